This design comes from an exercise in tuning for small area and a short achievable clock period on the open sky130 flow, not from production work.
RTL that was checked went through simulation tests only; none was proved equivalent to the original.
Runs are listed by start time; runs that overlapped did not see each other's results, and the first one shown may already differ from the original design.
Not every run is shown, and edits may drop behaviour that the tests do not exercise.
The RTL of runs 2 to 7, 10, 16, 19 and 20 was laid out without a check of its function.
Power figures rest on the tool's default switching activity, not on a simulated workload.

### flow/design.v
module shifter #(
  parameter WIDTH = 16
)  
(
  input logic [WIDTH-1:0] shift_in,
  input logic direction,
  input logic [($clog2(WIDTH))-1:0] shift_amount,
  output logic [WIDTH-1:0] shift_out
);
  logic [WIDTH-1:0] temp ;
  always_comb begin
    if (direction == 1'b1)
      temp = (shift_in >> shift_amount) | (shift_in << (WIDTH - shift_amount));
    else
      temp = (shift_in << shift_amount) | (shift_in >> (WIDTH - shift_amount));
  end
  assign shift_out = temp;
endmodule
module round (
  input logic clk, reset,
  input logic [15:0] x_in, y_in, key_in,
  output logic [15:0] x_out, y_out
);
  logic [15:0] S1_sig, S2_sig, S8_sig;
  logic [15:0] x_temp, y_temp;
  shifter #(16) S1 (x_in, 1'b0, 4'd1, S1_sig);
  shifter #(16) S2 (x_in, 1'b0, 4'd8, S8_sig);
  shifter #(16) S3 (x_in, 1'b0, 4'd2, S2_sig);
  always_ff @(posedge clk) begin
	  if (reset) begin
		x_temp <= 16'h00;
		y_temp <= 16'h00;
	  end
	  else begin
		x_temp <= (S1_sig & S8_sig) ^ y_in ^ S2_sig ^ key_in;
		y_temp <= x_in;
	  end
  end
  assign x_out = x_temp;
  assign y_out = y_temp;
endmodule
module key_gen (
  input logic clk, reset,
  input logic [63:0] key_in,
  input logic [31:0] z_in,
  output logic [31:0] z_out,
  output logic [15:0] key_out,
  output logic [63:0] next_key 
);
  logic [15:0] k1;
  logic [15:0] k2;
  logic [15:0] k3;
  logic [15:0] k4;
  logic [15:0] encrypt_c, k4_shifted, temp_1_shifted, C_Z;  
  logic [15:0] temp_1, temp_2, temp_3, temp_4; 			    
  logic [31:0] z_shifted, z_temp;
  shifter #(16) S1 (k4, 1'b1, 4'd3, k4_shifted);
  shifter #(16) S2 (temp_1, 1'b1, 4'd1, temp_1_shifted); 
  shifter #(32) S3 (z_in, 1'b0, 5'd1, z_shifted); 
  always_comb begin
	k1 = key_in[15:0];
	k2 = key_in[31:16];
	k3 = key_in[47:32];
	k4 = key_in[63:48];
  end
  always_comb begin
	C_Z = {{15'd0},{z_in[31]}};
	temp_1 = k4_shifted ^ k2;
	temp_2 = (temp_1 ^ k1);
	temp_3 = temp_2 ^ temp_1_shifted;
	temp_4 = 16'hfffc ^ C_Z;
	encrypt_c = temp_3 ^ temp_4;
  end
  always_ff @(posedge clk) begin
	if (reset) begin
		next_key <= {64{1'b0}};
		z_temp <= {32{1'b0}};
	end
	else begin
		next_key <= {{encrypt_c},{k4},{k3},{k2}};
		z_temp <= z_shifted;
	end
  end
  assign z_out = z_temp;
  assign key_out = k1;
endmodule
module simon32_64 (
	input logic clk, reset,
	input logic in_valid,
	input logic [31:0] plaintext,
	input logic [63:0] key,
	output logic out_valid,
	output logic [31:0] ciphertext
);
	logic [15:0] round_xin, round_yin, round_xout, round_yout;
	logic [15:0] x_in, y_in;
	logic [31:0] plaintext_r, temp_out;
	logic [63:0] key_r;
	logic [511:0] xx_in, yy_in, key_out;
	logic [2047:0] next_key;
	logic [1023:0] z_values;
	logic [31:0] z_0;
	logic [33:0] valid_r;
	assign z_0 = 32'hFA2561CD;
	always_ff @(posedge clk) begin
		plaintext_r <= plaintext;
		key_r <= key;
	end
	assign x_in = plaintext_r[31:16];
	assign y_in = plaintext_r[15:0];
	round round_function_1 (clk, reset, x_in, y_in, key_out[15:0],
							xx_in[15:0], yy_in[15:0]);
	key_gen key_generator_1(clk, reset, key_r, z_0, z_values[31:0],
							key_out[15:0], next_key[63:0]);
	generate
		genvar i;
		for(i=1; i<32; i=i+1) begin : encryption
			round round_function (clk, reset, xx_in[(i-1)*16 +: 16], yy_in[(i-1)*16 +: 16], 
									key_out[i*16 +: 16], xx_in[i*16 +: 16], yy_in[i*16 +: 16]);
			key_gen key_generator(clk, reset, next_key[(i-1)*64 +: 64], z_values[(i-1)*32 +: 32], z_values[i*32 +: 32],
									key_out[i*16 +: 16], next_key[i*64 +: 64]);
		end
	endgenerate
	always_ff @(posedge clk) begin
		if (reset)
			temp_out <= {32{1'b0}};
		else
			temp_out <= {{xx_in[511:496]},{yy_in[511:496]}};			
	end
	assign ciphertext = temp_out;
	always_ff @(posedge clk) begin
		if (reset)
			valid_r <= {34{1'b0}};
		else
			valid_r <= {valid_r[32:0], in_valid};
	end
	assign out_valid = valid_r[33];
endmodule
### flow/run.sh
#!/bin/bash
# synth_recipe.tcl (not shown) runs the flow's synth.tcl, then flattens the netlist and writes it again
# the make line also repeats each setting of config.mk as NAME=value (left out here)
make -C /OpenROAD-flow-scripts/flow DESIGN_CONFIG=/design/flow/config.mk WORK_HOME=/design/flow/orfs CLKGATE_MAP_FILE= SYNTH_SCRIPT=/design/flow/synth_recipe.tcl finish
### flow/config.mk
export PLATFORM = sky130hd
export DESIGN_NAME = simon32_64
export DESIGN_NICKNAME = simon32_64
export VERILOG_FILES = /design/flow/design.v
export SDC_FILE = /design/flow/constraint.sdc
export NUM_CORES = 4
export LEC_CHECK = 0
export CAP_MARGIN = 20
export CORE_MARGIN = 2
export CORE_UTILIZATION = 40
export SLEW_MARGIN = 20
### flow/constraint.sdc
create_clock -name core_clock -period 2.5 [get_ports {clk}]
set_input_delay 0.5000 -clock core_clock [delete_from_list [all_inputs] [get_ports {clk}]]
set_output_delay 0.5000 -clock core_clock [all_outputs]
set_load 0.01 [all_outputs]
==> summary.md, run 1 <==
| Metric | Value |
|---|---|
| Power density over the cells | `1160 mW/mm^2` |
| Max Freq | `423 MHz` |
| Maxcap violations | `0` |
| Fin. Hold Viols | `0` |
| Multi-input gate area | `0.0506 mm^2` |
| Sink of the worst hold path | `key_r[32]` |
| Endpoints failing setup | `0` |
| GRT Overall Usage | `0.190` |
| Critical Path Start Type | `register` |
| Synthesized Nets | `9,037` |
| Final ANT Viol Nets | `0` |
| Routability congestion estimate from global placement | `0.856` |
| Clock Sinks | `3,099` |
| Vias in the first global route | `61.9k` |
| Ratio of cells with drive above 1 in the final layout | `0.0766` |
| Nets | `9,304` |
| DP Wirelength | `214,000 um` |
| Synth top area cells | `dfxtp_1 54%, xnor3_1 13%, nor2b_1 11%, xor3_1 5.5%, xor2_1 4.3%` |
| Antenna violations before repair | `12` |
| Hold-fix buffers at CTS | `62` |
| Fin Setup TNS | `0 ps` |
| Port bufs | `131` |
| Critical Path Fanout Max | `1` |
| Worst reg2reg path depth | `3` |
| Critical R2R Launch | `encryption[8].round_function.x_temp[6]` |
| Unrepaired setup endpoints after global routing | `no` |
| DRC errors left | `0` |
| CTS max path bufs | `4` |
| CTS root buf | `clkbuf_16` |
| Vias | `58.3k` |
| Synthesized flop and latch total | `3,099` |
| Top delay family on crit path | `buffers and inverters` |
| R2R setup slack | `940 ps` |
| Starting Density | `0.401` |
| Detailed-route vias per instance | `4.41` |
| Synthesized cell area | `0.114 mm^2` |
| Data arrival, critical path | `1870 ps` |
| Seq/Total Area, Yosys | `0.543` |
| Reg2reg end | `encryption[9].round_function.x_temp[8]` |
| Synth unique cells | `18` |
| Total routed wirelength | `281,000 um` |
| Final period util | `0.947` |
| Worst-Margin Slew | `760 ps` |
| Iter 0 DRT Violations | `3,268` |
| Die Ht | `538 um` |
| Largest net degree at the start of global routing | `150` |
| CTS tree | `yes` |
| Core Area | `0.285 mm^2` |
| X dimension of the die | `538 um` |
| Cell taking the most area after synthesis | `dfxtp_1` |
| Critical path capture point type | `output port` |
| Insertion delay to the later sink of the worst-skew pair | `910 ps` |
| First-pass detailed-route iteration total | `5` |
| Clock Skew | `60.6 ps` |
| Num ports | `132` |
| Hold Path Stages | `1` |
| Register clock-pin slew on the reported worst setup and hold paths | `60 ps` |
| FILL cells | `25.3k` |
| Total clock buffers created by CTS | `325` |
| HP Class | `primary input to register` |
| Setup Buffers After CTS | `0` |
| Crit-path max cell delay | `570 ps` |
| Slew Limit Fails | `0` |
| Wire per inst | `21.2 um` |
| Warnings, synthesis | `5` |
| Synth Area per Inst | `12.8 um^2` |
| Crit-path cells | `clkdlybuf4s50_1` |
| FF/Latch Area | `0.0620 mm^2` |
| Final Power | `152 mW` |
| Die footprint | `0.290 mm^2` |
| H-tree depth | `5` |
| Total congestion overflow | `0` |
| First-pass GRT wire length | `410,000 um` |
| Critical path type | `register to output port` |
| Cells after Synth | `8,938` |
| Buf/Inv on CP | `1` |
| Status | `finished clean` |
| CP required | `2000 ps` |
| Final core utilization | `0.461` |
| Leak | `63.1 nW` |
| Top-area cell type share of the netlist area | `0.543` |
| Relative slew slack | `0.493` |
| Final worst path period need | `2370 ps` |
| Max IR drop VDD | `607 uV` |
| CP max-delay cell | `clkdlybuf4s50_1` |
| # rows | `196` |
| Hold_sp | `key[32]` |
| Cts repair resizes | `0` |
| Area Growth Syn to Fin | `14.9%` |
## per-stage QoR
step | hold slack [ps] | setup slack [ps] | cells | instance area [um^2]
after global routing | 9.47 | 38.3 | 13200 | 131000
final | 66.1 | 134 | 13200 | 131000
after detailed placement | 420 | 461 | 12600 | 120000
after global placement | 418 | 489 | 12600 | 120000
after floorplan | 414 | 1150 | 8938 | 114000
after CTS | 0.545 | 2.71 | 13200 | 131000
## per-layer routing
layer | global-route usage | wire length (um) | up-vias
li1 | - | - | 28400
met1 | 0.248 | 124000 | 28400
met2 | 0.331 | 138000 | 1119
met3 | 0.0228 | 10200 | 438
met4 | 0.0573 | 8480 | 0
met5 | 0 | 0 | -
## area by class of cell
cell class                      count  share of cell area
Sequential cell                  3099               0.473
Clock inverter                    115              0.0120
Timing Repair Buffer              273              0.0219
Antenna cell                        4           0.0000763
Inverter                            1           0.0000858
Clock buffer                      467              0.0719
Multi-Input combinational cell   5505               0.386
Tap cell                         3762              0.0359
## synth_stat cells
cell      count
dfxtp_1    3099
nor2b_1    2042
xnor3_1     638
and2_1      583
xor2_1      556
nand2_1     512
xnor2_1     405
nor2_1      377
xor3_1      264
buf_2       251
clkbuf_1     77
mux2_2       58
xnor2_2      47
xor2_2       23
buf_4         3
buf_6         1
clkbuf_2      1
inv_2         1
## worst max-delay path by stage
stage / endpoint / depth (start not counted) / slack (ps) / start
detailed placement: encryption[13].round_function.x_temp[1] / 5 / 460 / reset
global placement: encryption[14].round_function.x_temp[4] / 5 / 490 / reset
floorplan: encryption[12].round_function.x_temp[0] / 6 / 1150 / reset
CTS: ciphertext[20] / 1 / 3 / temp_out[20]
global route: ciphertext[20] / 1 / 40 / temp_out[20]
finish: ciphertext[20] / 1 / 130 / temp_out[20]
## cell families (layout without fill, tap and decap cells)
group,count (synthesis),in the layout,synth area share
xor+xnor,1933,1933,0.264
buf+inv,334,856,0.0139
flops,3099,3099,0.543
mux,58,58,0.00572
other cells,0,4,0
simple gates,3514,3514,0.173
## report_power, final
part	leakage (nW)	switching, mW	internal (mW)
clock	5.43	20.1	29.0
sequential	25.4	9.21	58.5
combinational	32.3	13.4	21.4
## registers in the layout (all words and copies together) (netlist names)
name / flops
key_r: 64
round_function_1.x_temp: 16
round_function_1.y_temp: 16
temp_out: 32
encryption.round_function.y_temp: 496
encryption.key_generator.z_temp: 24
plaintext_r: 32
key_generator_1.next_key: 64
encryption.key_generator.next_key: 1824
encryption.round_function.x_temp: 496
valid_r: 34
key_generator_1.z_temp: 1
## placed cells by master, fill, tap and decap left out, types with 47 or more instances in the layout
cell             synthesis  final
xnor2_1                405    405
xor2_1                 556    556
clkbuf_8                 0     73
buf_4                    3     54
clkinv_2                 0     56
xnor2_2                 47     47
nor2_1                 377    377
dfxtp_1               3099   3099
dlygate4sd3_1            0     62
mux2_2                  58     58
clkbuf_1                77     67
clkbuf_16                0    327
and2_1                 583    583
nand2_1                512    512
xor3_1                 264    264
clkdlybuf4s50_1          0    130
nor2b_1               2042   2042
xnor3_1                638    638
==> run 2, diff against run 1 <==
==> flow/design.v (replaced) <==
module shifter #(
  parameter int AMOUNT = 1
) (
  input  logic [15:0] shift_in,
  output logic [15:0] shift_out
);
  assign shift_out = (shift_in << AMOUNT) | (shift_in >> (16 - AMOUNT));
endmodule
module round (
  input  logic [15:0] x_in, y_in, key_in,
  output logic [15:0] x_out, y_out
);
  logic [15:0] s1, s2, s8;
  shifter #(1) S1 (x_in, s1);
  shifter #(8) S8 (x_in, s8);
  shifter #(2) S2 (x_in, s2);
  assign x_out = (s1 & s8) ^ y_in ^ s2 ^ key_in;
  assign y_out = x_in;
endmodule
module key_gen (
  input  logic [63:0] key_in,
  input  logic        zbit,
  output logic [63:0] key_out
);
  logic [15:0] k3r3, t, tr1;
  shifter #(13) S3 (key_in[63:48], k3r3);    
  assign t = k3r3 ^ key_in[31:16];
  shifter #(15) S1 (t, tr1);                 
  assign key_out = {key_in[15:0] ^ t ^ tr1 ^ 16'hfffc ^ {15'd0, zbit}, key_in[63:16]};
endmodule
module simon32_64 (
  input  logic        clk, reset,
  input  logic        in_valid,
  input  logic [31:0] plaintext,
  input  logic [63:0] key,
  output logic        out_valid,
  output logic [31:0] ciphertext
);
  localparam logic [32:0] REG_AFTER = 33'h155555555;
  localparam int NREG = 17;
  localparam logic [31:0] Z0 = 32'hFA2561CD;
  logic [15:0] xc [0:32], yc [0:32], xs [0:32], ys [0:32];
  logic [63:0] kc [0:32], ks [0:32];
  assign xc[0] = plaintext[31:16];
  assign yc[0] = plaintext[15:0];
  assign kc[0] = key;
  genvar r;
  generate
    for (r = 0; r <= 32; r++) begin : st
      if (REG_AFTER[r]) begin : q
        logic [15:0] xq, yq;
        logic [63:0] kq;
        always_ff @(posedge clk) begin
          xq <= xc[r];
          yq <= yc[r];
          kq <= kc[r];
        end
        assign xs[r] = xq;
        assign ys[r] = yq;
        assign ks[r] = kq;
      end else begin : w
        assign xs[r] = xc[r];
        assign ys[r] = yc[r];
        assign ks[r] = kc[r];
      end
      if (r < 32) begin : rd
        round   R (xs[r], ys[r], ks[r][15:0], xc[r+1], yc[r+1]);
        key_gen K (ks[r], Z0[31-r], kc[r+1]);
      end
    end
  endgenerate
  assign ciphertext = {xs[32], ys[32]};
  logic [NREG-1:0] valid_r;
  always_ff @(posedge clk) begin
    if (reset)
      valid_r <= '0;
    else
      valid_r <= {valid_r, in_valid};
  end
  assign out_valid = valid_r[NREG-1];
endmodule
==> run 2 against run 1 <==
Effect of this change:
- hold slack improved by 75 ps
- synthesized area decreased by 44%
- cell area decreased by 44%
- fmax increased by 9.8%
- register-to-register slack got worse by 560 ps
- via count decreased by 43%
- non-clock buffer count decreased by 113
- critical path depth unchanged
- sequential cell count decreased by 1546
- global-route usage increased by 4.1 points
- critical endpoint is now ciphertext[31]
==> summary.md, run 2 <==
| Metric | Value |
|---|---|
| Cell taking the most area after synthesis | `dfxtp_1 (unchanged)` |
| Synth async-reset ratio | `0 (unchanged)` |
| Synthesized cell area | `0.0635 mm^2 (was 0.114 mm^2)` |
| Dominant synthesized flop cell | `dfxtp_1 (unchanged)` |
| CTS max path bufs | `3 (was 4)` |
| H-tree depth | `4 (was 5)` |
| Register clock-pin slew on the reported worst setup and hold paths | `60 ps (about the same)` |
| Slew Limit Fails | `0 (unchanged)` |
| Cts repair resizes | `0 (unchanged)` |
| Seq/Total Area, Yosys | `0.489 (was 0.543)` |
| Most frequent cells in the layout | `1,700 x xnor2_1, 1,553 x dfxtp_1, 608 x xor2_1 (was 3,099 x dfxtp_1, 2,042 x nor2b_1, 638 x xnor3_1)` |
| Most used routing layer | `met2 (unchanged)` |
| Final worst path period need | `2150 ps (was 2370 ps)` |
| Total routed wirelength | `187,000 um (was 281,000 um)` |
| Critical path type | `register to output port (unchanged)` |
| Critical path capture point type | `output port (unchanged)` |
| Synthesized flop and latch total | `1,553 (was 3,099)` |
| Synth top area cells | `dfxtp_1 49%, xnor2_1 23%, xnor3_1 14%, xor2_1 8.4%, nand2_1 3.0% (was dfxtp_1 54%, xnor3_1 13%, nor2b_1 11%, xor3_1 5.5%, xor2_1 4.3%)` |
| X dimension of the die | `403 um (was 538 um)` |
| Met1 usage | `0.293 (was 0.248)` |
| Largest net degree at the start of global routing | `18 (was 150)` |
| Detailed-route vias per instance | `4.53 (was 4.41)` |
| Crit-path cells | `clkdlybuf4s50_1 (unchanged)` |
| Total clock buffers created by CTS | `165 (was 325)` |
| Port bufs | `131 (unchanged)` |
| Final period util | `0.862 (was 0.947)` |
| CTS tree | `yes (unchanged)` |
| # rows | `146 (was 196)` |
| Crit-path max cell delay | `540 ps (was 570 ps)` |
| Synth unique cells | `15 (was 18)` |
| Nets | `5,276 (was 9,304)` |
| Core Area | `0.158 mm^2 (was 0.285 mm^2)` |
| Total congestion overflow | `0 (unchanged)` |
| Iter 0 DRT Violations | `2,371 (was 3,268)` |
| Insertion delay to the later sink of the worst-skew pair | `800 ps (was 910 ps)` |
| Maxcap violations | `0 (unchanged)` |
| DRC errors left | `0 (unchanged)` |
| Die footprint | `0.162 mm^2 (was 0.290 mm^2)` |
| Unrepaired setup endpoints after global routing | `no (unchanged)` |
| First-pass detailed-route iteration total | `5 (unchanged)` |
| Starting Density | `0.402 (was 0.401)` |
| Relative slew slack | `0.500 (was 0.493)` |
| Worst-Margin Slew | `745 ps (was 760 ps)` |
| Critical Path Fanout Max | `1 (unchanged)` |
| Buf/Inv on CP | `1 (unchanged)` |
| Cells after Synth | `4,878 (was 8,938)` |
| Ratio of cells with drive above 1 in the final layout | `0.0638 (was 0.0766)` |
| Fin Setup TNS | `0 ps (unchanged)` |
| Num ports | `132 (unchanged)` |
| FILL cells | `14.3k (was 25.3k)` |
| Max Freq | `464 MHz (was 423 MHz)` |
| CP max-delay cell | `clkdlybuf4s50_1 (unchanged)` |
| Clock Sinks | `1,553 (was 3,099)` |
| Antenna violations before repair | `2 (was 12)` |
| Most common cell after layout, fill and taps aside | `xnor2_1 (was dfxtp_1)` |
| First-pass GRT wire length | `265,000 um (was 410,000 um)` |
| Synthesized Nets | `4,977 (was 9,037)` |
| Data arrival, critical path | `1650 ps (was 1870 ps)` |
| Routability congestion estimate from global placement | `0.921 (was 0.856)` |
| EDFF count, synth | `0 (unchanged)` |
| Critical Path Start Type | `register (unchanged)` |
| Top delay family on crit path | `buffers and inverters (unchanged)` |
| Status | `finished clean (unchanged)` |
| Reg with most FFs | `st.q.kq (was encryption.key_generator.next_key)` |
| Top flop regs | `st.q.kq: 960 flops, st.q.xq: 272 flops, st.q.yq: 272 flops (was encryption.key_generator.next_key: 1824 flops, encryption.round_function.x_temp: 496 flops, encryption.round_function.y_temp: 496 flops)` |
| Hold-fix buffers at CTS | `0 (was 62)` |
| Top-area cell type share of the netlist area | `0.489 (was 0.543)` |
| Endpoints failing setup | `0 (unchanged)` |
| CP required | `2000 ps (about the same)` |
| Max FFs per register | `960 (was 1,824)` |
| Met3 Resource Use GR | `0.0293 (was 0.0228)` |
| DP Wirelength | `153,000 um (was 214,000 um)` |
| CTS root buf | `clkbuf_16 (unchanged)` |
| Commonest cells post-synth | `1,700 x xnor2_1, 1,553 x dfxtp_1, 608 x xor2_1 (was 3,099 x dfxtp_1, 2,042 x nor2b_1, 638 x xnor3_1)` |
| Die Ht | `403 um (was 538 um)` |
| Area Growth Syn to Fin | `15.5% (was 14.9%)` |
| Synth Area per Inst | `13.0 um^2 (was 12.8 um^2)` |
| Warnings, synthesis | `13 (was 5)` |
| Clock Skew | `40.3 ps (was 60.6 ps)` |
| Final ANT Viol Nets | `0 (unchanged)` |
| Wire per inst | `25.3 um (was 21.2 um)` |
| GR Util met2 | `0.409 (was 0.331)` |
| Vias in the first global route | `36.0k (was 61.9k)` |
| Vias | `33.4k (was 58.3k)` |
| HP Class | `primary input to register (unchanged)` |
| Setup Buffers After CTS | `0 (unchanged)` |
| Fin. Hold Viols | `0 (unchanged)` |
| Most frequent cell after synthesis | `xnor2_1 (was dfxtp_1)` |
| GRT Overall Usage | `0.231 (was 0.190)` |
run 2: layer usage:
layer	part of all wire	wire (um)
met5	0	0
met4	0.029	5400
met3	0.041	7730
met2	0.50	93800
met1	0.43	80200
run 2: final timing paths:
kind | slack, ps | depth (start not counted) | startpoint | to
worst max-delay path | 350 | 1 | st[32].q.xq[15] | ciphertext[31]
worst max register to register | 380 | 4 | st[4].q.kq[17] | st[6].q.kq[60]
worst min-delay path | 140 | 1 | key[0] | st[0].q.kq[0]
worst min register to register | 320 | 0 | st[28].q.kq[58] | ks[30][26]
run 2: per-stage QoR:
stage	utilization	hold WS, ps	worst slack (ps)	cell area (um^2)	cells
floorplan	-	310	782	63500	4878
global placement	0.427	312	427	67500	7082
detailed placement	0.427	314	428	67500	7082
CTS	0.465	84.9	267	73400	7385
global route	0.465	101	273	73400	7385
finish	0.465	141	346	73400	7386
run 2: cell type report:
type,count,area (um^2),area share
Multi-Input combinational cell,3291,32300,0.440
Antenna cell,1,2.50,0.0000341
Clock inverter,68,1050,0.0144
Inverter,6,22.5,0.000307
Sequential cell,1553,31100,0.424
Clock buffer,235,4800,0.0655
Timing Repair Buffer,160,1530,0.0208
Tap cell,2072,2590,0.0353
run 2: kinds of logic (layout without fill, tap and decap cells):
group | count (synthesis) | after routing | share of synthesized area
XOR/XNOR | 2762 | 2762 | 0.477
buffers and inverters | 34 | 469 | 0.00223
flip-flops | 1553 | 1553 | 0.489
other | 0 | 1 | 0
AND/OR/NAND/NOR | 529 | 529 | 0.0319
Power of run 2 is left out: the tool's default activity adds up to more than one toggle a clock period on the data nets, which glitch-free logic cannot reach.
==> run 3, diff against run 2 <==
--- a/flow/design.v
+++ b/flow/design.v
@@ -36,8 +36,8 @@
   output logic        out_valid,
   output logic [31:0] ciphertext
 );
-  localparam logic [32:0] REG_AFTER = 33'h155555555;
-  localparam int NREG = 17;
+  localparam logic [32:0] REG_AFTER = 33'h111111110;
+  localparam int NREG = 8;
   localparam logic [31:0] Z0 = 32'hFA2561CD;
   logic [15:0] xc [0:32], yc [0:32], xs [0:32], ys [0:32];
   logic [63:0] kc [0:32], ks [0:32];
==> run 3 against run 2 <==
Effect of this change:
- now fails the layout checks on setup timing
- global-route usage up 6.5 points
- hold slack better by 240 ps
- register-to-register slack worse by 710 ps
- fmax down 24%
- routed wire length up 9.1%
- sequential cell count down 841
- critical path depth up 9
- setup slack worse by 680 ps
- non-clock buffer count up 2084
- critical endpoint is now st[12].q.xq[14]
- largest cell class unchanged
==> summary.md, run 3 <==
| Metric | Value |
|---|---|
| Status | `finished with violations (was finished clean)` |
| Layout Check Fails | `setup timing` |
| Synth unique cells | `24 (was 15)` |
| EDFF count, synth | `0 (unchanged)` |
| Critical Path Fanout Max | `4 (was 1)` |
| Top-area cell type share of the netlist area | `0.270 (was 0.489)` |
| Final ANT Viol Nets | `0 (unchanged)` |
| Slew Limit Fails | `0 (unchanged)` |
| DP Wirelength | `161,000 um (was 153,000 um)` |
| Critical path capture point type | `register (was output port)` |
| Most common cell after layout, fill and taps aside | `buf_4 (was xnor2_1)` |
| Relative slew slack | `0.612 (was 0.500)` |
| CP max-delay cell | `xnor3_2 (was clkdlybuf4s50_1)` |
| Max FFs per register | `448 (was 960)` |
| Dpl cell area | `0.0696 mm^2 (was 0.0675 mm^2)` |
| Setup ws final | `-330 ps (was 346 ps)` |
| CTS max path bufs | `3 (unchanged)` |
| Commonest cells post-synth | `1,217 x xnor2_1, 712 x dfxtp_1, 587 x xor2_1 (was 1,700 x xnor2_1, 1,553 x dfxtp_1, 608 x xor2_1)` |
| Warnings, synthesis | `13 (unchanged)` |
| Nets | `6,624 (was 5,276)` |
| Top flop regs | `st.q.kq: 448 flops, st.q.xq: 128 flops, st.q.yq: 128 flops (was st.q.kq: 960 flops, st.q.xq: 272 flops, st.q.yq: 272 flops)` |
| Synth top area cells | `dfxtp_1 27%, xnor3_1 24%, xnor2_1 20%, xor2_1 9.7%, xnor2_2 7.0% (was dfxtp_1 49%, xnor2_1 23%, xnor3_1 14%, xor2_1 8.4%, nand2_1 3.0%)` |
| Worst-Margin Slew | `581 ps (was 745 ps)` |
| Data arrival, critical path | `3380 ps (was 1650 ps)` |
| Finished Layout Cells | `8,350 (was 7,386)` |
| Hold-fix buffers at CTS | `0 (unchanged)` |
| CTS root buf | `clkbuf_16 (unchanged)` |
| HP Class | `primary input to register (unchanged)` |
| Die footprint | `0.135 mm^2 (was 0.162 mm^2)` |
| Critical Path Start Type | `register (unchanged)` |
| Vias in the first global route | `43.3k (was 36.0k)` |
| Fin Setup TNS | `-23,070 ps (was 0 ps)` |
| Max Freq | `353 MHz (was 464 MHz)` |
| Cell taking the most area after synthesis | `dfxtp_1 (unchanged)` |
| Total routed wirelength | `204,000 um (was 187,000 um)` |
| Clock Skew | `55.4 ps (was 40.3 ps)` |
| Area Growth Syn to Fin | `59.4% (was 15.5%)` |
| Maxcap violations | `0 (unchanged)` |
| GRT Overall Usage | `0.296 (was 0.231)` |
| Crit-path max cell delay | `460 ps (was 540 ps)` |
| Cells after Synth | `4,325 (was 4,878)` |
| Vias | `40.0k (was 33.4k)` |
| Crit-path cells | `xor2_2, xnor3_2, buf_6, nand2_2, xnor3_2, and3_4, buf_4, nor4_4, buf_4, xnor3_1 (was clkdlybuf4s50_1)` |
| Routability congestion estimate from global placement | `0.929 (was 0.921)` |
| # rows | `133 (was 146)` |
| CP required | `3050 ps (was 2000 ps)` |
| Reg with most FFs | `st.q.kq (unchanged)` |
| Register clock-pin slew on the reported worst setup and hold paths | `70 ps (was 60 ps)` |
| Largest net degree at the start of global routing | `15 (was 18)` |
| Fin. Hold Viols | `0 (unchanged)` |
| Total congestion overflow | `0 (unchanged)` |
| Die Ht | `368 um (was 403 um)` |
| Antenna violations before repair | `3 (was 2)` |
| Port bufs | `131 (unchanged)` |
| Placed cells | `7,889 (was 7,082)` |
| Ratio of cells with drive above 1 in the final layout | `0.586 (was 0.0638)` |
| Synth async-reset ratio | `0 (unchanged)` |
| Synthesized flop and latch total | `712 (was 1,553)` |
| Synthesized Nets | `4,424 (was 4,977)` |
| Multi-input gate area | `0.0461 mm^2 (was 0.0323 mm^2)` |
| DRC errors left | `0 (unchanged)` |
| Insertion delay to the later sink of the worst-skew pair | `710 ps (was 800 ps)` |
| Final worst path period need | `2830 ps (was 2150 ps)` |
| CTS tree | `yes (unchanged)` |
| Unrepaired setup endpoints after global routing | `yes (was no)` |
| Wire per inst | `24.5 um (was 25.3 um)` |
| Dominant synthesized flop cell | `dfxtp_1 (unchanged)` |
| Starting Density | `0.403 (was 0.402)` |
| Core Area | `0.131 mm^2 (was 0.158 mm^2)` |
| Num ports | `132 (unchanged)` |
| Most frequent cells in the layout | `1,917 x buf_4, 1,047 x xnor2_1, 503 x dfxtp_1 (was 1,700 x xnor2_1, 1,553 x dfxtp_1, 608 x xor2_1)` |
| Total clock buffers created by CTS | `82 (was 165)` |
| Critical path type | `register to register (was register to output port)` |
| Detailed-route vias per instance | `4.79 (was 4.53)` |
| First-pass GRT wire length | `291,000 um (was 265,000 um)` |
| First-pass detailed-route iteration total | `5 (unchanged)` |
| FILL cells | `9,668 (was 14.3k)` |
| Endpoints failing setup | `180 (was 0)` |
| Final period util | `1.13 (was 0.862)` |
| Clock Sinks | `712 (was 1,553)` |
| H-tree depth | `3 (was 4)` |
| FF/Latch Area | `0.0147 mm^2 (was 0.0311 mm^2)` |
| Final instance area | `0.0843 mm^2 (was 0.0734 mm^2)` |
| Iter 0 DRT Violations | `2,342 (was 2,371)` |
| Synthesized cell area | `0.0529 mm^2 (was 0.0635 mm^2)` |
| Seq/Total Area, Yosys | `0.270 (was 0.489)` |
| X dimension of the die | `368 um (was 403 um)` |
| Synth Area per Inst | `12.2 um^2 (was 13.0 um^2)` |
| Most frequent cell after synthesis | `xnor2_1 (unchanged)` |
[run 3: worst max-delay path, delay by kind of cell, from the launching register on]
kind / cells / cell delay [ps]
buffers and inverters: 3 / 480
AND/OR/NAND/NOR: 3 / 460
XOR/XNOR: 4 / 1390
flip-flops: 1 / 370
[run 3: timing repair]
action,in CTS,in global routing
setup endpoints to repair,253,277
buffers inserted,265,73
gates resized for setup,1650,373
pin swaps,555,165
[run 3: final cells by class]
class	count	share of cell area
Clock inverter	43	0.00781
Inverter	27	0.00120
Tap cell	1755	0.0261
Sequential cell	712	0.175
Clock buffer	109	0.0272
Antenna cell	2	0.0000594
Timing Repair Buffer	2244	0.215
Multi-Input combinational cell	3458	0.547
[run 3: worst paths after layout]
path / startpoint / endpoint / slack, ps / depth (start not counted)
hold / removal: in_valid / valid_r[0] / 380 / 2
hold reg to reg: valid_r[1] / valid_r[2] / 440 / 1
setup reg to reg: st[8].q.xq[10] / st[12].q.xq[14] / -330 / 10
setup / recovery: st[8].q.xq[10] / st[12].q.xq[14] / -330 / 10
[run 3: cells by family (layout without fill, tap and decap cells)]
logic type | after synthesis | in the layout | synth area share
DFF | 712 | 712 | 0.270
xor gates and xnor gates | 2682 | 2682 | 0.645
and+or+nand+nor | 648 | 648 | 0.0600
buffers and inverters | 155 | 2423 | 0.0134
other | 0 | 2 | 0
AOI/OAI and AO/OA | 128 | 128 | 0.0121
[run 3: layer usage]
| layer | track usage | share of wire | vias to the layer above |
|---|---|---|---|
| li1 | - | - | 18400 |
| met1 | 0.362 | 0.40 | 20100 |
| met2 | 0.535 | 0.51 | 1075 |
| met3 | 0.0292 | 0.036 | 434 |
| met4 | 0.114 | 0.046 | 2 |
| met5 | 0 | 0.000064 | - |
[run 3: stage by stage]
stage | setup slack [ps] | util | hold slack (ps)
2_1_floorplan | -44.5 | - | 414
3_3_place_gp | -1160 | 0.530 | 422
3_5_place_dp | -1140 | 0.530 | 428
4_1_cts | -289 | 0.623 | 331
5_1_grt | -384 | 0.642 | 351
6_report | -330 | 0.642 | 379
Power of run 3 is left out for the same reason.
==> run 4, diff against run 3 <==
--- a/flow/design.v
+++ b/flow/design.v
@@ -36,8 +36,8 @@
   output logic        out_valid,
   output logic [31:0] ciphertext
 );
-  localparam logic [32:0] REG_AFTER = 33'h111111110;
-  localparam int NREG = 8;
+  localparam logic [32:0] REG_AFTER = 33'h122108420;
+  localparam int NREG = 7;
   localparam logic [31:0] Z0 = 32'hFA2561CD;
   logic [15:0] xc [0:32], yc [0:32], xs [0:32], ys [0:32];
   logic [63:0] kc [0:32], ks [0:32];
==> run 4 against run 3 <==
Effect of this change:
- the layout still fails its checks (setup timing)
- critical endpoint is now st[20].q.kq[51]
- critical path depth grew 1
- cell area up 1.0%
- hold slack worse by 47 ps
- global-route usage increased by 2.0 points
- first-iteration DRC count increased by 31%
- setup slack got worse by 390 ps
==> summary.md, run 4 <==
| Metric | Value |
|---|---|
| Critical Path Start Type | `register (unchanged)` |
| Synthesized flop and latch total | `599 (was 712)` |
| Synthesized cell area | `0.0469 mm^2 (was 0.0529 mm^2)` |
| Status | `finished with violations (unchanged)` |
| X dimension of the die | `346 um (was 368 um)` |
| Antenna violations before repair | `2 (was 3)` |
| Reg with most FFs | `st.q.kq (unchanged)` |
| Unrepaired setup endpoints after global routing | `yes (unchanged)` |
| Max FFs per register | `320 (was 448)` |
| Routability congestion estimate from global placement | `0.999 (was 0.929)` |
| Final period util | `1.29 (was 1.13)` |
| Vias | `40.4k (was 40.0k)` |
| Hold-fix buffers at CTS | `0 (unchanged)` |
| Top delay family on crit path | `XOR/XNOR gates (unchanged)` |
| Cells after Synth | `4,331 (was 4,325)` |
| Synth async-reset ratio | `0 (unchanged)` |
| Dominant synthesized flop cell | `dfxtp_1 (unchanged)` |
| Starting Density | `0.404 (was 0.403)` |
| H-tree depth | `3 (unchanged)` |
| Worst reg2reg path depth | `11 (was 10)` |
| Total routed wirelength | `207,000 um (was 204,000 um)` |
| Critical path type | `register to register (unchanged)` |
| Insertion delay to the later sink of the worst-skew pair | `670 ps (was 710 ps)` |
| Die Ht | `346 um (was 368 um)` |
| Num ports | `132 (unchanged)` |
| Seq/Total Area, Yosys | `0.256 (was 0.270)` |
| CTS root buf | `clkbuf_16 (unchanged)` |
| Detailed-route vias per instance | `4.86 (was 4.79)` |
| Die footprint | `0.120 mm^2 (was 0.135 mm^2)` |
| CTS max path bufs | `3 (unchanged)` |
| Layout Check Fails | `setup timing (unchanged)` |
| FILL cells | `7,201 (was 9,668)` |
| Max Freq | `310 MHz (was 353 MHz)` |
| Cell taking the most area after synthesis | `xnor2_1 (was dfxtp_1)` |
| Total congestion overflow | `0 (unchanged)` |
| Crit-path max cell delay | `500 ps (was 460 ps)` |
| Hold Slack | `332 ps (was 379 ps)` |
| Crit-path cells | `xnor3_1, xor2_2, xor2_2, buf_6, buf_6, xor3_2, xor2_4, xnor2_4, xnor2_2, xnor2_1, xnor2_1 (was xor2_2, xnor3_2, buf_6, nand2_2, xnor3_2, and3_4, buf_4, nor4_4, buf_4, xnor3_1)` |
| Synth top area cells | `xnor2_1 33%, dfxtp_1 26%, xnor3_1 15%, xor2_1 11%, nand2_1 2.4% (was dfxtp_1 27%, xnor3_1 24%, xnor2_1 20%, xor2_1 9.7%, xnor2_2 7.0%)` |
| DP Wirelength | `152,000 um (was 161,000 um)` |
| Iter 0 DRT Violations | `3,068 (was 2,342)` |
| Crit path depth | `11 (was 10)` |
| Clock Sinks | `599 (was 712)` |
| CP required | `3070 ps (was 3050 ps)` |
| Final worst path period need | `3220 ps (was 2830 ps)` |
| EDFF count, synth | `0 (unchanged)` |
| Worst-Margin Slew | `909 ps (was 581 ps)` |
| Slew Limit Fails | `0 (unchanged)` |
| Top flop regs | `st.q.kq: 320 flops, st.q.xq: 112 flops, st.q.yq: 112 flops (was st.q.kq: 448 flops, st.q.xq: 128 flops, st.q.yq: 128 flops)` |
| Relative slew slack | `0.390 (was 0.612)` |
| Synth unique cells | `39 (was 24)` |
| Multi-input gate area | `0.0472 mm^2 (was 0.0461 mm^2)` |
| Most common cell after layout, fill and taps aside | `buf_4 (unchanged)` |
| CTS tree | `yes (unchanged)` |
| Critical R2R Launch | `st[15].q.kq[55] (was st[8].q.xq[10])` |
| CP max-delay cell | `xor3_2 (was xnor3_2)` |
| # rows | `125 (was 133)` |
| Clock Skew | `40.3 ps (was 55.4 ps)` |
| Register clock-pin slew on the reported worst setup and hold paths | `60 ps (was 70 ps)` |
| Reg2reg end | `st[20].q.kq[51] (was st[12].q.xq[14])` |
| Nets | `6,829 (was 6,624)` |
| Critical path capture point type | `register (unchanged)` |
| Most frequent cells in the layout | `1,822 x buf_4, 1,089 x xnor2_1, 488 x xnor2_2 (was 1,917 x buf_4, 1,047 x xnor2_1, 503 x dfxtp_1)` |
| R2R setup slack | `-720 ps (was -330 ps)` |
| GRT Overall Usage | `0.316 (was 0.296)` |
| HP Class | `primary input to register (unchanged)` |
| DRC errors left | `0 (unchanged)` |
| Endpoints failing setup | `292 (was 180)` |
| Most frequent cell after synthesis | `xnor2_1 (unchanged)` |
| Synthesized Nets | `4,430 (was 4,424)` |
| Total clock buffers created by CTS | `69 (was 82)` |
| Data arrival, critical path | `3790 ps (was 3380 ps)` |
| First-pass detailed-route iteration total | `5 (unchanged)` |
| Warnings, synthesis | `13 (unchanged)` |
| Top-area cell type share of the netlist area | `0.330 (was 0.270)` |
| Port bufs | `131 (unchanged)` |
| Setup ws final | `-721 ps (was -330 ps)` |
| Vias in the first global route | `41.1k (was 43.3k)` |
| Synth Area per Inst | `10.8 um^2 (was 12.2 um^2)` |
| Buf/Inv on CP | `2 (was 3)` |
| Fin. Hold Viols | `0 (unchanged)` |
| Ratio of cells with drive above 1 in the final layout | `0.647 (was 0.586)` |
| Commonest cells post-synth | `1,767 x xnor2_1, 610 x xor2_1, 599 x dfxtp_1 (was 1,217 x xnor2_1, 712 x dfxtp_1, 587 x xor2_1)` |
| First-pass GRT wire length | `276,000 um (was 291,000 um)` |
| Wire per inst | `24.9 um (was 24.5 um)` |
| CP endpoint | `st[20].q.kq[51] (was st[12].q.xq[14])` |
| Worst Setup SP | `st[15].q.kq[55] (was st[8].q.xq[10])` |
| Critical Path Fanout Max | `4 (unchanged)` |
| Final ANT Viol Nets | `0 (unchanged)` |
| Area Growth Syn to Fin | `81.6% (was 59.4%)` |
| Largest net degree at the start of global routing | `15 (unchanged)` |
| FF/Latch Area | `0.0125 mm^2 (was 0.0147 mm^2)` |
| Core Area | `0.116 mm^2 (was 0.131 mm^2)` |
| Maxcap violations | `0 (unchanged)` |
==> run 4: cell types whose count changed in the layout (fill, tap and decap cells not counted), moves of 75 or more <==
| cell | change |
|---|---|
| and3_4 | -75 |
| buf_4 | -95 |
| buf_6 | +268 |
| dfxtp_1 | -105 |
| xnor2_2 | +217 |
| xnor2_4 | +128 |
| xnor3_1 | -256 |
==> run 4: cell type report <==
class / instances / share of cell area
clock inverter: 28 / 0.00482
timing repair buffer: 2435 / 0.245
antenna: 3 / 0.0000882
sequential: 599 / 0.147
tap: 1524 / 0.0224
multi-input combinational: 3535 / 0.554
clock buffer: 94 / 0.0232
inverter: 90 / 0.00409
==> run 4: worst min path at each step <==
stage | startpoint | endpoint | cells past startpoint
floorplan | valid_r[0] | valid_r[1] | 1
global placement | valid_r[5] | valid_r[6] | 1
detailed placement | valid_r[1] | valid_r[2] | 1
CTS | key[19] | st[5].q.kq[3] | 3
global route | key[19] | st[5].q.kq[3] | 3
finish | key[19] | st[5].q.kq[3] | 3
==> run 4: kinds of logic (layout without fill, tap and decap cells) <==
kind of cell / after synthesis / in the layout / synth area share
DFF: 599 / 599 / 0.256
buffers and inverters: 197 / 2647 / 0.0181
and+or+nand+nor: 615 / 615 / 0.0622
xor gates and xnor gates: 2830 / 2830 / 0.652
AOI/OAI and AO/OA: 90 / 90 / 0.0120
other: 0 / 3 / 0
==> run 4: routing by layer <==
layer / vias up / part of all wire / track usage
met5: - / 0 / 0
met4: 0 / 0.048 / 0.107
met3: 498 / 0.067 / 0.0627
met2: 1534 / 0.49 / 0.534
met1: 20100 / 0.40 / 0.403
li1: 18300 / - / -
==> run 4: repair_timing <==
action / CTS / global route
gates resized for setup: 1658 / 843
setup buffers: 420 / 293
setup endpoints to repair: 370 / 363
pin swaps: 677 / 606
==> run 4: metrics by stage <==
stage,instance area [um^2],util,std cells,setup slack (ps),setup TNS [ps]
final,85100,0.733,8308,-721,-92950
after global routing,85100,0.733,8305,-812,-110500
after CTS,79000,0.680,8095,-545,-66990
after detailed placement,66100,0.569,7612,-1250,-188000
after global placement,66100,0.569,7612,-1190,-185030
after floorplan,50100,-,4331,-417,-22310
==> run 4: worst min-delay path, delay by kind of cell <==
family	cells	cell delay, ps
xor gates and xnor gates	1	70
buffers and inverters	2	350
Power of run 4 is left out for the same reason.
==> run 5, diff against run 4 <==
--- a/flow/design.v
+++ b/flow/design.v
@@ -36,8 +36,8 @@
   output logic        out_valid,
   output logic [31:0] ciphertext
 );
-  localparam logic [32:0] REG_AFTER = 33'h122108420;
-  localparam int NREG = 7;
+  localparam logic [32:0] REG_AFTER = 33'h149249248;
+  localparam int NREG = 11;
   localparam logic [31:0] Z0 = 32'hFA2561CD;
   logic [15:0] xc [0:32], yc [0:32], xs [0:32], ys [0:32];
   logic [63:0] kc [0:32], ks [0:32];
==> run 5 against run 4 <==
Effect of this change:
- the run now finishes clean
- sequential cell count rose by 372
- die area is 9.4% higher
- routed wire length down 17%
- critical path type unchanged
- largest cell class unchanged
- highest routed layer unchanged
==> summary.md, run 5 <==
| Metric | Value |
|---|---|
| Status | `finished clean (was finished with violations)` |
| Slew Limit Fails | `0 (unchanged)` |
| Clock Skew | `42.1 ps (was 40.3 ps)` |
| X dimension of the die | `362 um (was 346 um)` |
| Total congestion overflow | `0 (unchanged)` |
| Crit-path max cell delay | `540 ps (was 500 ps)` |
| Die Ht | `362 um (was 346 um)` |
| Final ANT Viol Nets | `0 (unchanged)` |
| Sink of the worst hold path | `valid_r[0] (was st[5].q.kq[3])` |
| Hold-fix buffers at CTS | `0 (unchanged)` |
| Register clock-pin slew on the reported worst setup and hold paths | `60 ps (about the same)` |
| Area Growth Syn to Fin | `21.2% (was 81.6%)` |
| Synthesized flop and latch total | `971 (was 599)` |
| Cells after Synth | `4,401 (was 4,331)` |
| Relative slew slack | `0.502 (was 0.390)` |
| CP max-delay cell | `xor3_1 (was xor3_2)` |
| Final worst path period need | `2430 ps (was 3220 ps)` |
| Synth top area cells | `dfxtp_1 38%, xnor2_1 34%, xnor3_1 13%, xor2_1 9.0%, nand2_1 3.7% (was xnor2_1 33%, dfxtp_1 26%, xnor3_1 15%, xor2_1 11%, nand2_1 2.4%)` |
| Clock Sinks | `971 (was 599)` |
| Multi-input gate area | `0.0319 mm^2 (was 0.0472 mm^2)` |
| Routability congestion estimate from global placement | `0.961 (was 0.999)` |
| Critical Path Start Type | `register (unchanged)` |
| Synth unique cells | `15 (was 39)` |
| Largest net degree at the start of global routing | `17 (was 15)` |
| Wire per inst | `24.8 um (was 24.9 um)` |
| Synthesized cell area | `0.0513 mm^2 (was 0.0469 mm^2)` |
| Maxcap violations | `0 (unchanged)` |
| Detailed-route vias per instance | `4.64 (was 4.86)` |
| Data arrival, critical path | `3040 ps (was 3790 ps)` |
| H-tree depth | `3 (unchanged)` |
| Commonest cells post-synth | `2,021 x xnor2_1, 971 x dfxtp_1, 525 x xor2_1 (was 1,767 x xnor2_1, 610 x xor2_1, 599 x dfxtp_1)` |
| Max FFs per register | `576 (was 320)` |
| Max Freq | `412 MHz (was 310 MHz)` |
| Crit path top cell by count | `xnor2_1` |
| CP required | `3120 ps (was 3070 ps)` |
| Worst reg2reg path depth | `6 (was 11)` |
| Vias | `31.9k (was 40.4k)` |
| Most frequent cell after synthesis | `xnor2_1 (unchanged)` |
| Die footprint | `0.131 mm^2 (was 0.120 mm^2)` |
| Buf/Inv on CP | `0 (was 2)` |
| R2R setup slack | `70 ps (was -720 ps)` |
| Most common cell after layout, fill and taps aside | `xnor2_1 (was buf_4)` |
| Cell taking the most area after synthesis | `dfxtp_1 (was xnor2_1)` |
| Total routed wirelength | `171,000 um (was 207,000 um)` |
| Top flop regs | `st.q.kq: 576 flops, st.q.xq: 176 flops, st.q.yq: 176 flops (was st.q.kq: 320 flops, st.q.xq: 112 flops, st.q.yq: 112 flops)` |
| Synth async-reset ratio | `0 (unchanged)` |
| Synthesized Nets | `4,500 (was 4,430)` |
| DRC errors left | `0 (unchanged)` |
| Warnings, synthesis | `13 (unchanged)` |
| Core Area | `0.128 mm^2 (was 0.116 mm^2)` |
| FF/Latch Area | `0.0194 mm^2 (was 0.0125 mm^2)` |
| GRT Overall Usage | `0.260 (was 0.316)` |
| Hold Slack | `333 ps (was 332 ps)` |
| Top-area cell type share of the netlist area | `0.379 (was 0.330)` |
| Endpoints failing setup | `0 (was 292)` |
| Port bufs | `131 (unchanged)` |
| CTS tree | `yes (unchanged)` |
| Top delay family on crit path | `XOR/XNOR gates (unchanged)` |
| Critical Path Fanout Max | `3 (was 4)` |
| Num ports | `132 (unchanged)` |
| Insertion delay to the later sink of the worst-skew pair | `750 ps (was 670 ps)` |
| Hold_sp | `in_valid (was key[19])` |
| Dominant synthesized flop cell | `dfxtp_1 (unchanged)` |
| Starting Density | `0.403 (was 0.404)` |
| Critical path capture point type | `register (unchanged)` |
| Critical path type | `register to register (unchanged)` |
| Final period util | `0.971 (was 1.29)` |
| FILL cells | `11.7k (was 7,201)` |
| Nets | `5,241 (was 6,829)` |
| HP Class | `primary input to register (unchanged)` |
| Hold Path Stages | `2 (was 3)` |
| Seq/Total Area, Yosys | `0.379 (was 0.256)` |
| DP Wirelength | `144,000 um (was 152,000 um)` |
| Total clock buffers created by CTS | `105 (was 69)` |
| CTS root buf | `clkbuf_16 (unchanged)` |
| Crit-path cells | `xnor3_1, xor2_1, xnor2_1, xor3_1, xnor2_2, xnor2_1 (was xnor3_1, xor2_2, xor2_2, buf_6, buf_6, xor3_2, xor2_4, xnor2_4, xnor2_2, xnor2_1, xnor2_1)` |
| EDFF count, synth | `0 (unchanged)` |
| Reg with most FFs | `st.q.kq (unchanged)` |
| Most frequent cells in the layout | `2,011 x xnor2_1, 969 x dfxtp_1, 525 x buf_4 (was 1,822 x buf_4, 1,089 x xnor2_1, 488 x xnor2_2)` |
| Vias in the first global route | `33.6k (was 41.1k)` |
| Ratio of cells with drive above 1 in the final layout | `0.139 (was 0.647)` |
| Synth Area per Inst | `11.7 um^2 (was 10.8 um^2)` |
| Reg2reg end | `st[27].q.kq[55] (was st[20].q.kq[51])` |
| Iter 0 DRT Violations | `2,361 (was 3,068)` |
| Antenna violations before repair | `3 (was 2)` |
| First-pass GRT wire length | `243,000 um (was 276,000 um)` |
| # rows | `131 (was 125)` |
| Worst-Margin Slew | `741 ps (was 909 ps)` |
| Fin. Hold Viols | `0 (unchanged)` |
| Critical R2R Launch | `st[24].q.kq[30] (was st[15].q.kq[55])` |
| CTS max path bufs | `3 (unchanged)` |
| First-pass detailed-route iteration total | `5 (unchanged)` |
[run 5: cell types whose count changed after synthesis, sizes merged, moves of 43 or more]
cell	change
dfxtp	+372
nand2	+217
xnor2	+196
xor2	-106
nor2	-92
inv	-87
buf	-62
nand3	-45
a21oi	-44
a21o	-43
[run 5: cell type report]
type                            count  area share
Multi-Input combinational cell   3404       0.513
Sequential cell                   971       0.312
Timing Repair Buffer              657      0.0847
Clock buffer                      146      0.0477
Tap cell                         1662      0.0334
Clock inverter                     40     0.00862
Inverter                            3    0.000181
Antenna cell                        2   0.0000804
[run 5: metal layers]
| metal | vias up | part of all wire | global-route usage |
|---|---|---|---|
| met5 | - | 0 | 0 |
| met4 | 0 | 0.034 | 0.0872 |
| li1 | 15200 | - | - |
| met3 | 261 | 0.045 | 0.0297 |
| met1 | 15700 | 0.44 | 0.342 |
| met2 | 832 | 0.48 | 0.442 |
[run 5: timing repair]
item | in CTS | in global routing
hold endpoints to repair | 0 | 0
buffers inserted | 0 | 0
pin swaps | 0 | 1
resized for setup | 3 | 18
setup endpoints to repair | 3 | 16
[run 5: per-stage QoR]
stage | setup WS [ps] | cells | area, um^2 | util | setup TNS (ps)
3_3_place_gp | -333 | 6697 | 58600 | 0.460 | -4250
2_1_floorplan | 209 | 4401 | 51300 | - | 0
6_report | 72.0 | 6885 | 62200 | 0.488 | 0
3_5_place_dp | -322 | 6697 | 58600 | 0.460 | -4820
4_1_cts | 5.38 | 6883 | 62100 | 0.487 | 0
5_1_grt | -2.03 | 6885 | 62200 | 0.488 | -2.03
[run 5: cells by family (layout without fill, tap and decap cells)]
| kind of cell | count (synthesis) | count (layout) | share of synthesized area |
|---|---|---|---|
| DFF | 971 | 971 | 0.379 |
| and+or+nand+nor | 523 | 523 | 0.0388 |
| buffers and inverters | 26 | 846 | 0.00200 |
| xor gates and xnor gates | 2881 | 2881 | 0.581 |
| other | 0 | 2 | 0 |
[run 5: worst max-delay path by stage]
stage                          startpoint               to  slack [ps]  cells past startpoint
final                     st[24].q.kq[30]  st[27].q.kq[55]          70                      6
after detailed placement          key[20]   st[3].q.kq[60]        -320                      8
after floorplan           st[18].q.kq[18]  st[21].q.kq[59]         210                      5
after CTS                 st[24].q.kq[22]  st[27].q.kq[61]           5                      6
after global routing      st[24].q.kq[30]  st[27].q.kq[55]          -2                      7
after global placement            key[20]   st[3].q.kq[60]        -330                      8
Power of run 5 is left out for the same reason.
==> run 6, diff against run 5 <==
--- a/flow/config.mk
+++ b/flow/config.mk
@@ -5,6 +5,7 @@
 export SDC_FILE = /design/flow/constraint.sdc
 export NUM_CORES = 4
 export LEC_CHECK = 0
+export ABC_CLOCK_PERIOD_IN_PS = 1700
 export CAP_MARGIN = 20
 export CORE_MARGIN = 2
 export CORE_UTILIZATION = 40
==> run 6 against run 5 <==
Effect of this change:
- first-iteration DRC count unchanged
- critical path depth did not move
- register-to-register slack about the same
- non-clock buffer count did not move
- critical path type unchanged
==> summary.md, run 6 <==
| Metric | Value |
|---|---|
| Seq/Total Area, Yosys | `0.379 (unchanged)` |
| Synthesized cell area | `0.0513 mm^2 (unchanged)` |
| Data arrival, critical path | `3040 ps (about the same)` |
| Antenna violations before repair | `3 (unchanged)` |
| Register clock-pin slew on the reported worst setup and hold paths | `60 ps (about the same)` |
| Critical Path Start Type | `register (unchanged)` |
| Synth async-reset ratio | `0 (unchanged)` |
| First-pass detailed-route iteration total | `5 (unchanged)` |
| CTS root buf | `clkbuf_16 (unchanged)` |
| Worst Setup SP | `st[24].q.kq[30] (unchanged)` |
| Hold_sp | `in_valid (unchanged)` |
| Clock Skew | `42.1 ps (unchanged)` |
| First-pass GRT wire length | `243,000 um (unchanged)` |
| Met3 WL post-DR | `7770 um (unchanged)` |
| Synth Area per Inst | `11.7 um^2 (unchanged)` |
| Insertion delay to the later sink of the worst-skew pair | `750 ps (about the same)` |
| Maxcap violations | `0 (unchanged)` |
| Nets | `5,241 (unchanged)` |
| Endpoints failing setup | `0 (unchanged)` |
| EDFF count, synth | `0 (unchanged)` |
| HP Class | `primary input to register (unchanged)` |
| Largest net degree at the start of global routing | `17 (unchanged)` |
| Top delay family on crit path | `XOR/XNOR gates (unchanged)` |
| Critical R2R Launch | `st[24].q.kq[30] (unchanged)` |
| Synth top area cells | `dfxtp_1 38%, xnor2_1 34%, xnor3_1 13%, xor2_1 9.0%, nand2_1 3.7% (unchanged)` |
| Wire per inst | `24.8 um (unchanged)` |
| Port bufs | `131 (unchanged)` |
| Fin. Hold Viols | `0 (unchanged)` |
| Total clock buffers created by CTS | `105 (unchanged)` |
| X dimension of the die | `362 um (unchanged)` |
| Total congestion overflow | `0 (unchanged)` |
| DP Wirelength | `144,000 um (unchanged)` |
| Reg with most FFs | `st.q.kq (unchanged)` |
| DRC errors left | `0 (unchanged)` |
| H-tree depth | `3 (unchanged)` |
| WL met2 | `81,800 um (unchanged)` |
| Iter 0 DRT Violations | `2,361 (unchanged)` |
| Critical Path Fanout Max | `3 (unchanged)` |
| Max Freq | `412 MHz (unchanged)` |
| CP required | `3120 ps (about the same)` |
| Detailed-route vias per instance | `4.64 (unchanged)` |
| Warnings, synthesis | `13 (unchanged)` |
| Dominant synthesized flop cell | `dfxtp_1 (unchanged)` |
| Cells after Synth | `4,401 (unchanged)` |
| Place WS | `-322 ps (unchanged)` |
| Area Growth Syn to Fin | `21.2% (unchanged)` |
| GRT Overall Usage | `0.260 (unchanged)` |
| Routability congestion estimate from global placement | `0.961 (unchanged)` |
| Core Area | `0.128 mm^2 (unchanged)` |
| Relative slew slack | `0.502 (unchanged)` |
| Most frequent cells in the layout | `2,011 x xnor2_1, 969 x dfxtp_1, 525 x buf_4 (unchanged)` |
| Top sig layer | `met4 (unchanged)` |
| Synthesized Nets | `4,500 (unchanged)` |
| Crit-path max cell delay | `540 ps (about the same)` |
| Slew Limit Fails | `0 (unchanged)` |
| Crit path top cell by count | `xnor2_1 (unchanged)` |
| Num ports | `132 (unchanged)` |
| Die Ht | `362 um (unchanged)` |
| Total routed wirelength | `171,000 um (unchanged)` |
| Max FFs per register | `576 (unchanged)` |
| Final ANT Viol Nets | `0 (unchanged)` |
| Clock Sinks | `971 (unchanged)` |
| Final period util | `0.971 (unchanged)` |
| Critical path type | `register to register (unchanged)` |
| Status | `finished clean (unchanged)` |
| Vias in the first global route | `33.6k (unchanged)` |
| Ratio of cells with drive above 1 in the final layout | `0.139 (unchanged)` |
| Final worst path period need | `2430 ps (unchanged)` |
| Setup Buffers After CTS | `0 (unchanged)` |
| Starting Density | `0.403 (unchanged)` |
| Vias | `31.9k (unchanged)` |
| Top-area cell type share of the netlist area | `0.379 (unchanged)` |
| Synthesized flop and latch total | `971 (unchanged)` |
| Crit-path cells | `xnor3_1, xor2_1, xnor2_1, xor3_1, xnor2_2, xnor2_1 (unchanged)` |
| Most frequent cell after synthesis | `xnor2_1 (unchanged)` |
| CTS max path bufs | `3 (unchanged)` |
| Top flop regs | `st.q.kq: 576 flops, st.q.xq: 176 flops, st.q.yq: 176 flops (unchanged)` |
| Worst-Margin Slew | `741 ps (unchanged)` |
| Cell taking the most area after synthesis | `dfxtp_1 (unchanged)` |
| Buf/Inv on CP | `0 (unchanged)` |
| Critical path capture point type | `register (unchanged)` |
| # rows | `131 (unchanged)` |
| Setup ws final | `72.0 ps (unchanged)` |
| Synth unique cells | `15 (unchanged)` |
| Commonest cells post-synth | `2,021 x xnor2_1, 971 x dfxtp_1, 525 x xor2_1 (unchanged)` |
| CTS tree | `yes (unchanged)` |
| M1 wire length | `75,600 um (unchanged)` |
| Die footprint | `0.131 mm^2 (unchanged)` |
| Most common cell after layout, fill and taps aside | `xnor2_1 (unchanged)` |
| CP max-delay cell | `xor3_1 (unchanged)` |
[run 6: cell counts after synthesis]
No cell type changed its count.
[run 6: worst paths after layout]
kind	end	slack [ps]	depth (start not counted)
max	st[27].q.kq[55]	70	6
min	valid_r[0]	330	2
max reg2reg	st[27].q.kq[55]	70	6
min reg2reg	ks[30][11]	370	0
[run 6: through the flow]
step	hold slack (ps)	cells	utilization	TNS [ps]	instance area, um^2
floorplan	329	4401	-	0	51300
global placement	356	6697	0.460	-4250	58600
detailed placement	361	6697	0.460	-4820	58600
CTS	279	6883	0.487	0	62100
global route	354	6885	0.488	-2.03	62200
finish	333	6885	0.488	0	62200
[run 6: layer usage]
layer,up-vias,track usage
met1,15700,0.342
li1,15200,-
met5,-,0
met4,0,0.0872
met3,261,0.0297
met2,832,0.442
[run 6: cell families (layout without fill, tap and decap cells)]
| logic type | count (synthesis) | count (layout) | share of synthesized area |
|---|---|---|---|
| other cells | 0 | 2 | 0 |
| xor+xnor | 2881 | 2881 | 0.581 |
| buf+inv | 26 | 846 | 0.00200 |
| flops | 971 | 971 | 0.379 |
| simple gates | 523 | 523 | 0.0388 |
[run 6: repair_timing]
action / CTS / global route
cloned: 0 / 0
hold buffers: 0 / 0
pin swaps: 0 / 1
gates resized for setup: 3 / 18
setup endpoints to repair: 3 / 16
[run 6: worst reg2reg max path, delay by kind of cell, from the launching register on]
kind	cells	cell delay [ps]
XOR/XNOR	6	1830
flip-flops	1	470
[run 6: final cells by class]
class / count / area, um^2
well taps: 1662 / 2080
repair buffers: 657 / 5270
diodes: 2 / 5.00
clock inverters: 40 / 537
multi-input cells: 3404 / 31900
inverters: 3 / 11.3
clock buffers: 146 / 2970
flip-flops and latches: 971 / 19400
fillers: 11700 / 65300
Power of run 6 is left out for the same reason.
==> run 7, diff against run 6 <==
==> flow/flow/run.sh (new file) <==
#!/bin/bash
# The standard layout, except that the output ports get a fast buffer (buf_4) instead of the
# default port buffer; the input ports keep the default. Everything else is standard.sh as is.
set -euo pipefail
here=$(pwd)
bash standard.sh DONT_BUFFER_PORTS=1 PRE_GLOBAL_PLACE_TCL="$here/flow/ports.tcl" finish > "$here/flow_standard.log" 2>&1
==> flow/flow/ports.tcl (new file) <==
# Port buffers, placed where global_place.tcl would put them: inputs with the default cell,
# outputs with a fast buffer.
buffer_ports -inputs
buffer_ports -outputs -buffer_cell sky130_fd_sc_hd__buf_4
==> flow/standard.sh (new file) <==
#!/bin/bash
# synth_recipe.tcl (not shown) runs the flow's synth.tcl, then flattens the netlist and writes it again
# the make line also repeats each setting of config.mk as NAME=value (left out here)
make -C /OpenROAD-flow-scripts/flow DESIGN_CONFIG=/design/flow/config.mk WORK_HOME=/design/flow/orfs CLKGATE_MAP_FILE= SYNTH_SCRIPT=/design/flow/synth_recipe.tcl "${@:-finish}"
--- a/flow/config.mk
+++ b/flow/config.mk
@@ -5,7 +5,6 @@
 export SDC_FILE = /design/flow/constraint.sdc
 export NUM_CORES = 4
 export LEC_CHECK = 0
-export ABC_CLOCK_PERIOD_IN_PS = 1700
 export CAP_MARGIN = 20
 export CORE_MARGIN = 2
 export CORE_UTILIZATION = 40
removed: flow/run.sh
==> run 7 against run 6 <==
Effect of this change:
- count of clock-buffer cells in the layout decreased by 9
- die area unchanged
- sequential cell count unchanged
- synthesized area unchanged
- non-clock buffer count decreased by 249
- utilization decreased by 1.4 points
- critical endpoint is now st[15].q.xq[9]
- via count decreased by 2.2%
- sequential share of layout area increased by 0.95 points
- cell area decreased by 3.0%
- clock skew about the same
==> summary.md, run 7 <==
| Metric | Value |
|---|---|
| Synth unique cells | `15 (unchanged)` |
| Critical path type | `register to register (unchanged)` |
| Max Freq | `409 MHz (was 412 MHz)` |
| Data arrival, critical path | `3040 ps (about the same)` |
| Die Ht | `362 um (unchanged)` |
| Warnings, synthesis | `13 (unchanged)` |
| Most common cell after layout, fill and taps aside | `xnor2_1 (unchanged)` |
| Cells after Synth | `4,401 (unchanged)` |
| Core Area | `0.128 mm^2 (unchanged)` |
| Iter 0 DRT Violations | `2,532 (was 2,361)` |
| Final worst path period need | `2440 ps (was 2430 ps)` |
| Dominant synthesized flop cell | `dfxtp_1 (unchanged)` |
| Insertion delay to the later sink of the worst-skew pair | `740 ps (was 750 ps)` |
| Most frequent cell after synthesis | `xnor2_1 (unchanged)` |
| Area Growth Syn to Fin | `17.6% (was 21.2%)` |
| Synth Area per Inst | `11.7 um^2 (unchanged)` |
| Wire per inst | `25.6 um (was 24.8 um)` |
| Synthesized cell area | `0.0513 mm^2 (unchanged)` |
| CTS max path bufs | `3 (unchanged)` |
| HP Class | `primary input to register (unchanged)` |
| Reg with most FFs | `st.q.kq (unchanged)` |
| Crit-path cells | `nand2_1, xnor3_1, nand2_1, xnor2_1, xnor2_1, xnor2_1 (was xnor3_1, xor2_1, xnor2_1, xor3_1, xnor2_2, xnor2_1)` |
| Synthesized flop and latch total | `971 (unchanged)` |
| Synthesized Nets | `4,500 (unchanged)` |
| Critical Path Fanout Max | `4 (was 3)` |
| Most frequent cells in the layout | `2,010 x xnor2_1, 970 x dfxtp_1, 522 x xor2_1 (was 2,011 x xnor2_1, 969 x dfxtp_1, 525 x buf_4)` |
| DP Wirelength | `142,000 um (was 144,000 um)` |
| Multi-input gate area | `0.0319 mm^2 (about the same)` |
| CTS tree | `yes (unchanged)` |
| H-tree depth | `3 (unchanged)` |
| Vias | `31.2k (was 31.9k)` |
| Die footprint | `0.131 mm^2 (unchanged)` |
| Worst-Margin Slew | `748 ps (was 741 ps)` |
| Dpl cell area | `0.0561 mm^2 (was 0.0586 mm^2)` |
| Slew Limit Fails | `0 (unchanged)` |
| Vias in the first global route | `32.8k (was 33.6k)` |
| Final ANT Viol Nets | `0 (unchanged)` |
| Clock Sinks | `971 (unchanged)` |
| Top sig layer | `met5 (was met4)` |
| Synth async-reset ratio | `0 (unchanged)` |
| Crit path top cell by count | `xnor2_1 (unchanged)` |
| Commonest cells post-synth | `2,021 x xnor2_1, 971 x dfxtp_1, 525 x xor2_1 (unchanged)` |
| M1 wire length | `74,000 um (was 75,600 um)` |
| # rows | `131 (unchanged)` |
| Top flop regs | `st.q.kq: 576 flops, st.q.xq: 176 flops, st.q.yq: 176 flops (unchanged)` |
| CP max-delay cell | `dfxtp_1 (was xor3_1)` |
| GRT Overall Usage | `0.259 (was 0.260)` |
| Critical path capture point type | `register (unchanged)` |
| X dimension of the die | `362 um (unchanged)` |
| Final instance area | `0.0604 mm^2 (was 0.0622 mm^2)` |
| Crit-path max cell delay | `620 ps (was 540 ps)` |
| Fin. Hold Viols | `0 (unchanged)` |
| Top-area cell type share of the netlist area | `0.379 (unchanged)` |
| EDFF count, synth | `0 (unchanged)` |
| Total routed wirelength | `170,000 um (was 171,000 um)` |
| Maxcap violations | `0 (unchanged)` |
| Num ports | `132 (unchanged)` |
| Synth top area cells | `dfxtp_1 38%, xnor2_1 34%, xnor3_1 13%, xor2_1 9.0%, nand2_1 3.7% (unchanged)` |
| Final period util | `0.977 (was 0.971)` |
| Register clock-pin slew on the reported worst setup and hold paths | `70 ps (was 60 ps)` |
| FILL cells | `11.9k (was 11.7k)` |
| Max FFs per register | `576 (unchanged)` |
| Relative slew slack | `0.498 (was 0.502)` |
| Largest net degree at the start of global routing | `15 (was 17)` |
| First-pass GRT wire length | `242,000 um (was 243,000 um)` |
| Endpoints failing setup | `0 (unchanged)` |
| Cell taking the most area after synthesis | `dfxtp_1 (unchanged)` |
| Routability congestion estimate from global placement | `0.958 (was 0.961)` |
| Seq/Total Area, Yosys | `0.379 (unchanged)` |
| Met3 WL post-DR | `9290 um (was 7770 um)` |
| Nets | `4,993 (was 5,241)` |
| WL met2 | `80,500 um (was 81,800 um)` |
| Clock Skew | `42.2 ps (was 42.1 ps)` |
| Total clock buffers created by CTS | `106 (was 105)` |
| DRC errors left | `0 (unchanged)` |
| Starting Density | `0.403 (unchanged)` |
| Critical Path Start Type | `register (unchanged)` |
| Total congestion overflow | `0 (unchanged)` |
| Ratio of cells with drive above 1 in the final layout | `0.117 (was 0.139)` |
| Detailed-route vias per instance | `4.70 (was 4.64)` |
| Port bufs | `130 (was 131)` |
| Antenna violations before repair | `2 (was 3)` |
| ANT cells | `0 (was 2)` |
| FF/Latch Area | `0.0194 mm^2 (about the same)` |
| First-pass detailed-route iteration total | `5 (unchanged)` |
| CP required | `3100 ps (was 3120 ps)` |
| Status | `finished clean (unchanged)` |
| CTS root buf | `clkbuf_16 (unchanged)` |
[run 7: cell counts after synthesis]
No cell type changed its count.
[run 7: kinds of logic (layout without fill, tap and decap cells)]
kind of cell           Yosys count  after routing  synth area share
flip-flops                     971            971             0.379
AND/OR/NAND/NOR                523            523            0.0388
buffers and inverters           26            608           0.00200
XOR/XNOR                      2881           2881             0.581
[run 7: cell type report]
cell class	instances	area share
multi-input combinational	3404	0.528
sequential	971	0.322
inverter	3	0.000186
timing repair buffer	408	0.0522
tap	1662	0.0344
clock inverter	60	0.0144
clock buffer	137	0.0487
[run 7: path summary, 6_finish.rpt]
kind                            cells after the start            start        endpoint  slack (ps)
worst max-delay path                                6  st[12].q.xq[14]  st[15].q.xq[9]          60
worst min-delay path                                2          key[53]  st[3].q.kq[52]          60
worst max register to register                      6  st[12].q.xq[14]  st[15].q.xq[9]          60
worst min register to register                      0  st[27].q.kq[51]       ks[30][3]         360
[run 7: metrics by stage]
stage	worst slack, ps	cells	hold slack (ps)	util	TNS (ps)
floorplan	209	4401	329	-	0
global placement	-109	6412	357	0.440	-117
detailed placement	-36.2	6412	360	0.440	-36.2
CTS	44.5	6645	1.74	0.473	0
global route	-28.6	6645	30.6	0.474	-28.6
finish	56.6	6645	61.2	0.474	0
[run 7: repair_timing]
action,CTS,global route
hold buffers,36,0
gates resized for setup,4,12
endpoints found under the setup margin,3,14
gates cloned,0,0
pin swaps,0,1
hold endpoints to repair,46,0
setup buffers,0,0
[run 7: critical path: cells and delay by family, from the launching register on]
kind | cells | cell delay [ps]
xor+xnor | 4 | 1410
flops | 1 | 620
simple gates | 2 | 270
[run 7: metal layers]
| metal | GRT usage | vias to the layer above |
|---|---|---|
| li1 | - | 14700 |
| met1 | 0.341 | 15300 |
| met2 | 0.435 | 956 |
| met3 | 0.0346 | 278 |
| met4 | 0.0958 | 2 |
| met5 | 0 | - |
Power of run 7 is left out for the same reason.
==> run 8, diff against run 7 <==
==> flow/design.v (replaced) <==
module g_xor2 (input logic a, b, output logic y);
  assign y = a ^ b;
endmodule
module g_xnor2 (input logic a, b, output logic y);
  assign y = ~(a ^ b);
endmodule
module g_nand2 (input logic a, b, output logic y);
  assign y = ~(a & b);
endmodule
module round #(
  parameter bit NEXT = 1
) (
  input  logic [15:0] x, w, kn,
  output logic [15:0] xn, wn
);
  genvar j;
  generate
    for (j = 0; j < 16; j++) begin : b
      logic q, p;
      g_nand2 Q (.a(x[(j+15)%16]), .b(x[(j+8)%16]), .y(q));
      g_xor2  P (.a(x[(j+14)%16]), .b(w[j]), .y(p));
      g_xnor2 X (.a(q), .b(p), .y(xn[j]));
      if (NEXT) begin : n
        g_xor2 W (.a(x[j]), .b(kn[j]), .y(wn[j]));
      end else begin : z
        assign wn[j] = 1'b0;
      end
    end
  endgenerate
endmodule
module key_d (
  input  logic [15:0] k,
  output logic [15:0] d
);
  genvar j;
  generate
    for (j = 0; j < 16; j++) begin : b
      g_xor2 D (.a(k[j]), .b(k[(j+1)%16]), .y(d[j]));
    end
  endgenerate
endmodule
module key_s #(
  parameter bit ZBIT = 0
) (
  input  logic [15:0] k0, d1,
  output logic [15:0] s
);
  localparam logic [15:0] C = 16'hfffc ^ {15'd0, ZBIT};
  genvar j;
  generate
    for (j = 0; j < 16; j++) begin : b
      if (C[j]) begin : one
        g_xnor2 S (.a(k0[j]), .b(d1[j]), .y(s[j]));
      end else begin : zero
        g_xor2  S (.a(k0[j]), .b(d1[j]), .y(s[j]));
      end
    end
  endgenerate
endmodule
module key_f (
  input  logic [15:0] s, d3,
  output logic [15:0] kn
);
  genvar j;
  generate
    for (j = 0; j < 16; j++) begin : b
      g_xor2 K (.a(s[j]), .b(d3[(j+3)%16]), .y(kn[j]));
    end
  endgenerate
endmodule
module simon32_64 (
  input  logic        clk, reset,
  input  logic        in_valid,
  input  logic [31:0] plaintext,
  input  logic [63:0] key,
  output logic        out_valid,
  output logic [31:0] ciphertext
);
  logic [15:0] w_0;
  logic [15:0] d1_r0;
  logic [15:0] s0_r0;
  logic [15:0] d3_r0;
  logic [15:0] k4;
  logic [15:0] x_1;
  logic [15:0] w_1;
  logic [15:0] d2_r1;
  logic [15:0] s1_r1;
  logic [15:0] d4_r1;
  logic [15:0] k5;
  logic [15:0] x_2;
  logic [15:0] w_2;
  logic [15:0] s2_r1;
  logic [15:0] xq2, wq2;
  logic [15:0] kq2_3;
  logic [15:0] kq2_4;
  logic [15:0] kq2_5;
  logic [15:0] sq2;
  logic [15:0] d5_r2;
  logic [15:0] k6;
  logic [15:0] x_3;
  logic [15:0] w_3;
  logic [15:0] d4_r3;
  logic [15:0] s3_r3;
  logic [15:0] d6_r3;
  logic [15:0] k7;
  logic [15:0] x_4;
  logic [15:0] w_4;
  logic [15:0] s4_r3;
  logic [15:0] xq4, wq4;
  logic [15:0] kq4_5;
  logic [15:0] kq4_6;
  logic [15:0] kq4_7;
  logic [15:0] sq4;
  logic [15:0] d7_r4;
  logic [15:0] k8;
  logic [15:0] x_5;
  logic [15:0] w_5;
  logic [15:0] d6_r5;
  logic [15:0] s5_r5;
  logic [15:0] d8_r5;
  logic [15:0] k9;
  logic [15:0] x_6;
  logic [15:0] w_6;
  logic [15:0] s6_r5;
  logic [15:0] xq6, wq6;
  logic [15:0] kq6_7;
  logic [15:0] kq6_8;
  logic [15:0] kq6_9;
  logic [15:0] sq6;
  logic [15:0] d9_r6;
  logic [15:0] k10;
  logic [15:0] x_7;
  logic [15:0] w_7;
  logic [15:0] d8_r7;
  logic [15:0] s7_r7;
  logic [15:0] d10_r7;
  logic [15:0] k11;
  logic [15:0] x_8;
  logic [15:0] w_8;
  logic [15:0] s8_r7;
  logic [15:0] xq8, wq8;
  logic [15:0] kq8_9;
  logic [15:0] kq8_10;
  logic [15:0] kq8_11;
  logic [15:0] sq8;
  logic [15:0] d11_r8;
  logic [15:0] k12;
  logic [15:0] x_9;
  logic [15:0] w_9;
  logic [15:0] d10_r9;
  logic [15:0] s9_r9;
  logic [15:0] d12_r9;
  logic [15:0] k13;
  logic [15:0] x_10;
  logic [15:0] w_10;
  logic [15:0] s10_r9;
  logic [15:0] xq10, wq10;
  logic [15:0] kq10_11;
  logic [15:0] kq10_12;
  logic [15:0] kq10_13;
  logic [15:0] sq10;
  logic [15:0] d13_r10;
  logic [15:0] k14;
  logic [15:0] x_11;
  logic [15:0] w_11;
  logic [15:0] d12_r11;
  logic [15:0] s11_r11;
  logic [15:0] d14_r11;
  logic [15:0] k15;
  logic [15:0] x_12;
  logic [15:0] w_12;
  logic [15:0] s12_r11;
  logic [15:0] xq12, wq12;
  logic [15:0] kq12_13;
  logic [15:0] kq12_14;
  logic [15:0] kq12_15;
  logic [15:0] sq12;
  logic [15:0] d15_r12;
  logic [15:0] k16;
  logic [15:0] x_13;
  logic [15:0] w_13;
  logic [15:0] d14_r13;
  logic [15:0] s13_r13;
  logic [15:0] d16_r13;
  logic [15:0] k17;
  logic [15:0] x_14;
  logic [15:0] w_14;
  logic [15:0] s14_r13;
  logic [15:0] xq14, wq14;
  logic [15:0] kq14_15;
  logic [15:0] kq14_16;
  logic [15:0] kq14_17;
  logic [15:0] sq14;
  logic [15:0] d17_r14;
  logic [15:0] k18;
  logic [15:0] x_15;
  logic [15:0] w_15;
  logic [15:0] d16_r15;
  logic [15:0] s15_r15;
  logic [15:0] d18_r15;
  logic [15:0] k19;
  logic [15:0] x_16;
  logic [15:0] w_16;
  logic [15:0] s16_r15;
  logic [15:0] xq16, wq16;
  logic [15:0] kq16_17;
  logic [15:0] kq16_18;
  logic [15:0] kq16_19;
  logic [15:0] sq16;
  logic [15:0] d19_r16;
  logic [15:0] k20;
  logic [15:0] x_17;
  logic [15:0] w_17;
  logic [15:0] d18_r17;
  logic [15:0] s17_r17;
  logic [15:0] d20_r17;
  logic [15:0] k21;
  logic [15:0] x_18;
  logic [15:0] w_18;
  logic [15:0] s18_r17;
  logic [15:0] xq18, wq18;
  logic [15:0] kq18_19;
  logic [15:0] kq18_20;
  logic [15:0] kq18_21;
  logic [15:0] sq18;
  logic [15:0] d21_r18;
  logic [15:0] k22;
  logic [15:0] x_19;
  logic [15:0] w_19;
  logic [15:0] d20_r19;
  logic [15:0] s19_r19;
  logic [15:0] d22_r19;
  logic [15:0] k23;
  logic [15:0] x_20;
  logic [15:0] w_20;
  logic [15:0] s20_r19;
  logic [15:0] xq20, wq20;
  logic [15:0] kq20_21;
  logic [15:0] kq20_22;
  logic [15:0] kq20_23;
  logic [15:0] sq20;
  logic [15:0] d23_r20;
  logic [15:0] k24;
  logic [15:0] x_21;
  logic [15:0] w_21;
  logic [15:0] d22_r21;
  logic [15:0] s21_r21;
  logic [15:0] d24_r21;
  logic [15:0] k25;
  logic [15:0] x_22;
  logic [15:0] w_22;
  logic [15:0] s22_r21;
  logic [15:0] xq22, wq22;
  logic [15:0] kq22_23;
  logic [15:0] kq22_24;
  logic [15:0] kq22_25;
  logic [15:0] sq22;
  logic [15:0] d25_r22;
  logic [15:0] k26;
  logic [15:0] x_23;
  logic [15:0] w_23;
  logic [15:0] d24_r23;
  logic [15:0] s23_r23;
  logic [15:0] d26_r23;
  logic [15:0] k27;
  logic [15:0] x_24;
  logic [15:0] w_24;
  logic [15:0] s24_r23;
  logic [15:0] xq24, wq24;
  logic [15:0] kq24_25;
  logic [15:0] kq24_26;
  logic [15:0] kq24_27;
  logic [15:0] sq24;
  logic [15:0] d27_r24;
  logic [15:0] k28;
  logic [15:0] x_25;
  logic [15:0] w_25;
  logic [15:0] d26_r25;
  logic [15:0] s25_r25;
  logic [15:0] d28_r25;
  logic [15:0] k29;
  logic [15:0] x_26;
  logic [15:0] w_26;
  logic [15:0] s26_r25;
  logic [15:0] xq26, wq26;
  logic [15:0] kq26_27;
  logic [15:0] kq26_28;
  logic [15:0] kq26_29;
  logic [15:0] sq26;
  logic [15:0] d29_r26;
  logic [15:0] k30;
  logic [15:0] x_27;
  logic [15:0] w_27;
  logic [15:0] d28_r27;
  logic [15:0] s27_r27;
  logic [15:0] d30_r27;
  logic [15:0] k31;
  logic [15:0] x_28;
  logic [15:0] w_28;
  logic [15:0] xq28, wq28;
  logic [15:0] kq28_29;
  logic [15:0] kq28_30;
  logic [15:0] kq28_31;
  logic [15:0] x_29;
  logic [15:0] w_29;
  logic [15:0] x_30;
  logic [15:0] w_30;
  logic [15:0] xq30, wq30;
  logic [15:0] kq30_31;
  logic [15:0] x_31;
  logic [15:0] w_31;
  logic [15:0] x_32;
  logic [31:0] ct_q;
  for (genvar j = 0; j < 16; j++) begin : w0
    g_xor2 W (.a(plaintext[j]), .b(key[j]), .y(w_0[j]));
  end
  key_d D1_r0 (.k(key[31:16]), .d(d1_r0));
  key_s #(.ZBIT(1'b1)) S0_r0 (.k0(key[15:0]), .d1(d1_r0), .s(s0_r0));
  key_d D3_r0 (.k(key[63:48]), .d(d3_r0));
  key_f K4 (.s(s0_r0), .d3(d3_r0), .kn(k4));
  round #(.NEXT(1'b1)) R0 (.x(plaintext[31:16]), .w(w_0), .kn(key[31:16]), .xn(x_1), .wn(w_1));
  key_d D2_r1 (.k(key[47:32]), .d(d2_r1));
  key_s #(.ZBIT(1'b1)) S1_r1 (.k0(key[31:16]), .d1(d2_r1), .s(s1_r1));
  key_d D4_r1 (.k(k4), .d(d4_r1));
  key_f K5 (.s(s1_r1), .d3(d4_r1), .kn(k5));
  round #(.NEXT(1'b1)) R1 (.x(x_1), .w(w_1), .kn(key[47:32]), .xn(x_2), .wn(w_2));
  key_s #(.ZBIT(1'b1)) S2_r1 (.k0(key[47:32]), .d1(d3_r0), .s(s2_r1));
  always_ff @(posedge clk) begin
    xq2 <= x_2;
    wq2 <= w_2;
    kq2_3 <= key[63:48];
    kq2_4 <= k4;
    kq2_5 <= k5;
    sq2 <= s2_r1;
  end
  key_d D5_r2 (.k(kq2_5), .d(d5_r2));
  key_f K6 (.s(sq2), .d3(d5_r2), .kn(k6));
  round #(.NEXT(1'b1)) R2 (.x(xq2), .w(wq2), .kn(kq2_3), .xn(x_3), .wn(w_3));
  key_d D4_r3 (.k(kq2_4), .d(d4_r3));
  key_s #(.ZBIT(1'b1)) S3_r3 (.k0(kq2_3), .d1(d4_r3), .s(s3_r3));
  key_d D6_r3 (.k(k6), .d(d6_r3));
  key_f K7 (.s(s3_r3), .d3(d6_r3), .kn(k7));
  round #(.NEXT(1'b1)) R3 (.x(x_3), .w(w_3), .kn(kq2_4), .xn(x_4), .wn(w_4));
  key_s #(.ZBIT(1'b1)) S4_r3 (.k0(kq2_4), .d1(d5_r2), .s(s4_r3));
  always_ff @(posedge clk) begin
    xq4 <= x_4;
    wq4 <= w_4;
    kq4_5 <= kq2_5;
    kq4_6 <= k6;
    kq4_7 <= k7;
    sq4 <= s4_r3;
  end
  key_d D7_r4 (.k(kq4_7), .d(d7_r4));
  key_f K8 (.s(sq4), .d3(d7_r4), .kn(k8));
  round #(.NEXT(1'b1)) R4 (.x(xq4), .w(wq4), .kn(kq4_5), .xn(x_5), .wn(w_5));
  key_d D6_r5 (.k(kq4_6), .d(d6_r5));
  key_s #(.ZBIT(1'b0)) S5_r5 (.k0(kq4_5), .d1(d6_r5), .s(s5_r5));
  key_d D8_r5 (.k(k8), .d(d8_r5));
  key_f K9 (.s(s5_r5), .d3(d8_r5), .kn(k9));
  round #(.NEXT(1'b1)) R5 (.x(x_5), .w(w_5), .kn(kq4_6), .xn(x_6), .wn(w_6));
  key_s #(.ZBIT(1'b1)) S6_r5 (.k0(kq4_6), .d1(d7_r4), .s(s6_r5));
  always_ff @(posedge clk) begin
    xq6 <= x_6;
    wq6 <= w_6;
    kq6_7 <= kq4_7;
    kq6_8 <= k8;
    kq6_9 <= k9;
    sq6 <= s6_r5;
  end
  key_d D9_r6 (.k(kq6_9), .d(d9_r6));
  key_f K10 (.s(sq6), .d3(d9_r6), .kn(k10));
  round #(.NEXT(1'b1)) R6 (.x(xq6), .w(wq6), .kn(kq6_7), .xn(x_7), .wn(w_7));
  key_d D8_r7 (.k(kq6_8), .d(d8_r7));
  key_s #(.ZBIT(1'b0)) S7_r7 (.k0(kq6_7), .d1(d8_r7), .s(s7_r7));
  key_d D10_r7 (.k(k10), .d(d10_r7));
  key_f K11 (.s(s7_r7), .d3(d10_r7), .kn(k11));
  round #(.NEXT(1'b1)) R7 (.x(x_7), .w(w_7), .kn(kq6_8), .xn(x_8), .wn(w_8));
  key_s #(.ZBIT(1'b0)) S8_r7 (.k0(kq6_8), .d1(d9_r6), .s(s8_r7));
  always_ff @(posedge clk) begin
    xq8 <= x_8;
    wq8 <= w_8;
    kq8_9 <= kq6_9;
    kq8_10 <= k10;
    kq8_11 <= k11;
    sq8 <= s8_r7;
  end
  key_d D11_r8 (.k(kq8_11), .d(d11_r8));
  key_f K12 (.s(sq8), .d3(d11_r8), .kn(k12));
  round #(.NEXT(1'b1)) R8 (.x(xq8), .w(wq8), .kn(kq8_9), .xn(x_9), .wn(w_9));
  key_d D10_r9 (.k(kq8_10), .d(d10_r9));
  key_s #(.ZBIT(1'b0)) S9_r9 (.k0(kq8_9), .d1(d10_r9), .s(s9_r9));
  key_d D12_r9 (.k(k12), .d(d12_r9));
  key_f K13 (.s(s9_r9), .d3(d12_r9), .kn(k13));
  round #(.NEXT(1'b1)) R9 (.x(x_9), .w(w_9), .kn(kq8_10), .xn(x_10), .wn(w_10));
  key_s #(.ZBIT(1'b1)) S10_r9 (.k0(kq8_10), .d1(d11_r8), .s(s10_r9));
  always_ff @(posedge clk) begin
    xq10 <= x_10;
    wq10 <= w_10;
    kq10_11 <= kq8_11;
    kq10_12 <= k12;
    kq10_13 <= k13;
    sq10 <= s10_r9;
  end
  key_d D13_r10 (.k(kq10_13), .d(d13_r10));
  key_f K14 (.s(sq10), .d3(d13_r10), .kn(k14));
  round #(.NEXT(1'b1)) R10 (.x(xq10), .w(wq10), .kn(kq10_11), .xn(x_11), .wn(w_11));
  key_d D12_r11 (.k(kq10_12), .d(d12_r11));
  key_s #(.ZBIT(1'b0)) S11_r11 (.k0(kq10_11), .d1(d12_r11), .s(s11_r11));
  key_d D14_r11 (.k(k14), .d(d14_r11));
  key_f K15 (.s(s11_r11), .d3(d14_r11), .kn(k15));
  round #(.NEXT(1'b1)) R11 (.x(x_11), .w(w_11), .kn(kq10_12), .xn(x_12), .wn(w_12));
  key_s #(.ZBIT(1'b0)) S12_r11 (.k0(kq10_12), .d1(d13_r10), .s(s12_r11));
  always_ff @(posedge clk) begin
    xq12 <= x_12;
    wq12 <= w_12;
    kq12_13 <= kq10_13;
    kq12_14 <= k14;
    kq12_15 <= k15;
    sq12 <= s12_r11;
  end
  key_d D15_r12 (.k(kq12_15), .d(d15_r12));
  key_f K16 (.s(sq12), .d3(d15_r12), .kn(k16));
  round #(.NEXT(1'b1)) R12 (.x(xq12), .w(wq12), .kn(kq12_13), .xn(x_13), .wn(w_13));
  key_d D14_r13 (.k(kq12_14), .d(d14_r13));
  key_s #(.ZBIT(1'b1)) S13_r13 (.k0(kq12_13), .d1(d14_r13), .s(s13_r13));
  key_d D16_r13 (.k(k16), .d(d16_r13));
  key_f K17 (.s(s13_r13), .d3(d16_r13), .kn(k17));
  round #(.NEXT(1'b1)) R13 (.x(x_13), .w(w_13), .kn(kq12_14), .xn(x_14), .wn(w_14));
  key_s #(.ZBIT(1'b0)) S14_r13 (.k0(kq12_14), .d1(d15_r12), .s(s14_r13));
  always_ff @(posedge clk) begin
    xq14 <= x_14;
    wq14 <= w_14;
    kq14_15 <= kq12_15;
    kq14_16 <= k16;
    kq14_17 <= k17;
    sq14 <= s14_r13;
  end
  key_d D17_r14 (.k(kq14_17), .d(d17_r14));
  key_f K18 (.s(sq14), .d3(d17_r14), .kn(k18));
  round #(.NEXT(1'b1)) R14 (.x(xq14), .w(wq14), .kn(kq14_15), .xn(x_15), .wn(w_15));
  key_d D16_r15 (.k(kq14_16), .d(d16_r15));
  key_s #(.ZBIT(1'b1)) S15_r15 (.k0(kq14_15), .d1(d16_r15), .s(s15_r15));
  key_d D18_r15 (.k(k18), .d(d18_r15));
  key_f K19 (.s(s15_r15), .d3(d18_r15), .kn(k19));
  round #(.NEXT(1'b1)) R15 (.x(x_15), .w(w_15), .kn(kq14_16), .xn(x_16), .wn(w_16));
  key_s #(.ZBIT(1'b0)) S16_r15 (.k0(kq14_16), .d1(d17_r14), .s(s16_r15));
  always_ff @(posedge clk) begin
    xq16 <= x_16;
    wq16 <= w_16;
    kq16_17 <= kq14_17;
    kq16_18 <= k18;
    kq16_19 <= k19;
    sq16 <= s16_r15;
  end
  key_d D19_r16 (.k(kq16_19), .d(d19_r16));
  key_f K20 (.s(sq16), .d3(d19_r16), .kn(k20));
  round #(.NEXT(1'b1)) R16 (.x(xq16), .w(wq16), .kn(kq16_17), .xn(x_17), .wn(w_17));
  key_d D18_r17 (.k(kq16_18), .d(d18_r17));
  key_s #(.ZBIT(1'b1)) S17_r17 (.k0(kq16_17), .d1(d18_r17), .s(s17_r17));
  key_d D20_r17 (.k(k20), .d(d20_r17));
  key_f K21 (.s(s17_r17), .d3(d20_r17), .kn(k21));
  round #(.NEXT(1'b1)) R17 (.x(x_17), .w(w_17), .kn(kq16_18), .xn(x_18), .wn(w_18));
  key_s #(.ZBIT(1'b1)) S18_r17 (.k0(kq16_18), .d1(d19_r16), .s(s18_r17));
  always_ff @(posedge clk) begin
    xq18 <= x_18;
    wq18 <= w_18;
    kq18_19 <= kq16_19;
    kq18_20 <= k20;
    kq18_21 <= k21;
    sq18 <= s18_r17;
  end
  key_d D21_r18 (.k(kq18_21), .d(d21_r18));
  key_f K22 (.s(sq18), .d3(d21_r18), .kn(k22));
  round #(.NEXT(1'b1)) R18 (.x(xq18), .w(wq18), .kn(kq18_19), .xn(x_19), .wn(w_19));
  key_d D20_r19 (.k(kq18_20), .d(d20_r19));
  key_s #(.ZBIT(1'b0)) S19_r19 (.k0(kq18_19), .d1(d20_r19), .s(s19_r19));
  key_d D22_r19 (.k(k22), .d(d22_r19));
  key_f K23 (.s(s19_r19), .d3(d22_r19), .kn(k23));
  round #(.NEXT(1'b1)) R19 (.x(x_19), .w(w_19), .kn(kq18_20), .xn(x_20), .wn(w_20));
  key_s #(.ZBIT(1'b0)) S20_r19 (.k0(kq18_20), .d1(d21_r18), .s(s20_r19));
  always_ff @(posedge clk) begin
    xq20 <= x_20;
    wq20 <= w_20;
    kq20_21 <= kq18_21;
    kq20_22 <= k22;
    kq20_23 <= k23;
    sq20 <= s20_r19;
  end
  key_d D23_r20 (.k(kq20_23), .d(d23_r20));
  key_f K24 (.s(sq20), .d3(d23_r20), .kn(k24));
  round #(.NEXT(1'b1)) R20 (.x(xq20), .w(wq20), .kn(kq20_21), .xn(x_21), .wn(w_21));
  key_d D22_r21 (.k(kq20_22), .d(d22_r21));
  key_s #(.ZBIT(1'b0)) S21_r21 (.k0(kq20_21), .d1(d22_r21), .s(s21_r21));
  key_d D24_r21 (.k(k24), .d(d24_r21));
  key_f K25 (.s(s21_r21), .d3(d24_r21), .kn(k25));
  round #(.NEXT(1'b1)) R21 (.x(x_21), .w(w_21), .kn(kq20_22), .xn(x_22), .wn(w_22));
  key_s #(.ZBIT(1'b0)) S22_r21 (.k0(kq20_22), .d1(d23_r20), .s(s22_r21));
  always_ff @(posedge clk) begin
    xq22 <= x_22;
    wq22 <= w_22;
    kq22_23 <= kq20_23;
    kq22_24 <= k24;
    kq22_25 <= k25;
    sq22 <= s22_r21;
  end
  key_d D25_r22 (.k(kq22_25), .d(d25_r22));
  key_f K26 (.s(sq22), .d3(d25_r22), .kn(k26));
  round #(.NEXT(1'b1)) R22 (.x(xq22), .w(wq22), .kn(kq22_23), .xn(x_23), .wn(w_23));
  key_d D24_r23 (.k(kq22_24), .d(d24_r23));
  key_s #(.ZBIT(1'b1)) S23_r23 (.k0(kq22_23), .d1(d24_r23), .s(s23_r23));
  key_d D26_r23 (.k(k26), .d(d26_r23));
  key_f K27 (.s(s23_r23), .d3(d26_r23), .kn(k27));
  round #(.NEXT(1'b1)) R23 (.x(x_23), .w(w_23), .kn(kq22_24), .xn(x_24), .wn(w_24));
  key_s #(.ZBIT(1'b1)) S24_r23 (.k0(kq22_24), .d1(d25_r22), .s(s24_r23));
  always_ff @(posedge clk) begin
    xq24 <= x_24;
    wq24 <= w_24;
    kq24_25 <= kq22_25;
    kq24_26 <= k26;
    kq24_27 <= k27;
    sq24 <= s24_r23;
  end
  key_d D27_r24 (.k(kq24_27), .d(d27_r24));
  key_f K28 (.s(sq24), .d3(d27_r24), .kn(k28));
  round #(.NEXT(1'b1)) R24 (.x(xq24), .w(wq24), .kn(kq24_25), .xn(x_25), .wn(w_25));
  key_d D26_r25 (.k(kq24_26), .d(d26_r25));
  key_s #(.ZBIT(1'b1)) S25_r25 (.k0(kq24_25), .d1(d26_r25), .s(s25_r25));
  key_d D28_r25 (.k(k28), .d(d28_r25));
  key_f K29 (.s(s25_r25), .d3(d28_r25), .kn(k29));
  round #(.NEXT(1'b1)) R25 (.x(x_25), .w(w_25), .kn(kq24_26), .xn(x_26), .wn(w_26));
  key_s #(.ZBIT(1'b0)) S26_r25 (.k0(kq24_26), .d1(d27_r24), .s(s26_r25));
  always_ff @(posedge clk) begin
    xq26 <= x_26;
    wq26 <= w_26;
    kq26_27 <= kq24_27;
    kq26_28 <= k28;
    kq26_29 <= k29;
    sq26 <= s26_r25;
  end
  key_d D29_r26 (.k(kq26_29), .d(d29_r26));
  key_f K30 (.s(sq26), .d3(d29_r26), .kn(k30));
  round #(.NEXT(1'b1)) R26 (.x(xq26), .w(wq26), .kn(kq26_27), .xn(x_27), .wn(w_27));
  key_d D28_r27 (.k(kq26_28), .d(d28_r27));
  key_s #(.ZBIT(1'b0)) S27_r27 (.k0(kq26_27), .d1(d28_r27), .s(s27_r27));
  key_d D30_r27 (.k(k30), .d(d30_r27));
  key_f K31 (.s(s27_r27), .d3(d30_r27), .kn(k31));
  round #(.NEXT(1'b1)) R27 (.x(x_27), .w(w_27), .kn(kq26_28), .xn(x_28), .wn(w_28));
  always_ff @(posedge clk) begin
    xq28 <= x_28;
    wq28 <= w_28;
    kq28_29 <= kq26_29;
    kq28_30 <= k30;
    kq28_31 <= k31;
  end
  round #(.NEXT(1'b1)) R28 (.x(xq28), .w(wq28), .kn(kq28_29), .xn(x_29), .wn(w_29));
  round #(.NEXT(1'b1)) R29 (.x(x_29), .w(w_29), .kn(kq28_30), .xn(x_30), .wn(w_30));
  always_ff @(posedge clk) begin
    xq30 <= x_30;
    wq30 <= w_30;
    kq30_31 <= kq28_31;
  end
  round #(.NEXT(1'b1)) R30 (.x(xq30), .w(wq30), .kn(kq30_31), .xn(x_31), .wn(w_31));
  round #(.NEXT(1'b0)) R31 (.x(x_31), .w(w_31), .kn(16'd0), .xn(x_32), .wn());
  always_ff @(posedge clk) ct_q <= {x_32, x_31};
  assign ciphertext = ct_q;
  logic [15:0] valid_r;
  always_ff @(posedge clk) begin
    if (reset)
      valid_r <= '0;
    else
      valid_r <= {valid_r[14:0], in_valid};
  end
  assign out_valid = valid_r[15];
endmodule
--- a/flow/config.mk
+++ b/flow/config.mk
@@ -9,3 +9,5 @@
 export CORE_MARGIN = 2
 export CORE_UTILIZATION = 40
 export SLEW_MARGIN = 20
+export SYNTH_HIERARCHICAL = 1
+export SYNTH_MINIMUM_KEEP_SIZE = 0
==> run 8 against run 7 <==
Effect of this change:
- non-clock buffer count decreased by 305
- sequential cell count up 453
- critical path depth is 2 lower
- routed wire length increased by 2.5%
- largest cell class unchanged
==> summary.md, run 8 <==
| Metric | Value |
|---|---|
| Status | `finished clean (unchanged)` |
| Most common cell after layout, fill and taps aside | `xor2_1 (was xnor2_1)` |
| Relative slew slack | `0.424 (was 0.498)` |
| Synthesized Nets | `5,172 (was 4,500)` |
| Dpl cell area | `0.0606 mm^2 (was 0.0561 mm^2)` |
| GRT Overall Usage | `0.235 (was 0.259)` |
| Critical path capture point type | `register (unchanged)` |
| Total congestion overflow | `0 (unchanged)` |
| Final period util | `0.819 (was 0.977)` |
| Final instance area | `0.0665 mm^2 (was 0.0604 mm^2)` |
| CTS max path bufs | `3 (unchanged)` |
| FILL cells | `13.4k (was 11.9k)` |
| CTS tree | `yes (unchanged)` |
| Final ANT Viol Nets | `0 (unchanged)` |
| Total clock buffers created by CTS | `148 (was 106)` |
| Cts repair resizes | `0 (was 4)` |
| Cells after Synth | `5,073 (was 4,401)` |
| Port bufs | `131 (was 130)` |
| Fin Setup TNS | `0 ps (unchanged)` |
| Vias in the first global route | `34.4k (was 32.8k)` |
| Max Freq | `488 MHz (was 409 MHz)` |
| Final worst path period need | `2050 ps (was 2440 ps)` |
| Synth Area per Inst | `11.4 um^2 (was 11.7 um^2)` |
| Clock Skew | `65.5 ps (was 42.2 ps)` |
| HP Class | `primary input to register (unchanged)` |
| Unrepaired setup endpoints after global routing | `no` |
| Fin. Hold Viols | `0 (unchanged)` |
| Ratio of cells with drive above 1 in the final layout | `0.0562 (was 0.117)` |
| Detailed-route vias per instance | `4.41 (was 4.70)` |
| X dimension of the die | `384 um (was 362 um)` |
| Maxcap violations | `0 (unchanged)` |
| Critical Path Start Type | `register (unchanged)` |
| CP required | `3100 ps (about the same)` |
| Die footprint | `0.148 mm^2 (was 0.131 mm^2)` |
| First-pass GRT wire length | `248,000 um (was 242,000 um)` |
| Most frequent cells in the layout | `2,202 x xor2_1, 1,424 x dfxtp_1, 918 x xnor2_1 (was 2,010 x xnor2_1, 970 x dfxtp_1, 522 x xor2_1)` |
| H-tree depth | `4 (was 3)` |
| Clock Sinks | `1,424 (was 971)` |
| Worst-Margin Slew | `858 ps (was 748 ps)` |
| Nets | `5,424 (was 4,993)` |
| Core Area | `0.144 mm^2 (was 0.128 mm^2)` |
| Iter 0 DRT Violations | `2,001 (was 2,532)` |
| Endpoints failing setup | `0 (unchanged)` |
| Antenna violations before repair | `5 (was 2)` |
| Hold Slack | `46.3 ps (was 61.2 ps)` |
| Largest net degree at the start of global routing | `17 (was 15)` |
| Max FFs per register | `32 (was 576)` |
| Die Ht | `384 um (was 362 um)` |
| DP Wirelength | `144,000 um (was 142,000 um)` |
| Insertion delay to the later sink of the worst-skew pair | `790 ps (was 740 ps)` |
| Critical path type | `register to register (unchanged)` |
| Vias | `32.4k (was 31.2k)` |
| Register clock-pin slew on the reported worst setup and hold paths | `60 ps (was 70 ps)` |
| Warnings, synthesis | `7 (was 13)` |
| Num ports | `132 (unchanged)` |
| Routability congestion estimate from global placement | `0.927 (was 0.958)` |
| Area Growth Syn to Fin | `14.9% (was 17.6%)` |
| First-pass detailed-route iteration total | `4 (was 5)` |
| # rows | `139 (was 131)` |
| Data arrival, critical path | `2650 ps (was 3040 ps)` |
| Slew Limit Fails | `0 (unchanged)` |
| Wire per inst | `23.7 um (was 25.6 um)` |
| CTS root buf | `clkbuf_16 (unchanged)` |
| Reg with most FFs | `ct_q (was st.q.kq)` |
| Total routed wirelength | `175,000 um (was 170,000 um)` |
| Synthesized cell area | `0.0579 mm^2 (was 0.0513 mm^2)` |
| Critical Path Fanout Max | `4 (unchanged)` |
| DRC errors left | `0 (unchanged)` |
| Starting Density | `0.403 (about the same)` |
run 8: layer usage:
layer / share of wire / GRT usage / wire (um)
met1: 0.45 / 0.305 / 78500
met2: 0.48 / 0.402 / 84200
met3: 0.039 / 0.0348 / 6740
met4: 0.029 / 0.0720 / 5130
met5: 0.00015 / 0 / 27
run 8: area by class of cell:
class	count	area, um^2	area share
diodes	2	5.00	0.0000752
clock buffers	205	4250	0.0639
clock inverters	66	1070	0.0161
multi-input cells	3648	29400	0.442
flip-flops and latches	1424	28500	0.429
well taps	1903	2380	0.0358
repair buffers	103	913	0.0137
run 8: metrics by stage:
stage	worst slack (ps)	utilization	instances
floorplan	975	-	5073
global route	480	0.463	7350
finish	452	0.463	7351
CTS	514	0.463	7349
global placement	554	0.422	7022
detailed placement	563	0.422	7022
run 8: path summary, 6_finish.rpt:
check	endpoint	cells past startpoint	startpoint	slack, ps
worst min-delay path	kq2_4[14]	2	key[14]	50
worst max-delay path	xq10[5]	4	xq8[11]	450
worst min register to register	kq30_31[9]	0	kq28_31[9]	320
worst max register to register	xq10[5]	4	xq8[11]	450
run 8: critical path, stage by stage (launching register included):
cell and delay [ps]:
dfxtp_1 520, xor2_1 140, xnor2_1 630, nand2_1 140, xnor2_1 450
run 8: timing repair:
item                                   4_1_cts  5_1_grt
hold buffers                                56        0
endpoints found under the hold margin       86        0
buffers inserted                             0        0
Power of run 8 is left out for the same reason.
==> run 9, diff against run 8 <==
--- a/flow/config.mk
+++ b/flow/config.mk
@@ -7,7 +7,9 @@
 export LEC_CHECK = 0
 export CAP_MARGIN = 20
 export CORE_MARGIN = 2
-export CORE_UTILIZATION = 40
+export CORE_UTILIZATION = 55
+export GPL_TIMING_DRIVEN = 0
+export SETUP_SLACK_MARGIN = 0.8
 export SLEW_MARGIN = 20
 export SYNTH_HIERARCHICAL = 1
 export SYNTH_MINIMUM_KEEP_SIZE = 0
==> run 9 against run 8 <==
Effect of this change:
- global-route usage up 7.0 points
- non-clock buffer count up 60
- utilization up 19 points
- still clean on timing, DRC and antenna
- fmax up 16%
- setup slack better by 290 ps
- die area down 27%
- register-to-register slack better by 290 ps
- synthesized area unchanged
- sequential cell count unchanged
- largest cell class unchanged
- first-iteration DRC count up 8.6%
- synthesized cell count unchanged
- hold slack better by 220 ps
==> summary.md, run 9 <==
| Metric | Value |
|---|---|
| Status | `finished clean (unchanged)` |
| CTS root buf | `clkbuf_16 (unchanged)` |
| Reg with most FFs | `ct_q (unchanged)` |
| X dimension of the die | `328 um (was 384 um)` |
| Crit-path max cell delay | `610 ps (was 630 ps)` |
| Buf/Inv on CP | `0 (unchanged)` |
| First-pass detailed-route iteration total | `7 (was 4)` |
| ANT cells | `0 (was 2)` |
| Iter 0 DRT Violations | `2,174 (was 2,001)` |
| Port bufs | `131 (unchanged)` |
| Top delay family on crit path | `XOR/XNOR gates (unchanged)` |
| Critical path type | `register to register (unchanged)` |
| CTS tree | `yes (unchanged)` |
| Vias in the first global route | `33.4k (was 34.4k)` |
| First-pass GRT wire length | `234,000 um (was 248,000 um)` |
| Hold Slack | `269 ps (was 46.3 ps)` |
| Vias | `33.0k (was 32.4k)` |
| Data arrival, critical path | `2420 ps (was 2650 ps)` |
| Clock Sinks | `1,424 (unchanged)` |
| Final ANT Viol Nets | `0 (unchanged)` |
| Die Ht | `328 um (was 384 um)` |
| Fin. Hold Viols | `0 (unchanged)` |
| Ratio of cells with drive above 1 in the final layout | `0.111 (was 0.0562)` |
| Insertion delay to the later sink of the worst-skew pair | `750 ps (was 790 ps)` |
| Worst-Margin Slew | `751 ps (was 858 ps)` |
| GRT Overall Usage | `0.305 (was 0.235)` |
| Most common cell after layout, fill and taps aside | `xor2_1 (unchanged)` |
| Relative slew slack | `0.496 (was 0.424)` |
| Synth Area per Inst | `11.4 um^2 (unchanged)` |
| CP max-delay cell | `dfxtp_1 (was xnor2_1)` |
| Synthesized Nets | `5,172 (unchanged)` |
| Starting Density | `0.552 (was 0.403)` |
| Detailed-route vias per instance | `4.79 (was 4.41)` |
| Final core utilization | `0.650 (was 0.463)` |
| DP Wirelength | `136,000 um (was 144,000 um)` |
| CP required | `3170 ps (was 3100 ps)` |
| Hold-fix buffers at CTS | `0 (was 56)` |
| Warnings, synthesis | `7 (unchanged)` |
| Critical Path Fanout Max | `4 (unchanged)` |
| Crit-path cells | `nand2_1, xnor2_2, xor2_1, xnor2_1 (was xor2_1, xnor2_1, nand2_1, xnor2_1)` |
| Total routed wirelength | `166,000 um (was 175,000 um)` |
| Max Freq | `569 MHz (was 488 MHz)` |
| H-tree depth | `4 (unchanged)` |
| HP Class | `primary input to register (unchanged)` |
| Core Area | `0.105 mm^2 (was 0.144 mm^2)` |
| Routability congestion estimate from global placement | `0.912 (was 0.927)` |
| # rows | `119 (was 139)` |
| CTS max path bufs | `3 (unchanged)` |
| Largest net degree at the start of global routing | `17 (unchanged)` |
| Unrepaired setup endpoints after global routing | `yes (was no)` |
| Critical Path Start Type | `register (unchanged)` |
| Slew Limit Fails | `0 (unchanged)` |
| Maxcap violations | `0 (unchanged)` |
| Cells after Synth | `5,073 (unchanged)` |
| Register clock-pin slew on the reported worst setup and hold paths | `60 ps (about the same)` |
| Most frequent cells in the layout | `2,028 x xor2_1, 1,377 x dfxtp_1, 824 x xnor2_1 (was 2,202 x xor2_1, 1,424 x dfxtp_1, 918 x xnor2_1)` |
| Endpoints failing setup | `0 (unchanged)` |
| Max FFs per register | `32 (unchanged)` |
| Final period util | `0.703 (was 0.819)` |
| Critical path capture point type | `register (unchanged)` |
| Synthesized cell area | `0.0579 mm^2 (unchanged)` |
| Num ports | `132 (unchanged)` |
| Clock Skew | `21.5 ps (was 65.5 ps)` |
| Final worst path period need | `1760 ps (was 2050 ps)` |
| Total clock buffers created by CTS | `147 (was 148)` |
| Die footprint | `0.108 mm^2 (was 0.148 mm^2)` |
| Antenna violations before repair | `3 (was 5)` |
| Nets | `5,483 (was 5,424)` |
| Wire per inst | `24.1 um (was 23.7 um)` |
| DRC errors left | `0 (unchanged)` |
| Total congestion overflow | `0 (unchanged)` |
| Area Growth Syn to Fin | `17.7% (was 14.9%)` |
-- run 9: layout make-up --
class	count	area [um^2]
fillers	8450	36700
multi-input cells	3648	31500
clock inverters	40	434
plain buffers	1	11.3
flip-flops and latches	1424	28600
repair buffers	162	1590
clock buffers	218	4300
well taps	1391	1740
-- run 9: worst paths after layout --
path | start | endpoint | slack (ps) | cells after the start
worst max-delay path | xq8[14] | xq10[8] | 740 | 4
worst min-delay path | key[25] | kq2_5[9] | 270 | 3
worst max register to register | xq8[14] | xq10[8] | 740 | 4
worst min register to register | kq28_31[6] | kq30_31[6] | 320 | 0
-- run 9: worst min-delay path, cell delays in order --
cell and delay [ps]:
dlymetal6s2s_1 210, xnor2_1 200, xor2_1 60
-- run 9: timing repair --
item	in CTS	in global routing
cloned	0	0
endpoints found under the setup margin	132	222
pin swaps	15	38
buffers inserted	13	18
gates resized for setup	155	209
-- run 9: layer usage --
metal / part of all wire / vias up / track usage
met5: 0 / - / 0
met4: 0.020 / 0 / 0.0695
met3: 0.044 / 192 / 0.0356
met2: 0.46 / 806 / 0.486
met1: 0.48 / 16100 / 0.442
li1: - / 15900 / -
-- run 9: per-stage QoR --
stage,worst slack [ps],area [um^2],TNS [ps],std cells
final,742,68200,0,6884
after global routing,717,68200,0,6884
after CTS,660,66600,0,6866
after detailed placement,-153,60900,-537,6595
after global placement,-143,60900,-567,6595
after floorplan,975,57900,0,5073
Power of run 9 is left out for the same reason.
==> run 10, diff against run 9 <==
==> flow/design.v (replaced) <==
module g_xor2 (input logic a, b, output logic y);
  assign y = a ^ b;
endmodule
module g_xnor2 (input logic a, b, output logic y);
  assign y = ~(a ^ b);
endmodule
module g_nand2 (input logic a, b, output logic y);
  assign y = ~(a & b);
endmodule
module round #(
  parameter bit NEXT = 1
) (
  input  logic [15:0] x, w, kn,
  output logic [15:0] xn, wn
);
  genvar j;
  generate
    for (j = 0; j < 16; j++) begin : b
      logic q, p;
      g_nand2 Q (.a(x[(j+15)%16]), .b(x[(j+8)%16]), .y(q));
      g_xor2  P (.a(x[(j+14)%16]), .b(w[j]), .y(p));
      g_xnor2 X (.a(q), .b(p), .y(xn[j]));
      if (NEXT) begin : n
        g_xor2 W (.a(x[j]), .b(kn[j]), .y(wn[j]));
      end else begin : z
        assign wn[j] = 1'b0;
      end
    end
  endgenerate
endmodule
module key_d (
  input  logic [15:0] k,
  output logic [15:0] d
);
  genvar j;
  generate
    for (j = 0; j < 16; j++) begin : b
      g_xor2 D (.a(k[j]), .b(k[(j+1)%16]), .y(d[j]));
    end
  endgenerate
endmodule
module key_s #(
  parameter bit ZBIT = 0
) (
  input  logic [15:0] k0, d1,
  output logic [15:0] s
);
  localparam logic [15:0] C = 16'hfffc ^ {15'd0, ZBIT};
  genvar j;
  generate
    for (j = 0; j < 16; j++) begin : b
      if (C[j]) begin : one
        g_xnor2 S (.a(k0[j]), .b(d1[j]), .y(s[j]));
      end else begin : zero
        g_xor2  S (.a(k0[j]), .b(d1[j]), .y(s[j]));
      end
    end
  endgenerate
endmodule
module key_f (
  input  logic [15:0] s, d3,
  output logic [15:0] kn
);
  genvar j;
  generate
    for (j = 0; j < 16; j++) begin : b
      g_xor2 K (.a(s[j]), .b(d3[(j+3)%16]), .y(kn[j]));
    end
  endgenerate
endmodule
module simon32_64 (
  input  logic        clk, reset,
  input  logic        in_valid,
  input  logic [31:0] plaintext,
  input  logic [63:0] key,
  output logic        out_valid,
  output logic [31:0] ciphertext
);
  logic [15:0] w_0;
  logic [15:0] d1_r0;
  logic [15:0] s0_r0;
  logic [15:0] d3_r0;
  logic [15:0] k4;
  logic [15:0] x_1;
  logic [15:0] w_1;
  logic [15:0] d2_r1;
  logic [15:0] s1_r1;
  logic [15:0] d4_r1;
  logic [15:0] k5;
  logic [15:0] x_2;
  logic [15:0] w_2;
  logic [15:0] s2_r2;
  logic [15:0] d5_r2;
  logic [15:0] k6;
  logic [15:0] x_3;
  logic [15:0] w_3;
  logic [15:0] s3_r2;
  logic [15:0] xq3, wq3;
  logic [15:0] kq3_4;
  logic [15:0] kq3_5;
  logic [15:0] kq3_6;
  logic [15:0] sq3;
  logic [15:0] d6_r3;
  logic [15:0] k7;
  logic [15:0] x_4;
  logic [15:0] w_4;
  logic [15:0] d5_r4;
  logic [15:0] s4_r4;
  logic [15:0] d7_r4;
  logic [15:0] k8;
  logic [15:0] x_5;
  logic [15:0] w_5;
  logic [15:0] s5_r5;
  logic [15:0] d8_r5;
  logic [15:0] k9;
  logic [15:0] x_6;
  logic [15:0] w_6;
  logic [15:0] s6_r5;
  logic [15:0] xq6, wq6;
  logic [15:0] kq6_7;
  logic [15:0] kq6_8;
  logic [15:0] kq6_9;
  logic [15:0] sq6;
  logic [15:0] d9_r6;
  logic [15:0] k10;
  logic [15:0] x_7;
  logic [15:0] w_7;
  logic [15:0] d8_r7;
  logic [15:0] s7_r7;
  logic [15:0] d10_r7;
  logic [15:0] k11;
  logic [15:0] x_8;
  logic [15:0] w_8;
  logic [15:0] s8_r8;
  logic [15:0] d11_r8;
  logic [15:0] k12;
  logic [15:0] x_9;
  logic [15:0] w_9;
  logic [15:0] s9_r8;
  logic [15:0] xq9, wq9;
  logic [15:0] kq9_10;
  logic [15:0] kq9_11;
  logic [15:0] kq9_12;
  logic [15:0] sq9;
  logic [15:0] d12_r9;
  logic [15:0] k13;
  logic [15:0] x_10;
  logic [15:0] w_10;
  logic [15:0] d11_r10;
  logic [15:0] s10_r10;
  logic [15:0] d13_r10;
  logic [15:0] k14;
  logic [15:0] x_11;
  logic [15:0] w_11;
  logic [15:0] s11_r11;
  logic [15:0] d14_r11;
  logic [15:0] k15;
  logic [15:0] x_12;
  logic [15:0] w_12;
  logic [15:0] s12_r11;
  logic [15:0] xq12, wq12;
  logic [15:0] kq12_13;
  logic [15:0] kq12_14;
  logic [15:0] kq12_15;
  logic [15:0] sq12;
  logic [15:0] d15_r12;
  logic [15:0] k16;
  logic [15:0] x_13;
  logic [15:0] w_13;
  logic [15:0] d14_r13;
  logic [15:0] s13_r13;
  logic [15:0] d16_r13;
  logic [15:0] k17;
  logic [15:0] x_14;
  logic [15:0] w_14;
  logic [15:0] s14_r14;
  logic [15:0] d17_r14;
  logic [15:0] k18;
  logic [15:0] x_15;
  logic [15:0] w_15;
  logic [15:0] s15_r14;
  logic [15:0] xq15, wq15;
  logic [15:0] kq15_16;
  logic [15:0] kq15_17;
  logic [15:0] kq15_18;
  logic [15:0] sq15;
  logic [15:0] d18_r15;
  logic [15:0] k19;
  logic [15:0] x_16;
  logic [15:0] w_16;
  logic [15:0] d17_r16;
  logic [15:0] s16_r16;
  logic [15:0] d19_r16;
  logic [15:0] k20;
  logic [15:0] x_17;
  logic [15:0] w_17;
  logic [15:0] s17_r17;
  logic [15:0] d20_r17;
  logic [15:0] k21;
  logic [15:0] x_18;
  logic [15:0] w_18;
  logic [15:0] s18_r17;
  logic [15:0] xq18, wq18;
  logic [15:0] kq18_19;
  logic [15:0] kq18_20;
  logic [15:0] kq18_21;
  logic [15:0] sq18;
  logic [15:0] d21_r18;
  logic [15:0] k22;
  logic [15:0] x_19;
  logic [15:0] w_19;
  logic [15:0] d20_r19;
  logic [15:0] s19_r19;
  logic [15:0] d22_r19;
  logic [15:0] k23;
  logic [15:0] x_20;
  logic [15:0] w_20;
  logic [15:0] s20_r20;
  logic [15:0] d23_r20;
  logic [15:0] k24;
  logic [15:0] x_21;
  logic [15:0] w_21;
  logic [15:0] s21_r20;
  logic [15:0] xq21, wq21;
  logic [15:0] kq21_22;
  logic [15:0] kq21_23;
  logic [15:0] kq21_24;
  logic [15:0] sq21;
  logic [15:0] d24_r21;
  logic [15:0] k25;
  logic [15:0] x_22;
  logic [15:0] w_22;
  logic [15:0] d23_r22;
  logic [15:0] s22_r22;
  logic [15:0] d25_r22;
  logic [15:0] k26;
  logic [15:0] x_23;
  logic [15:0] w_23;
  logic [15:0] s23_r23;
  logic [15:0] d26_r23;
  logic [15:0] k27;
  logic [15:0] x_24;
  logic [15:0] w_24;
  logic [15:0] s24_r23;
  logic [15:0] xq24, wq24;
  logic [15:0] kq24_25;
  logic [15:0] kq24_26;
  logic [15:0] kq24_27;
  logic [15:0] sq24;
  logic [15:0] d27_r24;
  logic [15:0] k28;
  logic [15:0] x_25;
  logic [15:0] w_25;
  logic [15:0] d26_r25;
  logic [15:0] s25_r25;
  logic [15:0] d28_r25;
  logic [15:0] k29;
  logic [15:0] x_26;
  logic [15:0] w_26;
  logic [15:0] s26_r26;
  logic [15:0] d29_r26;
  logic [15:0] k30;
  logic [15:0] x_27;
  logic [15:0] w_27;
  logic [15:0] s27_r26;
  logic [15:0] xq27, wq27;
  logic [15:0] kq27_28;
  logic [15:0] kq27_29;
  logic [15:0] kq27_30;
  logic [15:0] sq27;
  logic [15:0] d30_r27;
  logic [15:0] k31;
  logic [15:0] x_28;
  logic [15:0] w_28;
  logic [15:0] x_29;
  logic [15:0] w_29;
  logic [15:0] x_30;
  logic [15:0] w_30;
  logic [15:0] xq30, wq30;
  logic [15:0] kq30_31;
  logic [15:0] x_31;
  logic [15:0] w_31;
  logic [15:0] x_32;
  logic [31:0] ct_q;
  for (genvar j = 0; j < 16; j++) begin : w0
    g_xor2 W (.a(plaintext[j]), .b(key[j]), .y(w_0[j]));
  end
  key_d D1_r0 (.k(key[31:16]), .d(d1_r0));
  key_s #(.ZBIT(1'b1)) S0_r0 (.k0(key[15:0]), .d1(d1_r0), .s(s0_r0));
  key_d D3_r0 (.k(key[63:48]), .d(d3_r0));
  key_f K4 (.s(s0_r0), .d3(d3_r0), .kn(k4));
  round #(.NEXT(1'b1)) R0 (.x(plaintext[31:16]), .w(w_0), .kn(key[31:16]), .xn(x_1), .wn(w_1));
  key_d D2_r1 (.k(key[47:32]), .d(d2_r1));
  key_s #(.ZBIT(1'b1)) S1_r1 (.k0(key[31:16]), .d1(d2_r1), .s(s1_r1));
  key_d D4_r1 (.k(k4), .d(d4_r1));
  key_f K5 (.s(s1_r1), .d3(d4_r1), .kn(k5));
  round #(.NEXT(1'b1)) R1 (.x(x_1), .w(w_1), .kn(key[47:32]), .xn(x_2), .wn(w_2));
  key_s #(.ZBIT(1'b1)) S2_r2 (.k0(key[47:32]), .d1(d3_r0), .s(s2_r2));
  key_d D5_r2 (.k(k5), .d(d5_r2));
  key_f K6 (.s(s2_r2), .d3(d5_r2), .kn(k6));
  round #(.NEXT(1'b1)) R2 (.x(x_2), .w(w_2), .kn(key[63:48]), .xn(x_3), .wn(w_3));
  key_s #(.ZBIT(1'b1)) S3_r2 (.k0(key[63:48]), .d1(d4_r1), .s(s3_r2));
  always_ff @(posedge clk) begin
    xq3 <= x_3;
    wq3 <= w_3;
    kq3_4 <= k4;
    kq3_5 <= k5;
    kq3_6 <= k6;
    sq3 <= s3_r2;
  end
  key_d D6_r3 (.k(kq3_6), .d(d6_r3));
  key_f K7 (.s(sq3), .d3(d6_r3), .kn(k7));
  round #(.NEXT(1'b1)) R3 (.x(xq3), .w(wq3), .kn(kq3_4), .xn(x_4), .wn(w_4));
  key_d D5_r4 (.k(kq3_5), .d(d5_r4));
  key_s #(.ZBIT(1'b1)) S4_r4 (.k0(kq3_4), .d1(d5_r4), .s(s4_r4));
  key_d D7_r4 (.k(k7), .d(d7_r4));
  key_f K8 (.s(s4_r4), .d3(d7_r4), .kn(k8));
  round #(.NEXT(1'b1)) R4 (.x(x_4), .w(w_4), .kn(kq3_5), .xn(x_5), .wn(w_5));
  key_s #(.ZBIT(1'b0)) S5_r5 (.k0(kq3_5), .d1(d6_r3), .s(s5_r5));
  key_d D8_r5 (.k(k8), .d(d8_r5));
  key_f K9 (.s(s5_r5), .d3(d8_r5), .kn(k9));
  round #(.NEXT(1'b1)) R5 (.x(x_5), .w(w_5), .kn(kq3_6), .xn(x_6), .wn(w_6));
  key_s #(.ZBIT(1'b1)) S6_r5 (.k0(kq3_6), .d1(d7_r4), .s(s6_r5));
  always_ff @(posedge clk) begin
    xq6 <= x_6;
    wq6 <= w_6;
    kq6_7 <= k7;
    kq6_8 <= k8;
    kq6_9 <= k9;
    sq6 <= s6_r5;
  end
  key_d D9_r6 (.k(kq6_9), .d(d9_r6));
  key_f K10 (.s(sq6), .d3(d9_r6), .kn(k10));
  round #(.NEXT(1'b1)) R6 (.x(xq6), .w(wq6), .kn(kq6_7), .xn(x_7), .wn(w_7));
  key_d D8_r7 (.k(kq6_8), .d(d8_r7));
  key_s #(.ZBIT(1'b0)) S7_r7 (.k0(kq6_7), .d1(d8_r7), .s(s7_r7));
  key_d D10_r7 (.k(k10), .d(d10_r7));
  key_f K11 (.s(s7_r7), .d3(d10_r7), .kn(k11));
  round #(.NEXT(1'b1)) R7 (.x(x_7), .w(w_7), .kn(kq6_8), .xn(x_8), .wn(w_8));
  key_s #(.ZBIT(1'b0)) S8_r8 (.k0(kq6_8), .d1(d9_r6), .s(s8_r8));
  key_d D11_r8 (.k(k11), .d(d11_r8));
  key_f K12 (.s(s8_r8), .d3(d11_r8), .kn(k12));
  round #(.NEXT(1'b1)) R8 (.x(x_8), .w(w_8), .kn(kq6_9), .xn(x_9), .wn(w_9));
  key_s #(.ZBIT(1'b0)) S9_r8 (.k0(kq6_9), .d1(d10_r7), .s(s9_r8));
  always_ff @(posedge clk) begin
    xq9 <= x_9;
    wq9 <= w_9;
    kq9_10 <= k10;
    kq9_11 <= k11;
    kq9_12 <= k12;
    sq9 <= s9_r8;
  end
  key_d D12_r9 (.k(kq9_12), .d(d12_r9));
  key_f K13 (.s(sq9), .d3(d12_r9), .kn(k13));
  round #(.NEXT(1'b1)) R9 (.x(xq9), .w(wq9), .kn(kq9_10), .xn(x_10), .wn(w_10));
  key_d D11_r10 (.k(kq9_11), .d(d11_r10));
  key_s #(.ZBIT(1'b1)) S10_r10 (.k0(kq9_10), .d1(d11_r10), .s(s10_r10));
  key_d D13_r10 (.k(k13), .d(d13_r10));
  key_f K14 (.s(s10_r10), .d3(d13_r10), .kn(k14));
  round #(.NEXT(1'b1)) R10 (.x(x_10), .w(w_10), .kn(kq9_11), .xn(x_11), .wn(w_11));
  key_s #(.ZBIT(1'b0)) S11_r11 (.k0(kq9_11), .d1(d12_r9), .s(s11_r11));
  key_d D14_r11 (.k(k14), .d(d14_r11));
  key_f K15 (.s(s11_r11), .d3(d14_r11), .kn(k15));
  round #(.NEXT(1'b1)) R11 (.x(x_11), .w(w_11), .kn(kq9_12), .xn(x_12), .wn(w_12));
  key_s #(.ZBIT(1'b0)) S12_r11 (.k0(kq9_12), .d1(d13_r10), .s(s12_r11));
  always_ff @(posedge clk) begin
    xq12 <= x_12;
    wq12 <= w_12;
    kq12_13 <= k13;
    kq12_14 <= k14;
    kq12_15 <= k15;
    sq12 <= s12_r11;
  end
  key_d D15_r12 (.k(kq12_15), .d(d15_r12));
  key_f K16 (.s(sq12), .d3(d15_r12), .kn(k16));
  round #(.NEXT(1'b1)) R12 (.x(xq12), .w(wq12), .kn(kq12_13), .xn(x_13), .wn(w_13));
  key_d D14_r13 (.k(kq12_14), .d(d14_r13));
  key_s #(.ZBIT(1'b1)) S13_r13 (.k0(kq12_13), .d1(d14_r13), .s(s13_r13));
  key_d D16_r13 (.k(k16), .d(d16_r13));
  key_f K17 (.s(s13_r13), .d3(d16_r13), .kn(k17));
  round #(.NEXT(1'b1)) R13 (.x(x_13), .w(w_13), .kn(kq12_14), .xn(x_14), .wn(w_14));
  key_s #(.ZBIT(1'b0)) S14_r14 (.k0(kq12_14), .d1(d15_r12), .s(s14_r14));
  key_d D17_r14 (.k(k17), .d(d17_r14));
  key_f K18 (.s(s14_r14), .d3(d17_r14), .kn(k18));
  round #(.NEXT(1'b1)) R14 (.x(x_14), .w(w_14), .kn(kq12_15), .xn(x_15), .wn(w_15));
  key_s #(.ZBIT(1'b1)) S15_r14 (.k0(kq12_15), .d1(d16_r13), .s(s15_r14));
  always_ff @(posedge clk) begin
    xq15 <= x_15;
    wq15 <= w_15;
    kq15_16 <= k16;
    kq15_17 <= k17;
    kq15_18 <= k18;
    sq15 <= s15_r14;
  end
  key_d D18_r15 (.k(kq15_18), .d(d18_r15));
  key_f K19 (.s(sq15), .d3(d18_r15), .kn(k19));
  round #(.NEXT(1'b1)) R15 (.x(xq15), .w(wq15), .kn(kq15_16), .xn(x_16), .wn(w_16));
  key_d D17_r16 (.k(kq15_17), .d(d17_r16));
  key_s #(.ZBIT(1'b0)) S16_r16 (.k0(kq15_16), .d1(d17_r16), .s(s16_r16));
  key_d D19_r16 (.k(k19), .d(d19_r16));
  key_f K20 (.s(s16_r16), .d3(d19_r16), .kn(k20));
  round #(.NEXT(1'b1)) R16 (.x(x_16), .w(w_16), .kn(kq15_17), .xn(x_17), .wn(w_17));
  key_s #(.ZBIT(1'b1)) S17_r17 (.k0(kq15_17), .d1(d18_r15), .s(s17_r17));
  key_d D20_r17 (.k(k20), .d(d20_r17));
  key_f K21 (.s(s17_r17), .d3(d20_r17), .kn(k21));
  round #(.NEXT(1'b1)) R17 (.x(x_17), .w(w_17), .kn(kq15_18), .xn(x_18), .wn(w_18));
  key_s #(.ZBIT(1'b1)) S18_r17 (.k0(kq15_18), .d1(d19_r16), .s(s18_r17));
  always_ff @(posedge clk) begin
    xq18 <= x_18;
    wq18 <= w_18;
    kq18_19 <= k19;
    kq18_20 <= k20;
    kq18_21 <= k21;
    sq18 <= s18_r17;
  end
  key_d D21_r18 (.k(kq18_21), .d(d21_r18));
  key_f K22 (.s(sq18), .d3(d21_r18), .kn(k22));
  round #(.NEXT(1'b1)) R18 (.x(xq18), .w(wq18), .kn(kq18_19), .xn(x_19), .wn(w_19));
  key_d D20_r19 (.k(kq18_20), .d(d20_r19));
  key_s #(.ZBIT(1'b0)) S19_r19 (.k0(kq18_19), .d1(d20_r19), .s(s19_r19));
  key_d D22_r19 (.k(k22), .d(d22_r19));
  key_f K23 (.s(s19_r19), .d3(d22_r19), .kn(k23));
  round #(.NEXT(1'b1)) R19 (.x(x_19), .w(w_19), .kn(kq18_20), .xn(x_20), .wn(w_20));
  key_s #(.ZBIT(1'b0)) S20_r20 (.k0(kq18_20), .d1(d21_r18), .s(s20_r20));
  key_d D23_r20 (.k(k23), .d(d23_r20));
  key_f K24 (.s(s20_r20), .d3(d23_r20), .kn(k24));
  round #(.NEXT(1'b1)) R20 (.x(x_20), .w(w_20), .kn(kq18_21), .xn(x_21), .wn(w_21));
  key_s #(.ZBIT(1'b0)) S21_r20 (.k0(kq18_21), .d1(d22_r19), .s(s21_r20));
  always_ff @(posedge clk) begin
    xq21 <= x_21;
    wq21 <= w_21;
    kq21_22 <= k22;
    kq21_23 <= k23;
    kq21_24 <= k24;
    sq21 <= s21_r20;
  end
  key_d D24_r21 (.k(kq21_24), .d(d24_r21));
  key_f K25 (.s(sq21), .d3(d24_r21), .kn(k25));
  round #(.NEXT(1'b1)) R21 (.x(xq21), .w(wq21), .kn(kq21_22), .xn(x_22), .wn(w_22));
  key_d D23_r22 (.k(kq21_23), .d(d23_r22));
  key_s #(.ZBIT(1'b0)) S22_r22 (.k0(kq21_22), .d1(d23_r22), .s(s22_r22));
  key_d D25_r22 (.k(k25), .d(d25_r22));
  key_f K26 (.s(s22_r22), .d3(d25_r22), .kn(k26));
  round #(.NEXT(1'b1)) R22 (.x(x_22), .w(w_22), .kn(kq21_23), .xn(x_23), .wn(w_23));
  key_s #(.ZBIT(1'b1)) S23_r23 (.k0(kq21_23), .d1(d24_r21), .s(s23_r23));
  key_d D26_r23 (.k(k26), .d(d26_r23));
  key_f K27 (.s(s23_r23), .d3(d26_r23), .kn(k27));
  round #(.NEXT(1'b1)) R23 (.x(x_23), .w(w_23), .kn(kq21_24), .xn(x_24), .wn(w_24));
  key_s #(.ZBIT(1'b1)) S24_r23 (.k0(kq21_24), .d1(d25_r22), .s(s24_r23));
  always_ff @(posedge clk) begin
    xq24 <= x_24;
    wq24 <= w_24;
    kq24_25 <= k25;
    kq24_26 <= k26;
    kq24_27 <= k27;
    sq24 <= s24_r23;
  end
  key_d D27_r24 (.k(kq24_27), .d(d27_r24));
  key_f K28 (.s(sq24), .d3(d27_r24), .kn(k28));
  round #(.NEXT(1'b1)) R24 (.x(xq24), .w(wq24), .kn(kq24_25), .xn(x_25), .wn(w_25));
  key_d D26_r25 (.k(kq24_26), .d(d26_r25));
  key_s #(.ZBIT(1'b1)) S25_r25 (.k0(kq24_25), .d1(d26_r25), .s(s25_r25));
  key_d D28_r25 (.k(k28), .d(d28_r25));
  key_f K29 (.s(s25_r25), .d3(d28_r25), .kn(k29));
  round #(.NEXT(1'b1)) R25 (.x(x_25), .w(w_25), .kn(kq24_26), .xn(x_26), .wn(w_26));
  key_s #(.ZBIT(1'b0)) S26_r26 (.k0(kq24_26), .d1(d27_r24), .s(s26_r26));
  key_d D29_r26 (.k(k29), .d(d29_r26));
  key_f K30 (.s(s26_r26), .d3(d29_r26), .kn(k30));
  round #(.NEXT(1'b1)) R26 (.x(x_26), .w(w_26), .kn(kq24_27), .xn(x_27), .wn(w_27));
  key_s #(.ZBIT(1'b0)) S27_r26 (.k0(kq24_27), .d1(d28_r25), .s(s27_r26));
  always_ff @(posedge clk) begin
    xq27 <= x_27;
    wq27 <= w_27;
    kq27_28 <= k28;
    kq27_29 <= k29;
    kq27_30 <= k30;
    sq27 <= s27_r26;
  end
  key_d D30_r27 (.k(kq27_30), .d(d30_r27));
  key_f K31 (.s(sq27), .d3(d30_r27), .kn(k31));
  round #(.NEXT(1'b1)) R27 (.x(xq27), .w(wq27), .kn(kq27_28), .xn(x_28), .wn(w_28));
  round #(.NEXT(1'b1)) R28 (.x(x_28), .w(w_28), .kn(kq27_29), .xn(x_29), .wn(w_29));
  round #(.NEXT(1'b1)) R29 (.x(x_29), .w(w_29), .kn(kq27_30), .xn(x_30), .wn(w_30));
  always_ff @(posedge clk) begin
    xq30 <= x_30;
    wq30 <= w_30;
    kq30_31 <= k31;
  end
  round #(.NEXT(1'b1)) R30 (.x(xq30), .w(wq30), .kn(kq30_31), .xn(x_31), .wn(w_31));
  round #(.NEXT(1'b0)) R31 (.x(x_31), .w(w_31), .kn(16'd0), .xn(x_32), .wn());
  always_ff @(posedge clk) ct_q <= {x_32, x_31};
  assign ciphertext = ct_q;
  logic [10:0] valid_r;
  always_ff @(posedge clk) begin
    if (reset)
      valid_r <= '0;
    else
      valid_r <= {valid_r[9:0], in_valid};
  end
  assign out_valid = valid_r[10];
endmodule
--- a/flow/config.mk
+++ b/flow/config.mk
@@ -9,7 +9,7 @@
 export CORE_MARGIN = 2
 export CORE_UTILIZATION = 55
 export GPL_TIMING_DRIVEN = 0
-export SETUP_SLACK_MARGIN = 0.8
+export SETUP_SLACK_MARGIN = 0.4
 export SLEW_MARGIN = 20
 export SYNTH_HIERARCHICAL = 1
 export SYNTH_MINIMUM_KEEP_SIZE = 0
==> run 10 against run 9 <==
Effect of this change:
- global-route usage is 3.0 points higher
- register-to-register slack worse by 420 ps
- cell area decreased by 3.0%
- critical endpoint is now kq12_15[2]
- clock skew up 7.2 ps
- fmax down 19%
- non-clock buffer count is 282 higher
- utilization rose by 11 points
- setup slack got worse by 420 ps
- routed wire length fell by 4.5%
- hold slack improved by 9.2 ps
- die area fell by 17%
- synthesized cell count is 11% lower
==> summary.md, run 10 <==
| Metric | Value |
|---|---|
| Status | `finished clean (unchanged)` |
| Core Area | `0.0865 mm^2 (was 0.105 mm^2)` |
| Relative slew slack | `0.547 (was 0.496)` |
| DRC errors left | `0 (unchanged)` |
| Unrepaired setup endpoints after global routing | `yes (unchanged)` |
| Final core utilization | `0.764 (was 0.650)` |
| X dimension of the die | `299 um (was 328 um)` |
| Vias | `31.8k (was 33.0k)` |
| Critical R2R Launch | `kq9_12[13] (was xq8[14])` |
| Most frequent cells in the layout | `1,499 x xor2_1, 814 x dfxtp_1, 616 x xnor2_1 (was 2,028 x xor2_1, 1,377 x dfxtp_1, 824 x xnor2_1)` |
| Multi-input gate area | `0.0381 mm^2 (was 0.0315 mm^2)` |
| CP max-delay cell | `dfxtp_4 (was dfxtp_1)` |
| Total clock buffers created by CTS | `98 (was 147)` |
| Buf/Inv on CP | `1 (was 0)` |
| Cells after Synth | `4,519 (was 5,073)` |
| H-tree depth | `3 (was 4)` |
| FF/Latch Area | `0.0195 mm^2 (was 0.0286 mm^2)` |
| Starting Density | `0.553 (was 0.552)` |
| Largest net degree at the start of global routing | `15 (was 17)` |
| Worst reg2reg path depth | `7 (was 4)` |
| Insertion delay to the later sink of the worst-skew pair | `700 ps (was 750 ps)` |
| Die footprint | `0.0893 mm^2 (was 0.108 mm^2)` |
| Endpoints failing setup | `0 (unchanged)` |
| First-pass detailed-route iteration total | `5 (was 7)` |
| Final period util | `0.873 (was 0.703)` |
| Hold_sp | `key[62] (was key[25])` |
| Maxcap violations | `0 (unchanged)` |
| DP Wirelength | `120,000 um (was 136,000 um)` |
| Top delay family on crit path | `XOR/XNOR gates (unchanged)` |
| CTS root buf | `clkbuf_16 (unchanged)` |
| Hold Slack | `279 ps (was 269 ps)` |
| GRT Overall Usage | `0.335 (was 0.305)` |
| Place WS | `-811 ps (was -153 ps)` |
| Slew Limit Fails | `0 (unchanged)` |
| Crit-path max cell delay | `460 ps (was 610 ps)` |
| Reg with most FFs | `ct_q (unchanged)` |
| Hold-fix buffers at CTS | `0 (unchanged)` |
| R2R setup slack | `320 ps (was 740 ps)` |
| CTS tree | `yes (unchanged)` |
| Synthesized cell area | `0.0478 mm^2 (was 0.0579 mm^2)` |
| Antenna violations before repair | `2 (was 3)` |
| Ratio of cells with drive above 1 in the final layout | `0.309 (was 0.111)` |
| HP Class | `primary input to register (unchanged)` |
| Vias in the first global route | `31.9k (was 33.4k)` |
| Nets | `5,162 (was 5,483)` |
| Register clock-pin slew on the reported worst setup and hold paths | `60 ps (about the same)` |
| Warnings, synthesis | `7 (unchanged)` |
| Sink of the worst hold path | `sq3[14] (was kq2_5[9])` |
| Crit-path cells | `xor2_2, xor2_2, buf_4, xor2_2, xor2_2, xor2_1, xor2_1 (was nand2_1, xnor2_2, xor2_1, xnor2_1)` |
| Port bufs | `131 (unchanged)` |
| Clock Sinks | `955 (was 1,424)` |
| Critical path capture point type | `register (unchanged)` |
| Critical Path Fanout Max | `4 (unchanged)` |
| Max FFs per register | `32 (unchanged)` |
| Area Growth Syn to Fin | `38.3% (was 17.7%)` |
| CP required | `3090 ps (was 3170 ps)` |
| FILL cells | `5,548 (was 8,450)` |
| Crit path top cell by count | `xor2_2` |
| # rows | `108 (was 119)` |
| Wire per inst | `25.2 um (was 24.1 um)` |
| Data arrival, critical path | `2780 ps (was 2420 ps)` |
| Routability congestion estimate from global placement | `0.944 (was 0.912)` |
| Reg2reg end | `kq12_15[2] (was xq10[8])` |
| Setup ws final | `318 ps (was 742 ps)` |
| Total routed wirelength | `159,000 um (was 166,000 um)` |
| Synthesized Nets | `4,618 (was 5,172)` |
| Final worst path period need | `2180 ps (was 1760 ps)` |
| First-pass GRT wire length | `216,000 um (was 234,000 um)` |
| Synth Area per Inst | `10.6 um^2 (was 11.4 um^2)` |
| Detailed-route vias per instance | `5.05 (was 4.79)` |
| Max Freq | `458 MHz (was 569 MHz)` |
| ANT cells | `0 (unchanged)` |
| Hold Path Stages | `2 (was 3)` |
| CTS max path bufs | `3 (unchanged)` |
| Clock Skew | `28.7 ps (was 21.5 ps)` |
| Critical Path Start Type | `register (unchanged)` |
| Critical path type | `register to register (unchanged)` |
| Die Ht | `299 um (was 328 um)` |
| Iter 0 DRT Violations | `2,668 (was 2,174)` |
| Fin. Hold Viols | `0 (unchanged)` |
| Final ANT Viol Nets | `0 (unchanged)` |
| Num ports | `132 (unchanged)` |
| Worst-Margin Slew | `675 ps (was 751 ps)` |
| Most common cell after layout, fill and taps aside | `xor2_1 (unchanged)` |
| Total congestion overflow | `0 (unchanged)` |
[run 10: worst max path at each step]
stage	startpoint	to	slack, ps	cells after the start
2_1_floorplan	key[18]	kq3_6[9]	480	7
6_report	kq9_12[13]	kq12_15[2]	320	7
5_1_grt	kq3_6[10]	kq6_9[15]	250	6
4_1_cts	kq3_6[10]	kq6_9[15]	240	6
3_3_place_gp	key[16]	kq3_6[8]	-750	8
3_5_place_dp	key[16]	kq3_6[8]	-810	8
[run 10: area by class of cell]
class,instances,area share
plain buffers,1,0.000170
flip-flops and latches,955,0.296
clock inverters,37,0.00642
repair buffers,444,0.0550
well taps,1155,0.0219
clock buffers,142,0.0439
multi-input cells,3563,0.577
[run 10: per-layer routing]
metal	part of all wire	track usage	routed length, um	up-vias
met5	0	0	0	-
met4	0.028	0.0888	4390	0
met3	0.068	0.0489	10800	254
met2	0.48	0.537	75400	1128
met1	0.43	0.476	68100	16100
li1	-	-	-	14300
[run 10: repair_timing]
action / CTS / global route
buffers inserted: 152 / 161
cloned: 0 / 0
setup endpoints to repair: 436 / 377
pin swaps: 212 / 195
resized for setup: 734 / 696
[run 10: metrics by stage]
step / area, um^2 / instances / setup TNS (ps)
2_1_floorplan: 47800 / 4519 / 0
3_3_place_gp: 50500 / 5805 / -38000
3_5_place_dp: 50500 / 5805 / -38680
4_1_cts: 59700 / 6136 / 0
5_1_grt: 66100 / 6297 / 0
6_report: 66100 / 6297 / 0
Power of run 10 is left out for the same reason.
==> run 11, diff against run 10 <==
==> flow/design.v: back to that of run 8 <==
--- a/flow/config.mk
+++ b/flow/config.mk
@@ -9,7 +9,7 @@
 export CORE_MARGIN = 2
 export CORE_UTILIZATION = 55
 export GPL_TIMING_DRIVEN = 0
-export SETUP_SLACK_MARGIN = 0.4
+export SETUP_SLACK_MARGIN = 1.0
 export SLEW_MARGIN = 20
 export SYNTH_HIERARCHICAL = 1
 export SYNTH_MINIMUM_KEEP_SIZE = 0
==> run 11 against run 10 <==
Effect of this change:
- cell count up 13%
- global-route usage down 0.51 points
- first-iteration DRC count down 9.6%
- via count up 8.7%
- critical path type is now register to output port
- fmax up 28%
- count of clock-buffer cells in the layout up 73
- still clean
- critical path depth down 6
- critical endpoint is now ciphertext[24]
- die area up 21%
- clock skew down 0.70 ps
==> summary.md, run 11 <==
| Metric | Value |
|---|---|
| Status | `finished clean (unchanged)` |
| Most frequent cells in the layout | `1,654 x xor2_1, 1,142 x dfxtp_1, 641 x xnor2_1 (was 1,499 x xor2_1, 814 x dfxtp_1, 616 x xnor2_1)` |
| CP required | `2000 ps (was 3090 ps)` |
| R2R setup slack | `880 ps (was 320 ps)` |
| Antenna violations before repair | `5 (was 2)` |
| Area Growth Syn to Fin | `32.9% (was 38.3%)` |
| Total routed wirelength | `181,000 um (was 159,000 um)` |
| Nets | `5,676 (was 5,162)` |
| Register clock-pin slew on the reported worst setup and hold paths | `60 ps (about the same)` |
| Num ports | `132 (unchanged)` |
| Max Freq | `589 MHz (was 458 MHz)` |
| X dimension of the die | `328 um (was 299 um)` |
| CTS root buf | `clkbuf_16 (unchanged)` |
| Crit-path cells | `buf_6 (was xor2_2, xor2_2, buf_4, xor2_2, xor2_2, xor2_1, xor2_1)` |
| Synthesized cell area | `0.0579 mm^2 (was 0.0478 mm^2)` |
| Critical Path Start Type | `register (unchanged)` |
| Final ANT Viol Nets | `0 (unchanged)` |
| Placed cells | `6,595 (was 5,805)` |
| Wire per inst | `25.5 um (was 25.2 um)` |
| CTS tree | `yes (unchanged)` |
| Crit-path max cell delay | `330 ps (was 460 ps)` |
| Fin. Hold Viols | `0 (unchanged)` |
| Clock Sinks | `1,424 (was 955)` |
| GRT Overall Usage | `0.330 (was 0.335)` |
| Finished Layout Cells | `7,088 (was 6,297)` |
| Top delay family on crit path | `flip-flops (was XOR/XNOR gates)` |
| DRC errors left | `0 (unchanged)` |
| Critical path capture point type | `output port (was register)` |
| Critical Path Fanout Max | `1 (was 4)` |
| Routability congestion estimate from global placement | `0.928 (was 0.944)` |
| Max FFs per register | `32 (unchanged)` |
| Iter 0 DRT Violations | `2,413 (was 2,668)` |
| Largest net degree at the start of global routing | `17 (was 15)` |
| Hold-fix buffers at CTS | `0 (unchanged)` |
| Final core utilization | `0.734 (was 0.764)` |
| Unrepaired setup endpoints after global routing | `yes (unchanged)` |
| Starting Density | `0.552 (was 0.553)` |
| Dpl cell area | `0.0610 mm^2 (was 0.0505 mm^2)` |
| Core Area | `0.105 mm^2 (was 0.0865 mm^2)` |
| Die Ht | `328 um (was 299 um)` |
| H-tree depth | `4 (was 3)` |
| FILL cells | `7,146 (was 5,548)` |
| Final instance area | `0.0769 mm^2 (was 0.0661 mm^2)` |
| # rows | `119 (was 108)` |
| First-pass detailed-route iteration total | `5 (unchanged)` |
| Most common cell after layout, fill and taps aside | `xor2_1 (unchanged)` |
| Total clock buffers created by CTS | `147 (was 98)` |
| First-pass GRT wire length | `252,000 um (was 216,000 um)` |
| HP Class | `primary input to register (unchanged)` |
| Vias in the first global route | `35.8k (was 31.9k)` |
| Worst-Margin Slew | `620 ps (was 675 ps)` |
| Detailed-route vias per instance | `4.87 (was 5.05)` |
| Die footprint | `0.108 mm^2 (was 0.0893 mm^2)` |
| Insertion delay to the later sink of the worst-skew pair | `770 ps (was 700 ps)` |
| Final worst path period need | `1700 ps (was 2180 ps)` |
| CP max-delay cell | `dfxtp_2 (was dfxtp_4)` |
| Final period util | `0.680 (was 0.873)` |
| Reg with most FFs | `ct_q (unchanged)` |
| Vias | `34.5k (was 31.8k)` |
| Warnings, synthesis | `7 (unchanged)` |
| Buf/Inv on CP | `1 (unchanged)` |
| Maxcap violations | `0 (unchanged)` |
| Ratio of cells with drive above 1 in the final layout | `0.286 (was 0.309)` |
| Slew Limit Fails | `0 (unchanged)` |
| Relative slew slack | `0.584 (was 0.547)` |
| DP Wirelength | `143,000 um (was 120,000 um)` |
| Total congestion overflow | `0 (unchanged)` |
| Cells after Synth | `5,073 (was 4,519)` |
| CTS max path bufs | `3 (unchanged)` |
| Port bufs | `131 (unchanged)` |
| Clock Skew | `28.0 ps (was 28.7 ps)` |
| Synth Area per Inst | `11.4 um^2 (was 10.6 um^2)` |
| Synthesized Nets | `5,172 (was 4,618)` |
| Critical path type | `register to output port (was register to register)` |
| Data arrival, critical path | `1200 ps (was 2780 ps)` |
| Endpoints failing setup | `0 (unchanged)` |
run 11: through the flow:
| stage | worst slack, ps | hold slack, ps | setup TNS, ps |
|---|---|---|---|
| CTS | 773 | 92.3 | 0 |
| global route | 762 | 6.78 | 0 |
| global placement | -539 | 311 | -5330 |
| floorplan | 1010 | 310 | 0 |
| finish | 801 | 22.9 | 0 |
| detailed placement | -537 | 312 | -5270 |
run 11: repair_timing:
action | in CTS | in global routing
gates resized for setup | 882 | 589
endpoints found under the setup margin | 517 | 423
setup buffers | 123 | 101
pin swaps | 258 | 225
run 11: final cells by class:
type / count / area [um^2] / area share
Antenna cell: 1 / 2.50 / 0.0000325
Buffer: 1 / 11.3 / 0.000146
Clock buffer: 215 / 4340 / 0.0564
Clock inverter: 53 / 686 / 0.00891
Multi-Input combinational cell: 3648 / 37900 / 0.493
Sequential cell: 1424 / 29100 / 0.378
Tap cell: 1391 / 1740 / 0.0226
Timing Repair Buffer: 355 / 3120 / 0.0406
run 11: worst paths after layout:
check / startpoint / end / cells past startpoint
min reg2reg: kq28_31[4] / kq30_31[4] / 0
min: key[61] / kq2_3[13] / 1
max: ct_q[24] / ciphertext[24] / 1
max reg2reg: kq8_11[4] / kq10_13[14] / 4
run 11: per-layer routing:
metal,wire (um),up-vias,track usage
li1,-,16000,-
met1,74200,17300,0.417
met2,90300,970,0.569
met3,7770,316,0.0400
met4,8360,2,0.142
met5,7,-,0
Power of run 11 is left out for the same reason.
==> run 12, diff against run 11 <==
--- a/flow/config.mk
+++ b/flow/config.mk
@@ -8,6 +8,8 @@
 export CAP_MARGIN = 20
 export CORE_MARGIN = 2
 export CORE_UTILIZATION = 55
+export CTS_CLUSTER_DIAMETER = 80
+export CTS_CLUSTER_SIZE = 30
 export GPL_TIMING_DRIVEN = 0
 export SETUP_SLACK_MARGIN = 1.0
 export SLEW_MARGIN = 20
==> run 12 against run 11 <==
Effect of this change:
- synthesized area is the same
- fmax grew 1.2%
- synthesized cell count is the same
- cell area shrank 4.2%
- critical path depth is the same
- hold slack gained 18 ps
- non-clock buffer count shrank 9
- first-iteration DRC count shrank 4.8%
- critical endpoint is now ciphertext[19]
- sequential cell count is the same
- highest routed layer unchanged
- count of clock-buffer cells in the layout shrank 147
==> summary.md, run 12 <==
| Metric | Value |
|---|---|
| Status | `finished clean (unchanged)` |
| Area Growth Syn to Fin | `27.2% (was 32.9%)` |
| Iter 0 DRT Violations | `2,297 (was 2,413)` |
| Data arrival, critical path | `1180 ps (was 1200 ps)` |
| Crit-path max cell delay | `340 ps (was 330 ps)` |
| Largest net degree at the start of global routing | `31 (was 17)` |
| Max FFs per register | `32 (unchanged)` |
| Worst Setup SP | `ct_q[19] (was ct_q[24])` |
| Fin Setup TNS | `0 ps (unchanged)` |
| Clock Sinks | `1,424 (unchanged)` |
| Ratio of cells with drive above 1 in the final layout | `0.272 (was 0.286)` |
| Place WS | `-537 ps (unchanged)` |
| GRT Overall Usage | `0.323 (was 0.330)` |
| Critical Path Fanout Max | `1 (unchanged)` |
| Detailed-route vias per instance | `4.86 (was 4.87)` |
| X dimension of the die | `328 um (unchanged)` |
| Cells after Synth | `5,073 (unchanged)` |
| Vias | `33.5k (was 34.5k)` |
| DP Wirelength | `143,000 um (unchanged)` |
| CP required | `2000 ps (about the same)` |
| Reg with most FFs | `ct_q (unchanged)` |
| Final ANT Viol Nets | `0 (unchanged)` |
| Vias in the first global route | `34.6k (was 35.8k)` |
| Hold-fix buffers at CTS | `0 (unchanged)` |
| Top delay family on crit path | `flip-flops (unchanged)` |
| CP max-delay cell | `dfxtp_2 (unchanged)` |
| Routability congestion estimate from global placement | `0.928 (unchanged)` |
| Maxcap violations | `0 (unchanged)` |
| Slew Limit Fails | `0 (unchanged)` |
| Worst-Margin Slew | `649 ps (was 620 ps)` |
| Final period util | `0.672 (was 0.680)` |
| Total congestion overflow | `0 (unchanged)` |
| Total routed wirelength | `177,000 um (was 181,000 um)` |
| Port bufs | `131 (unchanged)` |
| Unrepaired setup endpoints after global routing | `yes (unchanged)` |
| Core Area | `0.105 mm^2 (unchanged)` |
| Die Ht | `328 um (unchanged)` |
| ANT cells | `0 (was 1)` |
| Final core utilization | `0.703 (was 0.734)` |
| First-pass GRT wire length | `247,000 um (was 252,000 um)` |
| Endpoints failing setup | `0 (unchanged)` |
| Fin. Hold Viols | `0 (unchanged)` |
| Critical Path Start Type | `register (unchanged)` |
| Final worst path period need | `1680 ps (was 1700 ps)` |
| Crit-path cells | `buf_6 (unchanged)` |
| Synth Area per Inst | `11.4 um^2 (unchanged)` |
| Buf/Inv on CP | `1 (unchanged)` |
| DRC errors left | `0 (unchanged)` |
| Critical R2R Launch | `kq24_27[14] (was kq8_11[4])` |
| Starting Density | `0.552 (unchanged)` |
| CTS root buf | `clkbuf_16 (unchanged)` |
| Die footprint | `0.108 mm^2 (unchanged)` |
| Total clock buffers created by CTS | `58 (was 147)` |
| Max Freq | `595 MHz (was 589 MHz)` |
| Most frequent cells in the layout | `1,656 x xor2_1, 1,110 x dfxtp_1, 636 x xnor2_1 (was 1,654 x xor2_1, 1,142 x dfxtp_1, 641 x xnor2_1)` |
| Critical path capture point type | `output port (unchanged)` |
| CTS max path bufs | `3 (unchanged)` |
| Wire per inst | `25.6 um (was 25.5 um)` |
| Critical path type | `register to output port (unchanged)` |
| Num ports | `132 (unchanged)` |
| Nets | `5,578 (was 5,676)` |
| Clock Skew | `26.9 ps (was 28.0 ps)` |
| Synthesized Nets | `5,172 (unchanged)` |
| Relative slew slack | `0.565 (was 0.584)` |
| First-pass detailed-route iteration total | `5 (unchanged)` |
| Register clock-pin slew on the reported worst setup and hold paths | `110 ps (was 60 ps)` |
| CTS tree | `yes (unchanged)` |
| Synthesized cell area | `0.0579 mm^2 (unchanged)` |
| Most common cell after layout, fill and taps aside | `xor2_1 (unchanged)` |
| Warnings, synthesis | `7 (unchanged)` |
| Hold_sp | `key[48] (was key[61])` |
| H-tree depth | `2 (was 4)` |
| Setup ws final | `820 ps (was 801 ps)` |
| Antenna violations before repair | `2 (was 5)` |
| Hold Slack | `40.5 ps (was 22.9 ps)` |
| HP Class | `primary input to register (unchanged)` |
| # rows | `119 (unchanged)` |
| Insertion delay to the later sink of the worst-skew pair | `740 ps (was 770 ps)` |
[run 12: cell count changes in the layout (fill, tap and decap cells not counted), moves of 5 or more]
cell / change
clkbuf_16: -90
xnor2_1: -5
buf_4: -13
dfxtp_1: -32
xor2_2: +8
xor2_4: -10
clkinv_2: -17
clkbuf_8: -27
clkbuf_1: -30
dfxtp_4: +21
bufinv_16: -12
inv_6: -7
xnor2_2: +8
dfxtp_2: +11
[run 12: path summary, 6_finish.rpt]
| path | cells past startpoint | end | slack (ps) |
|---|---|---|---|
| setup reg to reg | 4 | kq26_29[7] | 900 |
| hold / removal | 1 | kq2_3[0] | 40 |
| hold reg to reg | 0 | kq30_31[4] | 340 |
| setup / recovery | 1 | ciphertext[19] | 820 |
[run 12: repair_timing]
item                                    in CTS  in global routing
pin swaps                                  256                199
endpoints found under the setup margin     527                441
buffers inserted                           120                 95
resized for setup                          924                593
[run 12: stage by stage]
stage          instances  cell area [um^2]
2_1_floorplan       5073             58000
3_3_place_gp        6595             61000
3_5_place_dp        6595             61000
4_1_cts             6801             69400
5_1_grt             6896             73700
6_report            6896             73700
[run 12: cell type report]
class / count / area (um^2)
Timing Repair Buffer: 346 / 3100
Clock inverter: 18 / 218
Fill cell: 7608 / 31200
Multi-Input combinational cell: 3648 / 37800
Tap cell: 1391 / 1740
Clock buffer: 68 / 1600
Buffer: 1 / 11.3
Sequential cell: 1424 / 29200
[run 12: layer usage]
metal  part of all wire  GRT usage  routed length [um]  up-vias
met5           0.000074          0                  13        -
met4              0.043      0.120                7620        2
met3              0.039     0.0333                6870      262
met2               0.50      0.563               88300      801
met1               0.42      0.416               73700    16800
li1                   -          -                   -    15700
[run 12: worst register-to-register path: stages (launching register included)]
cell and delay, ps:
dfxtp_4 430, xor2_4 190, xor2_2 260, xor2_1 220, xor2_1 370
Power of run 12 is left out for the same reason.
==> run 13, diff against run 12 <==
--- a/flow/config.mk
+++ b/flow/config.mk
@@ -7,11 +7,11 @@
 export LEC_CHECK = 0
 export CAP_MARGIN = 20
 export CORE_MARGIN = 2
-export CORE_UTILIZATION = 55
+export CORE_UTILIZATION = 65
 export CTS_CLUSTER_DIAMETER = 80
 export CTS_CLUSTER_SIZE = 30
 export GPL_TIMING_DRIVEN = 0
-export SETUP_SLACK_MARGIN = 1.0
+export SETUP_SLACK_MARGIN = 0.85
 export SLEW_MARGIN = 20
 export SYNTH_HIERARCHICAL = 1
 export SYNTH_MINIMUM_KEEP_SIZE = 0
==> run 13 against run 12 <==
Effect of this change:
- register-to-register slack got worse by 110 ps
- count of clock-buffer cells in the layout down 6
- highest routed layer unchanged
- first-iteration DRC count increased by 15%
- global-route usage increased by 3.2 points
- non-clock buffer count fell by 174
- cell area decreased by 9.4%
- via count down 0.37%
- setup slack got worse by 26 ps
- fmax down 1.5%
- cell count is 5.9% lower
- clock skew down 2.3 ps
- synthesized area did not move
==> summary.md, run 13 <==
| Metric | Value |
|---|---|
| Fin. Hold Viols | `0 (unchanged)` |
| Core Area | `0.0884 mm^2 (was 0.105 mm^2)` |
| Num ports | `132 (unchanged)` |
| Setup ws final | `794 ps (was 820 ps)` |
| Maxcap violations | `0 (unchanged)` |
| CTS tree | `yes (unchanged)` |
| X dimension of the die | `302 um (was 328 um)` |
| Reg with most FFs | `ct_q (unchanged)` |
| ANT cells | `0 (unchanged)` |
| Fin Setup TNS | `0 ps (unchanged)` |
| Critical Path Start Type | `register (unchanged)` |
| Final ANT Viol Nets | `0 (unchanged)` |
| Critical R2R Launch | `kq24_27[10] (was kq24_27[14])` |
| CTS max path bufs | `3 (unchanged)` |
| Clock Skew | `24.6 ps (was 26.9 ps)` |
| GRT Overall Usage | `0.356 (was 0.323)` |
| DP Wirelength | `135,000 um (was 143,000 um)` |
| Final period util | `0.682 (was 0.672)` |
| Slew Limit Fails | `0 (unchanged)` |
| Area Growth Syn to Fin | `15.3% (was 27.2%)` |
| Synthesized Nets | `5,172 (unchanged)` |
| Iter 0 DRT Violations | `2,636 (was 2,297)` |
| Hold-fix buffers at CTS | `0 (unchanged)` |
| Register clock-pin slew on the reported worst setup and hold paths | `110 ps (about the same)` |
| Crit-path cells | `xor2_4, xor2_2, xor2_1, xor2_1 (was buf_6)` |
| Die footprint | `0.0915 mm^2 (was 0.108 mm^2)` |
| Synth Area per Inst | `11.4 um^2 (unchanged)` |
| Nets | `5,403 (was 5,578)` |
| First-pass GRT wire length | `232,000 um (was 247,000 um)` |
| Vias | `33.4k (was 33.5k)` |
| Antenna violations before repair | `2 (unchanged)` |
| DRC errors left | `0 (unchanged)` |
| Max FFs per register | `32 (unchanged)` |
| CP max-delay cell | `dfxtp_1 (was dfxtp_2)` |
| Most common cell after layout, fill and taps aside | `xor2_1 (unchanged)` |
| Dpl cell area | `0.0606 mm^2 (was 0.0610 mm^2)` |
| Cells after Synth | `5,073 (unchanged)` |
| HP Class | `register to register (was primary input to register)` |
| CTS root buf | `clkbuf_16 (unchanged)` |
| Data arrival, critical path | `2320 ps (was 1180 ps)` |
| Status | `finished clean (unchanged)` |
| Critical Path Fanout Max | `3 (was 1)` |
| Wire per inst | `25.4 um (was 25.6 um)` |
| Clock Sinks | `1,424 (unchanged)` |
| Critical path capture point type | `register (was output port)` |
| H-tree depth | `2 (unchanged)` |
| Hold_sp | `kq28_31[13] (was key[48])` |
| Most frequent cells in the layout | `1,901 x xor2_1, 1,309 x dfxtp_1, 752 x xnor2_1 (was 1,656 x xor2_1, 1,110 x dfxtp_1, 636 x xnor2_1)` |
| Critical path type | `register to register (was register to output port)` |
| Warnings, synthesis | `7 (unchanged)` |
| R2R setup slack | `790 ps (was 900 ps)` |
| Sink of the worst hold path | `kq30_31[13] (was kq2_3[0])` |
| Relative slew slack | `0.534 (was 0.565)` |
| Worst-Margin Slew | `694 ps (was 649 ps)` |
| Routability congestion estimate from global placement | `0.958 (was 0.928)` |
| Final instance area | `0.0668 mm^2 (was 0.0737 mm^2)` |
| Total congestion overflow | `0 (unchanged)` |
| First-pass detailed-route iteration total | `5 (unchanged)` |
| Endpoints failing setup | `0 (unchanged)` |
| Starting Density | `0.655 (was 0.552)` |
| Total clock buffers created by CTS | `57 (was 58)` |
| Ratio of cells with drive above 1 in the final layout | `0.141 (was 0.272)` |
| CP required | `3110 ps (was 2000 ps)` |
| Unrepaired setup endpoints after global routing | `yes (unchanged)` |
| Reg2reg end | `kq26_29[2] (was kq26_29[7])` |
| Hold Path Stages | `0 (was 1)` |
| Final core utilization | `0.755 (was 0.703)` |
| # rows | `109 (was 119)` |
| Vias in the first global route | `34.2k (was 34.6k)` |
| Place WS | `-469 ps (was -537 ps)` |
| Detailed-route vias per instance | `5.14 (was 4.86)` |
| Insertion delay to the later sink of the worst-skew pair | `690 ps (was 740 ps)` |
| Port bufs | `131 (unchanged)` |
| Crit-path max cell delay | `550 ps (was 340 ps)` |
| Total routed wirelength | `165,000 um (was 177,000 um)` |
| Largest net degree at the start of global routing | `31 (unchanged)` |
| Die Ht | `302 um (was 328 um)` |
| Synthesized cell area | `0.0579 mm^2 (unchanged)` |
| Crit path top cell by count | `xor2_1` |
| Max Freq | `586 MHz (was 595 MHz)` |
| Final worst path period need | `1710 ps (was 1680 ps)` |
| Worst reg2reg path depth | `4 (unchanged)` |
[run 13: cell count changes in the layout (fill, tap and decap cells not counted), sizes merged]
| cell | previous run | this run |
|---|---|---|
| buf | 249 | 75 |
| clkdlybuf4s50 | 71 | 82 |
| clkbuf | 70 | 62 |
| clkdlybuf4s15 | 7 | 0 |
| clkinvlp | 2 | 5 |
| dlymetal6s2s | 5 | 2 |
| clkinv | 6 | 5 |
| dlygate4sd2 | 13 | 14 |
| inv | 9 | 8 |
[run 13: worst max path at each step]
stage	startpoint	endpoint	slack [ps]	cells after the start
finish	kq24_27[10]	kq26_29[2]	790	4
CTS	xq2[11]	xq4[15]	710	4
global route	kq24_27[10]	kq26_29[2]	750	4
detailed placement	key[30]	kq2_5[9]	-470	6
floorplan	key[14]	xq2[0]	980	5
global placement	key[30]	kq2_5[9]	-480	6
[run 13: stage by stage]
stage	hold slack (ps)	instances
2_1_floorplan	310	5073
3_3_place_gp	312	6369
3_5_place_dp	312	6369
4_1_cts	315	6473
5_1_grt	344	6491
6_report	332	6491
[run 13: area by class of cell]
class                   instances  area [um^2]
multi-input cells            3648        33300
flip-flops and latches       1424        28700
fillers                      6067        21600
repair buffers                172         1660
clock buffers                  62         1490
well taps                    1165         1460
clock inverters                19          210
plain buffers                   1         11.3
[run 13: timing repair]
item | CTS | global route
endpoints found under the setup margin | 263 | 291
pin swaps | 59 | 73
resized for setup | 368 | 302
setup buffers | 23 | 18
cloned | 0 | 0
[run 13: metal layers]
layer  part of all wire  wire length (um)  up-vias  GRT usage
met5           0.000079                13        -          0
met4              0.049              8110        2      0.157
met3              0.052              8530      332     0.0356
met2               0.49             81100     1071      0.615
met1               0.41             66900    16400      0.454
li1                   -                 -    15500          -
[run 13: worst max-delay path: cells and delay by family (launching register included)]
kind                      cells  cell delay (ps)
xor gates and xnor gates      4             1070
DFF                           1              550
Power of run 13 is left out for the same reason.
==> run 14, diff against run 13 <==
--- a/flow/config.mk
+++ b/flow/config.mk
@@ -8,8 +8,6 @@
 export CAP_MARGIN = 20
 export CORE_MARGIN = 2
 export CORE_UTILIZATION = 65
-export CTS_CLUSTER_DIAMETER = 80
-export CTS_CLUSTER_SIZE = 30
 export GPL_TIMING_DRIVEN = 0
 export SETUP_SLACK_MARGIN = 0.85
 export SLEW_MARGIN = 20
==> run 14 against run 13 <==
Effect of this change:
- via count grew 3.4%
- sequential share of layout area shrank 1.9 points
- fmax grew 0.11%
- cell area grew 4.7%
- critical path depth is the same
- still clean
==> summary.md, run 14 <==
| Metric | Value |
|---|---|
| Status | `finished clean (unchanged)` |
| Starting Density | `0.655 (unchanged)` |
| CTS root buf | `clkbuf_16 (unchanged)` |
| Clock Skew | `22.4 ps (was 24.6 ps)` |
| Num ports | `132 (unchanged)` |
| CP required | `3140 ps (was 3110 ps)` |
| Fin. Hold Viols | `0 (unchanged)` |
| Port bufs | `131 (unchanged)` |
| GRT Overall Usage | `0.369 (was 0.356)` |
| Largest net degree at the start of global routing | `17 (was 31)` |
| Final instance area | `0.0699 mm^2 (was 0.0668 mm^2)` |
| Final period util | `0.682 (about the same)` |
| Finished Layout Cells | `6,673 (was 6,491)` |
| Iter 0 DRT Violations | `3,103 (was 2,636)` |
| Most common cell after layout, fill and taps aside | `xor2_1 (unchanged)` |
| DP Wirelength | `135,000 um (unchanged)` |
| Antenna violations before repair | `5 (was 2)` |
| Most frequent cells in the layout | `1,899 x xor2_1, 1,319 x dfxtp_1, 765 x xnor2_1 (was 1,901 x xor2_1, 1,309 x dfxtp_1, 752 x xnor2_1)` |
| Final ANT Viol Nets | `0 (unchanged)` |
| Crit-path max cell delay | `430 ps (was 550 ps)` |
| Clock Sinks | `1,424 (unchanged)` |
| First-pass GRT wire length | `241,000 um (was 232,000 um)` |
| DRC errors left | `0 (unchanged)` |
| Die Ht | `302 um (unchanged)` |
| Total routed wirelength | `170,000 um (was 165,000 um)` |
| Detailed-route vias per instance | `5.17 (was 5.14)` |
| Critical Path Start Type | `register (unchanged)` |
| Final core utilization | `0.791 (was 0.755)` |
| Vias | `34.5k (was 33.4k)` |
| Max FFs per register | `32 (unchanged)` |
| Relative slew slack | `0.525 (was 0.534)` |
| HP Class | `primary input to register (was register to register)` |
| Nets | `5,500 (was 5,403)` |
| Data arrival, critical path | `2340 ps (was 2320 ps)` |
| Top delay family on crit path | `XOR/XNOR gates (unchanged)` |
| Crit-path cells | `xor2_1, xor2_2, xor2_1, xor2_1 (was xor2_4, xor2_2, xor2_1, xor2_1)` |
| Critical path type | `register to register (unchanged)` |
| Synth Area per Inst | `11.4 um^2 (unchanged)` |
| Max Freq | `587 MHz (was 586 MHz)` |
| Cells after Synth | `5,073 (unchanged)` |
| Crit path top cell by count | `xor2_1 (unchanged)` |
| Multi-input gate area | `0.0332 mm^2 (was 0.0333 mm^2)` |
| Wire per inst | `25.5 um (was 25.4 um)` |
| Buf/Inv on CP | `0 (unchanged)` |
| X dimension of the die | `302 um (unchanged)` |
| Unrepaired setup endpoints after global routing | `yes (unchanged)` |
| # rows | `109 (unchanged)` |
| Critical path capture point type | `register (unchanged)` |
| Placed cells | `6,369 (unchanged)` |
| Vias in the first global route | `35.7k (was 34.2k)` |
| FILL cells | `5,516 (was 6,067)` |
| First-pass detailed-route iteration total | `6 (was 5)` |
| Routability congestion estimate from global placement | `0.958 (unchanged)` |
| Core Area | `0.0884 mm^2 (unchanged)` |
| Register clock-pin slew on the reported worst setup and hold paths | `60 ps (was 110 ps)` |
| CTS max path bufs | `3 (unchanged)` |
| Slew Limit Fails | `0 (unchanged)` |
| Dpl cell area | `0.0606 mm^2 (unchanged)` |
| CTS tree | `yes (unchanged)` |
| H-tree depth | `4 (was 2)` |
| Endpoints failing setup | `0 (unchanged)` |
| Ratio of cells with drive above 1 in the final layout | `0.162 (was 0.141)` |
| Die footprint | `0.0915 mm^2 (unchanged)` |
| Synthesized cell area | `0.0579 mm^2 (unchanged)` |
| FF/Latch Area | `0.0286 mm^2 (was 0.0287 mm^2)` |
| Insertion delay to the later sink of the worst-skew pair | `750 ps (was 690 ps)` |
| Total congestion overflow | `0 (unchanged)` |
| Worst-Margin Slew | `707 ps (was 694 ps)` |
| Critical Path Fanout Max | `3 (unchanged)` |
| Hold-fix buffers at CTS | `0 (unchanged)` |
| Area Growth Syn to Fin | `20.7% (was 15.3%)` |
| Final worst path period need | `1700 ps (was 1710 ps)` |
| CP max-delay cell | `dfxtp_1 (unchanged)` |
| Total clock buffers created by CTS | `142 (was 57)` |
| Reg with most FFs | `ct_q (unchanged)` |
| Synthesized Nets | `5,172 (unchanged)` |
| Maxcap violations | `0 (unchanged)` |
| Warnings, synthesis | `7 (unchanged)` |
[run 14: metrics by stage]
| stage | setup WS, ps | TNS (ps) | hold slack, ps |
|---|---|---|---|
| after floorplan | 975 | 0 | 310 |
| after global placement | -483 | -4170 | 312 |
| after detailed placement | -469 | -4440 | 312 |
| after CTS | 676 | 0 | 281 |
| after global routing | 722 | 0 | 309 |
| final | 796 | 0 | 303 |
[run 14: worst paths after layout]
check,to,slack (ps),cells after the start,from
worst max-delay path,kq18_21[7],800,4,kq16_19[13]
worst min-delay path,kq2_3[7],300,1,key[55]
worst max register to register,kq18_21[7],800,4,kq16_19[13]
worst min register to register,kq30_31[6],320,0,kq28_31[6]
[run 14: timing repair]
item,CTS,global route
buffers inserted,21,32
gates resized for setup,352,290
setup endpoints to repair,244,286
pin swaps,61,76
[run 14: worst register-to-register path, delay by kind of cell (launching register included)]
kind | cells | cell delay [ps]
xor gates and xnor gates | 4 | 1170
DFF | 1 | 430
[run 14: area by class of cell]
type                       instances  share of cell area
buffer                             1            0.000161
clock inverter                    60              0.0112
timing repair buffer             184              0.0255
tap                             1165              0.0209
sequential                      1424               0.410
multi-input combinational       3648               0.475
clock buffer                     190              0.0578
antenna                            1           0.0000358
[run 14: routing by layer]
metal / GRT usage / vias to the layer above / routed length, um
li1: - / 15800 / -
met1: 0.461 / 16900 / 67400
met2: 0.634 / 1325 / 83000
met3: 0.0488 / 440 / 10000
met4: 0.180 / 4 / 9400
met5: 0 / - / 20
Power of run 14 is left out for the same reason.
==> run 15, diff against run 14 <==
--- a/flow/config.mk
+++ b/flow/config.mk
@@ -8,8 +8,10 @@
 export CAP_MARGIN = 20
 export CORE_MARGIN = 2
 export CORE_UTILIZATION = 65
+export CTS_CLUSTER_DIAMETER = 80
+export CTS_CLUSTER_SIZE = 30
 export GPL_TIMING_DRIVEN = 0
-export SETUP_SLACK_MARGIN = 0.85
+export SETUP_SLACK_MARGIN = 1.0
 export SLEW_MARGIN = 20
 export SYNTH_HIERARCHICAL = 1
 export SYNTH_MINIMUM_KEEP_SIZE = 0
==> run 15 against run 14 <==
Effect of this change:
- clock skew increased by 9.8 ps
- non-clock buffer count increased by 164
- hold slack lost 220 ps
- via count is 2.2% higher
- largest cell class unchanged
==> summary.md, run 15 <==
| Metric | Value |
|---|---|
| Final core utilization | `0.831 (was 0.791)` |
| GRT Overall Usage | `0.374 (was 0.369)` |
| Clock Skew | `32.2 ps (was 22.4 ps)` |
| CTS tree | `yes (unchanged)` |
| Cells after Synth | `5,073 (unchanged)` |
| DRC errors left | `0 (unchanged)` |
| Nets | `5,580 (was 5,500)` |
| Final worst path period need | `1680 ps (was 1700 ps)` |
| HP Class | `primary input to register (unchanged)` |
| Critical Path Fanout Max | `1 (was 3)` |
| Clock Sinks | `1,424 (unchanged)` |
| R2R setup slack | `830 ps (was 800 ps)` |
| Most common cell after layout, fill and taps aside | `xor2_1 (unchanged)` |
| Warnings, synthesis | `7 (unchanged)` |
| Relative slew slack | `0.573 (was 0.525)` |
| FILL cells | `4,828 (was 5,516)` |
| Iter 0 DRT Violations | `3,182 (was 3,103)` |
| CP required | `2000 ps (was 3140 ps)` |
| X dimension of the die | `302 um (unchanged)` |
| Max FFs per register | `32 (unchanged)` |
| Final ANT Viol Nets | `0 (unchanged)` |
| Unrepaired setup endpoints after global routing | `yes (unchanged)` |
| Detailed-route vias per instance | `5.29 (was 5.17)` |
| Buf/Inv on CP | `1 (was 0)` |
| Maxcap violations | `0 (unchanged)` |
| Insertion delay to the later sink of the worst-skew pair | `710 ps (was 750 ps)` |
| Area Growth Syn to Fin | `26.9% (was 20.7%)` |
| Reg with most FFs | `ct_q (unchanged)` |
| Synth Area per Inst | `11.4 um^2 (unchanged)` |
| Worst-Margin Slew | `636 ps (was 707 ps)` |
| First-pass detailed-route iteration total | `7 (was 6)` |
| Die footprint | `0.0915 mm^2 (unchanged)` |
| Total routed wirelength | `181,000 um (was 170,000 um)` |
| Synthesized cell area | `0.0579 mm^2 (unchanged)` |
| First-pass GRT wire length | `243,000 um (was 241,000 um)` |
| Hold_sp | `key[62] (was key[55])` |
| # rows | `109 (unchanged)` |
| Reg2reg end | `kq16_19[8] (was kq18_21[7])` |
| H-tree depth | `2 (was 4)` |
| CP max-delay cell | `dfxtp_2 (was dfxtp_1)` |
| Starting Density | `0.655 (unchanged)` |
| Total congestion overflow | `0 (unchanged)` |
| Critical path type | `register to output port (was register to register)` |
| Worst reg2reg path depth | `5 (was 4)` |
| Crit-path max cell delay | `370 ps (was 430 ps)` |
| Most frequent cells in the layout | `1,653 x xor2_1, 1,110 x dfxtp_1, 654 x xnor2_1 (was 1,899 x xor2_1, 1,319 x dfxtp_1, 765 x xnor2_1)` |
| Placed cells | `6,369 (unchanged)` |
| Die Ht | `302 um (unchanged)` |
| Sink of the worst hold path | `kq2_3[14] (was kq2_3[7])` |
| Critical path capture point type | `output port (was register)` |
| Wire per inst | `27.1 um (was 25.5 um)` |
| Synthesized Nets | `5,172 (unchanged)` |
| Port bufs | `131 (unchanged)` |
| DP Wirelength | `134,000 um (was 135,000 um)` |
| Antenna violations before repair | `6 (was 5)` |
| Largest net degree at the start of global routing | `31 (was 17)` |
| Critical R2R Launch | `kq14_17[0] (was kq16_19[13])` |
| Data arrival, critical path | `1180 ps (was 2340 ps)` |
| Crit-path cells | `buf_6 (was xor2_1, xor2_2, xor2_1, xor2_1)` |
| CTS root buf | `clkbuf_16 (unchanged)` |
| Total clock buffers created by CTS | `58 (was 142)` |
| Routability congestion estimate from global placement | `0.970 (was 0.958)` |
| Core Area | `0.0884 mm^2 (unchanged)` |
| Top delay family on crit path | `flip-flops (was XOR/XNOR gates)` |
| Max Freq | `595 MHz (was 587 MHz)` |
| Status | `finished clean (unchanged)` |
| Finished Layout Cells | `6,668 (was 6,673)` |
| Endpoints failing setup | `0 (unchanged)` |
| Register clock-pin slew on the reported worst setup and hold paths | `110 ps (was 60 ps)` |
| Slew Limit Fails | `0 (unchanged)` |
| Num ports | `132 (unchanged)` |
| Fin. Hold Viols | `0 (unchanged)` |
| Ratio of cells with drive above 1 in the final layout | `0.267 (was 0.162)` |
| Critical Path Start Type | `register (unchanged)` |
| Vias in the first global route | `35.3k (was 35.7k)` |
| Hold Path Stages | `1 (unchanged)` |
| Hold-fix buffers at CTS | `0 (unchanged)` |
| CTS max path bufs | `3 (unchanged)` |
| Vias | `35.3k (was 34.5k)` |
| Final period util | `0.672 (was 0.682)` |
[run 15: metal layers]
layer,global-route usage,wire length (um)
met1,0.488,71200
met2,0.622,87500
met3,0.0516,11400
met4,0.167,10400
met5,0,13
[run 15: worst max path at each step]
| stage | to | start | cells after the start |
|---|---|---|---|
| 4_1_cts | ciphertext[21] | ct_q[21] | 1 |
| 2_1_floorplan | kq2_5[13] | key[18] | 5 |
| 5_1_grt | ciphertext[22] | ct_q[22] | 1 |
| 6_report | ciphertext[21] | ct_q[21] | 1 |
| 3_5_place_dp | kq2_5[7] | key[26] | 6 |
| 3_3_place_gp | kq2_5[7] | key[27] | 6 |
[run 15: final cells by class]
type,instances,area [um^2],area share
sequential,1424,29200,0.397
multi-input combinational,3648,38100,0.518
tap,1165,1460,0.0198
clock inverter,16,208,0.00283
clock buffer,63,1540,0.0210
timing repair buffer,348,3010,0.0410
buffer,1,11.3,0.000153
antenna,3,7.51,0.000102
[run 15: repair_timing]
| item | in CTS | in global routing |
|---|---|---|
| buffers inserted | 107 | 110 |
| pin swaps | 198 | 252 |
| resized for setup | 827 | 692 |
| endpoints found under the setup margin | 492 | 453 |
[run 15: through the flow]
stage	instance area (um^2)	worst slack [ps]	TNS [ps]	hold WS, ps
floorplan	58000	1010	0	310
global placement	60700	-222	-584	312
detailed placement	60700	-223	-596	314
CTS	68300	820	0	225
global route	73500	806	0	73.6
finish	73500	820	0	78.2
Power of run 15 is left out for the same reason.
==> run 16, diff against run 15 <==
==> flow/design.v (replaced) <==
module g_xor2 (input logic a, b, output logic y);
  assign y = a ^ b;
endmodule
module g_xnor2 (input logic a, b, output logic y);
  assign y = ~(a ^ b);
endmodule
module g_nand2 (input logic a, b, output logic y);
  assign y = ~(a & b);
endmodule
module round #(
  parameter bit NEXT = 1
) (
  input  logic [15:0] x, w, kn,
  output logic [15:0] xn, wn
);
  genvar j;
  generate
    for (j = 0; j < 16; j++) begin : b
      logic q, p;
      g_nand2 Q (.a(x[(j+15)%16]), .b(x[(j+8)%16]), .y(q));
      g_xor2  P (.a(x[(j+14)%16]), .b(w[j]), .y(p));
      g_xnor2 X (.a(q), .b(p), .y(xn[j]));
      if (NEXT) begin : n
        g_xor2 W (.a(x[j]), .b(kn[j]), .y(wn[j]));
      end else begin : z
        assign wn[j] = 1'b0;
      end
    end
  endgenerate
endmodule
module key_d (
  input  logic [15:0] k,
  output logic [15:0] d
);
  genvar j;
  generate
    for (j = 0; j < 16; j++) begin : b
      g_xor2 D (.a(k[j]), .b(k[(j+1)%16]), .y(d[j]));
    end
  endgenerate
endmodule
module key_s #(
  parameter bit ZBIT = 0
) (
  input  logic [15:0] k0, d1,
  output logic [15:0] s
);
  localparam logic [15:0] C = 16'hfffc ^ {15'd0, ZBIT};
  genvar j;
  generate
    for (j = 0; j < 16; j++) begin : b
      if (C[j]) begin : one
        g_xnor2 S (.a(k0[j]), .b(d1[j]), .y(s[j]));
      end else begin : zero
        g_xor2  S (.a(k0[j]), .b(d1[j]), .y(s[j]));
      end
    end
  endgenerate
endmodule
module key_f (
  input  logic [15:0] s, d3,
  output logic [15:0] kn
);
  genvar j;
  generate
    for (j = 0; j < 16; j++) begin : b
      g_xor2 K (.a(s[j]), .b(d3[(j+3)%16]), .y(kn[j]));
    end
  endgenerate
endmodule
module simon32_64 (
  input  logic        clk, reset,
  input  logic        in_valid,
  input  logic [31:0] plaintext,
  input  logic [63:0] key,
  output logic        out_valid,
  output logic [31:0] ciphertext
);
  logic [15:0] w_0;
  logic [15:0] d1_r0;
  logic [15:0] s0_r0;
  logic [15:0] d3_r0;
  logic [15:0] k4;
  logic [15:0] x_1;
  logic [15:0] w_1;
  logic [15:0] d2_r1;
  logic [15:0] s1_r1;
  logic [15:0] d4_r1;
  logic [15:0] k5;
  logic [15:0] x_2;
  logic [15:0] w_2;
  logic [15:0] s2_r2;
  logic [15:0] d5_r2;
  logic [15:0] k6;
  logic [15:0] x_3;
  logic [15:0] w_3;
  logic [15:0] s3_r2;
  logic [15:0] xq3, wq3;
  logic [15:0] kq3_4;
  logic [15:0] kq3_5;
  logic [15:0] kq3_6;
  logic [15:0] sq3;
  logic [15:0] d6_r3;
  logic [15:0] k7;
  logic [15:0] x_4;
  logic [15:0] w_4;
  logic [15:0] d5_r4;
  logic [15:0] s4_r4;
  logic [15:0] d7_r4;
  logic [15:0] k8;
  logic [15:0] x_5;
  logic [15:0] w_5;
  logic [15:0] s5_r4;
  logic [15:0] xq5, wq5;
  logic [15:0] kq5_6;
  logic [15:0] kq5_7;
  logic [15:0] kq5_8;
  logic [15:0] sq5;
  logic [15:0] d8_r5;
  logic [15:0] k9;
  logic [15:0] x_6;
  logic [15:0] w_6;
  logic [15:0] d7_r6;
  logic [15:0] s6_r6;
  logic [15:0] d9_r6;
  logic [15:0] k10;
  logic [15:0] x_7;
  logic [15:0] w_7;
  logic [15:0] s7_r6;
  logic [15:0] xq7, wq7;
  logic [15:0] kq7_8;
  logic [15:0] kq7_9;
  logic [15:0] kq7_10;
  logic [15:0] sq7;
  logic [15:0] d10_r7;
  logic [15:0] k11;
  logic [15:0] x_8;
  logic [15:0] w_8;
  logic [15:0] d9_r8;
  logic [15:0] s8_r8;
  logic [15:0] d11_r8;
  logic [15:0] k12;
  logic [15:0] x_9;
  logic [15:0] w_9;
  logic [15:0] s9_r8;
  logic [15:0] xq9, wq9;
  logic [15:0] kq9_10;
  logic [15:0] kq9_11;
  logic [15:0] kq9_12;
  logic [15:0] sq9;
  logic [15:0] d12_r9;
  logic [15:0] k13;
  logic [15:0] x_10;
  logic [15:0] w_10;
  logic [15:0] d11_r10;
  logic [15:0] s10_r10;
  logic [15:0] d13_r10;
  logic [15:0] k14;
  logic [15:0] x_11;
  logic [15:0] w_11;
  logic [15:0] s11_r10;
  logic [15:0] xq11, wq11;
  logic [15:0] kq11_12;
  logic [15:0] kq11_13;
  logic [15:0] kq11_14;
  logic [15:0] sq11;
  logic [15:0] d14_r11;
  logic [15:0] k15;
  logic [15:0] x_12;
  logic [15:0] w_12;
  logic [15:0] d13_r12;
  logic [15:0] s12_r12;
  logic [15:0] d15_r12;
  logic [15:0] k16;
  logic [15:0] x_13;
  logic [15:0] w_13;
  logic [15:0] s13_r12;
  logic [15:0] xq13, wq13;
  logic [15:0] kq13_14;
  logic [15:0] kq13_15;
  logic [15:0] kq13_16;
  logic [15:0] sq13;
  logic [15:0] d16_r13;
  logic [15:0] k17;
  logic [15:0] x_14;
  logic [15:0] w_14;
  logic [15:0] d15_r14;
  logic [15:0] s14_r14;
  logic [15:0] d17_r14;
  logic [15:0] k18;
  logic [15:0] x_15;
  logic [15:0] w_15;
  logic [15:0] s15_r14;
  logic [15:0] xq15, wq15;
  logic [15:0] kq15_16;
  logic [15:0] kq15_17;
  logic [15:0] kq15_18;
  logic [15:0] sq15;
  logic [15:0] d18_r15;
  logic [15:0] k19;
  logic [15:0] x_16;
  logic [15:0] w_16;
  logic [15:0] d17_r16;
  logic [15:0] s16_r16;
  logic [15:0] d19_r16;
  logic [15:0] k20;
  logic [15:0] x_17;
  logic [15:0] w_17;
  logic [15:0] s17_r16;
  logic [15:0] xq17, wq17;
  logic [15:0] kq17_18;
  logic [15:0] kq17_19;
  logic [15:0] kq17_20;
  logic [15:0] sq17;
  logic [15:0] d20_r17;
  logic [15:0] k21;
  logic [15:0] x_18;
  logic [15:0] w_18;
  logic [15:0] d19_r18;
  logic [15:0] s18_r18;
  logic [15:0] d21_r18;
  logic [15:0] k22;
  logic [15:0] x_19;
  logic [15:0] w_19;
  logic [15:0] s19_r18;
  logic [15:0] xq19, wq19;
  logic [15:0] kq19_20;
  logic [15:0] kq19_21;
  logic [15:0] kq19_22;
  logic [15:0] sq19;
  logic [15:0] d22_r19;
  logic [15:0] k23;
  logic [15:0] x_20;
  logic [15:0] w_20;
  logic [15:0] d21_r20;
  logic [15:0] s20_r20;
  logic [15:0] d23_r20;
  logic [15:0] k24;
  logic [15:0] x_21;
  logic [15:0] w_21;
  logic [15:0] s21_r20;
  logic [15:0] xq21, wq21;
  logic [15:0] kq21_22;
  logic [15:0] kq21_23;
  logic [15:0] kq21_24;
  logic [15:0] sq21;
  logic [15:0] d24_r21;
  logic [15:0] k25;
  logic [15:0] x_22;
  logic [15:0] w_22;
  logic [15:0] d23_r22;
  logic [15:0] s22_r22;
  logic [15:0] d25_r22;
  logic [15:0] k26;
  logic [15:0] x_23;
  logic [15:0] w_23;
  logic [15:0] s23_r22;
  logic [15:0] xq23, wq23;
  logic [15:0] kq23_24;
  logic [15:0] kq23_25;
  logic [15:0] kq23_26;
  logic [15:0] sq23;
  logic [15:0] d26_r23;
  logic [15:0] k27;
  logic [15:0] x_24;
  logic [15:0] w_24;
  logic [15:0] d25_r24;
  logic [15:0] s24_r24;
  logic [15:0] d27_r24;
  logic [15:0] k28;
  logic [15:0] x_25;
  logic [15:0] w_25;
  logic [15:0] s25_r24;
  logic [15:0] xq25, wq25;
  logic [15:0] kq25_26;
  logic [15:0] kq25_27;
  logic [15:0] kq25_28;
  logic [15:0] sq25;
  logic [15:0] d28_r25;
  logic [15:0] k29;
  logic [15:0] x_26;
  logic [15:0] w_26;
  logic [15:0] d27_r26;
  logic [15:0] s26_r26;
  logic [15:0] d29_r26;
  logic [15:0] k30;
  logic [15:0] x_27;
  logic [15:0] w_27;
  logic [15:0] s27_r26;
  logic [15:0] xq27, wq27;
  logic [15:0] kq27_28;
  logic [15:0] kq27_29;
  logic [15:0] kq27_30;
  logic [15:0] sq27;
  logic [15:0] d30_r27;
  logic [15:0] k31;
  logic [15:0] x_28;
  logic [15:0] w_28;
  logic [15:0] x_29;
  logic [15:0] w_29;
  logic [15:0] xq29, wq29;
  logic [15:0] kq29_30;
  logic [15:0] kq29_31;
  logic [15:0] x_30;
  logic [15:0] w_30;
  logic [15:0] x_31;
  logic [15:0] w_31;
  logic [15:0] xq31, wq31;
  logic [15:0] x_32;
  logic [31:0] ct_q;
  for (genvar j = 0; j < 16; j++) begin : w0
    g_xor2 W (.a(plaintext[j]), .b(key[j]), .y(w_0[j]));
  end
  key_d D1_r0 (.k(key[31:16]), .d(d1_r0));
  key_s #(.ZBIT(1'b1)) S0_r0 (.k0(key[15:0]), .d1(d1_r0), .s(s0_r0));
  key_d D3_r0 (.k(key[63:48]), .d(d3_r0));
  key_f K4 (.s(s0_r0), .d3(d3_r0), .kn(k4));
  round #(.NEXT(1'b1)) R0 (.x(plaintext[31:16]), .w(w_0), .kn(key[31:16]), .xn(x_1), .wn(w_1));
  key_d D2_r1 (.k(key[47:32]), .d(d2_r1));
  key_s #(.ZBIT(1'b1)) S1_r1 (.k0(key[31:16]), .d1(d2_r1), .s(s1_r1));
  key_d D4_r1 (.k(k4), .d(d4_r1));
  key_f K5 (.s(s1_r1), .d3(d4_r1), .kn(k5));
  round #(.NEXT(1'b1)) R1 (.x(x_1), .w(w_1), .kn(key[47:32]), .xn(x_2), .wn(w_2));
  key_s #(.ZBIT(1'b1)) S2_r2 (.k0(key[47:32]), .d1(d3_r0), .s(s2_r2));
  key_d D5_r2 (.k(k5), .d(d5_r2));
  key_f K6 (.s(s2_r2), .d3(d5_r2), .kn(k6));
  round #(.NEXT(1'b1)) R2 (.x(x_2), .w(w_2), .kn(key[63:48]), .xn(x_3), .wn(w_3));
  key_s #(.ZBIT(1'b1)) S3_r2 (.k0(key[63:48]), .d1(d4_r1), .s(s3_r2));
  always_ff @(posedge clk) begin
    xq3 <= x_3;
    wq3 <= w_3;
    kq3_4 <= k4;
    kq3_5 <= k5;
    kq3_6 <= k6;
    sq3 <= s3_r2;
  end
  key_d D6_r3 (.k(kq3_6), .d(d6_r3));
  key_f K7 (.s(sq3), .d3(d6_r3), .kn(k7));
  round #(.NEXT(1'b1)) R3 (.x(xq3), .w(wq3), .kn(kq3_4), .xn(x_4), .wn(w_4));
  key_d D5_r4 (.k(kq3_5), .d(d5_r4));
  key_s #(.ZBIT(1'b1)) S4_r4 (.k0(kq3_4), .d1(d5_r4), .s(s4_r4));
  key_d D7_r4 (.k(k7), .d(d7_r4));
  key_f K8 (.s(s4_r4), .d3(d7_r4), .kn(k8));
  round #(.NEXT(1'b1)) R4 (.x(x_4), .w(w_4), .kn(kq3_5), .xn(x_5), .wn(w_5));
  key_s #(.ZBIT(1'b0)) S5_r4 (.k0(kq3_5), .d1(d6_r3), .s(s5_r4));
  always_ff @(posedge clk) begin
    xq5 <= x_5;
    wq5 <= w_5;
    kq5_6 <= kq3_6;
    kq5_7 <= k7;
    kq5_8 <= k8;
    sq5 <= s5_r4;
  end
  key_d D8_r5 (.k(kq5_8), .d(d8_r5));
  key_f K9 (.s(sq5), .d3(d8_r5), .kn(k9));
  round #(.NEXT(1'b1)) R5 (.x(xq5), .w(wq5), .kn(kq5_6), .xn(x_6), .wn(w_6));
  key_d D7_r6 (.k(kq5_7), .d(d7_r6));
  key_s #(.ZBIT(1'b1)) S6_r6 (.k0(kq5_6), .d1(d7_r6), .s(s6_r6));
  key_d D9_r6 (.k(k9), .d(d9_r6));
  key_f K10 (.s(s6_r6), .d3(d9_r6), .kn(k10));
  round #(.NEXT(1'b1)) R6 (.x(x_6), .w(w_6), .kn(kq5_7), .xn(x_7), .wn(w_7));
  key_s #(.ZBIT(1'b0)) S7_r6 (.k0(kq5_7), .d1(d8_r5), .s(s7_r6));
  always_ff @(posedge clk) begin
    xq7 <= x_7;
    wq7 <= w_7;
    kq7_8 <= kq5_8;
    kq7_9 <= k9;
    kq7_10 <= k10;
    sq7 <= s7_r6;
  end
  key_d D10_r7 (.k(kq7_10), .d(d10_r7));
  key_f K11 (.s(sq7), .d3(d10_r7), .kn(k11));
  round #(.NEXT(1'b1)) R7 (.x(xq7), .w(wq7), .kn(kq7_8), .xn(x_8), .wn(w_8));
  key_d D9_r8 (.k(kq7_9), .d(d9_r8));
  key_s #(.ZBIT(1'b0)) S8_r8 (.k0(kq7_8), .d1(d9_r8), .s(s8_r8));
  key_d D11_r8 (.k(k11), .d(d11_r8));
  key_f K12 (.s(s8_r8), .d3(d11_r8), .kn(k12));
  round #(.NEXT(1'b1)) R8 (.x(x_8), .w(w_8), .kn(kq7_9), .xn(x_9), .wn(w_9));
  key_s #(.ZBIT(1'b0)) S9_r8 (.k0(kq7_9), .d1(d10_r7), .s(s9_r8));
  always_ff @(posedge clk) begin
    xq9 <= x_9;
    wq9 <= w_9;
    kq9_10 <= kq7_10;
    kq9_11 <= k11;
    kq9_12 <= k12;
    sq9 <= s9_r8;
  end
  key_d D12_r9 (.k(kq9_12), .d(d12_r9));
  key_f K13 (.s(sq9), .d3(d12_r9), .kn(k13));
  round #(.NEXT(1'b1)) R9 (.x(xq9), .w(wq9), .kn(kq9_10), .xn(x_10), .wn(w_10));
  key_d D11_r10 (.k(kq9_11), .d(d11_r10));
  key_s #(.ZBIT(1'b1)) S10_r10 (.k0(kq9_10), .d1(d11_r10), .s(s10_r10));
  key_d D13_r10 (.k(k13), .d(d13_r10));
  key_f K14 (.s(s10_r10), .d3(d13_r10), .kn(k14));
  round #(.NEXT(1'b1)) R10 (.x(x_10), .w(w_10), .kn(kq9_11), .xn(x_11), .wn(w_11));
  key_s #(.ZBIT(1'b0)) S11_r10 (.k0(kq9_11), .d1(d12_r9), .s(s11_r10));
  always_ff @(posedge clk) begin
    xq11 <= x_11;
    wq11 <= w_11;
    kq11_12 <= kq9_12;
    kq11_13 <= k13;
    kq11_14 <= k14;
    sq11 <= s11_r10;
  end
  key_d D14_r11 (.k(kq11_14), .d(d14_r11));
  key_f K15 (.s(sq11), .d3(d14_r11), .kn(k15));
  round #(.NEXT(1'b1)) R11 (.x(xq11), .w(wq11), .kn(kq11_12), .xn(x_12), .wn(w_12));
  key_d D13_r12 (.k(kq11_13), .d(d13_r12));
  key_s #(.ZBIT(1'b0)) S12_r12 (.k0(kq11_12), .d1(d13_r12), .s(s12_r12));
  key_d D15_r12 (.k(k15), .d(d15_r12));
  key_f K16 (.s(s12_r12), .d3(d15_r12), .kn(k16));
  round #(.NEXT(1'b1)) R12 (.x(x_12), .w(w_12), .kn(kq11_13), .xn(x_13), .wn(w_13));
  key_s #(.ZBIT(1'b1)) S13_r12 (.k0(kq11_13), .d1(d14_r11), .s(s13_r12));
  always_ff @(posedge clk) begin
    xq13 <= x_13;
    wq13 <= w_13;
    kq13_14 <= kq11_14;
    kq13_15 <= k15;
    kq13_16 <= k16;
    sq13 <= s13_r12;
  end
  key_d D16_r13 (.k(kq13_16), .d(d16_r13));
  key_f K17 (.s(sq13), .d3(d16_r13), .kn(k17));
  round #(.NEXT(1'b1)) R13 (.x(xq13), .w(wq13), .kn(kq13_14), .xn(x_14), .wn(w_14));
  key_d D15_r14 (.k(kq13_15), .d(d15_r14));
  key_s #(.ZBIT(1'b0)) S14_r14 (.k0(kq13_14), .d1(d15_r14), .s(s14_r14));
  key_d D17_r14 (.k(k17), .d(d17_r14));
  key_f K18 (.s(s14_r14), .d3(d17_r14), .kn(k18));
  round #(.NEXT(1'b1)) R14 (.x(x_14), .w(w_14), .kn(kq13_15), .xn(x_15), .wn(w_15));
  key_s #(.ZBIT(1'b1)) S15_r14 (.k0(kq13_15), .d1(d16_r13), .s(s15_r14));
  always_ff @(posedge clk) begin
    xq15 <= x_15;
    wq15 <= w_15;
    kq15_16 <= kq13_16;
    kq15_17 <= k17;
    kq15_18 <= k18;
    sq15 <= s15_r14;
  end
  key_d D18_r15 (.k(kq15_18), .d(d18_r15));
  key_f K19 (.s(sq15), .d3(d18_r15), .kn(k19));
  round #(.NEXT(1'b1)) R15 (.x(xq15), .w(wq15), .kn(kq15_16), .xn(x_16), .wn(w_16));
  key_d D17_r16 (.k(kq15_17), .d(d17_r16));
  key_s #(.ZBIT(1'b0)) S16_r16 (.k0(kq15_16), .d1(d17_r16), .s(s16_r16));
  key_d D19_r16 (.k(k19), .d(d19_r16));
  key_f K20 (.s(s16_r16), .d3(d19_r16), .kn(k20));
  round #(.NEXT(1'b1)) R16 (.x(x_16), .w(w_16), .kn(kq15_17), .xn(x_17), .wn(w_17));
  key_s #(.ZBIT(1'b1)) S17_r16 (.k0(kq15_17), .d1(d18_r15), .s(s17_r16));
  always_ff @(posedge clk) begin
    xq17 <= x_17;
    wq17 <= w_17;
    kq17_18 <= kq15_18;
    kq17_19 <= k19;
    kq17_20 <= k20;
    sq17 <= s17_r16;
  end
  key_d D20_r17 (.k(kq17_20), .d(d20_r17));
  key_f K21 (.s(sq17), .d3(d20_r17), .kn(k21));
  round #(.NEXT(1'b1)) R17 (.x(xq17), .w(wq17), .kn(kq17_18), .xn(x_18), .wn(w_18));
  key_d D19_r18 (.k(kq17_19), .d(d19_r18));
  key_s #(.ZBIT(1'b1)) S18_r18 (.k0(kq17_18), .d1(d19_r18), .s(s18_r18));
  key_d D21_r18 (.k(k21), .d(d21_r18));
  key_f K22 (.s(s18_r18), .d3(d21_r18), .kn(k22));
  round #(.NEXT(1'b1)) R18 (.x(x_18), .w(w_18), .kn(kq17_19), .xn(x_19), .wn(w_19));
  key_s #(.ZBIT(1'b0)) S19_r18 (.k0(kq17_19), .d1(d20_r17), .s(s19_r18));
  always_ff @(posedge clk) begin
    xq19 <= x_19;
    wq19 <= w_19;
    kq19_20 <= kq17_20;
    kq19_21 <= k21;
    kq19_22 <= k22;
    sq19 <= s19_r18;
  end
  key_d D22_r19 (.k(kq19_22), .d(d22_r19));
  key_f K23 (.s(sq19), .d3(d22_r19), .kn(k23));
  round #(.NEXT(1'b1)) R19 (.x(xq19), .w(wq19), .kn(kq19_20), .xn(x_20), .wn(w_20));
  key_d D21_r20 (.k(kq19_21), .d(d21_r20));
  key_s #(.ZBIT(1'b0)) S20_r20 (.k0(kq19_20), .d1(d21_r20), .s(s20_r20));
  key_d D23_r20 (.k(k23), .d(d23_r20));
  key_f K24 (.s(s20_r20), .d3(d23_r20), .kn(k24));
  round #(.NEXT(1'b1)) R20 (.x(x_20), .w(w_20), .kn(kq19_21), .xn(x_21), .wn(w_21));
  key_s #(.ZBIT(1'b0)) S21_r20 (.k0(kq19_21), .d1(d22_r19), .s(s21_r20));
  always_ff @(posedge clk) begin
    xq21 <= x_21;
    wq21 <= w_21;
    kq21_22 <= kq19_22;
    kq21_23 <= k23;
    kq21_24 <= k24;
    sq21 <= s21_r20;
  end
  key_d D24_r21 (.k(kq21_24), .d(d24_r21));
  key_f K25 (.s(sq21), .d3(d24_r21), .kn(k25));
  round #(.NEXT(1'b1)) R21 (.x(xq21), .w(wq21), .kn(kq21_22), .xn(x_22), .wn(w_22));
  key_d D23_r22 (.k(kq21_23), .d(d23_r22));
  key_s #(.ZBIT(1'b0)) S22_r22 (.k0(kq21_22), .d1(d23_r22), .s(s22_r22));
  key_d D25_r22 (.k(k25), .d(d25_r22));
  key_f K26 (.s(s22_r22), .d3(d25_r22), .kn(k26));
  round #(.NEXT(1'b1)) R22 (.x(x_22), .w(w_22), .kn(kq21_23), .xn(x_23), .wn(w_23));
  key_s #(.ZBIT(1'b1)) S23_r22 (.k0(kq21_23), .d1(d24_r21), .s(s23_r22));
  always_ff @(posedge clk) begin
    xq23 <= x_23;
    wq23 <= w_23;
    kq23_24 <= kq21_24;
    kq23_25 <= k25;
    kq23_26 <= k26;
    sq23 <= s23_r22;
  end
  key_d D26_r23 (.k(kq23_26), .d(d26_r23));
  key_f K27 (.s(sq23), .d3(d26_r23), .kn(k27));
  round #(.NEXT(1'b1)) R23 (.x(xq23), .w(wq23), .kn(kq23_24), .xn(x_24), .wn(w_24));
  key_d D25_r24 (.k(kq23_25), .d(d25_r24));
  key_s #(.ZBIT(1'b1)) S24_r24 (.k0(kq23_24), .d1(d25_r24), .s(s24_r24));
  key_d D27_r24 (.k(k27), .d(d27_r24));
  key_f K28 (.s(s24_r24), .d3(d27_r24), .kn(k28));
  round #(.NEXT(1'b1)) R24 (.x(x_24), .w(w_24), .kn(kq23_25), .xn(x_25), .wn(w_25));
  key_s #(.ZBIT(1'b1)) S25_r24 (.k0(kq23_25), .d1(d26_r23), .s(s25_r24));
  always_ff @(posedge clk) begin
    xq25 <= x_25;
    wq25 <= w_25;
    kq25_26 <= kq23_26;
    kq25_27 <= k27;
    kq25_28 <= k28;
    sq25 <= s25_r24;
  end
  key_d D28_r25 (.k(kq25_28), .d(d28_r25));
  key_f K29 (.s(sq25), .d3(d28_r25), .kn(k29));
  round #(.NEXT(1'b1)) R25 (.x(xq25), .w(wq25), .kn(kq25_26), .xn(x_26), .wn(w_26));
  key_d D27_r26 (.k(kq25_27), .d(d27_r26));
  key_s #(.ZBIT(1'b0)) S26_r26 (.k0(kq25_26), .d1(d27_r26), .s(s26_r26));
  key_d D29_r26 (.k(k29), .d(d29_r26));
  key_f K30 (.s(s26_r26), .d3(d29_r26), .kn(k30));
  round #(.NEXT(1'b1)) R26 (.x(x_26), .w(w_26), .kn(kq25_27), .xn(x_27), .wn(w_27));
  key_s #(.ZBIT(1'b0)) S27_r26 (.k0(kq25_27), .d1(d28_r25), .s(s27_r26));
  always_ff @(posedge clk) begin
    xq27 <= x_27;
    wq27 <= w_27;
    kq27_28 <= kq25_28;
    kq27_29 <= k29;
    kq27_30 <= k30;
    sq27 <= s27_r26;
  end
  key_d D30_r27 (.k(kq27_30), .d(d30_r27));
  key_f K31 (.s(sq27), .d3(d30_r27), .kn(k31));
  round #(.NEXT(1'b1)) R27 (.x(xq27), .w(wq27), .kn(kq27_28), .xn(x_28), .wn(w_28));
  round #(.NEXT(1'b1)) R28 (.x(x_28), .w(w_28), .kn(kq27_29), .xn(x_29), .wn(w_29));
  always_ff @(posedge clk) begin
    xq29 <= x_29;
    wq29 <= w_29;
    kq29_30 <= kq27_30;
    kq29_31 <= k31;
  end
  round #(.NEXT(1'b1)) R29 (.x(xq29), .w(wq29), .kn(kq29_30), .xn(x_30), .wn(w_30));
  round #(.NEXT(1'b1)) R30 (.x(x_30), .w(w_30), .kn(kq29_31), .xn(x_31), .wn(w_31));
  always_ff @(posedge clk) begin
    xq31 <= x_31;
    wq31 <= w_31;
  end
  round #(.NEXT(1'b0)) R31 (.x(xq31), .w(wq31), .kn(16'd0), .xn(x_32), .wn());
  always_ff @(posedge clk) ct_q <= {x_32, xq31};
  assign ciphertext = ct_q;
  logic [15:0] valid_r;
  always_ff @(posedge clk) begin
    if (reset)
      valid_r <= '0;
    else
      valid_r <= {valid_r[14:0], in_valid};
  end
  assign out_valid = valid_r[15];
endmodule
--- a/flow/config.mk
+++ b/flow/config.mk
@@ -11,7 +11,8 @@
 export CTS_CLUSTER_DIAMETER = 80
 export CTS_CLUSTER_SIZE = 30
 export GPL_TIMING_DRIVEN = 0
-export SETUP_SLACK_MARGIN = 1.0
+export PLACE_DENSITY = 0.8
+export SETUP_SLACK_MARGIN = 0.85
 export SLEW_MARGIN = 20
 export SYNTH_HIERARCHICAL = 1
 export SYNTH_MINIMUM_KEEP_SIZE = 0
==> run 16 against run 15 <==
Effect of this change:
- utilization shrank 4.4 points
- critical path type is now primary input to register
- sequential cell count shrank 32
- non-clock buffer count shrank 62
- routed wire length shrank 3.4%
- critical endpoint is now kq3_6[0]
- still clean
- critical path depth grew 10
- first-iteration DRC count grew 14%
- via count shrank 2.2%
- global-route usage shrank 0.38 points
- setup slack lost 200 ps
- synthesized cell count shrank 0.95%
==> summary.md, run 16 <==
| Metric | Value |
|---|---|
| Status | `finished clean (unchanged)` |
| Core Area | `0.0869 mm^2 (was 0.0884 mm^2)` |
| Insertion delay to the later sink of the worst-skew pair | `690 ps (was 710 ps)` |
| Fin Setup TNS | `0 ps (unchanged)` |
| DP Wirelength | `133,000 um (was 134,000 um)` |
| Wire per inst | `26.6 um (was 27.1 um)` |
| Num ports | `132 (unchanged)` |
| Slew Limit Fails | `0 (unchanged)` |
| Reg with most FFs | `ct_q (unchanged)` |
| FILL cells | `5,367 (was 4,828)` |
| Dpl cell area | `0.0600 mm^2 (was 0.0607 mm^2)` |
| First-pass GRT wire length | `240,000 um (was 243,000 um)` |
| Synthesized Nets | `5,124 (was 5,172)` |
| Total clock buffers created by CTS | `55 (was 58)` |
| Port bufs | `131 (unchanged)` |
| First-pass detailed-route iteration total | `5 (was 7)` |
| Reg2reg end | `xq15[14] (was kq16_19[8])` |
| Endpoints failing setup | `0 (unchanged)` |
| Fin. Hold Viols | `0 (unchanged)` |
| Total congestion overflow | `0 (unchanged)` |
| H-tree depth | `2 (unchanged)` |
| CP endpoint | `kq3_6[0] (was ciphertext[21])` |
| Nets | `5,467 (was 5,580)` |
| Hold-fix buffers at CTS | `0 (unchanged)` |
| Critical path capture point type | `register (was output port)` |
| Ratio of cells with drive above 1 in the final layout | `0.193 (was 0.267)` |
| Worst-Margin Slew | `688 ps (was 636 ps)` |
| Max Freq | `531 MHz (was 595 MHz)` |
| Most frequent cells in the layout | `1,798 x xor2_1, 1,288 x dfxtp_1, 729 x xnor2_1 (was 1,653 x xor2_1, 1,110 x dfxtp_1, 654 x xnor2_1)` |
| Crit path depth | `11 (was 1)` |
| Final period util | `0.753 (was 0.672)` |
| R2R setup slack | `770 ps (was 830 ps)` |
| Critical R2R Launch | `xq13[10] (was kq14_17[0])` |
| Cells after Synth | `5,025 (was 5,073)` |
| CTS tree | `yes (unchanged)` |
| Warnings, synthesis | `7 (unchanged)` |
| Clock Sinks | `1,392 (was 1,424)` |
| Crit-path cells | `buf_12, buf_12, xor2_4, xnor2_2, xor2_2, buf_6, xor2_4, xor2_2, buf_6, xor2_4, xor2_2 (was buf_6)` |
| Vias in the first global route | `34.3k (was 35.3k)` |
| Critical Path Fanout Max | `3 (was 1)` |
| Critical path type | `primary input to register (was register to output port)` |
| Top delay family on crit path | `XOR/XNOR gates (was flip-flops)` |
| Crit-path max cell delay | `250 ps (was 370 ps)` |
| Routability congestion estimate from global placement | `0.962 (was 0.970)` |
| Detailed-route vias per instance | `5.27 (was 5.29)` |
| CP required | `3110 ps (was 2000 ps)` |
| Register clock-pin slew on the reported worst setup and hold paths | `120 ps (was 110 ps)` |
| CP max-delay cell | `xor2_2 (was dfxtp_2)` |
| Critical Path Start Type | `primary input (was register)` |
| Final worst path period need | `1880 ps (was 1680 ps)` |
| # rows | `108 (was 109)` |
| CTS root buf | `clkbuf_16 (unchanged)` |
| CTS max path bufs | `3 (unchanged)` |
| Vias | `34.5k (was 35.3k)` |
| Buf/Inv on CP | `4 (was 1)` |
| Multi-input gate area | `0.0349 mm^2 (was 0.0381 mm^2)` |
| X dimension of the die | `300 um (was 302 um)` |
| Die Ht | `300 um (was 302 um)` |
| DRC errors left | `0 (unchanged)` |
| Final core utilization | `0.788 (was 0.831)` |
| Starting Density | `0.657 (was 0.655)` |
| Relative slew slack | `0.538 (was 0.573)` |
| Most common cell after layout, fill and taps aside | `xor2_1 (unchanged)` |
| Setup ws final | `618 ps (was 820 ps)` |
| Synth Area per Inst | `11.4 um^2 (about the same)` |
| Worst reg2reg path depth | `4 (was 5)` |
| Area Growth Syn to Fin | `19.8% (was 26.9%)` |
| Max FFs per register | `32 (unchanged)` |
| Antenna violations before repair | `8 (was 6)` |
| Total routed wirelength | `174,000 um (was 181,000 um)` |
| Clock Skew | `27.4 ps (was 32.2 ps)` |
| Largest net degree at the start of global routing | `31 (unchanged)` |
| Synthesized cell area | `0.0571 mm^2 (was 0.0579 mm^2)` |
| Worst Setup SP | `key[24] (was ct_q[21])` |
| FF/Latch Area | `0.0280 mm^2 (was 0.0292 mm^2)` |
| HP Class | `primary input to register (unchanged)` |
| Final ANT Viol Nets | `0 (unchanged)` |
| Maxcap violations | `0 (unchanged)` |
| Final instance area | `0.0684 mm^2 (was 0.0735 mm^2)` |
| Place WS | `-992 ps (was -223 ps)` |
| Data arrival, critical path | `2490 ps (was 1180 ps)` |
| GRT Overall Usage | `0.370 (was 0.374)` |
| Unrepaired setup endpoints after global routing | `yes (unchanged)` |
| Die footprint | `0.0903 mm^2 (was 0.0915 mm^2)` |
| Iter 0 DRT Violations | `3,642 (was 3,182)` |
run 16: metal layers:
metal | up-vias | GRT usage | part of all wire
li1 | 15500 | - | -
met2 | 1576 | 0.566 | 0.45
met1 | 17000 | 0.543 | 0.43
met5 | - | 0 | 0.00020
met4 | 6 | 0.101 | 0.037
met3 | 347 | 0.0610 | 0.085
run 16: metrics by stage:
| stage | hold WS, ps | instances |
|---|---|---|
| after floorplan | 373 | 5025 |
| after global placement | 379 | 6311 |
| after detailed placement | 382 | 6311 |
| after CTS | 157 | 6493 |
| after global routing | 173 | 6544 |
| final | 176 | 6547 |
run 16: layout make-up:
cell class / instances / share of cell area
multi-input cells: 3632 / 0.509
flip-flops and latches: 1392 / 0.409
repair buffers: 286 / 0.0362
clock buffers: 60 / 0.0213
well taps: 1155 / 0.0211
clock inverters: 15 / 0.00219
diodes: 6 / 0.000219
plain buffers: 1 / 0.000165
run 16: timing repair:
item / CTS / global route
pin swaps: 158 / 188
buffers inserted: 107 / 48
gates cloned: 0 / 0
gates resized for setup: 685 / 526
setup endpoints to repair: 256 / 323
run 16: worst min-delay path by stage:
stage               start          to  cells past startpoint  slack [ps]
2_1_floorplan   kq9_12[0]  kq11_12[0]                      0         370
3_3_place_gp   kq13_16[4]  kq15_16[4]                      0         380
3_5_place_dp    kq9_12[4]  kq11_12[4]                      0         380
4_1_cts           key[58]     sq3[10]                      2         160
5_1_grt           key[62]     sq3[14]                      2         170
6_report          key[62]     sq3[14]                      2         180
Power of run 16 is left out for the same reason.
==> run 17, diff against run 16 <==
==> flow/design.v: back to that of run 8 <==
--- a/flow/config.mk
+++ b/flow/config.mk
@@ -7,11 +7,11 @@
 export LEC_CHECK = 0
 export CAP_MARGIN = 20
 export CORE_MARGIN = 2
-export CORE_UTILIZATION = 65
+export CORE_UTILIZATION = 70
 export CTS_CLUSTER_DIAMETER = 80
 export CTS_CLUSTER_SIZE = 30
 export GPL_TIMING_DRIVEN = 0
-export PLACE_DENSITY = 0.8
+export PLACE_DENSITY = 0.9
 export SETUP_SLACK_MARGIN = 0.85
 export SLEW_MARGIN = 20
 export SYNTH_HIERARCHICAL = 1
==> run 17 against run 16 <==
Effect of this change:
- hold slack gained 4.7 ps
- first-iteration DRC count shrank 4.1%
- clock skew grew 8.9 ps
- global-route usage shrank 1.3 points
- count of clock-buffer cells in the layout is the same
- utilization grew 1.0 points
- synthesized area grew 1.4%
- non-clock buffer count shrank 123
- die area shrank 5.8%
- highest routed layer is now met4
- cell area shrank 4.5%
- register-to-register slack lost 80 ps
- setup slack gained 70 ps
- critical endpoint is now kq8_11[13]
==> summary.md, run 17 <==
| Metric | Value |
|---|---|
| Status | `finished clean (unchanged)` |
| Place WS | `-178 ps (was -992 ps)` |
| Critical path type | `register to register (was primary input to register)` |
| DP Wirelength | `123,000 um (was 133,000 um)` |
| Vias in the first global route | `34.6k (was 34.3k)` |
| Core Area | `0.0820 mm^2 (was 0.0869 mm^2)` |
| Unrepaired setup endpoints after global routing | `yes (unchanged)` |
| Routability congestion estimate from global placement | `0.977 (was 0.962)` |
| First-pass detailed-route iteration total | `7 (was 5)` |
| FILL cells | `4,730 (was 5,367)` |
| Total congestion overflow | `0 (unchanged)` |
| Total clock buffers created by CTS | `54 (was 55)` |
| Starting Density | `0.706 (was 0.657)` |
| Fin. Hold Viols | `0 (unchanged)` |
| CTS max path bufs | `3 (unchanged)` |
| DRC errors left | `0 (unchanged)` |
| Synth Area per Inst | `11.4 um^2 (about the same)` |
| Die footprint | `0.0850 mm^2 (was 0.0903 mm^2)` |
| Total routed wirelength | `163,000 um (was 174,000 um)` |
| Hold Slack | `181 ps (was 176 ps)` |
| Iter 0 DRT Violations | `3,494 (was 3,642)` |
| Maxcap violations | `0 (unchanged)` |
| Register clock-pin slew on the reported worst setup and hold paths | `120 ps (about the same)` |
| Hold-fix buffers at CTS | `0 (unchanged)` |
| Reg with most FFs | `ct_q (unchanged)` |
| Port bufs | `131 (unchanged)` |
| Cells after Synth | `5,073 (was 5,025)` |
| Nets | `5,391 (was 5,467)` |
| R2R setup slack | `690 ps (was 770 ps)` |
| Die Ht | `292 um (was 300 um)` |
| Num ports | `132 (unchanged)` |
| Most frequent cells in the layout | `1,909 x xor2_1, 1,353 x dfxtp_1, 836 x xnor2_1 (was 1,798 x xor2_1, 1,288 x dfxtp_1, 729 x xnor2_1)` |
| Antenna violations before repair | `0 (was 8)` |
| Critical Path Start Type | `register (was primary input)` |
| # rows | `105 (was 108)` |
| Critical Path Fanout Max | `3 (unchanged)` |
| Final ANT Viol Nets | `0 (unchanged)` |
| Synthesized Nets | `5,172 (was 5,124)` |
| ANT cells | `0 (was 6)` |
| Max FFs per register | `32 (unchanged)` |
| Slew Limit Fails | `0 (unchanged)` |
| Wire per inst | `25.6 um (was 26.6 um)` |
| Vias | `34.7k (was 34.5k)` |
| Area Growth Syn to Fin | `12.9% (was 19.8%)` |
| First-pass GRT wire length | `224,000 um (was 240,000 um)` |
| Ratio of cells with drive above 1 in the final layout | `0.111 (was 0.193)` |
| Synthesized cell area | `0.0579 mm^2 (was 0.0571 mm^2)` |
| Clock Sinks | `1,424 (was 1,392)` |
| Relative slew slack | `0.529 (was 0.538)` |
| FF/Latch Area | `0.0286 mm^2 (was 0.0280 mm^2)` |
| Data arrival, critical path | `2390 ps (was 2490 ps)` |
| Detailed-route vias per instance | `5.44 (was 5.27)` |
| CTS root buf | `clkbuf_16 (unchanged)` |
| Final core utilization | `0.797 (was 0.788)` |
| Endpoints failing setup | `0 (unchanged)` |
| Setup ws final | `688 ps (was 618 ps)` |
| Critical path capture point type | `register (unchanged)` |
| Worst-Margin Slew | `701 ps (was 688 ps)` |
| H-tree depth | `2 (unchanged)` |
| Warnings, synthesis | `7 (unchanged)` |
| Multi-input gate area | `0.0324 mm^2 (was 0.0349 mm^2)` |
| Clock Skew | `36.3 ps (was 27.4 ps)` |
| GRT Overall Usage | `0.357 (was 0.370)` |
| HP Class | `primary input to register (unchanged)` |
| X dimension of the die | `292 um (was 300 um)` |
| Max Freq | `552 MHz (was 531 MHz)` |
| CP required | `3080 ps (was 3110 ps)` |
| Fin Setup TNS | `0 ps (unchanged)` |
| Final period util | `0.725 (was 0.753)` |
| Final worst path period need | `1810 ps (was 1880 ps)` |
| CTS tree | `yes (unchanged)` |
| Most common cell after layout, fill and taps aside | `xor2_1 (unchanged)` |
| Insertion delay to the later sink of the worst-skew pair | `690 ps (about the same)` |
| Largest net degree at the start of global routing | `31 (unchanged)` |
[run 17: per-layer routing]
layer  GRT usage  wire [um]
met1       0.476      64000
met4       0.114       6890
met3      0.0657      14000
met2       0.589      78400
met5           0          0
[run 17: layout make-up]
class,count,area share
Multi-Input combinational cell,3648,0.495
Timing Repair Buffer,163,0.0244
Clock buffer,60,0.0215
Sequential cell,1424,0.437
Buffer,1,0.000172
Clock inverter,6,0.00119
Tap cell,1070,0.0205
[run 17: worst paths after layout]
kind,start,to,depth (start not counted)
min reg2reg,kq28_31[5],kq30_31[5],0
max reg2reg,kq6_9[4],kq8_11[13],4
min,key[49],kq2_3[1],1
max,kq6_9[4],kq8_11[13],4
[run 17: stage by stage]
| stage | area (um^2) | std cells |
|---|---|---|
| 4_1_cts | 63300 | 6357 |
| 5_1_grt | 65400 | 6372 |
| 6_report | 65400 | 6372 |
| 3_3_place_gp | 60500 | 6274 |
| 2_1_floorplan | 57900 | 5073 |
| 3_5_place_dp | 60500 | 6274 |
[run 17: worst max-delay path: stages (launching register included)]
cell     delay, ps
dfxtp_1        480
xor2_2         290
xor2_2         370
xor2_1         270
xor2_1         300
[run 17: repair_timing]
item / CTS / global route
setup endpoints to repair: 176 / 260
buffers inserted: 17 / 15
gates resized for setup: 210 / 296
pin swaps: 31 / 60
Power of run 17 is left out for the same reason.
==> run 18, diff against run 17 <==
--- a/flow/config.mk
+++ b/flow/config.mk
@@ -7,11 +7,11 @@
 export LEC_CHECK = 0
 export CAP_MARGIN = 20
 export CORE_MARGIN = 2
-export CORE_UTILIZATION = 70
+export CORE_UTILIZATION = 65
 export CTS_CLUSTER_DIAMETER = 80
 export CTS_CLUSTER_SIZE = 30
 export GPL_TIMING_DRIVEN = 0
-export PLACE_DENSITY = 0.9
+export PLACE_DENSITY = 0.8
 export SETUP_SLACK_MARGIN = 0.85
 export SLEW_MARGIN = 20
 export SYNTH_HIERARCHICAL = 1
==> run 18 against run 17 <==
Effect of this change:
- still clean on timing, DRC and antenna
- register-to-register slack improved by 110 ps
- cell count increased by 2.0%
- utilization decreased by 4.6 points
- non-clock buffer count increased by 24
- critical path type unchanged
- largest cell class unchanged
- highest routed layer is now met5
==> summary.md, run 18 <==
| Metric | Value |
|---|---|
| Max Freq | `588 MHz (was 552 MHz)` |
| Largest net degree at the start of global routing | `31 (unchanged)` |
| Nets | `5,417 (was 5,391)` |
| FF/Latch Area | `0.0286 mm^2 (about the same)` |
| Cells after Synth | `5,073 (unchanged)` |
| Die footprint | `0.0915 mm^2 (was 0.0850 mm^2)` |
| CP max-delay cell | `dfxtp_1 (unchanged)` |
| Area Growth Syn to Fin | `14.7% (was 12.9%)` |
| CTS max path bufs | `3 (unchanged)` |
| Total congestion overflow | `0 (unchanged)` |
| Final ANT Viol Nets | `0 (unchanged)` |
| Critical path type | `register to register (unchanged)` |
| CTS root buf | `clkbuf_16 (unchanged)` |
| Critical Path Start Type | `register (unchanged)` |
| Most frequent cells in the layout | `1,917 x xor2_1, 1,337 x dfxtp_1, 771 x xnor2_1 (was 1,909 x xor2_1, 1,353 x dfxtp_1, 836 x xnor2_1)` |
| Routability congestion estimate from global placement | `0.951 (was 0.977)` |
| Die Ht | `302 um (was 292 um)` |
| Multi-input gate area | `0.0329 mm^2 (was 0.0324 mm^2)` |
| X dimension of the die | `302 um (was 292 um)` |
| Setup ws final | `799 ps (was 688 ps)` |
| Max FFs per register | `32 (unchanged)` |
| Reg with most FFs | `ct_q (unchanged)` |
| Relative slew slack | `0.518 (was 0.529)` |
| Total routed wirelength | `164,000 um (was 163,000 um)` |
| Critical R2R Launch | `xq10[9] (was kq6_9[4])` |
| Endpoints failing setup | `0 (unchanged)` |
| Ratio of cells with drive above 1 in the final layout | `0.130 (was 0.111)` |
| First-pass detailed-route iteration total | `7 (unchanged)` |
| Place WS | `-194 ps (was -178 ps)` |
| HP Class | `primary input to register (unchanged)` |
| Synthesized cell area | `0.0579 mm^2 (unchanged)` |
| Top delay family on crit path | `XOR/XNOR gates (unchanged)` |
| Critical Path Fanout Max | `4 (was 3)` |
| Worst Setup SP | `xq10[9] (was kq6_9[4])` |
| Warnings, synthesis | `7 (unchanged)` |
| Wire per inst | `25.3 um (was 25.6 um)` |
| Clock Skew | `47.5 ps (was 36.3 ps)` |
| Insertion delay to the later sink of the worst-skew pair | `700 ps (was 690 ps)` |
| Final worst path period need | `1700 ps (was 1810 ps)` |
| R2R setup slack | `800 ps (was 690 ps)` |
| FILL cells | `6,023 (was 4,730)` |
| Hold-fix buffers at CTS | `0 (unchanged)` |
| Final period util | `0.680 (was 0.725)` |
| Fin. Hold Viols | `0 (unchanged)` |
| ANT cells | `0 (unchanged)` |
| Hold Slack | `127 ps (was 181 ps)` |
| Worst reg2reg path depth | `4 (unchanged)` |
| Synth Area per Inst | `11.4 um^2 (unchanged)` |
| Hold Path Stages | `1 (unchanged)` |
| Iter 0 DRT Violations | `2,731 (was 3,494)` |
| Final core utilization | `0.752 (was 0.797)` |
| Clock Sinks | `1,424 (unchanged)` |
| Vias | `33.2k (was 34.7k)` |
| Vias in the first global route | `34.2k (was 34.6k)` |
| Unrepaired setup endpoints after global routing | `yes (unchanged)` |
| H-tree depth | `2 (unchanged)` |
| CTS tree | `yes (unchanged)` |
| Total clock buffers created by CTS | `56 (was 54)` |
| CP endpoint | `xq12[3] (was kq8_11[13])` |
| Crit path depth | `4 (unchanged)` |
| Slew Limit Fails | `0 (unchanged)` |
| # rows | `109 (was 105)` |
| Most common cell after layout, fill and taps aside | `xor2_1 (unchanged)` |
| Maxcap violations | `0 (unchanged)` |
| First-pass GRT wire length | `233,000 um (was 224,000 um)` |
| Data arrival, critical path | `2290 ps (was 2390 ps)` |
| GRT Overall Usage | `0.354 (was 0.357)` |
| Num ports | `132 (unchanged)` |
| Critical path capture point type | `register (unchanged)` |
| Starting Density | `0.655 (was 0.706)` |
| Worst-Margin Slew | `718 ps (was 701 ps)` |
| Core Area | `0.0884 mm^2 (was 0.0820 mm^2)` |
| Synthesized Nets | `5,172 (unchanged)` |
| Detailed-route vias per instance | `5.11 (was 5.44)` |
| Buf/Inv on CP | `0 (unchanged)` |
| Antenna violations before repair | `1 (was 0)` |
| DRC errors left | `0 (unchanged)` |
| Crit-path max cell delay | `570 ps (was 480 ps)` |
| DP Wirelength | `131,000 um (was 123,000 um)` |
| Final instance area | `0.0664 mm^2 (was 0.0654 mm^2)` |
| Status | `finished clean (unchanged)` |
| Crit-path cells | `nand2_1, xnor2_2, xor2_1, xnor2_1 (was xor2_2, xor2_2, xor2_1, xor2_1)` |
| Dpl cell area | `0.0606 mm^2 (was 0.0605 mm^2)` |
| Reg2reg end | `xq12[3] (was kq8_11[13])` |
| Register clock-pin slew on the reported worst setup and hold paths | `110 ps (was 120 ps)` |
| CP required | `3090 ps (was 3080 ps)` |
| Port bufs | `131 (unchanged)` |
run 18: cell count changes in the layout (fill, tap and decap cells not counted), moves of 4 or more:
cell	change
xnor2_1	-65
xnor2_2	+56
buf_4	+19
dfxtp_1	-16
dfxtp_4	+10
xnor2_4	+9
xor2_1	+8
xor2_2	-8
dfxtp_2	+6
inv_6	+4
run 18: cell type report:
type | count | area share
flip-flops and latches | 1424 | 0.431
well taps | 1165 | 0.0219
multi-input cells | 3648 | 0.495
clock buffers | 62 | 0.0218
repair buffers | 187 | 0.0275
clock inverters | 13 | 0.00250
plain buffers | 1 | 0.000170
run 18: metrics by stage:
stage	instances	TNS [ps]
after global routing	6500	0
final	6500	0
after global placement	6369	-555
after floorplan	5073	0
after detailed placement	6370	-640
after CTS	6471	0
run 18: what timing repair did:
action | CTS | global route
hold endpoints to repair | 0 | 0
pin swaps | 50 | 71
buffers inserted | 26 | 29
endpoints found under the setup margin | 249 | 282
resized for setup | 309 | 294
run 18: how the worst min path moves through the flow:
stage                      startpoint           to  slack, ps
after floorplan            kq28_31[0]   kq30_31[0]        310
after global placement     kq28_31[4]   kq30_31[4]        310
after detailed placement   kq28_31[7]   kq30_31[7]        310
after CTS                 kq28_31[12]  kq30_31[12]        340
after global routing          key[61]    kq2_3[13]        110
final                         key[61]    kq2_3[13]        130
run 18: per-layer routing:
| layer | track usage | wire, um |
|---|---|---|
| met3 | 0.0447 | 9320 |
| met2 | 0.596 | 78800 |
| met1 | 0.465 | 68800 |
| met4 | 0.141 | 7490 |
| met5 | 0 | 13 |
Power of run 18 is left out for the same reason.
==> run 19, diff against run 18 <==
==> flow/design.v: back to that of run 16 <==
==> flow/flow/run.sh (replaced) <==
#!/bin/bash
# The standard layout, except that the output ports get a fast buffer (buf_4) instead of the
# default port buffer; the input ports get buf_4 too. Everything else is standard.sh as is.
set -euo pipefail
here=$(pwd)
bash standard.sh DONT_BUFFER_PORTS=1 PRE_GLOBAL_PLACE_TCL="$here/flow/ports.tcl" finish > "$here/flow_standard.log" 2>&1
==> flow/flow/ports.tcl (replaced) <==
# Port buffers, placed where global_place.tcl would put them: a fast buffer (buf_4) on every
# input and output port instead of the default delay buffer.
buffer_ports -inputs -buffer_cell sky130_fd_sc_hd__buf_4
buffer_ports -outputs -buffer_cell sky130_fd_sc_hd__buf_4
==> run 19 against run 18 <==
Effect of this change:
- register-to-register slack worse by 80 ps
- cell area is 1.5% higher
- critical path type is now primary input to register
- cell count is 0.42% higher
==> summary.md, run 19 <==
| Metric | Value |
|---|---|
| Crit path top cell by count | `xor2_1` |
| DP Wirelength | `133,000 um (was 131,000 um)` |
| Cells after Synth | `5,025 (was 5,073)` |
| Max FFs per register | `32 (unchanged)` |
| Most common cell after layout, fill and taps aside | `xor2_1 (unchanged)` |
| CTS tree | `yes (unchanged)` |
| Num ports | `132 (unchanged)` |
| Clock Sinks | `1,392 (was 1,424)` |
| Slew Limit Fails | `0 (unchanged)` |
| Vias | `33.8k (was 33.2k)` |
| R2R setup slack | `720 ps (was 800 ps)` |
| Total routed wirelength | `168,000 um (was 164,000 um)` |
| Worst-Margin Slew | `828 ps (was 718 ps)` |
| Most frequent cells in the layout | `1,829 x xor2_1, 1,293 x dfxtp_1, 741 x xnor2_1 (was 1,917 x xor2_1, 1,337 x dfxtp_1, 771 x xnor2_1)` |
| Synth Area per Inst | `11.4 um^2 (about the same)` |
| Starting Density | `0.657 (was 0.655)` |
| Data arrival, critical path | `2390 ps (was 2290 ps)` |
| Core Area | `0.0869 mm^2 (was 0.0884 mm^2)` |
| Hold Path Stages | `2 (was 1)` |
| Worst reg2reg path depth | `4 (unchanged)` |
| CTS max path bufs | `3 (unchanged)` |
| Relative slew slack | `0.444 (was 0.518)` |
| X dimension of the die | `300 um (was 302 um)` |
| Crit-path cells | `buf_12, xor2_2, xnor2_2, xor2_1, buf_4, xor2_4, xor2_2, xor2_1, xor2_1 (was nand2_1, xnor2_2, xor2_1, xnor2_1)` |
| Nets | `5,450 (was 5,417)` |
| Status | `finished clean (unchanged)` |
| FF/Latch Area | `0.0280 mm^2 (was 0.0286 mm^2)` |
| Critical Path Start Type | `primary input (was register)` |
| Buf/Inv on CP | `2 (was 0)` |
| Routability congestion estimate from global placement | `0.965 (was 0.951)` |
| Insertion delay to the later sink of the worst-skew pair | `710 ps (was 700 ps)` |
| Final period util | `0.722 (was 0.680)` |
| Total congestion overflow | `0 (unchanged)` |
| Sink of the worst hold path | `sq3[2] (was kq2_3[13])` |
| Clock Skew | `22.5 ps (was 47.5 ps)` |
| Detailed-route vias per instance | `5.18 (was 5.11)` |
| Vias in the first global route | `33.7k (was 34.2k)` |
| H-tree depth | `2 (unchanged)` |
| Endpoints failing setup | `0 (unchanged)` |
| Reg2reg end | `xq15[5] (was xq12[3])` |
| Die Ht | `300 um (was 302 um)` |
| Maxcap violations | `0 (unchanged)` |
| First-pass GRT wire length | `236,000 um (was 233,000 um)` |
| Die footprint | `0.0903 mm^2 (was 0.0915 mm^2)` |
| GRT Overall Usage | `0.365 (was 0.354)` |
| Worst Setup SP | `key[26] (was xq10[9])` |
| Final ANT Viol Nets | `0 (unchanged)` |
| Ratio of cells with drive above 1 in the final layout | `0.185 (was 0.130)` |
| Iter 0 DRT Violations | `3,592 (was 2,731)` |
| FILL cells | `5,661 (was 6,023)` |
| Hold_sp | `key[50] (was key[61])` |
| Finished Layout Cells | `6,527 (was 6,500)` |
| Port bufs | `131 (unchanged)` |
| Area Growth Syn to Fin | `18.0% (was 14.7%)` |
| Antenna violations before repair | `7 (was 1)` |
| Synthesized Nets | `5,124 (was 5,172)` |
| # rows | `108 (was 109)` |
| DRC errors left | `0 (unchanged)` |
| CP required | `3080 ps (was 3090 ps)` |
| Register clock-pin slew on the reported worst setup and hold paths | `120 ps (was 110 ps)` |
| First-pass detailed-route iteration total | `5 (was 7)` |
| Warnings, synthesis | `7 (unchanged)` |
| Critical path capture point type | `register (unchanged)` |
| Critical Path Fanout Max | `4 (unchanged)` |
| Critical path type | `primary input to register (was register to register)` |
| Synthesized cell area | `0.0571 mm^2 (was 0.0579 mm^2)` |
| CTS root buf | `clkbuf_16 (unchanged)` |
| Crit-path max cell delay | `310 ps (was 570 ps)` |
| Final worst path period need | `1800 ps (was 1700 ps)` |
| Wire per inst | `25.8 um (was 25.3 um)` |
| Largest net degree at the start of global routing | `31 (unchanged)` |
| Unrepaired setup endpoints after global routing | `yes (unchanged)` |
| Placed cells | `6,311 (was 6,370)` |
| Fin Setup TNS | `0 ps (unchanged)` |
| Top delay family on crit path | `XOR/XNOR gates (unchanged)` |
| Critical R2R Launch | `xq13[2] (was xq10[9])` |
| Final core utilization | `0.776 (was 0.752)` |
| CP max-delay cell | `xor2_1 (was dfxtp_1)` |
| Reg with most FFs | `ct_q (unchanged)` |
| Fin. Hold Viols | `0 (unchanged)` |
| Total clock buffers created by CTS | `56 (unchanged)` |
| Max Freq | `554 MHz (was 588 MHz)` |
| HP Class | `primary input to register (unchanged)` |
| Multi-input gate area | `0.0339 mm^2 (was 0.0329 mm^2)` |
[run 19: worst max-delay path by stage]
stage                 to  slack [ps]  cells after the start
2_1_floorplan   kq3_6[9]         490                      7
3_3_place_gp   kq3_6[14]        -460                      8
3_5_place_dp   kq3_6[14]        -490                      8
4_1_cts        kq3_6[15]         710                     10
5_1_grt         kq3_6[3]         640                      9
6_report        kq3_6[3]         700                      9
[run 19: cell type report]
type | count | area share
Multi-Input combinational cell | 3632 | 0.503
Sequential cell | 1392 | 0.415
Timing Repair Buffer | 268 | 0.0346
Clock buffer | 63 | 0.0223
Tap cell | 1155 | 0.0214
Clock inverter | 15 | 0.00349
Buffer | 1 | 0.000167
Antenna cell | 1 | 0.0000371
[run 19: what timing repair did]
item                       CTS  global route
hold endpoints to repair     1             0
setup endpoints to repair  214           302
resized for setup          343           396
buffers inserted            67            69
pin swaps                   56           141
hold buffers                 1             0
[run 19: per-layer routing]
layer  GRT usage  vias up  part of all wire
met5           0        -           0.00019
met4      0.0802        4             0.026
met3      0.0536      238             0.080
met2       0.560     1373              0.45
met1       0.546    16700              0.45
li1            -    15500                 -
[run 19: through the flow]
step,worst slack [ps],cell area (um^2),hold slack (ps)
3_3_place_gp,-463,59800,380
5_1_grt,640,67400,51.2
2_1_floorplan,485,57400,373
4_1_cts,714,64300,32.7
6_report,696,67400,71.6
3_5_place_dp,-485,59800,381
Power of run 19 is left out for the same reason.
==> run 20, diff against run 19 <==
--- a/flow/config.mk
+++ b/flow/config.mk
@@ -12,7 +12,7 @@
 export CTS_CLUSTER_SIZE = 30
 export GPL_TIMING_DRIVEN = 0
 export PLACE_DENSITY = 0.8
-export SETUP_SLACK_MARGIN = 0.85
+export SETUP_SLACK_MARGIN = 0.8
 export SLEW_MARGIN = 20
 export SYNTH_HIERARCHICAL = 1
 export SYNTH_MINIMUM_KEEP_SIZE = 0
==> run 20 against run 19 <==
Effect of this change:
- register-to-register slack got worse by 40 ps
- die area unchanged
- still clean
- cell area decreased by 3.3%
- global-route usage decreased by 0.83 points
- hold slack got worse by 34 ps
- via count decreased by 1.8%
- clock skew increased by 9.4 ps
- fmax decreased by 2.4%
- sequential share of layout area increased by 1.3 points
==> summary.md, run 20 <==
| Metric | Value |
|---|---|
| # rows | `108 (unchanged)` |
| CTS tree | `yes (unchanged)` |
| Area Growth Syn to Fin | `14.1% (was 18.0%)` |
| Most frequent cells in the layout | `1,954 x xor2_1, 1,356 x dfxtp_1, 798 x xnor2_1 (was 1,829 x xor2_1, 1,293 x dfxtp_1, 741 x xnor2_1)` |
| CTS max path bufs | `3 (unchanged)` |
| Die footprint | `0.0903 mm^2 (unchanged)` |
| FILL cells | `6,082 (was 5,661)` |
| Clock Skew | `31.9 ps (was 22.5 ps)` |
| Starting Density | `0.657 (unchanged)` |
| Multi-input gate area | `0.0324 mm^2 (was 0.0339 mm^2)` |
| Insertion delay to the later sink of the worst-skew pair | `680 ps (was 710 ps)` |
| Worst-Margin Slew | `871 ps (was 828 ps)` |
| Wire per inst | `25.2 um (was 25.8 um)` |
| Vias | `33.2k (was 33.8k)` |
| Reg with most FFs | `ct_q (unchanged)` |
| H-tree depth | `2 (unchanged)` |
| Nets | `5,398 (was 5,450)` |
| Synth Area per Inst | `11.4 um^2 (unchanged)` |
| Max FFs per register | `32 (unchanged)` |
| Port bufs | `131 (unchanged)` |
| Max Freq | `541 MHz (was 554 MHz)` |
| HP Class | `primary input to register (unchanged)` |
| Final period util | `0.740 (was 0.722)` |
| Total congestion overflow | `0 (unchanged)` |
| Status | `finished clean (unchanged)` |
| Antenna violations before repair | `6 (was 7)` |
| First-pass detailed-route iteration total | `5 (unchanged)` |
| Warnings, synthesis | `7 (unchanged)` |
| Critical Path Start Type | `primary input (unchanged)` |
| Fin. Hold Viols | `0 (unchanged)` |
| Ratio of cells with drive above 1 in the final layout | `0.131 (was 0.185)` |
| Total clock buffers created by CTS | `56 (unchanged)` |
| Critical path capture point type | `register (unchanged)` |
| Maxcap violations | `0 (unchanged)` |
| Critical Path Fanout Max | `4 (unchanged)` |
| Routability congestion estimate from global placement | `0.959 (was 0.965)` |
| Detailed-route vias per instance | `5.12 (was 5.18)` |
| Die Ht | `300 um (unchanged)` |
| First-pass GRT wire length | `231,000 um (was 236,000 um)` |
| Endpoints failing setup | `0 (unchanged)` |
| Cells after Synth | `5,025 (unchanged)` |
| Num ports | `132 (unchanged)` |
| Clock Sinks | `1,392 (unchanged)` |
| DP Wirelength | `132,000 um (was 133,000 um)` |
| Final worst path period need | `1850 ps (was 1800 ps)` |
| FF/Latch Area | `0.0279 mm^2 (was 0.0280 mm^2)` |
| Vias in the first global route | `33.5k (was 33.7k)` |
| Most common cell after layout, fill and taps aside | `xor2_1 (unchanged)` |
| Critical path type | `primary input to register (unchanged)` |
| Relative slew slack | `0.415 (was 0.444)` |
| CTS root buf | `clkbuf_16 (unchanged)` |
| Synthesized Nets | `5,124 (unchanged)` |
| Total routed wirelength | `163,000 um (was 168,000 um)` |
| DRC errors left | `0 (unchanged)` |
| Slew Limit Fails | `0 (unchanged)` |
| Data arrival, critical path | `2410 ps (was 2390 ps)` |
| CP required | `3060 ps (was 3080 ps)` |
| Register clock-pin slew on the reported worst setup and hold paths | `110 ps (was 120 ps)` |
| Final core utilization | `0.750 (was 0.776)` |
| Iter 0 DRT Violations | `3,338 (was 3,592)` |
| GRT Overall Usage | `0.357 (was 0.365)` |
| X dimension of the die | `300 um (unchanged)` |
| Unrepaired setup endpoints after global routing | `yes (unchanged)` |
| Synthesized cell area | `0.0571 mm^2 (unchanged)` |
| Hold-fix buffers at CTS | `0 (was 1)` |
| Largest net degree at the start of global routing | `31 (unchanged)` |
| Final ANT Viol Nets | `0 (unchanged)` |
| Core Area | `0.0869 mm^2 (unchanged)` |
-- run 20: final timing paths --
check	startpoint	endpoint	slack, ps	cells after the start
worst min register to register	kq23_26[0]	kq25_26[0]	390	0
worst min-delay path	in_valid	valid_r[0]	40	2
worst max-delay path	key[25]	kq3_6[2]	650	9
worst max register to register	xq9[14]	xq11[8]	680	4
-- run 20: final cells by class --
type / instances / area share
well taps: 1155 / 0.0222
clock inverters: 19 / 0.00401
diodes: 1 / 0.0000384
multi-input cells: 3632 / 0.496
flip-flops and latches: 1392 / 0.428
repair buffers: 216 / 0.0263
clock buffers: 62 / 0.0228
plain buffers: 1 / 0.000173
-- run 20: critical path, stage by stage --
cell and delay (ps):
buf_12 120, xor2_4 180, xnor2_2 180, xor2_1 180, buf_4 200, xor2_4 210
xor2_4 230, xor2_1 250, xor2_1 360
-- run 20: timing repair --
item / in CTS / in global routing
setup buffers: 52 / 33
pin swaps: 35 / 73
gates resized for setup: 178 / 245
endpoints found under the setup margin: 121 / 182
hold endpoints to repair: 0 / 0
-- run 20: routing by layer --
metal / track usage / wire length [um] / vias up
li1: - / - / 15500
met1: 0.517 / 73600 / 16300
met2: 0.540 / 71400 / 1186
met3: 0.0817 / 13900 / 213
met4: 0.0879 / 4290 / 2
met5: 0 / 12 / -
-- run 20: through the flow --
stage               std cells  TNS, ps  hold WS [ps]  instance area [um^2]  setup slack, ps
floorplan                5025        0           373                 57400              485
global placement         6311    -3330           378                 59800             -370
detailed placement       6311    -3900           381                 59800             -417
CTS                      6444        0          3.04                 63200              719
global route             6477        0          18.2                 65200              633
finish                   6478        0          37.2                 65200              651
Power of run 20 is left out for the same reason.
==> run 21, diff against run 20 <==
==> flow/design.v: back to that of run 8 <==
==> flow/flow/run.sh (replaced) <==
#!/bin/bash
# The standard layout, except that the output ports get a fast buffer (buf_4) instead of the
# default port buffer; the input ports keep the default. Everything else is standard.sh as is.
set -euo pipefail
here=$(pwd)
bash standard.sh DONT_BUFFER_PORTS=1 PRE_GLOBAL_PLACE_TCL="$here/flow/ports.tcl" finish > "$here/flow_standard.log" 2>&1
==> flow/flow/ports.tcl (replaced) <==
# Port buffers, placed where global_place.tcl would put them: inputs with the default cell,
# outputs with a fast buffer.
buffer_ports -inputs
buffer_ports -outputs -buffer_cell sky130_fd_sc_hd__buf_4
==> run 21 against run 20 <==
Effect of this change:
- still clean
- die area up 1.3%
- critical path depth shrank 4
- count of clock-buffer cells in the layout stayed put
- global-route usage fell by 0.52 points
==> summary.md, run 21 <==
| Metric | Value |
|---|---|
| Antenna violations before repair | `0 (was 6)` |
| Data arrival, critical path | `2310 ps (was 2410 ps)` |
| Area Growth Syn to Fin | `12.2% (was 14.1%)` |
| Max Freq | `569 MHz (was 541 MHz)` |
| ANT cells | `0 (was 1)` |
| Final worst path period need | `1760 ps (was 1850 ps)` |
| Fin. Hold Viols | `0 (unchanged)` |
| DRC errors left | `0 (unchanged)` |
| # rows | `109 (was 108)` |
| Total clock buffers created by CTS | `56 (unchanged)` |
| Vias in the first global route | `34.0k (was 33.5k)` |
| Max FFs per register | `32 (unchanged)` |
| Vias | `33.1k (was 33.2k)` |
| Critical path capture point type | `register (unchanged)` |
| Synth Area per Inst | `11.4 um^2 (about the same)` |
| Most frequent cells in the layout | `1,995 x xor2_1, 1,398 x dfxtp_1, 809 x xnor2_1 (was 1,954 x xor2_1, 1,356 x dfxtp_1, 798 x xnor2_1)` |
| Fin Setup TNS | `0 ps (unchanged)` |
| Hold-fix buffers at CTS | `0 (unchanged)` |
| CTS max path bufs | `3 (unchanged)` |
| Reg with most FFs | `ct_q (unchanged)` |
| Synthesized cell area | `0.0579 mm^2 (was 0.0571 mm^2)` |
| Most common cell after layout, fill and taps aside | `xor2_1 (unchanged)` |
| HP Class | `register to register (was primary input to register)` |
| CP required | `3050 ps (was 3060 ps)` |
| Clock Sinks | `1,424 (was 1,392)` |
| CTS tree | `yes (unchanged)` |
| Slew Limit Fails | `0 (unchanged)` |
| CP max-delay cell | `clkdlybuf4s50_1 (was xor2_1)` |
| First-pass detailed-route iteration total | `5 (unchanged)` |
| Relative slew slack | `0.491 (was 0.415)` |
| Warnings, synthesis | `7 (unchanged)` |
| Status | `finished clean (unchanged)` |
| Iter 0 DRT Violations | `2,838 (was 3,338)` |
| Crit-path cells | `clkdlybuf4s50_1, xor2_1, xor2_1, xor2_1, xor2_1 (was buf_12, xor2_4, xnor2_2, xor2_1, buf_4, xor2_4, xor2_4, xor2_1, xor2_1)` |
| Total congestion overflow | `0 (unchanged)` |
| Nets | `5,389 (was 5,398)` |
| Critical Path Start Type | `primary input (unchanged)` |
| Unrepaired setup endpoints after global routing | `yes (unchanged)` |
| Register clock-pin slew on the reported worst setup and hold paths | `110 ps (about the same)` |
| Final ANT Viol Nets | `0 (unchanged)` |
| Core Area | `0.0884 mm^2 (was 0.0869 mm^2)` |
| DP Wirelength | `131,000 um (was 132,000 um)` |
| Endpoints failing setup | `0 (unchanged)` |
| Routability congestion estimate from global placement | `0.951 (was 0.959)` |
| First-pass GRT wire length | `231,000 um (about the same)` |
| GRT Overall Usage | `0.352 (was 0.357)` |
| Port bufs | `131 (unchanged)` |
| Insertion delay to the later sink of the worst-skew pair | `690 ps (was 680 ps)` |
| Wire per inst | `25.2 um (about the same)` |
| H-tree depth | `2 (unchanged)` |
| Cells after Synth | `5,073 (was 5,025)` |
| Ratio of cells with drive above 1 in the final layout | `0.0918 (was 0.131)` |
| Maxcap violations | `0 (unchanged)` |
| Die footprint | `0.0915 mm^2 (was 0.0903 mm^2)` |
| Final period util | `0.702 (was 0.740)` |
| Critical Path Fanout Max | `3 (was 4)` |
| X dimension of the die | `302 um (was 300 um)` |
| Synthesized Nets | `5,172 (was 5,124)` |
| Largest net degree at the start of global routing | `31 (unchanged)` |
| CTS root buf | `clkbuf_16 (unchanged)` |
| Critical path type | `primary input to register (unchanged)` |
| Starting Density | `0.655 (was 0.657)` |
| Detailed-route vias per instance | `5.11 (was 5.12)` |
| Total routed wirelength | `163,000 um (about the same)` |
| Crit-path max cell delay | `610 ps (was 360 ps)` |
| Num ports | `132 (unchanged)` |
| Clock Skew | `47.2 ps (was 31.9 ps)` |
| Die Ht | `302 um (was 300 um)` |
| Crit path top cell by count | `xor2_1` |
| Worst-Margin Slew | `758 ps (was 871 ps)` |
==> run 21: worst paths after layout <==
kind / startpoint / endpoint / slack, ps / cells past startpoint
hold / removal: kq28_31[8] / kq30_31[8] / 330 / 0
setup reg to reg: xq18[13] / xq20[7] / 770 / 4
hold reg to reg: kq28_31[8] / kq30_31[8] / 330 / 0
setup / recovery: key[62] / kq2_5[7] / 740 / 5
==> run 21: stage by stage <==
| stage | hold slack (ps) | std cells | cell area [um^2] | setup WS (ps) | utilization |
|---|---|---|---|---|---|
| after floorplan | 310 | 5073 | 57900 | 975 | - |
| final | 329 | 6472 | 65000 | 744 | 0.735 |
| after global placement | 312 | 6369 | 60600 | -185 | 0.686 |
| after global routing | 339 | 6472 | 65000 | 722 | 0.735 |
| after CTS | 337 | 6462 | 63400 | 774 | 0.717 |
| after detailed placement | 313 | 6370 | 60600 | -194 | 0.686 |
==> run 21: what timing repair did <==
action / in CTS / in global routing
hold endpoints to repair: 0 / 0
gates resized for setup: 149 / 222
endpoints found under the setup margin: 138 / 200
pin swaps: 24 / 35
setup buffers: 17 / 10
==> run 21: final cells by class <==
type                            count  area (um^2)
Fill cell                        6290        23400
Clock inverter                     13          166
Multi-Input combinational cell   3648        31900
Tap cell                         1165         1460
Clock buffer                       62         1450
Timing Repair Buffer              159         1470
Sequential cell                  1424        28500
Buffer                              1         11.3
==> run 21: routing by layer <==
| metal | global-route usage | part of all wire | routed length [um] | vias to the layer above |
|---|---|---|---|---|
| li1 | - | - | - | 15600 |
| met1 | 0.464 | 0.42 | 69100 | 16200 |
| met2 | 0.591 | 0.47 | 77300 | 1023 |
| met3 | 0.0414 | 0.053 | 8710 | 320 |
| met4 | 0.142 | 0.047 | 7700 | 0 |
| met5 | 0 | 0 | 0 | - |
==> run 21: critical path, delay by kind of cell <==
family | cells | cell delay [ps]
xor gates and xnor gates | 4 | 1190
buffers and inverters | 1 | 610
Power of run 21 is left out for the same reason.
==> run 22, diff against run 21 <==
--- a/flow/config.mk
+++ b/flow/config.mk
@@ -10,9 +10,9 @@
 export CORE_UTILIZATION = 65
 export CTS_CLUSTER_DIAMETER = 80
 export CTS_CLUSTER_SIZE = 30
-export GPL_TIMING_DRIVEN = 0
+export GPL_TIMING_DRIVEN = 1
 export PLACE_DENSITY = 0.8
-export SETUP_SLACK_MARGIN = 0.8
+export SETUP_SLACK_MARGIN = 0.85
 export SLEW_MARGIN = 20
 export SYNTH_HIERARCHICAL = 1
 export SYNTH_MINIMUM_KEEP_SIZE = 0
==> run 22 against run 21 <==
Effect of this change:
- routed wire length is 5.0% higher
- register-to-register slack better by 20 ps
- cell count is 0.79% lower
- setup slack better by 48 ps
- synthesized area stayed put
- cell area is 0.21% higher
- non-clock buffer count is 55 lower
- critical path depth stayed put
- fmax is 2.8% higher
- sequential cell count stayed put
- via count is 1.5% higher
==> summary.md, run 22 <==
| Metric | Value |
|---|---|
| Crit path top cell by count | `xnor2_1 (was xor2_1)` |
| Routability congestion estimate from global placement | `1.02 (was 0.951)` |
| Area Growth Syn to Fin | `12.5% (was 12.2%)` |
| CP required | `3050 ps (about the same)` |
| DP Wirelength | `137,000 um (was 131,000 um)` |
| Critical path type | `register to register (was primary input to register)` |
| Endpoints failing setup | `0 (unchanged)` |
| First-pass GRT wire length | `241,000 um (was 231,000 um)` |
| CTS root buf | `clkbuf_16 (unchanged)` |
| Vias | `33.6k (was 33.1k)` |
| GR Util met2 | `0.611 (was 0.591)` |
| Register clock-pin slew on the reported worst setup and hold paths | `110 ps (about the same)` |
| GRT Overall Usage | `0.368 (was 0.352)` |
| # rows | `109 (unchanged)` |
| Vias in the first global route | `34.4k (was 34.0k)` |
| Clock Skew | `44.6 ps (was 47.2 ps)` |
| Largest net degree at the start of global routing | `31 (unchanged)` |
| Place WS | `306 ps (was -194 ps)` |
| Worst-Margin Slew | `738 ps (was 758 ps)` |
| X dimension of the die | `302 um (unchanged)` |
| Cells after Synth | `5,073 (unchanged)` |
| Warnings, synthesis | `7 (unchanged)` |
| Met3 Resource Use GR | `0.0532 (was 0.0414)` |
| Setup ws final | `792 ps (was 744 ps)` |
| Fin Setup TNS | `0 ps (unchanged)` |
| Critical path capture point type | `register (unchanged)` |
| Nets | `5,335 (was 5,389)` |
| Starting Density | `0.655 (unchanged)` |
| Max Freq | `585 MHz (was 569 MHz)` |
| Clock Sinks | `1,424 (unchanged)` |
| Fin. Hold Viols | `0 (unchanged)` |
| Crit-path max cell delay | `430 ps (was 610 ps)` |
| Insertion delay to the later sink of the worst-skew pair | `720 ps (was 690 ps)` |
| Antenna violations before repair | `6 (was 0)` |
| Most common cell after layout, fill and taps aside | `xor2_1 (unchanged)` |
| Core Area | `0.0884 mm^2 (unchanged)` |
| Relative slew slack | `0.505 (was 0.491)` |
| HP Class | `primary input to register (was register to register)` |
| Status | `finished clean (unchanged)` |
| Critical Path Fanout Max | `4 (was 3)` |
| Detailed-route vias per instance | `5.23 (was 5.11)` |
| Synthesized cell area | `0.0579 mm^2 (unchanged)` |
| Die Ht | `302 um (unchanged)` |
| Reg with most FFs | `ct_q (unchanged)` |
| Synth Area per Inst | `11.4 um^2 (unchanged)` |
| Iter 0 DRT Violations | `3,152 (was 2,838)` |
| Num ports | `132 (unchanged)` |
| CTS tree | `yes (unchanged)` |
| Total clock buffers created by CTS | `57 (was 56)` |
| Max FFs per register | `32 (unchanged)` |
| Port bufs | `131 (unchanged)` |
| Most used routing layer | `met2 (unchanged)` |
| Most frequent cells in the layout | `1,937 x xor2_1, 1,350 x dfxtp_1, 795 x xnor2_1 (was 1,995 x xor2_1, 1,398 x dfxtp_1, 809 x xnor2_1)` |
| Total routed wirelength | `171,000 um (was 163,000 um)` |
| CTS max path bufs | `3 (unchanged)` |
| Critical Path Start Type | `register (was primary input)` |
| CP max-delay cell | `dfxtp_1 (was clkdlybuf4s50_1)` |
| Synthesized Nets | `5,172 (unchanged)` |
| Crit-path cells | `nand2_1, xnor2_1, buf_4, xor2_1, xnor2_1 (was clkdlybuf4s50_1, xor2_1, xor2_1, xor2_1, xor2_1)` |
| H-tree depth | `2 (unchanged)` |
| Final period util | `0.683 (was 0.702)` |
| Slew Limit Fails | `0 (unchanged)` |
| Met1 usage | `0.501 (was 0.464)` |
| Final ANT Viol Nets | `0 (unchanged)` |
| Data arrival, critical path | `2260 ps (was 2310 ps)` |
| Die footprint | `0.0915 mm^2 (unchanged)` |
| Final worst path period need | `1710 ps (was 1760 ps)` |
| Wire per inst | `26.6 um (was 25.2 um)` |
| Total congestion overflow | `0 (unchanged)` |
| First-pass detailed-route iteration total | `5 (unchanged)` |
| DRC errors left | `0 (unchanged)` |
| Maxcap violations | `0 (unchanged)` |
| Unrepaired setup endpoints after global routing | `yes (unchanged)` |
| Ratio of cells with drive above 1 in the final layout | `0.118 (was 0.0918)` |
## run 22: cell count changes in the layout (fill, tap and decap cells not counted), moves of 14 or more
cell / change
xor2_2: +56
dfxtp_1: -48
clkdlybuf4s50_1: -83
dfxtp_2: +39
dlygate4sd3_1: +35
xnor2_1: -14
xor2_1: -58
## run 22: worst paths after layout
path	from	endpoint	slack, ps	cells after the start
max	xq24[8]	xq26[11]	790	5
min	reset	valid_r[1]	30	1
max reg2reg	xq24[8]	xq26[11]	790	5
min reg2reg	kq28_31[15]	kq30_31[15]	340	0
## run 22: repair_timing
item / in CTS / in global routing
hold buffers: 34 / 1
resized for setup: 194 / 295
setup buffers: 10 / 28
endpoints found under the hold margin: 60 / 3
pin swaps: 34 / 70
gates cloned: 0 / 0
endpoints found under the setup margin: 180 / 254
## run 22: layout make-up
class                           instances  area (um^2)
Multi-Input combinational cell       3648        32500
Clock buffer                           59         1450
Clock inverter                         15          219
Tap cell                             1165         1460
Fill cell                            6253        23300
Antenna cell                            5         12.5
Sequential cell                      1424        28600
Timing Repair Buffer                  105          876
## run 22: metal layers
metal,up-vias,part of all wire
li1,15400,-
met5,-,0.000059
met4,2,0.034
met2,1255,0.47
met1,16600,0.43
met3,290,0.066
## run 22: metrics by stage
step                 util  cells  hold slack, ps  area (um^2)
detailed placement  0.674   6269             312        59600
CTS                 0.713   6387           0.848        63000
global placement    0.674   6269             311        59600
floorplan               -   5073             310        57900
global route        0.737   6416            4.00        65100
finish              0.737   6421            26.1        65100
## run 22: worst max-delay path: cells and delay by family (launching register included)
family | cells | cell delay (ps)
AND/OR/NAND/NOR | 1 | 100
flip-flops | 1 | 430
buffers and inverters | 1 | 210
XOR/XNOR | 3 | 800
Power of run 22 is left out for the same reason.
==> run 23, diff against run 22 <==
==> flow/flow/run.sh (replaced) <==
#!/bin/bash
# The standard layout, with two changes made just before global placement (flow/ports.tcl):
# the output ports get a fast buffer (buf_4) instead of the default port buffer, and every
# flip-flop starts at drive strength 2. Everything else is standard.sh as is.
set -euo pipefail
here=$(pwd)
bash standard.sh DONT_BUFFER_PORTS=1 PRE_GLOBAL_PLACE_TCL="$here/flow/ports.tcl" finish > "$here/flow_standard.log" 2>&1
--- a/flow/flow/ports.tcl
+++ b/flow/flow/ports.tcl
@@ -2,3 +2,12 @@
 # outputs with a fast buffer.
 buffer_ports -inputs
 buffer_ports -outputs -buffer_cell sky130_fd_sc_hd__buf_4
+# Flip-flops at drive strength 2 (same cell type, stronger output).
+set n_ff2 0
+foreach inst [[ord::get_db_block] getInsts] {
+  if {[[$inst getMaster] getName] eq "sky130_fd_sc_hd__dfxtp_1"} {
+    replace_cell [get_cells [$inst getName]] sky130_fd_sc_hd__dfxtp_2
+    incr n_ff2
+  }
+}
+puts "ports.tcl: $n_ff2 flip-flops set to dfxtp_2"
--- a/flow/config.mk
+++ b/flow/config.mk
@@ -10,7 +10,8 @@
 export CORE_UTILIZATION = 65
 export CTS_CLUSTER_DIAMETER = 80
 export CTS_CLUSTER_SIZE = 30
-export GPL_TIMING_DRIVEN = 1
+export GPL_ROUTABILITY_DRIVEN = 0
+export GPL_TIMING_DRIVEN = 0
 export PLACE_DENSITY = 0.8
 export SETUP_SLACK_MARGIN = 0.85
 export SLEW_MARGIN = 20
==> run 23 against run 22 <==
Effect of this change:
- non-clock buffer count rose by 63
- cell count rose by 0.87%
- sequential cell count did not move
- global-route usage fell by 1.1 points
- critical endpoint is now kq20_23[4]
- highest routed layer unchanged
==> summary.md, run 23 <==
| Metric | Value |
|---|---|
| First-pass GRT wire length | `233,000 um (was 241,000 um)` |
| Worst reg2reg path depth | `5 (unchanged)` |
| Critical Path Start Type | `register (unchanged)` |
| Crit-path cells | `xor2_2, xor2_2, buf_4, xor2_2, xor2_1 (was nand2_1, xnor2_1, buf_4, xor2_1, xnor2_1)` |
| Cells after Synth | `5,073 (unchanged)` |
| Buf/Inv on CP | `1 (unchanged)` |
| # rows | `109 (unchanged)` |
| Die footprint | `0.0915 mm^2 (unchanged)` |
| Most used routing layer | `met2 (unchanged)` |
| Fin. Hold Viols | `0 (unchanged)` |
| Die Ht | `302 um (unchanged)` |
| Largest net degree at the start of global routing | `31 (unchanged)` |
| Insertion delay to the later sink of the worst-skew pair | `700 ps (was 720 ps)` |
| Ratio of cells with drive above 1 in the final layout | `0.349 (was 0.118)` |
| Crit-path max cell delay | `430 ps (about the same)` |
| Final period util | `0.693 (was 0.683)` |
| CTS tree | `yes (unchanged)` |
| HP Class | `primary input to register (unchanged)` |
| Hold_sp | `key[60] (was reset)` |
| Worst-Margin Slew | `845 ps (was 738 ps)` |
| Synthesized cell area | `0.0579 mm^2 (unchanged)` |
| Register clock-pin slew on the reported worst setup and hold paths | `120 ps (was 110 ps)` |
| GRT Overall Usage | `0.356 (was 0.368)` |
| Sink of the worst hold path | `kq2_3[12] (was valid_r[1])` |
| Vias | `33.3k (was 33.6k)` |
| Place WS | `-479 ps (was 306 ps)` |
| Top delay family on crit path | `XOR/XNOR gates (unchanged)` |
| Synthesized Nets | `5,172 (unchanged)` |
| Final worst path period need | `1730 ps (was 1710 ps)` |
| CTS max path bufs | `3 (unchanged)` |
| Status | `finished clean (unchanged)` |
| Reg2reg end | `kq20_23[4] (was xq26[11])` |
| Num ports | `132 (unchanged)` |
| Core Area | `0.0884 mm^2 (unchanged)` |
| Reg with most FFs | `ct_q (unchanged)` |
| FILL cells | `6,179 (was 6,253)` |
| Critical path capture point type | `register (unchanged)` |
| R2R setup slack | `770 ps (was 790 ps)` |
| Starting Density | `0.655 (unchanged)` |
| DRC errors left | `0 (unchanged)` |
| Slew Limit Fails | `0 (unchanged)` |
| Unrepaired setup endpoints after global routing | `yes (unchanged)` |
| First-pass detailed-route iteration total | `5 (unchanged)` |
| Critical Path Fanout Max | `3 (was 4)` |
| Most frequent cells in the layout | `2,010 x xor2_1, 1,417 x dfxtp_2, 837 x xnor2_1 (was 1,937 x xor2_1, 1,350 x dfxtp_1, 795 x xnor2_1)` |
| Port bufs | `131 (unchanged)` |
| CP required | `3090 ps (was 3050 ps)` |
| Final ANT Viol Nets | `0 (unchanged)` |
| Critical path type | `register to register (unchanged)` |
| Detailed-route vias per instance | `5.15 (was 5.23)` |
| Setup ws final | `767 ps (was 792 ps)` |
| Relative slew slack | `0.433 (was 0.505)` |
| Met3 Resource Use GR | `0.0460 (was 0.0532)` |
| Synth Area per Inst | `11.4 um^2 (unchanged)` |
| Met1 usage | `0.468 (was 0.501)` |
| Hold-fix buffers at CTS | `0 (was 34)` |
| DP Wirelength | `133,000 um (was 137,000 um)` |
| Max Freq | `577 MHz (was 585 MHz)` |
| Most common cell after layout, fill and taps aside | `xor2_1 (unchanged)` |
| H-tree depth | `2 (unchanged)` |
| Crit path top cell by count | `xor2_2 (was xnor2_1)` |
| Iter 0 DRT Violations | `2,901 (was 3,152)` |
| Total congestion overflow | `0 (unchanged)` |
| Clock Sinks | `1,424 (unchanged)` |
| Final core utilization | `0.754 (was 0.737)` |
| Wire per inst | `25.5 um (was 26.6 um)` |
| X dimension of the die | `302 um (unchanged)` |
| CTS root buf | `clkbuf_16 (unchanged)` |
| Data arrival, critical path | `2330 ps (was 2260 ps)` |
| Total routed wirelength | `165,000 um (was 171,000 um)` |
| Clock Skew | `27.9 ps (was 44.6 ps)` |
| Total clock buffers created by CTS | `55 (was 57)` |
| Antenna violations before repair | `4 (was 6)` |
| Max FFs per register | `32 (unchanged)` |
| Area Growth Syn to Fin | `15.1% (was 12.5%)` |
| Critical R2R Launch | `kq18_21[11] (was xq24[8])` |
| GR Util met2 | `0.605 (was 0.611)` |
| Vias in the first global route | `34.5k (was 34.4k)` |
| Warnings, synthesis | `7 (unchanged)` |
| Nets | `5,396 (was 5,335)` |
| Endpoints failing setup | `0 (unchanged)` |
| Maxcap violations | `0 (unchanged)` |
| Hold Path Stages | `1 (unchanged)` |
| CP max-delay cell | `dfxtp_4 (was dfxtp_1)` |
## run 23: final cells by class
class / instances / area [um^2] / area share
multi-input combinational: 3648 / 31600 / 0.474
sequential: 1424 / 30300 / 0.455
timing repair buffer: 167 / 1670 / 0.0251
tap: 1165 / 1460 / 0.0219
clock buffer: 57 / 1390 / 0.0209
clock inverter: 14 / 191 / 0.00287
buffer: 1 / 11.3 / 0.000169
antenna: 1 / 2.50 / 0.0000375
## run 23: stage by stage
step / hold slack (ps) / instance area, um^2 / instances / setup TNS [ps]
2_1_floorplan: 310 / 57900 / 5073 / 0
3_3_place_gp: 317 / 62400 / 6369 / -1230
3_5_place_dp: 318 / 62400 / 6369 / -1260
4_1_cts: 317 / 65300 / 6464 / 0
5_1_grt: 102 / 66700 / 6476 / 0
6_report: 104 / 66700 / 6477 / 0
## run 23: how the worst max path moves through the flow
stage / startpoint / end / cells after the start
floorplan: key[14] / xq2[0] / 5
global placement: key[24] / kq2_5[5] / 6
detailed placement: key[24] / kq2_5[5] / 6
CTS: ct_q[17] / ciphertext[17] / 1
global route: kq26_29[4] / kq28_31[13] / 4
finish: kq18_21[11] / kq20_23[4] / 5
## run 23: repair_timing
action,CTS,global route
gates resized for setup,172,179
buffers inserted,24,12
pin swaps,40,41
endpoints found under the setup margin,147,194
## run 23: worst register-to-register path, cell delays in order, from the launching register on
cell     delay, ps
dfxtp_4        430
xor2_2         240
xor2_2         280
buf_4          190
xor2_2         170
xor2_1         310
## run 23: layer usage
metal | wire [um] | vias to the layer above
met2 | 79200 | 1080
met3 | 9650 | 289
met5 | 23 | -
li1 | - | 15600
met1 | 69200 | 16400
met4 | 6900 | 4
Power of run 23 is left out for the same reason.
==> run 24, diff against run 23 <==
==> flow/flow/run.sh (replaced) <==
#!/bin/bash
# The standard layout, except that the output ports get a fast buffer (buf_4) instead of the
# default port buffer; the input ports keep the default. Everything else is standard.sh as is.
set -euo pipefail
here=$(pwd)
bash standard.sh DONT_BUFFER_PORTS=1 PRE_GLOBAL_PLACE_TCL="$here/flow/ports.tcl" finish > "$here/flow_standard.log" 2>&1
==> flow/flow/ports.tcl (replaced) <==
# Port buffers, placed where global_place.tcl would put them: inputs with the default cell,
# outputs with a fast buffer.
buffer_ports -inputs
buffer_ports -outputs -buffer_cell sky130_fd_sc_hd__buf_4
--- a/flow/config.mk
+++ b/flow/config.mk
@@ -8,8 +8,8 @@
 export CAP_MARGIN = 20
 export CORE_MARGIN = 2
 export CORE_UTILIZATION = 65
-export CTS_CLUSTER_DIAMETER = 80
-export CTS_CLUSTER_SIZE = 30
+export CTS_CLUSTER_DIAMETER = 70
+export CTS_CLUSTER_SIZE = 25
 export GPL_ROUTABILITY_DRIVEN = 0
 export GPL_TIMING_DRIVEN = 0
 export PLACE_DENSITY = 0.8
==> run 24 against run 23 <==
Effect of this change:
- count of clock-buffer cells in the layout grew 24
- synthesized cell count is the same
- first-iteration DRC count is essentially flat
- register-to-register slack improved by 20 ps
- global-route usage shrank 0.13 points
- via count rose by 1.7%
- hold slack improved by 8.3 ps
- sequential cell count is the same
- routed wire length grew 0.11%
- sequential share of layout area decreased by 2.9 points
- clock skew rose by 11 ps
- critical path depth is 2 higher
==> summary.md, run 24 <==
| Metric | Value |
|---|---|
| Wire per inst | `25.3 um (was 25.5 um)` |
| H-tree depth | `3 (was 2)` |
| CP required | `3030 ps (was 3090 ps)` |
| CP max-delay cell | `clkdlybuf4s50_1 (was dfxtp_4)` |
| Critical Path Fanout Max | `3 (unchanged)` |
| Vias | `33.9k (was 33.3k)` |
| Register clock-pin slew on the reported worst setup and hold paths | `90 ps (was 120 ps)` |
| Iter 0 DRT Violations | `2,903 (was 2,901)` |
| Cells after Synth | `5,073 (unchanged)` |
| Relative slew slack | `0.524 (was 0.433)` |
| HP Class | `primary input to register (unchanged)` |
| CTS tree | `yes (unchanged)` |
| Status | `finished clean (unchanged)` |
| Total routed wirelength | `165,000 um (about the same)` |
| Data arrival, critical path | `2260 ps (was 2330 ps)` |
| Largest net degree at the start of global routing | `26 (was 31)` |
| Final worst path period need | `1730 ps (about the same)` |
| Place WS | `-332 ps (was -479 ps)` |
| Maxcap violations | `0 (unchanged)` |
| Setup ws final | `770 ps (was 767 ps)` |
| Vias in the first global route | `34.8k (was 34.5k)` |
| Ratio of cells with drive above 1 in the final layout | `0.134 (was 0.349)` |
| Die footprint | `0.0915 mm^2 (unchanged)` |
| Fin. Hold Viols | `0 (unchanged)` |
| Total clock buffers created by CTS | `71 (was 55)` |
| Crit-path max cell delay | `500 ps (was 430 ps)` |
| Die Ht | `302 um (unchanged)` |
| Core Area | `0.0884 mm^2 (unchanged)` |
| Area Growth Syn to Fin | `16.1% (was 15.1%)` |
| Max Freq | `578 MHz (was 577 MHz)` |
| Critical path type | `primary input to register (was register to register)` |
| CTS max path bufs | `3 (unchanged)` |
| Critical path capture point type | `register (unchanged)` |
| Hold-fix buffers at CTS | `0 (unchanged)` |
| Unrepaired setup endpoints after global routing | `yes (unchanged)` |
| Max FFs per register | `32 (unchanged)` |
| R2R setup slack | `790 ps (was 770 ps)` |
| Crit-path cells | `clkdlybuf4s50_1, xor2_2, xor2_2, buf_4, buf_4, xor2_1, xor2_1 (was xor2_2, xor2_2, buf_4, xor2_2, xor2_1)` |
| Critical Path Start Type | `primary input (was register)` |
| Detailed-route vias per instance | `5.19 (was 5.15)` |
| Starting Density | `0.655 (unchanged)` |
| Worst-Margin Slew | `708 ps (was 845 ps)` |
| Final period util | `0.692 (was 0.693)` |
| DRC errors left | `0 (unchanged)` |
| First-pass detailed-route iteration total | `7 (was 5)` |
| X dimension of the die | `302 um (unchanged)` |
| CTS root buf | `clkbuf_16 (unchanged)` |
| Num ports | `132 (unchanged)` |
| DP Wirelength | `130,000 um (was 133,000 um)` |
| Antenna violations before repair | `3 (was 4)` |
| # rows | `109 (unchanged)` |
| Synth Area per Inst | `11.4 um^2 (unchanged)` |
| Synthesized Nets | `5,172 (unchanged)` |
| Endpoints failing setup | `0 (unchanged)` |
| Port bufs | `131 (unchanged)` |
| Synthesized cell area | `0.0579 mm^2 (unchanged)` |
| Nets | `5,433 (was 5,396)` |
| Clock Skew | `38.8 ps (was 27.9 ps)` |
| Final ANT Viol Nets | `0 (unchanged)` |
| Final instance area | `0.0672 mm^2 (was 0.0667 mm^2)` |
| GRT Overall Usage | `0.355 (was 0.356)` |
| Warnings, synthesis | `7 (unchanged)` |
| Slew Limit Fails | `0 (unchanged)` |
| First-pass GRT wire length | `233,000 um (about the same)` |
| Reg with most FFs | `ct_q (unchanged)` |
| Dpl cell area | `0.0606 mm^2 (was 0.0624 mm^2)` |
| Insertion delay to the later sink of the worst-skew pair | `670 ps (was 700 ps)` |
| Total congestion overflow | `0 (unchanged)` |
| Most frequent cells in the layout | `1,898 x xor2_1, 1,357 x dfxtp_1, 771 x xnor2_1 (was 2,010 x xor2_1, 1,417 x dfxtp_2, 837 x xnor2_1)` |
| Most common cell after layout, fill and taps aside | `xor2_1 (unchanged)` |
| Clock Sinks | `1,424 (unchanged)` |
==> run 24: repair_timing <==
item,4_1_cts,5_1_grt
pin swaps,60,97
resized for setup,262,333
setup buffers,29,28
setup endpoints to repair,182,291
==> run 24: layer usage <==
metal	global-route usage	share of wire
met1	0.462	0.41
met3	0.0520	0.062
met2	0.590	0.47
met5	0	0.000079
met4	0.159	0.055
==> run 24: worst max-delay path, delay by kind of cell <==
family / cells / cell delay [ps]
XOR/XNOR: 4 / 940
buffers and inverters: 3 / 810
==> run 24: final cells by class <==
class                      count  area, um^2
antenna                        2        5.00
sequential                  1424       28600
clock buffer                  81        1910
fill                        5784       21200
clock inverter                19         279
buffer                         1        11.3
multi-input combinational   3648       33200
tap                         1165        1460
timing repair buffer         188        1720
==> run 24: path summary, 6_finish.rpt <==
| kind | from | endpoint | depth (start not counted) |
|---|---|---|---|
| max reg2reg | kq18_21[13] | kq20_23[6] | 5 |
| min | key[61] | kq2_3[13] | 1 |
| max | key[60] | kq2_5[5] | 7 |
| min reg2reg | kq28_31[1] | kq30_31[1] | 0 |
==> run 24: metrics by stage <==
stage          hold slack [ps]  TNS, ps  std cells  utilization
2_1_floorplan              310        0       5073            -
3_3_place_gp               311    -1030       6369        0.686
3_5_place_dp               312    -1000       6369        0.686
4_1_cts                    222        0       6498        0.733
5_1_grt                    108        0       6526        0.760
6_report                   113        0       6528        0.760
Power of run 24 is left out for the same reason.
==> run 25, diff against run 24 <==
--- a/flow/config.mk
+++ b/flow/config.mk
@@ -8,12 +8,11 @@
 export CAP_MARGIN = 20
 export CORE_MARGIN = 2
 export CORE_UTILIZATION = 65
-export CTS_CLUSTER_DIAMETER = 70
-export CTS_CLUSTER_SIZE = 25
-export GPL_ROUTABILITY_DRIVEN = 0
+export CTS_CLUSTER_DIAMETER = 80
+export CTS_CLUSTER_SIZE = 30
 export GPL_TIMING_DRIVEN = 0
 export PLACE_DENSITY = 0.8
-export SETUP_SLACK_MARGIN = 0.85
+export SETUP_SLACK_MARGIN = 0.9
 export SLEW_MARGIN = 20
 export SYNTH_HIERARCHICAL = 1
 export SYNTH_MINIMUM_KEEP_SIZE = 0
==> run 25 against run 24 <==
Effect of this change:
- still clean
- routed wire length increased by 1.1%
- sequential share of layout area decreased by 0.46 points
- non-clock buffer count increased by 37
- setup slack improved by 64 ps
- critical path depth decreased by 3
- via count decreased by 0.88%
- count of clock-buffer cells in the layout decreased by 19
- clock skew about the same
- cell area increased by 1.5%
- first-iteration DRC count decreased by 0.93%
==> summary.md, run 25 <==
| Metric | Value |
|---|---|
| DP Wirelength | `131,000 um (was 130,000 um)` |
| Fin. Hold Viols | `0 (unchanged)` |
| # rows | `109 (unchanged)` |
| X dimension of the die | `302 um (unchanged)` |
| Reg2reg end | `kq28_31[7] (was kq20_23[6])` |
| Clock Sinks | `1,424 (unchanged)` |
| Final period util | `0.667 (was 0.692)` |
| Largest net degree at the start of global routing | `31 (was 26)` |
| Crit-path cells | `xor2_1, xor2_1, xor2_1, xor2_1 (was clkdlybuf4s50_1, xor2_2, xor2_2, buf_4, buf_4, xor2_1, xor2_1)` |
| CTS tree | `yes (unchanged)` |
| Clock Skew | `39.1 ps (was 38.8 ps)` |
| Final ANT Viol Nets | `0 (unchanged)` |
| Total clock buffers created by CTS | `56 (was 71)` |
| Die Ht | `302 um (unchanged)` |
| WL met2 | `80,400 um (was 78,000 um)` |
| First-pass GRT wire length | `234,000 um (was 233,000 um)` |
| Port bufs | `131 (unchanged)` |
| Final worst path period need | `1670 ps (was 1730 ps)` |
| Wire per inst | `25.5 um (was 25.3 um)` |
| Buf/Inv on CP | `0 (was 3)` |
| Worst reg2reg path depth | `4 (was 5)` |
| Critical Path Start Type | `register (was primary input)` |
| Synthesized Nets | `5,172 (unchanged)` |
| Most frequent cells in the layout | `1,799 x xor2_1, 1,275 x dfxtp_1, 727 x xnor2_1 (was 1,898 x xor2_1, 1,357 x dfxtp_1, 771 x xnor2_1)` |
| Ratio of cells with drive above 1 in the final layout | `0.178 (was 0.134)` |
| Max FFs per register | `32 (unchanged)` |
| Met3 WL post-DR | `9540 um (was 10,300 um)` |
| Unrepaired setup endpoints after global routing | `yes (unchanged)` |
| Antenna violations before repair | `0 (was 3)` |
| Core Area | `0.0884 mm^2 (unchanged)` |
| Detailed-route vias per instance | `5.14 (was 5.19)` |
| Num ports | `132 (unchanged)` |
| Hold Path Stages | `1 (unchanged)` |
| Synth Area per Inst | `11.4 um^2 (unchanged)` |
| Die footprint | `0.0915 mm^2 (unchanged)` |
| Warnings, synthesis | `7 (unchanged)` |
| Register clock-pin slew on the reported worst setup and hold paths | `120 ps (was 90 ps)` |
| Top delay family on crit path | `XOR/XNOR gates (unchanged)` |
| Starting Density | `0.655 (unchanged)` |
| DRC errors left | `0 (unchanged)` |
| Reg with most FFs | `ct_q (unchanged)` |
| HP Class | `primary input to register (unchanged)` |
| Status | `finished clean (unchanged)` |
| Vias | `33.6k (was 33.9k)` |
| Synthesized cell area | `0.0579 mm^2 (unchanged)` |
| CTS max path bufs | `3 (unchanged)` |
| H-tree depth | `2 (was 3)` |
| Crit-path max cell delay | `450 ps (was 500 ps)` |
| Critical Path Fanout Max | `3 (unchanged)` |
| Vias in the first global route | `34.5k (was 34.8k)` |
| Final instance area | `0.0682 mm^2 (was 0.0672 mm^2)` |
| Insertion delay to the later sink of the worst-skew pair | `690 ps (was 670 ps)` |
| Top sig layer | `met4 (was met5)` |
| Nets | `5,455 (was 5,433)` |
| Total routed wirelength | `167,000 um (was 165,000 um)` |
| Critical path type | `register to register (was primary input to register)` |
| Worst-Margin Slew | `652 ps (was 708 ps)` |
| Iter 0 DRT Violations | `2,876 (was 2,903)` |
| Relative slew slack | `0.562 (was 0.524)` |
| Maxcap violations | `0 (unchanged)` |
| Most common cell after layout, fill and taps aside | `xor2_1 (unchanged)` |
| CTS root buf | `clkbuf_16 (unchanged)` |
| Crit path top cell by count | `xor2_1` |
| Endpoints failing setup | `0 (unchanged)` |
| GRT Overall Usage | `0.356 (was 0.355)` |
| Cells after Synth | `5,073 (unchanged)` |
| Max Freq | `600 MHz (was 578 MHz)` |
| Hold-fix buffers at CTS | `0 (unchanged)` |
| Dpl cell area | `0.0606 mm^2 (about the same)` |
| M1 wire length | `69,000 um (was 67,600 um)` |
| Routability congestion estimate from global placement | `0.951` |
| Critical path capture point type | `register (unchanged)` |
| Sink of the worst hold path | `kq2_3[12] (was kq2_3[13])` |
| R2R setup slack | `830 ps (was 790 ps)` |
| Data arrival, critical path | `2280 ps (was 2260 ps)` |
| Area Growth Syn to Fin | `17.9% (was 16.1%)` |
| CP max-delay cell | `dfxtp_1 (was clkdlybuf4s50_1)` |
| First-pass detailed-route iteration total | `7 (unchanged)` |
| Hold_sp | `key[60] (was key[61])` |
| Total congestion overflow | `0 (unchanged)` |
| Slew Limit Fails | `0 (unchanged)` |
| Critical R2R Launch | `kq26_29[14] (was kq18_21[13])` |
| CP required | `3110 ps (was 3030 ps)` |
==> run 25: cell type report <==
cell class                 count  area [um^2]
clock buffer                  62         1450
clock inverter                13          166
timing repair buffer         225         2090
multi-input combinational   3648        34300
tap                         1165         1460
sequential                  1424        28700
buffer                         1         11.3
fill                        5670        20100
antenna                        1         2.50
==> run 25: metrics by stage <==
step	setup slack [ps]	setup TNS (ps)	cells	util	hold WS [ps]
CTS	822	0	6488	0.739	208
detailed placement	-194	-640	6370	0.686	313
global route	811	0	6538	0.772	96.3
global placement	-185	-555	6369	0.686	312
floorplan	975	0	5073	-	310
finish	834	0	6539	0.772	101
==> run 25: worst max path at each step <==
stage | from | endpoint | slack, ps | cells after the start
6_report | kq26_29[14] | kq28_31[7] | 830 | 4
5_1_grt | kq22_25[3] | kq24_27[11] | 810 | 4
4_1_cts | ct_q[19] | ciphertext[19] | 820 | 1
3_5_place_dp | key[24] | kq2_5[5] | -190 | 6
3_3_place_gp | key[24] | kq2_5[5] | -180 | 6
2_1_floorplan | key[14] | xq2[0] | 980 | 5
==> run 25: repair_timing <==
action | 4_1_cts | 5_1_grt
resized for setup | 455 | 407
endpoints found under the setup margin | 333 | 348
setup buffers | 43 | 50
pin swaps | 92 | 123
endpoints found under the hold margin | 0 | 0
==> run 25: routing by layer <==
layer	vias up	global-route usage
li1	15500	-
met1	16600	0.467
met2	1142	0.601
met3	337	0.0451
met4	0	0.144
met5	-	0
==> run 25: worst reg2reg max path, stage by stage, from the launching register on <==
cell	delay, ps
dfxtp_1	450
xor2_1	270
xor2_1	420
xor2_1	230
xor2_1	220
Power of run 25 is left out for the same reason.
==> run 26, diff against run 25 <==
--- a/flow/config.mk
+++ b/flow/config.mk
@@ -7,12 +7,12 @@
 export LEC_CHECK = 0
 export CAP_MARGIN = 20
 export CORE_MARGIN = 2
-export CORE_UTILIZATION = 65
+export CORE_UTILIZATION = 55
 export CTS_CLUSTER_DIAMETER = 80
 export CTS_CLUSTER_SIZE = 30
 export GPL_TIMING_DRIVEN = 0
 export PLACE_DENSITY = 0.8
-export SETUP_SLACK_MARGIN = 0.9
+export SETUP_SLACK_MARGIN = 0.85
 export SLEW_MARGIN = 20
 export SYNTH_HIERARCHICAL = 1
 export SYNTH_MINIMUM_KEEP_SIZE = 0
==> run 26 against run 25 <==
Effect of this change:
- still clean on timing, DRC and antenna
- non-clock buffer count shrank 52
- die area grew 18%
- clock skew grew 4.4 ps
- sequential share of layout area grew 1.1 points
- synthesized area is the same
- hold slack gained 230 ps
- via count shrank 2.3%
- sequential cell count is the same
- utilization shrank 14 points
- critical path depth shrank 3
- routed wire length shrank 3.9%
- critical path type is now register to output port
- highest routed layer unchanged
==> summary.md, run 26 <==
| Metric | Value |
|---|---|
| Hold Path Stages | `0 (was 1)` |
| X dimension of the die | `328 um (was 302 um)` |
| Reg with most FFs | `ct_q (unchanged)` |
| H-tree depth | `2 (unchanged)` |
| Antenna violations before repair | `1 (was 0)` |
| Reg2reg end | `kq8_11[1] (was kq28_31[7])` |
| Endpoints failing setup | `0 (unchanged)` |
| Setup ws final | `794 ps (was 834 ps)` |
| CP required | `2000 ps (was 3110 ps)` |
| ANT cells | `0 (was 1)` |
| Wire per inst | `23.9 um (was 25.5 um)` |
| Cells after Synth | `5,073 (unchanged)` |
| HP Class | `register to register (was primary input to register)` |
| Insertion delay to the later sink of the worst-skew pair | `740 ps (was 690 ps)` |
| Warnings, synthesis | `7 (unchanged)` |
| Maxcap violations | `0 (unchanged)` |
| R2R setup slack | `810 ps (was 830 ps)` |
| CTS tree | `yes (unchanged)` |
| Slew Limit Fails | `0 (unchanged)` |
| CP max-delay cell | `dfxtp_2 (was dfxtp_1)` |
| Ratio of cells with drive above 1 in the final layout | `0.119 (was 0.178)` |
| Critical path type | `register to output port (was register to register)` |
| Die Ht | `328 um (was 302 um)` |
| Starting Density | `0.552 (was 0.655)` |
| Clock Skew | `43.5 ps (was 39.1 ps)` |
| FF/Latch Area | `0.0286 mm^2 (was 0.0287 mm^2)` |
| Total clock buffers created by CTS | `57 (was 56)` |
| Status | `finished clean (unchanged)` |
| Max FFs per register | `32 (unchanged)` |
| CTS root buf | `clkbuf_16 (unchanged)` |
| Final worst path period need | `1710 ps (was 1670 ps)` |
| FILL cells | `8,153 (was 5,670)` |
| Detailed-route vias per instance | `4.89 (was 5.14)` |
| Hold_sp | `kq28_31[7] (was key[60])` |
| First-pass GRT wire length | `229,000 um (was 234,000 um)` |
| Clock Sinks | `1,424 (unchanged)` |
| Worst-Margin Slew | `739 ps (was 652 ps)` |
| Iter 0 DRT Violations | `2,149 (was 2,876)` |
| Die footprint | `0.108 mm^2 (was 0.0915 mm^2)` |
| Final instance area | `0.0662 mm^2 (was 0.0682 mm^2)` |
| # rows | `119 (was 109)` |
| DRC errors left | `0 (unchanged)` |
| Most frequent cells in the layout | `1,947 x xor2_1, 1,335 x dfxtp_1, 793 x xnor2_1 (was 1,799 x xor2_1, 1,275 x dfxtp_1, 727 x xnor2_1)` |
| Critical path capture point type | `output port (was register)` |
| Critical Path Fanout Max | `1 (was 3)` |
| Data arrival, critical path | `1210 ps (was 2280 ps)` |
| Final ANT Viol Nets | `0 (unchanged)` |
| First-pass detailed-route iteration total | `5 (was 7)` |
| Area Growth Syn to Fin | `14.4% (was 17.9%)` |
| Multi-input gate area | `0.0325 mm^2 (was 0.0343 mm^2)` |
| Worst reg2reg path depth | `4 (unchanged)` |
| Top delay family on crit path | `flip-flops (was XOR/XNOR gates)` |
| Core Area | `0.105 mm^2 (was 0.0884 mm^2)` |
| Synth Area per Inst | `11.4 um^2 (unchanged)` |
| Max Freq | `586 MHz (was 600 MHz)` |
| Place WS | `-187 ps (was -194 ps)` |
| Register clock-pin slew on the reported worst setup and hold paths | `110 ps (was 120 ps)` |
| Vias | `32.8k (was 33.6k)` |
| Relative slew slack | `0.504 (was 0.562)` |
| Sink of the worst hold path | `kq30_31[7] (was kq2_3[12])` |
| Port bufs | `131 (unchanged)` |
| Total routed wirelength | `160,000 um (was 167,000 um)` |
| CTS max path bufs | `3 (unchanged)` |
| Hold-fix buffers at CTS | `0 (unchanged)` |
| Synthesized Nets | `5,172 (unchanged)` |
| Total congestion overflow | `0 (unchanged)` |
| Buf/Inv on CP | `1 (was 0)` |
| Most common cell after layout, fill and taps aside | `xor2_1 (unchanged)` |
| GRT Overall Usage | `0.292 (was 0.356)` |
| Routability congestion estimate from global placement | `0.947 (was 0.951)` |
| Num ports | `132 (unchanged)` |
| Vias in the first global route | `34.4k (was 34.5k)` |
| Critical R2R Launch | `kq6_9[7] (was kq26_29[14])` |
| Fin Setup TNS | `0 ps (unchanged)` |
| Dpl cell area | `0.0609 mm^2 (was 0.0606 mm^2)` |
| DP Wirelength | `132,000 um (was 131,000 um)` |
| Synthesized cell area | `0.0579 mm^2 (unchanged)` |
| Crit-path cells | `buf_6 (was xor2_1, xor2_1, xor2_1, xor2_1)` |
| Final period util | `0.682 (was 0.667)` |
| Unrepaired setup endpoints after global routing | `yes (unchanged)` |
| Final core utilization | `0.632 (was 0.772)` |
| Critical Path Start Type | `register (unchanged)` |
| Crit-path max cell delay | `350 ps (was 450 ps)` |
| Largest net degree at the start of global routing | `31 (unchanged)` |
| Nets | `5,404 (was 5,455)` |
| Fin. Hold Viols | `0 (unchanged)` |
run 26: area by class of cell:
| cell class | instances | area share |
|---|---|---|
| Sequential cell | 1424 | 0.432 |
| Buffer | 1 | 0.000170 |
| Clock inverter | 15 | 0.00298 |
| Multi-Input combinational cell | 3648 | 0.491 |
| Clock buffer | 61 | 0.0221 |
| Tap cell | 1391 | 0.0263 |
| Timing Repair Buffer | 173 | 0.0256 |
run 26: how the worst max path moves through the flow:
stage,cells past startpoint,startpoint,to
final,1,ct_q[23],ciphertext[23]
after CTS,1,ct_q[23],ciphertext[23]
after global placement,6,key[24],kq2_5[5]
after global routing,4,kq6_9[8],kq8_11[1]
after floorplan,5,key[14],xq2[0]
after detailed placement,6,key[24],kq2_5[5]
run 26: what timing repair did:
action	4_1_cts	5_1_grt
pin swaps	42	59
hold endpoints to repair	0	0
gates resized for setup	275	263
buffers inserted	29	13
endpoints found under the setup margin	192	259
cloned	0	0
run 26: stage by stage:
step | hold WS, ps | instances
final | 329 | 6713
after global routing | 303 | 6713
after CTS | 302 | 6700
after detailed placement | 312 | 6595
after global placement | 312 | 6595
after floorplan | 310 | 5073
run 26: per-layer routing:
| layer | GRT usage | share of wire | vias up |
|---|---|---|---|
| li1 | - | - | 15600 |
| met1 | 0.345 | 0.39 | 16000 |
| met2 | 0.538 | 0.52 | 902 |
| met3 | 0.0303 | 0.042 | 333 |
| met4 | 0.122 | 0.048 | 0 |
| met5 | 0 | 0 | - |
Power of run 26 is left out for the same reason.
==> run 27, diff against run 26 <==
--- a/flow/config.mk
+++ b/flow/config.mk
@@ -8,8 +8,6 @@
 export CAP_MARGIN = 20
 export CORE_MARGIN = 2
 export CORE_UTILIZATION = 55
-export CTS_CLUSTER_DIAMETER = 80
-export CTS_CLUSTER_SIZE = 30
 export GPL_TIMING_DRIVEN = 0
 export PLACE_DENSITY = 0.8
 export SETUP_SLACK_MARGIN = 0.85
==> run 27 against run 26 <==
Effect of this change:
- still clean
- first-iteration DRC count up 12%
- sequential cell count unchanged
- count of clock-buffer cells in the layout up 143
- critical path depth is 3 higher
- sequential share of layout area fell by 2.1 points
- cell area rose by 5.1%
- routed wire length grew 3.5%
- hold slack got worse by 24 ps
- synthesized cell count is the same
- via count increased by 4.2%
- non-clock buffer count grew 10
- cell count increased by 3.0%
- critical endpoint is now xq28[1]
- largest cell class unchanged
==> summary.md, run 27 <==
| Metric | Value |
|---|---|
| M1 wire length | `63,300 um (was 63,100 um)` |
| Critical Path Fanout Max | `4 (was 1)` |
| Most common cell after layout, fill and taps aside | `xor2_1 (unchanged)` |
| CTS max path bufs | `3 (unchanged)` |
| Multi-input gate area | `0.0325 mm^2 (about the same)` |
| Final ANT Viol Nets | `0 (unchanged)` |
| Clock Skew | `25.4 ps (was 43.5 ps)` |
| CP required | `3120 ps (was 2000 ps)` |
| Slew Limit Fails | `0 (unchanged)` |
| Maxcap violations | `0 (unchanged)` |
| CTS tree | `yes (unchanged)` |
| Total congestion overflow | `0 (unchanged)` |
| Max Freq | `585 MHz (was 586 MHz)` |
| Worst-Margin Slew | `922 ps (was 739 ps)` |
| Insertion delay to the later sink of the worst-skew pair | `760 ps (was 740 ps)` |
| # rows | `119 (unchanged)` |
| Hold-fix buffers at CTS | `0 (unchanged)` |
| Total routed wirelength | `166,000 um (was 160,000 um)` |
| Top sig layer | `met4 (unchanged)` |
| Wire per inst | `24.0 um (was 23.9 um)` |
| Fin Setup TNS | `0 ps (unchanged)` |
| Met3 WL post-DR | `8020 um (was 6700 um)` |
| Synth Area per Inst | `11.4 um^2 (unchanged)` |
| Fin. Hold Viols | `0 (unchanged)` |
| Iter 0 DRT Violations | `2,404 (was 2,149)` |
| Final period util | `0.683 (was 0.682)` |
| HP Class | `primary input to register (was register to register)` |
| Hold Path Stages | `1 (was 0)` |
| Reg with most FFs | `ct_q (unchanged)` |
| GRT Overall Usage | `0.301 (was 0.292)` |
| Clock Sinks | `1,424 (unchanged)` |
| H-tree depth | `4 (was 2)` |
| Synthesized cell area | `0.0579 mm^2 (unchanged)` |
| Most frequent cells in the layout | `1,943 x xor2_1, 1,349 x dfxtp_1, 800 x xnor2_1 (was 1,947 x xor2_1, 1,335 x dfxtp_1, 793 x xnor2_1)` |
| Synthesized Nets | `5,172 (unchanged)` |
| Final worst path period need | `1710 ps (about the same)` |
| ANT cells | `0 (unchanged)` |
| Data arrival, critical path | `2330 ps (was 1210 ps)` |
| DP Wirelength | `132,000 um (unchanged)` |
| DRC errors left | `0 (unchanged)` |
| Critical path capture point type | `register (was output port)` |
| Starting Density | `0.552 (unchanged)` |
| X dimension of the die | `328 um (unchanged)` |
| Num ports | `132 (unchanged)` |
| Detailed-route vias per instance | `4.95 (was 4.89)` |
| FF/Latch Area | `0.0286 mm^2 (about the same)` |
| Endpoints failing setup | `0 (unchanged)` |
| Vias in the first global route | `35.7k (was 34.4k)` |
| Die Ht | `328 um (unchanged)` |
| Total clock buffers created by CTS | `145 (was 57)` |
| Port bufs | `131 (unchanged)` |
| Largest net degree at the start of global routing | `17 (was 31)` |
| First-pass GRT wire length | `235,000 um (was 229,000 um)` |
| WL met2 | `85,700 um (was 82,900 um)` |
| Register clock-pin slew on the reported worst setup and hold paths | `60 ps (was 110 ps)` |
| Critical Path Start Type | `register (unchanged)` |
| Critical path type | `register to register (was register to output port)` |
| Cells after Synth | `5,073 (unchanged)` |
| Unrepaired setup endpoints after global routing | `yes (unchanged)` |
| Relative slew slack | `0.381 (was 0.504)` |
| FILL cells | `7,609 (was 8,153)` |
| Core Area | `0.105 mm^2 (unchanged)` |
| Area Growth Syn to Fin | `20.2% (was 14.4%)` |
| Vias | `34.2k (was 32.8k)` |
| Antenna violations before repair | `0 (was 1)` |
| Routability congestion estimate from global placement | `0.947 (unchanged)` |
| Warnings, synthesis | `7 (unchanged)` |
| First-pass detailed-route iteration total | `5 (unchanged)` |
| Worst reg2reg path depth | `4 (unchanged)` |
| Nets | `5,502 (was 5,404)` |
| Die footprint | `0.108 mm^2 (unchanged)` |
| Ratio of cells with drive above 1 in the final layout | `0.144 (was 0.119)` |
| Max FFs per register | `32 (unchanged)` |
| CTS root buf | `clkbuf_16 (unchanged)` |
| Status | `finished clean (unchanged)` |
| Final core utilization | `0.664 (was 0.632)` |
==> run 27: repair_timing <==
item / 4_1_cts / 5_1_grt
buffers inserted: 29 / 23
pin swaps: 40 / 67
gates resized for setup: 246 / 274
endpoints found under the setup margin: 188 / 250
==> run 27: path summary, 6_finish.rpt <==
| check | startpoint | endpoint | slack [ps] |
|---|---|---|---|
| setup / recovery | xq26[7] | xq28[1] | 790 |
| hold / removal | key[51] | kq2_3[3] | 300 |
| setup reg to reg | xq26[7] | xq28[1] | 790 |
| hold reg to reg | kq28_31[5] | kq30_31[5] | 310 |
==> run 27: final cells by class <==
cell class | count | share of cell area
multi-input combinational | 3648 | 0.467
sequential | 1424 | 0.411
clock buffer | 204 | 0.0610
timing repair buffer | 183 | 0.0251
tap | 1391 | 0.0250
clock inverter | 64 | 0.0109
buffer | 1 | 0.000162
==> run 27: stage by stage <==
step	std cells	hold WS (ps)	area [um^2]	setup WS [ps]
finish	6915	305	69600	792
global placement	6595	312	60900	-246
CTS	6892	275	67700	690
global route	6915	285	69600	756
floorplan	5073	310	57900	975
detailed placement	6595	312	60900	-187
==> run 27: metal layers <==
layer,global-route usage,vias up
met1,0.345,16700
li1,-,15900
met2,0.548,1176
met3,0.0390,395
met4,0.149,0
met5,0,-
==> run 27: worst max-delay path, stage by stage, from the launching register on <==
cell and delay [ps]:
dfxtp_1 530, nand2_1 200, xnor2_4 340, xor2_1 160, xnor2_2 340
Power of run 27 is left out for the same reason.
==> run 28, diff against run 27 <==
--- a/flow/config.mk
+++ b/flow/config.mk
@@ -8,9 +8,12 @@
 export CAP_MARGIN = 20
 export CORE_MARGIN = 2
 export CORE_UTILIZATION = 55
+export CTS_CLUSTER_DIAMETER = 80
+export CTS_CLUSTER_SIZE = 30
 export GPL_TIMING_DRIVEN = 0
 export PLACE_DENSITY = 0.8
 export SETUP_SLACK_MARGIN = 0.85
 export SLEW_MARGIN = 20
 export SYNTH_HIERARCHICAL = 1
 export SYNTH_MINIMUM_KEEP_SIZE = 0
+export TNS_END_PERCENT = 0
==> run 28 against run 27 <==
Effect of this change:
- clock skew grew 17 ps
- die area did not move
- critical path depth did not move
- first-iteration DRC count shrank 16%
- routed wire length decreased by 4.8%
- via count decreased by 4.5%
- register-to-register slack worse by 210 ps
- critical path type unchanged
- sequential cell count stayed put
- global-route usage decreased by 1.1 points
- sequential share of layout area grew 4.1 points
==> summary.md, run 28 <==
| Metric | Value |
|---|---|
| Critical Path Start Type | `register (unchanged)` |
| Maxcap violations | `0 (unchanged)` |
| Critical path type | `register to register (unchanged)` |
| Total routed wirelength | `158,000 um (was 166,000 um)` |
| Hold-fix buffers at CTS | `0 (unchanged)` |
| Max FFs per register | `32 (unchanged)` |
| Total congestion overflow | `0 (unchanged)` |
| Wire per inst | `23.7 um (was 24.0 um)` |
| Register clock-pin slew on the reported worst setup and hold paths | `110 ps (was 60 ps)` |
| Final worst path period need | `1920 ps (was 1710 ps)` |
| Port bufs | `131 (unchanged)` |
| Clock Skew | `42.0 ps (was 25.4 ps)` |
| Insertion delay to the later sink of the worst-skew pair | `720 ps (was 760 ps)` |
| Max Freq | `521 MHz (was 585 MHz)` |
| Cells after Synth | `5,073 (unchanged)` |
| Starting Density | `0.552 (unchanged)` |
| # rows | `119 (unchanged)` |
| CTS max path bufs | `3 (unchanged)` |
| Slew Limit Fails | `0 (unchanged)` |
| Worst-Margin Slew | `844 ps (was 922 ps)` |
| Finished Layout Cells | `6,675 (was 6,915)` |
| CP max-delay cell | `dfxtp_1 (unchanged)` |
| WL met2 | `81,500 um (was 85,700 um)` |
| Final ANT Viol Nets | `0 (unchanged)` |
| Routability congestion estimate from global placement | `0.947 (unchanged)` |
| Vias in the first global route | `34.0k (was 35.7k)` |
| Buf/Inv on CP | `0 (unchanged)` |
| Unrepaired setup endpoints after global routing | `yes (unchanged)` |
| Largest net degree at the start of global routing | `31 (was 17)` |
| Top delay family on crit path | `XOR/XNOR gates (unchanged)` |
| Warnings, synthesis | `7 (unchanged)` |
| Critical Path Fanout Max | `4 (unchanged)` |
| Met3 WL post-DR | `6140 um (was 8020 um)` |
| Synthesized cell area | `0.0579 mm^2 (unchanged)` |
| Data arrival, critical path | `2490 ps (was 2330 ps)` |
| Critical path capture point type | `register (unchanged)` |
| Die Ht | `328 um (unchanged)` |
| Crit-path max cell delay | `560 ps (was 530 ps)` |
| Iter 0 DRT Violations | `2,031 (was 2,404)` |
| Placed cells | `6,595 (unchanged)` |
| Clock Sinks | `1,424 (unchanged)` |
| Detailed-route vias per instance | `4.89 (was 4.95)` |
| Most common cell after layout, fill and taps aside | `xor2_1 (unchanged)` |
| CP required | `3080 ps (was 3120 ps)` |
| H-tree depth | `2 (was 4)` |
| Synthesized Nets | `5,172 (unchanged)` |
| DRC errors left | `0 (unchanged)` |
| Reg with most FFs | `ct_q (unchanged)` |
| CTS tree | `yes (unchanged)` |
| HP Class | `register to register (was primary input to register)` |
| Die footprint | `0.108 mm^2 (unchanged)` |
| Relative slew slack | `0.433 (was 0.381)` |
| Nets | `5,365 (was 5,502)` |
| M1 wire length | `63,000 um (was 63,300 um)` |
| Num ports | `132 (unchanged)` |
| Hold Slack | `336 ps (was 305 ps)` |
| DP Wirelength | `132,000 um (unchanged)` |
| First-pass detailed-route iteration total | `7 (was 5)` |
| FILL cells | `8,661 (was 7,609)` |
| Endpoints failing setup | `0 (unchanged)` |
| Antenna violations before repair | `0 (unchanged)` |
| Final period util | `0.767 (was 0.683)` |
| X dimension of the die | `328 um (unchanged)` |
| CTS root buf | `clkbuf_16 (unchanged)` |
| Most frequent cells in the layout | `2,182 x xor2_1, 1,424 x dfxtp_1, 879 x xnor2_1 (was 1,943 x xor2_1, 1,349 x dfxtp_1, 800 x xnor2_1)` |
| First-pass GRT wire length | `227,000 um (was 235,000 um)` |
| Crit-path cells | `nand2_1, xnor2_2, xor2_1, xnor2_1 (was nand2_1, xnor2_4, xor2_1, xnor2_2)` |
| Fin. Hold Viols | `0 (unchanged)` |
| Area Growth Syn to Fin | `8.84% (was 20.2%)` |
| Top sig layer | `met4 (unchanged)` |
| Core Area | `0.105 mm^2 (unchanged)` |
| Status | `finished clean (unchanged)` |
| Synth Area per Inst | `11.4 um^2 (unchanged)` |
| Total clock buffers created by CTS | `57 (was 145)` |
| GRT Overall Usage | `0.290 (was 0.301)` |
| Ratio of cells with drive above 1 in the final layout | `0.0346 (was 0.144)` |
| Vias | `32.7k (was 34.2k)` |
==> run 28: repair_timing <==
| action | CTS | global route |
|---|---|---|
| pin swaps | 5 | 0 |
| hold endpoints to repair | 0 | 0 |
| setup endpoints to repair | 192 | 314 |
| buffers inserted | 3 | 0 |
| gates resized for setup | 53 | 8 |
==> run 28: metrics by stage <==
| step | utilization | setup WS (ps) | cell area, um^2 | TNS (ps) |
|---|---|---|---|---|
| finish | 0.601 | 582 | 63000 | 0 |
| global route | 0.601 | 622 | 63000 | 0 |
| CTS | 0.601 | 699 | 63000 | 0 |
| detailed placement | 0.581 | -187 | 60900 | -508 |
| global placement | 0.581 | -246 | 60900 | -536 |
| floorplan | - | 975 | 57900 | 0 |
==> run 28: routing by layer <==
| layer | track usage | up-vias |
|---|---|---|
| li1 | - | 15700 |
| met1 | 0.341 | 15900 |
| met2 | 0.534 | 792 |
| met3 | 0.0297 | 293 |
| met4 | 0.119 | 0 |
| met5 | 0 | - |
==> run 28: worst paths after layout <==
check | slack, ps | to | cells past startpoint | startpoint
min reg2reg | 340 | kq30_31[4] | 0 | kq28_31[4]
min | 340 | kq30_31[4] | 0 | kq28_31[4]
max reg2reg | 580 | xq28[1] | 4 | xq26[7]
max | 580 | xq28[1] | 4 | xq26[7]
==> run 28: area by class of cell <==
class,instances,area (um^2),area share
multi-input combinational,3648,29800,0.474
sequential,1424,28500,0.452
tap,1391,1740,0.0276
clock buffer,61,1460,0.0232
timing repair buffer,134,1250,0.0199
clock inverter,15,198,0.00314
buffer,1,11.3,0.000179
antenna,1,2.50,0.0000397
Power of run 28 is left out for the same reason.
==> run 29, diff against run 28 <==
--- a/flow/config.mk
+++ b/flow/config.mk
@@ -12,8 +12,8 @@
 export CTS_CLUSTER_SIZE = 30
 export GPL_TIMING_DRIVEN = 0
 export PLACE_DENSITY = 0.8
-export SETUP_SLACK_MARGIN = 0.85
+export SETUP_SLACK_MARGIN = 0.95
 export SLEW_MARGIN = 20
 export SYNTH_HIERARCHICAL = 1
 export SYNTH_MINIMUM_KEEP_SIZE = 0
-export TNS_END_PERCENT = 0
+export TNS_END_PERCENT = 10
==> run 29 against run 28 <==
Effect of this change:
- synthesized cell count stayed put
- cell area is 4.6% higher
- sequential share of layout area is 1.7 points lower
- sequential cell count stayed put
- global-route usage is 0.18 points higher
- non-clock buffer count is 58 higher
- still clean
- fmax is 11% higher
- hold slack worse by 79 ps
- clock skew is 2.2 ps lower
- via count is 0.92% higher
- utilization is 2.8 points higher
- first-iteration DRC count is 13% higher
==> summary.md, run 29 <==
| Metric | Value |
|---|---|
| Status | `finished clean (unchanged)` |
| Critical path capture point type | `register (unchanged)` |
| Critical path type | `register to register (unchanged)` |
| Max Freq | `578 MHz (was 521 MHz)` |
| Final ANT Viol Nets | `0 (unchanged)` |
| Maxcap violations | `0 (unchanged)` |
| CTS root buf | `clkbuf_16 (unchanged)` |
| GRT Overall Usage | `0.291 (was 0.290)` |
| Clock Sinks | `1,424 (unchanged)` |
| First-pass GRT wire length | `228,000 um (was 227,000 um)` |
| Most frequent cells in the layout | `2,014 x xor2_1, 1,317 x dfxtp_1, 838 x xnor2_1 (was 2,182 x xor2_1, 1,424 x dfxtp_1, 879 x xnor2_1)` |
| H-tree depth | `2 (unchanged)` |
| Endpoints failing setup | `0 (unchanged)` |
| Detailed-route vias per instance | `4.90 (was 4.89)` |
| FILL cells | `8,171 (was 8,661)` |
| Most common cell after layout, fill and taps aside | `xor2_1 (unchanged)` |
| Crit-path cells | `xor2_1, xor2_1, xor2_1, xor2_1 (was nand2_1, xnor2_2, xor2_1, xnor2_1)` |
| Unrepaired setup endpoints after global routing | `yes (unchanged)` |
| CP required | `3120 ps (was 3080 ps)` |
| Worst-Margin Slew | `810 ps (was 844 ps)` |
| Clock Skew | `39.7 ps (was 42.0 ps)` |
| Crit-path max cell delay | `440 ps (was 560 ps)` |
| DRC errors left | `0 (unchanged)` |
| HP Class | `primary input to register (was register to register)` |
| Final worst path period need | `1730 ps (was 1920 ps)` |
| Nets | `5,423 (was 5,365)` |
| Fin. Hold Viols | `0 (unchanged)` |
| X dimension of the die | `328 um (unchanged)` |
| Critical Path Start Type | `register (unchanged)` |
| Die Ht | `328 um (unchanged)` |
| Ratio of cells with drive above 1 in the final layout | `0.104 (was 0.0346)` |
| Core Area | `0.105 mm^2 (unchanged)` |
| Total congestion overflow | `0 (unchanged)` |
| Register clock-pin slew on the reported worst setup and hold paths | `110 ps (about the same)` |
| Slew Limit Fails | `0 (unchanged)` |
| Crit path top cell by count | `xor2_1` |
| First-pass detailed-route iteration total | `7 (unchanged)` |
| Antenna violations before repair | `0 (unchanged)` |
| # rows | `119 (unchanged)` |
| CTS max path bufs | `3 (unchanged)` |
| Starting Density | `0.552 (unchanged)` |
| Num ports | `132 (unchanged)` |
| Vias | `33.0k (was 32.7k)` |
| Largest net degree at the start of global routing | `31 (unchanged)` |
| CTS tree | `yes (unchanged)` |
| Max FFs per register | `32 (unchanged)` |
| Insertion delay to the later sink of the worst-skew pair | `730 ps (was 720 ps)` |
| Port bufs | `131 (unchanged)` |
| Buf/Inv on CP | `0 (unchanged)` |
| Relative slew slack | `0.456 (was 0.433)` |
| Warnings, synthesis | `7 (unchanged)` |
| CP max-delay cell | `dfxtp_1 (unchanged)` |
| Reg with most FFs | `ct_q (unchanged)` |
| Routability congestion estimate from global placement | `0.947 (unchanged)` |
| Final period util | `0.692 (was 0.767)` |
| Cells after Synth | `5,073 (unchanged)` |
| Data arrival, critical path | `2350 ps (was 2490 ps)` |
| Die footprint | `0.108 mm^2 (unchanged)` |
| Wire per inst | `23.8 um (was 23.7 um)` |
| Hold-fix buffers at CTS | `0 (unchanged)` |
| Synthesized cell area | `0.0579 mm^2 (unchanged)` |
| Synthesized Nets | `5,172 (unchanged)` |
| Synth Area per Inst | `11.4 um^2 (unchanged)` |
| Total clock buffers created by CTS | `57 (unchanged)` |
| Vias in the first global route | `34.2k (was 34.0k)` |
| Total routed wirelength | `160,000 um (was 158,000 um)` |
| Critical Path Fanout Max | `3 (was 4)` |
| Iter 0 DRT Violations | `2,297 (was 2,031)` |
| Area Growth Syn to Fin | `13.8% (was 8.84%)` |
| Hold Slack | `257 ps (was 336 ps)` |
| Top delay family on crit path | `XOR/XNOR gates (unchanged)` |
| DP Wirelength | `132,000 um (unchanged)` |
## run 29: cell count changes in the layout (fill, tap and decap cells not counted), sizes merged
cell and change:
buf +58, dlygate4sd2 +5, clkdlybuf4s50 -12, dlymetal6s2s +7
## run 29: final cells by class
type	count	area, um^2	share of cell area
timing repair buffer	192	1770	0.0268
clock buffer	61	1460	0.0222
tap	1391	1740	0.0264
clock inverter	15	198	0.00300
buffer	1	11.3	0.000171
sequential	1424	28700	0.435
antenna	1	2.50	0.0000380
multi-input combinational	3648	32000	0.486
## run 29: path summary, 6_finish.rpt
| path | startpoint | depth (start not counted) | slack [ps] | endpoint |
|---|---|---|---|---|
| min reg2reg | kq28_31[7] | 0 | 340 | kq30_31[7] |
| max | kq24_27[13] | 4 | 770 | kq26_29[6] |
| min | key[59] | 1 | 260 | kq2_3[11] |
| max reg2reg | kq24_27[13] | 4 | 770 | kq26_29[6] |
## run 29: what timing repair did
action                                  4_1_cts  5_1_grt
resized for setup                           196      277
endpoints found under the hold margin         0        0
pin swaps                                    34       76
buffers inserted                             30       31
endpoints found under the setup margin      366      481
## run 29: routing by layer
layer | up-vias | GRT usage | share of wire
li1 | 15700 | - | -
met1 | 16100 | 0.343 | 0.39
met2 | 904 | 0.538 | 0.52
met3 | 319 | 0.0307 | 0.041
met4 | 0 | 0.119 | 0.048
met5 | - | 0 | 0
## run 29: worst register-to-register path, stage by stage, from the launching register on
cell and delay [ps]:
dfxtp_1 440, xor2_1 300, xor2_1 400, xor2_1 220, xor2_1 280
## run 29: stage by stage
| stage | std cells | TNS, ps | utilization | setup slack [ps] | cell area, um^2 |
|---|---|---|---|---|---|
| detailed placement | 6595 | -508 | 0.581 | -187 | 60900 |
| CTS | 6701 | 0 | 0.611 | 761 | 64000 |
| global route | 6732 | 0 | 0.629 | 714 | 65900 |
| global placement | 6595 | -536 | 0.581 | -246 | 60900 |
| floorplan | 5073 | 0 | - | 975 | 57900 |
| finish | 6733 | 0 | 0.629 | 769 | 65900 |
Power of run 29 is left out for the same reason.
==> run 30, diff against run 29 <==
--- a/flow/config.mk
+++ b/flow/config.mk
@@ -12,8 +12,8 @@
 export CTS_CLUSTER_SIZE = 30
 export GPL_TIMING_DRIVEN = 0
 export PLACE_DENSITY = 0.8
-export SETUP_SLACK_MARGIN = 0.95
+export SETUP_SLACK_MARGIN = 1.0
 export SLEW_MARGIN = 20
 export SYNTH_HIERARCHICAL = 1
 export SYNTH_MINIMUM_KEEP_SIZE = 0
-export TNS_END_PERCENT = 10
+export TNS_END_PERCENT = 20
==> run 30 against run 29 <==
Effect of this change:
- still clean on timing, DRC and antenna
- count of clock-buffer cells in the layout is 2 higher
- cell count is 0.39% higher
- non-clock buffer count is 26 higher
- cell area is 3.0% higher
- sequential share of layout area is 1.0 points lower
- critical path type unchanged
- largest cell class unchanged
- highest routed layer unchanged
==> summary.md, run 30 <==
| Metric | Value |
|---|---|
| Status | `finished clean (unchanged)` |
| Most common cell after layout, fill and taps aside | `xor2_1 (unchanged)` |
| Vias | `33.4k (was 33.0k)` |
| Cells after Synth | `5,073 (unchanged)` |
| Insertion delay to the later sink of the worst-skew pair | `730 ps (about the same)` |
| Final period util | `0.694 (was 0.692)` |
| X dimension of the die | `328 um (unchanged)` |
| Detailed-route vias per instance | `4.94 (was 4.90)` |
| ANT cells | `0 (was 1)` |
| Fin. Hold Viols | `0 (unchanged)` |
| Largest net degree at the start of global routing | `31 (unchanged)` |
| Relative slew slack | `0.488 (was 0.456)` |
| Nets | `5,449 (was 5,423)` |
| FILL cells | `7,777 (was 8,171)` |
| Synthesized Nets | `5,172 (unchanged)` |
| Reg with most FFs | `ct_q (unchanged)` |
| CTS root buf | `clkbuf_16 (unchanged)` |
| Max Freq | `576 MHz (was 578 MHz)` |
| GRT Overall Usage | `0.292 (was 0.291)` |
| Total congestion overflow | `0 (unchanged)` |
| Endpoints failing setup | `0 (unchanged)` |
| Critical path type | `register to register (unchanged)` |
| CTS max path bufs | `3 (unchanged)` |
| Num ports | `132 (unchanged)` |
| CP required | `3150 ps (was 3120 ps)` |
| Total clock buffers created by CTS | `57 (unchanged)` |
| Fin Setup TNS | `0 ps (unchanged)` |
| Warnings, synthesis | `7 (unchanged)` |
| Place WS | `-67.7 ps (was -187 ps)` |
| Setup ws final | `764 ps (was 769 ps)` |
| Max FFs per register | `32 (unchanged)` |
| Port bufs | `131 (unchanged)` |
| First-pass GRT wire length | `229,000 um (was 228,000 um)` |
| Area Growth Syn to Fin | `17.3% (was 13.8%)` |
| Wire per inst | `24.0 um (was 23.8 um)` |
| Routability congestion estimate from global placement | `0.973 (was 0.947)` |
| Core Area | `0.105 mm^2 (unchanged)` |
| Ratio of cells with drive above 1 in the final layout | `0.149 (was 0.104)` |
| CP max-delay cell | `xnor2_1 (was dfxtp_1)` |
| Slew Limit Fails | `0 (unchanged)` |
| Critical Path Fanout Max | `4 (was 3)` |
| First-pass detailed-route iteration total | `5 (was 7)` |
| Iter 0 DRT Violations | `2,362 (was 2,297)` |
| Starting Density | `0.552 (unchanged)` |
| CTS tree | `yes (unchanged)` |
| Final worst path period need | `1740 ps (was 1730 ps)` |
| H-tree depth | `2 (unchanged)` |
| Clock Sinks | `1,424 (unchanged)` |
| Final ANT Viol Nets | `0 (unchanged)` |
| Synth Area per Inst | `11.4 um^2 (unchanged)` |
| Register clock-pin slew on the reported worst setup and hold paths | `110 ps (about the same)` |
| Total routed wirelength | `162,000 um (was 160,000 um)` |
| Unrepaired setup endpoints after global routing | `yes (unchanged)` |
| DRC errors left | `0 (unchanged)` |
| Maxcap violations | `0 (unchanged)` |
| Buf/Inv on CP | `0 (unchanged)` |
| Die footprint | `0.108 mm^2 (unchanged)` |
| Critical path capture point type | `register (unchanged)` |
| Vias in the first global route | `34.8k (was 34.2k)` |
| Final instance area | `0.0679 mm^2 (was 0.0659 mm^2)` |
| HP Class | `primary input to register (unchanged)` |
| Crit-path cells | `nand2_1, xnor2_1, nand2_1, xnor2_1 (was xor2_1, xor2_1, xor2_1, xor2_1)` |
| Data arrival, critical path | `2380 ps (was 2350 ps)` |
| Worst-Margin Slew | `763 ps (was 810 ps)` |
| DP Wirelength | `130,000 um (was 132,000 um)` |
| Clock Skew | `52.3 ps (was 39.7 ps)` |
| Dpl cell area | `0.0609 mm^2 (about the same)` |
| Die Ht | `328 um (unchanged)` |
| Most frequent cells in the layout | `1,914 x xor2_1, 1,239 x dfxtp_1, 800 x xnor2_1 (was 2,014 x xor2_1, 1,317 x dfxtp_1, 838 x xnor2_1)` |
| # rows | `119 (unchanged)` |
| Critical Path Start Type | `register (unchanged)` |
| Antenna violations before repair | `0 (unchanged)` |
| R2R setup slack | `760 ps (was 770 ps)` |
| Top delay family on crit path | `XOR/XNOR gates (unchanged)` |
| Synthesized cell area | `0.0579 mm^2 (unchanged)` |
| Crit-path max cell delay | `620 ps (was 440 ps)` |
## run 30: repair_timing
action | in CTS | in global routing
hold buffers | 0 | 0
pin swaps | 93 | 122
endpoints found under the hold margin | 0 | 0
endpoints found under the setup margin | 457 | 523
resized for setup | 363 | 422
buffers inserted | 55 | 32
## run 30: layer usage
metal | wire length (um) | global-route usage | vias to the layer above
li1 | - | - | 15600
met1 | 61400 | 0.332 | 16300
met2 | 83900 | 0.542 | 1060
met3 | 6780 | 0.0315 | 417
met4 | 10100 | 0.144 | 0
met5 | 0 | 0 | -
## run 30: worst reg2reg max path: stages (launching register included)
cell,delay [ps]
dfxtp_1,520
nand2_1,120
xnor2_1,620
nand2_1,170
xnor2_1,240
## run 30: final cells by class
| class | instances | area [um^2] | area share |
|---|---|---|---|
| Sequential cell | 1424 | 28900 | 0.425 |
| Tap cell | 1391 | 1740 | 0.0256 |
| Clock buffer | 63 | 1480 | 0.0218 |
| Clock inverter | 14 | 218 | 0.00321 |
| Multi-Input combinational cell | 3648 | 33600 | 0.494 |
| Timing Repair Buffer | 218 | 2020 | 0.0298 |
| Buffer | 1 | 11.3 | 0.000166 |
## run 30: final timing paths
check | startpoint | endpoint | depth (start not counted)
setup / recovery | xq26[4] | xq28[4] | 4
hold / removal | key[63] | kq2_3[15] | 1
hold reg to reg | kq28_31[9] | kq30_31[9] | 0
setup reg to reg | xq26[4] | xq28[4] | 4
## run 30: stage by stage
step	std cells	util	hold slack [ps]
after CTS	6727	0.622	172
after global placement	6595	0.581	313
final	6759	0.648	141
after detailed placement	6595	0.581	314
after global routing	6759	0.648	119
after floorplan	5073	-	310
Power of run 30 is left out for the same reason.
==> run 31, diff against run 30 <==
--- a/flow/config.mk
+++ b/flow/config.mk
@@ -12,8 +12,8 @@
 export CTS_CLUSTER_SIZE = 30
 export GPL_TIMING_DRIVEN = 0
 export PLACE_DENSITY = 0.8
-export SETUP_SLACK_MARGIN = 1.0
+export SETUP_SLACK_MARGIN = 0.9
 export SLEW_MARGIN = 20
 export SYNTH_HIERARCHICAL = 1
 export SYNTH_MINIMUM_KEEP_SIZE = 0
-export TNS_END_PERCENT = 20
+export TNS_END_PERCENT = 50
==> run 31 against run 30 <==
Effect of this change:
- critical path type is now register to output port
- cell count decreased by 0.46%
- largest cell class unchanged
- cell area decreased by 1.6%
- global-route usage decreased by 0.059 points
- fmax increased by 1.8%
- sequential cell count unchanged
- highest routed layer unchanged
- hold slack got worse by 5.7 ps
==> summary.md, run 31 <==
| Metric | Value |
|---|---|
| Status | `finished clean (unchanged)` |
| Top delay family on crit path | `flip-flops (was XOR/XNOR gates)` |
| Worst-Margin Slew | `739 ps (was 763 ps)` |
| Critical Path Fanout Max | `1 (was 4)` |
| Warnings, synthesis | `7 (unchanged)` |
| Hold-fix buffers at CTS | `0 (unchanged)` |
| Detailed-route vias per instance | `4.91 (was 4.94)` |
| Clock Sinks | `1,424 (unchanged)` |
| Fin. Hold Viols | `0 (unchanged)` |
| First-pass detailed-route iteration total | `5 (unchanged)` |
| Num ports | `132 (unchanged)` |
| Starting Density | `0.552 (unchanged)` |
| Port bufs | `131 (unchanged)` |
| Maxcap violations | `0 (unchanged)` |
| Reg2reg end | `kq16_19[12] (was xq28[4])` |
| Total clock buffers created by CTS | `57 (unchanged)` |
| Crit-path max cell delay | `350 ps (was 620 ps)` |
| Slew Limit Fails | `0 (unchanged)` |
| Final period util | `0.682 (was 0.694)` |
| Register clock-pin slew on the reported worst setup and hold paths | `110 ps (about the same)` |
| Most frequent cells in the layout | `1,905 x xor2_1, 1,295 x dfxtp_1, 790 x xnor2_1 (was 1,914 x xor2_1, 1,239 x dfxtp_1, 800 x xnor2_1)` |
| Most common cell after layout, fill and taps aside | `xor2_1 (unchanged)` |
| CP max-delay cell | `dfxtp_2 (was xnor2_1)` |
| R2R setup slack | `820 ps (was 760 ps)` |
| Total routed wirelength | `161,000 um (was 162,000 um)` |
| H-tree depth | `2 (unchanged)` |
| GRT Overall Usage | `0.292 (about the same)` |
| Die footprint | `0.108 mm^2 (unchanged)` |
| Buf/Inv on CP | `1 (was 0)` |
| Nets | `5,419 (was 5,449)` |
| Max FFs per register | `32 (unchanged)` |
| Iter 0 DRT Violations | `2,342 (was 2,362)` |
| Data arrival, critical path | `1200 ps (was 2380 ps)` |
| CTS root buf | `clkbuf_16 (unchanged)` |
| DRC errors left | `0 (unchanged)` |
| Final worst path period need | `1700 ps (was 1740 ps)` |
| Area Growth Syn to Fin | `15.4% (was 17.3%)` |
| ANT cells | `0 (unchanged)` |
| Insertion delay to the later sink of the worst-skew pair | `730 ps (about the same)` |
| Critical Path Start Type | `register (unchanged)` |
| Critical R2R Launch | `kq14_17[3] (was xq26[4])` |
| First-pass GRT wire length | `228,000 um (was 229,000 um)` |
| HP Class | `primary input to register (unchanged)` |
| Cells after Synth | `5,073 (unchanged)` |
| Max Freq | `587 MHz (was 576 MHz)` |
| CP endpoint | `ciphertext[23] (was xq28[4])` |
| Critical path type | `register to output port (was register to register)` |
| Place WS | `-187 ps (was -67.7 ps)` |
| CTS max path bufs | `3 (unchanged)` |
| Die Ht | `328 um (unchanged)` |
| CTS tree | `yes (unchanged)` |
| Wire per inst | `23.9 um (was 24.0 um)` |
| Vias | `33.1k (was 33.4k)` |
| Synthesized Nets | `5,172 (unchanged)` |
| Vias in the first global route | `34.4k (was 34.8k)` |
| Synthesized cell area | `0.0579 mm^2 (unchanged)` |
| Largest net degree at the start of global routing | `31 (unchanged)` |
| Relative slew slack | `0.504 (was 0.488)` |
| Unrepaired setup endpoints after global routing | `yes (unchanged)` |
| Setup ws final | `795 ps (was 764 ps)` |
| Routability congestion estimate from global placement | `0.947 (was 0.973)` |
| X dimension of the die | `328 um (unchanged)` |
| Core Area | `0.105 mm^2 (unchanged)` |
| Total congestion overflow | `0 (unchanged)` |
| DP Wirelength | `132,000 um (was 130,000 um)` |
| Critical path capture point type | `output port (was register)` |
| Worst Setup SP | `ct_q[23] (was xq26[4])` |
| Synth Area per Inst | `11.4 um^2 (unchanged)` |
| # rows | `119 (unchanged)` |
| CP required | `2000 ps (was 3150 ps)` |
| Endpoints failing setup | `0 (unchanged)` |
| Final ANT Viol Nets | `0 (unchanged)` |
| Clock Skew | `38.8 ps (was 52.3 ps)` |
| Worst reg2reg path depth | `4 (unchanged)` |
| Crit path depth | `1 (was 4)` |
| Ratio of cells with drive above 1 in the final layout | `0.137 (was 0.149)` |
| FILL cells | `8,028 (was 7,777)` |
| Crit-path cells | `buf_6 (was nand2_1, xnor2_1, nand2_1, xnor2_1)` |
| Reg with most FFs | `ct_q (unchanged)` |
| Antenna violations before repair | `0 (unchanged)` |
run 31: layer usage:
layer	part of all wire	vias up	GRT usage
met5	0	-	0
met4	0.046	0	0.120
met3	0.041	310	0.0298
met1	0.39	16300	0.343
met2	0.52	909	0.539
li1	-	15500	-
run 31: stage by stage:
| step | cell area (um^2) | setup TNS, ps | hold WS, ps | std cells | utilization |
|---|---|---|---|---|---|
| floorplan | 57900 | 0 | 310 | 5073 | - |
| global placement | 60900 | -536 | 312 | 6595 | 0.581 |
| detailed placement | 60900 | -508 | 312 | 6595 | 0.581 |
| CTS | 64500 | 0 | 302 | 6710 | 0.615 |
| global route | 66800 | 0 | 112 | 6728 | 0.637 |
| finish | 66800 | 0 | 135 | 6728 | 0.637 |
run 31: worst min-delay path by stage:
stage               depth (start not counted)  slack (ps)         from     endpoint
CTS                                         1         300      key[51]     kq2_3[3]
global route                                1         110      key[59]    kq2_3[11]
floorplan                                   0         310   kq28_31[0]   kq30_31[0]
detailed placement                          0         310   kq28_31[3]   kq30_31[3]
global placement                            0         310  kq28_31[10]  kq30_31[10]
finish                                      1         130      key[59]    kq2_3[11]
run 31: what timing repair did:
item / CTS / global route
pin swaps: 54 / 74
setup buffers: 39 / 18
endpoints found under the setup margin: 266 / 396
resized for setup: 289 / 347
run 31: layout make-up:
class | count | area, um^2 | share of cell area
multi-input combinational | 3648 | 32900 | 0.493
sequential | 1424 | 28700 | 0.429
timing repair buffer | 188 | 1800 | 0.0270
tap | 1391 | 1740 | 0.0261
clock buffer | 61 | 1460 | 0.0219
clock inverter | 15 | 198 | 0.00296
buffer | 1 | 11.3 | 0.000169
Power of run 31 is left out for the same reason.

[port drivers added, routing unchanged]
No port has a modelled driver above. Below, the same layouts with a new extraction and two added sets of constraints. Step 1: set_driving_cell puts a clkbuf_16 on clk and a buf_2 on each other input, an assumption about the parent block. Step 2 also shifts input and output timing later by t, the mid clock arrival at the registers, as if the neighbouring blocks saw the same clock. Three values: ideal ports, drivers, drivers and shift; two values: the first two.
run | t (ns) | setup slack, ns | worst hold slack (ns)
run 1 | 0.972 | 0.134 / 0.036 / -0.297 | 0.066 / -0.004 / 0.413
run 2 | 0.855 | 0.346 / 0.267 / 0.379 | 0.141 / 0.087 / 0.319
run 3 | 0.765 | -0.330 / -0.330 / -0.848 | 0.379 / 0.320 / 0.443
run 4 | 0.724 | -0.721 / -0.721 / -0.862 | 0.332 / 0.280 / 0.427
run 5 | 0.806 | 0.072 / 0.072 / -0.337 | 0.333 / 0.275 / 0.369
run 6 | 0.806 | 0.072 / 0.072 / -0.337 | 0.333 / 0.275 / 0.369
run 7 | 0.790 | 0.057 / 0.057 / 0.057 | 0.061 / 0.097 / 0.360
run 8 | 0.849 | 0.452 / 0.452 / 0.048 | 0.046 / 0.057 / 0.316
run 9 | 0.814 | 0.742 / 0.699 / 0.072 | 0.269 / 0.222 / 0.325
run 10 | 0.759 | 0.318 / 0.318 / -0.291 | 0.279 / 0.246 / 0.416
run 11 | 0.835 | 0.801 / 0.725 / 0.179 | 0.023 / -0.035 / 0.322
run 12 | 0.797 | 0.820 / 0.747 / 0.199 | 0.041 / -0.009 / 0.340
run 13 | 0.746 | 0.794 / 0.790 / 0.108 | 0.332 / 0.310 / 0.332
run 14 | 0.820 | 0.796 / 0.745 / 0.083 | 0.303 / 0.250 / 0.322
run 15 | 0.770 | 0.820 / 0.745 / 0.230 | 0.078 / 0.029 / 0.332
run 16 | 0.748 | 0.618 / 0.636 / -0.112 | 0.176 / 0.144 / 0.389
run 17 | 0.752 | 0.688 / 0.688 / 0.099 | 0.181 / 0.134 / 0.327
run 18 | 0.734 | 0.799 / 0.787 / 0.163 | 0.127 / 0.086 / 0.330
run 19 | 0.760 | 0.696 / 0.704 / -0.056 | 0.072 / 0.032 / 0.394
run 20 | 0.742 | 0.651 / 0.666 / -0.076 | 0.037 / 0.004 / 0.390
run 21 | 0.728 | 0.744 / 0.768 / 0.052 | 0.329 / 0.329 / 0.329
run 22 | 0.770 | 0.792 / 0.786 / 0.234 | 0.026 / 0.022 / 0.337
run 23 | 0.756 | 0.767 / 0.767 / 0.146 | 0.104 / 0.061 / 0.338
run 24 | 0.722 | 0.770 / 0.792 / 0.076 | 0.113 / 0.066 / 0.324
run 25 | 0.731 | 0.834 / 0.787 / 0.198 | 0.101 / 0.064 / 0.325
run 26 | 0.796 | 0.794 / 0.709 / 0.122 | 0.329 / 0.264 / 0.329
run 27 | 0.833 | 0.792 / 0.714 / 0.077 | 0.305 / 0.239 / 0.313
run 28 | 0.786 | 0.582 / 0.582 / -0.065 | 0.336 / 0.280 / 0.336
run 29 | 0.785 | 0.769 / 0.728 / 0.075 | 0.257 / 0.198 / 0.335
run 30 | 0.768 | 0.764 / 0.737 / 0.056 | 0.141 / 0.093 / 0.338
run 31 | 0.790 | 0.795 / 0.715 / 0.151 | 0.135 / 0.076 / 0.326
Met with ideal ports but missed after step 2: setup timing in 8 of these runs. The setup slack of run 19, which loses most, moves by +0.008 ns with the drivers and by -0.752 ns with both steps.
